This design comes from an exercise in tuning for small area on the open sky130 flow, not from production work. RTL that was checked went through simulation tests only; none was proved equivalent to the original. Order is by start time. A run may have started before the one above it ended, and the first run may already hold edits. Some runs may be left out. An edit can pass the tests and still lose a function that they never use. The RTL of runs 2, 3, 9 to 11 and 13 was laid out without a check of its function. No driver is modelled on the clock port, so clocking that relies on it looks cheaper here than on a real chip.

[design/flow/run.sh]
#!/bin/bash
# synth_recipe.tcl (not shown) runs the flow's synth.tcl, then flattens the netlist and writes it again
# the make line also repeats each setting of config.mk as NAME=value (left out here)
make -C /OpenROAD-flow-scripts/flow DESIGN_CONFIG=/design/flow/config.mk WORK_HOME=/design/flow/orfs CLKGATE_MAP_FILE= SYNTH_SCRIPT=/design/flow/synth_recipe.tcl finish
[design/flow/config.mk]
export PLATFORM = sky130hd
export DESIGN_NAME = fir
export DESIGN_NICKNAME = fir
export VERILOG_FILES = /design/flow/design.v
export SDC_FILE = /design/flow/constraint.sdc
export NUM_CORES = 4
export LEC_CHECK = 0
export CAP_MARGIN = 20
export CORE_MARGIN = 2
export CORE_UTILIZATION = 40
export SLEW_MARGIN = 20
[design/flow/constraint.sdc]
create_clock -name core_clock -period 12.0 [get_ports {clk}]
set_input_delay 2.4000 -clock core_clock [delete_from_list [all_inputs] [get_ports {clk}]]
set_output_delay 2.4000 -clock core_clock [all_outputs]
set_load 0.01 [all_outputs]
[design/flow/design.v]
`timescale 1ns/10ps
module fir(data_out, out_enable, data_in, sample_enable, coef_enable, error, clk, reset);
	parameter s_reset 	= 2'b00;
	parameter s_coeff 	= 2'b01;
	parameter s_filter 	= 2'b10;
	parameter s_error 	= 2'b11;
	output [15:0] data_out;
	output out_enable;
	output error;
	input [7:0] data_in;
	input sample_enable;
	input coef_enable;
	input clk;
	input reset;
        wire read_coef,read_samp,complete;
	Control_Unit M0(read_coef,read_samp,error,out_enable,sample_enable,coef_enable,clk,reset,complete,out_valid);
        Datapath_Unit M1(data_out,out_valid,complete,data_in,clk,reset,read_coef,read_samp);	
endmodule
module Datapath_Unit(
       output reg [15:0] data_out,
       output reg out_valid,complete,
       input [7:0] data_in,
       input clk,reset,read_coef,read_samp
);
reg[7:0] h[0:4]; 
reg[15:0] sample_his[0:3]; 
reg[2:0] i,j;
always@(*)
  data_out=sample_his[3]*h[4]+sample_his[2]*h[3]+sample_his[1]*h[2]+sample_his[0]*h[1]+h[0]*data_in;
always@(posedge clk or negedge reset)
if(~reset) begin 
h[0]<=0;
h[1]<=0;
h[2]<=0;
h[3]<=0;
h[4]<=0;
sample_his[0]<=0;
sample_his[1]<=0;
sample_his[2]<=0;
sample_his[3]<=0;
i<=0;
j<=0;
end
else begin
  if(read_coef) begin
      complete<=0;
      h[i]<=data_in;
      if(i<4) i<=i+1;
      else begin i<=0;complete<=1;end
  end
  if(read_samp) begin
      sample_his[0]<=data_in;
      sample_his[1]<=sample_his[0];
      sample_his[2]<=sample_his[1];
      sample_his[3]<=sample_his[2];
      end
end
endmodule 
module Control_Unit (
output reg read_coef,read_samp,error,out_enable,
input sample_enable,coef_enable,clk,reset,complete,out_valid
);
parameter s_reset 	= 2'b00;
parameter s_coeff 	= 2'b01;
parameter s_filter 	= 2'b10;
parameter s_error 	= 2'b11;
reg[1:0] state,nextstate;
always@(posedge clk or negedge reset)
 if(~reset) state<=s_reset; else state<=nextstate;
always@(*)begin
read_coef=0;
read_samp=0;
error=0;
nextstate=s_reset;
out_enable=0;
case(state)
   s_reset: begin
            if(coef_enable&&(!sample_enable))begin nextstate=s_coeff; read_coef=1;end
            else if(sample_enable) begin nextstate=s_error;error=1;end
            end
   s_coeff: begin
              if(coef_enable&&sample_enable) begin nextstate=s_error;error=1; end
              else if(coef_enable) begin nextstate=s_coeff;read_coef=1;end
              else if(!coef_enable&&complete) begin nextstate=s_filter;
                           if(sample_enable) begin read_samp=1;out_enable=1;end
                       end
              else if(!coef_enable&&(!complete)) begin error=1;nextstate=s_error;end
            end
   s_filter:begin
            out_enable=1;
            if(sample_enable&&(!coef_enable)) begin read_samp=1;nextstate=s_filter;end
            else if(sample_enable&&coef_enable) begin nextstate=s_error;error=1;end
            else if(!sample_enable&&!coef_enable) nextstate=s_filter;
            else if((!sample_enable)&&coef_enable) begin nextstate=s_coeff;read_coef=1;end
            end
   s_error: begin
            nextstate<=s_error;
            error=1;
            end
endcase
end
endmodule
==> impl_results.md, run 1 <==
- Die Y: 193 microns
- Pin slew with the least headroom to its limit: 0.672 ns
- GRT Total Usage: 0.198
- Routed wire length: 33700 microns
- First-pass GRT wire length: 55700 microns
- Arrival time worst endpoint: 9.34 ns
- Simple-gate area share of the yosys netlist: 0.139
- Drt first pass iters: 4
- Kind of critical path: in2out
- Synth cell types: 44
- Worst Hold Class: reg2reg
- Residual DRC count: 0
- Vias in the first global route: 10100
- Cells after Synth: 1434
- Initial antenna violation count: 0
- # port buffers: 29
- Final HPWL DP: about 28000 microns
- Largest family of logic cells by synthesized area: adder cells
- Site row count: 69
- Status: timing/DRC/antenna clean
- Syn_area_per_cell: 9.97 sq um
- CP max FO: 7
- Final Wtd Congestion: 0.831
- Die W: a little under 200 microns
- Tcrit/Tclk final: 0.978
- Clock tree buffer depth: 2
- CTS Root Cell: clkbuf_16
- Finished Cell Area: between 15000 and 20000 sq um
- Total number of vias: 9264
- CTS clk-pin slew, worst paths: ~0.06 ns
- WL/cell: around 18 microns
- Mapped cell area: 14300 sq um
- Fmax: 85.2 MHz
- Number of synthesized register bits: slightly below 80
- Synth Area in Adders: 0.517
- Max-slew violations: 0
- H-tree depth: 3
- Most used cell, CP: fa_1
- Cts bufs inserted: 9
- Core area: 35400 sq um
- XOR/XNOR Fraction of Synth Area: 0.0141
- Die ar.: 37300 sq um
- Post-layout min period: 11.74 ns
- Detail Route Antenna Nets: 0
- Core Util, Final: 0.438
- Largest net degree at the start of global routing: 49
- Top cell family by delay on the critical path: adder cells
- Relative slew margins: 0.552
- CTS tree: done
- Ys async rst share: 0.987
- Dpl cell area: between 15000 and 20000 sq um
- Starting Density: 0.404
- # diodes: 0
- Ys flop type: dfrtp_1
- Critical Path Slowest Stage Cell: clkdlybuf4s50_1
- Sequential area share after synthesis: 0.137
- GR Overflow Total: 0
- Sink Count: 78
- Startpoint Class: input port
- Layout cells sized above 1: 0.0794
- Cts hold-fix bufs: 0
- Multiplexer area fraction after synthesis: 0.0583
- Endpoints failing setup: 0
- Worst Skew: 0.0102 ns
- Worst hold margin: roughly 0.66 ns
- Ys Warns: 5
- Number of flops mapped to enable cells by yosys: 1
- Syn-to-layout area delta: 8.31%
- Number of DRC markers in iteration 0: 488
- CP Cell Sequence: clkdlybuf4s50_1 -> nand2_1 -> fa_1 -> fa_1 -> inv_1 -> fa_1 -> inv_1 -> fa_1 -> fa_1 -> inv_1 -> fa_1 -> fa_1 -> inv_1 -> fa_1 -> inv_1 -> ha_1 -> a21o_1 -> a21oi_2 -> o21ai_2 -> mux2_2 -> nor4_1 -> clkdlybuf4s50_1
- Worst-Skew Late Latency: between 0.3 and 0.4 ns
- Nets@finish: 1890
- Critical Path Sink Type: primary output
- Final hold violations: 0
- Max Cap Viol: 0
- WP data required: 9.60 ns
- IO Pins: 30
- Vias per inst: 4.82
- CP bufs+invs: 7
- Compound-Gate Fraction of Synth Area: 0.0198
- CP max stage delay: around 0.65 ns
- RSZ-0062 raised after global routing: false
[worst paths after layout]
path                       cells after the start                  end        start  slack [ns]
setup reg to reg                               4  M1.sample_his[3][0]  M0.state[1]       10.10
hold reg to reg                                2              M1.i[1]      M1.i[1]        0.66
min in group asynchronous                      1              M1.i[0]        reset        1.99
hold / removal                                 2              M1.i[1]      M1.i[1]        0.66
max in group asynchronous                      2  M1.sample_his[0][0]        reset        8.97
setup / recovery                              22         data_out[14]   data_in[4]        0.26
[state kept, by name, summed over array words and instances, names as in the netlist]
signal	flops
M0.state	2
M1.sample_his	32
M1.h	40
M1.complete	1
M1.i	3
[kinds of logic after synthesis]
family / after synthesis
and+or+nand+nor: 362
AOI/OAI and AO/OA: 41
muxes: 74
buffers and inverters: 433
adders and majority gates: 423
xor gates and xnor gates: 23
DFF: 78
[worst reg2reg max path, stage by stage, from the launching register on]
cell and delay [ns]:
dfrtp_1 0.47, nand3b_1 0.27, a21oi_4 0.15, buf_4 0.46, mux2_2 0.43
[per-stage QoR]
stage | std cells | worst slack (ns) | setup TNS, ns
6_report | 1922 | 0.265 | 0
5_1_grt | 1922 | 0.0287 | 0
4_1_cts | 1921 | 0.0400 | 0
3_5_place_dp | 1905 | 0.00493 | 0
3_3_place_gp | 1905 | -0.0297 | -0.0297
2_1_floorplan | 1434 | 1.33 | 0
[routing by layer]
layer | vias to the layer above | global-route usage | routed length [microns]
met1 | 4838 | 0.270 | 15200
li1 | 4238 | - | -
met3 | 36 | 0.0195 | 1050
met2 | 152 | 0.337 | 16600
met4 | 0 | 0.0589 | 848
met5 | - | 0 | 0
[cells in the final DEF (no fill, tap or decap), drive strengths merged, types with 8 or more instances in the layout]
| cell type | n |
|---|---|
| fa | 280 |
| clkdlybuf4s50 | 24 |
| xnor2 | 19 |
| and2 | 212 |
| buf | 19 |
| nor3 | 8 |
| inv | 397 |
| mux2 | 74 |
| a21oi | 9 |
| nor2 | 8 |
| nand2 | 122 |
| dfrtp | 77 |
| o21ai | 11 |
| ha | 142 |
| clkbuf | 12 |
[synthesized netlist by cell type (all sizes together), types with 2 or more instances]
cell type	instances	area, sq um
nand3b	2	15.0
and2	212	1330
dfrtp	77	1930
inv	397	1490
nand3	3	20.0
mux2	74	833
fa	280	5610
o2111ai	2	17.5
o21a	3	22.5
ha	142	1780
nand2	122	488
xnor2	19	166
o31ai	2	15.0
nor2	8	46.3
nor3	8	40.0
o21ai	11	55.1
clkbuf	29	109
or2	2	12.5
a211oi	4	30.0
xor2	4	35.0
a21o	3	22.5
buf	7	52.5
a21oi	9	56.3
o21bai	2	15.0
[final cells by class]
cell class	instances	area, sq um
Clock buffer	12	267
Tap cell	461	577
Sequential cell	78	1960
Fill cell	3473	19900
Inverter	397	1490
Clock inverter	4	53.8
Timing Repair Buffer	47	433
Multi-Input combinational cell	923	10700
[repair_timing]
item	CTS	global route
setup buffers	0	1
cloned	0	0
gates resized for setup	1	8
endpoints found under the setup margin	1	4
Power of run 1 is not shown: the default activity estimate is doubtful for this run.
==> run 2: changes to the inputs <==
==> design/flow/design.v (replaced) <==
`timescale 1ns/10ps
module fir(data_out, out_enable, data_in, sample_enable, coef_enable, error, clk, reset);
	output [15:0] data_out;
	output out_enable;
	output error;
	input [7:0] data_in;
	input sample_enable;
	input coef_enable;
	input clk;
	input reset;
	localparam S_RESET  = 3'd5;
	localparam S_FILTER = 3'd6;
	localparam S_ERROR  = 3'd7;
	reg [2:0] state;
	reg primed;
	reg [7:0] c0n, c1n, c2n, c3n, c4n;
	reg [7:0] x1n, x2n, x3n, x4n;
	wire [7:0] dn = ~data_in;
	wire ce = coef_enable;
	wire se = sample_enable;
	wire st_reset  = (state == S_RESET);
	wire st_filter = (state == S_FILTER);
	wire st_error  = (state == S_ERROR);
	wire st_coeff  = (state < 3'd5);
	wire st_c0     = (state == 3'd0);
	wire read_coef = ce & ~se & ~st_error;
	wire read_samp = se & ~ce & (st_filter | st_c0);
	assign out_enable = st_filter | (st_c0 & ~ce & se);
	assign error = st_error | (st_reset & se) | (st_coeff & ce & se) |
	               (st_coeff & ~st_c0 & ~ce) | (st_filter & ce & se);
	reg [2:0] nstate;
	always @(*) begin
		nstate = state;
		if (error) nstate = S_ERROR;
		else if (read_coef) nstate = (st_coeff && state != 3'd4) ? state + 3'd1 : (st_coeff ? 3'd0 : 3'd1);
		else if (st_c0) nstate = S_FILTER;
	end
	always @(posedge clk or negedge reset)
		if (~reset) begin
			state <= S_RESET;
			primed <= 1'b0;
		end else begin
			state <= nstate;
			if (st_c0 & ~ce) primed <= 1'b1;
		end
	always @(posedge clk)
		if (read_samp | ~primed) begin
			x1n <= read_samp ? dn : 8'hff;
			x2n <= x1n; x3n <= x2n; x4n <= x3n;
		end
	always @(posedge clk)
		if (read_coef) begin
			c0n <= dn; c1n <= c0n; c2n <= c1n; c3n <= c2n; c4n <= c3n;
		end
	wire p0;
	wire p1;
	wire p2;
	wire p3;
	wire p4;
	wire p5;
	wire p6;
	wire p7;
	wire p8;
	wire p9;
	wire p10;
	wire p11;
	wire p12;
	wire p13;
	wire p14;
	wire p15;
	wire p16;
	wire p17;
	wire p18;
	wire p19;
	wire p20;
	wire p21;
	wire p22;
	wire p23;
	wire p24;
	wire p25;
	wire p26;
	wire p27;
	wire p28;
	wire p29;
	wire p30;
	wire p31;
	wire p32;
	wire p33;
	wire p34;
	wire p35;
	wire p36;
	wire p37;
	wire p38;
	wire p39;
	wire p40;
	wire p41;
	wire p42;
	wire p43;
	wire p44;
	wire p45;
	wire p46;
	wire p47;
	wire p48;
	wire p49;
	wire p50;
	wire p51;
	wire p52;
	wire p53;
	wire p54;
	wire p55;
	wire p56;
	wire p57;
	wire p58;
	wire p59;
	wire p60;
	wire p61;
	wire p62;
	wire p63;
	wire p64;
	wire p65;
	wire p66;
	wire p67;
	wire p68;
	wire p69;
	wire p70;
	wire p71;
	wire p72;
	wire p73;
	wire p74;
	wire p75;
	wire p76;
	wire p77;
	wire p78;
	wire p79;
	wire p80;
	wire p81;
	wire p82;
	wire p83;
	wire p84;
	wire p85;
	wire p86;
	wire p87;
	wire p88;
	wire p89;
	wire p90;
	wire p91;
	wire p92;
	wire p93;
	wire p94;
	wire p95;
	wire p96;
	wire p97;
	wire p98;
	wire p99;
	wire p100;
	wire p101;
	wire p102;
	wire p103;
	wire p104;
	wire p105;
	wire p106;
	wire p107;
	wire p108;
	wire p109;
	wire p110;
	wire p111;
	wire p112;
	wire p113;
	wire p114;
	wire p115;
	wire p116;
	wire p117;
	wire p118;
	wire p119;
	wire p120;
	wire p121;
	wire p122;
	wire p123;
	wire p124;
	wire p125;
	wire p126;
	wire p127;
	wire p128;
	wire p129;
	wire p130;
	wire p131;
	wire p132;
	wire p133;
	wire p134;
	wire p135;
	wire p136;
	wire p137;
	wire p138;
	wire p139;
	wire p140;
	wire p141;
	wire p142;
	wire p143;
	wire p144;
	wire p145;
	wire p146;
	wire p147;
	wire p148;
	wire p149;
	wire p150;
	wire p151;
	wire p152;
	wire p153;
	wire p154;
	wire p155;
	wire p156;
	wire p157;
	wire p158;
	wire p159;
	wire p160;
	wire p161;
	wire p162;
	wire p163;
	wire p164;
	wire p165;
	wire p166;
	wire p167;
	wire p168;
	wire p169;
	wire p170;
	wire p171;
	wire p172;
	wire p173;
	wire p174;
	wire p175;
	wire p176;
	wire p177;
	wire p178;
	wire p179;
	wire p180;
	wire p181;
	wire p182;
	wire p183;
	wire p184;
	wire p185;
	wire p186;
	wire p187;
	wire p188;
	wire p189;
	wire p190;
	wire p191;
	wire p192;
	wire p193;
	wire p194;
	wire p195;
	wire p196;
	wire p197;
	wire p198;
	wire p199;
	wire p200;
	wire p201;
	wire p202;
	wire p203;
	wire p204;
	wire p205;
	wire p206;
	wire p207;
	wire p208;
	wire p209;
	wire p210;
	wire p211;
	wire p212;
	wire p213;
	wire p214;
	wire p215;
	wire p216;
	wire p217;
	wire p218;
	wire p219;
	wire p220;
	wire p221;
	wire p222;
	wire p223;
	wire p224;
	wire p225;
	wire p226;
	wire p227;
	wire p228;
	wire p229;
	wire p230;
	wire p231;
	wire p232;
	wire p233;
	wire p234;
	wire p235;
	wire p236;
	wire p237;
	wire p238;
	wire p239;
	wire p240;
	wire p241;
	wire p242;
	wire p243;
	wire p244;
	wire p245;
	wire p246;
	wire p247;
	wire p248;
	wire p249;
	wire p250;
	wire p251;
	wire p252;
	wire p253;
	wire p254;
	wire p255;
	wire p256;
	wire p257;
	wire p258;
	wire p259;
	wire p260;
	wire p261;
	wire p262;
	wire p263;
	wire p264;
	wire p265;
	wire p266;
	wire p267;
	wire p268;
	wire p269;
	wire p270;
	wire p271;
	wire p272;
	wire p273;
	wire p274;
	wire p275;
	wire p276;
	wire p277;
	wire p278;
	wire p279;
	wire p280;
	wire p281;
	wire p282;
	wire p283;
	wire p284;
	wire p285;
	wire p286;
	wire p287;
	wire p288;
	wire p289;
	wire p290;
	wire p291;
	wire p292;
	wire p293;
	wire p294;
	wire p295;
	wire p296;
	wire p297;
	wire p298;
	wire p299;
	wire p300;
	wire p301;
	wire p302;
	wire p303;
	wire p304;
	wire p305;
	wire p306;
	wire p307;
	wire p308;
	wire p309;
	wire p310;
	wire p311;
	wire p312;
	wire p313;
	wire p314;
	wire p315;
	wire p316;
	wire p317;
	wire p318;
	wire p319;
	wire s320;
	wire k320;
	wire s321;
	wire k321;
	wire s322;
	wire k322;
	wire s323;
	wire k323;
	wire s324;
	wire k324;
	wire s325;
	wire k325;
	wire s326;
	wire k326;
	wire s327;
	wire k327;
	wire s328;
	wire k328;
	wire s329;
	wire k329;
	wire s330;
	wire k330;
	wire s331;
	wire k331;
	wire s332;
	wire k332;
	wire s333;
	wire k333;
	wire s334;
	wire k334;
	wire s335;
	wire k335;
	wire s336;
	wire k336;
	wire s337;
	wire k337;
	wire s338;
	wire k338;
	wire s339;
	wire k339;
	wire s340;
	wire k340;
	wire s341;
	wire k341;
	wire s342;
	wire k342;
	wire s343;
	wire k343;
	wire s344;
	wire k344;
	wire s345;
	wire k345;
	wire s346;
	wire k346;
	wire s347;
	wire k347;
	wire s348;
	wire k348;
	wire s349;
	wire k349;
	wire s350;
	wire k350;
	wire s351;
	wire k351;
	wire s352;
	wire k352;
	wire s353;
	wire k353;
	wire s354;
	wire k354;
	wire s355;
	wire k355;
	wire s356;
	wire k356;
	wire s357;
	wire k357;
	wire s358;
	wire k358;
	wire s359;
	wire k359;
	wire s360;
	wire k360;
	wire s361;
	wire k361;
	wire s362;
	wire k362;
	wire s363;
	wire k363;
	wire s364;
	wire k364;
	wire s365;
	wire k365;
	wire s366;
	wire k366;
	wire s367;
	wire k367;
	wire s368;
	wire k368;
	wire s369;
	wire k369;
	wire s370;
	wire k370;
	wire s371;
	wire k371;
	wire s372;
	wire k372;
	wire s373;
	wire k373;
	wire s374;
	wire k374;
	wire s375;
	wire k375;
	wire s376;
	wire k376;
	wire s377;
	wire k377;
	wire s378;
	wire k378;
	wire s379;
	wire k379;
	wire s380;
	wire k380;
	wire s381;
	wire k381;
	wire s382;
	wire k382;
	wire s383;
	wire k383;
	wire s384;
	wire k384;
	wire s385;
	wire k385;
	wire s386;
	wire k386;
	wire s387;
	wire k387;
	wire s388;
	wire k388;
	wire s389;
	wire k389;
	wire s390;
	wire k390;
	wire s391;
	wire k391;
	wire s392;
	wire k392;
	wire s393;
	wire k393;
	wire s394;
	wire k394;
	wire s395;
	wire k395;
	wire s396;
	wire k396;
	wire s397;
	wire k397;
	wire s398;
	wire k398;
	wire s399;
	wire k399;
	wire s400;
	wire k400;
	wire s401;
	wire k401;
	wire s402;
	wire k402;
	wire s403;
	wire k403;
	wire s404;
	wire k404;
	wire s405;
	wire k405;
	wire s406;
	wire k406;
	wire s407;
	wire k407;
	wire s408;
	wire k408;
	wire s409;
	wire k409;
	wire s410;
	wire k410;
	wire s411;
	wire k411;
	wire s412;
	wire k412;
	wire s413;
	wire k413;
	wire s414;
	wire k414;
	wire s415;
	wire k415;
	wire s416;
	wire k416;
	wire s417;
	wire k417;
	wire s418;
	wire k418;
	wire s419;
	wire k419;
	wire s420;
	wire k420;
	wire s421;
	wire k421;
	wire s422;
	wire k422;
	wire s423;
	wire k423;
	wire s424;
	wire k424;
	wire s425;
	wire k425;
	wire s426;
	wire k426;
	wire s427;
	wire k427;
	wire s428;
	wire k428;
	wire s429;
	wire k429;
	wire s430;
	wire k430;
	wire s431;
	wire k431;
	wire s432;
	wire k432;
	wire s433;
	wire k433;
	wire s434;
	wire k434;
	wire s435;
	wire k435;
	wire s436;
	wire k436;
	wire s437;
	wire k437;
	wire s438;
	wire k438;
	wire s439;
	wire k439;
	wire s440;
	wire k440;
	wire s441;
	wire k441;
	wire s442;
	wire k442;
	wire s443;
	wire k443;
	wire s444;
	wire k444;
	wire s445;
	wire k445;
	wire s446;
	wire k446;
	wire s447;
	wire k447;
	wire s448;
	wire k448;
	wire s449;
	wire k449;
	wire s450;
	wire k450;
	wire s451;
	wire k451;
	wire s452;
	wire k452;
	wire s453;
	wire k453;
	wire s454;
	wire k454;
	wire s455;
	wire k455;
	wire s456;
	wire k456;
	wire s457;
	wire k457;
	wire s458;
	wire k458;
	wire s459;
	wire k459;
	wire s460;
	wire k460;
	wire s461;
	wire k461;
	wire s462;
	wire k462;
	wire s463;
	wire k463;
	wire s464;
	wire k464;
	wire s465;
	wire k465;
	wire s466;
	wire k466;
	wire s467;
	wire k467;
	wire s468;
	wire k468;
	wire s469;
	wire k469;
	wire s470;
	wire k470;
	wire s471;
	wire k471;
	wire s472;
	wire k472;
	wire s473;
	wire k473;
	wire s474;
	wire k474;
	wire s475;
	wire k475;
	wire s476;
	wire k476;
	wire s477;
	wire k477;
	wire s478;
	wire k478;
	wire s479;
	wire k479;
	wire s480;
	wire k480;
	wire s481;
	wire k481;
	wire s482;
	wire k482;
	wire s483;
	wire k483;
	wire s484;
	wire k484;
	wire s485;
	wire k485;
	wire s486;
	wire k486;
	wire s487;
	wire k487;
	wire s488;
	wire k488;
	wire s489;
	wire k489;
	wire s490;
	wire k490;
	wire s491;
	wire k491;
	wire s492;
	wire k492;
	wire s493;
	wire k493;
	wire s494;
	wire k494;
	wire s495;
	wire k495;
	wire s496;
	wire k496;
	wire s497;
	wire k497;
	wire s498;
	wire k498;
	wire s499;
	wire k499;
	wire s500;
	wire k500;
	wire s501;
	wire k501;
	wire s502;
	wire k502;
	wire s503;
	wire k503;
	wire s504;
	wire k504;
	wire s505;
	wire k505;
	wire s506;
	wire k506;
	wire s507;
	wire k507;
	wire s508;
	wire k508;
	wire s509;
	wire k509;
	wire s510;
	wire k510;
	wire s511;
	wire k511;
	wire s512;
	wire k512;
	wire s513;
	wire k513;
	wire s514;
	wire k514;
	wire s515;
	wire k515;
	wire s516;
	wire k516;
	wire s517;
	wire k517;
	wire s518;
	wire k518;
	wire s519;
	wire k519;
	wire s520;
	wire k520;
	wire s521;
	wire k521;
	wire s522;
	wire k522;
	wire s523;
	wire k523;
	wire s524;
	wire k524;
	wire s525;
	wire k525;
	wire s526;
	wire k526;
	wire s527;
	wire k527;
	wire s528;
	wire k528;
	wire s529;
	wire k529;
	wire s530;
	wire k530;
	wire s531;
	wire k531;
	wire s532;
	wire k532;
	wire s533;
	wire k533;
	wire s534;
	wire k534;
	wire s535;
	wire k535;
	wire s536;
	wire k536;
	wire s537;
	wire k537;
	wire s538;
	wire k538;
	wire s539;
	wire k539;
	wire s540;
	wire k540;
	wire s541;
	wire k541;
	wire s542;
	wire k542;
	wire s543;
	wire k543;
	wire s544;
	wire k544;
	wire s545;
	wire k545;
	wire s546;
	wire k546;
	wire s547;
	wire k547;
	wire s548;
	wire k548;
	wire s549;
	wire k549;
	wire s550;
	wire k550;
	wire s551;
	wire k551;
	wire s552;
	wire k552;
	wire s553;
	wire k553;
	wire s554;
	wire k554;
	wire s555;
	wire k555;
	wire s556;
	wire k556;
	wire s557;
	wire k557;
	wire s558;
	wire k558;
	wire s559;
	wire k559;
	wire s560;
	wire k560;
	wire s561;
	wire k561;
	wire s562;
	wire k562;
	wire s563;
	wire k563;
	wire s564;
	wire k564;
	wire s565;
	wire k565;
	wire s566;
	wire k566;
	wire s567;
	wire k567;
	wire s568;
	wire k568;
	wire s569;
	wire k569;
	wire s570;
	wire k570;
	wire s571;
	wire k571;
	wire s572;
	wire k572;
	wire s573;
	wire k573;
	wire s574;
	wire k574;
	wire s575;
	wire k575;
	wire s576;
	wire k576;
	wire s577;
	wire k577;
	wire s578;
	wire k578;
	wire s579;
	wire k579;
	wire s580;
	wire k580;
	wire s581;
	wire k581;
	wire s582;
	wire k582;
	wire s583;
	wire k583;
	wire s584;
	wire k584;
	wire s585;
	wire k585;
	wire s586;
	wire k586;
	wire s587;
	wire k587;
	wire s588;
	wire k588;
	wire s589;
	wire k589;
	wire s590;
	wire k590;
	wire s591;
	wire k591;
	wire s592;
	wire k592;
	wire s593;
	wire k593;
	wire s594;
	wire k594;
	wire s595;
	wire k595;
	wire s596;
	wire k596;
	wire s597;
	wire k597;
	wire s598;
	wire k598;
	wire s599;
	wire k599;
	wire s600;
	wire k600;
	wire s601;
	wire k601;
	wire s602;
	wire k602;
	wire s603;
	wire k603;
	wire s604;
	wire k604;
	wire s605;
	wire k605;
	wire s606;
	wire k606;
	wire s607;
	wire k607;
	wire s608;
	wire k608;
	wire s609;
	wire k609;
	wire s610;
	wire k610;
	wire s611;
	wire k611;
	wire s612;
	wire k612;
	wire s613;
	wire k613;
	wire s614;
	wire k614;
	wire s615;
	wire k615;
	wire s616;
	wire k616;
	wire s617;
	wire k617;
	wire s618;
	wire k618;
	wire s619;
	wire k619;
	wire s620;
	wire k620;
	wire s621;
	wire k621;
	wire s622;
	wire k622;
	wire s623;
	wire k623;
	wire s624;
	wire k624;
	wire s625;
	wire k625;
	wire s626;
	wire k626;
	wire s627;
	wire k627;
	assign p0 = ~(c4n[0] | dn[0]);
	assign p1 = ~(c4n[0] | dn[1]);
	assign p2 = ~(c4n[0] | dn[2]);
	assign p3 = ~(c4n[0] | dn[3]);
	assign p4 = ~(c4n[0] | dn[4]);
	assign p5 = ~(c4n[0] | dn[5]);
	assign p6 = ~(c4n[0] | dn[6]);
	assign p7 = ~(c4n[0] | dn[7]);
	assign p8 = ~(c4n[1] | dn[0]);
	assign p9 = ~(c4n[1] | dn[1]);
	assign p10 = ~(c4n[1] | dn[2]);
	assign p11 = ~(c4n[1] | dn[3]);
	assign p12 = ~(c4n[1] | dn[4]);
	assign p13 = ~(c4n[1] | dn[5]);
	assign p14 = ~(c4n[1] | dn[6]);
	assign p15 = ~(c4n[1] | dn[7]);
	assign p16 = ~(c4n[2] | dn[0]);
	assign p17 = ~(c4n[2] | dn[1]);
	assign p18 = ~(c4n[2] | dn[2]);
	assign p19 = ~(c4n[2] | dn[3]);
	assign p20 = ~(c4n[2] | dn[4]);
	assign p21 = ~(c4n[2] | dn[5]);
	assign p22 = ~(c4n[2] | dn[6]);
	assign p23 = ~(c4n[2] | dn[7]);
	assign p24 = ~(c4n[3] | dn[0]);
	assign p25 = ~(c4n[3] | dn[1]);
	assign p26 = ~(c4n[3] | dn[2]);
	assign p27 = ~(c4n[3] | dn[3]);
	assign p28 = ~(c4n[3] | dn[4]);
	assign p29 = ~(c4n[3] | dn[5]);
	assign p30 = ~(c4n[3] | dn[6]);
	assign p31 = ~(c4n[3] | dn[7]);
	assign p32 = ~(c4n[4] | dn[0]);
	assign p33 = ~(c4n[4] | dn[1]);
	assign p34 = ~(c4n[4] | dn[2]);
	assign p35 = ~(c4n[4] | dn[3]);
	assign p36 = ~(c4n[4] | dn[4]);
	assign p37 = ~(c4n[4] | dn[5]);
	assign p38 = ~(c4n[4] | dn[6]);
	assign p39 = ~(c4n[4] | dn[7]);
	assign p40 = ~(c4n[5] | dn[0]);
	assign p41 = ~(c4n[5] | dn[1]);
	assign p42 = ~(c4n[5] | dn[2]);
	assign p43 = ~(c4n[5] | dn[3]);
	assign p44 = ~(c4n[5] | dn[4]);
	assign p45 = ~(c4n[5] | dn[5]);
	assign p46 = ~(c4n[5] | dn[6]);
	assign p47 = ~(c4n[5] | dn[7]);
	assign p48 = ~(c4n[6] | dn[0]);
	assign p49 = ~(c4n[6] | dn[1]);
	assign p50 = ~(c4n[6] | dn[2]);
	assign p51 = ~(c4n[6] | dn[3]);
	assign p52 = ~(c4n[6] | dn[4]);
	assign p53 = ~(c4n[6] | dn[5]);
	assign p54 = ~(c4n[6] | dn[6]);
	assign p55 = ~(c4n[6] | dn[7]);
	assign p56 = ~(c4n[7] | dn[0]);
	assign p57 = ~(c4n[7] | dn[1]);
	assign p58 = ~(c4n[7] | dn[2]);
	assign p59 = ~(c4n[7] | dn[3]);
	assign p60 = ~(c4n[7] | dn[4]);
	assign p61 = ~(c4n[7] | dn[5]);
	assign p62 = ~(c4n[7] | dn[6]);
	assign p63 = ~(c4n[7] | dn[7]);
	assign p64 = ~(c3n[0] | x1n[0]);
	assign p65 = ~(c3n[0] | x1n[1]);
	assign p66 = ~(c3n[0] | x1n[2]);
	assign p67 = ~(c3n[0] | x1n[3]);
	assign p68 = ~(c3n[0] | x1n[4]);
	assign p69 = ~(c3n[0] | x1n[5]);
	assign p70 = ~(c3n[0] | x1n[6]);
	assign p71 = ~(c3n[0] | x1n[7]);
	assign p72 = ~(c3n[1] | x1n[0]);
	assign p73 = ~(c3n[1] | x1n[1]);
	assign p74 = ~(c3n[1] | x1n[2]);
	assign p75 = ~(c3n[1] | x1n[3]);
	assign p76 = ~(c3n[1] | x1n[4]);
	assign p77 = ~(c3n[1] | x1n[5]);
	assign p78 = ~(c3n[1] | x1n[6]);
	assign p79 = ~(c3n[1] | x1n[7]);
	assign p80 = ~(c3n[2] | x1n[0]);
	assign p81 = ~(c3n[2] | x1n[1]);
	assign p82 = ~(c3n[2] | x1n[2]);
	assign p83 = ~(c3n[2] | x1n[3]);
	assign p84 = ~(c3n[2] | x1n[4]);
	assign p85 = ~(c3n[2] | x1n[5]);
	assign p86 = ~(c3n[2] | x1n[6]);
	assign p87 = ~(c3n[2] | x1n[7]);
	assign p88 = ~(c3n[3] | x1n[0]);
	assign p89 = ~(c3n[3] | x1n[1]);
	assign p90 = ~(c3n[3] | x1n[2]);
	assign p91 = ~(c3n[3] | x1n[3]);
	assign p92 = ~(c3n[3] | x1n[4]);
	assign p93 = ~(c3n[3] | x1n[5]);
	assign p94 = ~(c3n[3] | x1n[6]);
	assign p95 = ~(c3n[3] | x1n[7]);
	assign p96 = ~(c3n[4] | x1n[0]);
	assign p97 = ~(c3n[4] | x1n[1]);
	assign p98 = ~(c3n[4] | x1n[2]);
	assign p99 = ~(c3n[4] | x1n[3]);
	assign p100 = ~(c3n[4] | x1n[4]);
	assign p101 = ~(c3n[4] | x1n[5]);
	assign p102 = ~(c3n[4] | x1n[6]);
	assign p103 = ~(c3n[4] | x1n[7]);
	assign p104 = ~(c3n[5] | x1n[0]);
	assign p105 = ~(c3n[5] | x1n[1]);
	assign p106 = ~(c3n[5] | x1n[2]);
	assign p107 = ~(c3n[5] | x1n[3]);
	assign p108 = ~(c3n[5] | x1n[4]);
	assign p109 = ~(c3n[5] | x1n[5]);
	assign p110 = ~(c3n[5] | x1n[6]);
	assign p111 = ~(c3n[5] | x1n[7]);
	assign p112 = ~(c3n[6] | x1n[0]);
	assign p113 = ~(c3n[6] | x1n[1]);
	assign p114 = ~(c3n[6] | x1n[2]);
	assign p115 = ~(c3n[6] | x1n[3]);
	assign p116 = ~(c3n[6] | x1n[4]);
	assign p117 = ~(c3n[6] | x1n[5]);
	assign p118 = ~(c3n[6] | x1n[6]);
	assign p119 = ~(c3n[6] | x1n[7]);
	assign p120 = ~(c3n[7] | x1n[0]);
	assign p121 = ~(c3n[7] | x1n[1]);
	assign p122 = ~(c3n[7] | x1n[2]);
	assign p123 = ~(c3n[7] | x1n[3]);
	assign p124 = ~(c3n[7] | x1n[4]);
	assign p125 = ~(c3n[7] | x1n[5]);
	assign p126 = ~(c3n[7] | x1n[6]);
	assign p127 = ~(c3n[7] | x1n[7]);
	assign p128 = ~(c2n[0] | x2n[0]);
	assign p129 = ~(c2n[0] | x2n[1]);
	assign p130 = ~(c2n[0] | x2n[2]);
	assign p131 = ~(c2n[0] | x2n[3]);
	assign p132 = ~(c2n[0] | x2n[4]);
	assign p133 = ~(c2n[0] | x2n[5]);
	assign p134 = ~(c2n[0] | x2n[6]);
	assign p135 = ~(c2n[0] | x2n[7]);
	assign p136 = ~(c2n[1] | x2n[0]);
	assign p137 = ~(c2n[1] | x2n[1]);
	assign p138 = ~(c2n[1] | x2n[2]);
	assign p139 = ~(c2n[1] | x2n[3]);
	assign p140 = ~(c2n[1] | x2n[4]);
	assign p141 = ~(c2n[1] | x2n[5]);
	assign p142 = ~(c2n[1] | x2n[6]);
	assign p143 = ~(c2n[1] | x2n[7]);
	assign p144 = ~(c2n[2] | x2n[0]);
	assign p145 = ~(c2n[2] | x2n[1]);
	assign p146 = ~(c2n[2] | x2n[2]);
	assign p147 = ~(c2n[2] | x2n[3]);
	assign p148 = ~(c2n[2] | x2n[4]);
	assign p149 = ~(c2n[2] | x2n[5]);
	assign p150 = ~(c2n[2] | x2n[6]);
	assign p151 = ~(c2n[2] | x2n[7]);
	assign p152 = ~(c2n[3] | x2n[0]);
	assign p153 = ~(c2n[3] | x2n[1]);
	assign p154 = ~(c2n[3] | x2n[2]);
	assign p155 = ~(c2n[3] | x2n[3]);
	assign p156 = ~(c2n[3] | x2n[4]);
	assign p157 = ~(c2n[3] | x2n[5]);
	assign p158 = ~(c2n[3] | x2n[6]);
	assign p159 = ~(c2n[3] | x2n[7]);
	assign p160 = ~(c2n[4] | x2n[0]);
	assign p161 = ~(c2n[4] | x2n[1]);
	assign p162 = ~(c2n[4] | x2n[2]);
	assign p163 = ~(c2n[4] | x2n[3]);
	assign p164 = ~(c2n[4] | x2n[4]);
	assign p165 = ~(c2n[4] | x2n[5]);
	assign p166 = ~(c2n[4] | x2n[6]);
	assign p167 = ~(c2n[4] | x2n[7]);
	assign p168 = ~(c2n[5] | x2n[0]);
	assign p169 = ~(c2n[5] | x2n[1]);
	assign p170 = ~(c2n[5] | x2n[2]);
	assign p171 = ~(c2n[5] | x2n[3]);
	assign p172 = ~(c2n[5] | x2n[4]);
	assign p173 = ~(c2n[5] | x2n[5]);
	assign p174 = ~(c2n[5] | x2n[6]);
	assign p175 = ~(c2n[5] | x2n[7]);
	assign p176 = ~(c2n[6] | x2n[0]);
	assign p177 = ~(c2n[6] | x2n[1]);
	assign p178 = ~(c2n[6] | x2n[2]);
	assign p179 = ~(c2n[6] | x2n[3]);
	assign p180 = ~(c2n[6] | x2n[4]);
	assign p181 = ~(c2n[6] | x2n[5]);
	assign p182 = ~(c2n[6] | x2n[6]);
	assign p183 = ~(c2n[6] | x2n[7]);
	assign p184 = ~(c2n[7] | x2n[0]);
	assign p185 = ~(c2n[7] | x2n[1]);
	assign p186 = ~(c2n[7] | x2n[2]);
	assign p187 = ~(c2n[7] | x2n[3]);
	assign p188 = ~(c2n[7] | x2n[4]);
	assign p189 = ~(c2n[7] | x2n[5]);
	assign p190 = ~(c2n[7] | x2n[6]);
	assign p191 = ~(c2n[7] | x2n[7]);
	assign p192 = ~(c1n[0] | x3n[0]);
	assign p193 = ~(c1n[0] | x3n[1]);
	assign p194 = ~(c1n[0] | x3n[2]);
	assign p195 = ~(c1n[0] | x3n[3]);
	assign p196 = ~(c1n[0] | x3n[4]);
	assign p197 = ~(c1n[0] | x3n[5]);
	assign p198 = ~(c1n[0] | x3n[6]);
	assign p199 = ~(c1n[0] | x3n[7]);
	assign p200 = ~(c1n[1] | x3n[0]);
	assign p201 = ~(c1n[1] | x3n[1]);
	assign p202 = ~(c1n[1] | x3n[2]);
	assign p203 = ~(c1n[1] | x3n[3]);
	assign p204 = ~(c1n[1] | x3n[4]);
	assign p205 = ~(c1n[1] | x3n[5]);
	assign p206 = ~(c1n[1] | x3n[6]);
	assign p207 = ~(c1n[1] | x3n[7]);
	assign p208 = ~(c1n[2] | x3n[0]);
	assign p209 = ~(c1n[2] | x3n[1]);
	assign p210 = ~(c1n[2] | x3n[2]);
	assign p211 = ~(c1n[2] | x3n[3]);
	assign p212 = ~(c1n[2] | x3n[4]);
	assign p213 = ~(c1n[2] | x3n[5]);
	assign p214 = ~(c1n[2] | x3n[6]);
	assign p215 = ~(c1n[2] | x3n[7]);
	assign p216 = ~(c1n[3] | x3n[0]);
	assign p217 = ~(c1n[3] | x3n[1]);
	assign p218 = ~(c1n[3] | x3n[2]);
	assign p219 = ~(c1n[3] | x3n[3]);
	assign p220 = ~(c1n[3] | x3n[4]);
	assign p221 = ~(c1n[3] | x3n[5]);
	assign p222 = ~(c1n[3] | x3n[6]);
	assign p223 = ~(c1n[3] | x3n[7]);
	assign p224 = ~(c1n[4] | x3n[0]);
	assign p225 = ~(c1n[4] | x3n[1]);
	assign p226 = ~(c1n[4] | x3n[2]);
	assign p227 = ~(c1n[4] | x3n[3]);
	assign p228 = ~(c1n[4] | x3n[4]);
	assign p229 = ~(c1n[4] | x3n[5]);
	assign p230 = ~(c1n[4] | x3n[6]);
	assign p231 = ~(c1n[4] | x3n[7]);
	assign p232 = ~(c1n[5] | x3n[0]);
	assign p233 = ~(c1n[5] | x3n[1]);
	assign p234 = ~(c1n[5] | x3n[2]);
	assign p235 = ~(c1n[5] | x3n[3]);
	assign p236 = ~(c1n[5] | x3n[4]);
	assign p237 = ~(c1n[5] | x3n[5]);
	assign p238 = ~(c1n[5] | x3n[6]);
	assign p239 = ~(c1n[5] | x3n[7]);
	assign p240 = ~(c1n[6] | x3n[0]);
	assign p241 = ~(c1n[6] | x3n[1]);
	assign p242 = ~(c1n[6] | x3n[2]);
	assign p243 = ~(c1n[6] | x3n[3]);
	assign p244 = ~(c1n[6] | x3n[4]);
	assign p245 = ~(c1n[6] | x3n[5]);
	assign p246 = ~(c1n[6] | x3n[6]);
	assign p247 = ~(c1n[6] | x3n[7]);
	assign p248 = ~(c1n[7] | x3n[0]);
	assign p249 = ~(c1n[7] | x3n[1]);
	assign p250 = ~(c1n[7] | x3n[2]);
	assign p251 = ~(c1n[7] | x3n[3]);
	assign p252 = ~(c1n[7] | x3n[4]);
	assign p253 = ~(c1n[7] | x3n[5]);
	assign p254 = ~(c1n[7] | x3n[6]);
	assign p255 = ~(c1n[7] | x3n[7]);
	assign p256 = ~(c0n[0] | x4n[0]);
	assign p257 = ~(c0n[0] | x4n[1]);
	assign p258 = ~(c0n[0] | x4n[2]);
	assign p259 = ~(c0n[0] | x4n[3]);
	assign p260 = ~(c0n[0] | x4n[4]);
	assign p261 = ~(c0n[0] | x4n[5]);
	assign p262 = ~(c0n[0] | x4n[6]);
	assign p263 = ~(c0n[0] | x4n[7]);
	assign p264 = ~(c0n[1] | x4n[0]);
	assign p265 = ~(c0n[1] | x4n[1]);
	assign p266 = ~(c0n[1] | x4n[2]);
	assign p267 = ~(c0n[1] | x4n[3]);
	assign p268 = ~(c0n[1] | x4n[4]);
	assign p269 = ~(c0n[1] | x4n[5]);
	assign p270 = ~(c0n[1] | x4n[6]);
	assign p271 = ~(c0n[1] | x4n[7]);
	assign p272 = ~(c0n[2] | x4n[0]);
	assign p273 = ~(c0n[2] | x4n[1]);
	assign p274 = ~(c0n[2] | x4n[2]);
	assign p275 = ~(c0n[2] | x4n[3]);
	assign p276 = ~(c0n[2] | x4n[4]);
	assign p277 = ~(c0n[2] | x4n[5]);
	assign p278 = ~(c0n[2] | x4n[6]);
	assign p279 = ~(c0n[2] | x4n[7]);
	assign p280 = ~(c0n[3] | x4n[0]);
	assign p281 = ~(c0n[3] | x4n[1]);
	assign p282 = ~(c0n[3] | x4n[2]);
	assign p283 = ~(c0n[3] | x4n[3]);
	assign p284 = ~(c0n[3] | x4n[4]);
	assign p285 = ~(c0n[3] | x4n[5]);
	assign p286 = ~(c0n[3] | x4n[6]);
	assign p287 = ~(c0n[3] | x4n[7]);
	assign p288 = ~(c0n[4] | x4n[0]);
	assign p289 = ~(c0n[4] | x4n[1]);
	assign p290 = ~(c0n[4] | x4n[2]);
	assign p291 = ~(c0n[4] | x4n[3]);
	assign p292 = ~(c0n[4] | x4n[4]);
	assign p293 = ~(c0n[4] | x4n[5]);
	assign p294 = ~(c0n[4] | x4n[6]);
	assign p295 = ~(c0n[4] | x4n[7]);
	assign p296 = ~(c0n[5] | x4n[0]);
	assign p297 = ~(c0n[5] | x4n[1]);
	assign p298 = ~(c0n[5] | x4n[2]);
	assign p299 = ~(c0n[5] | x4n[3]);
	assign p300 = ~(c0n[5] | x4n[4]);
	assign p301 = ~(c0n[5] | x4n[5]);
	assign p302 = ~(c0n[5] | x4n[6]);
	assign p303 = ~(c0n[5] | x4n[7]);
	assign p304 = ~(c0n[6] | x4n[0]);
	assign p305 = ~(c0n[6] | x4n[1]);
	assign p306 = ~(c0n[6] | x4n[2]);
	assign p307 = ~(c0n[6] | x4n[3]);
	assign p308 = ~(c0n[6] | x4n[4]);
	assign p309 = ~(c0n[6] | x4n[5]);
	assign p310 = ~(c0n[6] | x4n[6]);
	assign p311 = ~(c0n[6] | x4n[7]);
	assign p312 = ~(c0n[7] | x4n[0]);
	assign p313 = ~(c0n[7] | x4n[1]);
	assign p314 = ~(c0n[7] | x4n[2]);
	assign p315 = ~(c0n[7] | x4n[3]);
	assign p316 = ~(c0n[7] | x4n[4]);
	assign p317 = ~(c0n[7] | x4n[5]);
	assign p318 = ~(c0n[7] | x4n[6]);
	assign p319 = ~(c0n[7] | x4n[7]);
	fir_fa u320 (p128, p192, p256, s320, k320);
	fir_fa u321 (p64, s320, p0, s321, k321);
	fir_fa u322 (p129, p136, p193, s322, k322);
	fir_fa u323 (p200, p257, p264, s323, k323);
	fir_fa u324 (p65, p72, k320, s324, k324);
	fir_fa u325 (s322, s323, s324, s325, k325);
	fir_fa u326 (s325, p1, p8, s326, k326);
	fir_ha u327 (k321, s326, s327, k327);
	fir_fa u328 (p130, p137, p144, s328, k328);
	fir_fa u329 (p194, p201, p208, s329, k329);
	fir_fa u330 (p258, p265, p272, s330, k330);
	fir_fa u331 (p66, p73, p80, s331, k331);
	fir_fa u332 (k322, k323, s328, s332, k332);
	fir_fa u333 (s329, s330, s331, s333, k333);
	fir_fa u334 (k324, s332, s333, s334, k334);
	fir_fa u335 (k325, s334, p16, s335, k335);
	fir_fa u336 (p2, p9, k326, s336, k336);
	fir_fa u337 (s335, k327, s336, s337, k337);
	fir_fa u338 (p131, p138, p145, s338, k338);
	fir_fa u339 (p152, p195, p202, s339, k339);
	fir_fa u340 (p209, p216, p259, s340, k340);
	fir_fa u341 (p266, p273, p280, s341, k341);
	fir_fa u342 (p67, p74, p81, s342, k342);
	fir_fa u343 (p88, k328, k329, s343, k343);
	fir_fa u344 (k330, k331, s338, s344, k344);
	fir_fa u345 (s339, s340, s341, s345, k345);
	fir_fa u346 (s342, k332, k333, s346, k346);
	fir_fa u347 (s343, s344, s345, s347, k347);
	fir_fa u348 (s346, k334, s347, s348, k348);
	fir_fa u349 (s348, p10, p17, s349, k349);
	fir_fa u350 (p24, p3, k335, s350, k350);
	fir_fa u351 (s349, k336, s350, s351, k351);
	fir_ha u352 (k337, s351, s352, k352);
	fir_fa u353 (p132, p139, p146, s353, k353);
	fir_fa u354 (p153, p160, p196, s354, k354);
	fir_fa u355 (p203, p210, p217, s355, k355);
	fir_fa u356 (p224, p260, p267, s356, k356);
	fir_fa u357 (p274, p281, p288, s357, k357);
	fir_fa u358 (p68, p75, p82, s358, k358);
	fir_fa u359 (p89, p96, k338, s359, k359);
	fir_fa u360 (k339, k340, k341, s360, k360);
	fir_fa u361 (k342, s353, s354, s361, k361);
	fir_fa u362 (s355, s356, s357, s362, k362);
	fir_fa u363 (s358, k343, k344, s363, k363);
	fir_fa u364 (k345, s359, s360, s364, k364);
	fir_fa u365 (s361, s362, k346, s365, k365);
	fir_fa u366 (s363, k347, s364, s366, k366);
	fir_fa u367 (s365, k348, s366, s367, k367);
	fir_fa u368 (s367, p11, p18, s368, k368);
	fir_fa u369 (p25, p32, p4, s369, k369);
	fir_fa u370 (k349, s368, s369, s370, k370);
	fir_fa u371 (k350, s370, k351, s371, k371);
	fir_ha u372 (k352, s371, s372, k372);
	fir_fa u373 (p104, p133, p140, s373, k373);
	fir_fa u374 (p147, p154, p161, s374, k374);
	fir_fa u375 (p168, p197, p204, s375, k375);
	fir_fa u376 (p211, p218, p225, s376, k376);
	fir_fa u377 (p232, p261, p268, s377, k377);
	fir_fa u378 (p275, p282, p289, s378, k378);
	fir_fa u379 (p296, p69, p76, s379, k379);
	fir_fa u380 (p83, p90, p97, s380, k380);
	fir_fa u381 (k353, k354, k355, s381, k381);
	fir_fa u382 (k356, k357, k358, s382, k382);
	fir_fa u383 (s373, s374, s375, s383, k383);
	fir_fa u384 (s376, s377, s378, s384, k384);
	fir_fa u385 (s379, s380, k359, s385, k385);
	fir_fa u386 (k360, k361, k362, s386, k386);
	fir_fa u387 (s381, s382, s383, s387, k387);
	fir_fa u388 (s384, k363, k364, s388, k388);
	fir_fa u389 (s385, s386, s387, s389, k389);
	fir_fa u390 (k365, k366, s388, s390, k390);
	fir_fa u391 (s389, k367, s390, s391, k391);
	fir_fa u392 (p12, p19, p26, s392, k392);
	fir_fa u393 (p33, p40, p5, s393, k393);
	fir_fa u394 (s391, k368, k369, s394, k394);
	fir_fa u395 (s392, s393, k370, s395, k395);
	fir_fa u396 (s394, s395, k371, s396, k396);
	fir_ha u397 (k372, s396, s397, k397);
	fir_fa u398 (p105, p112, p134, s398, k398);
	fir_fa u399 (p141, p148, p155, s399, k399);
	fir_fa u400 (p162, p169, p176, s400, k400);
	fir_fa u401 (p198, p205, p212, s401, k401);
	fir_fa u402 (p219, p226, p233, s402, k402);
	fir_fa u403 (p240, p262, p269, s403, k403);
	fir_fa u404 (p276, p283, p290, s404, k404);
	fir_fa u405 (p297, p304, p70, s405, k405);
	fir_fa u406 (p77, p84, p91, s406, k406);
	fir_fa u407 (p98, k373, k374, s407, k407);
	fir_fa u408 (k375, k376, k377, s408, k408);
	fir_fa u409 (k378, k379, k380, s409, k409);
	fir_fa u410 (s398, s399, s400, s410, k410);
	fir_fa u411 (s401, s402, s403, s411, k411);
	fir_fa u412 (s404, s405, s406, s412, k412);
	fir_fa u413 (k381, k382, k383, s413, k413);
	fir_fa u414 (k384, s407, s408, s414, k414);
	fir_fa u415 (s409, s410, s411, s415, k415);
	fir_fa u416 (s412, k385, k386, s416, k416);
	fir_fa u417 (s413, k387, s414, s417, k417);
	fir_fa u418 (s415, k388, s416, s418, k418);
	fir_fa u419 (k389, s417, k390, s419, k419);
	fir_fa u420 (s418, p13, p20, s420, k420);
	fir_fa u421 (p27, p34, p41, s421, k421);
	fir_fa u422 (p48, p6, k391, s422, k422);
	fir_fa u423 (s419, k392, k393, s423, k423);
	fir_fa u424 (s420, s421, s422, s424, k424);
	fir_fa u425 (k394, s423, s424, s425, k425);
	fir_fa u426 (k395, s425, k396, s426, k426);
	fir_ha u427 (k397, s426, s427, k427);
	fir_fa u428 (p106, p113, p120, s428, k428);
	fir_fa u429 (p135, p142, p149, s429, k429);
	fir_fa u430 (p156, p163, p170, s430, k430);
	fir_fa u431 (p177, p184, p199, s431, k431);
	fir_fa u432 (p206, p213, p220, s432, k432);
	fir_fa u433 (p227, p234, p241, s433, k433);
	fir_fa u434 (p248, p263, p270, s434, k434);
	fir_fa u435 (p277, p284, p291, s435, k435);
	fir_fa u436 (p298, p305, p312, s436, k436);
	fir_fa u437 (p71, p78, p85, s437, k437);
	fir_fa u438 (p92, p99, k398, s438, k438);
	fir_fa u439 (k399, k400, k401, s439, k439);
	fir_fa u440 (k402, k403, k404, s440, k440);
	fir_fa u441 (k405, k406, s428, s441, k441);
	fir_fa u442 (s429, s430, s431, s442, k442);
	fir_fa u443 (s432, s433, s434, s443, k443);
	fir_fa u444 (s435, s436, s437, s444, k444);
	fir_fa u445 (k407, k408, k409, s445, k445);
	fir_fa u446 (k410, k411, k412, s446, k446);
	fir_fa u447 (s438, s439, s440, s447, k447);
	fir_fa u448 (s441, s442, s443, s448, k448);
	fir_fa u449 (s444, k413, k414, s449, k449);
	fir_fa u450 (s445, s446, k415, s450, k450);
	fir_fa u451 (s447, s448, k416, s451, k451);
	fir_fa u452 (k417, s449, s450, s452, k452);
	fir_fa u453 (k418, s451, s452, s453, k453);
	fir_fa u454 (k419, p14, p21, s454, k454);
	fir_fa u455 (p28, p35, p42, s455, k455);
	fir_fa u456 (p49, p56, p7, s456, k456);
	fir_fa u457 (s453, k420, k421, s457, k457);
	fir_fa u458 (k422, s454, s455, s458, k458);
	fir_fa u459 (s456, k423, s457, s459, k459);
	fir_fa u460 (k424, s458, k425, s460, k460);
	fir_fa u461 (s459, s460, k426, s461, k461);
	fir_ha u462 (k427, s461, s462, k462);
	fir_fa u463 (p100, p107, p114, s463, k463);
	fir_fa u464 (p121, p143, p150, s464, k464);
	fir_fa u465 (p157, p164, p171, s465, k465);
	fir_fa u466 (p178, p185, p207, s466, k466);
	fir_fa u467 (p214, p221, p228, s467, k467);
	fir_fa u468 (p235, p242, p249, s468, k468);
	fir_fa u469 (p271, p278, p285, s469, k469);
	fir_fa u470 (p292, p299, p306, s470, k470);
	fir_fa u471 (p313, p79, p86, s471, k471);
	fir_fa u472 (p93, k428, k429, s472, k472);
	fir_fa u473 (k430, k431, k432, s473, k473);
	fir_fa u474 (k433, k434, k435, s474, k474);
	fir_fa u475 (k436, k437, s463, s475, k475);
	fir_fa u476 (s464, s465, s466, s476, k476);
	fir_fa u477 (s467, s468, s469, s477, k477);
	fir_fa u478 (s470, s471, k438, s478, k478);
	fir_fa u479 (k439, k440, k441, s479, k479);
	fir_fa u480 (k442, k443, k444, s480, k480);
	fir_fa u481 (s472, s473, s474, s481, k481);
	fir_fa u482 (s475, s476, s477, s482, k482);
	fir_fa u483 (k445, k446, k447, s483, k483);
	fir_fa u484 (s478, s479, s480, s484, k484);
	fir_fa u485 (k448, s481, s482, s485, k485);
	fir_fa u486 (k449, k450, s483, s486, k486);
	fir_fa u487 (s484, s485, k451, s487, k487);
	fir_fa u488 (k452, s486, s487, s488, k488);
	fir_fa u489 (p15, p22, p29, s489, k489);
	fir_fa u490 (p36, p43, p50, s490, k490);
	fir_fa u491 (p57, k453, k454, s491, k491);
	fir_fa u492 (k455, k456, s488, s492, k492);
	fir_fa u493 (s489, s490, k457, s493, k493);
	fir_fa u494 (k458, s491, s492, s494, k494);
	fir_fa u495 (k459, s493, s494, s495, k495);
	fir_fa u496 (k460, s495, k461, s496, k496);
	fir_ha u497 (k462, s496, s497, k497);
	fir_fa u498 (p101, p108, p115, s498, k498);
	fir_fa u499 (p122, p151, p158, s499, k499);
	fir_fa u500 (p165, p172, p179, s500, k500);
	fir_fa u501 (p186, p215, p222, s501, k501);
	fir_fa u502 (p229, p236, p243, s502, k502);
	fir_fa u503 (p250, p279, p286, s503, k503);
	fir_fa u504 (p293, p300, p307, s504, k504);
	fir_fa u505 (p314, p87, p94, s505, k505);
	fir_fa u506 (k463, k464, k465, s506, k506);
	fir_fa u507 (k466, k467, k468, s507, k507);
	fir_fa u508 (k469, k470, k471, s508, k508);
	fir_fa u509 (s498, s499, s500, s509, k509);
	fir_fa u510 (s501, s502, s503, s510, k510);
	fir_fa u511 (s504, s505, k472, s511, k511);
	fir_fa u512 (k473, k474, k475, s512, k512);
	fir_fa u513 (k476, k477, s506, s513, k513);
	fir_fa u514 (s507, s508, s509, s514, k514);
	fir_fa u515 (s510, k478, k479, s515, k515);
	fir_fa u516 (k480, k481, s511, s516, k516);
	fir_fa u517 (s512, k482, s513, s517, k517);
	fir_fa u518 (s514, k483, k484, s518, k518);
	fir_fa u519 (s515, s516, k485, s519, k519);
	fir_fa u520 (s517, k486, s518, s520, k520);
	fir_fa u521 (s519, k487, p23, s521, k521);
	fir_fa u522 (p30, p37, p44, s522, k522);
	fir_fa u523 (p51, p58, s520, s523, k523);
	fir_fa u524 (k488, k489, k490, s524, k524);
	fir_fa u525 (s521, s522, s523, s525, k525);
	fir_fa u526 (k491, k492, s524, s526, k526);
	fir_fa u527 (s525, k493, k494, s527, k527);
	fir_fa u528 (s526, k495, s527, s528, k528);
	fir_fa u529 (s528, k496, k497, s529, k529);
	fir_fa u530 (p102, p109, p116, s530, k530);
	fir_fa u531 (p123, p159, p166, s531, k531);
	fir_fa u532 (p173, p180, p187, s532, k532);
	fir_fa u533 (p223, p230, p237, s533, k533);
	fir_fa u534 (p244, p251, p287, s534, k534);
	fir_fa u535 (p294, p301, p308, s535, k535);
	fir_fa u536 (p315, p95, k498, s536, k536);
	fir_fa u537 (k499, k500, k501, s537, k537);
	fir_fa u538 (k502, k503, k504, s538, k538);
	fir_fa u539 (k505, s530, s531, s539, k539);
	fir_fa u540 (s532, s533, s534, s540, k540);
	fir_fa u541 (s535, k506, k507, s541, k541);
	fir_fa u542 (k508, k509, k510, s542, k542);
	fir_fa u543 (s536, s537, s538, s543, k543);
	fir_fa u544 (s539, s540, k511, s544, k544);
	fir_fa u545 (k512, k513, s541, s545, k545);
	fir_fa u546 (s542, k514, s543, s546, k546);
	fir_fa u547 (k515, k516, s544, s547, k547);
	fir_fa u548 (k517, s545, s546, s548, k548);
	fir_fa u549 (k518, s547, k519, s549, k549);
	fir_fa u550 (s548, k520, p31, s550, k550);
	fir_fa u551 (p38, p45, p52, s551, k551);
	fir_fa u552 (p59, s549, k521, s552, k552);
	fir_fa u553 (k522, k523, s550, s553, k553);
	fir_fa u554 (s551, k524, s552, s554, k554);
	fir_fa u555 (k525, s553, k526, s555, k555);
	fir_fa u556 (s554, k527, s555, s556, k556);
	fir_fa u557 (k528, s556, k529, s557, k557);
	fir_fa u558 (p103, p110, p117, s558, k558);
	fir_fa u559 (p124, p167, p174, s559, k559);
	fir_fa u560 (p181, p188, p231, s560, k560);
	fir_fa u561 (p238, p245, p252, s561, k561);
	fir_fa u562 (p295, p302, p309, s562, k562);
	fir_fa u563 (p316, k530, k531, s563, k563);
	fir_fa u564 (k532, k533, k534, s564, k564);
	fir_fa u565 (k535, s558, s559, s565, k565);
	fir_fa u566 (s560, s561, s562, s566, k566);
	fir_fa u567 (k536, k537, k538, s567, k567);
	fir_fa u568 (k539, k540, s563, s568, k568);
	fir_fa u569 (s564, s565, s566, s569, k569);
	fir_fa u570 (k541, k542, k543, s570, k570);
	fir_fa u571 (s567, s568, s569, s571, k571);
	fir_fa u572 (k544, k545, k546, s572, k572);
	fir_fa u573 (s570, s571, k547, s573, k573);
	fir_fa u574 (k548, s572, s573, s574, k574);
	fir_fa u575 (p39, p46, p53, s575, k575);
	fir_fa u576 (p60, k549, k550, s576, k576);
	fir_fa u577 (k551, s574, s575, s577, k577);
	fir_fa u578 (k552, k553, s576, s578, k578);
	fir_fa u579 (s577, k554, s578, s579, k579);
	fir_fa u580 (k555, s579, k556, s580, k580);
	fir_ha u581 (s580, k557, s581, k581);
	fir_fa u582 (p111, p118, p125, s582, k582);
	fir_fa u583 (p175, p182, p189, s583, k583);
	fir_fa u584 (p239, p246, p253, s584, k584);
	fir_fa u585 (p303, p310, p317, s585, k585);
	fir_fa u586 (k558, k559, k560, s586, k586);
	fir_fa u587 (k561, k562, s582, s587, k587);
	fir_fa u588 (s583, s584, s585, s588, k588);
	fir_fa u589 (k563, k564, k565, s589, k589);
	fir_fa u590 (k566, s586, s587, s590, k590);
	fir_fa u591 (s588, k567, k568, s591, k591);
	fir_fa u592 (s589, k569, s590, s592, k592);
	fir_fa u593 (k570, s591, k571, s593, k593);
	fir_fa u594 (s592, k572, s593, s594, k594);
	fir_fa u595 (k573, p47, p54, s595, k595);
	fir_fa u596 (p61, s594, k574, s596, k596);
	fir_fa u597 (k575, s595, k576, s597, k597);
	fir_fa u598 (s596, k577, k578, s598, k598);
	fir_fa u599 (s597, k579, s598, s599, k599);
	fir_fa u600 (s599, k580, k581, s600, k600);
	fir_fa u601 (p119, p126, p183, s601, k601);
	fir_fa u602 (p190, p247, p254, s602, k602);
	fir_fa u603 (p311, p318, k582, s603, k603);
	fir_fa u604 (k583, k584, k585, s604, k604);
	fir_fa u605 (s601, s602, k586, s605, k605);
	fir_fa u606 (k587, k588, s603, s606, k606);
	fir_fa u607 (s604, k589, s605, s607, k607);
	fir_fa u608 (k590, s606, k591, s608, k608);
	fir_fa u609 (s607, k592, s608, s609, k609);
	fir_fa u610 (k593, p55, p62, s610, k610);
	fir_fa u611 (s609, k594, k595, s611, k611);
	fir_fa u612 (s610, k596, s611, s612, k612);
	fir_fa u613 (k597, s612, k598, s613, k613);
	fir_fa u614 (k599, s613, k600, s614, k614);
	fir_fa u615 (p127, p191, p255, s615, k615);
	fir_fa u616 (p319, k601, k602, s616, k616);
	fir_fa u617 (s615, k603, k604, s617, k617);
	fir_fa u618 (s616, k605, k606, s618, k618);
	fir_fa u619 (s617, k607, s618, s619, k619);
	fir_fa u620 (k608, s619, k609, s620, k620);
	fir_fa u621 (p63, k610, s620, s621, k621);
	fir_fa u622 (k611, s621, k612, s622, k622);
	fir_fa u623 (s622, k613, k614, s623, k623);
	fir_fa u624 (k615, k616, k617, s624, k624);
	fir_fa u625 (k618, s624, k619, s625, k625);
	fir_fa u626 (s625, k620, k621, s626, k626);
	fir_fa u627 (s626, k622, k623, s627, k627);
	assign data_out = {s627, s623, s614, s600, s581, s557, s529, s497, s462, s427, s397, s372, s352, s337, s327, s321};
endmodule
module fir_fa(input a, input b, input c, output s, output co);
	assign s = a ^ b ^ c;
	assign co = (a & b) | (c & (a ^ b));
endmodule
module fir_ha(input a, input b, output s, output co);
	assign s = a ^ b;
	assign co = a & b;
endmodule
--- a/design/flow/config.mk
+++ b/design/flow/config.mk
@@ -9,3 +9,4 @@
 export CORE_MARGIN = 2
 export CORE_UTILIZATION = 40
 export SLEW_MARGIN = 20
+export SYNTH_HIERARCHICAL = 1
==> impl_results.md, run 2 <==
- Status: timing/DRC/antenna clean
- RSZ-0062 raised after global routing: false
- Fill count: around 2300
- Syn-to-layout area delta: 12.5%
- Detail Route Antenna Nets: 0
- Ys flop type: edfxtp_1
- Routed wire length: roughly 26000 microns
- Sequential area share after synthesis: 0.220
- Reg2reg end: x3n[5]
- Max Cap Viol: 0
- R2r setup slk: approximately 9.1 ns
- Worst-Skew Late Latency: 0.36 ns
- Initial antenna violation count: 0
- Die Y: between 150 and 200 microns
- WL/cell: approximately 22 microns
- WP data required: 9.60 ns
- Critical Path Stages: 22
- Vias per inst: 5.26
- Critical Path Sink Type: primary output
- Synth top area share: 0.584
- Nets@finish: roughly 1200
- Critical Path Slowest Stage Cell: fa_1
- Worst Hold Class: reg2reg
- Number of flops mapped to enable cells by yosys: 72
- Mapped cell area: 10300 sq um
- Post-layout min period: 11.69 ns
- Kind of critical path: reg2out
- Clock tree buffer depth: 2
- Most frequent cell after synthesis: nor2_1
- Sink Count: 76
- Hold Path Stages: 1
- Cts bufs inserted: 9
- H-tree depth: 3
- Most used cell, CP: fa_1
- Endpoints failing setup: 0
- Largest net degree at the start of global routing: 26
- Leading area contributor after synthesis: fa_1
- GR Overflow Total: 0
- Ys async rst share: 0.0526
- Core Util, Final: 0.460
- Tcrit/Tclk final: 0.974
- Layout cells sized above 1: 0.150
- Commonest non-fill, non-tap cell in the layout: nor2_1
- Ranking of synthesized cells by area: fa_1 (58%), edfxtp_1 (21%), nor2_1 (12%)
- Starting Density: 0.408
- IO Pins: 30
- R2R depth: 6
- Synth cell types: 28
- Max-slew violations: 0
- Die W: 164 microns
- # port buffers: 29
- First-pass GRT wire length: around 42000 microns
- Crit path from: x2n[0]
- Ys Warns: 7
- Number of synthesized register bits: 76
- Vias in the first global route: approximately 7400
- Startpoint Class: flip-flop
- # diodes: 0
- Die ar.: 27000 sq um
- Top cell family by delay on the critical path: adder cells
- Core area: ~25000 sq um
- Pin slew with the least headroom to its limit: 0.702 ns
- Drt first pass iters: 5
- CP max stage delay: about 0.54 ns
- Fmax: between 80 and 90 MHz
- Final hold violations: 0
- Cts hold-fix bufs: 0
- Most frequent cells in the layout: nor2_1 (309), fa_1 (290), buf_4 (85)
- Residual DRC count: 0
- GRT Total Usage: 0.214
- CTS tree: done
- CP Cell Sequence: buf_4 -> buf_4 -> nor2_1 -> fa_1 -> fa_1 -> fa_1 -> fa_1 -> fa_2 -> fa_1 -> fa_1 -> fa_1 -> fa_1 -> fa_1 -> fa_1 -> ha_1 -> fa_2 -> fa_1 -> ha_1 -> fa_1 -> fa_2 -> fa_1 -> clkdlybuf4s50_1
- CP max FO: 4
- Synth cell count leaders: nor2_1 (321), fa_1 (300), clkbuf_1 (72), edfxtp_1 (72), buf_4 (16)
- Number of DRC markers in iteration 0: 530
- Critical Path End: data_out[14]
- Arrival time worst endpoint: just over 9 ns
- Relative slew margins: 0.532
- Total number of vias: 6364
- Worst Skew: 0.00983 ns
- Site row count: 58
- CTS Root Cell: clkbuf_16
- CTS clk-pin slew, worst paths: ~0.070 ns
- Worst r2r src: state[1]
- Syn_area_per_cell: 12.2 sq um
- Final Wtd Congestion: 0.910
- CP bufs+invs: 3
- Cells after Synth: 840
- Final HPWL DP: 21900 microns
## run 2: changes by cell type after synthesis, sizes merged, moves of 10 or more
cell,previous run,this run
ha,142,13
mux2,74,0
buf,7,17
dfrtp,77,2
and2,212,0
edfxtp,1,72
fa,280,300
clkbuf,29,72
inv,397,3
nor2,8,321
xnor2,19,0
nand2,122,12
## run 2: area by class of cell
type	count	area [sq um]	share of cell area
inverters	11	41.3	0.00357
clock inverters	7	70.1	0.00605
repair buffers	114	923	0.0798
flip-flops and latches	76	2260	0.196
well taps	330	413	0.0357
clock buffers	9	225	0.0195
multi-input cells	664	7640	0.660
## run 2: stage by stage
step	instances	setup slack, ns	setup TNS, ns	instance area (sq um)	hold WS, ns
floorplan	840	0.732	0	10300	0.424
global placement	1184	-0.0791	-0.0791	11100	0.460
detailed placement	1184	-0.151	-0.151	11100	0.477
CTS	1207	0.00223	0	11500	0.496
global route	1211	0.0136	0	11600	0.533
finish	1211	0.311	0	11600	0.496
## run 2: layer usage
layer	routed length, microns	track usage	vias to the layer above
met1	10200	0.284	3436
met3	1950	0.0460	57
met2	13200	0.349	268
li1	-	-	2603
met5	0	0	-
met4	846	0.0785	0
## run 2: worst min path at each step
stage / startpoint / end
final: primed / primed
after global routing: primed / primed
after CTS: primed / primed
after detailed placement: primed / primed
after global placement: primed / primed
after floorplan: c0n[0] / c1n[0]
## run 2: cells by family (layout without fill, tap and decap cells)
kind of cell / Yosys count / count (layout) / share of synthesized area
compound gates: 10 / 10 / 0.00803
flops: 76 / 76 / 0.220
buf+inv: 100 / 141 / 0.0434
fa+ha+maj: 313 / 313 / 0.600
simple gates: 341 / 341 / 0.129
## run 2: modules after synthesis (local to each module, per instance)
module	flops+latches	times used	area (sq um)	cells
fir	76	1	4180	532
fir_fa	0	300	20.0	1
fir_ha	0	8	12.5	1
## run 2: repair_timing
item / 4_1_cts / 5_1_grt
resized for setup: 10 / 15
endpoints found under the hold margin: 0 / 0
endpoints found under the setup margin: 1 / 2
setup buffers: 7 / 4
pin swaps: 3 / 16
Power of run 2 is not shown: the default activity estimate is doubtful for this run.
==> run 3: changes to the inputs <==
--- a/design/flow/design.v
+++ b/design/flow/design.v
@@ -1336,7 +1336,7 @@
 	fir_fa u345 (s339, s340, s341, s345, k345);
 	fir_fa u346 (s342, k332, k333, s346, k346);
 	fir_fa u347 (s343, s344, s345, s347, k347);
-	fir_fa u348 (s346, k334, s347, s348, k348);
+	fir_fa u348 (k334, s346, s347, s348, k348);
 	fir_fa u349 (s348, p10, p17, s349, k349);
 	fir_fa u350 (p24, p3, k335, s350, k350);
 	fir_fa u351 (s349, k336, s350, s351, k351);
@@ -1351,13 +1351,13 @@
 	fir_fa u360 (k339, k340, k341, s360, k360);
 	fir_fa u361 (k342, s353, s354, s361, k361);
 	fir_fa u362 (s355, s356, s357, s362, k362);
-	fir_fa u363 (s358, k343, k344, s363, k363);
-	fir_fa u364 (k345, s359, s360, s364, k364);
+	fir_fa u363 (s358, k343, s359, s363, k363);
+	fir_fa u364 (k344, k345, s360, s364, k364);
 	fir_fa u365 (s361, s362, k346, s365, k365);
 	fir_fa u366 (s363, k347, s364, s366, k366);
 	fir_fa u367 (s365, k348, s366, s367, k367);
-	fir_fa u368 (s367, p11, p18, s368, k368);
-	fir_fa u369 (p25, p32, p4, s369, k369);
+	fir_fa u368 (p11, p18, p25, s368, k368);
+	fir_fa u369 (p32, p4, s367, s369, k369);
 	fir_fa u370 (k349, s368, s369, s370, k370);
 	fir_fa u371 (k350, s370, k351, s371, k371);
 	fir_ha u372 (k352, s371, s372, k372);
@@ -1376,14 +1376,14 @@
 	fir_fa u385 (s379, s380, k359, s385, k385);
 	fir_fa u386 (k360, k361, k362, s386, k386);
 	fir_fa u387 (s381, s382, s383, s387, k387);
-	fir_fa u388 (s384, k363, k364, s388, k388);
-	fir_fa u389 (s385, s386, s387, s389, k389);
-	fir_fa u390 (k365, k366, s388, s390, k390);
-	fir_fa u391 (s389, k367, s390, s391, k391);
-	fir_fa u392 (p12, p19, p26, s392, k392);
-	fir_fa u393 (p33, p40, p5, s393, k393);
-	fir_fa u394 (s391, k368, k369, s394, k394);
-	fir_fa u395 (s392, s393, k370, s395, k395);
+	fir_fa u388 (s384, s385, k363, s388, k388);
+	fir_fa u389 (k364, s386, s387, s389, k389);
+	fir_fa u390 (k365, s388, k366, s390, k390);
+	fir_fa u391 (s389, p12, p19, s391, k391);
+	fir_fa u392 (p26, p33, p40, s392, k392);
+	fir_fa u393 (p5, s390, k367, s393, k393);
+	fir_fa u394 (k368, s391, s392, s394, k394);
+	fir_fa u395 (k369, s393, k370, s395, k395);
 	fir_fa u396 (s394, s395, k371, s396, k396);
 	fir_ha u397 (k372, s396, s397, k397);
 	fir_fa u398 (p105, p112, p134, s398, k398);
@@ -1408,10 +1408,10 @@
 	fir_fa u417 (s413, k387, s414, s417, k417);
 	fir_fa u418 (s415, k388, s416, s418, k418);
 	fir_fa u419 (k389, s417, k390, s419, k419);
-	fir_fa u420 (s418, p13, p20, s420, k420);
-	fir_fa u421 (p27, p34, p41, s421, k421);
-	fir_fa u422 (p48, p6, k391, s422, k422);
-	fir_fa u423 (s419, k392, k393, s423, k423);
+	fir_fa u420 (p13, p20, p27, s420, k420);
+	fir_fa u421 (p34, p41, p48, s421, k421);
+	fir_fa u422 (p6, s418, k391, s422, k422);
+	fir_fa u423 (k392, s419, k393, s423, k423);
 	fir_fa u424 (s420, s421, s422, s424, k424);
 	fir_fa u425 (k394, s423, s424, s425, k425);
 	fir_fa u426 (k395, s425, k396, s426, k426);
@@ -1434,22 +1434,22 @@
 	fir_fa u443 (s432, s433, s434, s443, k443);
 	fir_fa u444 (s435, s436, s437, s444, k444);
 	fir_fa u445 (k407, k408, k409, s445, k445);
-	fir_fa u446 (k410, k411, k412, s446, k446);
-	fir_fa u447 (s438, s439, s440, s447, k447);
+	fir_fa u446 (s438, k410, k411, s446, k446);
+	fir_fa u447 (k412, s439, s440, s447, k447);
 	fir_fa u448 (s441, s442, s443, s448, k448);
 	fir_fa u449 (s444, k413, k414, s449, k449);
-	fir_fa u450 (s445, s446, k415, s450, k450);
-	fir_fa u451 (s447, s448, k416, s451, k451);
-	fir_fa u452 (k417, s449, s450, s452, k452);
-	fir_fa u453 (k418, s451, s452, s453, k453);
-	fir_fa u454 (k419, p14, p21, s454, k454);
-	fir_fa u455 (p28, p35, p42, s455, k455);
-	fir_fa u456 (p49, p56, p7, s456, k456);
-	fir_fa u457 (s453, k420, k421, s457, k457);
-	fir_fa u458 (k422, s454, s455, s458, k458);
+	fir_fa u450 (s445, s446, s447, s450, k450);
+	fir_fa u451 (k415, s448, k416, s451, k451);
+	fir_fa u452 (s449, k417, s450, s452, k452);
+	fir_fa u453 (k418, s451, p14, s453, k453);
+	fir_fa u454 (p21, p28, p35, s454, k454);
+	fir_fa u455 (p42, p49, p56, s455, k455);
+	fir_fa u456 (p7, s452, k419, s456, k456);
+	fir_fa u457 (k420, k421, s453, s457, k457);
+	fir_fa u458 (s454, s455, k422, s458, k458);
 	fir_fa u459 (s456, k423, s457, s459, k459);
-	fir_fa u460 (k424, s458, k425, s460, k460);
-	fir_fa u461 (s459, s460, k426, s461, k461);
+	fir_fa u460 (k424, s458, s459, s460, k460);
+	fir_fa u461 (k425, s460, k426, s461, k461);
 	fir_ha u462 (k427, s461, s462, k462);
 	fir_fa u463 (p100, p107, p114, s463, k463);
 	fir_fa u464 (p121, p143, p150, s464, k464);
@@ -1471,19 +1471,19 @@
 	fir_fa u480 (k442, k443, k444, s480, k480);
 	fir_fa u481 (s472, s473, s474, s481, k481);
 	fir_fa u482 (s475, s476, s477, s482, k482);
-	fir_fa u483 (k445, k446, k447, s483, k483);
-	fir_fa u484 (s478, s479, s480, s484, k484);
-	fir_fa u485 (k448, s481, s482, s485, k485);
-	fir_fa u486 (k449, k450, s483, s486, k486);
+	fir_fa u483 (s478, k445, k446, s483, k483);
+	fir_fa u484 (k447, s479, s480, s484, k484);
+	fir_fa u485 (s481, k448, s482, s485, k485);
+	fir_fa u486 (k449, s483, k450, s486, k486);
 	fir_fa u487 (s484, s485, k451, s487, k487);
-	fir_fa u488 (k452, s486, s487, s488, k488);
-	fir_fa u489 (p15, p22, p29, s489, k489);
-	fir_fa u490 (p36, p43, p50, s490, k490);
-	fir_fa u491 (p57, k453, k454, s491, k491);
-	fir_fa u492 (k455, k456, s488, s492, k492);
-	fir_fa u493 (s489, s490, k457, s493, k493);
-	fir_fa u494 (k458, s491, s492, s494, k494);
-	fir_fa u495 (k459, s493, s494, s495, k495);
+	fir_fa u488 (p15, p22, p29, s488, k488);
+	fir_fa u489 (p36, p43, p50, s489, k489);
+	fir_fa u490 (p57, s486, k452, s490, k490);
+	fir_fa u491 (s487, k453, k454, s491, k491);
+	fir_fa u492 (k455, s488, s489, s492, k492);
+	fir_fa u493 (s490, k456, k457, s493, k493);
+	fir_fa u494 (s491, s492, k458, s494, k494);
+	fir_fa u495 (s493, k459, s494, s495, k495);
 	fir_fa u496 (k460, s495, k461, s496, k496);
 	fir_ha u497 (k462, s496, s497, k497);
 	fir_fa u498 (p101, p108, p115, s498, k498);
@@ -1504,19 +1504,19 @@
 	fir_fa u513 (k476, k477, s506, s513, k513);
 	fir_fa u514 (s507, s508, s509, s514, k514);
 	fir_fa u515 (s510, k478, k479, s515, k515);
-	fir_fa u516 (k480, k481, s511, s516, k516);
-	fir_fa u517 (s512, k482, s513, s517, k517);
-	fir_fa u518 (s514, k483, k484, s518, k518);
-	fir_fa u519 (s515, s516, k485, s519, k519);
-	fir_fa u520 (s517, k486, s518, s520, k520);
-	fir_fa u521 (s519, k487, p23, s521, k521);
-	fir_fa u522 (p30, p37, p44, s522, k522);
-	fir_fa u523 (p51, p58, s520, s523, k523);
-	fir_fa u524 (k488, k489, k490, s524, k524);
-	fir_fa u525 (s521, s522, s523, s525, k525);
-	fir_fa u526 (k491, k492, s524, s526, k526);
-	fir_fa u527 (s525, k493, k494, s527, k527);
-	fir_fa u528 (s526, k495, s527, s528, k528);
+	fir_fa u516 (s511, k480, k481, s516, k516);
+	fir_fa u517 (s512, s513, k482, s517, k517);
+	fir_fa u518 (s514, s515, k483, s518, k518);
+	fir_fa u519 (k484, s516, k485, s519, k519);
+	fir_fa u520 (s517, p23, p30, s520, k520);
+	fir_fa u521 (p37, p44, p51, s521, k521);
+	fir_fa u522 (p58, s518, k486, s522, k522);
+	fir_fa u523 (s519, k487, k488, s523, k523);
+	fir_fa u524 (k489, s520, s521, s524, k524);
+	fir_fa u525 (k490, s522, k491, s525, k525);
+	fir_fa u526 (s523, k492, s524, s526, k526);
+	fir_fa u527 (k493, s525, s526, s527, k527);
+	fir_fa u528 (k494, s527, k495, s528, k528);
 	fir_fa u529 (s528, k496, k497, s529, k529);
 	fir_fa u530 (p102, p109, p116, s530, k530);
 	fir_fa u531 (p123, p159, p166, s531, k531);
@@ -1530,22 +1530,22 @@
 	fir_fa u539 (k505, s530, s531, s539, k539);
 	fir_fa u540 (s532, s533, s534, s540, k540);
 	fir_fa u541 (s535, k506, k507, s541, k541);
-	fir_fa u542 (k508, k509, k510, s542, k542);
-	fir_fa u543 (s536, s537, s538, s543, k543);
+	fir_fa u542 (k508, s536, k509, s542, k542);
+	fir_fa u543 (k510, s537, s538, s543, k543);
 	fir_fa u544 (s539, s540, k511, s544, k544);
 	fir_fa u545 (k512, k513, s541, s545, k545);
 	fir_fa u546 (s542, k514, s543, s546, k546);
-	fir_fa u547 (k515, k516, s544, s547, k547);
+	fir_fa u547 (k515, s544, k516, s547, k547);
 	fir_fa u548 (k517, s545, s546, s548, k548);
-	fir_fa u549 (k518, s547, k519, s549, k549);
-	fir_fa u550 (s548, k520, p31, s550, k550);
-	fir_fa u551 (p38, p45, p52, s551, k551);
-	fir_fa u552 (p59, s549, k521, s552, k552);
-	fir_fa u553 (k522, k523, s550, s553, k553);
-	fir_fa u554 (s551, k524, s552, s554, k554);
-	fir_fa u555 (k525, s553, k526, s555, k555);
+	fir_fa u549 (k518, p31, p38, s549, k549);
+	fir_fa u550 (p45, p52, p59, s550, k550);
+	fir_fa u551 (s547, k519, s548, s551, k551);
+	fir_fa u552 (k520, k521, k522, s552, k552);
+	fir_fa u553 (s549, s550, s551, s553, k553);
+	fir_fa u554 (k523, k524, s552, s554, k554);
+	fir_fa u555 (s553, k525, k526, s555, k555);
 	fir_fa u556 (s554, k527, s555, s556, k556);
-	fir_fa u557 (k528, s556, k529, s557, k557);
+	fir_fa u557 (s556, k528, k529, s557, k557);
 	fir_fa u558 (p103, p110, p117, s558, k558);
 	fir_fa u559 (p124, p167, p174, s559, k559);
 	fir_fa u560 (p181, p188, p231, s560, k560);
@@ -1560,13 +1560,13 @@
 	fir_fa u569 (s564, s565, s566, s569, k569);
 	fir_fa u570 (k541, k542, k543, s570, k570);
 	fir_fa u571 (s567, s568, s569, s571, k571);
-	fir_fa u572 (k544, k545, k546, s572, k572);
-	fir_fa u573 (s570, s571, k547, s573, k573);
-	fir_fa u574 (k548, s572, s573, s574, k574);
-	fir_fa u575 (p39, p46, p53, s575, k575);
-	fir_fa u576 (p60, k549, k550, s576, k576);
-	fir_fa u577 (k551, s574, s575, s577, k577);
-	fir_fa u578 (k552, k553, s576, s578, k578);
+	fir_fa u572 (k544, k545, s570, s572, k572);
+	fir_fa u573 (k546, s571, k547, s573, k573);
+	fir_fa u574 (p39, p46, p53, s574, k574);
+	fir_fa u575 (p60, k548, s572, s575, k575);
+	fir_fa u576 (s573, k549, k550, s576, k576);
+	fir_fa u577 (s574, k551, s575, s577, k577);
+	fir_fa u578 (k552, s576, k553, s578, k578);
 	fir_fa u579 (s577, k554, s578, s579, k579);
 	fir_fa u580 (k555, s579, k556, s580, k580);
 	fir_ha u581 (s580, k557, s581, k581);
@@ -1580,40 +1580,40 @@
 	fir_fa u589 (k563, k564, k565, s589, k589);
 	fir_fa u590 (k566, s586, s587, s590, k590);
 	fir_fa u591 (s588, k567, k568, s591, k591);
-	fir_fa u592 (s589, k569, s590, s592, k592);
+	fir_fa u592 (s589, s590, k569, s592, k592);
 	fir_fa u593 (k570, s591, k571, s593, k593);
-	fir_fa u594 (s592, k572, s593, s594, k594);
-	fir_fa u595 (k573, p47, p54, s595, k595);
-	fir_fa u596 (p61, s594, k574, s596, k596);
-	fir_fa u597 (k575, s595, k576, s597, k597);
-	fir_fa u598 (s596, k577, k578, s598, k598);
-	fir_fa u599 (s597, k579, s598, s599, k599);
+	fir_fa u594 (s592, k572, p47, s594, k594);
+	fir_fa u595 (p54, p61, s593, s595, k595);
+	fir_fa u596 (k573, k574, k575, s596, k596);
+	fir_fa u597 (s594, s595, k576, s597, k597);
+	fir_fa u598 (s596, k577, s597, s598, k598);
+	fir_fa u599 (k578, s598, k579, s599, k599);
 	fir_fa u600 (s599, k580, k581, s600, k600);
 	fir_fa u601 (p119, p126, p183, s601, k601);
 	fir_fa u602 (p190, p247, p254, s602, k602);
 	fir_fa u603 (p311, p318, k582, s603, k603);
 	fir_fa u604 (k583, k584, k585, s604, k604);
 	fir_fa u605 (s601, s602, k586, s605, k605);
-	fir_fa u606 (k587, k588, s603, s606, k606);
-	fir_fa u607 (s604, k589, s605, s607, k607);
+	fir_fa u606 (s603, k587, k588, s606, k606);
+	fir_fa u607 (s604, s605, k589, s607, k607);
 	fir_fa u608 (k590, s606, k591, s608, k608);
 	fir_fa u609 (s607, k592, s608, s609, k609);
-	fir_fa u610 (k593, p55, p62, s610, k610);
+	fir_fa u610 (p55, p62, k593, s610, k610);
 	fir_fa u611 (s609, k594, k595, s611, k611);
 	fir_fa u612 (s610, k596, s611, s612, k612);
 	fir_fa u613 (k597, s612, k598, s613, k613);
-	fir_fa u614 (k599, s613, k600, s614, k614);
+	fir_fa u614 (s613, k599, k600, s614, k614);
 	fir_fa u615 (p127, p191, p255, s615, k615);
 	fir_fa u616 (p319, k601, k602, s616, k616);
 	fir_fa u617 (s615, k603, k604, s617, k617);
-	fir_fa u618 (s616, k605, k606, s618, k618);
-	fir_fa u619 (s617, k607, s618, s619, k619);
-	fir_fa u620 (k608, s619, k609, s620, k620);
-	fir_fa u621 (p63, k610, s620, s621, k621);
+	fir_fa u618 (s616, k605, s617, s618, k618);
+	fir_fa u619 (k606, k607, s618, s619, k619);
+	fir_fa u620 (k608, p63, s619, s620, k620);
+	fir_fa u621 (k609, k610, s620, s621, k621);
 	fir_fa u622 (k611, s621, k612, s622, k622);
 	fir_fa u623 (s622, k613, k614, s623, k623);
 	fir_fa u624 (k615, k616, k617, s624, k624);
-	fir_fa u625 (k618, s624, k619, s625, k625);
+	fir_fa u625 (s624, k618, k619, s625, k625);
 	fir_fa u626 (s625, k620, k621, s626, k626);
 	fir_fa u627 (s626, k622, k623, s627, k627);
 	assign data_out = {s627, s623, s614, s600, s581, s557, s529, s497, s462, s427, s397, s372, s352, s337, s327, s321};
--- a/design/flow/config.mk
+++ b/design/flow/config.mk
@@ -8,5 +8,6 @@
 export CAP_MARGIN = 20
 export CORE_MARGIN = 2
 export CORE_UTILIZATION = 40
+export GPL_TIMING_DRIVEN = 0
 export SLEW_MARGIN = 20
 export SYNTH_HIERARCHICAL = 1
==> impl_results.md, run 3 <==
- Final Wtd Congestion: 0.912
- Total number of vias: approximately 6500
- Ys async rst share: 0.0526
- Initial antenna violation count: 0
- Cts hold-fix bufs: 0
- CP max FO: 8
- Worst Hold Class: reg2reg
- GR peak layer: met2
- Leading area contributor after synthesis: fa_1
- Hold Path Stages: 0
- Sequential area share after synthesis: 0.220
- IO Pins: 30
- Critical Path Slowest Stage Cell: fa_2
- WL/cell: 20.7 microns
- Status: timing/DRC/antenna clean
- Vias per inst: 5.23
- Worst r2r src: state[1]
- Ranking of synthesized cells by area: fa_1 (58%), edfxtp_1 (21%), nor2_1 (12%)
- Number of flops mapped to enable cells by yosys: 72
- CTS Root Cell: clkbuf_16
- Worst Skew: approximately 0.01 ns
- Cts bufs inserted: 9
- GRT Total Usage: 0.206
- Worst-Skew Late Latency: 0.35 ns
- R2R depth: 6
- Critical Path Sink Type: primary output
- # port buffers: 29
- Fmax: roughly 85 MHz
- Sink Count: 76
- Synth top area share: 0.584
- Cells after Synth: between 800 and 900
- Relative slew margins: 0.528
- CP bufs+invs: 3
- Post-layout min period: 11.78 ns
- Top cell family by delay on the critical path: adder cells
- Number of synthesized register bits: 76
- M2 GR Usage: 0.347
- Reg2reg end: x1n[2]
- H-tree depth: 3
- CTS tree: done
- Max-slew violations: 0
- Commonest non-fill, non-tap cell in the layout: nor2_1
- Die W: around 160 microns
- Starting Density: 0.408
- GR Overflow Total: 0
- Synth cell count leaders: nor2_1 (321), fa_1 (300), clkbuf_1 (72), edfxtp_1 (72), buf_4 (16)
- Max Cap Viol: 0
- CP max stage delay: 0.61 ns
- Nets@finish: about 1200
- Core area: roughly 25000 sq um
- WP data required: 9.60 ns
- Hold Path Sink: c1n[4]
- Final hold violations: 0
- Synth cell types: 28
- Mapped cell area: 10300 sq um
- Detail Route Antenna Nets: 0
- Site row count: 58
- Final HPWL DP: 21100 microns
- Pin slew with the least headroom to its limit: 0.707 ns
- Ys flop type: edfxtp_1
- CP Cell Sequence: buf_4 -> nor2_4 -> fa_1 -> fa_2 -> fa_2 -> fa_2 -> fa_1 -> fa_1 -> fa_2 -> fa_1 -> fa_1 -> fa_2 -> fa_2 -> fa_1 -> ha_2 -> fa_2 -> fa_2 -> ha_1 -> fa_2 -> fa_2 -> fa_1 -> fa_1 -> buf_4 -> dlygate4sd2_1
- CTS clk-pin slew, worst paths: around 0.06 ns
- Hold path start: c0n[4]
- Most frequent cells in the layout: nor2_1 (309), fa_1 (285), edfxtp_1 (72)
- Vias in the first global route: 7466
- Routed wire length: 25600 microns
- Syn_area_per_cell: between 10 and 15 sq um
- Die Y: between 150 and 200 microns
- M3 GR Usage: 0.0391
- Startpoint Class: flip-flop
- Worst hold margin: 0.441 ns
- Most used cell, CP: fa_2
- Largest net degree at the start of global routing: 30
- Most frequent cell after synthesis: nor2_1
- Ys Warns: 7
- # diodes: 0
- Residual DRC count: 0
- Endpoints failing setup: 0
- Syn-to-layout area delta: 14.8%
- Drt first pass iters: 6
- Arrival time worst endpoint: between 9 and 10 ns
- Met1 Usage GRT: 0.259
- Die ar.: approximately 27000 sq um
- First-pass GRT wire length: around 40000 microns
- R2r setup slk: 9.65 ns
- Layout cells sized above 1: 0.141
- Tcrit/Tclk final: 0.982
- Clock tree buffer depth: 2
- Kind of critical path: reg2out
- Number of DRC markers in iteration 0: 370
## run 3: cell count changes in the layout (fill, tap and decap cells not counted), sizes merged
cell	before	now
clkinv	11	9
buf	85	54
dlygate4sd2	0	1
inv	6	4
bufinv	0	3
clkbuf	10	66
## run 3: kinds of logic after synthesis
logic type / count (synthesis) / synth area share
flip-flops: 76 / 0.220
adder cells (fa/ha/maj): 313 / 0.600
AO/OA/AOI/OAI: 10 / 0.00803
AND/OR/NAND/NOR: 341 / 0.129
buffers and inverters: 100 / 0.0434
## run 3: how the worst max path moves through the flow
stage,startpoint,to,slack [ns],cells past startpoint
2_1_floorplan,x2n[0],data_out[15],0.86,23
3_3_place_gp,data_in[3],data_out[15],-0.45,20
3_5_place_dp,data_in[3],data_out[15],-0.48,20
4_1_cts,c0n[2],data_out[15],0.03,24
5_1_grt,c0n[0],data_out[15],-0.03,24
6_report,c1n[0],data_out[15],0.22,24
## run 3: final cells by class
| class | count | area, sq um |
|---|---|---|
| buffer | 81 | 549 |
| clock buffer | 10 | 229 |
| clock inverter | 6 | 111 |
| fill | 2207 | 13400 |
| inverter | 11 | 46.3 |
| multi-input combinational | 664 | 7660 |
| sequential | 76 | 2260 |
| tap | 330 | 413 |
| timing repair buffer | 58 | 534 |
## run 3: per-stage QoR
step	util	TNS, ns	setup WS, ns	instance area [sq um]	instances
after floorplan	-	0	0.860	10300	840
after global placement	0.436	-0.491	-0.445	11000	1199
after detailed placement	0.439	-0.572	-0.483	11100	1203
after CTS	0.465	0	0.0301	11700	1230
after global routing	0.469	-0.0260	-0.0260	11800	1236
final	0.469	0	0.215	11800	1236
## run 3: modules after synthesis, one instance, submodules excluded
module | cell area, sq um | cells
fir_ha | 12.5 | 1
fir | 4180 | 532
fir_fa | 20.0 | 1
## run 3: worst register-to-register path, stage by stage, from the launching register on
cell	delay (ns)
dfrtp_1	0.43
inv_1	0.10
ha_1	0.25
nand2b_4	0.08
a21oi_2	0.58
nand2b_2	0.34
buf_12	0.22
## run 3: per-layer routing
layer  wire length [microns]  up-vias
met5                       0        -
met1                    9760     3502
met2                   13200      254
met3                    1610       54
met4                    1100        0
li1                        -     2653
## run 3: what timing repair did
item | in CTS | in global routing
pin swaps | 7 | 8
gates cloned | 0 | 0
setup buffers | 18 | 7
resized for setup | 81 | 28
setup endpoints to repair | 2 | 2
Power of run 3 is not shown: the default activity estimate is doubtful for this run.
==> run 4: changes to the inputs <==
--- a/design/flow/design.v
+++ b/design/flow/design.v
@@ -986,8 +986,14 @@
 	wire k625;
 	wire s626;
 	wire k626;
-	wire s627;
-	wire k627;
+	wire o627;
+	wire o628;
+	wire r629;
+	wire o630;
+	wire r631;
+	wire o632;
+	wire r633;
+	wire o634;
 	assign p0 = ~(c4n[0] | dn[0]);
 	assign p1 = ~(c4n[0] | dn[1]);
 	assign p2 = ~(c4n[0] | dn[2]);
@@ -1569,54 +1575,61 @@
 	fir_fa u578 (k552, s576, k553, s578, k578);
 	fir_fa u579 (s577, k554, s578, s579, k579);
 	fir_fa u580 (k555, s579, k556, s580, k580);
-	fir_ha u581 (s580, k557, s581, k581);
-	fir_fa u582 (p111, p118, p125, s582, k582);
-	fir_fa u583 (p175, p182, p189, s583, k583);
-	fir_fa u584 (p239, p246, p253, s584, k584);
-	fir_fa u585 (p303, p310, p317, s585, k585);
-	fir_fa u586 (k558, k559, k560, s586, k586);
-	fir_fa u587 (k561, k562, s582, s587, k587);
-	fir_fa u588 (s583, s584, s585, s588, k588);
-	fir_fa u589 (k563, k564, k565, s589, k589);
-	fir_fa u590 (k566, s586, s587, s590, k590);
-	fir_fa u591 (s588, k567, k568, s591, k591);
-	fir_fa u592 (s589, s590, k569, s592, k592);
-	fir_fa u593 (k570, s591, k571, s593, k593);
-	fir_fa u594 (s592, k572, p47, s594, k594);
-	fir_fa u595 (p54, p61, s593, s595, k595);
-	fir_fa u596 (k573, k574, k575, s596, k596);
-	fir_fa u597 (s594, s595, k576, s597, k597);
-	fir_fa u598 (s596, k577, s597, s598, k598);
-	fir_fa u599 (k578, s598, k579, s599, k599);
-	fir_fa u600 (s599, k580, k581, s600, k600);
-	fir_fa u601 (p119, p126, p183, s601, k601);
-	fir_fa u602 (p190, p247, p254, s602, k602);
-	fir_fa u603 (p311, p318, k582, s603, k603);
-	fir_fa u604 (k583, k584, k585, s604, k604);
-	fir_fa u605 (s601, s602, k586, s605, k605);
-	fir_fa u606 (s603, k587, k588, s606, k606);
-	fir_fa u607 (s604, s605, k589, s607, k607);
-	fir_fa u608 (k590, s606, k591, s608, k608);
-	fir_fa u609 (s607, k592, s608, s609, k609);
-	fir_fa u610 (p55, p62, k593, s610, k610);
-	fir_fa u611 (s609, k594, k595, s611, k611);
-	fir_fa u612 (s610, k596, s611, s612, k612);
-	fir_fa u613 (k597, s612, k598, s613, k613);
-	fir_fa u614 (s613, k599, k600, s614, k614);
-	fir_fa u615 (p127, p191, p255, s615, k615);
-	fir_fa u616 (p319, k601, k602, s616, k616);
-	fir_fa u617 (s615, k603, k604, s617, k617);
-	fir_fa u618 (s616, k605, s617, s618, k618);
-	fir_fa u619 (k606, k607, s618, s619, k619);
-	fir_fa u620 (k608, p63, s619, s620, k620);
-	fir_fa u621 (k609, k610, s620, s621, k621);
-	fir_fa u622 (k611, s621, k612, s622, k622);
-	fir_fa u623 (s622, k613, k614, s623, k623);
-	fir_fa u624 (k615, k616, k617, s624, k624);
-	fir_fa u625 (s624, k618, k619, s625, k625);
-	fir_fa u626 (s625, k620, k621, s626, k626);
-	fir_fa u627 (s626, k622, k623, s627, k627);
-	assign data_out = {s627, s623, s614, s600, s581, s557, s529, s497, s462, s427, s397, s372, s352, s337, s327, s321};
+	fir_fa u581 (p111, p118, p125, s581, k581);
+	fir_fa u582 (p175, p182, p189, s582, k582);
+	fir_fa u583 (p239, p246, p253, s583, k583);
+	fir_fa u584 (p303, p310, p317, s584, k584);
+	fir_fa u585 (k558, k559, k560, s585, k585);
+	fir_fa u586 (k561, k562, s581, s586, k586);
+	fir_fa u587 (s582, s583, s584, s587, k587);
+	fir_fa u588 (k563, k564, k565, s588, k588);
+	fir_fa u589 (k566, s585, s586, s589, k589);
+	fir_fa u590 (s587, k567, k568, s590, k590);
+	fir_fa u591 (s588, s589, k569, s591, k591);
+	fir_fa u592 (k570, s590, k571, s592, k592);
+	fir_fa u593 (s591, k572, p47, s593, k593);
+	fir_fa u594 (p54, p61, s592, s594, k594);
+	fir_fa u595 (k573, k574, k575, s595, k595);
+	fir_fa u596 (s593, s594, k576, s596, k596);
+	fir_fa u597 (s595, k577, s596, s597, k597);
+	fir_fa u598 (k578, s597, k579, s598, k598);
+	fir_ha u599 (s598, k580, s599, k599);
+	fir_fa u600 (p119, p126, p183, s600, k600);
+	fir_fa u601 (p190, p247, p254, s601, k601);
+	fir_fa u602 (p311, p318, k581, s602, k602);
+	fir_fa u603 (k582, k583, k584, s603, k603);
+	fir_fa u604 (s600, s601, k585, s604, k604);
+	fir_fa u605 (s602, k586, k587, s605, k605);
+	fir_fa u606 (s603, s604, k588, s606, k606);
+	fir_fa u607 (k589, s605, k590, s607, k607);
+	fir_fa u608 (s606, k591, s607, s608, k608);
+	fir_fa u609 (p55, p62, k592, s609, k609);
+	fir_fa u610 (s608, k593, k594, s610, k610);
+	fir_fa u611 (s609, k595, s610, s611, k611);
+	fir_fa u612 (k596, s611, k597, s612, k612);
+	fir_fa u613 (s612, k598, k599, s613, k613);
+	fir_fa u614 (p127, p191, p255, s614, k614);
+	fir_fa u615 (p319, k600, k601, s615, k615);
+	fir_fa u616 (s614, k602, k603, s616, k616);
+	fir_fa u617 (s615, k604, s616, s617, k617);
+	fir_fa u618 (k605, k606, s617, s618, k618);
+	fir_fa u619 (k607, p63, s618, s619, k619);
+	fir_fa u620 (k608, k609, s619, s620, k620);
+	fir_fa u621 (k610, s620, k611, s621, k621);
+	fir_fa u622 (s621, k612, k613, s622, k622);
+	fir_fa u623 (k614, k615, k616, s623, k623);
+	fir_fa u624 (s623, k617, k618, s624, k624);
+	fir_fa u625 (s624, k619, k620, s625, k625);
+	fir_fa u626 (s625, k621, k622, s626, k626);
+	assign o627 = s580 ^ k557;
+	assign o628 = s599 ^ (k557 & s580);
+	assign r629 = s580 & s599;
+	assign o630 = s613 ^ (k557 & r629);
+	assign r631 = r629 & s613;
+	assign o632 = s622 ^ (k557 & r631);
+	assign r633 = r631 & s622;
+	assign o634 = s626 ^ (k557 & r633);
+	assign data_out = {o634, o632, o630, o628, o627, s557, s529, s497, s462, s427, s397, s372, s352, s337, s327, s321};
 endmodule
 module fir_fa(input a, input b, input c, output s, output co);
 	assign s = a ^ b ^ c;
--- a/design/flow/config.mk
+++ b/design/flow/config.mk
@@ -8,6 +8,5 @@
 export CAP_MARGIN = 20
 export CORE_MARGIN = 2
 export CORE_UTILIZATION = 40
-export GPL_TIMING_DRIVEN = 0
 export SLEW_MARGIN = 20
 export SYNTH_HIERARCHICAL = 1
==> impl_results.md, run 4 <==
- Kind of critical path: reg2out
- Worst Skew: 0.00898 ns
- Final HPWL DP: roughly 20000 microns
- Ys Warns: 7
- Sink Count: 76
- Final hold violations: 0
- Vias in the first global route: ~7200
- Arrival time worst endpoint: 8.55 ns
- Post-layout min period: 10.95 ns
- RSZ-0062 raised after global routing: false
- Core area: 25300 sq um
- Most frequent cell after synthesis: nor2_1
- Compound-Gate Fraction of Synth Area: 0.00897
- Total number of vias: 6258
- Mapped cell area: 10300 sq um
- Synth Area in Adders: 0.597
- Routed wire length: 25800 microns
- Worst Hold Class: reg2reg
- CTS tree: done
- Site row count: 58
- Postcts setup bufs: 0
- Leading area contributor after synthesis: fa_1
- Commonest non-fill, non-tap cell in the layout: nor2_1
- Die ar.: 27100 sq um
- WL/cell: around 23 microns
- Clock tree buffer depth: 2
- Max Cap Viol: 0
- Layout cells sized above 1: 0.0309
- Final Wtd Congestion: 0.930
- Relative slew margins: 0.595
- Synth top area share: 0.580
- GRT Total Usage: 0.209
- XOR/XNOR Fraction of Synth Area: 0.00339
- Resize count post-CTS: 0
- GR Overflow Total: 0
- Final worst slack: about 1.0 ns
- Ranking of synthesized cells by area: fa_1 (58%), edfxtp_1 (21%), nor2_1 (12%)
- Die Y: 165 microns
- Largest net degree at the start of global routing: 41
- # port buffers: 29
- Vias per inst: 5.49
- Number of synthesized register bits: 76
- # diodes: 0
- Tcrit/Tclk final: 0.913
- H-tree depth: 3
- CTS Root Cell: clkbuf_16
- Cts hold-fix bufs: 0
- Initial antenna violation count: 0
- CP max FO: 9
- Detail Route Antenna Nets: 0
- Worst hold margin: about 0.48 ns
- IO Pins: 30
- Most frequent cells in the layout: nor2_1 (322), fa_1 (299), edfxtp_1 (72)
- Drt first pass iters: 5
- Startpoint Class: flip-flop
- Post-Route Setup TNS: 0 ns
- Critical Path Sink Type: primary output
- Starting Density: 0.409
- Nets@finish: ~1100
- Fmax: slightly above 90 MHz
- Ys async rst share: 0.0526
- Simple-gate area share of the yosys netlist: 0.128
- Worst-Skew Late Latency: 0.34 ns
- Sequential area share after synthesis: 0.219
- Status: timing/DRC/antenna clean
- Max-slew violations: 0
- CTS clk-pin slew, worst paths: 0.07 ns
- Largest family of logic cells by synthesized area: adder cells
- Dpl ws: 1.18 ns
- Cts bufs inserted: 9
- Multiplexer area fraction after synthesis: 0
- Number of DRC markers in iteration 0: 411
- Syn-to-layout area delta: 5.82%
- Number of flops mapped to enable cells by yosys: 72
- WP data required: 9.60 ns
- Cells after Synth: 850
- Syn_area_per_cell: about 12 sq um
- Ys flop type: edfxtp_1
- Synth cell types: 28
- Residual DRC count: 0
- First-pass GRT wire length: roughly 41000 microns
- Endpoints failing setup: 0
- Pin slew with the least headroom to its limit: approximately 0.61 ns
- Synth cell count leaders: nor2_1 (322), fa_1 (299), clkbuf_1 (72), edfxtp_1 (72), buf_4 (16)
- Die W: 165 microns
run 4: cell types whose count changed in the layout (fill, tap and decap cells not counted), sizes merged, moves of 2 or more:
cell / before / now
buf: 54 / 3
bufinv: 3 / 0
clkbuf: 66 / 9
clkinv: 9 / 14
nand3: 1 / 3
xnor2: 0 / 2
xor2: 0 / 2
run 4: modules after synthesis (local to each module, per instance):
| module | cell area, sq um | flip-flops and latches |
|---|---|---|
| fir | 4240 | 76 |
| fir_fa | 20.0 | 0 |
| fir_ha | 12.5 | 0 |
run 4: cell type report:
class / instances / area [sq um]
clock buffer: 9 / 225
clock inverter: 7 / 51.3
fill: 2327 / 14300
inverter: 13 / 48.8
multi-input combinational: 672 / 7610
sequential: 76 / 2260
tap: 330 / 413
timing repair buffer: 32 / 313
run 4: per-layer routing:
layer	track usage	routed length, microns	up-vias
met1	0.279	10100	3415
met2	0.339	12800	305
met4	0.0858	1050	0
met3	0.0394	1960	69
met5	0	0	-
li1	-	-	2469
run 4: cell families after synthesis:
kind of cell / after synthesis
xor gates and xnor gates: 4
adders and majority gates: 313
and+or+nand+nor: 345
AOI/OAI and AO/OA: 10
buffers and inverters: 102
DFF: 76
run 4: worst max-delay path, stage by stage, from the launching register on:
cell and delay (ns):
edfxtp_1 0.71, nor2_1 0.13, fa_1 0.48, fa_1 0.44, fa_1 0.58, fa_1 0.44, fa_1 0.48, fa_1 0.52
fa_1 0.44, fa_1 0.42, fa_1 0.39, fa_1 0.39, fa_1 0.39, fa_1 0.44, ha_1 0.21, fa_1 0.38
fa_1 0.44, ha_1 0.23, xor2_1 0.14, clkdlybuf4s50_1 0.54
run 4: through the flow:
stage	utilization	cells	area, sq um
after floorplan	-	850	10300
after global placement	0.422	1123	10700
after detailed placement	0.422	1123	10700
after CTS	0.433	1139	10900
after global routing	0.433	1139	10900
final	0.433	1139	10900
run 4: worst paths after layout:
check,depth (start not counted),slack [ns],end,from
worst max-delay path,19,1.05,data_out[12],x1n[2]
worst min-delay path,1,0.48,primed,primed
worst max register to register,6,9.70,x1n[3],state[1]
worst min register to register,1,0.48,primed,primed
max in group asynchronous,1,9.50,state[2],reset
min in group asynchronous,1,2.26,primed,reset
Power of run 4 is not shown: the default activity estimate is doubtful for this run.
==> run 5: changes to the inputs <==
==> design/flow/flow/run.sh (new file) <==
#!/bin/bash
# The standard layout, with smaller port buffers and a clock tree built
# from small clock buffers without dummy balancing loads.
set -uo pipefail
bash standard.sh \
  "BUFFER_PORTS_ARGS=-buffer_cell sky130_fd_sc_hd__buf_1" \
  "CTS_ARGS=-sink_clustering_enable -repair_clock_nets -buf_list sky130_fd_sc_hd__clkbuf_4 -root_buf sky130_fd_sc_hd__clkbuf_8 -dont_use_dummy_load" \
  finish > standard_make.log 2>&1
==> design/flow/standard.sh (new file) <==
#!/bin/bash
# synth_recipe.tcl (not shown) runs the flow's synth.tcl, then flattens the netlist and writes it again
# the make line also repeats each setting of config.mk as NAME=value (left out here)
make -C /OpenROAD-flow-scripts/flow DESIGN_CONFIG=/design/flow/config.mk WORK_HOME=/design/flow/orfs CLKGATE_MAP_FILE= SYNTH_SCRIPT=/design/flow/synth_recipe.tcl "${@:-finish}"
removed: design/flow/run.sh
==> impl_results.md, run 5 <==
- Status: timing/DRC/antenna clean
- Worst Hold Class: reg2reg
- Simple-gate area share of the yosys netlist: 0.128
- Fmax: 94.5 MHz
- Endpoints failing setup: 0
- Max Cap Viol: 0
- Residual DRC count: 0
- Relative slew margins: 0.568
- Worst-Skew Late Latency: 0.38 ns
- Cells after Synth: 850
- Vias per inst: 5.43
- Number of synthesized register bits: 76
- Sequential area share after synthesis: 0.219
- Ys async rst share: 0.0526
- CP max FO: 9
- Critical Path Sink Type: primary output
- GR Overflow Total: 0
- Worst Skew: 0.0256 ns
- Drt first pass iters: 5
- Most frequent cell after synthesis: nor2_1
- Mapped cell area: between 10000 and 15000 sq um
- Critical Path Slowest Stage Cell: edfxtp_1
- H-tree depth: 3
- Site row count: 58
- Sink Count: 76
- Core area: 25300 sq um
- Synth Area in Adders: 0.597
- CTS tree: done
- Most used cell, CP: fa_1
- CTS Root Cell: clkbuf_8
- Synth cell count leaders: nor2_1 (322), fa_1 (299), clkbuf_1 (72), edfxtp_1 (72), buf_4 (16)
- Vias in the first global route: 7069
- WL/cell: roughly 23 microns
- IO Pins: 30
- Resize count post-CTS: 0
- First-pass GRT wire length: 40900 microns
- Ys Warns: 7
- CP max stage delay: 0.59 ns
- Max-slew violations: 0
- Post-layout min period: about 11 ns
- CTS clk-pin slew, worst paths: around 0.09 ns
- Commonest non-fill, non-tap cell in the layout: nor2_1
- Clock tree buffer depth: 2
- Total number of vias: 6146
- WP data required: 9.60 ns
- Ranking of synthesized cells by area: fa_1 (58%), edfxtp_1 (21%), nor2_1 (12%)
- Number of flops mapped to enable cells by yosys: 72
- Routed wire length: approximately 25000 microns
- Arrival time worst endpoint: 8.18 ns
- Nets@finish: 1128
- RSZ-0062 raised after global routing: false
- Cts bufs inserted: 9
- Die W: 165 microns
- Synth cell types: 28
- Leading area contributor after synthesis: fa_1
- Syn_area_per_cell: 12.1 sq um
- Final hold violations: 0
- Die ar.: 27100 sq um
- Die Y: around 160 microns
- Cts hold-fix bufs: 0
- GRT Total Usage: 0.207
- Largest net degree at the start of global routing: 45
- Kind of critical path: reg2out
- Number of DRC markers in iteration 0: 514
- Final HPWL DP: 20800 microns
- Ys flop type: edfxtp_1
- Initial antenna violation count: 0
- Tcrit/Tclk final: 0.882
- Detail Route Antenna Nets: 0
- Postcts setup bufs: 0
- Final Wtd Congestion: 0.975
- Largest family of logic cells by synthesized area: adder cells
- Synth top area share: 0.580
- Post-Route Setup TNS: 0 ns
- Pin slew with the least headroom to its limit: 0.648 ns
- Layout cells sized above 1: 0.0225
- Most frequent cells in the layout: nor2_1 (322), fa_1 (299), edfxtp_1 (72)
- Multiplexer area fraction after synthesis: 0
- Starting Density: 0.409
- CP Cell Sequence: nor2_1 -> fa_1 -> fa_1 -> fa_1 -> fa_1 -> fa_1 -> fa_1 -> fa_1 -> fa_1 -> fa_1 -> fa_1 -> fa_1 -> fa_1 -> ha_1 -> fa_1 -> fa_1 -> ha_1 -> xor2_1 -> buf_1
- Startpoint Class: flip-flop
- XOR/XNOR Fraction of Synth Area: 0.00339
- # port buffers: 29
- Syn-to-layout area delta: 2.51%
- # diodes: 0
- Compound-Gate Fraction of Synth Area: 0.00897
==> run 5: cell counts after synthesis <==
Identical to the previous run, type by type.
==> run 5: critical path: cells and delay by family (launching register included) <==
family,cells,cell delay [ns]
xor gates and xnor gates,1,0.14
adders and majority gates,16,6.71
buffers and inverters,1,0.16
DFF,1,0.59
and+or+nand+nor,1,0.21
==> run 5: worst paths after layout <==
| kind | start | endpoint | slack, ns | cells past startpoint |
|---|---|---|---|---|
| max in group asynchronous | reset | state[2] | 9.91 | 1 |
| min in group asynchronous | reset | state[1] | 1.84 | 1 |
| worst max register to register | state[0] | x1n[2] | 9.74 | 6 |
| worst min register to register | primed | primed | 0.49 | 1 |
| worst max-delay path | x3n[2] | data_out[12] | 1.42 | 19 |
| worst min-delay path | primed | primed | 0.49 | 1 |
==> run 5: cell type report <==
type | count | area (sq um)
fill | 2381 | 14700
clock buffer | 9 | 124
multi-input combinational | 672 | 7610
tap | 330 | 413
inverter | 13 | 48.8
sequential | 76 | 2260
timing repair buffer | 31 | 124
==> run 5: logic make-up (layout without fill, tap and decap cells) <==
family,Yosys count,count (layout)
flops,76,76
compound gates,10,10
xor+xnor,4,4
simple gates,345,345
buf+inv,102,53
fa+ha+maj,313,313
==> run 5: metal layers <==
layer / track usage / share of wire / vias up
met3: 0.0369 / 0.071 / 56
met1: 0.273 / 0.38 / 3350
li1: - / - / 2458
met2: 0.350 / 0.51 / 282
met5: 0 / 0 / -
met4: 0.0676 / 0.031 / 0
==> run 5: per-stage QoR <==
stage / cells / cell area (sq um) / util / hold slack [ns] / setup slack (ns)
floorplan: 850 / 10300 / - / 0.424 / 2.23
global placement: 1122 / 10500 / 0.414 / 0.462 / 1.83
detailed placement: 1122 / 10500 / 0.414 / 0.468 / 1.77
CTS: 1131 / 10600 / 0.419 / 0.493 / 1.37
global route: 1131 / 10600 / 0.419 / 0.512 / 1.10
finish: 1131 / 10600 / 0.419 / 0.494 / 1.42
==> run 5: Yosys stat by module (local to each module, per instance) <==
module,times used,cell area [sq um],cells
fir,1,4240,543
fir_ha,8,12.5,1
fir_fa,299,20.0,1
Power of run 5 is not shown: the default activity estimate is doubtful for this run.
==> run 6: changes to the inputs <==
==> design/flow/flow/run.sh (replaced) <==
#!/bin/bash
# The standard layout, with smaller port buffers and a clock tree built
# from small clock buffers without dummy balancing loads.
set -uo pipefail
bash standard.sh \
  "BUFFER_PORTS_ARGS=-buffer_cell sky130_fd_sc_hd__buf_1" \
  "CTS_ARGS=-sink_clustering_enable -repair_clock_nets -buf_list sky130_fd_sc_hd__clkbuf_8 -root_buf sky130_fd_sc_hd__clkbuf_8 -sink_clustering_size 40 -sink_clustering_max_diameter 300 -dont_use_dummy_load" \
  finish > standard_make.log 2>&1
--- a/design/flow/config.mk
+++ b/design/flow/config.mk
@@ -7,6 +7,6 @@
 export LEC_CHECK = 0
 export CAP_MARGIN = 20
 export CORE_MARGIN = 2
-export CORE_UTILIZATION = 40
+export CORE_UTILIZATION = 65
 export SLEW_MARGIN = 20
 export SYNTH_HIERARCHICAL = 1
==> impl_results.md, run 6 <==
- Starting Density: 0.657
- Post-Route Setup TNS: 0 ns
- Hold path start: primed
- Endpoints failing setup: 0
- WP data required: 9.60 ns
- GRT Total Usage: 0.346
- Ys flop type: edfxtp_1
- Number of synthesized register bits: between 70 and 80
- Final worst slack: approximately 1.3 ns
- Syn_area_per_cell: roughly 12 sq um
- Synth cell count leaders: nor2_1 (322), fa_1 (299), clkbuf_1 (72), edfxtp_1 (72), buf_4 (16)
- Sequential area share after synthesis: 0.219
- Crit path from: x2n[1]
- Routed wire length: around 26000 microns
- Die Y: about 130 microns
- Largest net degree at the start of global routing: 45
- Core area: 15700 sq um
- Synth top area share: 0.580
- Syn-to-layout area delta: 1.13%
- Most frequent cell after synthesis: nor2_1
- Ys Warns: 7
- Initial antenna violation count: 0
- Startpoint Class: flip-flop
- Vias per inst: 6.27
- Fmax: slightly above 90 MHz
- Max Cap Viol: 0
- Resize count post-CTS: 0
- CTS Root Cell: clkbuf_8
- Vias in the first global route: 7297
- Final hold violations: 0
- Leading area contributor after synthesis: fa_1
- Worst-Skew Late Latency: 0.38 ns
- Status: timing/DRC/antenna clean
- Kind of critical path: reg2out
- Sink Count: between 70 and 80
- CTS clk-pin slew, worst paths: 0.09 ns
- Ranking of synthesized cells by area: fa_1 (58%), edfxtp_1 (21%), nor2_1 (12%)
- Layout cells sized above 1: 0.0225
- Die ar.: approximately 17000 sq um
- Number of flops mapped to enable cells by yosys: 72
- Worst Skew: about 0.028 ns
- Detail Route Antenna Nets: 0
- Die W: 130 microns
- Residual DRC count: 0
- Nets@finish: between 1000 and 1500
- Ys async rst share: 0.0526
- Dpl ws: 1.70 ns
- GR Overflow Total: 0
- Arrival time worst endpoint: 8.30 ns
- Postcts setup bufs: 0
- # diodes: 0
- Mapped cell area: about 10000 sq um
- Cells after Synth: 850
- First-pass GRT wire length: 41100 microns
- Tcrit/Tclk final: 0.892
- CTS tree: done
- Commonest non-fill, non-tap cell in the layout: nor2_1
- Cts hold-fix bufs: 0
- Site row count: 46
- Cts bufs inserted: 9
- IO Pins: 30
- Post-layout min period: 10.70 ns
- H-tree depth: 3
- Final Wtd Congestion: 0.974
- Pin slew with the least headroom to its limit: 0.665 ns
- Total number of vias: 6377
- Critical Path Sink Type: primary output
- RSZ-0062 raised after global routing: false
- Relative slew margins: 0.557
- Most frequent cells in the layout: nor2_1 (322), fa_1 (299), edfxtp_1 (72)
- Synth cell types: 28
- WL/cell: 25.6 microns
- Number of DRC markers in iteration 0: just under 500
- CP max FO: 9
- # port buffers: 29
- Clock tree buffer depth: 2
- Drt first pass iters: 5
- Worst r2r src: state[1]
- Worst Hold Class: reg2reg
- Max-slew violations: 0
- Final HPWL DP: 20900 microns
-- run 6: cell counts after synthesis --
Identical to the previous run, type by type.
-- run 6: worst paths after layout --
| kind | end | slack (ns) | depth (start not counted) |
|---|---|---|---|
| max reg2reg | x1n[0] | 9.72 | 6 |
| max in group asynchronous | state[0] | 9.89 | 1 |
| min in group asynchronous | primed | 1.86 | 1 |
| max | data_out[12] | 1.30 | 19 |
| min | primed | 0.49 | 1 |
| min reg2reg | primed | 0.49 | 1 |
-- run 6: per-module statistics from Yosys (local to each module, per instance) --
| module | area, sq um | flip-flops and latches | cells | copies in the design |
|---|---|---|---|---|
| fir_ha | 12.5 | 0 | 1 | 8 |
| fir | 4240 | 76 | 543 | 1 |
| fir_fa | 20.0 | 0 | 1 | 299 |
-- run 6: critical path, cell delays in order, from the launching register on --
cell	delay, ns
edfxtp_1	0.70
nor2_1	0.13
fa_1	0.48
fa_1	0.46
fa_1	0.43
fa_1	0.49
fa_1	0.63
fa_1	0.47
fa_1	0.39
fa_1	0.47
fa_1	0.42
fa_1	0.38
fa_1	0.39
fa_1	0.45
ha_1	0.23
fa_1	0.41
fa_1	0.45
ha_1	0.25
xor2_1	0.14
buf_1	0.16
-- run 6: through the flow --
| step | instances | util | cell area (sq um) | hold slack (ns) |
|---|---|---|---|---|
| 2_1_floorplan | 850 | - | 10300 | 0.424 |
| 3_3_place_gp | 1008 | 0.657 | 10300 | 0.465 |
| 3_5_place_dp | 1008 | 0.657 | 10300 | 0.472 |
| 4_1_cts | 1017 | 0.665 | 10400 | 0.492 |
| 5_1_grt | 1017 | 0.665 | 10400 | 0.502 |
| 6_report | 1017 | 0.665 | 10400 | 0.488 |
-- run 6: layer usage --
layer  global-route usage  vias up  share of wire
met5                    0        -              0
met3               0.0701       95          0.084
met2                0.585      379           0.52
met1                0.432     3441           0.33
li1                     -     2462              -
met4                0.174        0          0.060
-- run 6: area by class of cell --
type / instances / area [sq um]
timing repair buffer: 31 / 124
fill: 1223 / 5270
tap: 216 / 270
clock buffer: 9 / 124
inverter: 13 / 48.8
sequential: 76 / 2260
multi-input combinational: 672 / 7610
-- run 6: cell families after synthesis --
group | synth area share
xor gates and xnor gates | 0.00339
AOI/OAI and AO/OA | 0.00897
adders and majority gates | 0.597
and+or+nand+nor | 0.128
DFF | 0.219
buffers and inverters | 0.0436
Power of run 6 is not shown: the default activity estimate is doubtful for this run.
==> run 7: changes to the inputs <==
==> design/flow/flow/run.sh (replaced) <==
#!/bin/bash
# The standard layout, with smaller port buffers and a clock tree built
# from small clock buffers without dummy balancing loads.
set -uo pipefail
bash standard.sh \
  "BUFFER_PORTS_ARGS=-buffer_cell sky130_fd_sc_hd__buf_1" \
  "CTS_ARGS=-sink_clustering_enable -repair_clock_nets -buf_list sky130_fd_sc_hd__clkbuf_16 -root_buf sky130_fd_sc_hd__clkbuf_16 -sink_clustering_size 80 -sink_clustering_max_diameter 500 -dont_use_dummy_load" \
  finish > standard_make.log 2>&1
--- a/design/flow/config.mk
+++ b/design/flow/config.mk
@@ -7,6 +7,6 @@
 export LEC_CHECK = 0
 export CAP_MARGIN = 20
 export CORE_MARGIN = 2
-export CORE_UTILIZATION = 65
+export CORE_UTILIZATION = 40
 export SLEW_MARGIN = 20
 export SYNTH_HIERARCHICAL = 1
==> impl_results.md, run 7 <==
- Status: timing/DRC/antenna clean
- # diodes: 0
- Detail Route Antenna Nets: 0
- Relative slew margins: 0.561
- Synth top area share: 0.580
- Cts hold-fix bufs: 0
- Mapped cell area: 10300 sq um
- Pin slew with the least headroom to its limit: 0.658 ns
- CP max FO: 9
- Starting Density: 0.409
- Final hold violations: 0
- Worst hold margin: between 0.4 and 0.5 ns
- Core area: 25300 sq um
- Worst Hold Class: reg2reg
- Resize count post-CTS: 0
- Residual DRC count: 0
- WL/cell: ~23 microns
- Post-layout min period: approximately 11 ns
- Max-slew violations: 0
- Number of flops mapped to enable cells by yosys: 72
- Worst-Skew Late Latency: 0.35 ns
- Fill count: 2371
- Leading area contributor after synthesis: fa_1
- Final HPWL DP: roughly 21000 microns
- Nets@finish: 1128
- Dpl cell area: around 10000 sq um
- Routed wire length: approximately 26000 microns
- WP data required: 9.60 ns
- IO Pins: 30
- Vias in the first global route: 7067
- Register area: about 2300 sq um
- Post-Route Setup TNS: 0 ns
- Kind of critical path: reg2out
- Most frequent cells in the layout: nor2_1 (322), fa_1 (299), edfxtp_1 (72)
- Syn-to-layout area delta: 3.49%
- Syn_area_per_cell: 12.1 sq um
- Finished Cell Area: 10700 sq um
- # port buffers: 29
- Clock tree buffer depth: 2
- CTS clk-pin slew, worst paths: 0.06 ns
- Critical Path Sink Type: primary output
- Postcts setup bufs: 0
- Final worst slack: 1.46 ns
- Die Y: 165 microns
- Die ar.: ~27000 sq um
- GRT Total Usage: 0.208
- Synth cell types: 28
- Ranking of synthesized cells by area: fa_1 (58%), edfxtp_1 (21%), nor2_1 (12%)
- Layout cells sized above 1: 0.0225
- Largest net degree at the start of global routing: 45
- RSZ-0062 raised after global routing: false
- Most frequent cell after synthesis: nor2_1
- Area of the multi-input gates: between 7000 and 8000 sq um
- GR Overflow Total: 0
- Site row count: 58
- Worst Skew: 0.0173 ns
- Cells after Synth: 850
- Crit path from: x3n[2]
- Ys async rst share: 0.0526
- CTS Root Cell: clkbuf_16
- CTS tree: done
- Number of DRC markers in iteration 0: 566
- First-pass GRT wire length: 41100 microns
- Fmax: around 95 MHz
- Tcrit/Tclk final: 0.878
- Dpl ws: roughly 1.8 ns
- Total number of vias: 6148
- Sink Count: 76
- Startpoint Class: flip-flop
- Ys Warns: 7
- Sequential area share after synthesis: 0.219
- Arrival time worst endpoint: 8.14 ns
- Cts bufs inserted: 9
- Hold path start: primed
- Endpoints failing setup: 0
- Final Wtd Congestion: ~0.98
- Number of synthesized register bits: 76
- Vias per inst: approximately 5.4
- Worst r2r src: state[0]
- Commonest non-fill, non-tap cell in the layout: nor2_1
- Initial antenna violation count: 0
- Ys flop type: edfxtp_1
- Synth cell count leaders: nor2_1 (322), fa_1 (299), clkbuf_1 (72), edfxtp_1 (72), buf_4 (16)
- Die W: roughly 160 microns
- Drt first pass iters: 5
- H-tree depth: 3
- Max Cap Viol: 0
-- run 7: cell counts after synthesis --
No cell type changed its count.
-- run 7: logic make-up after synthesis --
group                    share of synthesized area
AO/OA/AOI/OAI                              0.00897
XOR/XNOR                                   0.00339
adder cells (fa/ha/maj)                      0.597
buffers and inverters                       0.0436
flip-flops                                   0.219
AND/OR/NAND/NOR                              0.128
-- run 7: final timing paths --
path                                end  slack (ns)  cells after the start
max                        data_out[12]        1.46                     19
min                              primed        0.49                      1
max reg2reg                      x1n[2]        9.76                      6
min reg2reg                      primed        0.49                      1
max in group asynchronous      state[2]        9.87                      1
min in group asynchronous      state[1]        1.87                      1
-- run 7: layer usage --
layer / wire length (microns) / part of all wire / track usage
met3: 1880 / 0.073 / 0.0362
met5: 0 / 0 / 0
met2: 13100 / 0.51 / 0.351
met1: 9730 / 0.38 / 0.276
met4: 802 / 0.031 / 0.0640
-- run 7: modules after synthesis, one instance, submodules excluded --
| module | copies in the design | flops+latches | cell area (sq um) | cells inside |
|---|---|---|---|---|
| fir_fa | 299 | 0 | 20.0 | 1 |
| fir_ha | 8 | 0 | 12.5 | 1 |
| fir | 1 | 76 | 4240 | 543 |
-- run 7: cell type report --
type / instances / area share
flip-flops and latches: 76 / 0.212
clock buffers: 9 / 0.0211
repair buffers: 31 / 0.0116
inverters: 13 / 0.00457
multi-input cells: 672 / 0.712
well taps: 330 / 0.0386
-- run 7: worst max-delay path, stage by stage (launching register included) --
cell and delay (ns):
edfxtp_1 0.58, nor2_1 0.21, fa_1 0.48, fa_1 0.58
fa_1 0.44, fa_1 0.40, fa_1 0.57, fa_1 0.44
fa_1 0.39, fa_1 0.46, fa_1 0.43, fa_1 0.39
fa_1 0.39, fa_1 0.44, ha_1 0.21, fa_1 0.40
fa_1 0.44, ha_1 0.23, xor2_1 0.14, buf_1 0.16
-- run 7: per-stage QoR --
| stage | util | instances |
|---|---|---|
| floorplan | - | 850 |
| global route | 0.423 | 1131 |
| finish | 0.423 | 1131 |
| detailed placement | 0.414 | 1122 |
| CTS | 0.423 | 1131 |
| global placement | 0.414 | 1122 |
Power of run 7 is not shown: the default activity estimate is doubtful for this run.
==> run 8: changes to the inputs <==
==> design/flow/design.v (replaced) <==
`timescale 1ns/10ps
module fir(data_out, out_enable, data_in, sample_enable, coef_enable, error, clk, reset);
	output [15:0] data_out;
	output out_enable;
	output error;
	input [7:0] data_in;
	input sample_enable;
	input coef_enable;
	input clk;
	input reset;
	localparam S_RESET  = 3'd0;
	localparam S_C0     = 3'd1;
	localparam S_C1     = 3'd2;
	localparam S_C4     = 3'd5;
	localparam S_FILTER = 3'd6;
	localparam S_ERROR  = 3'd7;
	reg [2:0] state;
	reg primed;
	reg [7:0] c0, c1, c2, c3, c4;
	reg [7:0] x1n, x2n, x3n, x4n;
	wire ce = coef_enable;
	wire se = sample_enable;
	wire st_reset  = (state == S_RESET);
	wire st_filter = (state == S_FILTER);
	wire st_error  = (state == S_ERROR);
	wire st_coeff  = (state != S_RESET) && (state <= S_C4);
	wire st_c0     = (state == S_C0);
	wire read_coef = ce & ~se & ~st_error;
	wire read_samp = se & ~ce & (st_filter | st_c0);
	assign out_enable = st_filter | (st_c0 & ~ce & se);
	assign error = st_error | (st_reset & se) | (st_coeff & ce & se) |
	               (st_coeff & ~st_c0 & ~ce) | (st_filter & ce & se);
	reg [2:0] nstate;
	always @(*) begin
		nstate = state;
		if (error) nstate = S_ERROR;
		else if (read_coef) nstate = !st_coeff ? S_C1 : (state == S_C4 ? S_C0 : state + 3'd1);
		else if (st_c0) nstate = S_FILTER;
	end
	always @(posedge clk or negedge reset)
		if (~reset) begin
			state <= S_RESET;
			primed <= 1'b0;
		end else begin
			state <= nstate;
			if (st_c0 & ~ce) primed <= 1'b1;
		end
	always @(posedge clk)
		if (read_samp | ~primed) begin
			x1n <= read_samp ? ~data_in : 8'hff;
			x2n <= x1n; x3n <= x2n; x4n <= x3n;
		end
	always @(posedge clk)
		if (read_coef) begin
			c0 <= data_in; c1 <= c0; c2 <= c1; c3 <= c2; c4 <= c3;
		end
	wire p0;
	wire p1;
	wire p2;
	wire p3;
	wire p4;
	wire p5;
	wire p6;
	wire p7;
	wire p8;
	wire p9;
	wire p10;
	wire p11;
	wire p12;
	wire p13;
	wire p14;
	wire p15;
	wire p16;
	wire p17;
	wire p18;
	wire p19;
	wire p20;
	wire p21;
	wire p22;
	wire p23;
	wire p24;
	wire p25;
	wire p26;
	wire p27;
	wire p28;
	wire p29;
	wire p30;
	wire p31;
	wire p32;
	wire p33;
	wire p34;
	wire p35;
	wire p36;
	wire p37;
	wire p38;
	wire p39;
	wire p40;
	wire p41;
	wire p42;
	wire p43;
	wire p44;
	wire p45;
	wire p46;
	wire p47;
	wire p48;
	wire p49;
	wire p50;
	wire p51;
	wire p52;
	wire p53;
	wire p54;
	wire p55;
	wire p56;
	wire p57;
	wire p58;
	wire p59;
	wire p60;
	wire p61;
	wire p62;
	wire p63;
	wire s64;
	wire k64;
	wire s65;
	wire k65;
	wire s66;
	wire k66;
	wire s67;
	wire k67;
	wire s68;
	wire k68;
	wire s69;
	wire k69;
	wire s70;
	wire k70;
	wire s71;
	wire k71;
	wire e72;
	wire e73;
	wire e74;
	wire p75;
	wire p76;
	wire p78;
	wire p80;
	wire p82;
	wire p84;
	wire p86;
	wire p88;
	wire p90;
	wire p91;
	wire e92;
	wire e93;
	wire e94;
	wire p95;
	wire p96;
	wire p98;
	wire p100;
	wire p102;
	wire p104;
	wire p106;
	wire p108;
	wire p110;
	wire p111;
	wire e112;
	wire e113;
	wire e114;
	wire p115;
	wire p116;
	wire p118;
	wire p120;
	wire p122;
	wire p124;
	wire p126;
	wire p128;
	wire p130;
	wire p131;
	wire e132;
	wire e133;
	wire e134;
	wire p135;
	wire p136;
	wire p138;
	wire p140;
	wire p142;
	wire p144;
	wire p146;
	wire p148;
	wire p150;
	wire p151;
	wire s152;
	wire k152;
	wire s153;
	wire k153;
	wire s154;
	wire k154;
	wire s155;
	wire k155;
	wire s156;
	wire k156;
	wire s157;
	wire k157;
	wire s158;
	wire k158;
	wire s159;
	wire k159;
	wire e160;
	wire e161;
	wire e162;
	wire p163;
	wire p164;
	wire p166;
	wire p168;
	wire p170;
	wire p172;
	wire p174;
	wire p176;
	wire p178;
	wire p179;
	wire e180;
	wire e181;
	wire e182;
	wire p183;
	wire p184;
	wire p186;
	wire p188;
	wire p190;
	wire p192;
	wire p194;
	wire p196;
	wire p198;
	wire p199;
	wire e200;
	wire e201;
	wire e202;
	wire p203;
	wire p204;
	wire p206;
	wire p208;
	wire p210;
	wire p212;
	wire p214;
	wire p216;
	wire p218;
	wire p219;
	wire e220;
	wire e221;
	wire e222;
	wire p223;
	wire p224;
	wire p226;
	wire p228;
	wire p230;
	wire p232;
	wire p234;
	wire p236;
	wire p238;
	wire p239;
	wire s240;
	wire k240;
	wire s241;
	wire k241;
	wire s242;
	wire k242;
	wire s243;
	wire k243;
	wire s244;
	wire k244;
	wire s245;
	wire k245;
	wire s246;
	wire k246;
	wire s247;
	wire k247;
	wire e248;
	wire e249;
	wire e250;
	wire p251;
	wire p252;
	wire p254;
	wire p256;
	wire p258;
	wire p260;
	wire p262;
	wire p264;
	wire p266;
	wire p267;
	wire e268;
	wire e269;
	wire e270;
	wire p271;
	wire p272;
	wire p274;
	wire p276;
	wire p278;
	wire p280;
	wire p282;
	wire p284;
	wire p286;
	wire p287;
	wire e288;
	wire e289;
	wire e290;
	wire p291;
	wire p292;
	wire p294;
	wire p296;
	wire p298;
	wire p300;
	wire p302;
	wire p304;
	wire p306;
	wire p307;
	wire e308;
	wire e309;
	wire e310;
	wire p311;
	wire p312;
	wire p314;
	wire p316;
	wire p318;
	wire p320;
	wire p322;
	wire p324;
	wire p326;
	wire p327;
	wire s328;
	wire k328;
	wire s329;
	wire k329;
	wire s330;
	wire k330;
	wire s331;
	wire k331;
	wire s332;
	wire k332;
	wire s333;
	wire k333;
	wire s334;
	wire k334;
	wire s335;
	wire k335;
	wire e336;
	wire e337;
	wire e338;
	wire p339;
	wire p340;
	wire p342;
	wire p344;
	wire p346;
	wire p348;
	wire p350;
	wire p352;
	wire p354;
	wire p355;
	wire e356;
	wire e357;
	wire e358;
	wire p359;
	wire p360;
	wire p362;
	wire p364;
	wire p366;
	wire p368;
	wire p370;
	wire p372;
	wire p374;
	wire p375;
	wire e376;
	wire e377;
	wire e378;
	wire p379;
	wire p380;
	wire p382;
	wire p384;
	wire p386;
	wire p388;
	wire p390;
	wire p392;
	wire p394;
	wire p395;
	wire e396;
	wire e397;
	wire e398;
	wire p399;
	wire p400;
	wire p402;
	wire p404;
	wire p406;
	wire p408;
	wire p410;
	wire p412;
	wire p414;
	wire p415;
	wire s416;
	wire k416;
	wire s417;
	wire k417;
	wire s418;
	wire k418;
	wire s419;
	wire k419;
	wire s420;
	wire k420;
	wire s421;
	wire k421;
	wire s422;
	wire k422;
	wire s423;
	wire k423;
	wire s424;
	wire k424;
	wire s425;
	wire k425;
	wire s426;
	wire k426;
	wire s427;
	wire k427;
	wire s428;
	wire k428;
	wire s429;
	wire k429;
	wire s430;
	wire k430;
	wire s431;
	wire k431;
	wire s432;
	wire k432;
	wire s433;
	wire k433;
	wire s434;
	wire k434;
	wire s435;
	wire k435;
	wire s436;
	wire k436;
	wire s437;
	wire k437;
	wire s438;
	wire k438;
	wire s439;
	wire k439;
	wire s440;
	wire k440;
	wire s441;
	wire k441;
	wire s442;
	wire k442;
	wire s443;
	wire k443;
	wire s444;
	wire k444;
	wire s445;
	wire k445;
	wire s446;
	wire k446;
	wire s447;
	wire k447;
	wire s448;
	wire k448;
	wire s449;
	wire k449;
	wire s450;
	wire k450;
	wire s451;
	wire k451;
	wire s452;
	wire k452;
	wire s453;
	wire k453;
	wire s454;
	wire k454;
	wire s455;
	wire k455;
	wire s456;
	wire k456;
	wire s457;
	wire k457;
	wire s458;
	wire k458;
	wire s459;
	wire k459;
	wire s460;
	wire k460;
	wire s461;
	wire k461;
	wire s462;
	wire k462;
	wire s463;
	wire k463;
	wire s464;
	wire k464;
	wire s465;
	wire k465;
	wire s466;
	wire k466;
	wire s467;
	wire k467;
	wire s468;
	wire k468;
	wire s469;
	wire k469;
	wire s470;
	wire k470;
	wire s471;
	wire k471;
	wire s472;
	wire k472;
	wire s473;
	wire k473;
	wire s474;
	wire k474;
	wire s475;
	wire k475;
	wire s476;
	wire k476;
	wire s477;
	wire k477;
	wire s478;
	wire k478;
	wire s479;
	wire k479;
	wire s480;
	wire k480;
	wire s481;
	wire k481;
	wire s482;
	wire k482;
	wire s483;
	wire k483;
	wire s484;
	wire k484;
	wire s485;
	wire k485;
	wire s486;
	wire k486;
	wire s487;
	wire k487;
	wire s488;
	wire k488;
	wire s489;
	wire k489;
	wire s490;
	wire k490;
	wire s491;
	wire k491;
	wire s492;
	wire k492;
	wire s493;
	wire k493;
	wire s494;
	wire k494;
	wire s495;
	wire k495;
	wire s496;
	wire k496;
	wire s497;
	wire k497;
	wire s498;
	wire k498;
	wire s499;
	wire k499;
	wire s500;
	wire k500;
	wire s501;
	wire k501;
	wire s502;
	wire k502;
	wire s503;
	wire k503;
	wire s504;
	wire k504;
	wire s505;
	wire k505;
	wire s506;
	wire k506;
	wire s507;
	wire k507;
	wire s508;
	wire k508;
	wire s509;
	wire k509;
	wire s510;
	wire k510;
	wire s511;
	wire k511;
	wire s512;
	wire k512;
	wire s513;
	wire k513;
	wire s514;
	wire k514;
	wire s515;
	wire k515;
	wire s516;
	wire k516;
	wire s517;
	wire k517;
	wire s518;
	wire k518;
	wire s519;
	wire k519;
	wire s520;
	wire k520;
	wire s521;
	wire k521;
	wire s522;
	wire k522;
	wire s523;
	wire k523;
	wire s524;
	wire k524;
	wire s525;
	wire k525;
	wire s526;
	wire k526;
	wire s527;
	wire k527;
	wire s528;
	wire k528;
	wire s529;
	wire k529;
	wire s530;
	wire k530;
	wire s531;
	wire k531;
	wire s532;
	wire k532;
	wire s533;
	wire k533;
	wire s534;
	wire k534;
	wire s535;
	wire k535;
	wire s536;
	wire k536;
	wire s537;
	wire k537;
	wire s538;
	wire k538;
	wire s539;
	wire k539;
	wire s540;
	wire k540;
	wire s541;
	wire k541;
	wire s542;
	wire k542;
	wire s543;
	wire k543;
	wire s544;
	wire k544;
	wire s545;
	wire k545;
	wire s546;
	wire k546;
	wire s547;
	wire k547;
	wire s548;
	wire k548;
	wire s549;
	wire k549;
	wire s550;
	wire k550;
	wire s551;
	wire k551;
	wire s552;
	wire k552;
	wire s553;
	wire k553;
	wire s554;
	wire k554;
	wire s555;
	wire k555;
	wire s556;
	wire k556;
	wire s557;
	wire k557;
	wire s558;
	wire k558;
	wire s559;
	wire k559;
	wire s560;
	wire k560;
	wire s561;
	wire k561;
	wire s562;
	wire k562;
	wire s563;
	wire k563;
	wire s564;
	wire k564;
	wire s565;
	wire k565;
	wire s566;
	wire k566;
	wire s567;
	wire k567;
	wire s568;
	wire k568;
	wire s569;
	wire k569;
	wire s570;
	wire k570;
	wire s571;
	wire k571;
	wire s572;
	wire k572;
	wire s573;
	wire k573;
	wire s574;
	wire k574;
	wire s575;
	wire k575;
	wire s576;
	wire k576;
	wire s577;
	wire k577;
	wire s578;
	wire k578;
	wire s579;
	wire k579;
	wire s580;
	wire k580;
	wire s581;
	wire k581;
	wire s582;
	wire k582;
	wire s583;
	wire k583;
	wire s584;
	wire k584;
	wire s585;
	wire k585;
	wire s586;
	wire k586;
	wire s587;
	wire k587;
	wire s588;
	wire k588;
	wire s589;
	wire k589;
	wire s590;
	wire k590;
	wire s591;
	wire k591;
	wire s592;
	wire k592;
	wire s593;
	wire k593;
	wire s594;
	wire k594;
	wire s595;
	wire k595;
	wire s596;
	wire k596;
	wire s597;
	wire k597;
	wire s598;
	wire k598;
	wire s599;
	wire k599;
	wire s600;
	wire k600;
	wire s601;
	wire k601;
	wire s602;
	wire k602;
	wire s603;
	wire k603;
	wire s604;
	wire k604;
	wire s605;
	wire k605;
	wire s606;
	wire k606;
	wire s607;
	wire k607;
	wire s608;
	wire k608;
	wire s609;
	wire k609;
	wire s610;
	wire k610;
	wire s611;
	wire k611;
	wire s612;
	wire k612;
	wire s613;
	wire k613;
	wire s614;
	wire k614;
	wire s615;
	wire k615;
	wire s616;
	wire k616;
	wire s617;
	wire k617;
	wire s618;
	wire k618;
	wire s619;
	wire k619;
	wire s620;
	wire k620;
	wire s621;
	wire k621;
	wire s622;
	wire k622;
	wire s623;
	wire k623;
	wire o624;
	wire o625;
	wire o626;
	wire o627;
	wire o628;
	wire o629;
	wire o630;
	wire o631;
	wire o632;
	wire o633;
	wire o634;
	wire o635;
	wire o636;
	wire o637;
	wire o638;
	wire o639;
	wire o640;
	wire o641;
	wire r642;
	wire o643;
	wire r644;
	wire o645;
	assign p0 = ~(c4[0] & data_in[0]);
	assign p1 = ~(c4[0] & data_in[1]);
	assign p2 = ~(c4[0] & data_in[2]);
	assign p3 = ~(c4[0] & data_in[3]);
	assign p4 = ~(c4[0] & data_in[4]);
	assign p5 = ~(c4[0] & data_in[5]);
	assign p6 = ~(c4[0] & data_in[6]);
	assign p7 = ~(c4[0] & data_in[7]);
	assign p8 = ~(c4[1] & data_in[0]);
	assign p9 = ~(c4[1] & data_in[1]);
	assign p10 = ~(c4[1] & data_in[2]);
	assign p11 = ~(c4[1] & data_in[3]);
	assign p12 = ~(c4[1] & data_in[4]);
	assign p13 = ~(c4[1] & data_in[5]);
	assign p14 = ~(c4[1] & data_in[6]);
	assign p15 = ~(c4[1] & data_in[7]);
	assign p16 = ~(c4[2] & data_in[0]);
	assign p17 = ~(c4[2] & data_in[1]);
	assign p18 = ~(c4[2] & data_in[2]);
	assign p19 = ~(c4[2] & data_in[3]);
	assign p20 = ~(c4[2] & data_in[4]);
	assign p21 = ~(c4[2] & data_in[5]);
	assign p22 = ~(c4[2] & data_in[6]);
	assign p23 = ~(c4[2] & data_in[7]);
	assign p24 = ~(c4[3] & data_in[0]);
	assign p25 = ~(c4[3] & data_in[1]);
	assign p26 = ~(c4[3] & data_in[2]);
	assign p27 = ~(c4[3] & data_in[3]);
	assign p28 = ~(c4[3] & data_in[4]);
	assign p29 = ~(c4[3] & data_in[5]);
	assign p30 = ~(c4[3] & data_in[6]);
	assign p31 = ~(c4[3] & data_in[7]);
	assign p32 = ~(c4[4] & data_in[0]);
	assign p33 = ~(c4[4] & data_in[1]);
	assign p34 = ~(c4[4] & data_in[2]);
	assign p35 = ~(c4[4] & data_in[3]);
	assign p36 = ~(c4[4] & data_in[4]);
	assign p37 = ~(c4[4] & data_in[5]);
	assign p38 = ~(c4[4] & data_in[6]);
	assign p39 = ~(c4[4] & data_in[7]);
	assign p40 = ~(c4[5] & data_in[0]);
	assign p41 = ~(c4[5] & data_in[1]);
	assign p42 = ~(c4[5] & data_in[2]);
	assign p43 = ~(c4[5] & data_in[3]);
	assign p44 = ~(c4[5] & data_in[4]);
	assign p45 = ~(c4[5] & data_in[5]);
	assign p46 = ~(c4[5] & data_in[6]);
	assign p47 = ~(c4[5] & data_in[7]);
	assign p48 = ~(c4[6] & data_in[0]);
	assign p49 = ~(c4[6] & data_in[1]);
	assign p50 = ~(c4[6] & data_in[2]);
	assign p51 = ~(c4[6] & data_in[3]);
	assign p52 = ~(c4[6] & data_in[4]);
	assign p53 = ~(c4[6] & data_in[5]);
	assign p54 = ~(c4[6] & data_in[6]);
	assign p55 = ~(c4[6] & data_in[7]);
	assign p56 = ~(c4[7] & data_in[0]);
	assign p57 = ~(c4[7] & data_in[1]);
	assign p58 = ~(c4[7] & data_in[2]);
	assign p59 = ~(c4[7] & data_in[3]);
	assign p60 = ~(c4[7] & data_in[4]);
	assign p61 = ~(c4[7] & data_in[5]);
	assign p62 = ~(c4[7] & data_in[6]);
	assign p63 = ~(c4[7] & data_in[7]);
	fir_ha u64 (c3[1], c3[0], s64, k64);
	fir_fa u65 (c3[2], c3[1], k64, s65, k65);
	fir_fa u66 (c3[3], c3[2], k65, s66, k66);
	fir_fa u67 (c3[4], c3[3], k66, s67, k67);
	fir_fa u68 (c3[5], c3[4], k67, s68, k68);
	fir_fa u69 (c3[6], c3[5], k68, s69, k69);
	fir_fa u70 (c3[7], c3[6], k69, s70, k70);
	fir_ha u71 (c3[7], k70, s71, k71);
	assign e72 = (~x1n[0]) & ~(~x1n[1]);
	assign e73 = ~(~x1n[0]) & (~x1n[1]);
	assign e74 = (~x1n[0]) & (~x1n[1]);
	assign p75 = ~(c3[0] & (~x1n[0]));
	fir_sel3 u77 (p76, e72, c3[1], e73, c3[0], e74, s64);
	fir_sel3 u79 (p78, e72, c3[2], e73, c3[1], e74, s65);
	fir_sel3 u81 (p80, e72, c3[3], e73, c3[2], e74, s66);
	fir_sel3 u83 (p82, e72, c3[4], e73, c3[3], e74, s67);
	fir_sel3 u85 (p84, e72, c3[5], e73, c3[4], e74, s68);
	fir_sel3 u87 (p86, e72, c3[6], e73, c3[5], e74, s69);
	fir_sel3 u89 (p88, e72, c3[7], e73, c3[6], e74, s70);
	assign p90 = ~((e73 & c3[7]) | (e74 & s71));
	assign p91 = ~((e74 & k71));
	assign e92 = (~x1n[2]) & ~(~x1n[3]);
	assign e93 = ~(~x1n[2]) & (~x1n[3]);
	assign e94 = (~x1n[2]) & (~x1n[3]);
	assign p95 = ~(c3[0] & (~x1n[2]));
	fir_sel3 u97 (p96, e92, c3[1], e93, c3[0], e94, s64);
	fir_sel3 u99 (p98, e92, c3[2], e93, c3[1], e94, s65);
	fir_sel3 u101 (p100, e92, c3[3], e93, c3[2], e94, s66);
	fir_sel3 u103 (p102, e92, c3[4], e93, c3[3], e94, s67);
	fir_sel3 u105 (p104, e92, c3[5], e93, c3[4], e94, s68);
	fir_sel3 u107 (p106, e92, c3[6], e93, c3[5], e94, s69);
	fir_sel3 u109 (p108, e92, c3[7], e93, c3[6], e94, s70);
	assign p110 = ~((e93 & c3[7]) | (e94 & s71));
	assign p111 = ~((e94 & k71));
	assign e112 = (~x1n[4]) & ~(~x1n[5]);
	assign e113 = ~(~x1n[4]) & (~x1n[5]);
	assign e114 = (~x1n[4]) & (~x1n[5]);
	assign p115 = ~(c3[0] & (~x1n[4]));
	fir_sel3 u117 (p116, e112, c3[1], e113, c3[0], e114, s64);
	fir_sel3 u119 (p118, e112, c3[2], e113, c3[1], e114, s65);
	fir_sel3 u121 (p120, e112, c3[3], e113, c3[2], e114, s66);
	fir_sel3 u123 (p122, e112, c3[4], e113, c3[3], e114, s67);
	fir_sel3 u125 (p124, e112, c3[5], e113, c3[4], e114, s68);
	fir_sel3 u127 (p126, e112, c3[6], e113, c3[5], e114, s69);
	fir_sel3 u129 (p128, e112, c3[7], e113, c3[6], e114, s70);
	assign p130 = ~((e113 & c3[7]) | (e114 & s71));
	assign p131 = ~((e114 & k71));
	assign e132 = (~x1n[6]) & ~(~x1n[7]);
	assign e133 = ~(~x1n[6]) & (~x1n[7]);
	assign e134 = (~x1n[6]) & (~x1n[7]);
	assign p135 = ~(c3[0] & (~x1n[6]));
	fir_sel3 u137 (p136, e132, c3[1], e133, c3[0], e134, s64);
	fir_sel3 u139 (p138, e132, c3[2], e133, c3[1], e134, s65);
	fir_sel3 u141 (p140, e132, c3[3], e133, c3[2], e134, s66);
	fir_sel3 u143 (p142, e132, c3[4], e133, c3[3], e134, s67);
	fir_sel3 u145 (p144, e132, c3[5], e133, c3[4], e134, s68);
	fir_sel3 u147 (p146, e132, c3[6], e133, c3[5], e134, s69);
	fir_sel3 u149 (p148, e132, c3[7], e133, c3[6], e134, s70);
	assign p150 = ~((e133 & c3[7]) | (e134 & s71));
	assign p151 = ~((e134 & k71));
	fir_ha u152 (c2[1], c2[0], s152, k152);
	fir_fa u153 (c2[2], c2[1], k152, s153, k153);
	fir_fa u154 (c2[3], c2[2], k153, s154, k154);
	fir_fa u155 (c2[4], c2[3], k154, s155, k155);
	fir_fa u156 (c2[5], c2[4], k155, s156, k156);
	fir_fa u157 (c2[6], c2[5], k156, s157, k157);
	fir_fa u158 (c2[7], c2[6], k157, s158, k158);
	fir_ha u159 (c2[7], k158, s159, k159);
	assign e160 = (~x2n[0]) & ~(~x2n[1]);
	assign e161 = ~(~x2n[0]) & (~x2n[1]);
	assign e162 = (~x2n[0]) & (~x2n[1]);
	assign p163 = ~(c2[0] & (~x2n[0]));
	fir_sel3 u165 (p164, e160, c2[1], e161, c2[0], e162, s152);
	fir_sel3 u167 (p166, e160, c2[2], e161, c2[1], e162, s153);
	fir_sel3 u169 (p168, e160, c2[3], e161, c2[2], e162, s154);
	fir_sel3 u171 (p170, e160, c2[4], e161, c2[3], e162, s155);
	fir_sel3 u173 (p172, e160, c2[5], e161, c2[4], e162, s156);
	fir_sel3 u175 (p174, e160, c2[6], e161, c2[5], e162, s157);
	fir_sel3 u177 (p176, e160, c2[7], e161, c2[6], e162, s158);
	assign p178 = ~((e161 & c2[7]) | (e162 & s159));
	assign p179 = ~((e162 & k159));
	assign e180 = (~x2n[2]) & ~(~x2n[3]);
	assign e181 = ~(~x2n[2]) & (~x2n[3]);
	assign e182 = (~x2n[2]) & (~x2n[3]);
	assign p183 = ~(c2[0] & (~x2n[2]));
	fir_sel3 u185 (p184, e180, c2[1], e181, c2[0], e182, s152);
	fir_sel3 u187 (p186, e180, c2[2], e181, c2[1], e182, s153);
	fir_sel3 u189 (p188, e180, c2[3], e181, c2[2], e182, s154);
	fir_sel3 u191 (p190, e180, c2[4], e181, c2[3], e182, s155);
	fir_sel3 u193 (p192, e180, c2[5], e181, c2[4], e182, s156);
	fir_sel3 u195 (p194, e180, c2[6], e181, c2[5], e182, s157);
	fir_sel3 u197 (p196, e180, c2[7], e181, c2[6], e182, s158);
	assign p198 = ~((e181 & c2[7]) | (e182 & s159));
	assign p199 = ~((e182 & k159));
	assign e200 = (~x2n[4]) & ~(~x2n[5]);
	assign e201 = ~(~x2n[4]) & (~x2n[5]);
	assign e202 = (~x2n[4]) & (~x2n[5]);
	assign p203 = ~(c2[0] & (~x2n[4]));
	fir_sel3 u205 (p204, e200, c2[1], e201, c2[0], e202, s152);
	fir_sel3 u207 (p206, e200, c2[2], e201, c2[1], e202, s153);
	fir_sel3 u209 (p208, e200, c2[3], e201, c2[2], e202, s154);
	fir_sel3 u211 (p210, e200, c2[4], e201, c2[3], e202, s155);
	fir_sel3 u213 (p212, e200, c2[5], e201, c2[4], e202, s156);
	fir_sel3 u215 (p214, e200, c2[6], e201, c2[5], e202, s157);
	fir_sel3 u217 (p216, e200, c2[7], e201, c2[6], e202, s158);
	assign p218 = ~((e201 & c2[7]) | (e202 & s159));
	assign p219 = ~((e202 & k159));
	assign e220 = (~x2n[6]) & ~(~x2n[7]);
	assign e221 = ~(~x2n[6]) & (~x2n[7]);
	assign e222 = (~x2n[6]) & (~x2n[7]);
	assign p223 = ~(c2[0] & (~x2n[6]));
	fir_sel3 u225 (p224, e220, c2[1], e221, c2[0], e222, s152);
	fir_sel3 u227 (p226, e220, c2[2], e221, c2[1], e222, s153);
	fir_sel3 u229 (p228, e220, c2[3], e221, c2[2], e222, s154);
	fir_sel3 u231 (p230, e220, c2[4], e221, c2[3], e222, s155);
	fir_sel3 u233 (p232, e220, c2[5], e221, c2[4], e222, s156);
	fir_sel3 u235 (p234, e220, c2[6], e221, c2[5], e222, s157);
	fir_sel3 u237 (p236, e220, c2[7], e221, c2[6], e222, s158);
	assign p238 = ~((e221 & c2[7]) | (e222 & s159));
	assign p239 = ~((e222 & k159));
	fir_ha u240 (c1[1], c1[0], s240, k240);
	fir_fa u241 (c1[2], c1[1], k240, s241, k241);
	fir_fa u242 (c1[3], c1[2], k241, s242, k242);
	fir_fa u243 (c1[4], c1[3], k242, s243, k243);
	fir_fa u244 (c1[5], c1[4], k243, s244, k244);
	fir_fa u245 (c1[6], c1[5], k244, s245, k245);
	fir_fa u246 (c1[7], c1[6], k245, s246, k246);
	fir_ha u247 (c1[7], k246, s247, k247);
	assign e248 = (~x3n[0]) & ~(~x3n[1]);
	assign e249 = ~(~x3n[0]) & (~x3n[1]);
	assign e250 = (~x3n[0]) & (~x3n[1]);
	assign p251 = ~(c1[0] & (~x3n[0]));
	fir_sel3 u253 (p252, e248, c1[1], e249, c1[0], e250, s240);
	fir_sel3 u255 (p254, e248, c1[2], e249, c1[1], e250, s241);
	fir_sel3 u257 (p256, e248, c1[3], e249, c1[2], e250, s242);
	fir_sel3 u259 (p258, e248, c1[4], e249, c1[3], e250, s243);
	fir_sel3 u261 (p260, e248, c1[5], e249, c1[4], e250, s244);
	fir_sel3 u263 (p262, e248, c1[6], e249, c1[5], e250, s245);
	fir_sel3 u265 (p264, e248, c1[7], e249, c1[6], e250, s246);
	assign p266 = ~((e249 & c1[7]) | (e250 & s247));
	assign p267 = ~((e250 & k247));
	assign e268 = (~x3n[2]) & ~(~x3n[3]);
	assign e269 = ~(~x3n[2]) & (~x3n[3]);
	assign e270 = (~x3n[2]) & (~x3n[3]);
	assign p271 = ~(c1[0] & (~x3n[2]));
	fir_sel3 u273 (p272, e268, c1[1], e269, c1[0], e270, s240);
	fir_sel3 u275 (p274, e268, c1[2], e269, c1[1], e270, s241);
	fir_sel3 u277 (p276, e268, c1[3], e269, c1[2], e270, s242);
	fir_sel3 u279 (p278, e268, c1[4], e269, c1[3], e270, s243);
	fir_sel3 u281 (p280, e268, c1[5], e269, c1[4], e270, s244);
	fir_sel3 u283 (p282, e268, c1[6], e269, c1[5], e270, s245);
	fir_sel3 u285 (p284, e268, c1[7], e269, c1[6], e270, s246);
	assign p286 = ~((e269 & c1[7]) | (e270 & s247));
	assign p287 = ~((e270 & k247));
	assign e288 = (~x3n[4]) & ~(~x3n[5]);
	assign e289 = ~(~x3n[4]) & (~x3n[5]);
	assign e290 = (~x3n[4]) & (~x3n[5]);
	assign p291 = ~(c1[0] & (~x3n[4]));
	fir_sel3 u293 (p292, e288, c1[1], e289, c1[0], e290, s240);
	fir_sel3 u295 (p294, e288, c1[2], e289, c1[1], e290, s241);
	fir_sel3 u297 (p296, e288, c1[3], e289, c1[2], e290, s242);
	fir_sel3 u299 (p298, e288, c1[4], e289, c1[3], e290, s243);
	fir_sel3 u301 (p300, e288, c1[5], e289, c1[4], e290, s244);
	fir_sel3 u303 (p302, e288, c1[6], e289, c1[5], e290, s245);
	fir_sel3 u305 (p304, e288, c1[7], e289, c1[6], e290, s246);
	assign p306 = ~((e289 & c1[7]) | (e290 & s247));
	assign p307 = ~((e290 & k247));
	assign e308 = (~x3n[6]) & ~(~x3n[7]);
	assign e309 = ~(~x3n[6]) & (~x3n[7]);
	assign e310 = (~x3n[6]) & (~x3n[7]);
	assign p311 = ~(c1[0] & (~x3n[6]));
	fir_sel3 u313 (p312, e308, c1[1], e309, c1[0], e310, s240);
	fir_sel3 u315 (p314, e308, c1[2], e309, c1[1], e310, s241);
	fir_sel3 u317 (p316, e308, c1[3], e309, c1[2], e310, s242);
	fir_sel3 u319 (p318, e308, c1[4], e309, c1[3], e310, s243);
	fir_sel3 u321 (p320, e308, c1[5], e309, c1[4], e310, s244);
	fir_sel3 u323 (p322, e308, c1[6], e309, c1[5], e310, s245);
	fir_sel3 u325 (p324, e308, c1[7], e309, c1[6], e310, s246);
	assign p326 = ~((e309 & c1[7]) | (e310 & s247));
	assign p327 = ~((e310 & k247));
	fir_ha u328 (c0[1], c0[0], s328, k328);
	fir_fa u329 (c0[2], c0[1], k328, s329, k329);
	fir_fa u330 (c0[3], c0[2], k329, s330, k330);
	fir_fa u331 (c0[4], c0[3], k330, s331, k331);
	fir_fa u332 (c0[5], c0[4], k331, s332, k332);
	fir_fa u333 (c0[6], c0[5], k332, s333, k333);
	fir_fa u334 (c0[7], c0[6], k333, s334, k334);
	fir_ha u335 (c0[7], k334, s335, k335);
	assign e336 = (~x4n[0]) & ~(~x4n[1]);
	assign e337 = ~(~x4n[0]) & (~x4n[1]);
	assign e338 = (~x4n[0]) & (~x4n[1]);
	assign p339 = ~(c0[0] & (~x4n[0]));
	fir_sel3 u341 (p340, e336, c0[1], e337, c0[0], e338, s328);
	fir_sel3 u343 (p342, e336, c0[2], e337, c0[1], e338, s329);
	fir_sel3 u345 (p344, e336, c0[3], e337, c0[2], e338, s330);
	fir_sel3 u347 (p346, e336, c0[4], e337, c0[3], e338, s331);
	fir_sel3 u349 (p348, e336, c0[5], e337, c0[4], e338, s332);
	fir_sel3 u351 (p350, e336, c0[6], e337, c0[5], e338, s333);
	fir_sel3 u353 (p352, e336, c0[7], e337, c0[6], e338, s334);
	assign p354 = ~((e337 & c0[7]) | (e338 & s335));
	assign p355 = ~((e338 & k335));
	assign e356 = (~x4n[2]) & ~(~x4n[3]);
	assign e357 = ~(~x4n[2]) & (~x4n[3]);
	assign e358 = (~x4n[2]) & (~x4n[3]);
	assign p359 = ~(c0[0] & (~x4n[2]));
	fir_sel3 u361 (p360, e356, c0[1], e357, c0[0], e358, s328);
	fir_sel3 u363 (p362, e356, c0[2], e357, c0[1], e358, s329);
	fir_sel3 u365 (p364, e356, c0[3], e357, c0[2], e358, s330);
	fir_sel3 u367 (p366, e356, c0[4], e357, c0[3], e358, s331);
	fir_sel3 u369 (p368, e356, c0[5], e357, c0[4], e358, s332);
	fir_sel3 u371 (p370, e356, c0[6], e357, c0[5], e358, s333);
	fir_sel3 u373 (p372, e356, c0[7], e357, c0[6], e358, s334);
	assign p374 = ~((e357 & c0[7]) | (e358 & s335));
	assign p375 = ~((e358 & k335));
	assign e376 = (~x4n[4]) & ~(~x4n[5]);
	assign e377 = ~(~x4n[4]) & (~x4n[5]);
	assign e378 = (~x4n[4]) & (~x4n[5]);
	assign p379 = ~(c0[0] & (~x4n[4]));
	fir_sel3 u381 (p380, e376, c0[1], e377, c0[0], e378, s328);
	fir_sel3 u383 (p382, e376, c0[2], e377, c0[1], e378, s329);
	fir_sel3 u385 (p384, e376, c0[3], e377, c0[2], e378, s330);
	fir_sel3 u387 (p386, e376, c0[4], e377, c0[3], e378, s331);
	fir_sel3 u389 (p388, e376, c0[5], e377, c0[4], e378, s332);
	fir_sel3 u391 (p390, e376, c0[6], e377, c0[5], e378, s333);
	fir_sel3 u393 (p392, e376, c0[7], e377, c0[6], e378, s334);
	assign p394 = ~((e377 & c0[7]) | (e378 & s335));
	assign p395 = ~((e378 & k335));
	assign e396 = (~x4n[6]) & ~(~x4n[7]);
	assign e397 = ~(~x4n[6]) & (~x4n[7]);
	assign e398 = (~x4n[6]) & (~x4n[7]);
	assign p399 = ~(c0[0] & (~x4n[6]));
	fir_sel3 u401 (p400, e396, c0[1], e397, c0[0], e398, s328);
	fir_sel3 u403 (p402, e396, c0[2], e397, c0[1], e398, s329);
	fir_sel3 u405 (p404, e396, c0[3], e397, c0[2], e398, s330);
	fir_sel3 u407 (p406, e396, c0[4], e397, c0[3], e398, s331);
	fir_sel3 u409 (p408, e396, c0[5], e397, c0[4], e398, s332);
	fir_sel3 u411 (p410, e396, c0[6], e397, c0[5], e398, s333);
	fir_sel3 u413 (p412, e396, c0[7], e397, c0[6], e398, s334);
	assign p414 = ~((e397 & c0[7]) | (e398 & s335));
	assign p415 = ~((e398 & k335));
	fir_fa u416 (p163, p251, p339, s416, k416);
	fir_fa u417 (p75, s416, p0, s417, k417);
	fir_fa u418 (p164, p252, p340, s418, k418);
	fir_fa u419 (p76, k416, s418, s419, k419);
	fir_fa u420 (s419, p1, p8, s420, k420);
	fir_fa u421 (k417, s420, 1'b1, s421, k421);
	fir_fa u422 (p183, p271, p359, s422, k422);
	fir_fa u423 (p95, p166, p254, s423, k423);
	fir_fa u424 (p342, p78, k418, s424, k424);
	fir_fa u425 (s422, s423, s424, s425, k425);
	fir_fa u426 (k419, p16, p2, s426, k426);
	fir_fa u427 (p9, s425, k420, s427, k427);
	fir_fa u428 (s426, s427, k421, s428, k428);
	fir_fa u429 (p184, p272, p360, s429, k429);
	fir_fa u430 (p96, k422, s429, s430, k430);
	fir_fa u431 (p168, p256, p344, s431, k431);
	fir_fa u432 (p80, k423, k424, s432, k432);
	fir_fa u433 (s430, s431, k425, s433, k433);
	fir_fa u434 (s432, p10, p17, s434, k434);
	fir_fa u435 (p24, p3, s433, s435, k435);
	fir_fa u436 (k426, s434, k427, s436, k436);
	fir_fa u437 (s435, s436, k428, s437, k437);
	fir_fa u438 (p115, p203, p291, s438, k438);
	fir_fa u439 (p379, p186, p274, s439, k439);
	fir_fa u440 (p362, p98, k429, s440, k440);
	fir_fa u441 (s438, s439, s440, s441, k441);
	fir_fa u442 (k430, p170, p258, s442, k442);
	fir_fa u443 (p346, p82, k431, s443, k443);
	fir_fa u444 (k432, p11, p18, s444, k444);
	fir_fa u445 (p25, p32, p4, s445, k445);
	fir_fa u446 (s441, s442, s443, s446, k446);
	fir_fa u447 (k433, k434, s444, s447, k447);
	fir_fa u448 (s445, k435, s446, s448, k448);
	fir_fa u449 (s447, k436, s448, s449, k449);
	fir_fa u450 (k437, s449, 1'b1, s450, k450);
	fir_fa u451 (p116, p204, p292, s451, k451);
	fir_fa u452 (p380, k438, s451, s452, k452);
	fir_fa u453 (p100, p188, p276, s453, k453);
	fir_fa u454 (p364, k439, k440, s454, k454);
	fir_fa u455 (s452, s453, k441, s455, k455);
	fir_fa u456 (s454, p12, p19, s456, k456);
	fir_fa u457 (p26, p33, p40, s457, k457);
	fir_fa u458 (p5, p172, p260, s458, k458);
	fir_fa u459 (p348, p84, k442, s459, k459);
	fir_fa u460 (k443, s455, k444, s460, k460);
	fir_fa u461 (k445, s456, s457, s461, k461);
	fir_fa u462 (s458, s459, k446, s462, k462);
	fir_fa u463 (k447, s460, s461, s463, k463);
	fir_fa u464 (s462, k448, s463, s464, k464);
	fir_fa u465 (k449, s464, k450, s465, k465);
	fir_fa u466 (p135, p223, p311, s466, k466);
	fir_fa u467 (p399, p118, p206, s467, k467);
	fir_fa u468 (p294, p382, k451, s468, k468);
	fir_fa u469 (s466, s467, s468, s469, k469);
	fir_fa u470 (k452, p102, p190, s470, k470);
	fir_fa u471 (p278, p366, k453, s471, k471);
	fir_fa u472 (k454, p13, p20, s472, k472);
	fir_fa u473 (p27, p34, p41, s473, k473);
	fir_fa u474 (p48, p6, s469, s474, k474);
	fir_fa u475 (s470, s471, k455, s475, k475);
	fir_fa u476 (k456, k457, p174, s476, k476);
	fir_fa u477 (p262, p350, p86, s477, k477);
	fir_fa u478 (s472, s473, s474, s478, k478);
	fir_fa u479 (k458, k459, s475, s479, k479);
	fir_fa u480 (k460, k461, s476, s480, k480);
	fir_fa u481 (s477, s478, k462, s481, k481);
	fir_fa u482 (s479, k463, s480, s482, k482);
	fir_fa u483 (s481, k464, s482, s483, k483);
	fir_fa u484 (s483, k465, 1'b1, s484, k484);
	fir_fa u485 (p136, p224, p312, s485, k485);
	fir_fa u486 (p400, k466, s485, s486, k486);
	fir_fa u487 (p120, p208, p296, s487, k487);
	fir_fa u488 (p384, k467, k468, s488, k488);
	fir_fa u489 (s486, s487, k469, s489, k489);
	fir_fa u490 (s488, p14, p21, s490, k490);
	fir_fa u491 (p28, p35, p42, s491, k491);
	fir_fa u492 (p49, p56, p7, s492, k492);
	fir_fa u493 (p104, p192, p280, s493, k493);
	fir_fa u494 (p368, k470, k471, s494, k494);
	fir_fa u495 (s489, k472, k473, s495, k495);
	fir_fa u496 (k474, s490, s491, s496, k496);
	fir_fa u497 (s492, s493, k475, s497, k497);
	fir_fa u498 (s494, k476, p176, s498, k498);
	fir_fa u499 (p264, p352, p88, s499, k499);
	fir_fa u500 (k477, k478, s495, s500, k500);
	fir_fa u501 (s496, k479, s497, s501, k501);
	fir_fa u502 (k480, s498, s499, s502, k502);
	fir_fa u503 (k481, s500, s501, s503, k503);
	fir_fa u504 (k482, s502, s503, s504, k504);
	fir_fa u505 (k483, s504, k484, s505, k505);
	fir_fa u506 (p138, p226, p314, s506, k506);
	fir_fa u507 (p402, k485, s506, s507, k507);
	fir_fa u508 (k486, p122, p210, s508, k508);
	fir_fa u509 (p298, p386, k487, s509, k509);
	fir_fa u510 (k488, s507, p15, s510, k510);
	fir_fa u511 (p22, p29, p36, s511, k511);
	fir_fa u512 (p43, p50, p57, s512, k512);
	fir_fa u513 (s508, s509, k489, s513, k513);
	fir_fa u514 (k490, k491, k492, s514, k514);
	fir_fa u515 (s510, p106, p194, s515, k515);
	fir_fa u516 (p282, p370, s511, s516, k516);
	fir_fa u517 (s512, k493, k494, s517, k517);
	fir_fa u518 (s513, k495, k496, s518, k518);
	fir_fa u519 (s514, s515, s516, s519, k519);
	fir_fa u520 (k497, s517, p178, s520, k520);
	fir_fa u521 (p266, p354, p90, s521, k521);
	fir_fa u522 (k498, k499, k500, s522, k522);
	fir_fa u523 (s518, s519, k501, s523, k523);
	fir_fa u524 (s520, s521, k502, s524, k524);
	fir_fa u525 (s522, s523, k503, s525, k525);
	fir_fa u526 (s524, k504, s525, s526, k526);
	fir_fa u527 (s526, k505, 1'b1, s527, k527);
	fir_fa u528 (p140, p228, p316, s528, k528);
	fir_fa u529 (p404, k506, k507, s529, k529);
	fir_fa u530 (s528, p23, p30, s530, k530);
	fir_fa u531 (p37, p44, p51, s531, k531);
	fir_fa u532 (p58, p124, p212, s532, k532);
	fir_fa u533 (p300, p388, k508, s533, k533);
	fir_fa u534 (k509, s529, k510, s534, k534);
	fir_fa u535 (k511, k512, s530, s535, k535);
	fir_fa u536 (s531, s532, s533, s536, k536);
	fir_fa u537 (k513, k514, s534, s537, k537);
	fir_fa u538 (p108, p196, p284, s538, k538);
	fir_fa u539 (p372, k515, k516, s539, k539);
	fir_fa u540 (s535, k517, p179, s540, k540);
	fir_fa u541 (p267, p355, p91, s541, k541);
	fir_fa u542 (s536, k518, s537, s542, k542);
	fir_fa u543 (s538, k519, s539, s543, k543);
	fir_fa u544 (k520, s540, k521, s544, k544);
	fir_fa u545 (s541, k522, s542, s545, k545);
	fir_fa u546 (k523, s543, s544, s546, k546);
	fir_fa u547 (k524, s545, k525, s547, k547);
	fir_fa u548 (s546, s547, k526, s548, k548);
	fir_fa u549 (s548, k527, 1'b1, s549, k549);
	fir_fa u550 (p142, p230, p318, s550, k550);
	fir_fa u551 (p406, k528, p31, s551, k551);
	fir_fa u552 (p38, p45, p52, s552, k552);
	fir_fa u553 (p59, k529, s550, s553, k553);
	fir_fa u554 (k530, k531, s551, s554, k554);
	fir_fa u555 (p126, p214, p302, s555, k555);
	fir_fa u556 (p390, s552, k532, s556, k556);
	fir_fa u557 (k533, k534, s553, s557, k557);
	fir_fa u558 (k535, s554, s555, s558, k558);
	fir_fa u559 (s556, k536, p110, s559, k559);
	fir_fa u560 (p198, p286, p374, s560, k560);
	fir_fa u561 (k537, s557, k538, s561, k561);
	fir_fa u562 (k539, k540, k541, s562, k562);
	fir_fa u563 (s558, s559, s560, s563, k563);
	fir_fa u564 (k542, s561, k543, s564, k564);
	fir_fa u565 (k544, s562, s563, s565, k565);
	fir_fa u566 (k545, s564, k546, s566, k566);
	fir_fa u567 (s565, s566, k547, s567, k567);
	fir_fa u568 (k548, s567, k549, s568, k568);
	fir_fa u569 (p39, p46, p53, s569, k569);
	fir_fa u570 (p60, p144, p232, s570, k570);
	fir_fa u571 (p320, p408, k550, s571, k571);
	fir_fa u572 (k551, k552, s569, s572, k572);
	fir_fa u573 (s570, s571, k553, s573, k573);
	fir_fa u574 (k554, p128, p216, s574, k574);
	fir_fa u575 (p304, p392, k555, s575, k575);
	fir_fa u576 (k556, s572, p111, s576, k576);
	fir_fa u577 (p199, p287, p375, s577, k577);
	fir_fa u578 (s573, k557, s574, s578, k578);
	fir_fa u579 (s575, k558, s576, s579, k579);
	fir_fa u580 (k559, k560, s577, s580, k580);
	fir_fa u581 (k561, k562, s578, s581, k581);
	fir_fa u582 (s579, k563, s580, s582, k582);
	fir_fa u583 (k564, s581, k565, s583, k583);
	fir_fa u584 (s582, k566, s583, s584, k584);
	fir_fa u585 (k567, s584, k568, s585, k585);
	fir_fa u586 (p47, p54, p61, s586, k586);
	fir_fa u587 (k569, p146, p234, s587, k587);
	fir_fa u588 (p322, p410, s586, s588, k588);
	fir_fa u589 (k570, k571, k572, s589, k589);
	fir_fa u590 (s587, s588, k573, s590, k590);
	fir_fa u591 (p130, p218, p306, s591, k591);
	fir_fa u592 (p394, k574, k575, s592, k592);
	fir_fa u593 (s589, k576, k577, s593, k593);
	fir_fa u594 (s590, s591, k578, s594, k594);
	fir_fa u595 (s592, k579, s593, s595, k595);
	fir_fa u596 (k580, s594, k581, s596, k596);
	fir_fa u597 (s595, k582, s596, s597, k597);
	fir_fa u598 (k583, s597, k584, s598, k598);
	fir_fa u599 (p55, p62, k586, s599, k599);
	fir_fa u600 (s599, p148, p236, s600, k600);
	fir_fa u601 (p324, p412, k587, s601, k601);
	fir_fa u602 (k588, p131, p219, s602, k602);
	fir_fa u603 (p307, p395, k589, s603, k603);
	fir_fa u604 (s600, s601, k590, s604, k604);
	fir_fa u605 (k591, s602, s603, s605, k605);
	fir_fa u606 (k592, k593, s604, s606, k606);
	fir_fa u607 (k594, s605, k595, s607, k607);
	fir_fa u608 (s606, k596, s607, s608, k608);
	fir_fa u609 (k597, s608, k598, s609, k609);
	fir_fa u610 (p63, k599, p150, s610, k610);
	fir_fa u611 (p238, p326, p414, s611, k611);
	fir_fa u612 (k600, k601, k602, s612, k612);
	fir_fa u613 (s610, s611, k603, s613, k613);
	fir_fa u614 (k604, s612, k605, s614, k614);
	fir_fa u615 (s613, k606, s614, s615, k615);
	fir_fa u616 (k607, s615, k608, s616, k616);
	fir_fa u617 (s616, k609, 1'b1, s617, k617);
	fir_fa u618 (p151, p239, p327, s618, k618);
	fir_fa u619 (p415, k610, k611, s619, k619);
	fir_fa u620 (s618, k612, s619, s620, k620);
	fir_fa u621 (k613, s620, k614, s621, k621);
	fir_fa u622 (k615, s621, k616, s622, k622);
	fir_fa u623 (s622, k617, 1'b1, s623, k623);
	assign o624 = ~s417;
	assign o625 = ~s421;
	assign o626 = ~s428;
	assign o627 = ~s437;
	assign o628 = ~s450;
	assign o629 = ~s465;
	assign o630 = ~s484;
	assign o631 = ~s505;
	assign o632 = ~s527;
	assign o633 = ~s549;
	assign o634 = ~s568;
	assign o635 = ~s585;
	assign o636 = ~s598;
	assign o637 = ~s609;
	assign o638 = ~s617;
	assign o639 = ~s623;
	assign o640 = o636 ^ ~k585;
	assign o641 = o637 ^ (~k585 & o636);
	assign r642 = o636 & o637;
	assign o643 = o638 ^ (~k585 & r642);
	assign r644 = r642 & o638;
	assign o645 = o639 ^ (~k585 & r644);
	assign data_out = {o645, o643, o641, o640, o635, o634, o633, o632, o631, o630, o629, o628, o627, o626, o625, o624};
endmodule
module fir_fa(input a, input b, input c, output s, output co);
	assign s = a ^ b ^ c;
	assign co = (a & b) | (c & (a ^ b));
endmodule
module fir_sel3(output y, input s1, input a1, input s2, input a2, input s3, input a3);
	assign y = ~((s1 & a1) | (s2 & a2) | (s3 & a3));
endmodule
module fir_ha(input a, input b, output s, output co);
	assign s = a ^ b;
	assign co = a & b;
endmodule
==> design/flow/flow/run.sh (replaced) <==
#!/bin/bash
# The standard layout, with smaller port buffers and a clock tree built
# from small clock buffers without dummy balancing loads.
set -uo pipefail
bash standard.sh \
  "BUFFER_PORTS_ARGS=-buffer_cell sky130_fd_sc_hd__buf_1" \
  "CTS_ARGS=-sink_clustering_enable -repair_clock_nets -buf_list sky130_fd_sc_hd__clkbuf_4 -root_buf sky130_fd_sc_hd__clkbuf_8 -dont_use_dummy_load" \
  finish > standard_make.log 2>&1
==> impl_results.md, run 8 <==
- Status: timing/DRC/antenna clean
- Routed wire length: 33300 microns
- Drt first pass iters: 12
- Synth cell types: 32
- CTS clk-pin slew, worst paths: 0.10 ns
- Ys flop type: edfxtp_1
- Final hold violations: 0
- CTS Root Cell: clkbuf_8
- Detail Route Antenna Nets: 0
- Postcts setup bufs: 0
- Total number of vias: about 7000
- Relative slew margins: 0.410
- Post-Route Setup TNS: 0 ns
- Largest net degree at the start of global routing: 43
- Core Util, Final: 0.435
- CP max FO: 11
- Ranking of synthesized cells by area: fa_1 (49%), edfxtp_1 (23%), a222oi_1 (12%)
- Residual DRC count: 0
- # port buffers: 29
- Clock tree buffer depth: 2
- Leading area contributor after synthesis: fa_1
- Finished Cell Area: 10200 sq um
- Most frequent cell after synthesis: fa_1
- Max-slew violations: 0
- Sink Count: 76
- CTS tree: done
- RSZ-0062 raised after global routing: false
- Number of flops mapped to enable cells by yosys: slightly above 70
- Worst Hold Class: reg2reg
- Fmax: 86.3 MHz
- Worst Skew: 0.0300 ns
- Nets@finish: 990
- Ys Warns: 7
- Kind of critical path: reg2out
- Endpoints failing setup: 0
- Resize count post-CTS: 0
- Fill count: 2159
- Synth cell count leaders: fa_1 (232), a222oi_1 (112), nand2_1 (93)
- Commonest non-fill, non-tap cell in the layout: fa_1
- Syn_area_per_cell: 13.7 sq um
- GR Overflow Total: 0
- Vias in the first global route: 7177
- Startpoint Class: flip-flop
- GRT Total Usage: 0.277
- Die ar.: 25200 sq um
- Die Y: between 150 and 200 microns
- WL/cell: 31.6 microns
- H-tree depth: 3
- Final HPWL DP: around 28000 microns
- Sequential area share after synthesis: 0.237
- Most frequent cells in the layout: fa_1 (232), a222oi_1 (112), nand2_1 (93)
- Core area: ~23000 sq um
- Critical Path Sink Type: primary output
- Tcrit/Tclk final: 0.965
- Initial antenna violation count: 0
- Worst hold margin: 0.515 ns
- Starting Density: 0.407
- Dpl cell area: 10100 sq um
- Number of DRC markers in iteration 0: 1949
- Cells after Synth: 698
- Vias per inst: 6.61
- IO Pins: 30
- Pin slew with the least headroom to its limit: 0.886 ns
- Number of synthesized register bits: 76
- Syn-to-layout area delta: 6.90%
- Post-layout min period: 11.58 ns
- Die W: ~160 microns
- Cts bufs inserted: 9
- First-pass GRT wire length: 47900 microns
- Arrival time worst endpoint: 9.18 ns
- Ys async rst share: 0.0526
- WP data required: 9.60 ns
- Mapped cell area: between 9000 and 10000 sq um
- Site row count: 56
- Synth top area share: 0.486
- Cts hold-fix bufs: 0
- Final Wtd Congestion: 1.04
- Layout cells sized above 1: 0.0722
- Max Cap Viol: 0
- Worst-Skew Late Latency: approximately 0.39 ns
## run 8: cell count changes after synthesis, moves of 3 or more
cell and change:
nand2b_1 +15, clkbuf_1 -56, a21oi_1 +3, nand2_1 +80, clkinv_1 -8, nor2_1 -304
mux2i_1 +16, nor2b_1 +32, a222oi_1 +112, or2_2 +16, inv_1 +13, fa_1 -67
ha_1 -4
## run 8: worst paths after layout
check / from / end / slack (ns) / cells past startpoint
hold reg to reg: primed / primed / 0.51 / 1
max in group asynchronous: reset / state[0] / 9.98 / 1
min in group asynchronous: reset / state[1] / 1.83 / 1
setup / recovery: c3[1] / data_out[15] / 0.42 / 20
setup reg to reg: state[2] / x2n[3] / 9.40 / 5
hold / removal: primed / primed / 0.51 / 1
## run 8: critical path, cell delays in order (launching register included)
cell	delay (ns)
edfxtp_1	0.57
ha_1	0.30
fa_1	0.52
a222oi_1	0.51
fa_1	0.52
fa_1	0.39
fa_1	0.47
fa_1	0.40
fa_1	0.54
fa_1	0.44
fa_1	0.42
fa_1	0.40
fa_1	0.45
fa_1	0.40
fa_1	0.43
fa_1	0.42
fa_1	0.39
fa_1	0.46
nor4_1	0.43
xnor2_1	0.17
buf_1	0.17
## run 8: Yosys stat by module, one instance, submodules excluded
module	cells inside	cell area, sq um	flops+latches
fir_ha	1	12.5	0
fir_fa	1	20.0	0
fir_sel3	1	10.0	0
fir	346	3700	76
## run 8: cell type report
class                   count  area [sq um]  share of cell area
flip-flops and latches     76          2260               0.221
repair buffers             54           297              0.0290
diodes                      1          2.50            0.000245
inverters                  19          72.6             0.00710
well taps                 319           399              0.0390
multi-input cells         576          7060               0.691
clock buffers               9           124              0.0121
## run 8: through the flow
step,std cells,worst slack [ns]
after global placement,1044,0.685
after floorplan,704,1.28
final,1054,0.419
after detailed placement,1044,0.634
after CTS,1053,0.396
after global routing,1053,0.0957
## run 8: cells by family after synthesis
logic type / share of synthesized area
DFF: 0.237
AOI/OAI and AO/OA: 0.127
xor gates and xnor gates: 0.00275
muxes: 0.0167
buffers and inverters: 0.0270
other: 0.000392
adders and majority gates: 0.499
and+or+nand+nor: 0.0907
## run 8: routing by layer
layer | vias up | part of all wire | routed length, microns | global-route usage
li1 | 2687 | - | - | -
met1 | 3688 | 0.38 | 12500 | 0.365
met2 | 515 | 0.48 | 15800 | 0.442
met3 | 72 | 0.096 | 3200 | 0.0574
met4 | 0 | 0.052 | 1750 | 0.131
met5 | - | 0 | 0 | 0
Power of run 8 is not shown: the default activity estimate is doubtful for this run.
==> run 9: changes to the inputs <==
==> design/flow/design.v (replaced) <==
`timescale 1ns/10ps
module fir(data_out, out_enable, data_in, sample_enable, coef_enable, error, clk, reset);
	output [15:0] data_out;
	output out_enable;
	output error;
	input [7:0] data_in;
	input sample_enable;
	input coef_enable;
	input clk;
	input reset;
	localparam S_RESET  = 3'd0;
	localparam S_C0     = 3'd1;
	localparam S_C1     = 3'd2;
	localparam S_C4     = 3'd5;
	localparam S_FILTER = 3'd6;
	localparam S_ERROR  = 3'd7;
	reg [2:0] state;
	reg primed;
	reg [7:0] c0, c1, c2, c3, c4;
	reg [7:0] x1n, x2n, x3n, x4n;
	wire ce = coef_enable;
	wire se = sample_enable;
	wire st_reset  = (state == S_RESET);
	wire st_filter = (state == S_FILTER);
	wire st_error  = (state == S_ERROR);
	wire st_coeff  = (state != S_RESET) && (state <= S_C4);
	wire st_c0     = (state == S_C0);
	wire read_coef = ce & ~se & ~st_error;
	wire read_samp = se & ~ce & (st_filter | st_c0);
	assign out_enable = st_filter | (st_c0 & ~ce & se);
	assign error = st_error | (st_reset & se) | (st_coeff & ce & se) |
	               (st_coeff & ~st_c0 & ~ce) | (st_filter & ce & se);
	reg [2:0] nstate;
	always @(*) begin
		nstate = state;
		if (error) nstate = S_ERROR;
		else if (read_coef) nstate = !st_coeff ? S_C1 : (state == S_C4 ? S_C0 : state + 3'd1);
		else if (st_c0) nstate = S_FILTER;
	end
	always @(posedge clk or negedge reset)
		if (~reset) begin
			state <= S_RESET;
			primed <= 1'b0;
		end else begin
			state <= nstate;
			if (st_c0 & ~ce) primed <= 1'b1;
		end
	always @(posedge clk)
		if (read_samp | ~primed) begin
			x1n <= read_samp ? ~data_in : 8'hff;
			x2n <= x1n; x3n <= x2n; x4n <= x3n;
		end
	always @(posedge clk)
		if (read_coef) begin
			c0 <= data_in; c1 <= c0; c2 <= c1; c3 <= c2; c4 <= c3;
		end
	wire s0;
	wire k0;
	wire s1;
	wire k1;
	wire s2;
	wire k2;
	wire s3;
	wire k3;
	wire s4;
	wire k4;
	wire s5;
	wire k5;
	wire s6;
	wire k6;
	wire s7;
	wire k7;
	wire e8;
	wire e9;
	wire e10;
	wire p11;
	wire p12;
	wire p14;
	wire p16;
	wire p18;
	wire p20;
	wire p22;
	wire p24;
	wire p26;
	wire p27;
	wire e28;
	wire e29;
	wire e30;
	wire p31;
	wire p32;
	wire p34;
	wire p36;
	wire p38;
	wire p40;
	wire p42;
	wire p44;
	wire p46;
	wire p47;
	wire e48;
	wire e49;
	wire e50;
	wire p51;
	wire p52;
	wire p54;
	wire p56;
	wire p58;
	wire p60;
	wire p62;
	wire p64;
	wire p66;
	wire p67;
	wire e68;
	wire e69;
	wire e70;
	wire p71;
	wire p72;
	wire p74;
	wire p76;
	wire p78;
	wire p80;
	wire p82;
	wire p84;
	wire p86;
	wire p87;
	wire s88;
	wire k88;
	wire s89;
	wire k89;
	wire s90;
	wire k90;
	wire s91;
	wire k91;
	wire s92;
	wire k92;
	wire s93;
	wire k93;
	wire s94;
	wire k94;
	wire s95;
	wire k95;
	wire e96;
	wire e97;
	wire e98;
	wire p99;
	wire p100;
	wire p102;
	wire p104;
	wire p106;
	wire p108;
	wire p110;
	wire p112;
	wire p114;
	wire p115;
	wire e116;
	wire e117;
	wire e118;
	wire p119;
	wire p120;
	wire p122;
	wire p124;
	wire p126;
	wire p128;
	wire p130;
	wire p132;
	wire p134;
	wire p135;
	wire e136;
	wire e137;
	wire e138;
	wire p139;
	wire p140;
	wire p142;
	wire p144;
	wire p146;
	wire p148;
	wire p150;
	wire p152;
	wire p154;
	wire p155;
	wire e156;
	wire e157;
	wire e158;
	wire p159;
	wire p160;
	wire p162;
	wire p164;
	wire p166;
	wire p168;
	wire p170;
	wire p172;
	wire p174;
	wire p175;
	wire s176;
	wire k176;
	wire s177;
	wire k177;
	wire s178;
	wire k178;
	wire s179;
	wire k179;
	wire s180;
	wire k180;
	wire s181;
	wire k181;
	wire s182;
	wire k182;
	wire s183;
	wire k183;
	wire e184;
	wire e185;
	wire e186;
	wire p187;
	wire p188;
	wire p190;
	wire p192;
	wire p194;
	wire p196;
	wire p198;
	wire p200;
	wire p202;
	wire p203;
	wire e204;
	wire e205;
	wire e206;
	wire p207;
	wire p208;
	wire p210;
	wire p212;
	wire p214;
	wire p216;
	wire p218;
	wire p220;
	wire p222;
	wire p223;
	wire e224;
	wire e225;
	wire e226;
	wire p227;
	wire p228;
	wire p230;
	wire p232;
	wire p234;
	wire p236;
	wire p238;
	wire p240;
	wire p242;
	wire p243;
	wire e244;
	wire e245;
	wire e246;
	wire p247;
	wire p248;
	wire p250;
	wire p252;
	wire p254;
	wire p256;
	wire p258;
	wire p260;
	wire p262;
	wire p263;
	wire s264;
	wire k264;
	wire s265;
	wire k265;
	wire s266;
	wire k266;
	wire s267;
	wire k267;
	wire s268;
	wire k268;
	wire s269;
	wire k269;
	wire s270;
	wire k270;
	wire s271;
	wire k271;
	wire e272;
	wire e273;
	wire e274;
	wire p275;
	wire p276;
	wire p278;
	wire p280;
	wire p282;
	wire p284;
	wire p286;
	wire p288;
	wire p290;
	wire p291;
	wire e292;
	wire e293;
	wire e294;
	wire p295;
	wire p296;
	wire p298;
	wire p300;
	wire p302;
	wire p304;
	wire p306;
	wire p308;
	wire p310;
	wire p311;
	wire e312;
	wire e313;
	wire e314;
	wire p315;
	wire p316;
	wire p318;
	wire p320;
	wire p322;
	wire p324;
	wire p326;
	wire p328;
	wire p330;
	wire p331;
	wire e332;
	wire e333;
	wire e334;
	wire p335;
	wire p336;
	wire p338;
	wire p340;
	wire p342;
	wire p344;
	wire p346;
	wire p348;
	wire p350;
	wire p351;
	wire s352;
	wire k352;
	wire s353;
	wire k353;
	wire s354;
	wire k354;
	wire s355;
	wire k355;
	wire s356;
	wire k356;
	wire s357;
	wire k357;
	wire s358;
	wire k358;
	wire s359;
	wire k359;
	wire e360;
	wire e361;
	wire e362;
	wire p363;
	wire p364;
	wire p366;
	wire p368;
	wire p370;
	wire p372;
	wire p374;
	wire p376;
	wire p378;
	wire p379;
	wire e380;
	wire e381;
	wire e382;
	wire p383;
	wire p384;
	wire p386;
	wire p388;
	wire p390;
	wire p392;
	wire p394;
	wire p396;
	wire p398;
	wire p399;
	wire e400;
	wire e401;
	wire e402;
	wire p403;
	wire p404;
	wire p406;
	wire p408;
	wire p410;
	wire p412;
	wire p414;
	wire p416;
	wire p418;
	wire p419;
	wire e420;
	wire e421;
	wire e422;
	wire p423;
	wire p424;
	wire p426;
	wire p428;
	wire p430;
	wire p432;
	wire p434;
	wire p436;
	wire p438;
	wire p439;
	wire s440;
	wire k440;
	wire s441;
	wire k441;
	wire s442;
	wire k442;
	wire s443;
	wire k443;
	wire s444;
	wire k444;
	wire s445;
	wire k445;
	wire s446;
	wire k446;
	wire s447;
	wire k447;
	wire s448;
	wire k448;
	wire s449;
	wire k449;
	wire s450;
	wire k450;
	wire s451;
	wire k451;
	wire s452;
	wire k452;
	wire s453;
	wire k453;
	wire s454;
	wire k454;
	wire s455;
	wire k455;
	wire s456;
	wire k456;
	wire s457;
	wire k457;
	wire s458;
	wire k458;
	wire s459;
	wire k459;
	wire s460;
	wire k460;
	wire s461;
	wire k461;
	wire s462;
	wire k462;
	wire s463;
	wire k463;
	wire s464;
	wire k464;
	wire s465;
	wire k465;
	wire s466;
	wire k466;
	wire s467;
	wire k467;
	wire s468;
	wire k468;
	wire s469;
	wire k469;
	wire s470;
	wire k470;
	wire s471;
	wire k471;
	wire s472;
	wire k472;
	wire s473;
	wire k473;
	wire s474;
	wire k474;
	wire s475;
	wire k475;
	wire s476;
	wire k476;
	wire s477;
	wire k477;
	wire s478;
	wire k478;
	wire s479;
	wire k479;
	wire s480;
	wire k480;
	wire s481;
	wire k481;
	wire s482;
	wire k482;
	wire s483;
	wire k483;
	wire s484;
	wire k484;
	wire s485;
	wire k485;
	wire s486;
	wire k486;
	wire s487;
	wire k487;
	wire s488;
	wire k488;
	wire s489;
	wire k489;
	wire s490;
	wire k490;
	wire s491;
	wire k491;
	wire s492;
	wire k492;
	wire s493;
	wire k493;
	wire s494;
	wire k494;
	wire s495;
	wire k495;
	wire s496;
	wire k496;
	wire s497;
	wire k497;
	wire s498;
	wire k498;
	wire s499;
	wire k499;
	wire s500;
	wire k500;
	wire s501;
	wire k501;
	wire s502;
	wire k502;
	wire s503;
	wire k503;
	wire s504;
	wire k504;
	wire s505;
	wire k505;
	wire s506;
	wire k506;
	wire s507;
	wire k507;
	wire s508;
	wire k508;
	wire s509;
	wire k509;
	wire s510;
	wire k510;
	wire s511;
	wire k511;
	wire s512;
	wire k512;
	wire s513;
	wire k513;
	wire s514;
	wire k514;
	wire s515;
	wire k515;
	wire s516;
	wire k516;
	wire s517;
	wire k517;
	wire s518;
	wire k518;
	wire s519;
	wire k519;
	wire s520;
	wire k520;
	wire s521;
	wire k521;
	wire s522;
	wire k522;
	wire s523;
	wire k523;
	wire s524;
	wire k524;
	wire s525;
	wire k525;
	wire s526;
	wire k526;
	wire s527;
	wire k527;
	wire s528;
	wire k528;
	wire s529;
	wire k529;
	wire s530;
	wire k530;
	wire s531;
	wire k531;
	wire s532;
	wire k532;
	wire s533;
	wire k533;
	wire s534;
	wire k534;
	wire s535;
	wire k535;
	wire s536;
	wire k536;
	wire s537;
	wire k537;
	wire s538;
	wire k538;
	wire s539;
	wire k539;
	wire s540;
	wire k540;
	wire s541;
	wire k541;
	wire s542;
	wire k542;
	wire s543;
	wire k543;
	wire s544;
	wire k544;
	wire s545;
	wire k545;
	wire s546;
	wire k546;
	wire s547;
	wire k547;
	wire s548;
	wire k548;
	wire s549;
	wire k549;
	wire s550;
	wire k550;
	wire s551;
	wire k551;
	wire s552;
	wire k552;
	wire s553;
	wire k553;
	wire s554;
	wire k554;
	wire s555;
	wire k555;
	wire s556;
	wire k556;
	wire s557;
	wire k557;
	wire s558;
	wire k558;
	wire s559;
	wire k559;
	wire s560;
	wire k560;
	wire s561;
	wire k561;
	wire s562;
	wire k562;
	wire s563;
	wire k563;
	wire s564;
	wire k564;
	wire s565;
	wire k565;
	wire s566;
	wire k566;
	wire s567;
	wire k567;
	wire s568;
	wire k568;
	wire s569;
	wire k569;
	wire s570;
	wire k570;
	wire s571;
	wire k571;
	wire s572;
	wire k572;
	wire s573;
	wire k573;
	wire s574;
	wire k574;
	wire s575;
	wire k575;
	wire s576;
	wire k576;
	wire s577;
	wire k577;
	wire s578;
	wire k578;
	wire s579;
	wire k579;
	wire s580;
	wire k580;
	wire s581;
	wire k581;
	wire s582;
	wire k582;
	wire s583;
	wire k583;
	wire s584;
	wire k584;
	wire s585;
	wire k585;
	wire s586;
	wire k586;
	wire s587;
	wire k587;
	wire s588;
	wire k588;
	wire s589;
	wire k589;
	wire s590;
	wire k590;
	wire s591;
	wire k591;
	wire s592;
	wire k592;
	wire s593;
	wire k593;
	wire s594;
	wire k594;
	wire s595;
	wire k595;
	wire s596;
	wire k596;
	wire s597;
	wire k597;
	wire s598;
	wire k598;
	wire s599;
	wire k599;
	wire s600;
	wire k600;
	wire s601;
	wire k601;
	wire s602;
	wire k602;
	wire s603;
	wire k603;
	wire s604;
	wire k604;
	wire s605;
	wire k605;
	wire s606;
	wire k606;
	wire s607;
	wire k607;
	wire s608;
	wire k608;
	wire s609;
	wire k609;
	wire s610;
	wire k610;
	wire s611;
	wire k611;
	wire s612;
	wire k612;
	wire s613;
	wire k613;
	wire s614;
	wire k614;
	wire s615;
	wire k615;
	wire s616;
	wire k616;
	wire s617;
	wire k617;
	wire s618;
	wire k618;
	wire s619;
	wire k619;
	wire s620;
	wire k620;
	wire s621;
	wire k621;
	wire s622;
	wire k622;
	wire s623;
	wire k623;
	wire s624;
	wire k624;
	wire o625;
	wire o626;
	wire o627;
	wire o628;
	wire o629;
	wire o630;
	wire o631;
	wire o632;
	wire o633;
	wire o634;
	wire o635;
	wire o636;
	wire o637;
	wire o638;
	wire o639;
	wire o640;
	wire o641;
	wire o642;
	wire r643;
	wire o644;
	wire r645;
	wire o646;
	fir_ha u0 (c4[1], c4[0], s0, k0);
	fir_fa u1 (c4[2], c4[1], k0, s1, k1);
	fir_fa u2 (c4[3], c4[2], k1, s2, k2);
	fir_fa u3 (c4[4], c4[3], k2, s3, k3);
	fir_fa u4 (c4[5], c4[4], k3, s4, k4);
	fir_fa u5 (c4[6], c4[5], k4, s5, k5);
	fir_fa u6 (c4[7], c4[6], k5, s6, k6);
	fir_ha u7 (c4[7], k6, s7, k7);
	assign e8 = (data_in[0]) & ~(data_in[1]);
	assign e9 = ~(data_in[0]) & (data_in[1]);
	assign e10 = (data_in[0]) & (data_in[1]);
	assign p11 = ~(c4[0] & (data_in[0]));
	fir_sel3 u13 (p12, e8, c4[1], e9, c4[0], e10, s0);
	fir_sel3 u15 (p14, e8, c4[2], e9, c4[1], e10, s1);
	fir_sel3 u17 (p16, e8, c4[3], e9, c4[2], e10, s2);
	fir_sel3 u19 (p18, e8, c4[4], e9, c4[3], e10, s3);
	fir_sel3 u21 (p20, e8, c4[5], e9, c4[4], e10, s4);
	fir_sel3 u23 (p22, e8, c4[6], e9, c4[5], e10, s5);
	fir_sel3 u25 (p24, e8, c4[7], e9, c4[6], e10, s6);
	assign p26 = ~((e9 & c4[7]) | (e10 & s7));
	assign p27 = ~((e10 & k7));
	assign e28 = (data_in[2]) & ~(data_in[3]);
	assign e29 = ~(data_in[2]) & (data_in[3]);
	assign e30 = (data_in[2]) & (data_in[3]);
	assign p31 = ~(c4[0] & (data_in[2]));
	fir_sel3 u33 (p32, e28, c4[1], e29, c4[0], e30, s0);
	fir_sel3 u35 (p34, e28, c4[2], e29, c4[1], e30, s1);
	fir_sel3 u37 (p36, e28, c4[3], e29, c4[2], e30, s2);
	fir_sel3 u39 (p38, e28, c4[4], e29, c4[3], e30, s3);
	fir_sel3 u41 (p40, e28, c4[5], e29, c4[4], e30, s4);
	fir_sel3 u43 (p42, e28, c4[6], e29, c4[5], e30, s5);
	fir_sel3 u45 (p44, e28, c4[7], e29, c4[6], e30, s6);
	assign p46 = ~((e29 & c4[7]) | (e30 & s7));
	assign p47 = ~((e30 & k7));
	assign e48 = (data_in[4]) & ~(data_in[5]);
	assign e49 = ~(data_in[4]) & (data_in[5]);
	assign e50 = (data_in[4]) & (data_in[5]);
	assign p51 = ~(c4[0] & (data_in[4]));
	fir_sel3 u53 (p52, e48, c4[1], e49, c4[0], e50, s0);
	fir_sel3 u55 (p54, e48, c4[2], e49, c4[1], e50, s1);
	fir_sel3 u57 (p56, e48, c4[3], e49, c4[2], e50, s2);
	fir_sel3 u59 (p58, e48, c4[4], e49, c4[3], e50, s3);
	fir_sel3 u61 (p60, e48, c4[5], e49, c4[4], e50, s4);
	fir_sel3 u63 (p62, e48, c4[6], e49, c4[5], e50, s5);
	fir_sel3 u65 (p64, e48, c4[7], e49, c4[6], e50, s6);
	assign p66 = ~((e49 & c4[7]) | (e50 & s7));
	assign p67 = ~((e50 & k7));
	assign e68 = (data_in[6]) & ~(data_in[7]);
	assign e69 = ~(data_in[6]) & (data_in[7]);
	assign e70 = (data_in[6]) & (data_in[7]);
	assign p71 = ~(c4[0] & (data_in[6]));
	fir_sel3 u73 (p72, e68, c4[1], e69, c4[0], e70, s0);
	fir_sel3 u75 (p74, e68, c4[2], e69, c4[1], e70, s1);
	fir_sel3 u77 (p76, e68, c4[3], e69, c4[2], e70, s2);
	fir_sel3 u79 (p78, e68, c4[4], e69, c4[3], e70, s3);
	fir_sel3 u81 (p80, e68, c4[5], e69, c4[4], e70, s4);
	fir_sel3 u83 (p82, e68, c4[6], e69, c4[5], e70, s5);
	fir_sel3 u85 (p84, e68, c4[7], e69, c4[6], e70, s6);
	assign p86 = ~((e69 & c4[7]) | (e70 & s7));
	assign p87 = ~((e70 & k7));
	fir_ha u88 (c3[1], c3[0], s88, k88);
	fir_fa u89 (c3[2], c3[1], k88, s89, k89);
	fir_fa u90 (c3[3], c3[2], k89, s90, k90);
	fir_fa u91 (c3[4], c3[3], k90, s91, k91);
	fir_fa u92 (c3[5], c3[4], k91, s92, k92);
	fir_fa u93 (c3[6], c3[5], k92, s93, k93);
	fir_fa u94 (c3[7], c3[6], k93, s94, k94);
	fir_ha u95 (c3[7], k94, s95, k95);
	assign e96 = (~x1n[0]) & ~(~x1n[1]);
	assign e97 = ~(~x1n[0]) & (~x1n[1]);
	assign e98 = (~x1n[0]) & (~x1n[1]);
	assign p99 = ~(c3[0] & (~x1n[0]));
	fir_sel3 u101 (p100, e96, c3[1], e97, c3[0], e98, s88);
	fir_sel3 u103 (p102, e96, c3[2], e97, c3[1], e98, s89);
	fir_sel3 u105 (p104, e96, c3[3], e97, c3[2], e98, s90);
	fir_sel3 u107 (p106, e96, c3[4], e97, c3[3], e98, s91);
	fir_sel3 u109 (p108, e96, c3[5], e97, c3[4], e98, s92);
	fir_sel3 u111 (p110, e96, c3[6], e97, c3[5], e98, s93);
	fir_sel3 u113 (p112, e96, c3[7], e97, c3[6], e98, s94);
	assign p114 = ~((e97 & c3[7]) | (e98 & s95));
	assign p115 = ~((e98 & k95));
	assign e116 = (~x1n[2]) & ~(~x1n[3]);
	assign e117 = ~(~x1n[2]) & (~x1n[3]);
	assign e118 = (~x1n[2]) & (~x1n[3]);
	assign p119 = ~(c3[0] & (~x1n[2]));
	fir_sel3 u121 (p120, e116, c3[1], e117, c3[0], e118, s88);
	fir_sel3 u123 (p122, e116, c3[2], e117, c3[1], e118, s89);
	fir_sel3 u125 (p124, e116, c3[3], e117, c3[2], e118, s90);
	fir_sel3 u127 (p126, e116, c3[4], e117, c3[3], e118, s91);
	fir_sel3 u129 (p128, e116, c3[5], e117, c3[4], e118, s92);
	fir_sel3 u131 (p130, e116, c3[6], e117, c3[5], e118, s93);
	fir_sel3 u133 (p132, e116, c3[7], e117, c3[6], e118, s94);
	assign p134 = ~((e117 & c3[7]) | (e118 & s95));
	assign p135 = ~((e118 & k95));
	assign e136 = (~x1n[4]) & ~(~x1n[5]);
	assign e137 = ~(~x1n[4]) & (~x1n[5]);
	assign e138 = (~x1n[4]) & (~x1n[5]);
	assign p139 = ~(c3[0] & (~x1n[4]));
	fir_sel3 u141 (p140, e136, c3[1], e137, c3[0], e138, s88);
	fir_sel3 u143 (p142, e136, c3[2], e137, c3[1], e138, s89);
	fir_sel3 u145 (p144, e136, c3[3], e137, c3[2], e138, s90);
	fir_sel3 u147 (p146, e136, c3[4], e137, c3[3], e138, s91);
	fir_sel3 u149 (p148, e136, c3[5], e137, c3[4], e138, s92);
	fir_sel3 u151 (p150, e136, c3[6], e137, c3[5], e138, s93);
	fir_sel3 u153 (p152, e136, c3[7], e137, c3[6], e138, s94);
	assign p154 = ~((e137 & c3[7]) | (e138 & s95));
	assign p155 = ~((e138 & k95));
	assign e156 = (~x1n[6]) & ~(~x1n[7]);
	assign e157 = ~(~x1n[6]) & (~x1n[7]);
	assign e158 = (~x1n[6]) & (~x1n[7]);
	assign p159 = ~(c3[0] & (~x1n[6]));
	fir_sel3 u161 (p160, e156, c3[1], e157, c3[0], e158, s88);
	fir_sel3 u163 (p162, e156, c3[2], e157, c3[1], e158, s89);
	fir_sel3 u165 (p164, e156, c3[3], e157, c3[2], e158, s90);
	fir_sel3 u167 (p166, e156, c3[4], e157, c3[3], e158, s91);
	fir_sel3 u169 (p168, e156, c3[5], e157, c3[4], e158, s92);
	fir_sel3 u171 (p170, e156, c3[6], e157, c3[5], e158, s93);
	fir_sel3 u173 (p172, e156, c3[7], e157, c3[6], e158, s94);
	assign p174 = ~((e157 & c3[7]) | (e158 & s95));
	assign p175 = ~((e158 & k95));
	fir_ha u176 (c2[1], c2[0], s176, k176);
	fir_fa u177 (c2[2], c2[1], k176, s177, k177);
	fir_fa u178 (c2[3], c2[2], k177, s178, k178);
	fir_fa u179 (c2[4], c2[3], k178, s179, k179);
	fir_fa u180 (c2[5], c2[4], k179, s180, k180);
	fir_fa u181 (c2[6], c2[5], k180, s181, k181);
	fir_fa u182 (c2[7], c2[6], k181, s182, k182);
	fir_ha u183 (c2[7], k182, s183, k183);
	assign e184 = (~x2n[0]) & ~(~x2n[1]);
	assign e185 = ~(~x2n[0]) & (~x2n[1]);
	assign e186 = (~x2n[0]) & (~x2n[1]);
	assign p187 = ~(c2[0] & (~x2n[0]));
	fir_sel3 u189 (p188, e184, c2[1], e185, c2[0], e186, s176);
	fir_sel3 u191 (p190, e184, c2[2], e185, c2[1], e186, s177);
	fir_sel3 u193 (p192, e184, c2[3], e185, c2[2], e186, s178);
	fir_sel3 u195 (p194, e184, c2[4], e185, c2[3], e186, s179);
	fir_sel3 u197 (p196, e184, c2[5], e185, c2[4], e186, s180);
	fir_sel3 u199 (p198, e184, c2[6], e185, c2[5], e186, s181);
	fir_sel3 u201 (p200, e184, c2[7], e185, c2[6], e186, s182);
	assign p202 = ~((e185 & c2[7]) | (e186 & s183));
	assign p203 = ~((e186 & k183));
	assign e204 = (~x2n[2]) & ~(~x2n[3]);
	assign e205 = ~(~x2n[2]) & (~x2n[3]);
	assign e206 = (~x2n[2]) & (~x2n[3]);
	assign p207 = ~(c2[0] & (~x2n[2]));
	fir_sel3 u209 (p208, e204, c2[1], e205, c2[0], e206, s176);
	fir_sel3 u211 (p210, e204, c2[2], e205, c2[1], e206, s177);
	fir_sel3 u213 (p212, e204, c2[3], e205, c2[2], e206, s178);
	fir_sel3 u215 (p214, e204, c2[4], e205, c2[3], e206, s179);
	fir_sel3 u217 (p216, e204, c2[5], e205, c2[4], e206, s180);
	fir_sel3 u219 (p218, e204, c2[6], e205, c2[5], e206, s181);
	fir_sel3 u221 (p220, e204, c2[7], e205, c2[6], e206, s182);
	assign p222 = ~((e205 & c2[7]) | (e206 & s183));
	assign p223 = ~((e206 & k183));
	assign e224 = (~x2n[4]) & ~(~x2n[5]);
	assign e225 = ~(~x2n[4]) & (~x2n[5]);
	assign e226 = (~x2n[4]) & (~x2n[5]);
	assign p227 = ~(c2[0] & (~x2n[4]));
	fir_sel3 u229 (p228, e224, c2[1], e225, c2[0], e226, s176);
	fir_sel3 u231 (p230, e224, c2[2], e225, c2[1], e226, s177);
	fir_sel3 u233 (p232, e224, c2[3], e225, c2[2], e226, s178);
	fir_sel3 u235 (p234, e224, c2[4], e225, c2[3], e226, s179);
	fir_sel3 u237 (p236, e224, c2[5], e225, c2[4], e226, s180);
	fir_sel3 u239 (p238, e224, c2[6], e225, c2[5], e226, s181);
	fir_sel3 u241 (p240, e224, c2[7], e225, c2[6], e226, s182);
	assign p242 = ~((e225 & c2[7]) | (e226 & s183));
	assign p243 = ~((e226 & k183));
	assign e244 = (~x2n[6]) & ~(~x2n[7]);
	assign e245 = ~(~x2n[6]) & (~x2n[7]);
	assign e246 = (~x2n[6]) & (~x2n[7]);
	assign p247 = ~(c2[0] & (~x2n[6]));
	fir_sel3 u249 (p248, e244, c2[1], e245, c2[0], e246, s176);
	fir_sel3 u251 (p250, e244, c2[2], e245, c2[1], e246, s177);
	fir_sel3 u253 (p252, e244, c2[3], e245, c2[2], e246, s178);
	fir_sel3 u255 (p254, e244, c2[4], e245, c2[3], e246, s179);
	fir_sel3 u257 (p256, e244, c2[5], e245, c2[4], e246, s180);
	fir_sel3 u259 (p258, e244, c2[6], e245, c2[5], e246, s181);
	fir_sel3 u261 (p260, e244, c2[7], e245, c2[6], e246, s182);
	assign p262 = ~((e245 & c2[7]) | (e246 & s183));
	assign p263 = ~((e246 & k183));
	fir_ha u264 (c1[1], c1[0], s264, k264);
	fir_fa u265 (c1[2], c1[1], k264, s265, k265);
	fir_fa u266 (c1[3], c1[2], k265, s266, k266);
	fir_fa u267 (c1[4], c1[3], k266, s267, k267);
	fir_fa u268 (c1[5], c1[4], k267, s268, k268);
	fir_fa u269 (c1[6], c1[5], k268, s269, k269);
	fir_fa u270 (c1[7], c1[6], k269, s270, k270);
	fir_ha u271 (c1[7], k270, s271, k271);
	assign e272 = (~x3n[0]) & ~(~x3n[1]);
	assign e273 = ~(~x3n[0]) & (~x3n[1]);
	assign e274 = (~x3n[0]) & (~x3n[1]);
	assign p275 = ~(c1[0] & (~x3n[0]));
	fir_sel3 u277 (p276, e272, c1[1], e273, c1[0], e274, s264);
	fir_sel3 u279 (p278, e272, c1[2], e273, c1[1], e274, s265);
	fir_sel3 u281 (p280, e272, c1[3], e273, c1[2], e274, s266);
	fir_sel3 u283 (p282, e272, c1[4], e273, c1[3], e274, s267);
	fir_sel3 u285 (p284, e272, c1[5], e273, c1[4], e274, s268);
	fir_sel3 u287 (p286, e272, c1[6], e273, c1[5], e274, s269);
	fir_sel3 u289 (p288, e272, c1[7], e273, c1[6], e274, s270);
	assign p290 = ~((e273 & c1[7]) | (e274 & s271));
	assign p291 = ~((e274 & k271));
	assign e292 = (~x3n[2]) & ~(~x3n[3]);
	assign e293 = ~(~x3n[2]) & (~x3n[3]);
	assign e294 = (~x3n[2]) & (~x3n[3]);
	assign p295 = ~(c1[0] & (~x3n[2]));
	fir_sel3 u297 (p296, e292, c1[1], e293, c1[0], e294, s264);
	fir_sel3 u299 (p298, e292, c1[2], e293, c1[1], e294, s265);
	fir_sel3 u301 (p300, e292, c1[3], e293, c1[2], e294, s266);
	fir_sel3 u303 (p302, e292, c1[4], e293, c1[3], e294, s267);
	fir_sel3 u305 (p304, e292, c1[5], e293, c1[4], e294, s268);
	fir_sel3 u307 (p306, e292, c1[6], e293, c1[5], e294, s269);
	fir_sel3 u309 (p308, e292, c1[7], e293, c1[6], e294, s270);
	assign p310 = ~((e293 & c1[7]) | (e294 & s271));
	assign p311 = ~((e294 & k271));
	assign e312 = (~x3n[4]) & ~(~x3n[5]);
	assign e313 = ~(~x3n[4]) & (~x3n[5]);
	assign e314 = (~x3n[4]) & (~x3n[5]);
	assign p315 = ~(c1[0] & (~x3n[4]));
	fir_sel3 u317 (p316, e312, c1[1], e313, c1[0], e314, s264);
	fir_sel3 u319 (p318, e312, c1[2], e313, c1[1], e314, s265);
	fir_sel3 u321 (p320, e312, c1[3], e313, c1[2], e314, s266);
	fir_sel3 u323 (p322, e312, c1[4], e313, c1[3], e314, s267);
	fir_sel3 u325 (p324, e312, c1[5], e313, c1[4], e314, s268);
	fir_sel3 u327 (p326, e312, c1[6], e313, c1[5], e314, s269);
	fir_sel3 u329 (p328, e312, c1[7], e313, c1[6], e314, s270);
	assign p330 = ~((e313 & c1[7]) | (e314 & s271));
	assign p331 = ~((e314 & k271));
	assign e332 = (~x3n[6]) & ~(~x3n[7]);
	assign e333 = ~(~x3n[6]) & (~x3n[7]);
	assign e334 = (~x3n[6]) & (~x3n[7]);
	assign p335 = ~(c1[0] & (~x3n[6]));
	fir_sel3 u337 (p336, e332, c1[1], e333, c1[0], e334, s264);
	fir_sel3 u339 (p338, e332, c1[2], e333, c1[1], e334, s265);
	fir_sel3 u341 (p340, e332, c1[3], e333, c1[2], e334, s266);
	fir_sel3 u343 (p342, e332, c1[4], e333, c1[3], e334, s267);
	fir_sel3 u345 (p344, e332, c1[5], e333, c1[4], e334, s268);
	fir_sel3 u347 (p346, e332, c1[6], e333, c1[5], e334, s269);
	fir_sel3 u349 (p348, e332, c1[7], e333, c1[6], e334, s270);
	assign p350 = ~((e333 & c1[7]) | (e334 & s271));
	assign p351 = ~((e334 & k271));
	fir_ha u352 (c0[1], c0[0], s352, k352);
	fir_fa u353 (c0[2], c0[1], k352, s353, k353);
	fir_fa u354 (c0[3], c0[2], k353, s354, k354);
	fir_fa u355 (c0[4], c0[3], k354, s355, k355);
	fir_fa u356 (c0[5], c0[4], k355, s356, k356);
	fir_fa u357 (c0[6], c0[5], k356, s357, k357);
	fir_fa u358 (c0[7], c0[6], k357, s358, k358);
	fir_ha u359 (c0[7], k358, s359, k359);
	assign e360 = (~x4n[0]) & ~(~x4n[1]);
	assign e361 = ~(~x4n[0]) & (~x4n[1]);
	assign e362 = (~x4n[0]) & (~x4n[1]);
	assign p363 = ~(c0[0] & (~x4n[0]));
	fir_sel3 u365 (p364, e360, c0[1], e361, c0[0], e362, s352);
	fir_sel3 u367 (p366, e360, c0[2], e361, c0[1], e362, s353);
	fir_sel3 u369 (p368, e360, c0[3], e361, c0[2], e362, s354);
	fir_sel3 u371 (p370, e360, c0[4], e361, c0[3], e362, s355);
	fir_sel3 u373 (p372, e360, c0[5], e361, c0[4], e362, s356);
	fir_sel3 u375 (p374, e360, c0[6], e361, c0[5], e362, s357);
	fir_sel3 u377 (p376, e360, c0[7], e361, c0[6], e362, s358);
	assign p378 = ~((e361 & c0[7]) | (e362 & s359));
	assign p379 = ~((e362 & k359));
	assign e380 = (~x4n[2]) & ~(~x4n[3]);
	assign e381 = ~(~x4n[2]) & (~x4n[3]);
	assign e382 = (~x4n[2]) & (~x4n[3]);
	assign p383 = ~(c0[0] & (~x4n[2]));
	fir_sel3 u385 (p384, e380, c0[1], e381, c0[0], e382, s352);
	fir_sel3 u387 (p386, e380, c0[2], e381, c0[1], e382, s353);
	fir_sel3 u389 (p388, e380, c0[3], e381, c0[2], e382, s354);
	fir_sel3 u391 (p390, e380, c0[4], e381, c0[3], e382, s355);
	fir_sel3 u393 (p392, e380, c0[5], e381, c0[4], e382, s356);
	fir_sel3 u395 (p394, e380, c0[6], e381, c0[5], e382, s357);
	fir_sel3 u397 (p396, e380, c0[7], e381, c0[6], e382, s358);
	assign p398 = ~((e381 & c0[7]) | (e382 & s359));
	assign p399 = ~((e382 & k359));
	assign e400 = (~x4n[4]) & ~(~x4n[5]);
	assign e401 = ~(~x4n[4]) & (~x4n[5]);
	assign e402 = (~x4n[4]) & (~x4n[5]);
	assign p403 = ~(c0[0] & (~x4n[4]));
	fir_sel3 u405 (p404, e400, c0[1], e401, c0[0], e402, s352);
	fir_sel3 u407 (p406, e400, c0[2], e401, c0[1], e402, s353);
	fir_sel3 u409 (p408, e400, c0[3], e401, c0[2], e402, s354);
	fir_sel3 u411 (p410, e400, c0[4], e401, c0[3], e402, s355);
	fir_sel3 u413 (p412, e400, c0[5], e401, c0[4], e402, s356);
	fir_sel3 u415 (p414, e400, c0[6], e401, c0[5], e402, s357);
	fir_sel3 u417 (p416, e400, c0[7], e401, c0[6], e402, s358);
	assign p418 = ~((e401 & c0[7]) | (e402 & s359));
	assign p419 = ~((e402 & k359));
	assign e420 = (~x4n[6]) & ~(~x4n[7]);
	assign e421 = ~(~x4n[6]) & (~x4n[7]);
	assign e422 = (~x4n[6]) & (~x4n[7]);
	assign p423 = ~(c0[0] & (~x4n[6]));
	fir_sel3 u425 (p424, e420, c0[1], e421, c0[0], e422, s352);
	fir_sel3 u427 (p426, e420, c0[2], e421, c0[1], e422, s353);
	fir_sel3 u429 (p428, e420, c0[3], e421, c0[2], e422, s354);
	fir_sel3 u431 (p430, e420, c0[4], e421, c0[3], e422, s355);
	fir_sel3 u433 (p432, e420, c0[5], e421, c0[4], e422, s356);
	fir_sel3 u435 (p434, e420, c0[6], e421, c0[5], e422, s357);
	fir_sel3 u437 (p436, e420, c0[7], e421, c0[6], e422, s358);
	assign p438 = ~((e421 & c0[7]) | (e422 & s359));
	assign p439 = ~((e422 & k359));
	fir_fa u440 (p187, p275, p363, s440, k440);
	fir_fa u441 (p99, s440, p11, s441, k441);
	fir_fa u442 (p100, p188, p276, s442, k442);
	fir_fa u443 (p364, k440, s442, s443, k443);
	fir_fa u444 (s443, p12, k441, s444, k444);
	fir_fa u445 (p119, p207, p295, s445, k445);
	fir_fa u446 (p383, p102, p190, s446, k446);
	fir_fa u447 (p278, p366, k442, s447, k447);
	fir_fa u448 (s445, s446, s447, s448, k448);
	fir_fa u449 (k443, s448, p14, s449, k449);
	fir_fa u450 (p31, s449, k444, s450, k450);
	fir_fa u451 (p120, p208, p296, s451, k451);
	fir_fa u452 (p384, k445, s451, s452, k452);
	fir_fa u453 (p104, p192, p280, s453, k453);
	fir_fa u454 (p368, k446, k447, s454, k454);
	fir_fa u455 (s452, s453, k448, s455, k455);
	fir_fa u456 (s454, s455, p16, s456, k456);
	fir_fa u457 (p32, k449, s456, s457, k457);
	fir_fa u458 (s457, k450, 1'b1, s458, k458);
	fir_fa u459 (p139, p227, p315, s459, k459);
	fir_fa u460 (p403, p122, p210, s460, k460);
	fir_fa u461 (p298, p386, k451, s461, k461);
	fir_fa u462 (s459, s460, s461, s462, k462);
	fir_fa u463 (k452, p106, p194, s463, k463);
	fir_fa u464 (p282, p370, k453, s464, k464);
	fir_fa u465 (k454, s462, s463, s465, k465);
	fir_fa u466 (s464, k455, p18, s466, k466);
	fir_fa u467 (p34, p51, s465, s467, k467);
	fir_fa u468 (k456, s466, s467, s468, k468);
	fir_fa u469 (k457, s468, k458, s469, k469);
	fir_fa u470 (p140, p228, p316, s470, k470);
	fir_fa u471 (p404, k459, s470, s471, k471);
	fir_fa u472 (p124, p212, p300, s472, k472);
	fir_fa u473 (p388, k460, k461, s473, k473);
	fir_fa u474 (s471, s472, k462, s474, k474);
	fir_fa u475 (s473, p108, p196, s475, k475);
	fir_fa u476 (p284, p372, k463, s476, k476);
	fir_fa u477 (k464, s474, p20, s477, k477);
	fir_fa u478 (p36, p52, k465, s478, k478);
	fir_fa u479 (s475, s476, k466, s479, k479);
	fir_fa u480 (s477, s478, k467, s480, k480);
	fir_fa u481 (s479, k468, s480, s481, k481);
	fir_fa u482 (s481, k469, 1'b1, s482, k482);
	fir_fa u483 (p159, p247, p335, s483, k483);
	fir_fa u484 (p423, p142, p230, s484, k484);
	fir_fa u485 (p318, p406, k470, s485, k485);
	fir_fa u486 (s483, s484, s485, s486, k486);
	fir_fa u487 (k471, p126, p214, s487, k487);
	fir_fa u488 (p302, p390, k472, s488, k488);
	fir_fa u489 (k473, s486, s487, s489, k489);
	fir_fa u490 (s488, k474, p38, s490, k490);
	fir_fa u491 (p54, p71, p110, s491, k491);
	fir_fa u492 (p198, p22, p286, s492, k492);
	fir_fa u493 (p374, k475, k476, s493, k493);
	fir_fa u494 (s489, k477, s490, s494, k494);
	fir_fa u495 (s491, k478, s492, s495, k495);
	fir_fa u496 (s493, k479, s494, s496, k496);
	fir_fa u497 (k480, s495, s496, s497, k497);
	fir_fa u498 (k481, s497, k482, s498, k498);
	fir_fa u499 (p160, p248, p336, s499, k499);
	fir_fa u500 (p424, k483, s499, s500, k500);
	fir_fa u501 (p144, p232, p320, s501, k501);
	fir_fa u502 (p408, k484, k485, s502, k502);
	fir_fa u503 (s500, s501, k486, s503, k503);
	fir_fa u504 (s502, p128, p216, s504, k504);
	fir_fa u505 (p304, p392, k487, s505, k505);
	fir_fa u506 (k488, s503, p40, s506, k506);
	fir_fa u507 (p56, p72, k489, s507, k507);
	fir_fa u508 (s504, s505, k490, s508, k508);
	fir_fa u509 (p112, p200, p24, s509, k509);
	fir_fa u510 (p288, p376, k491, s510, k510);
	fir_fa u511 (s506, k492, k493, s511, k511);
	fir_fa u512 (s507, k494, s508, s512, k512);
	fir_fa u513 (s509, s510, k495, s513, k513);
	fir_fa u514 (s511, k496, s512, s514, k514);
	fir_fa u515 (s513, k497, s514, s515, k515);
	fir_fa u516 (s515, k498, 1'b1, s516, k516);
	fir_fa u517 (p162, p250, p338, s517, k517);
	fir_fa u518 (p426, k499, s517, s518, k518);
	fir_fa u519 (k500, p146, p234, s519, k519);
	fir_fa u520 (p322, p410, k501, s520, k520);
	fir_fa u521 (k502, s518, s519, s521, k521);
	fir_fa u522 (s520, k503, p58, s522, k522);
	fir_fa u523 (p74, p130, p218, s523, k523);
	fir_fa u524 (p306, p394, p42, s524, k524);
	fir_fa u525 (k504, k505, s521, s525, k525);
	fir_fa u526 (k506, s522, k507, s526, k526);
	fir_fa u527 (s523, s524, p114, s527, k527);
	fir_fa u528 (p202, p26, p290, s528, k528);
	fir_fa u529 (p378, s525, k508, s529, k529);
	fir_fa u530 (k509, k510, k511, s530, k530);
	fir_fa u531 (s526, s527, s528, s531, k531);
	fir_fa u532 (s529, k512, s530, s532, k532);
	fir_fa u533 (k513, s531, k514, s533, k533);
	fir_fa u534 (s532, s533, k515, s534, k534);
	fir_fa u535 (s534, k516, 1'b1, s535, k535);
	fir_fa u536 (p164, p252, p340, s536, k536);
	fir_fa u537 (p428, k517, k518, s537, k537);
	fir_fa u538 (s536, p148, p236, s538, k538);
	fir_fa u539 (p324, p412, k519, s539, k539);
	fir_fa u540 (k520, s537, p60, s540, k540);
	fir_fa u541 (p76, k521, s538, s541, k541);
	fir_fa u542 (s539, k522, p132, s542, k542);
	fir_fa u543 (p220, p308, p396, s543, k543);
	fir_fa u544 (p44, s540, k523, s544, k544);
	fir_fa u545 (k524, p115, p203, s545, k545);
	fir_fa u546 (p27, p291, p379, s546, k546);
	fir_fa u547 (k525, s541, s542, s547, k547);
	fir_fa u548 (s543, k526, s544, s548, k548);
	fir_fa u549 (k527, k528, s545, s549, k549);
	fir_fa u550 (s546, k529, k530, s550, k550);
	fir_fa u551 (s547, s548, k531, s551, k551);
	fir_fa u552 (s549, s550, k532, s552, k552);
	fir_fa u553 (s551, k533, s552, s553, k553);
	fir_fa u554 (k534, s553, k535, s554, k554);
	fir_fa u555 (p166, p254, p342, s555, k555);
	fir_fa u556 (p430, k536, k537, s556, k556);
	fir_fa u557 (s555, p78, p150, s557, k557);
	fir_fa u558 (p238, p326, p414, s558, k558);
	fir_fa u559 (p62, k538, k539, s559, k559);
	fir_fa u560 (s556, k540, s557, s560, k560);
	fir_fa u561 (s558, k541, s559, s561, k561);
	fir_fa u562 (p134, p222, p310, s562, k562);
	fir_fa u563 (p398, p46, k542, s563, k563);
	fir_fa u564 (k543, k544, s560, s564, k564);
	fir_fa u565 (k545, k546, s561, s565, k565);
	fir_fa u566 (s562, s563, k547, s566, k566);
	fir_fa u567 (k548, s564, k549, s567, k567);
	fir_fa u568 (s565, k550, s566, s568, k568);
	fir_fa u569 (k551, s567, k552, s569, k569);
	fir_fa u570 (s568, s569, k553, s570, k570);
	fir_fa u571 (s570, k554, 1'b1, s571, k571);
	fir_fa u572 (p168, p256, p344, s572, k572);
	fir_fa u573 (p432, k555, p80, s573, k573);
	fir_fa u574 (k556, s572, p152, s574, k574);
	fir_fa u575 (p240, p328, p416, s575, k575);
	fir_fa u576 (p64, k557, s573, s576, k576);
	fir_fa u577 (k558, k559, p135, s577, k577);
	fir_fa u578 (p223, p311, p399, s578, k578);
	fir_fa u579 (p47, s574, k560, s579, k579);
	fir_fa u580 (s575, s576, k561, s580, k580);
	fir_fa u581 (s577, k562, s578, s581, k581);
	fir_fa u582 (k563, k564, s579, s582, k582);
	fir_fa u583 (s580, k565, s581, s583, k583);
	fir_fa u584 (k566, s582, k567, s584, k584);
	fir_fa u585 (s583, k568, s584, s585, k585);
	fir_fa u586 (k569, s585, k570, s586, k586);
	fir_fa u587 (s586, k571, 1'b1, s587, k587);
	fir_fa u588 (p170, p258, p346, s588, k588);
	fir_fa u589 (p434, p82, k572, s589, k589);
	fir_fa u590 (k573, s588, s589, s590, k590);
	fir_fa u591 (p154, p242, p330, s591, k591);
	fir_fa u592 (p418, p66, k574, s592, k592);
	fir_fa u593 (k575, k576, k577, s593, k593);
	fir_fa u594 (k578, s590, s591, s594, k594);
	fir_fa u595 (s592, k579, s593, s595, k595);
	fir_fa u596 (k580, k581, s594, s596, k596);
	fir_fa u597 (k582, s595, k583, s597, k597);
	fir_fa u598 (s596, k584, s597, s598, k598);
	fir_fa u599 (k585, s598, k586, s599, k599);
	fir_fa u600 (p172, p260, p348, s600, k600);
	fir_fa u601 (p436, p84, k588, s601, k601);
	fir_fa u602 (k589, p155, p243, s602, k602);
	fir_fa u603 (p331, p419, p67, s603, k603);
	fir_fa u604 (s600, s601, k590, s604, k604);
	fir_fa u605 (k591, s602, s603, s605, k605);
	fir_fa u606 (k592, k593, s604, s606, k606);
	fir_fa u607 (k594, s605, k595, s607, k607);
	fir_fa u608 (s606, k596, s607, s608, k608);
	fir_fa u609 (k597, s608, k598, s609, k609);
	fir_fa u610 (s609, k599, 1'b1, s610, k610);
	fir_fa u611 (p174, p262, p350, s611, k611);
	fir_fa u612 (p438, p86, k600, s612, k612);
	fir_fa u613 (k601, k602, k603, s613, k613);
	fir_fa u614 (s611, s612, k604, s614, k614);
	fir_fa u615 (k605, s613, s614, s615, k615);
	fir_fa u616 (k606, k607, s615, s616, k616);
	fir_fa u617 (k608, s616, k609, s617, k617);
	fir_fa u618 (s617, k610, 1'b1, s618, k618);
	fir_fa u619 (p175, p263, p351, s619, k619);
	fir_fa u620 (p439, p87, k611, s620, k620);
	fir_fa u621 (s619, k612, k613, s621, k621);
	fir_fa u622 (s620, k614, s621, s622, k622);
	fir_fa u623 (k615, s622, k616, s623, k623);
	fir_fa u624 (s623, k617, k618, s624, k624);
	assign o625 = ~s441;
	assign o626 = ~s444;
	assign o627 = ~s450;
	assign o628 = ~s458;
	assign o629 = ~s469;
	assign o630 = ~s482;
	assign o631 = ~s498;
	assign o632 = ~s516;
	assign o633 = ~s535;
	assign o634 = ~s554;
	assign o635 = ~s571;
	assign o636 = ~s587;
	assign o637 = ~s599;
	assign o638 = ~s610;
	assign o639 = ~s618;
	assign o640 = ~s624;
	assign o641 = o637 ^ ~k587;
	assign o642 = o638 ^ (~k587 & o637);
	assign r643 = o637 & o638;
	assign o644 = o639 ^ (~k587 & r643);
	assign r645 = r643 & o639;
	assign o646 = o640 ^ (~k587 & r645);
	assign data_out = {o646, o644, o642, o641, o636, o635, o634, o633, o632, o631, o630, o629, o628, o627, o626, o625};
endmodule
module fir_fa(input a, input b, input c, output s, output co);
	assign s = a ^ b ^ c;
	assign co = (a & b) | (c & (a ^ b));
endmodule
module fir_sel3(output y, input s1, input a1, input s2, input a2, input s3, input a3);
	assign y = ~((s1 & a1) | (s2 & a2) | (s3 & a3));
endmodule
module fir_ha(input a, input b, output s, output co);
	assign s = a ^ b;
	assign co = a & b;
endmodule
==> impl_results.md, run 9 <==
- Status: timing/DRC/antenna clean
- GR Overflow Total: 0
- Tcrit/Tclk final: 0.971
- Hold path start: primed
- First-pass GRT wire length: roughly 48000 microns
- Resize count post-CTS: 0
- Post-layout min period: 11.66 ns
- IO Pins: 30
- Number of DRC markers in iteration 0: 2038
- Number of synthesized register bits: 76
- Vias in the first global route: between 7000 and 8000
- Pin slew with the least headroom to its limit: about 0.73 ns
- Synth cell types: 34
- Post-Route Setup TNS: 0 ns
- Postcts setup bufs: 0
- Cts hold-fix bufs: 0
- Final Instance Count excl. Fillers: 1049
- Worst Hold Class: reg2reg
- Mapped cell area: 9400 sq um
- Die W: roughly 160 microns
- Syn_area_per_cell: 14.3 sq um
- Total number of vias: 7287
- Critical Path Sink Type: primary output
- Commonest non-fill, non-tap cell in the layout: fa_1
- Max Cap Viol: 0
- Area of the multi-input gates: 6970 sq um
- Most frequent cell after synthesis: fa_1
- CTS Root Cell: clkbuf_8
- CP max FO: 10
- Drt first pass iters: 17
- Fill count: 2147
- Kind of critical path: reg2out
- CP bufs+invs: 2
- Dpl cell area: approximately 10000 sq um
- Number of flops mapped to enable cells by yosys: 72
- Cells after Synth: between 600 and 700
- Register area: 2260 sq um
- Arrival time worst endpoint: 9.26 ns
- Max-slew violations: 0
- Residual DRC count: 0
- GRT Total Usage: 0.274
- Top cell family by delay on the critical path: adder cells
- Ys flop type: edfxtp_1
- Nets@finish: 971
- Cts bufs inserted: 9
- Core Util, Final: 0.441
- Startpoint Class: flip-flop
- Ys async rst share: 0.0526
- Largest net degree at the start of global routing: 41
- Synth top area share: 0.458
- Initial antenna violation count: 0
- Sequential area share after synthesis: 0.241
- Die Y: between 150 and 200 microns
- H-tree depth: 3
- Fmax: 85.8 MHz
- # diodes: 0
- Worst r2r src: state[2]
- Most frequent cells in the layout: fa_1 (215), a222oi_1 (140), edfxtp_1 (72)
- Routed wire length: 32800 microns
- # port buffers: 29
- Final hold violations: 0
- Ranking of synthesized cells by area: fa_1 (46%), edfxtp_1 (23%), a222oi_1 (15%)
- Crit path from: c3[1]
- RSZ-0062 raised after global routing: false
- Vias per inst: 6.95
- Clock tree buffer depth: 2
- Worst Skew: 0.0277 ns
- Starting Density: 0.404
- Ys Warns: 7
- Relative slew margins: 0.514
- CP max stage delay: 0.59 ns
- Most used cell, CP: fa_1
- Layout cells sized above 1: 0.105
- WP data required: 9.60 ns
- Synth cell count leaders: fa_1 (215), a222oi_1 (140), edfxtp_1 (72)
- Core area: about 23000 sq um
- Finished Cell Area: 10300 sq um
- Placed cells: 1040
- CTS tree: done
- Final Wtd Congestion: 1.05
- Site row count: 56
- Sink Count: 76
- Final HPWL DP: 27000 microns
- CTS clk-pin slew, worst paths: 0.08 ns
- Syn-to-layout area delta: 9.11%
- Critical Path Slowest Stage Cell: fa_1
- Leading area contributor after synthesis: fa_1
- Die ar.: 24700 sq um
- WL/cell: 31.3 microns
- Worst-Skew Late Latency: 0.37 ns
- CP Cell Sequence: buf_4 -> fa_1 -> a222oi_1 -> fa_1 -> fa_1 -> fa_1 -> fa_1 -> fa_1 -> fa_1 -> fa_1 -> fa_1 -> fa_1 -> fa_1 -> fa_1 -> fa_1 -> fa_1 -> fa_1 -> nor4_1 -> xnor2_1 -> buf_1
- Endpoints failing setup: 0
- Detail Route Antenna Nets: 0
## run 9: kinds of logic (layout without fill, tap and decap cells)
| family | after synthesis | count (layout) | share of synthesized area |
|---|---|---|---|
| adders and majority gates | 227 | 227 | 0.474 |
| AOI/OAI and AO/OA | 154 | 154 | 0.160 |
| and+or+nand+nor | 145 | 145 | 0.0810 |
| DFF | 76 | 76 | 0.241 |
| buffers and inverters | 34 | 98 | 0.0201 |
| muxes | 20 | 20 | 0.0218 |
| xor gates and xnor gates | 2 | 2 | 0.00186 |
| other | 1 | 8 | 0.000399 |
## run 9: metal layers
layer  up-vias  part of all wire  track usage
li1       2769                 -            -
met1      3795              0.37        0.377
met2       630              0.45        0.419
met3        93              0.13       0.0688
met4         0             0.046        0.105
met5         -                 0            0
## run 9: final cells by class
type	instances	share of cell area
flip-flops and latches	76	0.221
inverters	17	0.00622
repair buffers	72	0.0421
clock buffers	9	0.0121
multi-input cells	556	0.680
well taps	319	0.0389
## run 9: worst paths after layout
kind | to | slack, ns | cells past startpoint
worst min register to register | primed | 0.49 | 1
max in group asynchronous | primed | 9.95 | 1
worst min-delay path | primed | 0.49 | 1
min in group asynchronous | state[2] | 1.86 | 1
worst max-delay path | data_out[15] | 0.34 | 20
worst max register to register | x4n[2] | 9.51 | 5
## run 9: per-stage QoR
stage               hold slack [ns]  worst slack [ns]
detailed placement            0.471             0.514
global placement              0.467             0.595
floorplan                     0.444              1.26
CTS                           0.491             0.276
global route                  0.538            0.0337
finish                        0.487             0.342
## run 9: modules after synthesis, one instance, submodules excluded
module    copies in the design  flops+latches
fir_fa                     215              0
fir_sel3                   140              0
fir                          1             76
fir_ha                      10              0
Power of run 9 is not shown: the default activity estimate is doubtful for this run.
==> run 10: changes to the inputs <==
--- a/design/flow/config.mk
+++ b/design/flow/config.mk
@@ -6,6 +6,8 @@
 export NUM_CORES = 4
 export LEC_CHECK = 0
 export CAP_MARGIN = 20
+export CELL_PAD_IN_SITES_DETAIL_PLACEMENT = 1
+export CELL_PAD_IN_SITES_GLOBAL_PLACEMENT = 1
 export CORE_MARGIN = 2
 export CORE_UTILIZATION = 40
 export SLEW_MARGIN = 20
==> impl_results.md, run 10 <==
- Status: timing/DRC/antenna clean
- Cts hold-fix bufs: 0
- R2R depth: 5
- Startpoint Class: flip-flop
- Crit path from: c3[1]
- CP max stage delay: between 0.7 and 0.8 ns
- H-tree depth: 3
- Syn-to-layout area delta: 8.78%
- Number of DRC markers in iteration 0: ~1500
- Drt first pass iters: 11
- Initial antenna violation count: 0
- Kind of critical path: reg2out
- IO Pins: 30
- Fmax: 85.3 MHz
- Max-slew violations: 0
- R2r setup slk: 9.39 ns
- Arrival time worst endpoint: ~9.3 ns
- CTS tree: done
- Worst r2r src: state[2]
- WP data required: 9.60 ns
- Top layer in use: met4
- Critical Path End: data_out[15]
- Post-Route M1 WL: between 10000 and 15000 microns
- Worst-Skew Late Latency: roughly 0.38 ns
- WL/cell: 32.8 microns
- Site row count: 56
- CTS clk-pin slew, worst paths: 0.08 ns
- Metal3 WL: 3070 microns
- Syn_area_per_cell: 14.3 sq um
- GR Overflow Total: 0
- Sink Count: 76
- Vias per inst: 6.77
- Endpoints failing setup: 0
- Ys Warns: 7
- Critical Path Sink Type: primary output
- Number of synthesized register bits: 76
- Final hold violations: 0
- Mapped cell area: between 9000 and 10000 sq um
- Total number of vias: 7069
- Critical Path Slowest Stage Cell: a222oi_1
- Commonest non-fill, non-tap cell in the layout: fa_1
- Met2 WL post-DR: approximately 16000 microns
- Starting Density: 0.404
- Layout cells sized above 1: 0.101
- Final Wtd Congestion: 1.04
- Synth cell count leaders: fa_1 (215), a222oi_1 (140), edfxtp_1 (72)
- CTS Root Cell: clkbuf_8
- Die ar.: 24700 sq um
- Most frequent cell after synthesis: fa_1
- Leading area contributor after synthesis: fa_1
- Post-layout min period: 11.73 ns
- Core area: 23300 sq um
- Tcrit/Tclk final: 0.977
- Sequential area share after synthesis: 0.241
- Synth cell types: 34
- GRT Total Usage: 0.293
- Pin slew with the least headroom to its limit: around 0.8 ns
- # port buffers: 29
- Max Cap Viol: 0
- Cells after Synth: between 600 and 700
- CP max FO: 10
- Residual DRC count: 0
- Post-Route Setup TNS: 0 ns
- Clock tree buffer depth: 2
- Routed wire length: about 34000 microns
- CP Cell Sequence: buf_4 -> fa_1 -> fa_1 -> fa_1 -> fa_1 -> fa_1 -> a222oi_1 -> fa_1 -> fa_1 -> fa_1 -> fa_1 -> fa_1 -> fa_1 -> fa_1 -> fa_1 -> fa_1 -> fa_1 -> fa_1 -> xnor2_1 -> buf_1
- Vias in the first global route: 7528
- Cts bufs inserted: 9
- Worst Hold Class: reg2reg
- Nets@finish: 966
- Ys async rst share: 0.0526
- Relative slew margins: 0.466
- Reg2reg end: x3n[3]
- Most frequent cells in the layout: fa_1 (215), a222oi_1 (140), edfxtp_1 (72)
- Most used cell, CP: fa_1
- Ys flop type: edfxtp_1
- Ranking of synthesized cells by area: fa_1 (46%), edfxtp_1 (23%), a222oi_1 (15%)
- Number of flops mapped to enable cells by yosys: 72
- Die W: 157 microns
- Hold path start: primed
- Fill count: 2404
- Synth top area share: 0.458
- Worst Skew: 0.0156 ns
- Final HPWL DP: 28700 microns
- Largest net degree at the start of global routing: 43
- Detail Route Antenna Nets: 0
- Die Y: 157 microns
- # diodes: 0
- First-pass GRT wire length: approximately 51000 microns
- RSZ-0062 raised after global routing: false
-- run 10: cell counts after synthesis --
No cell type changed its count.
-- run 10: final cells by class --
| class | instances | area [sq um] | area share |
|---|---|---|---|
| Clock buffer | 9 | 124 | 0.0121 |
| Inverter | 17 | 63.8 | 0.00624 |
| Multi-Input combinational cell | 556 | 6980 | 0.683 |
| Sequential cell | 76 | 2260 | 0.221 |
| Tap cell | 319 | 399 | 0.0391 |
| Timing Repair Buffer | 67 | 394 | 0.0386 |
-- run 10: timing repair --
item | in CTS | in global routing
gates resized for setup | 0 | 1
buffers inserted | 0 | 3
endpoints found under the setup margin | 0 | 1
-- run 10: worst max-delay path, delay by kind of cell, from the launching register on --
kind	cells	cell delay, ns
fa+ha+maj	16	7.34
compound gates	1	0.71
flops	1	0.40
buf+inv	2	0.38
xor+xnor	1	0.12
-- run 10: how the worst min path moves through the flow --
| stage | to | cells after the start |
|---|---|---|
| 6_report | primed | 1 |
| 3_5_place_dp | primed | 1 |
| 3_3_place_gp | primed | 1 |
| 2_1_floorplan | primed | 1 |
| 4_1_cts | primed | 1 |
| 5_1_grt | primed | 1 |
-- run 10: cells by family (layout without fill, tap and decap cells) --
| group | count (synthesis) | count (layout) | synth area share |
|---|---|---|---|
| and+or+nand+nor | 145 | 145 | 0.0810 |
| xor gates and xnor gates | 2 | 2 | 0.00186 |
| muxes | 20 | 20 | 0.0218 |
| AOI/OAI and AO/OA | 154 | 154 | 0.160 |
| adders and majority gates | 227 | 227 | 0.474 |
| DFF | 76 | 76 | 0.241 |
| other | 1 | 8 | 0.000399 |
| buffers and inverters | 34 | 93 | 0.0201 |
-- run 10: per-stage QoR --
| step | instance area (sq um) | std cells | hold WS [ns] | setup slack [ns] | utilization |
|---|---|---|---|---|---|
| 2_1_floorplan | 9420 | 666 | 0.444 | 1.26 | - |
| 3_3_place_gp | 10100 | 1032 | 0.466 | 0.481 | 0.433 |
| 3_5_place_dp | 10100 | 1032 | 0.470 | 0.367 | 0.433 |
| 4_1_cts | 10200 | 1041 | 0.490 | 0.180 | 0.438 |
| 5_1_grt | 10200 | 1044 | 0.508 | 0.00804 | 0.439 |
| 6_report | 10200 | 1044 | 0.489 | 0.271 | 0.439 |
-- run 10: layer usage --
layer  track usage  vias to the layer above
met5             0                        -
met2         0.448                      460
met3        0.0578                       80
li1              -                     2762
met1         0.404                     3767
met4         0.138                        0
-- run 10: Yosys stat by module (local to each module, per instance) --
module    flops+latches  cell area, sq um
fir_ha                0              12.5
fir_sel3              0              10.0
fir_fa                0              20.0
fir                  76              3560
Power of run 10 is not shown: the default activity estimate is doubtful for this run.
==> run 11: changes to the inputs <==
--- a/design/flow/design.v
+++ b/design/flow/design.v
@@ -782,10 +782,6 @@
 	wire o640;
 	wire o641;
 	wire o642;
-	wire r643;
-	wire o644;
-	wire r645;
-	wire o646;
 	fir_ha u0 (c4[1], c4[0], s0, k0);
 	fir_fa u1 (c4[2], c4[1], k0, s1, k1);
 	fir_fa u2 (c4[3], c4[2], k1, s2, k2);
@@ -1104,7 +1100,8 @@
 	fir_fa u455 (s452, s453, k448, s455, k455);
 	fir_fa u456 (s454, s455, p16, s456, k456);
 	fir_fa u457 (p32, k449, s456, s457, k457);
-	fir_fa u458 (s457, k450, 1'b1, s458, k458);
+	fir_xnor u458 (s457, k450, s458);
+	fir_or v458 (s457, k450, k458);
 	fir_fa u459 (p139, p227, p315, s459, k459);
 	fir_fa u460 (p403, p122, p210, s460, k460);
 	fir_fa u461 (p298, p386, k451, s461, k461);
@@ -1128,7 +1125,8 @@
 	fir_fa u479 (s475, s476, k466, s479, k479);
 	fir_fa u480 (s477, s478, k467, s480, k480);
 	fir_fa u481 (s479, k468, s480, s481, k481);
-	fir_fa u482 (s481, k469, 1'b1, s482, k482);
+	fir_xnor u482 (s481, k469, s482);
+	fir_or v482 (s481, k469, k482);
 	fir_fa u483 (p159, p247, p335, s483, k483);
 	fir_fa u484 (p423, p142, p230, s484, k484);
 	fir_fa u485 (p318, p406, k470, s485, k485);
@@ -1162,7 +1160,8 @@
 	fir_fa u513 (s509, s510, k495, s513, k513);
 	fir_fa u514 (s511, k496, s512, s514, k514);
 	fir_fa u515 (s513, k497, s514, s515, k515);
-	fir_fa u516 (s515, k498, 1'b1, s516, k516);
+	fir_xnor u516 (s515, k498, s516);
+	fir_or v516 (s515, k498, k516);
 	fir_fa u517 (p162, p250, p338, s517, k517);
 	fir_fa u518 (p426, k499, s517, s518, k518);
 	fir_fa u519 (k500, p146, p234, s519, k519);
@@ -1181,7 +1180,8 @@
 	fir_fa u532 (s529, k512, s530, s532, k532);
 	fir_fa u533 (k513, s531, k514, s533, k533);
 	fir_fa u534 (s532, s533, k515, s534, k534);
-	fir_fa u535 (s534, k516, 1'b1, s535, k535);
+	fir_xnor u535 (s534, k516, s535);
+	fir_or v535 (s534, k516, k535);
 	fir_fa u536 (p164, p252, p340, s536, k536);
 	fir_fa u537 (p428, k517, k518, s537, k537);
 	fir_fa u538 (s536, p148, p236, s538, k538);
@@ -1217,7 +1217,8 @@
 	fir_fa u568 (s565, k550, s566, s568, k568);
 	fir_fa u569 (k551, s567, k552, s569, k569);
 	fir_fa u570 (s568, s569, k553, s570, k570);
-	fir_fa u571 (s570, k554, 1'b1, s571, k571);
+	fir_xnor u571 (s570, k554, s571);
+	fir_or v571 (s570, k554, k571);
 	fir_fa u572 (p168, p256, p344, s572, k572);
 	fir_fa u573 (p432, k555, p80, s573, k573);
 	fir_fa u574 (k556, s572, p152, s574, k574);
@@ -1233,7 +1234,8 @@
 	fir_fa u584 (k566, s582, k567, s584, k584);
 	fir_fa u585 (s583, k568, s584, s585, k585);
 	fir_fa u586 (k569, s585, k570, s586, k586);
-	fir_fa u587 (s586, k571, 1'b1, s587, k587);
+	fir_xnor u587 (s586, k571, s587);
+	fir_or v587 (s586, k571, k587);
 	fir_fa u588 (p170, p258, p346, s588, k588);
 	fir_fa u589 (p434, p82, k572, s589, k589);
 	fir_fa u590 (k573, s588, s589, s590, k590);
@@ -1246,31 +1248,33 @@
 	fir_fa u597 (k582, s595, k583, s597, k597);
 	fir_fa u598 (s596, k584, s597, s598, k598);
 	fir_fa u599 (k585, s598, k586, s599, k599);
-	fir_fa u600 (p172, p260, p348, s600, k600);
-	fir_fa u601 (p436, p84, k588, s601, k601);
-	fir_fa u602 (k589, p155, p243, s602, k602);
-	fir_fa u603 (p331, p419, p67, s603, k603);
-	fir_fa u604 (s600, s601, k590, s604, k604);
-	fir_fa u605 (k591, s602, s603, s605, k605);
-	fir_fa u606 (k592, k593, s604, s606, k606);
-	fir_fa u607 (k594, s605, k595, s607, k607);
-	fir_fa u608 (s606, k596, s607, s608, k608);
-	fir_fa u609 (k597, s608, k598, s609, k609);
-	fir_fa u610 (s609, k599, 1'b1, s610, k610);
-	fir_fa u611 (p174, p262, p350, s611, k611);
-	fir_fa u612 (p438, p86, k600, s612, k612);
-	fir_fa u613 (k601, k602, k603, s613, k613);
-	fir_fa u614 (s611, s612, k604, s614, k614);
-	fir_fa u615 (k605, s613, s614, s615, k615);
-	fir_fa u616 (k606, k607, s615, s616, k616);
-	fir_fa u617 (k608, s616, k609, s617, k617);
-	fir_fa u618 (s617, k610, 1'b1, s618, k618);
+	fir_xnor u600 (s599, k587, s600);
+	fir_or v600 (s599, k587, k600);
+	fir_fa u601 (p172, p260, p348, s601, k601);
+	fir_fa u602 (p436, p84, k588, s602, k602);
+	fir_fa u603 (k589, p155, p243, s603, k603);
+	fir_fa u604 (p331, p419, p67, s604, k604);
+	fir_fa u605 (s601, s602, k590, s605, k605);
+	fir_fa u606 (k591, s603, s604, s606, k606);
+	fir_fa u607 (k592, k593, s605, s607, k607);
+	fir_fa u608 (k594, s606, k595, s608, k608);
+	fir_fa u609 (s607, k596, s608, s609, k609);
+	fir_fa u610 (k597, s609, k598, s610, k610);
+	fir_fa u611 (s610, k599, k600, s611, k611);
+	fir_fa u612 (p174, p262, p350, s612, k612);
+	fir_fa u613 (p438, p86, k601, s613, k613);
+	fir_fa u614 (k602, k603, k604, s614, k614);
+	fir_fa u615 (s612, s613, k605, s615, k615);
+	fir_fa u616 (k606, s614, s615, s616, k616);
+	fir_fa u617 (k607, k608, s616, s617, k617);
+	fir_fa u618 (k609, s617, k610, s618, k618);
 	fir_fa u619 (p175, p263, p351, s619, k619);
-	fir_fa u620 (p439, p87, k611, s620, k620);
-	fir_fa u621 (s619, k612, k613, s621, k621);
-	fir_fa u622 (s620, k614, s621, s622, k622);
-	fir_fa u623 (k615, s622, k616, s623, k623);
-	fir_fa u624 (s623, k617, k618, s624, k624);
+	fir_fa u620 (p439, p87, k612, s620, k620);
+	fir_fa u621 (s619, k613, k614, s621, k621);
+	fir_fa u622 (s620, k615, s621, s622, k622);
+	fir_fa u623 (k616, s622, k617, s623, k623);
+	fir_xnor u624 (s623, k618, s624);
+	fir_or v624 (s623, k618, k624);
 	assign o625 = ~s441;
 	assign o626 = ~s444;
 	assign o627 = ~s450;
@@ -1283,17 +1287,13 @@
 	assign o634 = ~s554;
 	assign o635 = ~s571;
 	assign o636 = ~s587;
-	assign o637 = ~s599;
-	assign o638 = ~s610;
+	assign o637 = ~s600;
+	assign o638 = ~s611;
 	assign o639 = ~s618;
 	assign o640 = ~s624;
-	assign o641 = o637 ^ ~k587;
-	assign o642 = o638 ^ (~k587 & o637);
-	assign r643 = o637 & o638;
-	assign o644 = o639 ^ (~k587 & r643);
-	assign r645 = r643 & o639;
-	assign o646 = o640 ^ (~k587 & r645);
-	assign data_out = {o646, o644, o642, o641, o636, o635, o634, o633, o632, o631, o630, o629, o628, o627, o626, o625};
+	assign o641 = o639 ^ ~k611;
+	assign o642 = o640 ^ (~k611 & o639);
+	assign data_out = {o642, o641, o638, o637, o636, o635, o634, o633, o632, o631, o630, o629, o628, o627, o626, o625};
 endmodule
 module fir_fa(input a, input b, input c, output s, output co);
 	assign s = a ^ b ^ c;
@@ -1302,6 +1302,12 @@
 module fir_sel3(output y, input s1, input a1, input s2, input a2, input s3, input a3);
 	assign y = ~((s1 & a1) | (s2 & a2) | (s3 & a3));
 endmodule
+module fir_xnor(input a, input b, output y);
+	assign y = ~(a ^ b);
+endmodule
+module fir_or(input a, input b, output y);
+	assign y = a | b;
+endmodule
 module fir_ha(input a, input b, output s, output co);
 	assign s = a ^ b;
 	assign co = a & b;
==> design/flow/flow/run.sh (replaced) <==
#!/bin/bash
# The standard layout with three changes: port buffers chosen per
# direction (flow/pre_gpl.tcl), global placement that is not timing driven,
# and a clock tree of small clock buffers without dummy balancing loads.
set -uo pipefail
here=$(pwd)
bash standard.sh \
  "DONT_BUFFER_PORTS=1" \
  "PRE_GLOBAL_PLACE_TCL=$here/flow/pre_gpl.tcl" \
  "CTS_ARGS=-sink_clustering_enable -repair_clock_nets -buf_list sky130_fd_sc_hd__clkbuf_4 -root_buf sky130_fd_sc_hd__clkbuf_8 -dont_use_dummy_load" \
  finish > standard_make.log 2>&1
==> design/flow/flow/pre_gpl.tcl (new file) <==
# Runs before global placement: drop the buffers synthesis left in the
# netlist, then give each input port a buf_2 and each output port a buf_1.
remove_buffers
buffer_ports -inputs -buffer_cell sky130_fd_sc_hd__buf_2
buffer_ports -outputs -buffer_cell sky130_fd_sc_hd__buf_1
--- a/design/flow/config.mk
+++ b/design/flow/config.mk
@@ -10,5 +10,6 @@
 export CELL_PAD_IN_SITES_GLOBAL_PLACEMENT = 1
 export CORE_MARGIN = 2
 export CORE_UTILIZATION = 40
+export GPL_TIMING_DRIVEN = 0
 export SLEW_MARGIN = 20
 export SYNTH_HIERARCHICAL = 1
==> impl_results.md, run 11 <==
- CTS clk-pin slew, worst paths: 0.09 ns
- Die ar.: 24600 sq um
- GR Overflow Total: 0
- Sink Count: 76
- Critical Path Slowest Stage Cell: a222oi_1
- CTS Root Cell: clkbuf_8
- Number of synthesized register bits: 76
- CP max stage delay: 0.87 ns
- Die Y: ~160 microns
- Endpoints failing setup: 0
- Worst Hold Class: reg2reg
- Mapped cell area: around 9300 sq um
- Resize count post-CTS: 0
- Number of DRC markers in iteration 0: 1760
- Detail Route Antenna Nets: 0
- CTS tree: done
- Layout cells sized above 1: 0.0714
- Vias per inst: 6.99
- Syn_area_per_cell: 14.1 sq um
- Site row count: 55
- Ys async rst share: 0.0526
- Pin slew with the least headroom to its limit: 1.02 ns
- Cts hold-fix bufs: 0
- Arrival time worst endpoint: 9.17 ns
- Final Wtd Congestion: 1.02
- Startpoint Class: flip-flop
- Final hold violations: 0
- Worst-Skew Late Latency: 0.38 ns
- Drt first pass iters: 15
- Sequential area share after synthesis: 0.243
- Total number of vias: 6985
- IO Pins: 30
- Residual DRC count: 0
- Kind of critical path: reg2out
- Final HPWL DP: 27600 microns
- Synth cell count leaders: fa_1 (207), a222oi_1 (140), edfxtp_1 (72)
- Post-layout min period: roughly 12 ns
- RSZ-0062 raised after global routing: false
- Initial antenna violation count: 0
- Max Cap Viol: 0
- First-pass GRT wire length: 48800 microns
- Most frequent cells in the layout: fa_1 (207), a222oi_1 (140), edfxtp_1 (72)
- Hold path start: primed
- Fill count: 2302
- Starting Density: 0.409
- CP max FO: 11
- Relative slew margins: 0.320
- Tcrit/Tclk final: 0.964
- WL/cell: between 30 and 40 microns
- Leading area contributor after synthesis: fa_1
- Postcts setup bufs: 0
- Worst Skew: 0.0194 ns
- Routed wire length: ~33000 microns
- Ys Warns: 7
- Cells after Synth: approximately 660
- CP bufs+invs: 2
- # port buffers: 29
- Most frequent cell after synthesis: fa_1
- WP data required: 9.60 ns
- Critical Path Sink Type: primary output
- Largest net degree at the start of global routing: 24
- Cts bufs inserted: 9
- Fmax: 86.4 MHz
- Vias in the first global route: ~7400
- Nets@finish: 919
- Register area: ~2300 sq um
- H-tree depth: 3
- Syn-to-layout area delta: 6.15%
- Post-Route Setup TNS: 0 ns
- CP Cell Sequence: ha_1 -> fa_1 -> fa_1 -> fa_1 -> fa_1 -> fa_1 -> fa_1 -> a222oi_1 -> fa_1 -> fa_1 -> fa_1 -> fa_1 -> fa_1 -> fa_1 -> fa_1 -> fa_1 -> or2_1 -> fa_1 -> inv_1 -> ha_1 -> xnor2_1 -> buf_1
- Crit path from: c1[1]
- Ys flop type: edfxtp_1
- Number of flops mapped to enable cells by yosys: 72
- Max-slew violations: 0
- Worst r2r src: state[2]
- Commonest non-fill, non-tap cell in the layout: fa_1
- Area of the multi-input gates: 6870 sq um
- GRT Total Usage: 0.282
- Synth top area share: 0.444
- Top cell family by delay on the critical path: adder cells
- Status: timing/DRC/antenna clean
- Die W: ~160 microns
- Synth cell types: 32
- Most used cell, CP: fa_1
- R2r setup slk: 9.36 ns
- Ranking of synthesized cells by area: fa_1 (44%), edfxtp_1 (23%), a222oi_1 (15%)
- Core area: 22800 sq um
- Clock tree buffer depth: 2
[run 11: kinds of logic (layout without fill, tap and decap cells)]
family,Yosys count,in the layout,share of synthesized area
DFF,76,76,0.243
other,0,1,0
buffers and inverters,36,59,0.0211
and+or+nand+nor,150,150,0.0852
AOI/OAI and AO/OA,153,153,0.160
muxes,20,20,0.0220
adders and majority gates,219,219,0.460
xor gates and xnor gates,9,9,0.00845
[run 11: layout make-up]
cell class / count / share of cell area
multi-input cells: 551 / 0.694
flip-flops and latches: 76 / 0.229
well taps: 313 / 0.0396
repair buffers: 31 / 0.0179
clock buffers: 9 / 0.0125
inverters: 19 / 0.00721
diodes: 1 / 0.000253
[run 11: worst paths after layout]
path / cells past startpoint / to
min in group asynchronous: 1 / state[1]
min: 1 / primed
max in group asynchronous: 1 / state[0]
max reg2reg: 5 / x4n[1]
min reg2reg: 1 / primed
max: 22 / data_out[15]
[run 11: routing by layer]
metal	GRT usage	wire length [microns]
met5	0	0
met2	0.462	16100
met4	0.0913	1130
met1	0.387	12500
met3	0.0438	3440
[run 11: per-module statistics from Yosys (local to each module, per instance)]
module,cell area [sq um],copies in the design,cells inside,flops+latches
fir,3540,1,291,76
fir_fa,20.0,207,1,0
fir_ha,12.5,10,1,0
fir_sel3,10.0,140,1,0
fir_xnor,8.76,8,1,0
fir_or,6.26,7,1,0
[run 11: worst reg2reg max path: cells and delay by family, from the launching register on]
kind                   cells  cell delay, ns
AO/OA/AOI/OAI              1            0.53
AND/OR/NAND/NOR            3            1.02
buffers and inverters      1            0.23
flip-flops                 1            0.53
[run 11: metrics by stage]
stage / setup slack [ns] / utilization / hold WS [ns] / std cells / instance area (sq um)
6_report: 0.432 / 0.435 / 0.515 / 1000 / 9900
5_1_grt: 0.168 / 0.434 / 0.547 / 999 / 9900
4_1_cts: 0.408 / 0.434 / 0.528 / 999 / 9900
3_5_place_dp: 0.857 / 0.429 / 0.506 / 990 / 9770
3_3_place_gp: 0.926 / 0.426 / 0.468 / 988 / 9710
2_1_floorplan: 1.73 / - / 0.444 / 663 / 9330
Power of run 11 is not shown: the default activity estimate is doubtful for this run.
==> run 12: changes to the inputs <==
==> design/flow/design.v: back to that of run 8 <==
--- a/design/flow/config.mk
+++ b/design/flow/config.mk
@@ -6,8 +6,6 @@
 export NUM_CORES = 4
 export LEC_CHECK = 0
 export CAP_MARGIN = 20
-export CELL_PAD_IN_SITES_DETAIL_PLACEMENT = 1
-export CELL_PAD_IN_SITES_GLOBAL_PLACEMENT = 1
 export CORE_MARGIN = 2
 export CORE_UTILIZATION = 40
 export GPL_TIMING_DRIVEN = 0
==> impl_results.md, run 12 <==
- Initial antenna violation count: 0
- Post-Route Setup TNS: 0 ns
- Vias per inst: 6.58
- Final worst slack: 0.243 ns
- Total number of vias: 6791
- Most used cell, CP: fa_1
- CP max stage delay: 0.72 ns
- Number of DRC markers in iteration 0: 1600
- Pin slew with the least headroom to its limit: 0.872 ns
- Synth cell types: 32
- Worst Skew: 0.0320 ns
- Layout cells sized above 1: 0.0631
- Clock tree buffer depth: 2
- Final HPWL DP: 25000 microns
- Sink Count: 76
- Max Cap Viol: 0
- Most frequent cells in the layout: fa_1 (232), a222oi_1 (112), nand2_1 (93)
- H-tree depth: 3
- Tcrit/Tclk final: 0.980
- Post-layout min period: 11.76 ns
- CP max FO: 10
- Endpoints failing setup: 0
- Startpoint Class: flip-flop
- Critical Path Slowest Stage Cell: a222oi_1
- Leading area contributor after synthesis: fa_1
- Final Instance Count excl. Fillers: 1032
- WP data required: 9.60 ns
- Number of flops mapped to enable cells by yosys: 72
- Synth cell count leaders: fa_1 (232), a222oi_1 (112), nand2_1 (93)
- Sequential area share after synthesis: 0.237
- Die Y: 159 microns
- Largest net degree at the start of global routing: 43
- First-pass GRT wire length: 45600 microns
- Routed wire length: a little over 30000 microns
- Ys async rst share: 0.0526
- Worst-Skew Late Latency: 0.39 ns
- Arrival time worst endpoint: 9.36 ns
- R2R depth: 8
- CTS Root Cell: clkbuf_8
- Final Wtd Congestion: about 0.98
- Vias in the first global route: 7095
- Core area: 23500 sq um
- Worst hold margin: 0.523 ns
- Die ar.: 25200 sq um
- # port buffers: 29
- Starting Density: 0.407
- GRT Total Usage: 0.258
- Most frequent cell after synthesis: fa_1
- Placed cells: between 1000 and 1500
- Synth top area share: 0.486
- Nets@finish: 969
- Fmax: 85.1 MHz
- Worst Hold Class: reg2reg
- CTS clk-pin slew, worst paths: 0.09 ns
- Reg2reg end: state[2]
- Mapped cell area: 9560 sq um
- Critical Path End: data_out[15]
- Die W: about 160 microns
- Status: timing/DRC/antenna clean
- Cells after Synth: 698
- CTS tree: done
- Worst r2r src: state[1]
- # diodes: 0
- Site row count: 56
- Cts bufs inserted: 9
- Kind of critical path: reg2out
- Crit path from: c0[0]
- R2r setup slk: 9.53 ns
- Final hold violations: 0
- Ys Warns: 7
- Critical Path Sink Type: primary output
- Ys flop type: edfxtp_1
- Drt first pass iters: 17
- RSZ-0062 raised after global routing: false
- Relative slew margins: 0.418
- Syn_area_per_cell: approximately 14 sq um
- Fill count: 2163
- Syn-to-layout area delta: 5.80%
- Ranking of synthesized cells by area: fa_1 (49%), edfxtp_1 (23%), a222oi_1 (12%)
- IO Pins: 30
- Detail Route Antenna Nets: 0
- Number of synthesized register bits: 76
- Max-slew violations: 0
- WL/cell: 29.9 microns
- Commonest non-fill, non-tap cell in the layout: fa_1
- Residual DRC count: 0
- Dpl ws: 0.431 ns
- GR Overflow Total: 0
- CP Cell Sequence: buf_12 -> ha_1 -> fa_1 -> a222oi_1 -> fa_1 -> fa_1 -> fa_1 -> fa_1 -> fa_1 -> fa_1 -> fa_1 -> fa_1 -> fa_1 -> fa_1 -> fa_1 -> fa_1 -> fa_1 -> fa_1 -> nor4_2 -> xnor2_1 -> buf_1
-- run 12: worst min path at each step --
stage / from / to / cells past startpoint
6_report: primed / primed / 1
2_1_floorplan: primed / primed / 1
3_5_place_dp: primed / primed / 1
4_1_cts: primed / primed / 1
3_3_place_gp: primed / primed / 1
5_1_grt: primed / primed / 1
-- run 12: final cells by class --
class / instances / area [sq um] / area share
timing repair buffer: 33 / 185 / 0.0183
inverter: 19 / 72.6 / 0.00717
clock buffer: 9 / 124 / 0.0122
sequential: 76 / 2260 / 0.224
tap: 319 / 399 / 0.0395
multi-input combinational: 576 / 7070 / 0.699
-- run 12: cells by family (layout without fill, tap and decap cells) --
family                     count (synthesis)  after routing  share of synthesized area
xor gates and xnor gates                   3              3                    0.00275
and+or+nand+nor                          182            182                     0.0907
AOI/OAI and AO/OA                        126            126                      0.127
DFF                                       76             76                      0.237
other                                      1              7                   0.000392
buffers and inverters                     52             61                     0.0270
muxes                                     16             16                     0.0167
adders and majority gates                242            242                      0.499
-- run 12: through the flow --
step / instance area [sq um] / util
after floorplan: 9580 / -
after global placement: 9920 / 0.423
after detailed placement: 9950 / 0.424
after CTS: 10100 / 0.429
after global routing: 10100 / 0.431
final: 10100 / 0.431
-- run 12: repair_timing --
item / in CTS / in global routing
resized for setup: 0 / 1
hold buffers: 0 / 0
buffers inserted: 0 / 3
endpoints found under the setup margin: 0 / 2
endpoints found under the hold margin: 0 / 0
-- run 12: critical path: cells and delay by family, from the launching register on --
| family | cells | cell delay [ns] |
|---|---|---|
| fa+ha+maj | 16 | 6.97 |
| compound gates | 1 | 0.72 |
| flops | 1 | 0.42 |
| simple gates | 1 | 0.37 |
| buf+inv | 2 | 0.33 |
| xor+xnor | 1 | 0.15 |
-- run 12: Yosys stat by module, one instance, submodules excluded --
module	cell area (sq um)	copies in the design
fir	3700	1
fir_fa	20.0	232
fir_ha	12.5	8
fir_sel3	10.0	112
-- run 12: metal layers --
layer,wire (microns),share of wire,track usage
met5,0,0,0
met4,1530,0.050,0.117
met3,3180,0.10,0.0408
met2,14600,0.47,0.414
met1,11500,0.37,0.349
Power of run 12 is not shown: the default activity estimate is doubtful for this run.
==> run 13: changes to the inputs <==
==> design/flow/design.v: back to that of run 11 <==
==> design/flow/flow/run.sh (replaced) <==
#!/bin/bash
# The standard layout with these changes: port buffers chosen per direction
# (flow/pre_gpl.tcl), global placement that is not timing driven, only
# small buffers for the resizer (flow/small_bufs.tcl), and a clock tree of
# clock buffers without dummy balancing loads.
set -uo pipefail
here=$(pwd)
bash standard.sh synth > standard_synth.log 2>&1 || exit 1
bash standard.sh \
  "DONT_BUFFER_PORTS=1" \
  "PRE_GLOBAL_PLACE_TCL=$here/flow/pre_gpl.tcl" \
  "PRE_RESIZE_TCL=$here/flow/small_bufs.tcl" \
  "PRE_CTS_TCL=$here/flow/small_bufs.tcl" \
  "PRE_GLOBAL_ROUTE_TCL=$here/flow/small_bufs.tcl" \
  "CTS_ARGS=-sink_clustering_enable -repair_clock_nets -buf_list sky130_fd_sc_hd__clkbuf_4 -root_buf sky130_fd_sc_hd__clkbuf_8 -dont_use_dummy_load" \
  finish > standard_make.log 2>&1
==> design/flow/flow/small_bufs.tcl (new file) <==
set_dont_use {sky130_fd_sc_hd__buf_6 sky130_fd_sc_hd__buf_8 sky130_fd_sc_hd__buf_12 sky130_fd_sc_hd__buf_16 sky130_fd_sc_hd__bufbuf_8 sky130_fd_sc_hd__bufbuf_16}
--- a/design/flow/config.mk
+++ b/design/flow/config.mk
@@ -6,6 +6,8 @@
 export NUM_CORES = 4
 export LEC_CHECK = 0
 export CAP_MARGIN = 20
+export CELL_PAD_IN_SITES_DETAIL_PLACEMENT = 1
+export CELL_PAD_IN_SITES_GLOBAL_PLACEMENT = 1
 export CORE_MARGIN = 2
 export CORE_UTILIZATION = 40
 export GPL_TIMING_DRIVEN = 0
==> impl_results.md, run 13 <==
- Worst-Skew Late Latency: 0.38 ns
- WP data required: 9.60 ns
- Synth top area share: 0.444
- GRT Total Usage: 0.282
- Die W: 157 microns
- Residual DRC count: 0
- Arrival time worst endpoint: 9.21 ns
- Ranking of synthesized cells by area: fa_1 (44%), edfxtp_1 (23%), a222oi_1 (15%)
- Ys async rst share: 0.0526
- Core area: between 20000 and 25000 sq um
- # diodes: 0
- Die Y: 157 microns
- Most used cell, CP: fa_1
- Number of flops mapped to enable cells by yosys: 72
- Cts bufs inserted: 9
- WL/cell: 33.3 microns
- Vias in the first global route: 7275
- Initial antenna violation count: 0
- Fmax: 86.1 MHz
- Ys Warns: 7
- Ys flop type: edfxtp_1
- Critical Path Sink Type: primary output
- Commonest non-fill, non-tap cell in the layout: fa_1
- Final Instance Count excl. Fillers: around 1000
- Status: timing/DRC/antenna clean
- Final hold violations: 0
- Site row count: 55
- Endpoints failing setup: 0
- Drt first pass iters: 12
- Synth cell types: 32
- Die ar.: 24600 sq um
- Tcrit/Tclk final: 0.968
- # port buffers: 29
- Placed cells: just under 1000
- Post-Route Setup TNS: 0 ns
- Relative slew margins: 0.264
- RSZ-0062 raised after global routing: false
- Cts hold-fix bufs: 0
- Dpl ws: 0.851 ns
- Pin slew with the least headroom to its limit: roughly 1.1 ns
- Syn_area_per_cell: 14.1 sq um
- Final HPWL DP: about 28000 microns
- Sink Count: between 70 and 80
- Vias per inst: 6.96
- Postcts setup bufs: 0
- Number of synthesized register bits: 76
- Routed wire length: between 30000 and 40000 microns
- Starting Density: 0.409
- Kind of critical path: reg2out
- Final Wtd Congestion: 1.02
- Largest net degree at the start of global routing: 24
- Leading area contributor after synthesis: fa_1
- Max Cap Viol: 0
- CP max stage delay: 0.95 ns
- Most frequent cells in the layout: fa_1 (207), a222oi_1 (140), edfxtp_1 (72)
- Critical Path Slowest Stage Cell: a222oi_1
- Total number of vias: 6953
- Nets@finish: 919
- CP max FO: 10
- CTS clk-pin slew, worst paths: 0.08 ns
- Number of DRC markers in iteration 0: 1703
- Cells after Synth: 663
- GR Overflow Total: 0
- IO Pins: 30
- Layout cells sized above 1: 0.0714
- Top cell family by delay on the critical path: adder cells
- Mapped cell area: 9330 sq um
- Final worst slack: 0.388 ns
- Sequential area share after synthesis: 0.243
- Most frequent cell after synthesis: fa_1
- First-pass GRT wire length: about 50000 microns
- CP Cell Sequence: ha_1 -> fa_1 -> fa_1 -> fa_1 -> fa_1 -> fa_1 -> fa_1 -> a222oi_1 -> fa_1 -> fa_1 -> fa_1 -> fa_1 -> fa_1 -> fa_1 -> fa_1 -> fa_1 -> or2_1 -> fa_1 -> inv_1 -> ha_1 -> xnor2_1 -> buf_1
- CP bufs+invs: 2
- CTS tree: done
- Post-layout min period: 11.61 ns
- Syn-to-layout area delta: 5.69%
- Startpoint Class: flip-flop
- Detail Route Antenna Nets: 0
- Resize count post-CTS: 0
- Worst Skew: 0.0245 ns
- Worst Hold Class: reg2reg
- Synth cell count leaders: fa_1 (207), a222oi_1 (140), edfxtp_1 (72)
- Max-slew violations: 0
==> run 13: worst paths after layout <==
check,slack [ns],endpoint,depth (start not counted),startpoint
worst max-delay path,0.39,data_out[15],22,c2[0]
worst min-delay path,0.53,primed,1,primed
worst max register to register,9.24,x4n[5],5,state[2]
worst min register to register,0.53,primed,1,primed
max in group asynchronous,10.06,state[2],1,reset
min in group asynchronous,1.82,primed,1,reset
==> run 13: per-module statistics from Yosys (local to each module, per instance) <==
module	cells inside	times used	area, sq um
fir_ha	1	10	12.5
fir	291	1	3540
fir_sel3	1	140	10.0
fir_fa	1	207	20.0
fir_xnor	1	8	8.76
fir_or	1	7	6.26
==> run 13: cell families (layout without fill, tap and decap cells) <==
family	count (synthesis)	count (layout)	synth area share
AO/OA/AOI/OAI	153	153	0.160
XOR/XNOR	9	9	0.00845
adder cells (fa/ha/maj)	219	219	0.460
buffers and inverters	36	59	0.0211
flip-flops	76	76	0.243
multiplexers	20	20	0.0220
AND/OR/NAND/NOR	150	150	0.0852
==> run 13: cell type report <==
cell class | instances | area (sq um)
tap | 313 | 392
clock buffer | 9 | 124
sequential | 76 | 2260
multi-input combinational | 551 | 6870
timing repair buffer | 31 | 138
inverter | 19 | 71.3
fill | 2329 | 12900
==> run 13: through the flow <==
stage / utilization / hold slack, ns / cell area [sq um]
global route: 0.433 / 0.572 / 9860
detailed placement: 0.427 / 0.515 / 9730
global placement: 0.426 / 0.468 / 9710
floorplan: - / 0.444 / 9330
CTS: 0.433 / 0.540 / 9860
finish: 0.433 / 0.530 / 9860
==> run 13: metal layers <==
metal / track usage / wire length (microns) / up-vias
li1: - / - / 2698
met1: 0.384 / 12300 / 3662
met5: 0 / 0 / -
met2: 0.464 / 16100 / 525
met4: 0.0900 / 1260 / 0
met3: 0.0457 / 3620 / 68
Power of run 13 is not shown: the default activity estimate is doubtful for this run.
==> run 14: changes to the inputs <==
--- a/design/flow/design.v
+++ b/design/flow/design.v
@@ -774,14 +774,6 @@
 	wire o632;
 	wire o633;
 	wire o634;
-	wire o635;
-	wire o636;
-	wire o637;
-	wire o638;
-	wire o639;
-	wire o640;
-	wire o641;
-	wire o642;
 	fir_ha u0 (c4[1], c4[0], s0, k0);
 	fir_fa u1 (c4[2], c4[1], k0, s1, k1);
 	fir_fa u2 (c4[3], c4[2], k1, s2, k2);
@@ -1100,7 +1092,7 @@
 	fir_fa u455 (s452, s453, k448, s455, k455);
 	fir_fa u456 (s454, s455, p16, s456, k456);
 	fir_fa u457 (p32, k449, s456, s457, k457);
-	fir_xnor u458 (s457, k450, s458);
+	fir_xor u458 (s457, k450, s458);
 	fir_or v458 (s457, k450, k458);
 	fir_fa u459 (p139, p227, p315, s459, k459);
 	fir_fa u460 (p403, p122, p210, s460, k460);
@@ -1125,7 +1117,7 @@
 	fir_fa u479 (s475, s476, k466, s479, k479);
 	fir_fa u480 (s477, s478, k467, s480, k480);
 	fir_fa u481 (s479, k468, s480, s481, k481);
-	fir_xnor u482 (s481, k469, s482);
+	fir_xor u482 (s481, k469, s482);
 	fir_or v482 (s481, k469, k482);
 	fir_fa u483 (p159, p247, p335, s483, k483);
 	fir_fa u484 (p423, p142, p230, s484, k484);
@@ -1160,7 +1152,7 @@
 	fir_fa u513 (s509, s510, k495, s513, k513);
 	fir_fa u514 (s511, k496, s512, s514, k514);
 	fir_fa u515 (s513, k497, s514, s515, k515);
-	fir_xnor u516 (s515, k498, s516);
+	fir_xor u516 (s515, k498, s516);
 	fir_or v516 (s515, k498, k516);
 	fir_fa u517 (p162, p250, p338, s517, k517);
 	fir_fa u518 (p426, k499, s517, s518, k518);
@@ -1180,7 +1172,7 @@
 	fir_fa u532 (s529, k512, s530, s532, k532);
 	fir_fa u533 (k513, s531, k514, s533, k533);
 	fir_fa u534 (s532, s533, k515, s534, k534);
-	fir_xnor u535 (s534, k516, s535);
+	fir_xor u535 (s534, k516, s535);
 	fir_or v535 (s534, k516, k535);
 	fir_fa u536 (p164, p252, p340, s536, k536);
 	fir_fa u537 (p428, k517, k518, s537, k537);
@@ -1217,7 +1209,7 @@
 	fir_fa u568 (s565, k550, s566, s568, k568);
 	fir_fa u569 (k551, s567, k552, s569, k569);
 	fir_fa u570 (s568, s569, k553, s570, k570);
-	fir_xnor u571 (s570, k554, s571);
+	fir_xor u571 (s570, k554, s571);
 	fir_or v571 (s570, k554, k571);
 	fir_fa u572 (p168, p256, p344, s572, k572);
 	fir_fa u573 (p432, k555, p80, s573, k573);
@@ -1234,7 +1226,7 @@
 	fir_fa u584 (k566, s582, k567, s584, k584);
 	fir_fa u585 (s583, k568, s584, s585, k585);
 	fir_fa u586 (k569, s585, k570, s586, k586);
-	fir_xnor u587 (s586, k571, s587);
+	fir_xor u587 (s586, k571, s587);
 	fir_or v587 (s586, k571, k587);
 	fir_fa u588 (p170, p258, p346, s588, k588);
 	fir_fa u589 (p434, p82, k572, s589, k589);
@@ -1248,7 +1240,7 @@
 	fir_fa u597 (k582, s595, k583, s597, k597);
 	fir_fa u598 (s596, k584, s597, s598, k598);
 	fir_fa u599 (k585, s598, k586, s599, k599);
-	fir_xnor u600 (s599, k587, s600);
+	fir_xor u600 (s599, k587, s600);
 	fir_or v600 (s599, k587, k600);
 	fir_fa u601 (p172, p260, p348, s601, k601);
 	fir_fa u602 (p436, p84, k588, s602, k602);
@@ -1273,27 +1265,19 @@
 	fir_fa u621 (s619, k613, k614, s621, k621);
 	fir_fa u622 (s620, k615, s621, s622, k622);
 	fir_fa u623 (k616, s622, k617, s623, k623);
-	fir_xnor u624 (s623, k618, s624);
+	fir_xor u624 (s623, k618, s624);
 	fir_or v624 (s623, k618, k624);
 	assign o625 = ~s441;
 	assign o626 = ~s444;
 	assign o627 = ~s450;
-	assign o628 = ~s458;
-	assign o629 = ~s469;
-	assign o630 = ~s482;
-	assign o631 = ~s498;
-	assign o632 = ~s516;
-	assign o633 = ~s535;
-	assign o634 = ~s554;
-	assign o635 = ~s571;
-	assign o636 = ~s587;
-	assign o637 = ~s600;
-	assign o638 = ~s611;
-	assign o639 = ~s618;
-	assign o640 = ~s624;
-	assign o641 = o639 ^ ~k611;
-	assign o642 = o640 ^ (~k611 & o639);
-	assign data_out = {o642, o641, o638, o637, o636, o635, o634, o633, o632, o631, o630, o629, o628, o627, o626, o625};
+	assign o628 = ~s469;
+	assign o629 = ~s498;
+	assign o630 = ~s554;
+	assign o631 = ~s611;
+	assign o632 = ~s618;
+	assign o633 = o632 ^ ~k611;
+	assign o634 = s624 ^ (~k611 & o632);
+	assign data_out = {o634, o633, o631, s600, s587, s571, o630, s535, s516, o629, s482, o628, s458, o627, o626, o625};
 endmodule
 module fir_fa(input a, input b, input c, output s, output co);
 	assign s = a ^ b ^ c;
@@ -1305,6 +1289,9 @@
 module fir_xnor(input a, input b, output y);
 	assign y = ~(a ^ b);
 endmodule
+module fir_xor(input a, input b, output y);
+	assign y = a ^ b;
+endmodule
 module fir_or(input a, input b, output y);
 	assign y = a | b;
 endmodule
==> impl_results.md, run 14 <==
- Vias per inst: 7.18
- Starting Density: 0.409
- # port buffers: 29
- Fmax: 86.3 MHz
- GRT Total Usage: 0.288
- Syn-to-layout area delta: 5.33%
- Die ar.: 24500 sq um
- Vias in the first global route: roughly 7400
- First-pass GRT wire length: 49700 microns
- Die Y: 156 microns
- Most frequent cells in the layout: fa_1 (207), a222oi_1 (140), edfxtp_1 (72)
- Area of the multi-input gates: about 6900 sq um
- Syn_area_per_cell: 14.2 sq um
- Die W: 156 microns
- Endpoints failing setup: 0
- Reg2reg end: x3n[3]
- Max Cap Viol: 0
- Relative slew margins: 0.299
- Pin slew with the least headroom to its limit: 1.05 ns
- Number of flops mapped to enable cells by yosys: 72
- Worst Hold Class: reg2reg
- Worst r2r src: state[2]
- R2r setup slk: 9.30 ns
- Most frequent cell after synthesis: fa_1
- Post-layout min period: 11.59 ns
- Compound-Gate Fraction of Synth Area: 0.161
- Commonest non-fill, non-tap cell in the layout: fa_1
- Mapped cell area: 9300 sq um
- Ys flop type: edfxtp_1
- Kind of critical path: reg2out
- Arrival time worst endpoint: 9.19 ns
- CTS tree: done
- Number of DRC markers in iteration 0: 1645
- Post-Route Setup TNS: 0 ns
- Synth cell types: 32
- Total number of vias: 6925
- Sink Count: 76
- Cts bufs inserted: 9
- Synth cell count leaders: fa_1 (207), a222oi_1 (140), edfxtp_1 (72)
- Hold path start: primed
- Synth top area share: 0.446
- Cts hold-fix bufs: 0
- Multiplexer area fraction after synthesis: 0.0221
- Final Wtd Congestion: 1.04
- Layout cells sized above 1: 0.0722
- WP data required: 9.60 ns
- Initial antenna violation count: 0
- Critical Path End: data_out[15]
- Largest net degree at the start of global routing: 29
- Largest family of logic cells by synthesized area: adder cells
- XOR/XNOR Fraction of Synth Area: 0.00848
- Ys async rst share: 0.0526
- Ys Warns: 7
- Drt first pass iters: 11
- Final HPWL DP: 27700 microns
- Critical Path Sink Type: primary output
- Site row count: 55
- Final hold violations: 0
- Max-slew violations: 0
- Ranking of synthesized cells by area: fa_1 (45%), edfxtp_1 (23%), a222oi_1 (15%)
- Leading area contributor after synthesis: fa_1
- Resize count post-CTS: 0
- Worst-Skew Late Latency: 0.38 ns
- GR Overflow Total: 0
- Routed wire length: 33200 microns
- Nets@finish: around 900
- Detail Route Antenna Nets: 0
- Fill count: 2314
- R2R depth: 5
- Core area: 22700 sq um
- Startpoint Class: flip-flop
- Tcrit/Tclk final: 0.966
- IO Pins: 30
- Synth Area in Adders: 0.462
- CTS clk-pin slew, worst paths: 0.09 ns
- Residual DRC count: 0
- Sequential area share after synthesis: 0.243
- RSZ-0062 raised after global routing: false
- CP max FO: 10
- # diodes: 0
- Postcts setup bufs: 0
- Register area: 2260 sq um
- Status: timing/DRC/antenna clean
- Number of synthesized register bits: 76
- Simple-gate area share of the yosys netlist: 0.0854
- Crit path from: c2[0]
- Worst Skew: 0.0277 ns
- WL/cell: ~34 microns
- Cells after Synth: 656
## run 14: cell types whose count changed after synthesis, sizes merged
cell,previous run,this run
inv,19,12
xnor2,9,0
xor2,0,9
## run 14: through the flow
stage	std cells	util	hold slack [ns]	worst slack, ns	instance area [sq um]
4_1_cts	964	0.431	0.517	0.427	9790
3_3_place_gp	953	0.425	0.469	0.962	9650
6_report	964	0.431	0.525	0.408	9790
5_1_grt	964	0.431	0.540	0.0832	9790
2_1_floorplan	656	-	0.444	1.72	9300
3_5_place_dp	955	0.426	0.510	0.880	9670
## run 14: logic make-up after synthesis
logic type,count (synthesis)
adder cells (fa/ha/maj),219
AO/OA/AOI/OAI,153
AND/OR/NAND/NOR,150
flip-flops,76
buffers and inverters,29
multiplexers,20
XOR/XNOR,9
## run 14: how the worst min path moves through the flow
stage,endpoint,slack (ns),cells after the start
floorplan,primed,0.44,1
global placement,primed,0.47,1
detailed placement,primed,0.51,1
CTS,x4n[3],0.52,0
global route,primed,0.54,1
finish,primed,0.53,1
## run 14: per-layer routing
layer	GRT usage	up-vias	wire [microns]
met5	0	-	0
met1	0.383	3663	12300
met4	0.148	0	2010
li1	-	2683	-
met3	0.0454	96	3240
met2	0.458	483	15700
## run 14: modules after synthesis, one instance, submodules excluded
| module | flip-flops and latches | times used | cells | cell area, sq um |
|---|---|---|---|---|
| fir | 76 | 1 | 284 | 3510 |
| fir_fa | 0 | 207 | 1 | 20.0 |
| fir_ha | 0 | 10 | 1 | 12.5 |
| fir_or | 0 | 7 | 1 | 6.26 |
| fir_sel3 | 0 | 140 | 1 | 10.0 |
| fir_xor | 0 | 8 | 1 | 8.76 |
## run 14: worst max-delay path: stages (launching register included)
cell	delay, ns
edfxtp_1	0.61
ha_1	0.30
fa_1	0.38
fa_1	0.39
fa_1	0.39
fa_1	0.39
fa_1	0.56
a222oi_1	0.83
fa_1	0.58
fa_1	0.60
fa_1	0.45
fa_1	0.55
fa_1	0.45
or2_1	0.24
fa_1	0.41
or2_1	0.27
or2_1	0.26
or2_1	0.25
fa_1	0.37
inv_1	0.07
ha_1	0.16
xor2_1	0.13
buf_1	0.16
## run 14: layout make-up
class                           instances  area share
Timing Repair Buffer                   31      0.0141
Multi-Input combinational cell        551       0.701
Inverter                               12     0.00460
Clock buffer                            9      0.0126
Sequential cell                        76       0.231
Tap cell                              285      0.0364
Power of run 14 is not shown: the default activity estimate is doubtful for this run.
==> run 15: changes to the inputs <==
==> design/flow/design.v (replaced) <==
`timescale 1ns/10ps
module fir(data_out, out_enable, data_in, sample_enable, coef_enable, error, clk, reset);
	output [15:0] data_out;
	output out_enable;
	output error;
	input [7:0] data_in;
	input sample_enable;
	input coef_enable;
	input clk;
	input reset;
	localparam S_RESET  = 3'd0;
	localparam S_C0     = 3'd1;
	localparam S_C1     = 3'd2;
	localparam S_C4     = 3'd5;
	localparam S_FILTER = 3'd6;
	localparam S_ERROR  = 3'd7;
	reg [2:0] state;
	reg primed;
	reg [7:0] c0, c1, c2, c3, c4;
	reg [7:0] x1m, x2m, x3m, x4m;
	wire ce = coef_enable;
	wire se = sample_enable;
	wire st_reset  = (state == S_RESET);
	wire st_filter = (state == S_FILTER);
	wire st_error  = (state == S_ERROR);
	wire st_coeff  = (state != S_RESET) && (state <= S_C4);
	wire st_c0     = (state == S_C0);
	wire read_coef = ce & ~se & ~st_error;
	wire read_samp = se & ~ce & (st_filter | st_c0);
	assign out_enable = st_filter | (st_c0 & ~ce & se);
	assign error = st_error | (st_reset & se) | (st_coeff & ce & se) |
	               (st_coeff & ~st_c0 & ~ce) | (st_filter & ce & se);
	reg [2:0] nstate;
	always @(*) begin
		nstate = state;
		if (error) nstate = S_ERROR;
		else if (read_coef) nstate = !st_coeff ? S_C1 : (state == S_C4 ? S_C0 : state + 3'd1);
		else if (st_c0) nstate = S_FILTER;
	end
	always @(posedge clk or negedge reset)
		if (~reset) begin
			state <= S_RESET;
			primed <= 1'b0;
		end else begin
			state <= nstate;
			if (st_c0 & ~ce) primed <= 1'b1;
		end
	always @(posedge clk)
		if (read_samp | ~primed) begin
			x1m <= read_samp ? data_in ^ 8'haa : 8'haa;
			x2m <= x1m; x3m <= x2m; x4m <= x3m;
		end
	always @(posedge clk)
		if (read_coef) begin
			c0 <= data_in; c1 <= c0; c2 <= c1; c3 <= c2; c4 <= c3;
		end
	wire s0;
	wire k0;
	wire s1;
	wire k1;
	wire s2;
	wire k2;
	wire s3;
	wire k3;
	wire s4;
	wire k4;
	wire s5;
	wire k5;
	wire s6;
	wire k6;
	wire s7;
	wire k7;
	wire e8;
	wire e9;
	wire e10;
	wire p11;
	wire p12;
	wire p14;
	wire p16;
	wire p18;
	wire p20;
	wire p22;
	wire p24;
	wire p26;
	wire p28;
	wire e29;
	wire e30;
	wire e31;
	wire p32;
	wire p33;
	wire p35;
	wire p37;
	wire p39;
	wire p41;
	wire p43;
	wire p45;
	wire p47;
	wire p49;
	wire e50;
	wire e51;
	wire e52;
	wire p53;
	wire p54;
	wire p56;
	wire p58;
	wire p60;
	wire p62;
	wire p64;
	wire p66;
	wire p68;
	wire p70;
	wire e71;
	wire e72;
	wire e73;
	wire p74;
	wire p75;
	wire p77;
	wire p79;
	wire p81;
	wire p83;
	wire p85;
	wire p87;
	wire p89;
	wire p91;
	wire s92;
	wire k92;
	wire s93;
	wire k93;
	wire s94;
	wire k94;
	wire s95;
	wire k95;
	wire s96;
	wire k96;
	wire s97;
	wire k97;
	wire s98;
	wire k98;
	wire s99;
	wire k99;
	wire e100;
	wire e101;
	wire e102;
	wire p103;
	wire p104;
	wire p106;
	wire p108;
	wire p110;
	wire p112;
	wire p114;
	wire p116;
	wire p118;
	wire p120;
	wire e121;
	wire e122;
	wire e123;
	wire p124;
	wire p125;
	wire p127;
	wire p129;
	wire p131;
	wire p133;
	wire p135;
	wire p137;
	wire p139;
	wire p141;
	wire e142;
	wire e143;
	wire e144;
	wire p145;
	wire p146;
	wire p148;
	wire p150;
	wire p152;
	wire p154;
	wire p156;
	wire p158;
	wire p160;
	wire p162;
	wire e163;
	wire e164;
	wire e165;
	wire p166;
	wire p167;
	wire p169;
	wire p171;
	wire p173;
	wire p175;
	wire p177;
	wire p179;
	wire p181;
	wire p183;
	wire s184;
	wire k184;
	wire s185;
	wire k185;
	wire s186;
	wire k186;
	wire s187;
	wire k187;
	wire s188;
	wire k188;
	wire s189;
	wire k189;
	wire s190;
	wire k190;
	wire s191;
	wire k191;
	wire e192;
	wire e193;
	wire e194;
	wire p195;
	wire p196;
	wire p198;
	wire p200;
	wire p202;
	wire p204;
	wire p206;
	wire p208;
	wire p210;
	wire p212;
	wire e213;
	wire e214;
	wire e215;
	wire p216;
	wire p217;
	wire p219;
	wire p221;
	wire p223;
	wire p225;
	wire p227;
	wire p229;
	wire p231;
	wire p233;
	wire e234;
	wire e235;
	wire e236;
	wire p237;
	wire p238;
	wire p240;
	wire p242;
	wire p244;
	wire p246;
	wire p248;
	wire p250;
	wire p252;
	wire p254;
	wire e255;
	wire e256;
	wire e257;
	wire p258;
	wire p259;
	wire p261;
	wire p263;
	wire p265;
	wire p267;
	wire p269;
	wire p271;
	wire p273;
	wire p275;
	wire s276;
	wire k276;
	wire s277;
	wire k277;
	wire s278;
	wire k278;
	wire s279;
	wire k279;
	wire s280;
	wire k280;
	wire s281;
	wire k281;
	wire s282;
	wire k282;
	wire s283;
	wire k283;
	wire e284;
	wire e285;
	wire e286;
	wire p287;
	wire p288;
	wire p290;
	wire p292;
	wire p294;
	wire p296;
	wire p298;
	wire p300;
	wire p302;
	wire p304;
	wire e305;
	wire e306;
	wire e307;
	wire p308;
	wire p309;
	wire p311;
	wire p313;
	wire p315;
	wire p317;
	wire p319;
	wire p321;
	wire p323;
	wire p325;
	wire e326;
	wire e327;
	wire e328;
	wire p329;
	wire p330;
	wire p332;
	wire p334;
	wire p336;
	wire p338;
	wire p340;
	wire p342;
	wire p344;
	wire p346;
	wire e347;
	wire e348;
	wire e349;
	wire p350;
	wire p351;
	wire p353;
	wire p355;
	wire p357;
	wire p359;
	wire p361;
	wire p363;
	wire p365;
	wire p367;
	wire s368;
	wire k368;
	wire s369;
	wire k369;
	wire s370;
	wire k370;
	wire s371;
	wire k371;
	wire s372;
	wire k372;
	wire s373;
	wire k373;
	wire s374;
	wire k374;
	wire s375;
	wire k375;
	wire e376;
	wire e377;
	wire e378;
	wire p379;
	wire p380;
	wire p382;
	wire p384;
	wire p386;
	wire p388;
	wire p390;
	wire p392;
	wire p394;
	wire p396;
	wire e397;
	wire e398;
	wire e399;
	wire p400;
	wire p401;
	wire p403;
	wire p405;
	wire p407;
	wire p409;
	wire p411;
	wire p413;
	wire p415;
	wire p417;
	wire e418;
	wire e419;
	wire e420;
	wire p421;
	wire p422;
	wire p424;
	wire p426;
	wire p428;
	wire p430;
	wire p432;
	wire p434;
	wire p436;
	wire p438;
	wire e439;
	wire e440;
	wire e441;
	wire p442;
	wire p443;
	wire p445;
	wire p447;
	wire p449;
	wire p451;
	wire p453;
	wire p455;
	wire p457;
	wire p459;
	wire s460;
	wire k460;
	wire s461;
	wire k461;
	wire s462;
	wire k462;
	wire s463;
	wire k463;
	wire s464;
	wire k464;
	wire s465;
	wire k465;
	wire s466;
	wire k466;
	wire s467;
	wire k467;
	wire s468;
	wire k468;
	wire s469;
	wire k469;
	wire s470;
	wire k470;
	wire s471;
	wire k471;
	wire s472;
	wire k472;
	wire s473;
	wire k473;
	wire s474;
	wire k474;
	wire s475;
	wire k475;
	wire s476;
	wire k476;
	wire s477;
	wire k477;
	wire s478;
	wire k478;
	wire s479;
	wire k479;
	wire s480;
	wire k480;
	wire s481;
	wire k481;
	wire s482;
	wire k482;
	wire s483;
	wire k483;
	wire s484;
	wire k484;
	wire s485;
	wire k485;
	wire s486;
	wire k486;
	wire s487;
	wire k487;
	wire s488;
	wire k488;
	wire s489;
	wire k489;
	wire s490;
	wire k490;
	wire s491;
	wire k491;
	wire s492;
	wire k492;
	wire s493;
	wire k493;
	wire s494;
	wire k494;
	wire s495;
	wire k495;
	wire s496;
	wire k496;
	wire s497;
	wire k497;
	wire s498;
	wire k498;
	wire s499;
	wire k499;
	wire s500;
	wire k500;
	wire s501;
	wire k501;
	wire s502;
	wire k502;
	wire s503;
	wire k503;
	wire s504;
	wire k504;
	wire s505;
	wire k505;
	wire s506;
	wire k506;
	wire s507;
	wire k507;
	wire s508;
	wire k508;
	wire s509;
	wire k509;
	wire s510;
	wire k510;
	wire s511;
	wire k511;
	wire s512;
	wire k512;
	wire s513;
	wire k513;
	wire s514;
	wire k514;
	wire s515;
	wire k515;
	wire s516;
	wire k516;
	wire s517;
	wire k517;
	wire s518;
	wire k518;
	wire s519;
	wire k519;
	wire s520;
	wire k520;
	wire s521;
	wire k521;
	wire s522;
	wire k522;
	wire s523;
	wire k523;
	wire s524;
	wire k524;
	wire s525;
	wire k525;
	wire s526;
	wire k526;
	wire s527;
	wire k527;
	wire s528;
	wire k528;
	wire s529;
	wire k529;
	wire s530;
	wire k530;
	wire s531;
	wire k531;
	wire s532;
	wire k532;
	wire s533;
	wire k533;
	wire s534;
	wire k534;
	wire s535;
	wire k535;
	wire s536;
	wire k536;
	wire s537;
	wire k537;
	wire s538;
	wire k538;
	wire s539;
	wire k539;
	wire s540;
	wire k540;
	wire s541;
	wire k541;
	wire s542;
	wire k542;
	wire s543;
	wire k543;
	wire s544;
	wire k544;
	wire s545;
	wire k545;
	wire s546;
	wire k546;
	wire s547;
	wire k547;
	wire s548;
	wire k548;
	wire s549;
	wire k549;
	wire s550;
	wire k550;
	wire s551;
	wire k551;
	wire s552;
	wire k552;
	wire s553;
	wire k553;
	wire s554;
	wire k554;
	wire s555;
	wire k555;
	wire s556;
	wire k556;
	wire s557;
	wire k557;
	wire s558;
	wire k558;
	wire s559;
	wire k559;
	wire s560;
	wire k560;
	wire s561;
	wire k561;
	wire s562;
	wire k562;
	wire s563;
	wire k563;
	wire s564;
	wire k564;
	wire s565;
	wire k565;
	wire s566;
	wire k566;
	wire s567;
	wire k567;
	wire s568;
	wire k568;
	wire s569;
	wire k569;
	wire s570;
	wire k570;
	wire s571;
	wire k571;
	wire s572;
	wire k572;
	wire s573;
	wire k573;
	wire s574;
	wire k574;
	wire s575;
	wire k575;
	wire s576;
	wire k576;
	wire s577;
	wire k577;
	wire s578;
	wire k578;
	wire s579;
	wire k579;
	wire s580;
	wire k580;
	wire s581;
	wire k581;
	wire s582;
	wire k582;
	wire s583;
	wire k583;
	wire s584;
	wire k584;
	wire s585;
	wire k585;
	wire s586;
	wire k586;
	wire s587;
	wire k587;
	wire s588;
	wire k588;
	wire s589;
	wire k589;
	wire s590;
	wire k590;
	wire s591;
	wire k591;
	wire s592;
	wire k592;
	wire s593;
	wire k593;
	wire s594;
	wire k594;
	wire s595;
	wire k595;
	wire s596;
	wire k596;
	wire s597;
	wire k597;
	wire s598;
	wire k598;
	wire s599;
	wire k599;
	wire s600;
	wire k600;
	wire s601;
	wire k601;
	wire s602;
	wire k602;
	wire s603;
	wire k603;
	wire s604;
	wire k604;
	wire s605;
	wire k605;
	wire s606;
	wire k606;
	wire s607;
	wire k607;
	wire s608;
	wire k608;
	wire s609;
	wire k609;
	wire s610;
	wire k610;
	wire s611;
	wire k611;
	wire s612;
	wire k612;
	wire s613;
	wire k613;
	wire s614;
	wire k614;
	wire s615;
	wire k615;
	wire s616;
	wire k616;
	wire s617;
	wire k617;
	wire s618;
	wire k618;
	wire s619;
	wire k619;
	wire s620;
	wire k620;
	wire s621;
	wire k621;
	wire s622;
	wire k622;
	wire s623;
	wire k623;
	wire s624;
	wire k624;
	wire s625;
	wire k625;
	wire s626;
	wire k626;
	wire s627;
	wire k627;
	wire s628;
	wire k628;
	wire s629;
	wire k629;
	wire s630;
	wire k630;
	wire s631;
	wire k631;
	wire s632;
	wire k632;
	wire s633;
	wire k633;
	wire s634;
	wire k634;
	wire s635;
	wire k635;
	wire s636;
	wire k636;
	wire s637;
	wire k637;
	wire s638;
	wire k638;
	wire s639;
	wire k639;
	wire s640;
	wire k640;
	wire s641;
	wire k641;
	wire s642;
	wire k642;
	wire s643;
	wire k643;
	wire s644;
	wire k644;
	wire o645;
	wire o646;
	wire o647;
	wire o648;
	wire o649;
	wire o650;
	wire o651;
	wire o652;
	wire o653;
	wire o654;
	fir_ha u0 (c4[1], c4[0], s0, k0);
	fir_fa u1 (c4[2], c4[1], k0, s1, k1);
	fir_fa u2 (c4[3], c4[2], k1, s2, k2);
	fir_fa u3 (c4[4], c4[3], k2, s3, k3);
	fir_fa u4 (c4[5], c4[4], k3, s4, k4);
	fir_fa u5 (c4[6], c4[5], k4, s5, k5);
	fir_fa u6 (c4[7], c4[6], k5, s6, k6);
	fir_ha u7 (c4[7], k6, s7, k7);
	assign e8 = (data_in[0]) & ~(data_in[1]);
	assign e9 = ~(data_in[0]) & (data_in[1]);
	assign e10 = (data_in[0]) & (data_in[1]);
	assign p11 = ~(c4[0] & (data_in[0]));
	fir_sel3 u13 (p12, e8, c4[1], e9, c4[0], e10, s0);
	fir_sel3 u15 (p14, e8, c4[2], e9, c4[1], e10, s1);
	fir_sel3 u17 (p16, e8, c4[3], e9, c4[2], e10, s2);
	fir_sel3 u19 (p18, e8, c4[4], e9, c4[3], e10, s3);
	fir_sel3 u21 (p20, e8, c4[5], e9, c4[4], e10, s4);
	fir_sel3 u23 (p22, e8, c4[6], e9, c4[5], e10, s5);
	fir_sel3 u25 (p24, e8, c4[7], e9, c4[6], e10, s6);
	fir_sel2 u27 (p26, e9, c4[7], e10, s7);
	assign p28 = ~((e10 & k7));
	assign e29 = (data_in[2]) & ~(data_in[3]);
	assign e30 = ~(data_in[2]) & (data_in[3]);
	assign e31 = (data_in[2]) & (data_in[3]);
	assign p32 = ~(c4[0] & (data_in[2]));
	fir_sel3 u34 (p33, e29, c4[1], e30, c4[0], e31, s0);
	fir_sel3 u36 (p35, e29, c4[2], e30, c4[1], e31, s1);
	fir_sel3 u38 (p37, e29, c4[3], e30, c4[2], e31, s2);
	fir_sel3 u40 (p39, e29, c4[4], e30, c4[3], e31, s3);
	fir_sel3 u42 (p41, e29, c4[5], e30, c4[4], e31, s4);
	fir_sel3 u44 (p43, e29, c4[6], e30, c4[5], e31, s5);
	fir_sel3 u46 (p45, e29, c4[7], e30, c4[6], e31, s6);
	fir_sel2 u48 (p47, e30, c4[7], e31, s7);
	assign p49 = ~((e31 & k7));
	assign e50 = (data_in[4]) & ~(data_in[5]);
	assign e51 = ~(data_in[4]) & (data_in[5]);
	assign e52 = (data_in[4]) & (data_in[5]);
	assign p53 = ~(c4[0] & (data_in[4]));
	fir_sel3 u55 (p54, e50, c4[1], e51, c4[0], e52, s0);
	fir_sel3 u57 (p56, e50, c4[2], e51, c4[1], e52, s1);
	fir_sel3 u59 (p58, e50, c4[3], e51, c4[2], e52, s2);
	fir_sel3 u61 (p60, e50, c4[4], e51, c4[3], e52, s3);
	fir_sel3 u63 (p62, e50, c4[5], e51, c4[4], e52, s4);
	fir_sel3 u65 (p64, e50, c4[6], e51, c4[5], e52, s5);
	fir_sel3 u67 (p66, e50, c4[7], e51, c4[6], e52, s6);
	fir_sel2 u69 (p68, e51, c4[7], e52, s7);
	assign p70 = ~((e52 & k7));
	assign e71 = (data_in[6]) & ~(data_in[7]);
	assign e72 = ~(data_in[6]) & (data_in[7]);
	assign e73 = (data_in[6]) & (data_in[7]);
	assign p74 = ~(c4[0] & (data_in[6]));
	fir_sel3 u76 (p75, e71, c4[1], e72, c4[0], e73, s0);
	fir_sel3 u78 (p77, e71, c4[2], e72, c4[1], e73, s1);
	fir_sel3 u80 (p79, e71, c4[3], e72, c4[2], e73, s2);
	fir_sel3 u82 (p81, e71, c4[4], e72, c4[3], e73, s3);
	fir_sel3 u84 (p83, e71, c4[5], e72, c4[4], e73, s4);
	fir_sel3 u86 (p85, e71, c4[6], e72, c4[5], e73, s5);
	fir_sel3 u88 (p87, e71, c4[7], e72, c4[6], e73, s6);
	fir_sel2 u90 (p89, e72, c4[7], e73, s7);
	assign p91 = ~((e73 & k7));
	fir_ha u92 (c3[1], c3[0], s92, k92);
	fir_fa u93 (c3[2], c3[1], k92, s93, k93);
	fir_fa u94 (c3[3], c3[2], k93, s94, k94);
	fir_fa u95 (c3[4], c3[3], k94, s95, k95);
	fir_fa u96 (c3[5], c3[4], k95, s96, k96);
	fir_fa u97 (c3[6], c3[5], k96, s97, k97);
	fir_fa u98 (c3[7], c3[6], k97, s98, k98);
	fir_ha u99 (c3[7], k98, s99, k99);
	assign e100 = (x1m[0]) & ~(~x1m[1]);
	assign e101 = ~(x1m[0]) & (~x1m[1]);
	assign e102 = (x1m[0]) & (~x1m[1]);
	assign p103 = ~(c3[0] & (x1m[0]));
	fir_sel3 u105 (p104, e100, c3[1], e101, c3[0], e102, s92);
	fir_sel3 u107 (p106, e100, c3[2], e101, c3[1], e102, s93);
	fir_sel3 u109 (p108, e100, c3[3], e101, c3[2], e102, s94);
	fir_sel3 u111 (p110, e100, c3[4], e101, c3[3], e102, s95);
	fir_sel3 u113 (p112, e100, c3[5], e101, c3[4], e102, s96);
	fir_sel3 u115 (p114, e100, c3[6], e101, c3[5], e102, s97);
	fir_sel3 u117 (p116, e100, c3[7], e101, c3[6], e102, s98);
	fir_sel2 u119 (p118, e101, c3[7], e102, s99);
	assign p120 = ~((e102 & k99));
	assign e121 = (x1m[2]) & ~(~x1m[3]);
	assign e122 = ~(x1m[2]) & (~x1m[3]);
	assign e123 = (x1m[2]) & (~x1m[3]);
	assign p124 = ~(c3[0] & (x1m[2]));
	fir_sel3 u126 (p125, e121, c3[1], e122, c3[0], e123, s92);
	fir_sel3 u128 (p127, e121, c3[2], e122, c3[1], e123, s93);
	fir_sel3 u130 (p129, e121, c3[3], e122, c3[2], e123, s94);
	fir_sel3 u132 (p131, e121, c3[4], e122, c3[3], e123, s95);
	fir_sel3 u134 (p133, e121, c3[5], e122, c3[4], e123, s96);
	fir_sel3 u136 (p135, e121, c3[6], e122, c3[5], e123, s97);
	fir_sel3 u138 (p137, e121, c3[7], e122, c3[6], e123, s98);
	fir_sel2 u140 (p139, e122, c3[7], e123, s99);
	assign p141 = ~((e123 & k99));
	assign e142 = (x1m[4]) & ~(~x1m[5]);
	assign e143 = ~(x1m[4]) & (~x1m[5]);
	assign e144 = (x1m[4]) & (~x1m[5]);
	assign p145 = ~(c3[0] & (x1m[4]));
	fir_sel3 u147 (p146, e142, c3[1], e143, c3[0], e144, s92);
	fir_sel3 u149 (p148, e142, c3[2], e143, c3[1], e144, s93);
	fir_sel3 u151 (p150, e142, c3[3], e143, c3[2], e144, s94);
	fir_sel3 u153 (p152, e142, c3[4], e143, c3[3], e144, s95);
	fir_sel3 u155 (p154, e142, c3[5], e143, c3[4], e144, s96);
	fir_sel3 u157 (p156, e142, c3[6], e143, c3[5], e144, s97);
	fir_sel3 u159 (p158, e142, c3[7], e143, c3[6], e144, s98);
	fir_sel2 u161 (p160, e143, c3[7], e144, s99);
	assign p162 = ~((e144 & k99));
	assign e163 = (x1m[6]) & ~(~x1m[7]);
	assign e164 = ~(x1m[6]) & (~x1m[7]);
	assign e165 = (x1m[6]) & (~x1m[7]);
	assign p166 = ~(c3[0] & (x1m[6]));
	fir_sel3 u168 (p167, e163, c3[1], e164, c3[0], e165, s92);
	fir_sel3 u170 (p169, e163, c3[2], e164, c3[1], e165, s93);
	fir_sel3 u172 (p171, e163, c3[3], e164, c3[2], e165, s94);
	fir_sel3 u174 (p173, e163, c3[4], e164, c3[3], e165, s95);
	fir_sel3 u176 (p175, e163, c3[5], e164, c3[4], e165, s96);
	fir_sel3 u178 (p177, e163, c3[6], e164, c3[5], e165, s97);
	fir_sel3 u180 (p179, e163, c3[7], e164, c3[6], e165, s98);
	fir_sel2 u182 (p181, e164, c3[7], e165, s99);
	assign p183 = ~((e165 & k99));
	fir_ha u184 (c2[1], c2[0], s184, k184);
	fir_fa u185 (c2[2], c2[1], k184, s185, k185);
	fir_fa u186 (c2[3], c2[2], k185, s186, k186);
	fir_fa u187 (c2[4], c2[3], k186, s187, k187);
	fir_fa u188 (c2[5], c2[4], k187, s188, k188);
	fir_fa u189 (c2[6], c2[5], k188, s189, k189);
	fir_fa u190 (c2[7], c2[6], k189, s190, k190);
	fir_ha u191 (c2[7], k190, s191, k191);
	assign e192 = (x2m[0]) & ~(~x2m[1]);
	assign e193 = ~(x2m[0]) & (~x2m[1]);
	assign e194 = (x2m[0]) & (~x2m[1]);
	assign p195 = ~(c2[0] & (x2m[0]));
	fir_sel3 u197 (p196, e192, c2[1], e193, c2[0], e194, s184);
	fir_sel3 u199 (p198, e192, c2[2], e193, c2[1], e194, s185);
	fir_sel3 u201 (p200, e192, c2[3], e193, c2[2], e194, s186);
	fir_sel3 u203 (p202, e192, c2[4], e193, c2[3], e194, s187);
	fir_sel3 u205 (p204, e192, c2[5], e193, c2[4], e194, s188);
	fir_sel3 u207 (p206, e192, c2[6], e193, c2[5], e194, s189);
	fir_sel3 u209 (p208, e192, c2[7], e193, c2[6], e194, s190);
	fir_sel2 u211 (p210, e193, c2[7], e194, s191);
	assign p212 = ~((e194 & k191));
	assign e213 = (x2m[2]) & ~(~x2m[3]);
	assign e214 = ~(x2m[2]) & (~x2m[3]);
	assign e215 = (x2m[2]) & (~x2m[3]);
	assign p216 = ~(c2[0] & (x2m[2]));
	fir_sel3 u218 (p217, e213, c2[1], e214, c2[0], e215, s184);
	fir_sel3 u220 (p219, e213, c2[2], e214, c2[1], e215, s185);
	fir_sel3 u222 (p221, e213, c2[3], e214, c2[2], e215, s186);
	fir_sel3 u224 (p223, e213, c2[4], e214, c2[3], e215, s187);
	fir_sel3 u226 (p225, e213, c2[5], e214, c2[4], e215, s188);
	fir_sel3 u228 (p227, e213, c2[6], e214, c2[5], e215, s189);
	fir_sel3 u230 (p229, e213, c2[7], e214, c2[6], e215, s190);
	fir_sel2 u232 (p231, e214, c2[7], e215, s191);
	assign p233 = ~((e215 & k191));
	assign e234 = (x2m[4]) & ~(~x2m[5]);
	assign e235 = ~(x2m[4]) & (~x2m[5]);
	assign e236 = (x2m[4]) & (~x2m[5]);
	assign p237 = ~(c2[0] & (x2m[4]));
	fir_sel3 u239 (p238, e234, c2[1], e235, c2[0], e236, s184);
	fir_sel3 u241 (p240, e234, c2[2], e235, c2[1], e236, s185);
	fir_sel3 u243 (p242, e234, c2[3], e235, c2[2], e236, s186);
	fir_sel3 u245 (p244, e234, c2[4], e235, c2[3], e236, s187);
	fir_sel3 u247 (p246, e234, c2[5], e235, c2[4], e236, s188);
	fir_sel3 u249 (p248, e234, c2[6], e235, c2[5], e236, s189);
	fir_sel3 u251 (p250, e234, c2[7], e235, c2[6], e236, s190);
	fir_sel2 u253 (p252, e235, c2[7], e236, s191);
	assign p254 = ~((e236 & k191));
	assign e255 = (x2m[6]) & ~(~x2m[7]);
	assign e256 = ~(x2m[6]) & (~x2m[7]);
	assign e257 = (x2m[6]) & (~x2m[7]);
	assign p258 = ~(c2[0] & (x2m[6]));
	fir_sel3 u260 (p259, e255, c2[1], e256, c2[0], e257, s184);
	fir_sel3 u262 (p261, e255, c2[2], e256, c2[1], e257, s185);
	fir_sel3 u264 (p263, e255, c2[3], e256, c2[2], e257, s186);
	fir_sel3 u266 (p265, e255, c2[4], e256, c2[3], e257, s187);
	fir_sel3 u268 (p267, e255, c2[5], e256, c2[4], e257, s188);
	fir_sel3 u270 (p269, e255, c2[6], e256, c2[5], e257, s189);
	fir_sel3 u272 (p271, e255, c2[7], e256, c2[6], e257, s190);
	fir_sel2 u274 (p273, e256, c2[7], e257, s191);
	assign p275 = ~((e257 & k191));
	fir_ha u276 (c1[1], c1[0], s276, k276);
	fir_fa u277 (c1[2], c1[1], k276, s277, k277);
	fir_fa u278 (c1[3], c1[2], k277, s278, k278);
	fir_fa u279 (c1[4], c1[3], k278, s279, k279);
	fir_fa u280 (c1[5], c1[4], k279, s280, k280);
	fir_fa u281 (c1[6], c1[5], k280, s281, k281);
	fir_fa u282 (c1[7], c1[6], k281, s282, k282);
	fir_ha u283 (c1[7], k282, s283, k283);
	assign e284 = (x3m[0]) & ~(~x3m[1]);
	assign e285 = ~(x3m[0]) & (~x3m[1]);
	assign e286 = (x3m[0]) & (~x3m[1]);
	assign p287 = ~(c1[0] & (x3m[0]));
	fir_sel3 u289 (p288, e284, c1[1], e285, c1[0], e286, s276);
	fir_sel3 u291 (p290, e284, c1[2], e285, c1[1], e286, s277);
	fir_sel3 u293 (p292, e284, c1[3], e285, c1[2], e286, s278);
	fir_sel3 u295 (p294, e284, c1[4], e285, c1[3], e286, s279);
	fir_sel3 u297 (p296, e284, c1[5], e285, c1[4], e286, s280);
	fir_sel3 u299 (p298, e284, c1[6], e285, c1[5], e286, s281);
	fir_sel3 u301 (p300, e284, c1[7], e285, c1[6], e286, s282);
	fir_sel2 u303 (p302, e285, c1[7], e286, s283);
	assign p304 = ~((e286 & k283));
	assign e305 = (x3m[2]) & ~(~x3m[3]);
	assign e306 = ~(x3m[2]) & (~x3m[3]);
	assign e307 = (x3m[2]) & (~x3m[3]);
	assign p308 = ~(c1[0] & (x3m[2]));
	fir_sel3 u310 (p309, e305, c1[1], e306, c1[0], e307, s276);
	fir_sel3 u312 (p311, e305, c1[2], e306, c1[1], e307, s277);
	fir_sel3 u314 (p313, e305, c1[3], e306, c1[2], e307, s278);
	fir_sel3 u316 (p315, e305, c1[4], e306, c1[3], e307, s279);
	fir_sel3 u318 (p317, e305, c1[5], e306, c1[4], e307, s280);
	fir_sel3 u320 (p319, e305, c1[6], e306, c1[5], e307, s281);
	fir_sel3 u322 (p321, e305, c1[7], e306, c1[6], e307, s282);
	fir_sel2 u324 (p323, e306, c1[7], e307, s283);
	assign p325 = ~((e307 & k283));
	assign e326 = (x3m[4]) & ~(~x3m[5]);
	assign e327 = ~(x3m[4]) & (~x3m[5]);
	assign e328 = (x3m[4]) & (~x3m[5]);
	assign p329 = ~(c1[0] & (x3m[4]));
	fir_sel3 u331 (p330, e326, c1[1], e327, c1[0], e328, s276);
	fir_sel3 u333 (p332, e326, c1[2], e327, c1[1], e328, s277);
	fir_sel3 u335 (p334, e326, c1[3], e327, c1[2], e328, s278);
	fir_sel3 u337 (p336, e326, c1[4], e327, c1[3], e328, s279);
	fir_sel3 u339 (p338, e326, c1[5], e327, c1[4], e328, s280);
	fir_sel3 u341 (p340, e326, c1[6], e327, c1[5], e328, s281);
	fir_sel3 u343 (p342, e326, c1[7], e327, c1[6], e328, s282);
	fir_sel2 u345 (p344, e327, c1[7], e328, s283);
	assign p346 = ~((e328 & k283));
	assign e347 = (x3m[6]) & ~(~x3m[7]);
	assign e348 = ~(x3m[6]) & (~x3m[7]);
	assign e349 = (x3m[6]) & (~x3m[7]);
	assign p350 = ~(c1[0] & (x3m[6]));
	fir_sel3 u352 (p351, e347, c1[1], e348, c1[0], e349, s276);
	fir_sel3 u354 (p353, e347, c1[2], e348, c1[1], e349, s277);
	fir_sel3 u356 (p355, e347, c1[3], e348, c1[2], e349, s278);
	fir_sel3 u358 (p357, e347, c1[4], e348, c1[3], e349, s279);
	fir_sel3 u360 (p359, e347, c1[5], e348, c1[4], e349, s280);
	fir_sel3 u362 (p361, e347, c1[6], e348, c1[5], e349, s281);
	fir_sel3 u364 (p363, e347, c1[7], e348, c1[6], e349, s282);
	fir_sel2 u366 (p365, e348, c1[7], e349, s283);
	assign p367 = ~((e349 & k283));
	fir_ha u368 (c0[1], c0[0], s368, k368);
	fir_fa u369 (c0[2], c0[1], k368, s369, k369);
	fir_fa u370 (c0[3], c0[2], k369, s370, k370);
	fir_fa u371 (c0[4], c0[3], k370, s371, k371);
	fir_fa u372 (c0[5], c0[4], k371, s372, k372);
	fir_fa u373 (c0[6], c0[5], k372, s373, k373);
	fir_fa u374 (c0[7], c0[6], k373, s374, k374);
	fir_ha u375 (c0[7], k374, s375, k375);
	assign e376 = (x4m[0]) & ~(~x4m[1]);
	assign e377 = ~(x4m[0]) & (~x4m[1]);
	assign e378 = (x4m[0]) & (~x4m[1]);
	assign p379 = ~(c0[0] & (x4m[0]));
	fir_sel3 u381 (p380, e376, c0[1], e377, c0[0], e378, s368);
	fir_sel3 u383 (p382, e376, c0[2], e377, c0[1], e378, s369);
	fir_sel3 u385 (p384, e376, c0[3], e377, c0[2], e378, s370);
	fir_sel3 u387 (p386, e376, c0[4], e377, c0[3], e378, s371);
	fir_sel3 u389 (p388, e376, c0[5], e377, c0[4], e378, s372);
	fir_sel3 u391 (p390, e376, c0[6], e377, c0[5], e378, s373);
	fir_sel3 u393 (p392, e376, c0[7], e377, c0[6], e378, s374);
	fir_sel2 u395 (p394, e377, c0[7], e378, s375);
	assign p396 = ~((e378 & k375));
	assign e397 = (x4m[2]) & ~(~x4m[3]);
	assign e398 = ~(x4m[2]) & (~x4m[3]);
	assign e399 = (x4m[2]) & (~x4m[3]);
	assign p400 = ~(c0[0] & (x4m[2]));
	fir_sel3 u402 (p401, e397, c0[1], e398, c0[0], e399, s368);
	fir_sel3 u404 (p403, e397, c0[2], e398, c0[1], e399, s369);
	fir_sel3 u406 (p405, e397, c0[3], e398, c0[2], e399, s370);
	fir_sel3 u408 (p407, e397, c0[4], e398, c0[3], e399, s371);
	fir_sel3 u410 (p409, e397, c0[5], e398, c0[4], e399, s372);
	fir_sel3 u412 (p411, e397, c0[6], e398, c0[5], e399, s373);
	fir_sel3 u414 (p413, e397, c0[7], e398, c0[6], e399, s374);
	fir_sel2 u416 (p415, e398, c0[7], e399, s375);
	assign p417 = ~((e399 & k375));
	assign e418 = (x4m[4]) & ~(~x4m[5]);
	assign e419 = ~(x4m[4]) & (~x4m[5]);
	assign e420 = (x4m[4]) & (~x4m[5]);
	assign p421 = ~(c0[0] & (x4m[4]));
	fir_sel3 u423 (p422, e418, c0[1], e419, c0[0], e420, s368);
	fir_sel3 u425 (p424, e418, c0[2], e419, c0[1], e420, s369);
	fir_sel3 u427 (p426, e418, c0[3], e419, c0[2], e420, s370);
	fir_sel3 u429 (p428, e418, c0[4], e419, c0[3], e420, s371);
	fir_sel3 u431 (p430, e418, c0[5], e419, c0[4], e420, s372);
	fir_sel3 u433 (p432, e418, c0[6], e419, c0[5], e420, s373);
	fir_sel3 u435 (p434, e418, c0[7], e419, c0[6], e420, s374);
	fir_sel2 u437 (p436, e419, c0[7], e420, s375);
	assign p438 = ~((e420 & k375));
	assign e439 = (x4m[6]) & ~(~x4m[7]);
	assign e440 = ~(x4m[6]) & (~x4m[7]);
	assign e441 = (x4m[6]) & (~x4m[7]);
	assign p442 = ~(c0[0] & (x4m[6]));
	fir_sel3 u444 (p443, e439, c0[1], e440, c0[0], e441, s368);
	fir_sel3 u446 (p445, e439, c0[2], e440, c0[1], e441, s369);
	fir_sel3 u448 (p447, e439, c0[3], e440, c0[2], e441, s370);
	fir_sel3 u450 (p449, e439, c0[4], e440, c0[3], e441, s371);
	fir_sel3 u452 (p451, e439, c0[5], e440, c0[4], e441, s372);
	fir_sel3 u454 (p453, e439, c0[6], e440, c0[5], e441, s373);
	fir_sel3 u456 (p455, e439, c0[7], e440, c0[6], e441, s374);
	fir_sel2 u458 (p457, e440, c0[7], e441, s375);
	assign p459 = ~((e441 & k375));
	fir_fa u460 (p103, p195, p287, s460, k460);
	fir_fa u461 (p379, s460, p11, s461, k461);
	fir_fa u462 (p104, p196, p288, s462, k462);
	fir_fa u463 (p380, k460, s462, s463, k463);
	fir_fa u464 (s463, p12, k461, s464, k464);
	fir_fa u465 (p124, p216, p308, s465, k465);
	fir_fa u466 (p400, p106, p198, s466, k466);
	fir_fa u467 (p290, p382, k462, s467, k467);
	fir_fa u468 (s465, s466, s467, s468, k468);
	fir_fa u469 (k463, s468, p14, s469, k469);
	fir_fa u470 (p32, s469, k464, s470, k470);
	fir_fa u471 (p125, p217, p309, s471, k471);
	fir_fa u472 (p401, k465, s471, s472, k472);
	fir_fa u473 (p108, p200, p292, s473, k473);
	fir_fa u474 (p384, k466, k467, s474, k474);
	fir_fa u475 (s472, s473, k468, s475, k475);
	fir_fa u476 (s474, s475, p16, s476, k476);
	fir_fa u477 (p33, k469, s476, s477, k477);
	fir_xor u478 (s477, k470, s478);
	fir_or v478 (s477, k470, k478);
	fir_fa u479 (p145, p237, p329, s479, k479);
	fir_fa u480 (p421, p127, p219, s480, k480);
	fir_fa u481 (p311, p403, k471, s481, k481);
	fir_fa u482 (s479, s480, s481, s482, k482);
	fir_fa u483 (k472, p110, p202, s483, k483);
	fir_fa u484 (p294, p386, k473, s484, k484);
	fir_fa u485 (k474, s482, s483, s485, k485);
	fir_fa u486 (s484, k475, p18, s486, k486);
	fir_fa u487 (p35, p53, s485, s487, k487);
	fir_fa u488 (k476, s486, s487, s488, k488);
	fir_fa u489 (k477, s488, k478, s489, k489);
	fir_fa u490 (p146, p238, p330, s490, k490);
	fir_fa u491 (p422, k479, s490, s491, k491);
	fir_fa u492 (p129, p221, p313, s492, k492);
	fir_fa u493 (p405, k480, k481, s493, k493);
	fir_fa u494 (s491, s492, k482, s494, k494);
	fir_fa u495 (s493, p112, p204, s495, k495);
	fir_fa u496 (p296, p388, k483, s496, k496);
	fir_fa u497 (k484, s494, p20, s497, k497);
	fir_fa u498 (p37, p54, k485, s498, k498);
	fir_fa u499 (s495, s496, k486, s499, k499);
	fir_fa u500 (s497, s498, k487, s500, k500);
	fir_fa u501 (s499, k488, s500, s501, k501);
	fir_xor u502 (s501, k489, s502);
	fir_or v502 (s501, k489, k502);
	fir_fa u503 (p166, p258, p350, s503, k503);
	fir_fa u504 (p442, p148, p240, s504, k504);
	fir_fa u505 (p332, p424, k490, s505, k505);
	fir_fa u506 (s503, s504, s505, s506, k506);
	fir_fa u507 (k491, p131, p223, s507, k507);
	fir_fa u508 (p315, p407, k492, s508, k508);
	fir_fa u509 (k493, s506, s507, s509, k509);
	fir_fa u510 (s508, k494, p39, s510, k510);
	fir_fa u511 (p56, p74, p114, s511, k511);
	fir_fa u512 (p206, p22, p298, s512, k512);
	fir_fa u513 (p390, k495, k496, s513, k513);
	fir_fa u514 (s509, k497, s510, s514, k514);
	fir_fa u515 (s511, k498, s512, s515, k515);
	fir_fa u516 (s513, k499, s514, s516, k516);
	fir_fa u517 (k500, s515, s516, s517, k517);
	fir_fa u518 (k501, s517, k502, s518, k518);
	fir_fa u519 (p167, p259, p351, s519, k519);
	fir_fa u520 (p443, k503, s519, s520, k520);
	fir_fa u521 (p150, p242, p334, s521, k521);
	fir_fa u522 (p426, k504, k505, s522, k522);
	fir_fa u523 (s520, s521, k506, s523, k523);
	fir_fa u524 (s522, p133, p225, s524, k524);
	fir_fa u525 (p317, p409, k507, s525, k525);
	fir_fa u526 (k508, s523, p41, s526, k526);
	fir_fa u527 (p58, p75, k509, s527, k527);
	fir_fa u528 (s524, s525, k510, s528, k528);
	fir_fa u529 (p116, p208, p24, s529, k529);
	fir_fa u530 (p300, p392, k511, s530, k530);
	fir_fa u531 (s526, k512, k513, s531, k531);
	fir_fa u532 (s527, k514, s528, s532, k532);
	fir_fa u533 (s529, s530, k515, s533, k533);
	fir_fa u534 (s531, k516, s532, s534, k534);
	fir_fa u535 (s533, k517, s534, s535, k535);
	fir_xor u536 (s535, k518, s536);
	fir_or v536 (s535, k518, k536);
	fir_fa u537 (p169, p261, p353, s537, k537);
	fir_fa u538 (p445, k519, s537, s538, k538);
	fir_fa u539 (k520, p152, p244, s539, k539);
	fir_fa u540 (p336, p428, k521, s540, k540);
	fir_fa u541 (k522, s538, s539, s541, k541);
	fir_fa u542 (s540, k523, p60, s542, k542);
	fir_fa u543 (p77, p135, p227, s543, k543);
	fir_fa u544 (p319, p411, p43, s544, k544);
	fir_fa u545 (k524, k525, s541, s545, k545);
	fir_fa u546 (k526, s542, k527, s546, k546);
	fir_fa u547 (s543, s544, p118, s547, k547);
	fir_fa u548 (p210, p26, p302, s548, k548);
	fir_fa u549 (p394, s545, k528, s549, k549);
	fir_fa u550 (k529, k530, k531, s550, k550);
	fir_fa u551 (s546, s547, s548, s551, k551);
	fir_fa u552 (s549, k532, s550, s552, k552);
	fir_fa u553 (k533, s551, k534, s553, k553);
	fir_fa u554 (s552, s553, k535, s554, k554);
	fir_xor u555 (s554, k536, s555);
	fir_or v555 (s554, k536, k555);
	fir_fa u556 (p171, p263, p355, s556, k556);
	fir_fa u557 (p447, k537, k538, s557, k557);
	fir_fa u558 (s556, p154, p246, s558, k558);
	fir_fa u559 (p338, p430, k539, s559, k559);
	fir_fa u560 (k540, s557, p62, s560, k560);
	fir_fa u561 (p79, k541, s558, s561, k561);
	fir_fa u562 (s559, k542, p137, s562, k562);
	fir_fa u563 (p229, p321, p413, s563, k563);
	fir_fa u564 (p45, s560, k543, s564, k564);
	fir_fa u565 (k544, p120, p212, s565, k565);
	fir_fa u566 (p28, p304, p396, s566, k566);
	fir_fa u567 (k545, s561, s562, s567, k567);
	fir_fa u568 (s563, k546, s564, s568, k568);
	fir_fa u569 (k547, k548, s565, s569, k569);
	fir_fa u570 (s566, k549, k550, s570, k570);
	fir_fa u571 (s567, s568, k551, s571, k571);
	fir_fa u572 (s569, s570, k552, s572, k572);
	fir_fa u573 (s571, k553, s572, s573, k573);
	fir_fa u574 (k554, s573, k555, s574, k574);
	fir_fa u575 (p173, p265, p357, s575, k575);
	fir_fa u576 (p449, k556, k557, s576, k576);
	fir_fa u577 (s575, p81, p156, s577, k577);
	fir_fa u578 (p248, p340, p432, s578, k578);
	fir_fa u579 (p64, k558, k559, s579, k579);
	fir_fa u580 (s576, k560, s577, s580, k580);
	fir_fa u581 (s578, k561, s579, s581, k581);
	fir_fa u582 (p139, p231, p323, s582, k582);
	fir_fa u583 (p415, p47, k562, s583, k583);
	fir_fa u584 (k563, k564, s580, s584, k584);
	fir_fa u585 (k565, k566, s581, s585, k585);
	fir_fa u586 (s582, s583, k567, s586, k586);
	fir_fa u587 (k568, s584, k569, s587, k587);
	fir_fa u588 (s585, k570, s586, s588, k588);
	fir_fa u589 (k571, s587, k572, s589, k589);
	fir_fa u590 (s588, s589, k573, s590, k590);
	fir_xor u591 (s590, k574, s591);
	fir_or v591 (s590, k574, k591);
	fir_fa u592 (p175, p267, p359, s592, k592);
	fir_fa u593 (p451, k575, p83, s593, k593);
	fir_fa u594 (k576, s592, p158, s594, k594);
	fir_fa u595 (p250, p342, p434, s595, k595);
	fir_fa u596 (p66, k577, s593, s596, k596);
	fir_fa u597 (k578, k579, p141, s597, k597);
	fir_fa u598 (p233, p325, p417, s598, k598);
	fir_fa u599 (p49, s594, k580, s599, k599);
	fir_fa u600 (s595, s596, k581, s600, k600);
	fir_fa u601 (s597, k582, s598, s601, k601);
	fir_fa u602 (k583, k584, s599, s602, k602);
	fir_fa u603 (s600, k585, s601, s603, k603);
	fir_fa u604 (k586, s602, k587, s604, k604);
	fir_fa u605 (s603, k588, s604, s605, k605);
	fir_fa u606 (k589, s605, k590, s606, k606);
	fir_xor u607 (s606, k591, s607);
	fir_or v607 (s606, k591, k607);
	fir_fa u608 (p177, p269, p361, s608, k608);
	fir_fa u609 (p453, p85, k592, s609, k609);
	fir_fa u610 (k593, s608, s609, s610, k610);
	fir_fa u611 (p160, p252, p344, s611, k611);
	fir_fa u612 (p436, p68, k594, s612, k612);
	fir_fa u613 (k595, k596, k597, s613, k613);
	fir_fa u614 (k598, s610, s611, s614, k614);
	fir_fa u615 (s612, k599, s613, s615, k615);
	fir_fa u616 (k600, k601, s614, s616, k616);
	fir_fa u617 (k602, s615, k603, s617, k617);
	fir_fa u618 (s616, k604, s617, s618, k618);
	fir_fa u619 (k605, s618, k606, s619, k619);
	fir_xor u620 (s619, k607, s620);
	fir_or v620 (s619, k607, k620);
	fir_fa u621 (p179, p271, p363, s621, k621);
	fir_fa u622 (p455, p87, k608, s622, k622);
	fir_fa u623 (k609, p162, p254, s623, k623);
	fir_fa u624 (p346, p438, p70, s624, k624);
	fir_fa u625 (s621, s622, k610, s625, k625);
	fir_fa u626 (k611, s623, s624, s626, k626);
	fir_fa u627 (k612, k613, s625, s627, k627);
	fir_fa u628 (k614, s626, k615, s628, k628);
	fir_fa u629 (s627, k616, s628, s629, k629);
	fir_fa u630 (k617, s629, k618, s630, k630);
	fir_fa u631 (s630, k619, k620, s631, k631);
	fir_fa u632 (p181, p273, p365, s632, k632);
	fir_fa u633 (p457, p89, k621, s633, k633);
	fir_fa u634 (k622, k623, k624, s634, k634);
	fir_fa u635 (s632, s633, k625, s635, k635);
	fir_fa u636 (k626, s634, s635, s636, k636);
	fir_fa u637 (k627, k628, s636, s637, k637);
	fir_fa u638 (k629, s637, k630, s638, k638);
	fir_fa u639 (p183, p275, p367, s639, k639);
	fir_fa u640 (p459, p91, k632, s640, k640);
	fir_fa u641 (s639, k633, k634, s641, k641);
	fir_fa u642 (s640, k635, s641, s642, k642);
	fir_fa u643 (k636, s642, k637, s643, k643);
	fir_xor u644 (s643, k638, s644);
	fir_or v644 (s643, k638, k644);
	assign o645 = ~s461;
	assign o646 = ~s464;
	assign o647 = ~s470;
	assign o648 = ~s489;
	assign o649 = ~s518;
	assign o650 = ~s574;
	assign o651 = ~s631;
	assign o652 = ~s638;
	assign o653 = o652 ^ ~k631;
	assign o654 = s644 ^ (~k631 & o652);
	assign data_out = {o654, o653, o651, s620, s607, s591, o650, s555, s536, o649, s502, o648, s478, o647, o646, o645};
endmodule
module fir_fa(input a, input b, input c, output s, output co);
	assign s = a ^ b ^ c;
	assign co = (a & b) | (c & (a ^ b));
endmodule
module fir_sel3(output y, input s1, input a1, input s2, input a2, input s3, input a3);
	assign y = ~((s1 & a1) | (s2 & a2) | (s3 & a3));
endmodule
module fir_sel2(output y, input s1, input a1, input s2, input a2);
	assign y = ~((s1 & a1) | (s2 & a2));
endmodule
module fir_xnor(input a, input b, output y);
	assign y = ~(a ^ b);
endmodule
module fir_xor(input a, input b, output y);
	assign y = a ^ b;
endmodule
module fir_or(input a, input b, output y);
	assign y = a | b;
endmodule
module fir_ha(input a, input b, output s, output co);
	assign s = a ^ b;
	assign co = a & b;
endmodule
==> design/flow/flow/pre_gpl.tcl (replaced) <==
# Runs before global placement: drop the buffers synthesis left in the
# netlist, then give each port a buf_1.
remove_buffers
buffer_ports -inputs -buffer_cell sky130_fd_sc_hd__buf_1
buffer_ports -outputs -buffer_cell sky130_fd_sc_hd__buf_1
==> impl_results.md, run 15 <==
- Status: timing/DRC/antenna clean
- CP max FO: 11
- WP data required: 9.60 ns
- Worst Skew: between 0.01 and 0.015 ns
- Total number of vias: 6573
- Vias per inst: 6.97
- Final Instance Count excl. Fillers: 943
- Hold Path Sink: primed
- Fill count: between 2000 and 2500
- Worst hold margin: 0.497 ns
- Hold Path Stages: 1
- CTS tree: done
- GRT Total Usage: 0.262
- Final HPWL DP: between 20000 and 25000 microns
- Drt first pass iters: 9
- Most frequent cell after synthesis: fa_1
- Tcrit/Tclk final: 0.954
- R2R depth: 5
- Die Y: 156 microns
- Most frequent cells in the layout: fa_1 (207), a222oi_1 (140), edfxtp_1 (72)
- Number of synthesized register bits: 76
- Die W: 156 microns
- Endpoints failing setup: 0
- Mapped cell area: 9230 sq um
- Number of flops mapped to enable cells by yosys: 72
- Area of the multi-input gates: 6780 sq um
- Largest net degree at the start of global routing: 44
- Synth cell count leaders: fa_1 (207), a222oi_1 (140), edfxtp_1 (72)
- Worst Hold Class: reg2reg
- WL/cell: 32.1 microns
- Ys Warns: 7
- Synth top area share: 0.449
- Relative slew margins: 0.374
- R2r setup slk: about 9.5 ns
- IO Pins: 30
- Layout cells sized above 1: 0.0578
- Max Cap Viol: 0
- First-pass GRT wire length: 46500 microns
- Kind of critical path: reg2out
- Core area: 22600 sq um
- Pin slew with the least headroom to its limit: 0.938 ns
- Routed wire length: 30200 microns
- Site row count: 55
- Syn_area_per_cell: 14.5 sq um
- Critical Path Sink Type: primary output
- Ys flop type: edfxtp_1
- GR Overflow Total: 0
- Synth cell types: 31
- Ranking of synthesized cells by area: fa_1 (45%), edfxtp_1 (23%), a222oi_1 (15%)
- Resize count post-CTS: 0
- Commonest non-fill, non-tap cell in the layout: fa_1
- Detail Route Antenna Nets: 0
- Hold path start: primed
- Register area: 2260 sq um
- Vias in the first global route: 7258
- Fmax: 87.4 MHz
- Arrival time worst endpoint: 9.05 ns
- Postcts setup bufs: 0
- Reg2reg end: x2m[1]
- # diodes: 0
- # port buffers: 29
- Sink Count: 76
- Cells after Synth: 637
- Final Wtd Congestion: about 1
- Nets@finish: 891
- Starting Density: 0.408
- Initial antenna violation count: 0
- Sequential area share after synthesis: 0.245
- Worst-Skew Late Latency: 0.36 ns
- Leading area contributor after synthesis: fa_1
- Final hold violations: 0
- Max-slew violations: 0
- Cts bufs inserted: 9
- Ys async rst share: 0.0526
- Number of DRC markers in iteration 0: roughly 1300
- Residual DRC count: 0
- Post-layout min period: between 10 and 15 ns
- Startpoint Class: flip-flop
- Die ar.: 24300 sq um
- Crit path from: c3[1]
- Worst r2r src: state[2]
- Cts hold-fix bufs: 0
- RSZ-0062 raised after global routing: false
- Post-Route Setup TNS: 0 ns
- CTS clk-pin slew, worst paths: 0.08 ns
- Placed cells: 934
- Core Util, Final: 0.428
- Syn-to-layout area delta: 4.99%
[run 15: area by class of cell]
type | count | area share
clock buffer | 9 | 0.0128
tap | 285 | 0.0368
multi-input combinational | 531 | 0.700
sequential | 76 | 0.233
inverter | 12 | 0.00516
timing repair buffer | 30 | 0.0120
[run 15: through the flow]
stage / cell area [sq um] / setup WS [ns]
after detailed placement: 9570 / 0.836
after floorplan: 9230 / 1.71
final: 9690 / 0.554
after global routing: 9690 / 0.187
after global placement: 9560 / 0.899
after CTS: 9690 / 0.554
[run 15: how the worst max path moves through the flow]
stage                     cells past startpoint           end  slack (ns)
final                                        21  data_out[15]        0.55
after floorplan                              17  data_out[15]        1.71
after detailed placement                     17  data_out[15]        0.84
after global routing                         21  data_out[15]        0.19
after global placement                       17  data_out[15]        0.90
after CTS                                    21  data_out[15]        0.55
[run 15: kinds of logic after synthesis]
kind of cell | after synthesis | synth area share
compound gates | 172 | 0.189
buf+inv | 30 | 0.0205
flops | 76 | 0.245
fa+ha+maj | 219 | 0.465
xor+xnor | 10 | 0.00949
simple gates | 130 | 0.0710
[run 15: per-module statistics from Yosys, one instance, submodules excluded]
module	flip-flops and latches	times used	cell area, sq um
fir_xor	0	8	8.76
fir	76	1	3200
fir_or	0	7	6.26
fir_ha	0	10	12.5
fir_sel2	0	20	12.5
fir_sel3	0	140	10.0
fir_fa	0	207	20.0
[run 15: metal layers]
metal  share of wire  GRT usage  wire, microns
met4           0.027     0.0795            825
met5               0          0              0
met1            0.40      0.349          12100
met3           0.088     0.0536           2650
met2            0.49      0.435          14700
[run 15: worst max-delay path: stages (launching register included)]
cell and delay [ns]:
edfxtp_1 0.63, ha_1 0.32, fa_1 0.41, fa_1 0.57, a222oi_1 0.47, fa_1 0.50
fa_1 0.62, fa_1 0.48, fa_1 0.46, fa_1 0.42, fa_1 0.49, fa_1 0.42
fa_1 0.47, fa_1 0.42, fa_1 0.39, fa_1 0.47, or2_1 0.24, fa_1 0.37
inv_1 0.07, ha_1 0.16, xor2_1 0.14, buf_1 0.17
Power of run 15 is not shown: the default activity estimate is doubtful for this run.
==> run 16: changes to the inputs <==
--- a/design/flow/config.mk
+++ b/design/flow/config.mk
@@ -9,7 +9,7 @@
 export CELL_PAD_IN_SITES_DETAIL_PLACEMENT = 1
 export CELL_PAD_IN_SITES_GLOBAL_PLACEMENT = 1
 export CORE_MARGIN = 2
-export CORE_UTILIZATION = 40
+export CORE_UTILIZATION = 55
 export GPL_TIMING_DRIVEN = 0
 export SLEW_MARGIN = 20
 export SYNTH_HIERARCHICAL = 1
==> impl_results.md, run 16 <==
- Status: timing/DRC/antenna clean
- Commonest non-fill, non-tap cell in the layout: fa_1
- Pin slew with the least headroom to its limit: 1.06 ns
- Detail Route Antenna Nets: 0
- Critical Path Stages: 21
- CTS clk-pin slew, worst paths: 0.10 ns
- Critical Path Sink Type: primary output
- GR Overflow Total: 0
- Endpoints failing setup: 0
- Starting Density: 0.561
- Final hold violations: 0
- Synth top area share: 0.449
- Total number of vias: between 6000 and 7000
- Die W: ~130 microns
- Drt first pass iters: 12
- Die ar.: 17800 sq um
- Syn_area_per_cell: 14.5 sq um
- Leading area contributor after synthesis: fa_1
- R2r setup slk: 9.32 ns
- CP max FO: 11
- Residual DRC count: 0
- Cells after Synth: roughly 640
- Fill count: 1595
- Nets@finish: 890
- Site row count: 47
- Max-slew violations: 0
- Ys Warns: 7
- # port buffers: 29
- Synth cell types: 31
- Top cell family by delay on the critical path: adder cells
- Compound-Gate Fraction of Synth Area: 0.189
- Worst Hold Class: reg2reg
- Mapped cell area: 9230 sq um
- Most used cell, CP: fa_1
- Number of DRC markers in iteration 0: about 1600
- Most frequent cell after synthesis: fa_1
- Synth Area in Adders: 0.465
- CP Cell Sequence: ha_1 -> fa_1 -> a222oi_1 -> fa_1 -> fa_1 -> fa_1 -> fa_1 -> fa_1 -> fa_1 -> fa_1 -> fa_1 -> fa_1 -> fa_1 -> fa_1 -> fa_1 -> or2_1 -> fa_1 -> inv_1 -> ha_1 -> xor2_1 -> buf_1
- Routed wire length: 29600 microns
- Most frequent cells in the layout: fa_1 (207), a222oi_1 (140), edfxtp_1 (72)
- Relative slew margins: 0.294
- Die Y: 134 microns
- Hold Path Stages: 0
- Postcts setup bufs: 0
- Vias per inst: 7.75
- Worst r2r src: state[2]
- CTS tree: done
- Kind of critical path: reg2out
- Number of synthesized register bits: 76
- IO Pins: 30
- Startpoint Class: flip-flop
- Critical Path End: data_out[15]
- Layout cells sized above 1: 0.0563
- RSZ-0062 raised after global routing: false
- Synth cell count leaders: fa_1 (207), a222oi_1 (140), edfxtp_1 (72)
- Critical Path Slowest Stage Cell: edfxtp_1
- WL/cell: 33.7 microns
- Tcrit/Tclk final: 0.956
- GRT Total Usage: 0.352
- Sequential area share after synthesis: 0.245
- Core area: 16500 sq um
- Largest net degree at the start of global routing: 44
- Fmax: ~87 MHz
- Post-layout min period: 11.47 ns
- Reg2reg end: x1m[4]
- Multiplexer area fraction after synthesis: 0
- Crit path from: c0[1]
- Ys flop type: edfxtp_1
- Initial antenna violation count: 0
- WP data required: 9.60 ns
- Largest family of logic cells by synthesized area: adder cells
- Syn-to-layout area delta: 4.03%
- Vias in the first global route: 7372
- Ranking of synthesized cells by area: fa_1 (45%), edfxtp_1 (23%), a222oi_1 (15%)
- Resize count post-CTS: 0
- Worst Skew: between 0.02 and 0.03 ns
- Max Cap Viol: 0
- Arrival time worst endpoint: 9.07 ns
- CP bufs+invs: 2
- Cts hold-fix bufs: 0
- Ys async rst share: 0.0526
- Final Wtd Congestion: between 0.9 and 1
- R2R depth: 4
- Number of flops mapped to enable cells by yosys: 72
- Worst-Skew Late Latency: about 0.38 ns
- Final HPWL DP: 24100 microns
- Cts bufs inserted: 9
- # diodes: 0
- Post-Route Setup TNS: 0 ns
- XOR/XNOR Fraction of Synth Area: 0.00949
- Sink Count: 76
- Simple-gate area share of the yosys netlist: 0.0710
- First-pass GRT wire length: around 45000 microns
- CP max stage delay: 0.63 ns
## run 16: cell counts after synthesis
No cell type changed its count.
## run 16: worst min path at each step
stage,endpoint,start
after floorplan,primed,primed
after global placement,primed,primed
after detailed placement,primed,primed
after CTS,x4m[1],x3m[1]
after global routing,x4m[1],x3m[1]
final,x4m[7],x3m[7]
## run 16: cell families after synthesis
logic type / count (synthesis)
AO/OA/AOI/OAI: 172
XOR/XNOR: 10
adder cells (fa/ha/maj): 219
buffers and inverters: 30
flip-flops: 76
AND/OR/NAND/NOR: 130
## run 16: cell type report
type,instances,area (sq um),share of cell area
clock buffer,9,124,0.0129
inverter,12,50.0,0.00521
multi-input combinational,531,6780,0.706
sequential,76,2260,0.236
tap,220,275,0.0287
timing repair buffer,29,109,0.0113
## run 16: layer usage
layer,track usage,share of wire
met1,0.483,0.37
met2,0.581,0.49
met3,0.0677,0.11
met4,0.103,0.027
met5,0,0
## run 16: per-module statistics from Yosys (local to each module, per instance)
module	copies in the design	flip-flops and latches	area, sq um	cells inside
fir_xor	8	0	8.76	1
fir_sel3	140	0	10.0	1
fir_ha	10	0	12.5	1
fir_fa	207	0	20.0	1
fir_or	7	0	6.26	1
fir	1	76	3200	245
fir_sel2	20	0	12.5	1
## run 16: through the flow
step	hold WS [ns]	setup WS, ns	utilization	cell area, sq um	std cells
2_1_floorplan	0.441	1.71	-	9230	637
3_3_place_gp	0.453	0.968	0.575	9480	868
3_5_place_dp	0.484	0.881	0.576	9480	868
4_1_cts	0.494	0.523	0.583	9600	877
5_1_grt	0.500	0.220	0.583	9600	877
6_report	0.502	0.528	0.583	9600	877
Power of run 16 is not shown: the default activity estimate is doubtful for this run.
==> run 17: changes to the inputs <==
==> design/flow/flow/run.sh (replaced) <==
#!/bin/bash
# The standard layout with these changes: port buffers chosen per direction
# (flow/pre_gpl.tcl), global placement that is not timing driven, only
# small buffers for the resizer (flow/small_bufs.tcl), a clock tree of
# clock buffers without dummy balancing loads, and cells downsized where
# timing allows after clock tree synthesis (flow/post_cts.tcl).
set -uo pipefail
here=$(pwd)
bash standard.sh synth > standard_synth.log 2>&1 || exit 1
bash standard.sh \
  "DONT_BUFFER_PORTS=1" \
  "PRE_GLOBAL_PLACE_TCL=$here/flow/pre_gpl.tcl" \
  "PRE_RESIZE_TCL=$here/flow/small_bufs.tcl" \
  "PRE_CTS_TCL=$here/flow/small_bufs.tcl" \
  "POST_CTS_TCL=$here/flow/post_cts.tcl" \
  "PRE_GLOBAL_ROUTE_TCL=$here/flow/small_bufs.tcl" \
  "CTS_ARGS=-sink_clustering_enable -repair_clock_nets -buf_list sky130_fd_sc_hd__clkbuf_4 -root_buf sky130_fd_sc_hd__clkbuf_8 -dont_use_dummy_load" \
  finish > standard_make.log 2>&1
==> design/flow/flow/post_cts.tcl (new file) <==
# Runs after clock tree synthesis: move each combinational cell to the
# smallest drive strength of its function that keeps setup slack above a
# margin, with no slew or capacitance violation. Flip-flops and clock
# buffers are left alone.
proc my_downsize { margin } {
  set dont_use {}
  if {[info exists ::env(DONT_USE_CELLS)]} { set dont_use $::env(DONT_USE_CELLS) }
  set changed 0
  foreach inst [get_cells *] {
    set ref [get_property $inst ref_name]
    if {![regexp {^(sky130_fd_sc_hd__[a-z0-9]+)_([0-9]+)$} $ref -> base drive]} continue
    if {[string match "*clkbuf*" $base] || [string match "*clkinv*" $base]} continue
    if {[string match "*df*" $base]} continue
    foreach d {0 1 2} {
      if {$d >= $drive} break
      set cand ${base}_$d
      if {[get_lib_cells -quiet */$cand] == ""} continue
      if {[lsearch $dont_use $cand] >= 0} continue
      replace_cell $inst $cand
      estimate_parasitics -placement
      if {[sta::worst_slack -max] >= $margin
          && [sta::max_slew_violation_count] == 0
          && [sta::max_capacitance_violation_count] == 0} {
        incr changed
        break
      }
      replace_cell $inst $ref
      estimate_parasitics -placement
    }
  }
  return $changed
}
estimate_parasitics -placement
puts "my_downsize: resized [my_downsize 0.3] instances"
--- a/design/flow/config.mk
+++ b/design/flow/config.mk
@@ -9,7 +9,7 @@
 export CELL_PAD_IN_SITES_DETAIL_PLACEMENT = 1
 export CELL_PAD_IN_SITES_GLOBAL_PLACEMENT = 1
 export CORE_MARGIN = 2
-export CORE_UTILIZATION = 55
+export CORE_UTILIZATION = 40
 export GPL_TIMING_DRIVEN = 0
 export SLEW_MARGIN = 20
 export SYNTH_HIERARCHICAL = 1
==> impl_results.md, run 17 <==
- Status: timing/DRC/antenna clean
- Final hold violations: 0
- Initial antenna violation count: 0
- Worst r2r src: state[2]
- WP data required: 9.60 ns
- Reg2reg end: x2m[1]
- Most frequent cell after synthesis: fa_1
- R2r setup slk: between 9 and 10 ns
- Site row count: 55
- Starting Density: 0.408
- Critical Path Sink Type: primary output
- Post-layout min period: approximately 11 ns
- Residual DRC count: 0
- Die Y: around 160 microns
- Arrival time worst endpoint: 9.05 ns
- Relative slew margins: 0.352
- RSZ-0062 raised after global routing: false
- Vias per inst: ~7.0
- Top cell family by delay on the critical path: adder cells
- Fmax: around 87 MHz
- Leading area contributor after synthesis: fa_1
- # port buffers: 29
- Synth cell types: 31
- Ys Warns: 7
- Sink Count: 76
- Detail Route Antenna Nets: 0
- Worst Hold Class: reg2reg
- Number of flops mapped to enable cells by yosys: ~70
- Hold Path Sink: primed
- Total number of vias: approximately 6600
- Syn-to-layout area delta: 3.63%
- Cells after Synth: 637
- Sequential area share after synthesis: 0.245
- Finished Cell Area: 9570 sq um
- CP Cell Sequence: ha_1 -> fa_1 -> fa_1 -> a222oi_1 -> fa_1 -> fa_1 -> fa_1 -> fa_1 -> fa_1 -> fa_1 -> fa_1 -> fa_1 -> fa_1 -> fa_1 -> fa_1 -> or2_0 -> fa_1 -> inv_1 -> ha_1 -> xor2_1 -> buf_1
- Max-slew violations: 0
- Worst Skew: 0.0109 ns
- Drt first pass iters: 15
- CP bufs+invs: 2
- Synth cell count leaders: fa_1 (207), a222oi_1 (140), edfxtp_1 (72)
- Max Cap Viol: 0
- Ranking of synthesized cells by area: fa_1 (45%), edfxtp_1 (23%), a222oi_1 (15%)
- Kind of critical path: reg2out
- # diodes: 0
- CTS tree: done
- Critical Path Stages: 21
- Tcrit/Tclk final: 0.954
- CP max stage delay: 0.63 ns
- Endpoints failing setup: 0
- Number of DRC markers in iteration 0: 1391
- Fill count: 2313
- Critical Path Slowest Stage Cell: edfxtp_1
- Core area: approximately 23000 sq um
- Post-Route Setup TNS: 0 ns
- Syn_area_per_cell: 14.5 sq um
- Nets@finish: 891
- IO Pins: 30
- Number of synthesized register bits: 76
- Commonest non-fill, non-tap cell in the layout: fa_1
- Vias in the first global route: 7276
- WL/cell: 32.1 microns
- R2R depth: 5
- Pin slew with the least headroom to its limit: roughly 0.97 ns
- Mapped cell area: roughly 9200 sq um
- Die ar.: 24300 sq um
- Layout cells sized above 1: 0.0167
- Routed wire length: ~30000 microns
- Final Wtd Congestion: 0.983
- Final HPWL DP: 25000 microns
- Hold path start: primed
- Ys async rst share: 0.0526
- Most frequent cells in the layout: fa_1 (207), a222oi_1 (140), edfxtp_1 (72)
- Worst-Skew Late Latency: 0.36 ns
- Dpl cell area: 9570 sq um
- GRT Total Usage: 0.262
- First-pass GRT wire length: 46500 microns
- Most used cell, CP: fa_1
- Die W: 156 microns
- CTS clk-pin slew, worst paths: 0.08 ns
- Synth top area share: 0.449
- Startpoint Class: flip-flop
- Hold Path Stages: 1
- CP max FO: 11
- Ys flop type: edfxtp_1
- Largest net degree at the start of global routing: 44
- GR Overflow Total: 0
## run 17: cell type report
| class | count | area (sq um) | share of cell area |
|---|---|---|---|
| Clock buffer | 9 | 124 | 0.0129 |
| Multi-Input combinational cell | 531 | 6660 | 0.696 |
| Inverter | 12 | 50.0 | 0.00523 |
| Timing Repair Buffer | 30 | 114 | 0.0119 |
| Tap cell | 285 | 357 | 0.0373 |
| Sequential cell | 76 | 2260 | 0.236 |
## run 17: worst max path at each step
stage | start | end | slack [ns]
after floorplan | data_in[2] | data_out[15] | 1.71
after global placement | data_in[7] | data_out[15] | 0.90
after detailed placement | data_in[7] | data_out[15] | 0.84
after global routing | c3[1] | data_out[15] | 0.18
final | c3[1] | data_out[15] | 0.55
## run 17: metal layers
layer,global-route usage,share of wire
met1,0.347,0.39
met2,0.435,0.49
met3,0.0572,0.091
met4,0.0808,0.029
met5,0,0
## run 17: metrics by stage
stage	utilization	worst slack (ns)	std cells	hold WS, ns
after floorplan	-	1.71	637	0.441
after global placement	0.422	0.899	933	0.454
after detailed placement	0.423	0.836	934	0.485
after global routing	0.422	0.182	943	0.539
final	0.422	0.549	943	0.492
## run 17: cells by family after synthesis
kind of cell    share of synthesized area
flops                               0.245
compound gates                      0.189
xor+xnor                          0.00949
simple gates                       0.0710
buf+inv                            0.0205
fa+ha+maj                           0.465
## run 17: per-module statistics from Yosys (local to each module, per instance)
module | cells | copies in the design | cell area, sq um
fir | 245 | 1 | 3200
fir_xor | 1 | 8 | 8.76
fir_sel2 | 1 | 20 | 12.5
fir_ha | 1 | 10 | 12.5
fir_fa | 1 | 207 | 20.0
fir_or | 1 | 7 | 6.26
fir_sel3 | 1 | 140 | 10.0
Power of run 17 is not shown: the default activity estimate is doubtful for this run.
==> run 18: changes to the inputs <==
--- a/design/flow/design.v
+++ b/design/flow/design.v
@@ -9,11 +9,13 @@
 	input clk;
 	input reset;
 	localparam S_RESET  = 3'd0;
-	localparam S_C0     = 3'd1;
-	localparam S_C1     = 3'd2;
-	localparam S_C4     = 3'd5;
+	localparam S_C0     = 3'd2;
+	localparam S_C1     = 3'd1;
+	localparam S_C2     = 3'd3;
+	localparam S_C3     = 3'd5;
+	localparam S_C4     = 3'd7;
 	localparam S_FILTER = 3'd6;
-	localparam S_ERROR  = 3'd7;
+	localparam S_ERROR  = 3'd4;
 	reg [2:0] state;
 	reg primed;
 	reg [7:0] c0, c1, c2, c3, c4;
@@ -23,18 +25,29 @@
 	wire st_reset  = (state == S_RESET);
 	wire st_filter = (state == S_FILTER);
 	wire st_error  = (state == S_ERROR);
-	wire st_coeff  = (state != S_RESET) && (state <= S_C4);
+	wire st_coeff  = (state == S_C0) || (state == S_C1) || (state == S_C2) ||
+	                 (state == S_C3) || (state == S_C4);
 	wire st_c0     = (state == S_C0);
 	wire read_coef = ce & ~se & ~st_error;
 	wire read_samp = se & ~ce & (st_filter | st_c0);
 	assign out_enable = st_filter | (st_c0 & ~ce & se);
 	assign error = st_error | (st_reset & se) | (st_coeff & ce & se) |
 	               (st_coeff & ~st_c0 & ~ce) | (st_filter & ce & se);
+	reg [2:0] after_coef;
+	always @(*)
+		case (state)
+			S_C0: after_coef = S_C1;
+			S_C1: after_coef = S_C2;
+			S_C2: after_coef = S_C3;
+			S_C3: after_coef = S_C4;
+			S_C4: after_coef = S_C0;
+			default: after_coef = S_C1;
+		endcase
 	reg [2:0] nstate;
 	always @(*) begin
 		nstate = state;
 		if (error) nstate = S_ERROR;
-		else if (read_coef) nstate = !st_coeff ? S_C1 : (state == S_C4 ? S_C0 : state + 3'd1);
+		else if (read_coef) nstate = after_coef;
 		else if (st_c0) nstate = S_FILTER;
 	end
 	always @(posedge clk or negedge reset)
@@ -753,27 +766,26 @@
 	wire s638;
 	wire k638;
 	wire s639;
-	wire k639;
 	wire s640;
-	wire k640;
 	wire s641;
-	wire k641;
 	wire s642;
-	wire k642;
 	wire s643;
-	wire k643;
 	wire s644;
-	wire k644;
-	wire o645;
-	wire o646;
-	wire o647;
-	wire o648;
-	wire o649;
+	wire s645;
+	wire s646;
+	wire s647;
+	wire s648;
+	wire s649;
 	wire o650;
 	wire o651;
 	wire o652;
 	wire o653;
 	wire o654;
+	wire o655;
+	wire o656;
+	wire o657;
+	wire o658;
+	wire o659;
 	fir_ha u0 (c4[1], c4[0], s0, k0);
 	fir_fa u1 (c4[2], c4[1], k0, s1, k1);
 	fir_fa u2 (c4[3], c4[2], k1, s2, k2);
@@ -1260,24 +1272,28 @@
 	fir_fa u636 (k626, s634, s635, s636, k636);
 	fir_fa u637 (k627, k628, s636, s637, k637);
 	fir_fa u638 (k629, s637, k630, s638, k638);
-	fir_fa u639 (p183, p275, p367, s639, k639);
-	fir_fa u640 (p459, p91, k632, s640, k640);
-	fir_fa u641 (s639, k633, k634, s641, k641);
-	fir_fa u642 (s640, k635, s641, s642, k642);
-	fir_fa u643 (k636, s642, k637, s643, k643);
-	fir_xor u644 (s643, k638, s644);
-	fir_or v644 (s643, k638, k644);
-	assign o645 = ~s461;
-	assign o646 = ~s464;
-	assign o647 = ~s470;
-	assign o648 = ~s489;
-	assign o649 = ~s518;
-	assign o650 = ~s574;
-	assign o651 = ~s631;
-	assign o652 = ~s638;
-	assign o653 = o652 ^ ~k631;
-	assign o654 = s644 ^ (~k631 & o652);
-	assign data_out = {o654, o653, o651, s620, s607, s591, o650, s555, s536, o649, s502, o648, s478, o647, o646, o645};
+	fir_xor u639 (p183, p275, s639);
+	fir_xor u640 (p367, p459, s640);
+	fir_xor u641 (p91, s639, s641);
+	fir_xor u642 (s640, k632, s642);
+	fir_xor u643 (s641, k633, s643);
+	fir_xor u644 (s642, k634, s644);
+	fir_xor u645 (s643, s644, s645);
+	fir_xor u646 (k635, s645, s646);
+	fir_xor u647 (k636, s646, s647);
+	fir_xor u648 (s647, k637, s648);
+	fir_xor u649 (s648, k638, s649);
+	assign o650 = ~s461;
+	assign o651 = ~s464;
+	assign o652 = ~s470;
+	assign o653 = ~s489;
+	assign o654 = ~s518;
+	assign o655 = ~s574;
+	assign o656 = ~s631;
+	assign o657 = ~s638;
+	assign o658 = o657 ^ ~k631;
+	assign o659 = s649 ^ (~k631 & o657);
+	assign data_out = {o659, o658, o656, s620, s607, s591, o655, s555, s536, o654, s502, o653, s478, o652, o651, o650};
 endmodule
 module fir_fa(input a, input b, input c, output s, output co);
 	assign s = a ^ b ^ c;
==> impl_results.md, run 18 <==
- Site row count: 55
- Register area: 2260 sq um
- Layout cells sized above 1: 0.0199
- Ranking of synthesized cells by area: fa_1 (44%), edfxtp_1 (24%), a222oi_1 (15%)
- Final Wtd Congestion: 0.950
- Detail Route Antenna Nets: 0
- Status: timing/DRC/antenna clean
- Starting Density: 0.406
- Hold Path Stages: 1
- # diodes: 0
- Kind of critical path: reg2out
- Number of DRC markers in iteration 0: 1565
- CTS clk-pin slew, worst paths: 0.08 ns
- First-pass GRT wire length: 46400 microns
- Syn_area_per_cell: 14.5 sq um
- R2R depth: 4
- Fill count: 2309
- Vias in the first global route: 7373
- CP max FO: 11
- Relative slew margins: 0.367
- Mapped cell area: 9130 sq um
- Tcrit/Tclk final: 0.947
- Core area: 22500 sq um
- Routed wire length: 30200 microns
- Most frequent cell after synthesis: fa_1
- Synth cell types: 25
- Worst hold margin: 0.492 ns
- Ys Warns: 7
- Post-Route Setup TNS: 0 ns
- Dpl ws: 0.822 ns
- WP data required: 9.60 ns
- Worst-Skew Late Latency: between 0.3 and 0.4 ns
- Number of flops mapped to enable cells by yosys: 72
- Final hold violations: 0
- Endpoints failing setup: 0
- Post-layout min period: about 11 ns
- Area of the multi-input gates: 6600 sq um
- Residual DRC count: 0
- Total number of vias: 6552
- Vias per inst: 6.98
- WL/cell: roughly 32 microns
- Critical Path Sink Type: primary output
- Cells after Synth: 630
- Worst Skew: 0.0206 ns
- Die Y: 155 microns
- Initial antenna violation count: 0
- Die ar.: around 24000 sq um
- Sink Count: 76
- Synth top area share: 0.443
- Worst Hold Class: reg2reg
- CTS tree: done
- GR Overflow Total: 0
- Syn-to-layout area delta: 4.19%
- Ys flop type: edfxtp_1
- Number of synthesized register bits: 76
- Most used cell, CP: fa_1
- Leading area contributor after synthesis: fa_1
- RSZ-0062 raised after global routing: false
- Drt first pass iters: 12
- Max Cap Viol: 0
- Die W: 155 microns
- Synth cell count leaders: fa_1 (202), a222oi_1 (140), edfxtp_1 (72)
- Arrival time worst endpoint: approximately 9 ns
- GRT Total Usage: 0.262
- Ys async rst share: 0.0526
- Commonest non-fill, non-tap cell in the layout: fa_1
- Largest net degree at the start of global routing: 24
- IO Pins: 30
- Fmax: 88.0 MHz
- Critical Path Slowest Stage Cell: fa_1
- Most frequent cells in the layout: fa_1 (202), a222oi_1 (140), edfxtp_1 (72)
- CP Cell Sequence: ha_1 -> fa_1 -> fa_1 -> a222oi_1 -> fa_1 -> fa_1 -> fa_1 -> fa_1 -> fa_1 -> fa_1 -> fa_1 -> fa_1 -> fa_1 -> fa_1 -> fa_1 -> or2_0 -> fa_1 -> inv_1 -> ha_1 -> xor2_1 -> buf_1
- Pin slew with the least headroom to its limit: about 0.95 ns
- CP max stage delay: about 0.64 ns
- Final HPWL DP: 24900 microns
- Sequential area share after synthesis: 0.248
- Max-slew violations: 0
- Nets@finish: 881
- Final worst slack: 0.634 ns
- # port buffers: 29
- Startpoint Class: flip-flop
==> run 18: changes by cell type in the layout (fill, tap and decap cells not counted), sizes merged, moves of 2 or more <==
cell	delta
fa	-5
inv	+2
o21ai	-4
xor2	+10
nand2	-3
or3b	-2
a31oi	+2
==> run 18: stage by stage <==
step                      utilization  area (sq um)  cells
final                           0.423          9510    939
after global routing            0.423          9510    939
after detailed placement        0.422          9510    930
after global placement          0.421          9470    928
after floorplan                     -          9130    630
==> run 18: kinds of logic after synthesis <==
kind of cell               share of synthesized area
AOI/OAI and AO/OA                              0.189
DFF                                            0.248
xor gates and xnor gates                      0.0182
adders and majority gates                      0.458
buffers and inverters                         0.0185
and+or+nand+nor                               0.0684
==> run 18: layer usage <==
| layer | up-vias | routed length [microns] | GRT usage |
|---|---|---|---|
| li1 | 2624 | - | - |
| met1 | 3475 | 11600 | 0.338 |
| met2 | 395 | 14700 | 0.436 |
| met3 | 58 | 3080 | 0.0680 |
| met4 | 0 | 884 | 0.0829 |
| met5 | - | 0 | 0 |
==> run 18: critical path, delay by kind of cell, from the launching register on <==
family / cells / cell delay [ns]
fa+ha+maj: 16 / 6.93
flops: 1 / 0.62
compound gates: 1 / 0.43
buf+inv: 2 / 0.24
simple gates: 1 / 0.24
xor+xnor: 1 / 0.14
==> run 18: final timing paths <==
check	start	end	slack, ns
max in group asynchronous	reset	state[1]	9.94
min reg2reg	primed	primed	0.49
min in group asynchronous	reset	state[0]	1.85
max reg2reg	state[0]	x4m[3]	9.25
max	c3[1]	data_out[15]	0.63
min	primed	primed	0.49
==> run 18: per-module statistics from Yosys (local to each module, per instance) <==
module,copies in the design,flops+latches,cells inside
fir_fa,202,0,1
fir_sel2,20,0,1
fir_or,7,0,1
fir,1,76,233
fir_xor,18,0,1
fir_sel3,140,0,1
fir_ha,10,0,1
==> run 18: final cells by class <==
type | count | share of cell area
inverter | 13 | 0.00513
multi-input combinational | 525 | 0.694
clock buffer | 9 | 0.0130
sequential | 76 | 0.238
tap | 285 | 0.0375
timing repair buffer | 31 | 0.0125
Power of run 18 is not shown: the default activity estimate is doubtful for this run.
==> run 19: changes to the inputs <==
--- a/design/flow/design.v
+++ b/design/flow/design.v
@@ -766,6 +766,7 @@
 	wire s638;
 	wire k638;
 	wire s639;
+	wire k639;
 	wire s640;
 	wire s641;
 	wire s642;
@@ -776,8 +777,8 @@
 	wire s647;
 	wire s648;
 	wire s649;
-	wire o650;
-	wire o651;
+	wire s650;
+	wire s651;
 	wire o652;
 	wire o653;
 	wire o654;
@@ -785,7 +786,6 @@
 	wire o656;
 	wire o657;
 	wire o658;
-	wire o659;
 	fir_ha u0 (c4[1], c4[0], s0, k0);
 	fir_fa u1 (c4[2], c4[1], k0, s1, k1);
 	fir_fa u2 (c4[3], c4[2], k1, s2, k2);
@@ -1272,28 +1272,28 @@
 	fir_fa u636 (k626, s634, s635, s636, k636);
 	fir_fa u637 (k627, k628, s636, s637, k637);
 	fir_fa u638 (k629, s637, k630, s638, k638);
-	fir_xor u639 (p183, p275, s639);
-	fir_xor u640 (p367, p459, s640);
-	fir_xor u641 (p91, s639, s641);
-	fir_xor u642 (s640, k632, s642);
-	fir_xor u643 (s641, k633, s643);
-	fir_xor u644 (s642, k634, s644);
-	fir_xor u645 (s643, s644, s645);
-	fir_xor u646 (k635, s645, s646);
-	fir_xor u647 (k636, s646, s647);
-	fir_xor u648 (s647, k637, s648);
-	fir_xor u649 (s648, k638, s649);
-	assign o650 = ~s461;
-	assign o651 = ~s464;
-	assign o652 = ~s470;
-	assign o653 = ~s489;
-	assign o654 = ~s518;
-	assign o655 = ~s574;
-	assign o656 = ~s631;
-	assign o657 = ~s638;
-	assign o658 = o657 ^ ~k631;
-	assign o659 = s649 ^ (~k631 & o657);
-	assign data_out = {o659, o658, o656, s620, s607, s591, o655, s555, s536, o654, s502, o653, s478, o652, o651, o650};
+	fir_xor u639 (s638, k631, s639);
+	fir_or v639 (s638, k631, k639);
+	fir_xor u640 (p183, p275, s640);
+	fir_xor u641 (p367, p459, s641);
+	fir_xor u642 (p91, s640, s642);
+	fir_xor u643 (s641, k632, s643);
+	fir_xor u644 (s642, k633, s644);
+	fir_xor u645 (s643, k634, s645);
+	fir_xor u646 (s644, s645, s646);
+	fir_xor u647 (k635, s646, s647);
+	fir_xor u648 (k636, s647, s648);
+	fir_xor u649 (s648, k637, s649);
+	fir_xor u650 (s649, k638, s650);
+	fir_xnor u651 (s650, k639, s651);
+	assign o652 = ~s461;
+	assign o653 = ~s464;
+	assign o654 = ~s470;
+	assign o655 = ~s489;
+	assign o656 = ~s518;
+	assign o657 = ~s574;
+	assign o658 = ~s631;
+	assign data_out = {s651, s639, o658, s620, s607, s591, o657, s555, s536, o656, s502, o655, s478, o654, o653, o652};
 endmodule
 module fir_fa(input a, input b, input c, output s, output co);
 	assign s = a ^ b ^ c;
==> impl_results.md, run 19 <==
- Number of DRC markers in iteration 0: 1432
- Ys Warns: 7
- Most used cell, CP: fa_1
- Pin slew with the least headroom to its limit: a little under 1 ns
- Largest net degree at the start of global routing: 24
- Worst r2r src: state[1]
- Endpoints failing setup: 0
- CP max FO: 11
- R2R depth: 4
- Residual DRC count: 0
- Startpoint Class: flip-flop
- R2r setup slk: 9.20 ns
- IO Pins: 30
- First-pass GRT wire length: 46600 microns
- Critical Path Sink Type: primary output
- CP max stage delay: approximately 0.66 ns
- Nets@finish: 880
- Hold path start: primed
- Worst-Skew Late Latency: roughly 0.36 ns
- Layout cells sized above 1: 0.0199
- Post-layout min period: 11.57 ns
- Ys async rst share: 0.0526
- Hold Path Stages: 1
- Die ar.: between 20000 and 25000 sq um
- CTS clk-pin slew, worst paths: 0.07 ns
- Placed cells: 930
- Starting Density: 0.405
- Final Wtd Congestion: roughly 0.95
- RSZ-0062 raised after global routing: false
- Synth cell count leaders: fa_1 (202), a222oi_1 (140), edfxtp_1 (72)
- Vias per inst: between 7 and 8
- Most frequent cell after synthesis: fa_1
- Sink Count: 76
- Relative slew margins: 0.359
- Detail Route Antenna Nets: 0
- Worst Hold Class: reg2reg
- Total number of vias: roughly 6600
- Fmax: 86.4 MHz
- Critical Path Slowest Stage Cell: edfxtp_1
- Mapped cell area: 9120 sq um
- Leading area contributor after synthesis: fa_1
- Ranking of synthesized cells by area: fa_1 (44%), edfxtp_1 (24%), a222oi_1 (15%)
- Max Cap Viol: 0
- Commonest non-fill, non-tap cell in the layout: fa_1
- Die W: 155 microns
- Vias in the first global route: 7293
- Drt first pass iters: 12
- Syn_area_per_cell: about 15 sq um
- Die Y: approximately 160 microns
- # port buffers: 29
- Worst hold margin: 0.488 ns
- Final Instance Count excl. Fillers: 939
- Post-Route Setup TNS: 0 ns
- Dpl cell area: around 9500 sq um
- # diodes: 0
- Status: timing/DRC/antenna clean
- Syn-to-layout area delta: 4.09%
- Sequential area share after synthesis: 0.248
- Max-slew violations: 0
- Routed wire length: 30400 microns
- Number of synthesized register bits: 76
- Core area: 22500 sq um
- CTS tree: done
- WL/cell: 32.4 microns
- Final HPWL DP: 25100 microns
- Initial antenna violation count: 0
- Hold Path Sink: primed
- GRT Total Usage: 0.265
- Fill count: 2282
- Site row count: 55
- Cells after Synth: 629
- GR Overflow Total: 0
- WP data required: 9.60 ns
- Finished Cell Area: 9500 sq um
- Synth top area share: 0.443
- Number of flops mapped to enable cells by yosys: 72
- Arrival time worst endpoint: roughly 9.2 ns
- Final hold violations: 0
- Ys flop type: edfxtp_1
- Worst Skew: between 0.02 and 0.025 ns
- Kind of critical path: reg2out
- Reg2reg end: x1m[3]
- Most frequent cells in the layout: fa_1 (202), a222oi_1 (140), edfxtp_1 (72)
- Synth cell types: 26
- CP Cell Sequence: ha_1 -> fa_1 -> a222oi_1 -> fa_1 -> fa_1 -> fa_1 -> fa_1 -> fa_1 -> fa_1 -> fa_1 -> fa_1 -> fa_1 -> fa_1 -> fa_1 -> fa_1 -> or2_0 -> fa_1 -> or2_0 -> xnor2_1 -> buf_1
- Tcrit/Tclk final: 0.964
==> run 19: metal layers <==
| layer | up-vias | wire [microns] | track usage |
|---|---|---|---|
| met5 | - | 0 | 0 |
| met4 | 0 | 455 | 0.0578 |
| met3 | 40 | 2820 | 0.0510 |
| met2 | 382 | 15100 | 0.451 |
| met1 | 3576 | 12000 | 0.356 |
| li1 | 2625 | - | - |
==> run 19: worst max-delay path by stage <==
stage,start,to,slack [ns],cells after the start
2_1_floorplan,data_in[2],data_out[15],1.61,16
3_3_place_gp,data_in[7],data_out[15],0.81,16
3_5_place_dp,data_in[1],data_out[15],0.74,18
5_1_grt,c3[1],data_out[15],0.19,20
6_report,c3[1],data_out[15],0.43,20
==> run 19: cell families after synthesis <==
kind of cell | share of synthesized area
buf+inv | 0.0177
compound gates | 0.189
fa+ha+maj | 0.457
simple gates | 0.0691
flops | 0.248
xor+xnor | 0.0192
==> run 19: stage by stage <==
stage	setup slack (ns)	util
5_1_grt	0.189	0.422
3_3_place_gp	0.808	0.421
2_1_floorplan	1.61	-
6_report	0.426	0.422
3_5_place_dp	0.739	0.423
==> run 19: critical path, delay by kind of cell, from the launching register on <==
family,cells,cell delay (ns)
compound gates,1,0.43
xor+xnor,1,0.17
fa+ha+maj,15,6.89
buf+inv,1,0.17
flops,1,0.66
simple gates,2,0.49
==> run 19: layout make-up <==
| type | instances | area [sq um] | share of cell area |
|---|---|---|---|
| clock buffers | 9 | 124 | 0.0130 |
| flip-flops and latches | 76 | 2260 | 0.238 |
| multi-input cells | 526 | 6590 | 0.694 |
| inverters | 11 | 41.3 | 0.00435 |
| well taps | 285 | 357 | 0.0376 |
| repair buffers | 32 | 124 | 0.0130 |
==> run 19: Yosys stat by module (local to each module, per instance) <==
module	times used	cells inside	flops+latches
fir_ha	10	1	0
fir_xor	19	1	0
fir_xnor	1	1	0
fir_fa	202	1	0
fir_sel2	20	1	0
fir_sel3	140	1	0
fir_or	8	1	0
fir	1	229	76
Power of run 19 is not shown: the default activity estimate is doubtful for this run.

-- afterwards: timing with drivers on the ports --
The results above use ideal ports. As a check the final layouts listed here were re-extracted and re-timed, cells and wires unchanged.
Step 1 sets driving cells, clkbuf_16 on the clock port and buf_2 on the other inputs (assumed; they add their load-dependent delay and slew).
Step 2 also shifts input and output timing later by t, the mid clock arrival at the registers, as if the neighbouring blocks saw the same clock.
a / b / c = no drivers / after step 1 / after step 2; a / b = the first two.
run | t (ns) | setup WS [ns] | worst data-port slew with drivers (ns)
run 1 | 0.388 | 0.265 / 0.238 / 0.238 | 0.04
run 2 | 0.402 | 0.311 / 0.265 / 0.361 | 0.04
run 3 | 0.395 | 0.215 / 0.168 / 0.288 | 0.03
run 4 | 0.383 | 1.048 / 1.006 / 1.212 | 0.04
run 5 | 0.404 | 1.419 / 1.381 / 1.785 | 0.04
run 6 | 0.403 | 1.299 / 1.261 / 1.664 | 0.04
run 7 | 0.382 | 1.465 / 1.423 / 1.804 | 0.04
run 8 | 0.413 | 0.419 / 0.376 / 0.608 | 0.04
run 9 | 0.398 | 0.342 / 0.304 / 0.447 | 0.03
run 10 | 0.410 | 0.271 / 0.232 / 0.341 | 0.03
run 11 | 0.407 | 0.432 / 0.391 / 0.798 | 0.03
run 12 | 0.412 | 0.243 / 0.202 / 0.614 | 0.03
run 13 | 0.409 | 0.388 / 0.346 / 0.756 | 0.03
run 14 | 0.409 | 0.408 / 0.366 / 0.775 | 0.03
run 15 | 0.390 | 0.554 / 0.519 / 0.692 | 0.03
run 16 | 0.408 | 0.528 / 0.487 / 0.804 | 0.04
run 17 | 0.390 | 0.549 / 0.515 / 0.728 | 0.03
run 18 | 0.401 | 0.634 / 0.593 / 0.682 | 0.03
run 19 | 0.394 | 0.426 / 0.385 / 0.671 | 0.03
After both steps every run listed still meets setup and hold. For run 1, which loses most, drivers alone change the setup slack by -0.027 ns; drivers and shift together by -0.027 ns.
